Background: an optimization exercise with open tools, aiming at small area and a short achievable clock period. Do not read the settings as production practice.
RTL that was checked went through simulation tests only; none was proved equivalent to the original.
The runs stand in the order in which they began. Some may have run side by side, so a run need not build on the results above it, and the first need not be the original design.
Not every run is shown, and edits may drop behaviour that the tests do not exercise.
For runs 2, 5 to 8, 10, 12, 13, 15 and 26, only the layout was checked, not whether the RTL still works.
Power and IR drop assume default switching activity.

## flow/design.v

```verilog
module blackBox(gL,aL,gR,gOut);
input gL,aL,gR;
output gOut;
assign gOut = gL | (aL&gR);
endmodule
module whiteBox(gL,aL,gR,aR,gOut,aOut);
input gL,aL,gR,aR;
output gOut,aOut;
assign gOut = gL | (aL&gR);
assign aOut = aL&aR;
endmodule
module DFlipFlop(data,clk,q);
input data,clk;
output reg  q;
always@ (posedge clk)
begin
	q <= data;
end
endmodule  
module DFlipFlop2(DATA,clk,OUT);
input[1:0] DATA;
input clk;
output[1:0] OUT;
reg[1:0] OUT;
always @(posedge clk)
begin
	OUT <= DATA;
end
endmodule  
module DFlipFlop2IN(data1,data2,clk,out1,out2);
input data1, data2, clk;
output reg out1, out2;
always @(posedge clk)
begin
	out1 <= data1;
	out2 <= data2;
end
endmodule  
module DFlipFlop3(DATA,clk,OUT);
input[2:0] DATA;
input clk;
output[2:0] OUT;
reg[2:0] OUT;
always @(posedge clk)
begin
	OUT <= DATA;
end
endmodule  
module DFlipFlop4(DATA,clk,OUT);
input[3:0] DATA;
input clk;
output[3:0] OUT;
reg[3:0] OUT;
always @(posedge clk)
begin
	OUT <= DATA;
end
endmodule  
module DFlipFlop4IN(DATA1,DATA2,clk,OUT);
input[1:0] DATA1;
input[1:0] DATA2;
input clk;
output[3:0] OUT;
reg[3:0] OUT;
always @(posedge clk)
begin
	OUT[3:2] <= DATA1;
	OUT[1:0] <= DATA2;
end
endmodule  
module DFlipFlop5(DATA,clk,OUT);
input[4:0] DATA;
input clk;
output[4:0] OUT;
reg[4:0] OUT;
always @(posedge clk)
begin
	OUT <= DATA;
end
endmodule  
module DFlipFlop8IN(DATA1,DATA2,clk,OUT);
input[3:0] DATA1;
input[3:0] DATA2;
input clk;
output[7:0] OUT;
reg[7:0] OUT;
always @(posedge clk)
begin
	OUT[7:4] <= DATA1;
	OUT[3:0] <= DATA2;
end
endmodule  
module DFlipFlop8(DATA,clk,OUT);
input[7:0] DATA;
input clk;
output[7:0] OUT;
reg[7:0] OUT;
always @(posedge clk)
begin
	OUT <= DATA;
end
endmodule  
module DFlipFlop12(DATA,clk,OUT);
input[11:0] DATA;
input clk;
output[11:0] OUT;
reg[11:0] OUT;
always @(posedge clk)
begin
	OUT <= DATA;
end
endmodule  
module DFlipFlop14(DATA,clk,OUT);
input[13:0] DATA;
input clk;
output[13:0] OUT;
reg[13:0] OUT;
always @(posedge clk)
begin
	OUT <= DATA;
end
endmodule  
module DFlipFlop15(DATA,clk,OUT);
input[14:0] DATA;
input clk;
output[14:0] OUT;
reg[14:0] OUT;
always @(posedge clk)
begin
	OUT <= DATA;
end
endmodule  
module DFlipFlop16(DATA,clk,OUT);
input[15:0] DATA;
input clk;
output[15:0] OUT;
reg[15:0] OUT;
always @(posedge clk)
begin
	OUT <= DATA;
end
endmodule  
module DFlipFlop16IN(DATA1,DATA2,clk,OUT);
input[7:0] DATA1;
input[7:0] DATA2;
input clk;
output[15:0] OUT;
reg[15:0] OUT;
always @(posedge clk)
begin
	OUT[15:8] <= DATA1;
	OUT[7:0] <= DATA2;
end
endmodule  
module DFlipFlop23(DATA,clk, OUT);
input [22:0] DATA;
input clk;
output[22:0] OUT;
reg[22:0] OUT;
always @(posedge clk)
begin
	OUT <= DATA;
end
endmodule  
module DFlipFlop24(DATA,clk, OUT);
input [23:0] DATA;
input clk;
output[23:0] OUT;
reg[23:0] OUT;
always @(posedge clk)
begin
	OUT <= DATA;
end
endmodule  
module DFlipFlop32IN(DATA1,DATA2,clk,OUT);
input [15:0] DATA1;
input [15:0] DATA2;
input clk;
output[31:0] OUT;
reg[31:0] OUT;
always @(posedge clk)
begin
	OUT[31:16] <= DATA1;
	OUT[15:0]  <= DATA2;
end
endmodule  
module DFlipFlop32(DATA,clk, OUT);
input [31:0] DATA;
input clk;
output[31:0] OUT;
reg[31:0] OUT;
always @(posedge clk)
begin
	OUT <= DATA;
end
endmodule  
module DFlipFlop63bit(DATA,clk,OUT);
input[62:0] DATA;
input clk;
output[62:0] OUT;
reg[62:0] OUT;
always@ (posedge clk)
begin
	OUT <= DATA;
end
endmodule  
module DFlipFlop64(DATA,clk,OUT);
input[63:0] DATA;
input clk;
output[63:0] OUT;
reg[63:0] OUT;
always@ (posedge clk)
begin
	OUT <= DATA;
end
endmodule  
module delay10_1bit_DFF(in,clk,out);
	input in,clk;
	output out;
	wire level1_FF_OUT;
	DFlipFlop DFF_layer1(in,clk,level1_FF_OUT);
	wire level2_FF_OUT;
	DFlipFlop DFF_layer2(level1_FF_OUT,clk,level2_FF_OUT);
	wire level3_FF_OUT;
	DFlipFlop DFF_layer3(level2_FF_OUT,clk,level3_FF_OUT);
	wire level4_FF_OUT;
	DFlipFlop DFF_layer4(level3_FF_OUT,clk,level4_FF_OUT);
	wire level5_FF_OUT;
	DFlipFlop DFF_layer5(level4_FF_OUT,clk,level5_FF_OUT);
	wire level6_FF_OUT;
	DFlipFlop DFF_layer6(level5_FF_OUT,clk,level6_FF_OUT);
	wire level7_FF_OUT;
	DFlipFlop DFF_layer7(level6_FF_OUT,clk,level7_FF_OUT);
	wire level8_FF_OUT;
	DFlipFlop DFF_layer8(level7_FF_OUT,clk,level8_FF_OUT);
	wire level9_FF_OUT;
	DFlipFlop DFF_layer9(level8_FF_OUT,clk,level9_FF_OUT);
	wire level10_FF_OUT;
	DFlipFlop DFF_layer10(level9_FF_OUT,clk,out);
endmodule
module MUX_2x1(A,select,out);
	input[1:0] A;
	input select;
	output out;
	assign out=A[0]&(~select)|A[1]&select;
endmodule
module MUX2x1(data0,data1,select,out);
	input data0,data1,select;
	output out;
	assign out = data0 & (~select) | data1 & select;
endmodule  
module MUX8bit_2x1(DATA0,DATA1,select,OUT);
	input[7:0] DATA0, DATA1;
	input select;
	output[7:0] OUT;
	MUX2x1 MUX0(DATA0[0],DATA1[0],select,OUT[0]);
	MUX2x1 MUX1(DATA0[1],DATA1[1],select,OUT[1]);
	MUX2x1 MUX2(DATA0[2],DATA1[2],select,OUT[2]);
	MUX2x1 MUX3(DATA0[3],DATA1[3],select,OUT[3]);
	MUX2x1 MUX4(DATA0[4],DATA1[4],select,OUT[4]);
	MUX2x1 MUX5(DATA0[5],DATA1[5],select,OUT[5]);
	MUX2x1 MUX6(DATA0[6],DATA1[6],select,OUT[6]);
	MUX2x1 MUX7(DATA0[7],DATA1[7],select,OUT[7]);
endmodule  
module MUX24bit_2x1(DATA0,DATA1,select,OUT);
	input[23:0] DATA0,DATA1;
	input select;
	output[23:0] OUT;
	MUX2x1 MUX0(DATA0[0],DATA1[0],select,OUT[0]);
	MUX2x1 MUX1(DATA0[1],DATA1[1],select,OUT[1]);
	MUX2x1 MUX2(DATA0[2],DATA1[2],select,OUT[2]);
	MUX2x1 MUX3(DATA0[3],DATA1[3],select,OUT[3]);
	MUX2x1 MUX4(DATA0[4],DATA1[4],select,OUT[4]);
	MUX2x1 MUX5(DATA0[5],DATA1[5],select,OUT[5]);
	MUX2x1 MUX6(DATA0[6],DATA1[6],select,OUT[6]);
	MUX2x1 MUX7(DATA0[7],DATA1[7],select,OUT[7]);
	MUX2x1 MUX8(DATA0[8],DATA1[8],select,OUT[8]);
	MUX2x1 MUX9(DATA0[9],DATA1[9],select,OUT[9]);
	MUX2x1 MUX10(DATA0[10],DATA1[10],select,OUT[10]);
	MUX2x1 MUX11(DATA0[11],DATA1[11],select,OUT[11]);
	MUX2x1 MUX12(DATA0[12],DATA1[12],select,OUT[12]);
	MUX2x1 MUX13(DATA0[13],DATA1[13],select,OUT[13]);
	MUX2x1 MUX14(DATA0[14],DATA1[14],select,OUT[14]);
	MUX2x1 MUX15(DATA0[15],DATA1[15],select,OUT[15]);
	MUX2x1 MUX16(DATA0[16],DATA1[16],select,OUT[16]);
	MUX2x1 MUX17(DATA0[17],DATA1[17],select,OUT[17]);
	MUX2x1 MUX18(DATA0[18],DATA1[18],select,OUT[18]);
	MUX2x1 MUX19(DATA0[19],DATA1[19],select,OUT[19]);
	MUX2x1 MUX20(DATA0[20],DATA1[20],select,OUT[20]);
	MUX2x1 MUX21(DATA0[21],DATA1[21],select,OUT[21]);
	MUX2x1 MUX22(DATA0[22],DATA1[22],select,OUT[22]);
	MUX2x1 MUX23(DATA0[23],DATA1[23],select,OUT[23]);
endmodule  
module MUX32bit_2x1(DATA0,DATA1,select,OUT);
	input[31:0] DATA0,DATA1;
	input select;
	output[31:0] OUT;
	MUX2x1 MUX0(DATA0[0],DATA1[0],select,OUT[0]);
	MUX2x1 MUX1(DATA0[1],DATA1[1],select,OUT[1]);
	MUX2x1 MUX2(DATA0[2],DATA1[2],select,OUT[2]);
	MUX2x1 MUX3(DATA0[3],DATA1[3],select,OUT[3]);
	MUX2x1 MUX4(DATA0[4],DATA1[4],select,OUT[4]);
	MUX2x1 MUX5(DATA0[5],DATA1[5],select,OUT[5]);
	MUX2x1 MUX6(DATA0[6],DATA1[6],select,OUT[6]);
	MUX2x1 MUX7(DATA0[7],DATA1[7],select,OUT[7]);
	MUX2x1 MUX8(DATA0[8],DATA1[8],select,OUT[8]);
	MUX2x1 MUX9(DATA0[9],DATA1[9],select,OUT[9]);
	MUX2x1 MUX10(DATA0[10],DATA1[10],select,OUT[10]);
	MUX2x1 MUX11(DATA0[11],DATA1[11],select,OUT[11]);
	MUX2x1 MUX12(DATA0[12],DATA1[12],select,OUT[12]);
	MUX2x1 MUX13(DATA0[13],DATA1[13],select,OUT[13]);
	MUX2x1 MUX14(DATA0[14],DATA1[14],select,OUT[14]);
	MUX2x1 MUX15(DATA0[15],DATA1[15],select,OUT[15]);
	MUX2x1 MUX16(DATA0[16],DATA1[16],select,OUT[16]);
	MUX2x1 MUX17(DATA0[17],DATA1[17],select,OUT[17]);
	MUX2x1 MUX18(DATA0[18],DATA1[18],select,OUT[18]);
	MUX2x1 MUX19(DATA0[19],DATA1[19],select,OUT[19]);
	MUX2x1 MUX20(DATA0[20],DATA1[20],select,OUT[20]);
	MUX2x1 MUX21(DATA0[21],DATA1[21],select,OUT[21]);
	MUX2x1 MUX22(DATA0[22],DATA1[22],select,OUT[22]);
	MUX2x1 MUX23(DATA0[23],DATA1[23],select,OUT[23]);
	MUX2x1 MUX24(DATA0[24],DATA1[24],select,OUT[24]);
	MUX2x1 MUX25(DATA0[25],DATA1[25],select,OUT[25]);
	MUX2x1 MUX26(DATA0[26],DATA1[26],select,OUT[26]);
	MUX2x1 MUX27(DATA0[27],DATA1[27],select,OUT[27]);
	MUX2x1 MUX28(DATA0[28],DATA1[28],select,OUT[28]);
	MUX2x1 MUX29(DATA0[29],DATA1[29],select,OUT[29]);
	MUX2x1 MUX30(DATA0[30],DATA1[30],select,OUT[30]);
	MUX2x1 MUX31(DATA0[31],DATA1[31],select,OUT[31]);
endmodule  
module MUX_24bitShifter(DATA,shift,OUT);
	input[23:0] DATA;
	input shift;
	output[23:0] OUT;
	MUX2x1 MUX0(DATA[0],DATA[1],shift,OUT[0]);
	MUX2x1 MUX1(DATA[1],DATA[2],shift,OUT[1]);
	MUX2x1 MUX2(DATA[2],DATA[3],shift,OUT[2]);
	MUX2x1 MUX3(DATA[3],DATA[4],shift,OUT[3]);
	MUX2x1 MUX4(DATA[4],DATA[5],shift,OUT[4]);
	MUX2x1 MUX5(DATA[5],DATA[6],shift,OUT[5]);
	MUX2x1 MUX6(DATA[6],DATA[7],shift,OUT[6]);
	MUX2x1 MUX7(DATA[7],DATA[8],shift,OUT[7]);
	MUX2x1 MUX8(DATA[8],DATA[9],shift,OUT[8]);
	MUX2x1 MUX9(DATA[9],DATA[10],shift,OUT[9]);
	MUX2x1 MUX10(DATA[10],DATA[11],shift,OUT[10]);
	MUX2x1 MUX11(DATA[11],DATA[12],shift,OUT[11]);
	MUX2x1 MUX12(DATA[12],DATA[13],shift,OUT[12]);
	MUX2x1 MUX13(DATA[13],DATA[14],shift,OUT[13]);
	MUX2x1 MUX14(DATA[14],DATA[15],shift,OUT[14]);
	MUX2x1 MUX15(DATA[15],DATA[16],shift,OUT[15]);
	MUX2x1 MUX16(DATA[16],DATA[17],shift,OUT[16]);
	MUX2x1 MUX17(DATA[17],DATA[18],shift,OUT[17]);
	MUX2x1 MUX18(DATA[18],DATA[19],shift,OUT[18]);
	MUX2x1 MUX19(DATA[19],DATA[20],shift,OUT[19]);
	MUX2x1 MUX20(DATA[20],DATA[21],shift,OUT[20]);
	MUX2x1 MUX21(DATA[21],DATA[22],shift,OUT[21]);
	MUX2x1 MUX22(DATA[22],DATA[23],shift,OUT[22]);
	MUX2x1 MUX23(DATA[23],0,shift,OUT[23]);
endmodule
module MUX2x1_DFF(data0,data1,select,out,clk);
	input data0,data1,select,clk;
	output out;
	wire mux_out;
	assign mux_out = data0 & (~select) | data1 & select;
	DFlipFlop DFF(mux_out,clk,out);
endmodule  
module MUX4x1(data0,data1,data2,data3,SELECT,out,clk);
	input data0,data1,data2,data3,clk;
	input[1:0] SELECT;
	output out;
	wire level1_MUX0_out,level1_MUX1_out;
	MUX2x1 level1_MUX0(data0,data1,SELECT[0],level1_MUX0_out);
	MUX2x1 level1_MUX1(data2,data3,SELECT[0],level1_MUX1_out);
	MUX2x1 level2_MUX(level1_MUX0_out,level1_MUX1_out,SELECT[1],out);
endmodule  
module MUX64bit_4x1(DATA0,DATA1,DATA2,DATA3,SELECT,OUT,clk);
	input[63:0] DATA0,DATA1,DATA2,DATA3;
	input[1:0] SELECT;
	input clk;
	output[63:0] OUT;
	MUX4x1 MUX0(DATA0[0],DATA1[0],DATA2[0],DATA3[0],SELECT,OUT[0],clk);
	MUX4x1 MUX1(DATA0[1],DATA1[1],DATA2[1],DATA3[1],SELECT,OUT[1],clk);
	MUX4x1 MUX2(DATA0[2],DATA1[2],DATA2[2],DATA3[2],SELECT,OUT[2],clk);
	MUX4x1 MUX3(DATA0[3],DATA1[3],DATA2[3],DATA3[3],SELECT,OUT[3],clk);
	MUX4x1 MUX4(DATA0[4],DATA1[4],DATA2[4],DATA3[4],SELECT,OUT[4],clk);
	MUX4x1 MUX5(DATA0[5],DATA1[5],DATA2[5],DATA3[5],SELECT,OUT[5],clk);
	MUX4x1 MUX6(DATA0[6],DATA1[6],DATA2[6],DATA3[6],SELECT,OUT[6],clk);
	MUX4x1 MUX7(DATA0[7],DATA1[7],DATA2[7],DATA3[7],SELECT,OUT[7],clk);
	MUX4x1 MUX8(DATA0[8],DATA1[8],DATA2[8],DATA3[8],SELECT,OUT[8],clk);
	MUX4x1 MUX9(DATA0[9],DATA1[9],DATA2[9],DATA3[9],SELECT,OUT[9],clk);
	MUX4x1 MUX10(DATA0[10],DATA1[10],DATA2[10],DATA3[10],SELECT,OUT[10],clk);
	MUX4x1 MUX11(DATA0[11],DATA1[11],DATA2[11],DATA3[11],SELECT,OUT[11],clk);
	MUX4x1 MUX12(DATA0[12],DATA1[12],DATA2[12],DATA3[12],SELECT,OUT[12],clk);
	MUX4x1 MUX13(DATA0[13],DATA1[13],DATA2[13],DATA3[13],SELECT,OUT[13],clk);
	MUX4x1 MUX14(DATA0[14],DATA1[14],DATA2[14],DATA3[14],SELECT,OUT[14],clk);
	MUX4x1 MUX15(DATA0[15],DATA1[15],DATA2[15],DATA3[15],SELECT,OUT[15],clk);
	MUX4x1 MUX16(DATA0[16],DATA1[16],DATA2[16],DATA3[16],SELECT,OUT[16],clk);
	MUX4x1 MUX17(DATA0[17],DATA1[17],DATA2[17],DATA3[17],SELECT,OUT[17],clk);
	MUX4x1 MUX18(DATA0[18],DATA1[18],DATA2[18],DATA3[18],SELECT,OUT[18],clk);
	MUX4x1 MUX19(DATA0[19],DATA1[19],DATA2[19],DATA3[19],SELECT,OUT[19],clk);
	MUX4x1 MUX20(DATA0[20],DATA1[20],DATA2[20],DATA3[20],SELECT,OUT[20],clk);
	MUX4x1 MUX21(DATA0[21],DATA1[21],DATA2[21],DATA3[21],SELECT,OUT[21],clk);
	MUX4x1 MUX22(DATA0[22],DATA1[22],DATA2[22],DATA3[22],SELECT,OUT[22],clk);
	MUX4x1 MUX23(DATA0[23],DATA1[23],DATA2[23],DATA3[23],SELECT,OUT[23],clk);
	MUX4x1 MUX24(DATA0[24],DATA1[24],DATA2[24],DATA3[24],SELECT,OUT[24],clk);
	MUX4x1 MUX25(DATA0[25],DATA1[25],DATA2[25],DATA3[25],SELECT,OUT[25],clk);
	MUX4x1 MUX26(DATA0[26],DATA1[26],DATA2[26],DATA3[26],SELECT,OUT[26],clk);
	MUX4x1 MUX27(DATA0[27],DATA1[27],DATA2[27],DATA3[27],SELECT,OUT[27],clk);
	MUX4x1 MUX28(DATA0[28],DATA1[28],DATA2[28],DATA3[28],SELECT,OUT[28],clk);
	MUX4x1 MUX29(DATA0[29],DATA1[29],DATA2[29],DATA3[29],SELECT,OUT[29],clk);
	MUX4x1 MUX30(DATA0[30],DATA1[30],DATA2[30],DATA3[30],SELECT,OUT[30],clk);
	MUX4x1 MUX31(DATA0[31],DATA1[31],DATA2[31],DATA3[31],SELECT,OUT[31],clk);
	MUX4x1 MUX32(DATA0[32],DATA1[32],DATA2[32],DATA3[32],SELECT,OUT[32],clk);
	MUX4x1 MUX33(DATA0[33],DATA1[33],DATA2[33],DATA3[33],SELECT,OUT[33],clk);
	MUX4x1 MUX34(DATA0[34],DATA1[34],DATA2[34],DATA3[34],SELECT,OUT[34],clk);
	MUX4x1 MUX35(DATA0[35],DATA1[35],DATA2[35],DATA3[35],SELECT,OUT[35],clk);
	MUX4x1 MUX36(DATA0[36],DATA1[36],DATA2[36],DATA3[36],SELECT,OUT[36],clk);
	MUX4x1 MUX37(DATA0[37],DATA1[37],DATA2[37],DATA3[37],SELECT,OUT[37],clk);
	MUX4x1 MUX38(DATA0[38],DATA1[38],DATA2[38],DATA3[38],SELECT,OUT[38],clk);
	MUX4x1 MUX39(DATA0[39],DATA1[39],DATA2[39],DATA3[39],SELECT,OUT[39],clk);
	MUX4x1 MUX40(DATA0[40],DATA1[40],DATA2[40],DATA3[40],SELECT,OUT[40],clk);
	MUX4x1 MUX41(DATA0[41],DATA1[41],DATA2[41],DATA3[41],SELECT,OUT[41],clk);
	MUX4x1 MUX42(DATA0[42],DATA1[42],DATA2[42],DATA3[42],SELECT,OUT[42],clk);
	MUX4x1 MUX43(DATA0[43],DATA1[43],DATA2[43],DATA3[43],SELECT,OUT[43],clk);
	MUX4x1 MUX44(DATA0[44],DATA1[44],DATA2[44],DATA3[44],SELECT,OUT[44],clk);
	MUX4x1 MUX45(DATA0[45],DATA1[45],DATA2[45],DATA3[45],SELECT,OUT[45],clk);
	MUX4x1 MUX46(DATA0[46],DATA1[46],DATA2[46],DATA3[46],SELECT,OUT[46],clk);
	MUX4x1 MUX47(DATA0[47],DATA1[47],DATA2[47],DATA3[47],SELECT,OUT[47],clk);
	MUX4x1 MUX48(DATA0[48],DATA1[48],DATA2[48],DATA3[48],SELECT,OUT[48],clk);
	MUX4x1 MUX49(DATA0[49],DATA1[49],DATA2[49],DATA3[49],SELECT,OUT[49],clk);
	MUX4x1 MUX50(DATA0[50],DATA1[50],DATA2[50],DATA3[50],SELECT,OUT[50],clk);
	MUX4x1 MUX51(DATA0[51],DATA1[51],DATA2[51],DATA3[51],SELECT,OUT[51],clk);
	MUX4x1 MUX52(DATA0[52],DATA1[52],DATA2[52],DATA3[52],SELECT,OUT[52],clk);
	MUX4x1 MUX53(DATA0[53],DATA1[53],DATA2[53],DATA3[53],SELECT,OUT[53],clk);
	MUX4x1 MUX54(DATA0[54],DATA1[54],DATA2[54],DATA3[54],SELECT,OUT[54],clk);
	MUX4x1 MUX55(DATA0[55],DATA1[55],DATA2[55],DATA3[55],SELECT,OUT[55],clk);
	MUX4x1 MUX56(DATA0[56],DATA1[56],DATA2[56],DATA3[56],SELECT,OUT[56],clk);
	MUX4x1 MUX57(DATA0[57],DATA1[57],DATA2[57],DATA3[57],SELECT,OUT[57],clk);
	MUX4x1 MUX58(DATA0[58],DATA1[58],DATA2[58],DATA3[58],SELECT,OUT[58],clk);
	MUX4x1 MUX59(DATA0[59],DATA1[59],DATA2[59],DATA3[59],SELECT,OUT[59],clk);
	MUX4x1 MUX60(DATA0[60],DATA1[60],DATA2[60],DATA3[60],SELECT,OUT[60],clk);
	MUX4x1 MUX61(DATA0[61],DATA1[61],DATA2[61],DATA3[61],SELECT,OUT[61],clk);
	MUX4x1 MUX62(DATA0[62],DATA1[62],DATA2[62],DATA3[62],SELECT,OUT[62],clk);
	MUX4x1 MUX63(DATA0[63],DATA1[63],DATA2[63],DATA3[63],SELECT,OUT[63],clk);
endmodule  
module MUX64bit_16x1(DATA0,DATA1,DATA2,DATA3,DATA4,DATA5,DATA6,DATA7,DATA8,DATA9,DATA10,DATA11,DATA12,DATA13,DATA14,DATA15,SELECT,OUT,clk);
	input[63:0] DATA0,DATA1,DATA2,DATA3,DATA4,DATA5,DATA6,DATA7,DATA8,DATA9,DATA10,DATA11,DATA12,DATA13,DATA14,DATA15;
	input[3:0] SELECT;
	input clk;
	output[63:0] OUT;
	wire[63:0] LEVEL1_MUX0_OUT,LEVEL1_MUX1_OUT,LEVEL1_MUX2_OUT,LEVEL1_MUX3_OUT;
  	MUX64bit_4x1 level1_MUX0(DATA0,DATA1,DATA2,DATA3,SELECT[1:0],LEVEL1_MUX0_OUT,clk);
	MUX64bit_4x1 level1_MUX1(DATA4,DATA5,DATA6,DATA7,SELECT[1:0],LEVEL1_MUX1_OUT,clk);
	MUX64bit_4x1 level1_MUX2(DATA8,DATA9,DATA10,DATA11,SELECT[1:0],LEVEL1_MUX2_OUT,clk);
	MUX64bit_4x1 level1_MUX3(DATA12,DATA13,DATA14,DATA15,SELECT[1:0],LEVEL1_MUX3_OUT,clk);
	wire[63:0] LEVEL1_MUX0_FFOUT,LEVEL1_MUX1_FFOUT,LEVEL1_MUX2_FFOUT,LEVEL1_MUX3_FFOUT;
	DFlipFlop64 MUX0_outFF(LEVEL1_MUX0_OUT,clk,LEVEL1_MUX0_FFOUT);
	DFlipFlop64 MUX1_outFF(LEVEL1_MUX1_OUT,clk,LEVEL1_MUX1_FFOUT);
	DFlipFlop64 MUX2_outFF(LEVEL1_MUX2_OUT,clk,LEVEL1_MUX2_FFOUT);
	DFlipFlop64 MUX3_outFF(LEVEL1_MUX3_OUT,clk,LEVEL1_MUX3_FFOUT);
	wire[1:0] LEVEL1_SELECT_FFOUT;
	DFlipFlop2 level1_SELECT_FF(SELECT[3:2],clk,LEVEL1_SELECT_FFOUT);
	MUX64bit_4x1 level2_MUX(LEVEL1_MUX0_FFOUT,LEVEL1_MUX1_FFOUT,LEVEL1_MUX2_FFOUT,LEVEL1_MUX3_FFOUT,LEVEL1_SELECT_FFOUT,OUT,clk);
endmodule  
module fullAdder(a,b,cin,sum,cout);
	input a, b, cin;
	output cout, sum;
	assign sum = a^b^cin;
	assign cout= (a&b) | (b&cin) | (cin&a);
endmodule  
module CSA63bit(A,B,C,SUM,CARRY);
	input[62:0] A,B,C;
	output[62:0] SUM,CARRY;
	assign CARRY[0]=0;
	fullAdder FA0(A[0],B[0],C[0],SUM[0],CARRY[1]);
	fullAdder FA1(A[1],B[1],C[1],SUM[1],CARRY[2]);
	fullAdder FA2(A[2],B[2],C[2],SUM[2],CARRY[3]);
	fullAdder FA3(A[3],B[3],C[3],SUM[3],CARRY[4]);
	fullAdder FA4(A[4],B[4],C[4],SUM[4],CARRY[5]);
	fullAdder FA5(A[5],B[5],C[5],SUM[5],CARRY[6]);
	fullAdder FA6(A[6],B[6],C[6],SUM[6],CARRY[7]);
	fullAdder FA7(A[7],B[7],C[7],SUM[7],CARRY[8]);
	fullAdder FA8(A[8],B[8],C[8],SUM[8],CARRY[9]);
	fullAdder FA9(A[9],B[9],C[9],SUM[9],CARRY[10]);
	fullAdder FA10(A[10],B[10],C[10],SUM[10],CARRY[11]);
	fullAdder FA11(A[11],B[11],C[11],SUM[11],CARRY[12]);
	fullAdder FA12(A[12],B[12],C[12],SUM[12],CARRY[13]);
	fullAdder FA13(A[13],B[13],C[13],SUM[13],CARRY[14]);
	fullAdder FA14(A[14],B[14],C[14],SUM[14],CARRY[15]);
	fullAdder FA15(A[15],B[15],C[15],SUM[15],CARRY[16]);
	fullAdder FA16(A[16],B[16],C[16],SUM[16],CARRY[17]);
	fullAdder FA17(A[17],B[17],C[17],SUM[17],CARRY[18]);
	fullAdder FA18(A[18],B[18],C[18],SUM[18],CARRY[19]);
	fullAdder FA19(A[19],B[19],C[19],SUM[19],CARRY[20]);
	fullAdder FA20(A[20],B[20],C[20],SUM[20],CARRY[21]);
	fullAdder FA21(A[21],B[21],C[21],SUM[21],CARRY[22]);
	fullAdder FA22(A[22],B[22],C[22],SUM[22],CARRY[23]);
	fullAdder FA23(A[23],B[23],C[23],SUM[23],CARRY[24]);
	fullAdder FA24(A[24],B[24],C[24],SUM[24],CARRY[25]);
	fullAdder FA25(A[25],B[25],C[25],SUM[25],CARRY[26]);
	fullAdder FA26(A[26],B[26],C[26],SUM[26],CARRY[27]);
	fullAdder FA27(A[27],B[27],C[27],SUM[27],CARRY[28]);
	fullAdder FA28(A[28],B[28],C[28],SUM[28],CARRY[29]);
	fullAdder FA29(A[29],B[29],C[29],SUM[29],CARRY[30]);
	fullAdder FA30(A[30],B[30],C[30],SUM[30],CARRY[31]);
	fullAdder FA31(A[31],B[31],C[31],SUM[31],CARRY[32]);
	fullAdder FA32(A[32],B[32],C[32],SUM[32],CARRY[33]);
	fullAdder FA33(A[33],B[33],C[33],SUM[33],CARRY[34]);
	fullAdder FA34(A[34],B[34],C[34],SUM[34],CARRY[35]);
	fullAdder FA35(A[35],B[35],C[35],SUM[35],CARRY[36]);
	fullAdder FA36(A[36],B[36],C[36],SUM[36],CARRY[37]);
	fullAdder FA37(A[37],B[37],C[37],SUM[37],CARRY[38]);
	fullAdder FA38(A[38],B[38],C[38],SUM[38],CARRY[39]);
	fullAdder FA39(A[39],B[39],C[39],SUM[39],CARRY[40]);
	fullAdder FA40(A[40],B[40],C[40],SUM[40],CARRY[41]);
	fullAdder FA41(A[41],B[41],C[41],SUM[41],CARRY[42]);
	fullAdder FA42(A[42],B[42],C[42],SUM[42],CARRY[43]);
	fullAdder FA43(A[43],B[43],C[43],SUM[43],CARRY[44]);
	fullAdder FA44(A[44],B[44],C[44],SUM[44],CARRY[45]);
	fullAdder FA45(A[45],B[45],C[45],SUM[45],CARRY[46]);
	fullAdder FA46(A[46],B[46],C[46],SUM[46],CARRY[47]);
	fullAdder FA47(A[47],B[47],C[47],SUM[47],CARRY[48]);
	fullAdder FA48(A[48],B[48],C[48],SUM[48],CARRY[49]);
	fullAdder FA49(A[49],B[49],C[49],SUM[49],CARRY[50]);
	fullAdder FA50(A[50],B[50],C[50],SUM[50],CARRY[51]);
	fullAdder FA51(A[51],B[51],C[51],SUM[51],CARRY[52]);
	fullAdder FA52(A[52],B[52],C[52],SUM[52],CARRY[53]);
	fullAdder FA53(A[53],B[53],C[53],SUM[53],CARRY[54]);
	fullAdder FA54(A[54],B[54],C[54],SUM[54],CARRY[55]);
	fullAdder FA55(A[55],B[55],C[55],SUM[55],CARRY[56]);
	fullAdder FA56(A[56],B[56],C[56],SUM[56],CARRY[57]);
	fullAdder FA57(A[57],B[57],C[57],SUM[57],CARRY[58]);
	fullAdder FA58(A[58],B[58],C[58],SUM[58],CARRY[59]);
	fullAdder FA59(A[59],B[59],C[59],SUM[59],CARRY[60]);
	fullAdder FA60(A[60],B[60],C[60],SUM[60],CARRY[61]);
	fullAdder FA61(A[61],B[61],C[61],SUM[61],CARRY[62]);
	wire temp;
	fullAdder FA62(A[62],B[62],C[62],SUM[62],temp);
endmodule  
module partialSum(A,b,OUT);
	input[31:0] A;
	input b;
	output[31:0] OUT;
	assign OUT[0] = A[0]&b;
	assign OUT[1] = A[1]&b;
	assign OUT[2] = A[2]&b;
	assign OUT[3] = A[3]&b;
	assign OUT[4] = A[4]&b;
	assign OUT[5] = A[5]&b;
	assign OUT[6] = A[6]&b;
	assign OUT[7] = A[7]&b;
	assign OUT[8] = A[8]&b;
	assign OUT[9] = A[9]&b;
	assign OUT[10] = A[10]&b;
	assign OUT[11] = A[11]&b;
	assign OUT[12] = A[12]&b;
	assign OUT[13] = A[13]&b;
	assign OUT[14] = A[14]&b;
	assign OUT[15] = A[15]&b;
	assign OUT[16] = A[16]&b;
	assign OUT[17] = A[17]&b;
	assign OUT[18] = A[18]&b;
	assign OUT[19] = A[19]&b;
	assign OUT[20] = A[20]&b;
	assign OUT[21] = A[21]&b;
	assign OUT[22] = A[22]&b;
	assign OUT[23] = A[23]&b;
	assign OUT[24] = A[24]&b;
	assign OUT[25] = A[25]&b;
	assign OUT[26] = A[26]&b;
	assign OUT[27] = A[27]&b;
	assign OUT[28] = A[28]&b;
	assign OUT[29] = A[29]&b;
	assign OUT[30] = A[30]&b;
	assign OUT[31] = A[31]&b;
endmodule  
module prefixAdder(X,Y,cin,cout,SUM,clk);
input[31:0] X,Y;
input cin,clk;
output[31:0] SUM;
output cout;
wire[31:0] P,G,A;
assign P = X^Y;
assign G = X&Y;
assign A = P|G;
wire[31:0] carry;
assign carry[0]=cin;
wire[14:0] level01_FFIN_gOutL1;
wire[14:0] level01_FFIN_aOutL1;
blackBox level1_01(G[0],A[0],carry[0],carry[1]);
whiteBox level1_02(G[2],A[2],G[1],A[1],level01_FFIN_gOutL1[0],level01_FFIN_aOutL1[0]);
whiteBox level1_03(G[4],A[4],G[3],A[3],level01_FFIN_gOutL1[1],level01_FFIN_aOutL1[1]);
whiteBox level1_04(G[6],A[6],G[5],A[5],level01_FFIN_gOutL1[2],level01_FFIN_aOutL1[2]);
whiteBox level1_05(G[8],A[8],G[7],A[7],level01_FFIN_gOutL1[3],level01_FFIN_aOutL1[3]);
whiteBox level1_06(G[10],A[10],G[9],A[9],level01_FFIN_gOutL1[4],level01_FFIN_aOutL1[4]);
whiteBox level1_07(G[12],A[12],G[11],A[11],level01_FFIN_gOutL1[5],level01_FFIN_aOutL1[5]);
whiteBox level1_08(G[14],A[14],G[13],A[13],level01_FFIN_gOutL1[6],level01_FFIN_aOutL1[6]);
whiteBox level1_09(G[16],A[16],G[15],A[15],level01_FFIN_gOutL1[7],level01_FFIN_aOutL1[7]);
whiteBox level1_10(G[18],A[18],G[17],A[17],level01_FFIN_gOutL1[8],level01_FFIN_aOutL1[8]);
whiteBox level1_11(G[20],A[20],G[19],A[19],level01_FFIN_gOutL1[9],level01_FFIN_aOutL1[9]);
whiteBox level1_12(G[22],A[22],G[21],A[21],level01_FFIN_gOutL1[10],level01_FFIN_aOutL1[10]);
whiteBox level1_13(G[24],A[24],G[23],A[23],level01_FFIN_gOutL1[11],level01_FFIN_aOutL1[11]);
whiteBox level1_14(G[26],A[26],G[25],A[25],level01_FFIN_gOutL1[12],level01_FFIN_aOutL1[12]);
whiteBox level1_15(G[28],A[28],G[27],A[27],level01_FFIN_gOutL1[13],level01_FFIN_aOutL1[13]);
whiteBox level1_16(G[30],A[30],G[29],A[29],level01_FFIN_gOutL1[14],level01_FFIN_aOutL1[14]);
wire[31:0] level01_PFF_OUT;
DFlipFlop32 layer01_P_FF(P,clk,level01_PFF_OUT);
wire[1:0] level_01_carryFF_OUT;
DFlipFlop2IN layer01_CARRY_FF(carry[1],carry[0],clk,level_01_carryFF_OUT[1],level_01_carryFF_OUT[0]);
wire[31:0] level01_FFOUT_G;
DFlipFlop32 layer01_G_FF(G[31:0],clk,level01_FFOUT_G);
wire[31:0] level01_FFOUT_A;
DFlipFlop32 layer01_A_FF(A[31:0],clk,level01_FFOUT_A);
wire[14:0] level01_FFOUT_gOutL1;
wire[14:0] level01_FFOUT_aOutL1;
DFlipFlop15 layer01_gOutL1_FF(level01_FFIN_gOutL1[14:0],clk,level01_FFOUT_gOutL1[14:0]);
DFlipFlop15 layer01_aOutL1_FF(level01_FFIN_aOutL1[14:0],clk,level01_FFOUT_aOutL1[14:0]);
wire[13:0] level02_FFIN_gOutL2;
wire[13:0] level02_FFIN_aOutL2;
blackBox level2_01(level01_FFOUT_G[1],level01_FFOUT_A[1],level_01_carryFF_OUT[1],carry[2]);
blackBox level2_02(level01_FFOUT_gOutL1[0],level01_FFOUT_aOutL1[0],level_01_carryFF_OUT[1],carry[3]);
whiteBox level2_03(level01_FFOUT_G[5],level01_FFOUT_A[5],level01_FFOUT_gOutL1[1],level01_FFOUT_aOutL1[1],level02_FFIN_gOutL2[0],level02_FFIN_aOutL2[0]);
whiteBox level2_04(level01_FFOUT_gOutL1[2],level01_FFOUT_aOutL1[2],level01_FFOUT_gOutL1[1],level01_FFOUT_aOutL1[1],level02_FFIN_gOutL2[1],level02_FFIN_aOutL2[1]);
whiteBox level2_05(level01_FFOUT_G[9],level01_FFOUT_A[9],level01_FFOUT_gOutL1[3],level01_FFOUT_aOutL1[3],level02_FFIN_gOutL2[2],level02_FFIN_aOutL2[2]);
whiteBox level2_06(level01_FFOUT_gOutL1[4],level01_FFOUT_aOutL1[4],level01_FFOUT_gOutL1[3],level01_FFOUT_aOutL1[3],level02_FFIN_gOutL2[3],level02_FFIN_aOutL2[3]);
whiteBox level2_07(level01_FFOUT_G[13],level01_FFOUT_A[13],level01_FFOUT_gOutL1[5],level01_FFOUT_aOutL1[5],level02_FFIN_gOutL2[4],level02_FFIN_aOutL2[4]);
whiteBox level2_08(level01_FFOUT_gOutL1[6],level01_FFOUT_aOutL1[6],level01_FFOUT_gOutL1[5],level01_FFOUT_aOutL1[5],level02_FFIN_gOutL2[5],level02_FFIN_aOutL2[5]);
whiteBox level2_09(level01_FFOUT_G[17],level01_FFOUT_A[17],level01_FFOUT_gOutL1[7],level01_FFOUT_aOutL1[7],level02_FFIN_gOutL2[6],level02_FFIN_aOutL2[6]);
whiteBox level2_10(level01_FFOUT_gOutL1[8],level01_FFOUT_aOutL1[8],level01_FFOUT_gOutL1[7],level01_FFOUT_aOutL1[7],level02_FFIN_gOutL2[7],level02_FFIN_aOutL2[7]);
whiteBox level2_11(level01_FFOUT_G[21],level01_FFOUT_A[21],level01_FFOUT_gOutL1[9],level01_FFOUT_aOutL1[9],level02_FFIN_gOutL2[8],level02_FFIN_aOutL2[8]);
whiteBox level2_12(level01_FFOUT_gOutL1[10],level01_FFOUT_aOutL1[10],level01_FFOUT_gOutL1[9],level01_FFOUT_aOutL1[9],level02_FFIN_gOutL2[9],level02_FFIN_aOutL2[9]);
whiteBox level2_13(level01_FFOUT_G[25],level01_FFOUT_A[25],level01_FFOUT_gOutL1[11],level01_FFOUT_aOutL1[11],level02_FFIN_gOutL2[10],level02_FFIN_aOutL2[10]);
whiteBox level2_14(level01_FFOUT_gOutL1[12],level01_FFOUT_aOutL1[12],level01_FFOUT_gOutL1[11],level01_FFOUT_aOutL1[11],level02_FFIN_gOutL2[11],level02_FFIN_aOutL2[11]);
whiteBox level2_15(level01_FFOUT_G[29],level01_FFOUT_A[29],level01_FFOUT_gOutL1[13],level01_FFOUT_aOutL1[13],level02_FFIN_gOutL2[12],level02_FFIN_aOutL2[12]);
whiteBox level2_16(level01_FFOUT_gOutL1[14],level01_FFOUT_aOutL1[14],level01_FFOUT_gOutL1[13],level01_FFOUT_aOutL1[13],level02_FFIN_gOutL2[13],level02_FFIN_aOutL2[13]);
wire[31:0] level02_PFF_OUT;
DFlipFlop32 layer02_P_FF(level01_PFF_OUT,clk,level02_PFF_OUT);
wire[3:0] level_02_carryFF_OUT;
DFlipFlop4IN layer02_CARRY_FF(carry[3:2],level_01_carryFF_OUT[1:0],clk,level_02_carryFF_OUT[3:0]);
wire[31:0] level02_FFOUT_G;
DFlipFlop32 layer02_G_FF(level01_FFOUT_G,clk,level02_FFOUT_G);
wire[31:0] level02_FFOUT_A;
DFlipFlop32 layer02_A_FF(level01_FFOUT_A,clk,level02_FFOUT_A);
wire[14:0] level02_FFOUT_gOutL1;
wire[14:0] level02_FFOUT_aOutL1;
DFlipFlop15 layer02_gOutL1_FF(level01_FFOUT_gOutL1[14:0],clk,level02_FFOUT_gOutL1[14:0]);
DFlipFlop15 layer02_aOutL1_FF(level01_FFOUT_aOutL1[14:0],clk,level02_FFOUT_aOutL1[14:0]);
wire[13:0] level02_FFOUT_gOutL2;
wire[13:0] level02_FFOUT_aOutL2;
DFlipFlop14 layer02_gOutL2_FF(level02_FFIN_gOutL2[13:0],clk,level02_FFOUT_gOutL2[13:0]);
DFlipFlop14 layer02_aOutL2_FF(level02_FFIN_aOutL2[13:0],clk,level02_FFOUT_aOutL2[13:0]);
wire[11:0] level03_FFIN_gOutL3;
wire[11:0] level03_FFIN_aOutL3;
blackBox level3_01(level02_FFOUT_G[3],level02_FFOUT_A[3],level_02_carryFF_OUT[3],carry[4]);
blackBox level3_02(level02_FFOUT_gOutL1[1],level02_FFOUT_aOutL1[1],level_02_carryFF_OUT[3],carry[5]);
blackBox level3_03(level02_FFOUT_gOutL2[0],level02_FFOUT_aOutL2[0],level_02_carryFF_OUT[3],carry[6]);
blackBox level3_04(level02_FFOUT_gOutL2[1],level02_FFOUT_aOutL2[1],level_02_carryFF_OUT[3],carry[7]);
whiteBox level3_05(level02_FFOUT_G[11],level02_FFOUT_A[11],level02_FFOUT_gOutL2[3],level02_FFOUT_aOutL2[3],level03_FFIN_gOutL3[0],level03_FFIN_aOutL3[0]);
whiteBox level3_06(level02_FFOUT_gOutL1[5],level02_FFOUT_aOutL1[5],level02_FFOUT_gOutL2[3],level02_FFOUT_aOutL2[3],level03_FFIN_gOutL3[1],level03_FFIN_aOutL3[1]);
whiteBox level3_07(level02_FFOUT_gOutL2[4],level02_FFOUT_aOutL2[4],level02_FFOUT_gOutL2[3],level02_FFOUT_aOutL2[3],level03_FFIN_gOutL3[2],level03_FFIN_aOutL3[2]);
whiteBox level3_08(level02_FFOUT_gOutL2[5],level02_FFOUT_aOutL2[5],level02_FFOUT_gOutL2[3],level02_FFOUT_aOutL2[3],level03_FFIN_gOutL3[3],level03_FFIN_aOutL3[3]);
whiteBox level3_09(level02_FFOUT_G[19],level02_FFOUT_A[19],level02_FFOUT_gOutL2[7],level02_FFOUT_aOutL2[7],level03_FFIN_gOutL3[4],level03_FFIN_aOutL3[4]);
whiteBox level3_10(level02_FFOUT_gOutL1[9],level02_FFOUT_aOutL1[9],level02_FFOUT_gOutL2[7],level02_FFOUT_aOutL2[7],level03_FFIN_gOutL3[5],level03_FFIN_aOutL3[5]);
whiteBox level3_11(level02_FFOUT_gOutL2[8],level02_FFOUT_aOutL2[8],level02_FFOUT_gOutL2[7],level02_FFOUT_aOutL2[7],level03_FFIN_gOutL3[6],level03_FFIN_aOutL3[6]);
whiteBox level3_12(level02_FFOUT_gOutL2[9],level02_FFOUT_aOutL2[9],level02_FFOUT_gOutL2[7],level02_FFOUT_aOutL2[7],level03_FFIN_gOutL3[7],level03_FFIN_aOutL3[7]);
whiteBox level3_13(level02_FFOUT_G[27],level02_FFOUT_A[27],level02_FFOUT_gOutL2[11],level02_FFOUT_aOutL2[11],level03_FFIN_gOutL3[8],level03_FFIN_aOutL3[8]);
whiteBox level3_14(level02_FFOUT_gOutL1[13],level02_FFOUT_aOutL1[13],level02_FFOUT_gOutL2[11],level02_FFOUT_aOutL2[11],level03_FFIN_gOutL3[9],level03_FFIN_aOutL3[9]);
whiteBox level3_15(level02_FFOUT_gOutL2[12],level02_FFOUT_aOutL2[12],level02_FFOUT_gOutL2[11],level02_FFOUT_aOutL2[11],level03_FFIN_gOutL3[10],level03_FFIN_aOutL3[10]);
whiteBox level3_16(level02_FFOUT_gOutL2[13],level02_FFOUT_aOutL2[13],level02_FFOUT_gOutL2[11],level02_FFOUT_aOutL2[11],level03_FFIN_gOutL3[11],level03_FFIN_aOutL3[11]);
wire[31:0] level03_PFF_OUT;
DFlipFlop32 layer03_P_FF(level02_PFF_OUT,clk,level03_PFF_OUT);
wire[7:0] level_03_carryFF_OUT;
DFlipFlop8IN layer03_CARRY_FF(carry[7:4],level_02_carryFF_OUT[3:0],clk,level_03_carryFF_OUT[7:0]);
wire[31:0] level03_FFOUT_G;
DFlipFlop32 layer03_G_FF(level02_FFOUT_G,clk,level03_FFOUT_G);
wire[31:0] level03_FFOUT_A;
DFlipFlop32 layer03_A_FF(level02_FFOUT_A,clk,level03_FFOUT_A);
wire[14:0] level03_FFOUT_gOutL1;
wire[14:0] level03_FFOUT_aOutL1;
DFlipFlop15 layer03_gOutL1_FF(level02_FFOUT_gOutL1[14:0],clk,level03_FFOUT_gOutL1[14:0]);
DFlipFlop15 layer03_aOutL1_FF(level02_FFOUT_aOutL1[14:0],clk,level03_FFOUT_aOutL1[14:0]);
wire[13:0] level03_FFOUT_gOutL2;
wire[13:0] level03_FFOUT_aOutL2;
DFlipFlop14 layer03_gOutL2_FF(level02_FFOUT_gOutL2[13:0],clk,level03_FFOUT_gOutL2[13:0]);
DFlipFlop14 layer03_aOutL2_FF(level02_FFOUT_aOutL2[13:0],clk,level03_FFOUT_aOutL2[13:0]);
wire[11:0] level03_FFOUT_gOutL3;
wire[11:0] level03_FFOUT_aOutL3;
DFlipFlop12 layer03_gOutL3_FF(level03_FFIN_gOutL3[11:0],clk,level03_FFOUT_gOutL3[11:0]);
DFlipFlop12 layer03_aOutL3_FF(level03_FFIN_aOutL3[11:0],clk,level03_FFOUT_aOutL3[11:0]);
wire[7:0] level04_FFIN_gOutL4;
wire[7:0] level04_FFIN_aOutL4;
blackBox level4_01(level03_FFOUT_G[7],level03_FFOUT_A[7],level_03_carryFF_OUT[7],carry[8]);
blackBox level4_02(level03_FFOUT_gOutL1[3],level03_FFOUT_aOutL1[3],level_03_carryFF_OUT[7],carry[9]);
blackBox level4_03(level03_FFOUT_gOutL2[2],level03_FFOUT_aOutL2[2],level_03_carryFF_OUT[7],carry[10]);
blackBox level4_04(level03_FFOUT_gOutL2[3],level03_FFOUT_aOutL2[3],level_03_carryFF_OUT[7],carry[11]);
blackBox level4_05(level03_FFOUT_gOutL3[0],level03_FFOUT_aOutL3[0],level_03_carryFF_OUT[7],carry[12]);
blackBox level4_06(level03_FFOUT_gOutL3[1],level03_FFOUT_aOutL3[1],level_03_carryFF_OUT[7],carry[13]);
blackBox level4_07(level03_FFOUT_gOutL3[2],level03_FFOUT_aOutL3[2],level_03_carryFF_OUT[7],carry[14]);
blackBox level4_08(level03_FFOUT_gOutL3[3],level03_FFOUT_aOutL3[3],level_03_carryFF_OUT[7],carry[15]);
whiteBox level4_09(level03_FFOUT_G[23],level03_FFOUT_A[23],level03_FFOUT_gOutL3[7],level03_FFOUT_aOutL3[7],level04_FFIN_gOutL4[0],level04_FFIN_aOutL4[0]);
whiteBox level4_10(level03_FFOUT_gOutL1[11],level03_FFOUT_aOutL1[11],level03_FFOUT_gOutL3[7],level03_FFOUT_aOutL3[7],level04_FFIN_gOutL4[1],level04_FFIN_aOutL4[1]);
whiteBox level4_11(level03_FFOUT_gOutL2[10],level03_FFOUT_aOutL2[10],level03_FFOUT_gOutL3[7],level03_FFOUT_aOutL3[7],level04_FFIN_gOutL4[2],level04_FFIN_aOutL4[2]);
whiteBox level4_12(level03_FFOUT_gOutL2[11],level03_FFOUT_aOutL2[11],level03_FFOUT_gOutL3[7],level03_FFOUT_aOutL3[7],level04_FFIN_gOutL4[3],level04_FFIN_aOutL4[3]);
whiteBox level4_13(level03_FFOUT_gOutL3[8],level03_FFOUT_aOutL3[8],level03_FFOUT_gOutL3[7],level03_FFOUT_aOutL3[7],level04_FFIN_gOutL4[4],level04_FFIN_aOutL4[4]);
whiteBox level4_14(level03_FFOUT_gOutL3[9],level03_FFOUT_aOutL3[9],level03_FFOUT_gOutL3[7],level03_FFOUT_aOutL3[7],level04_FFIN_gOutL4[5],level04_FFIN_aOutL4[5]);
whiteBox level4_15(level03_FFOUT_gOutL3[10],level03_FFOUT_aOutL3[10],level03_FFOUT_gOutL3[7],level03_FFOUT_aOutL3[7],level04_FFIN_gOutL4[6],level04_FFIN_aOutL4[6]);
whiteBox level4_16(level03_FFOUT_gOutL3[11],level03_FFOUT_aOutL3[11],level03_FFOUT_gOutL3[7],level03_FFOUT_aOutL3[7],level04_FFIN_gOutL4[7],level04_FFIN_aOutL4[7]);
wire[31:0] level04_PFF_OUT;
DFlipFlop32 layer04_P_FF(level03_PFF_OUT,clk,level04_PFF_OUT);
wire[15:0] level_04_carryFF_OUT;
DFlipFlop16IN layer04_CARRY_FF(carry[15:8],level_03_carryFF_OUT[7:0],clk,level_04_carryFF_OUT[15:0]);
wire[31:0] level04_FFOUT_G;
DFlipFlop32 layer04_G_FF(level03_FFOUT_G,clk,level04_FFOUT_G);
wire[31:0] level04_FFOUT_A;
DFlipFlop32 layer04_A_FF(level03_FFOUT_A,clk,level04_FFOUT_A);
wire[14:0] level04_FFOUT_gOutL1;
wire[14:0] level04_FFOUT_aOutL1;
DFlipFlop15 layer04_gOutL1_FF(level03_FFOUT_gOutL1[14:0],clk,level04_FFOUT_gOutL1[14:0]);
DFlipFlop15 layer04_aOutL1_FF(level03_FFOUT_aOutL1[14:0],clk,level04_FFOUT_aOutL1[14:0]);
wire[13:0] level04_FFOUT_gOutL2;
wire[13:0] level04_FFOUT_aOutL2;
DFlipFlop14 layer04_gOutL2_FF(level03_FFOUT_gOutL2[13:0],clk,level04_FFOUT_gOutL2[13:0]);
DFlipFlop14 layer04_aOutL2_FF(level03_FFOUT_aOutL2[13:0],clk,level04_FFOUT_aOutL2[13:0]);
wire[11:0] level04_FFOUT_gOutL3;
wire[11:0] level04_FFOUT_aOutL3;
DFlipFlop12 layer04_gOutL3_FF(level03_FFOUT_gOutL3[11:0],clk,level04_FFOUT_gOutL3[11:0]);
DFlipFlop12 layer04_aOutL3_FF(level03_FFOUT_aOutL3[11:0],clk,level04_FFOUT_aOutL3[11:0]);
wire[7:0] level04_FFOUT_gOutL4;
wire[7:0] level04_FFOUT_aOutL4;
DFlipFlop8 layer04_gOutL4_FF(level04_FFIN_gOutL4[7:0],clk,level04_FFOUT_gOutL4[7:0]);
DFlipFlop8 layer04_aOutL4_FF(level04_FFIN_aOutL4[7:0],clk,level04_FFOUT_aOutL4[7:0]);
blackBox level5_01(level04_FFOUT_G[15],level04_FFOUT_A[15],level_04_carryFF_OUT[15],carry[16]);
blackBox level5_02(level04_FFOUT_gOutL1[7],level04_FFOUT_aOutL1[7],level_04_carryFF_OUT[15],carry[17]);
blackBox level5_03(level04_FFOUT_gOutL2[6],level04_FFOUT_aOutL2[6],level_04_carryFF_OUT[15],carry[18]);
blackBox level5_04(level04_FFOUT_gOutL2[7],level04_FFOUT_aOutL2[7],level_04_carryFF_OUT[15],carry[19]);
blackBox level5_05(level04_FFOUT_gOutL3[4],level04_FFOUT_aOutL3[4],level_04_carryFF_OUT[15],carry[20]);
blackBox level5_06(level04_FFOUT_gOutL3[5],level04_FFOUT_aOutL3[5],level_04_carryFF_OUT[15],carry[21]);
blackBox level5_07(level04_FFOUT_gOutL3[6],level04_FFOUT_aOutL3[6],level_04_carryFF_OUT[15],carry[22]);
blackBox level5_08(level04_FFOUT_gOutL3[7],level04_FFOUT_aOutL3[7],level_04_carryFF_OUT[15],carry[23]);
blackBox level5_09(level04_FFOUT_gOutL4[0],level04_FFOUT_aOutL4[0],level_04_carryFF_OUT[15],carry[24]);
blackBox level5_10(level04_FFOUT_gOutL4[1],level04_FFOUT_aOutL4[1],level_04_carryFF_OUT[15],carry[25]);
blackBox level5_11(level04_FFOUT_gOutL4[2],level04_FFOUT_aOutL4[2],level_04_carryFF_OUT[15],carry[26]);
blackBox level5_12(level04_FFOUT_gOutL4[3],level04_FFOUT_aOutL4[3],level_04_carryFF_OUT[15],carry[27]);
blackBox level5_13(level04_FFOUT_gOutL4[4],level04_FFOUT_aOutL4[4],level_04_carryFF_OUT[15],carry[28]);
blackBox level5_14(level04_FFOUT_gOutL4[5],level04_FFOUT_aOutL4[5],level_04_carryFF_OUT[15],carry[29]);
blackBox level5_15(level04_FFOUT_gOutL4[6],level04_FFOUT_aOutL4[6],level_04_carryFF_OUT[15],carry[30]);
blackBox level5_16(level04_FFOUT_gOutL4[7],level04_FFOUT_aOutL4[7],level_04_carryFF_OUT[15],carry[31]);
wire[31:0] level_05_carry_OUT;
assign level_05_carry_OUT[31:16]= carry[31:16];
assign level_05_carry_OUT[15:0] = level_04_carryFF_OUT[15:0];
blackBox carry_out(level04_FFOUT_G[31],level04_FFOUT_A[31],carry[31],cout);
assign SUM = level04_PFF_OUT^level_05_carry_OUT;
endmodule
module prefixAdder8bit(X,Y,cin,cout,SUM,clk);
	input[7:0] X,Y;
	input cin,clk;
	output[7:0] SUM;
	output cout;
	wire[7:0] P,G,A;
	assign P = X ^ Y;
	assign G = X & Y;
	assign A = X | Y;
	wire[7:0] carry;
	assign carry[0]=cin;
	wire[2:0] level01_FFIN_gOutL1,level01_FFIN_aOutL1;
	blackBox level1_01(G[0],A[0],carry[0],carry[1]);
	whiteBox level1_02(G[2],A[2],G[1],A[1],level01_FFIN_gOutL1[0],level01_FFIN_aOutL1[0]);
	whiteBox level1_03(G[4],A[4],G[3],A[3],level01_FFIN_gOutL1[1],level01_FFIN_aOutL1[1]);
	whiteBox level1_04(G[6],A[6],G[5],A[5],level01_FFIN_gOutL1[2],level01_FFIN_aOutL1[2]);
	wire[7:0] level01_FFOUT_P, level01_FFOUT_G, level01_FFOUT_A;
	DFlipFlop8 level01_P_FF(P,clk,level01_FFOUT_P);
	DFlipFlop8 level01_G_FF(G,clk,level01_FFOUT_G);
	DFlipFlop8 level01_A_FF(A,clk,level01_FFOUT_A);
	wire[1:0] level_01_carryFF_OUT;
	DFlipFlop2IN layer01_CARRY_FF(carry[1],carry[0],clk,level_01_carryFF_OUT[1],level_01_carryFF_OUT[0]);
	wire[2:0] level01_FFOUT_gOutL1, level01_FFOUT_aOutL1;
	DFlipFlop3 layer01_gOutL1_FF(level01_FFIN_gOutL1,clk,level01_FFOUT_gOutL1);
	DFlipFlop3 layer01_aOutL1_FF(level01_FFIN_aOutL1,clk,level01_FFOUT_aOutL1);
	wire[1:0] level02_FFIN_gOutL2, level02_FFIN_aOutL2;
	blackBox level2_01(level01_FFOUT_G[1],level01_FFOUT_A[1],level_01_carryFF_OUT[1],carry[2]);
	blackBox level2_02(level01_FFOUT_gOutL1[0],level01_FFOUT_aOutL1[0],level_01_carryFF_OUT[1],carry[3]);
	whiteBox level2_03(level01_FFOUT_G[5],level01_FFOUT_A[5],level01_FFOUT_gOutL1[1],level01_FFOUT_aOutL1[1],level02_FFIN_gOutL2[0],level02_FFIN_aOutL2[0]);
	whiteBox level2_04(level01_FFOUT_gOutL1[2],level01_FFOUT_aOutL1[2],level01_FFOUT_gOutL1[1],level01_FFOUT_aOutL1[1],level02_FFIN_gOutL2[1],level02_FFIN_aOutL2[1]);
	wire[7:0] level02_FFOUT_P, level02_FFOUT_G, level02_FFOUT_A;
	DFlipFlop8 level02_P_FF(level01_FFOUT_P,clk,level02_FFOUT_P);
	DFlipFlop8 level02_G_FF(level01_FFOUT_G,clk,level02_FFOUT_G);
	DFlipFlop8 level02_A_FF(level01_FFOUT_A,clk,level02_FFOUT_A);
	wire[3:0] level_02_carryFF_OUT;
	DFlipFlop4IN layer02_CARRY_FF(carry[3:2],level_01_carryFF_OUT[1:0],clk,level_02_carryFF_OUT[3:0]);
	wire[2:0] level02_FFOUT_gOutL1, level02_FFOUT_aOutL1;
	DFlipFlop3 layer02_gOutL1_FF(level01_FFOUT_gOutL1,clk,level02_FFOUT_gOutL1);
	DFlipFlop3 layer02_aOutL1_FF(level01_FFOUT_aOutL1,clk,level02_FFOUT_aOutL1);
	wire[1:0] level02_FFOUT_gOutL2, level02_FFOUT_aOutL2;
	DFlipFlop2 layer02_gOutL2_FF(level02_FFIN_gOutL2,clk,level02_FFOUT_gOutL2);
	DFlipFlop2 layer02_aOutL2_FF(level02_FFIN_aOutL2,clk,level02_FFOUT_aOutL2);
	blackBox level3_01(level02_FFOUT_G[3],level02_FFOUT_A[3],level_02_carryFF_OUT[3],carry[4]);
	blackBox level3_02(level02_FFOUT_gOutL1[1],level02_FFOUT_aOutL1[1],level_02_carryFF_OUT[3],carry[5]);
	blackBox level3_03(level02_FFOUT_gOutL2[0],level02_FFOUT_aOutL2[0],level_02_carryFF_OUT[3],carry[6]);
	blackBox level3_04(level02_FFOUT_gOutL2[1],level02_FFOUT_aOutL2[1],level_02_carryFF_OUT[3],carry[7]);
	wire[7:0] level_03_carry_OUT;
	assign level_03_carry_OUT[7:4]=carry[7:4];
	assign level_03_carry_OUT[3:0]=level_02_carryFF_OUT;
	blackBox carry_out(level02_FFOUT_G[7],level02_FFOUT_A[7],carry[7],cout);
	assign SUM = level_03_carry_OUT ^ level02_FFOUT_P;
endmodule  
module prefixAdder64(A,B,cin,cout,SUM,clk);
	input[63:0] A,B;
	input cin,clk;
	output[63:0] SUM;
	output cout;
	wire PA32_LSB_cout;
	wire[31:0] PA32_LSB_SUM;
	prefixAdder PA32_LSB(A[31:0],B[31:0],cin,PA32_LSB_cout,PA32_LSB_SUM,clk);
	wire PA32_MSB_cout0,PA32_MSB_cout1;
	wire[31:0] PA32_MSB_SUM0;
	wire[31:0] PA32_MSB_SUM1;
	prefixAdder PA32_MSB_0(A[63:32],B[63:32],0,PA32_MSB_cout0,PA32_MSB_SUM0,clk);
	prefixAdder PA32_MSB_1(A[63:32],B[63:32],1,PA32_MSB_cout1,PA32_MSB_SUM1,clk);
	wire[31:0] LSB_SUM_OUT,MSB_SUM0_OUT,MSB_SUM1_OUT;
	DFlipFlop32 SUM_LSB_FF(PA32_LSB_SUM,clk,LSB_SUM_OUT);
	DFlipFlop32 SUM_MSB_FF0(PA32_MSB_SUM0,clk,MSB_SUM0_OUT);
	DFlipFlop32 SUM_MSB_FF1(PA32_MSB_SUM1,clk,MSB_SUM1_OUT);
	wire LSB_cout_OUT,MSB_cout0_OUT,MSB_cout1_OUT;
	DFlipFlop cout_LSB_FF(PA32_LSB_cout,clk,LSB_cout_OUT);
	DFlipFlop cout_MSB0_FF(PA32_MSB_cout0,clk,MSB_cout0_OUT);
	DFlipFlop cout_MSB1_FF(PA32_MSB_cout1,clk,MSB_cout1_OUT);
	assign SUM[31:0] = LSB_SUM_OUT;
	MUX32bit_2x1 SUM_SELECT(MSB_SUM0_OUT,MSB_SUM1_OUT,LSB_cout_OUT,SUM[63:32]);
	MUX2x1 cout_Select(MSB_cout0_OUT,MSB_cout1_OUT,LSB_cout_OUT,cout);
endmodule  
module wallaceMultiplier(A,B,OUT,clk);
	input[31:0] A,B;
	input clk;
	output[63:0] OUT;
	wire[62:0] level1_partial_sum[0:31];
	assign level1_partial_sum[0][62:32]=31'b0;
	assign level1_partial_sum[1][0]=0;
	assign level1_partial_sum[1][62:33]=30'b0;
	assign level1_partial_sum[2][1:0]=2'b0;
	assign level1_partial_sum[2][62:34]=29'b0;
	assign level1_partial_sum[3][2:0]=3'b0;
	assign level1_partial_sum[3][62:35]=28'b0;
	assign level1_partial_sum[4][3:0]=4'b0;
	assign level1_partial_sum[4][62:36]=27'b0;
	assign level1_partial_sum[5][4:0]=5'b0;
	assign level1_partial_sum[5][62:37]=26'b0;
	assign level1_partial_sum[6][5:0]=6'b0;
	assign level1_partial_sum[6][62:38]=25'b0;
	assign level1_partial_sum[7][6:0]=7'b0;
	assign level1_partial_sum[7][62:39]=24'b0;
	assign level1_partial_sum[8][7:0]=8'b0;
	assign level1_partial_sum[8][62:40]=23'b0;
	assign level1_partial_sum[9][8:0]=9'b0;
	assign level1_partial_sum[9][62:41]=22'b0;
	assign level1_partial_sum[10][9:0]=10'b0;
	assign level1_partial_sum[10][62:42]=21'b0;
	assign level1_partial_sum[11][10:0]=11'b0;
	assign level1_partial_sum[11][62:43]=20'b0;
	assign level1_partial_sum[12][11:0]=12'b0;
	assign level1_partial_sum[12][62:44]=19'b0;
	assign level1_partial_sum[13][12:0]=13'b0;
	assign level1_partial_sum[13][62:45]=18'b0;
	assign level1_partial_sum[14][13:0]=14'b0;
	assign level1_partial_sum[14][62:46]=17'b0;
	assign level1_partial_sum[15][14:0]=15'b0;
	assign level1_partial_sum[15][62:47]=16'b0;
	assign level1_partial_sum[16][15:0]=16'b0;
	assign level1_partial_sum[16][62:48]=15'b0;
	assign level1_partial_sum[17][16:0]=17'b0;
	assign level1_partial_sum[17][62:49]=14'b0;
	assign level1_partial_sum[18][17:0]=18'b0;
	assign level1_partial_sum[18][62:50]=13'b0;
	assign level1_partial_sum[19][18:0]=19'b0;
	assign level1_partial_sum[19][62:51]=12'b0;
	assign level1_partial_sum[20][19:0]=20'b0;
	assign level1_partial_sum[20][62:52]=11'b0;
	assign level1_partial_sum[21][20:0]=21'b0;
	assign level1_partial_sum[21][62:53]=10'b0;
	assign level1_partial_sum[22][21:0]=22'b0;
	assign level1_partial_sum[22][62:54]=9'b0;
	assign level1_partial_sum[23][22:0]=23'b0;
	assign level1_partial_sum[23][62:55]=8'b0;
	assign level1_partial_sum[24][23:0]=24'b0;
	assign level1_partial_sum[24][62:56]=7'b0;
	assign level1_partial_sum[25][24:0]=25'b0;
	assign level1_partial_sum[25][62:57]=6'b0;
	assign level1_partial_sum[26][25:0]=26'b0;
	assign level1_partial_sum[26][62:58]=5'b0;
	assign level1_partial_sum[27][26:0]=27'b0;
	assign level1_partial_sum[27][62:59]=4'b0;
	assign level1_partial_sum[28][27:0]=28'b0;
	assign level1_partial_sum[28][62:60]=3'b0;
	assign level1_partial_sum[29][28:0]=29'b0;
	assign level1_partial_sum[29][62:61]=2'b0;
	assign level1_partial_sum[30][29:0]=30'b0;
	assign level1_partial_sum[30][62]=1'b0;
	assign level1_partial_sum[31][30:0]=31'b0;
	partialSum level1_PS0(A,B[0],level1_partial_sum[0][31:0]);
	partialSum level1_PS1(A,B[1],level1_partial_sum[1][32:1]);
	partialSum level1_PS2(A,B[2],level1_partial_sum[2][33:2]);
	partialSum level1_PS3(A,B[3],level1_partial_sum[3][34:3]);
	partialSum level1_PS4(A,B[4],level1_partial_sum[4][35:4]);
	partialSum level1_PS5(A,B[5],level1_partial_sum[5][36:5]);
	partialSum level1_PS6(A,B[6],level1_partial_sum[6][37:6]);
	partialSum level1_PS7(A,B[7],level1_partial_sum[7][38:7]);
	partialSum level1_PS8(A,B[8],level1_partial_sum[8][39:8]);
	partialSum level1_PS9(A,B[9],level1_partial_sum[9][40:9]);
	partialSum level1_PS10(A,B[10],level1_partial_sum[10][41:10]);
	partialSum level1_PS11(A,B[11],level1_partial_sum[11][42:11]);
	partialSum level1_PS12(A,B[12],level1_partial_sum[12][43:12]);
	partialSum level1_PS13(A,B[13],level1_partial_sum[13][44:13]);
	partialSum level1_PS14(A,B[14],level1_partial_sum[14][45:14]);
	partialSum level1_PS15(A,B[15],level1_partial_sum[15][46:15]);
	partialSum level1_PS16(A,B[16],level1_partial_sum[16][47:16]);
	partialSum level1_PS17(A,B[17],level1_partial_sum[17][48:17]);
	partialSum level1_PS18(A,B[18],level1_partial_sum[18][49:18]);
	partialSum level1_PS19(A,B[19],level1_partial_sum[19][50:19]);
	partialSum level1_PS20(A,B[20],level1_partial_sum[20][51:20]);
	partialSum level1_PS21(A,B[21],level1_partial_sum[21][52:21]);
	partialSum level1_PS22(A,B[22],level1_partial_sum[22][53:22]);
	partialSum level1_PS23(A,B[23],level1_partial_sum[23][54:23]);
	partialSum level1_PS24(A,B[24],level1_partial_sum[24][55:24]);
	partialSum level1_PS25(A,B[25],level1_partial_sum[25][56:25]);
	partialSum level1_PS26(A,B[26],level1_partial_sum[26][57:26]);
	partialSum level1_PS27(A,B[27],level1_partial_sum[27][58:27]);
	partialSum level1_PS28(A,B[28],level1_partial_sum[28][59:28]);
	partialSum level1_PS29(A,B[29],level1_partial_sum[29][60:29]);
	partialSum level1_PS30(A,B[30],level1_partial_sum[30][61:30]);
	partialSum level1_PS31(A,B[31],level1_partial_sum[31][62:31]);
	wire[62:0] level1_PS_FFIN[0:21];
	CSA63bit CSA_level1_0(level1_partial_sum[0],level1_partial_sum[1],level1_partial_sum[2],level1_PS_FFIN[0],level1_PS_FFIN[1]);
	CSA63bit CSA_level1_1(level1_partial_sum[3],level1_partial_sum[4],level1_partial_sum[5],level1_PS_FFIN[2],level1_PS_FFIN[3]);
	CSA63bit CSA_level1_2(level1_partial_sum[6],level1_partial_sum[7],level1_partial_sum[8],level1_PS_FFIN[4],level1_PS_FFIN[5]);
	CSA63bit CSA_level1_3(level1_partial_sum[9],level1_partial_sum[10],level1_partial_sum[11],level1_PS_FFIN[6],level1_PS_FFIN[7]);
	CSA63bit CSA_level1_4(level1_partial_sum[12],level1_partial_sum[13],level1_partial_sum[14],level1_PS_FFIN[8],level1_PS_FFIN[9]);
	CSA63bit CSA_level1_5(level1_partial_sum[15],level1_partial_sum[16],level1_partial_sum[17],level1_PS_FFIN[10],level1_PS_FFIN[11]);
	CSA63bit CSA_level1_6(level1_partial_sum[18],level1_partial_sum[19],level1_partial_sum[20],level1_PS_FFIN[12],level1_PS_FFIN[13]);
	CSA63bit CSA_level1_7(level1_partial_sum[21],level1_partial_sum[22],level1_partial_sum[23],level1_PS_FFIN[14],level1_PS_FFIN[15]);
	CSA63bit CSA_level1_8(level1_partial_sum[24],level1_partial_sum[25],level1_partial_sum[26],level1_PS_FFIN[16],level1_PS_FFIN[17]);
	CSA63bit CSA_level1_9(level1_partial_sum[27],level1_partial_sum[28],level1_partial_sum[29],level1_PS_FFIN[18],level1_PS_FFIN[19]);
	assign level1_PS_FFIN[20] = level1_partial_sum[30];
	assign level1_PS_FFIN[21] = level1_partial_sum[31];
	wire[62:0] level1_PS_FFOUT[0:21];
	DFlipFlop63bit level1_PSFF0(level1_PS_FFIN[0],clk,level1_PS_FFOUT[0]);
	DFlipFlop63bit level1_PSFF1(level1_PS_FFIN[1],clk,level1_PS_FFOUT[1]);
	DFlipFlop63bit level1_PSFF2(level1_PS_FFIN[2],clk,level1_PS_FFOUT[2]);
	DFlipFlop63bit level1_PSFF3(level1_PS_FFIN[3],clk,level1_PS_FFOUT[3]);
	DFlipFlop63bit level1_PSFF4(level1_PS_FFIN[4],clk,level1_PS_FFOUT[4]);
	DFlipFlop63bit level1_PSFF5(level1_PS_FFIN[5],clk,level1_PS_FFOUT[5]);
	DFlipFlop63bit level1_PSFF6(level1_PS_FFIN[6],clk,level1_PS_FFOUT[6]);
	DFlipFlop63bit level1_PSFF7(level1_PS_FFIN[7],clk,level1_PS_FFOUT[7]);
	DFlipFlop63bit level1_PSFF8(level1_PS_FFIN[8],clk,level1_PS_FFOUT[8]);
	DFlipFlop63bit level1_PSFF9(level1_PS_FFIN[9],clk,level1_PS_FFOUT[9]);
	DFlipFlop63bit level1_PSFF10(level1_PS_FFIN[10],clk,level1_PS_FFOUT[10]);
	DFlipFlop63bit level1_PSFF11(level1_PS_FFIN[11],clk,level1_PS_FFOUT[11]);
	DFlipFlop63bit level1_PSFF12(level1_PS_FFIN[12],clk,level1_PS_FFOUT[12]);
	DFlipFlop63bit level1_PSFF13(level1_PS_FFIN[13],clk,level1_PS_FFOUT[13]);
	DFlipFlop63bit level1_PSFF14(level1_PS_FFIN[14],clk,level1_PS_FFOUT[14]);
	DFlipFlop63bit level1_PSFF15(level1_PS_FFIN[15],clk,level1_PS_FFOUT[15]);
	DFlipFlop63bit level1_PSFF16(level1_PS_FFIN[16],clk,level1_PS_FFOUT[16]);
	DFlipFlop63bit level1_PSFF17(level1_PS_FFIN[17],clk,level1_PS_FFOUT[17]);
	DFlipFlop63bit level1_PSFF18(level1_PS_FFIN[18],clk,level1_PS_FFOUT[18]);
	DFlipFlop63bit level1_PSFF19(level1_PS_FFIN[19],clk,level1_PS_FFOUT[19]);
	DFlipFlop63bit level1_PSFF20(level1_PS_FFIN[20],clk,level1_PS_FFOUT[20]);
	DFlipFlop63bit level1_PSFF21(level1_PS_FFIN[21],clk,level1_PS_FFOUT[21]);
	wire[62:0] level2_partial_sum[0:14];
	CSA63bit CSA_level2_0(level1_PS_FFOUT[0],level1_PS_FFOUT[1],level1_PS_FFOUT[2],level2_partial_sum[0],level2_partial_sum[1]);
	CSA63bit CSA_level2_1(level1_PS_FFOUT[3],level1_PS_FFOUT[4],level1_PS_FFOUT[5],level2_partial_sum[2],level2_partial_sum[3]);
	CSA63bit CSA_level2_2(level1_PS_FFOUT[6],level1_PS_FFOUT[7],level1_PS_FFOUT[8],level2_partial_sum[4],level2_partial_sum[5]);
	CSA63bit CSA_level2_3(level1_PS_FFOUT[9],level1_PS_FFOUT[10],level1_PS_FFOUT[11],level2_partial_sum[6],level2_partial_sum[7]);
	CSA63bit CSA_level2_4(level1_PS_FFOUT[12],level1_PS_FFOUT[13],level1_PS_FFOUT[14],level2_partial_sum[8],level2_partial_sum[9]);
	CSA63bit CSA_level2_5(level1_PS_FFOUT[15],level1_PS_FFOUT[16],level1_PS_FFOUT[17],level2_partial_sum[10],level2_partial_sum[11]);
	CSA63bit CSA_level2_6(level1_PS_FFOUT[18],level1_PS_FFOUT[19],level1_PS_FFOUT[20],level2_partial_sum[12],level2_partial_sum[13]);
	assign level2_partial_sum[14] = level1_PS_FFOUT[21];
	wire[62:0] level3_partial_sum[0:9];
	CSA63bit CSA_level3_0(level2_partial_sum[0],level2_partial_sum[1],level2_partial_sum[2],level3_partial_sum[0],level3_partial_sum[1]);
	CSA63bit CSA_level3_1(level2_partial_sum[3],level2_partial_sum[4],level2_partial_sum[5],level3_partial_sum[2],level3_partial_sum[3]);
	CSA63bit CSA_level3_2(level2_partial_sum[6],level2_partial_sum[7],level2_partial_sum[8],level3_partial_sum[4],level3_partial_sum[5]);
	CSA63bit CSA_level3_3(level2_partial_sum[9],level2_partial_sum[10],level2_partial_sum[11],level3_partial_sum[6],level3_partial_sum[7]);
	CSA63bit CSA_level3_4(level2_partial_sum[12],level2_partial_sum[13],level2_partial_sum[14],level3_partial_sum[8],level3_partial_sum[9]);
	wire[62:0] level3_PS_FFOUT[0:9];
	DFlipFlop63bit level3_PSFF0(level3_partial_sum[0],clk,level3_PS_FFOUT[0]);
	DFlipFlop63bit level3_PSFF1(level3_partial_sum[1],clk,level3_PS_FFOUT[1]);
	DFlipFlop63bit level3_PSFF2(level3_partial_sum[2],clk,level3_PS_FFOUT[2]);
	DFlipFlop63bit level3_PSFF3(level3_partial_sum[3],clk,level3_PS_FFOUT[3]);
	DFlipFlop63bit level3_PSFF4(level3_partial_sum[4],clk,level3_PS_FFOUT[4]);
	DFlipFlop63bit level3_PSFF5(level3_partial_sum[5],clk,level3_PS_FFOUT[5]);
	DFlipFlop63bit level3_PSFF6(level3_partial_sum[6],clk,level3_PS_FFOUT[6]);
	DFlipFlop63bit level3_PSFF7(level3_partial_sum[7],clk,level3_PS_FFOUT[7]);
	DFlipFlop63bit level3_PSFF8(level3_partial_sum[8],clk,level3_PS_FFOUT[8]);
	DFlipFlop63bit level3_PSFF9(level3_partial_sum[9],clk,level3_PS_FFOUT[9]);
	wire[62:0] level4_partial_sum[0:6];
	CSA63bit CSA_level4_0(level3_PS_FFOUT[0],level3_PS_FFOUT[1],level3_PS_FFOUT[2],level4_partial_sum[0],level4_partial_sum[1]);
	CSA63bit CSA_level4_1(level3_PS_FFOUT[3],level3_PS_FFOUT[4],level3_PS_FFOUT[5],level4_partial_sum[2],level4_partial_sum[3]);
	CSA63bit CSA_level4_2(level3_PS_FFOUT[6],level3_PS_FFOUT[7],level3_PS_FFOUT[8],level4_partial_sum[4],level4_partial_sum[5]);
	assign level4_partial_sum[6] = level3_PS_FFOUT[9];
	wire[62:0] level5_partial_sum[0:4];
	CSA63bit CSA_level5_0(level4_partial_sum[0],level4_partial_sum[1],level4_partial_sum[2],level5_partial_sum[0],level5_partial_sum[1]);
	CSA63bit CSA_level5_1(level4_partial_sum[3],level4_partial_sum[4],level4_partial_sum[5],level5_partial_sum[2],level5_partial_sum[3]);
	assign level5_partial_sum[4] = level4_partial_sum[6];
	wire[62:0] level5_PS_FFOUT[0:4];
	DFlipFlop63bit level5_PSFF0(level5_partial_sum[0],clk,level5_PS_FFOUT[0]);
	DFlipFlop63bit level5_PSFF1(level5_partial_sum[1],clk,level5_PS_FFOUT[1]);
	DFlipFlop63bit level5_PSFF2(level5_partial_sum[2],clk,level5_PS_FFOUT[2]);
	DFlipFlop63bit level5_PSFF3(level5_partial_sum[3],clk,level5_PS_FFOUT[3]);
	DFlipFlop63bit level5_PSFF4(level5_partial_sum[4],clk,level5_PS_FFOUT[4]);
	wire[62:0] level6_partial_sum[0:3];
	CSA63bit CSA_level6_0(level5_PS_FFOUT[0],level5_PS_FFOUT[1],level5_PS_FFOUT[2],level6_partial_sum[0],level6_partial_sum[1]);
	assign level6_partial_sum[2] = level5_PS_FFOUT[3];
	assign level6_partial_sum[3] = level5_PS_FFOUT[4];
	wire[62:0] level7_partial_sum[0:2];
	CSA63bit CSA_level7_0(level6_partial_sum[0],level6_partial_sum[1],level6_partial_sum[2],level7_partial_sum[0],level7_partial_sum[1]);
	assign level7_partial_sum[2] = level6_partial_sum[3];
	wire[62:0] level7_PS_FFOUT[0:2];
	DFlipFlop63bit level7_PSFF0(level7_partial_sum[0],clk,level7_PS_FFOUT[0]);
	DFlipFlop63bit level7_PSFF1(level7_partial_sum[1],clk,level7_PS_FFOUT[1]);
	DFlipFlop63bit level7_PSFF2(level7_partial_sum[2],clk,level7_PS_FFOUT[2]);
	wire[62:0] level8_partial_sum[0:1];
	CSA63bit CSA_level8_0(level7_PS_FFOUT[0],level7_PS_FFOUT[1],level7_PS_FFOUT[2],level8_partial_sum[0],level8_partial_sum[1]);
	wire[63:0] partial_sumA,partial_sumB;
	assign partial_sumA[62:0] = level8_partial_sum[0];
	assign partial_sumB[62:0] = level8_partial_sum[1];
	assign partial_sumA[63] = 0;
	assign partial_sumB[63] = 0;
	wire temp_cout;
	prefixAdder64 PS_finalFF(partial_sumA,partial_sumB,0,temp_cout,OUT,clk);
endmodule  
module FPM(A,B,SUM,clk);
	input[31:0] A,B;
	input clk;
	output[31:0] SUM;
	wire exponentSUM_PA_cout;
	wire[7:0] exponent_SUM_FFIN;
	prefixAdder8bit exponentSUM_PA8(A[30:23],B[30:23],0,exponentSUM_PA_cout,exponent_SUM_FFIN,clk);
	wire[7:0] exponent_SUM_FFOUT;
	DFlipFlop8 exponentSUM_FF(exponent_SUM_FFIN,clk,exponent_SUM_FFOUT);
	wire exp_normalise_cout0, exp_normalise_cout1;
	wire[7:0] exp_normalise0__FFIN, exp_normalise1__FFIN;
	prefixAdder8bit exp_normalisePA_case0(exponent_SUM_FFOUT,8'b10000001,0,exp_normalise_cout0,exp_normalise0__FFIN,clk);
	prefixAdder8bit exp_normalisePA_case1(exponent_SUM_FFOUT,8'b10000001,1,exp_normalise_cout1,exp_normalise1__FFIN,clk);
	wire[7:0] exp_normalise0__FF0OUT, exp_normalise1__FF0OUT;
	DFlipFlop8 expSUM_norm_FF0_level0(exp_normalise0__FFIN,clk,exp_normalise0__FF0OUT);
	DFlipFlop8 expSUM_norm_FF1_level0(exp_normalise1__FFIN,clk,exp_normalise1__FF0OUT);
	wire[7:0] exp_normalise0__FF1OUT, exp_normalise1__FF1OUT;
	DFlipFlop8 expSUM_norm_FF0_level1(exp_normalise0__FF0OUT,clk,exp_normalise0__FF1OUT);
	DFlipFlop8 expSUM_norm_FF1_level1(exp_normalise1__FF0OUT,clk,exp_normalise1__FF1OUT);
	wire[7:0] exp_normalise0__FF2OUT, exp_normalise1__FF2OUT;
	DFlipFlop8 expSUM_norm_FF0_level2(exp_normalise0__FF1OUT,clk,exp_normalise0__FF2OUT);
	DFlipFlop8 expSUM_norm_FF1_level2(exp_normalise1__FF1OUT,clk,exp_normalise1__FF2OUT);
	wire[7:0] exp_normalise0__FF3OUT, exp_normalise1__FF3OUT;
	DFlipFlop8 expSUM_norm_FF0_level3(exp_normalise0__FF2OUT,clk,exp_normalise0__FF3OUT);
	DFlipFlop8 expSUM_norm_FF1_level3(exp_normalise1__FF2OUT,clk,exp_normalise1__FF3OUT);
	wire[7:0] exp_normalise0__FFOUT, exp_normalise1__FFOUT;
	DFlipFlop8 expSUM_norm_FF0(exp_normalise0__FF3OUT,clk,exp_normalise0__FFOUT);
	DFlipFlop8 expSUM_norm_FF1(exp_normalise1__FF3OUT,clk,exp_normalise1__FFOUT);
	wire[31:0] mantissa_A, mantissa_B;
	assign mantissa_A[22:0] = A[22:0];
	assign mantissa_B[22:0] = B[22:0];
	assign mantissa_A[23]=1;
	assign mantissa_B[23]=1;
	assign mantissa_A[31:24] = 8'd0;
	assign mantissa_B[31:24] = 8'd0;
	wire[63:0] mantissa_product_FFIN, mantissa_product_FFOUT;
	wallaceMultiplier mantissas_WM(mantissa_A,mantissa_B,mantissa_product_FFIN,clk);
	DFlipFlop64 mantissa_product_FF(mantissa_product_FFIN,clk,mantissa_product_FFOUT);
	MUX8bit_2x1 MUX_exp_norm(exp_normalise0__FFOUT, exp_normalise1__FFOUT, mantissa_product_FFOUT[47],SUM[30:23]);
	wire[23:0] mantissa_pro_shifted;
	MUX_24bitShifter mantissa_shifter(mantissa_product_FFOUT[46:23],mantissa_product_FFOUT[47],mantissa_pro_shifted);
	assign SUM[22:0] = mantissa_pro_shifted[22:0];
	assign SUM_sign = A[31] ^ B[31];
	delay10_1bit_DFF sign_delay_FFs(SUM_sign,clk,SUM[31]);
endmodule  
```

## flow/run.sh

```bash
#!/bin/bash
# synth_recipe.tcl (not shown) runs the flow's synth.tcl, then flattens the netlist and writes it again
# the make line also repeats each setting of config.mk as NAME=value (left out here)
make -C /OpenROAD-flow-scripts/flow DESIGN_CONFIG=/design/flow/config.mk WORK_HOME=/design/flow/orfs CLKGATE_MAP_FILE= SYNTH_SCRIPT=/design/flow/synth_recipe.tcl finish
```

## flow/config.mk

```make
export PLATFORM = sky130hd
export DESIGN_NAME = FPM
export DESIGN_NICKNAME = FPM
export VERILOG_FILES = /design/flow/design.v
export SDC_FILE = /design/flow/constraint.sdc
export NUM_CORES = 4
export LEC_CHECK = 0
export CAP_MARGIN = 20
export CORE_MARGIN = 2
export CORE_UTILIZATION = 40
export SLEW_MARGIN = 20
```

## flow/constraint.sdc

```tcl
create_clock -name core_clock -period 3.0 [get_ports {clk}]
set_input_delay 0.6000 -clock core_clock [delete_from_list [all_inputs] [get_ports {clk}]]
set_output_delay 0.6000 -clock core_clock [all_outputs]
set_load 0.01 [all_outputs]
```

==> results of run 1 <==
per-layer routing:
layer,up-vias,share of wire (%),track usage (%)
met5,-,0,0
met2,406,46,23.7
li1,11600,-,-
met1,11800,46,18.9
met3,174,4.4,3.10
met4,0,3.3,5.81
layout by cell type (no fill, tap or decap), drive strengths merged:
| cell | count |
|---|---|
| a21o | 79 |
| a21oi | 17 |
| a22oi | 1 |
| a31oi | 5 |
| a32oi | 1 |
| and2 | 363 |
| and3 | 3 |
| buf | 53 |
| bufinv | 7 |
| clkbuf | 199 |
| clkdlybuf4s50 | 96 |
| clkinv | 39 |
| clkinvlp | 4 |
| dfxtp | 1376 |
| diode | 1 |
| fa | 487 |
| ha | 242 |
| inv | 837 |
| mux2 | 47 |
| nand2 | 63 |
| nor2 | 171 |
| o22a | 5 |
| xnor2 | 20 |
| xor2 | 42 |
logic make-up after synthesis:
| logic type | Yosys count |
|---|---|
| simple gates | 600 |
| buf+inv | 955 |
| compound gates | 108 |
| xor+xnor | 62 |
| mux | 47 |
| flops | 1376 |
| fa+ha+maj | 729 |
state kept, by name, indices dropped and copies added, names as in the netlist, 27 cells and up:
register and cells:
mantissas_WM.level7_PSFF0.OUT 40, mantissas_WM.level7_PSFF1.OUT 40, mantissas_WM.level5_PSFF2.OUT 32, mantissas_WM.level5_PSFF0.OUT 40
mantissas_WM.level3_PSFF2.OUT 31, mantissas_WM.level3_PSFF4.OUT 32, mantissas_WM.level3_PSFF0.OUT 28, mantissas_WM.level5_PSFF1.OUT 33
mantissas_WM.level3_PSFF3.OUT 27
how the worst max path moves through the flow:
stage,from,end,slack (ns),cells past startpoint
floorplan,B[21],mantissas_WM.level1_PSFF14.OUT[26],1.40,4
global placement,B[20],mantissas_WM.level1_PSFF12.OUT[41],0.43,4
detailed placement,B[20],mantissas_WM.level1_PSFF12.OUT[20],0.40,3
CTS,mantissa_product_FF.OUT[47],SUM[29],0.03,3
global route,mantissa_product_FF.OUT[47],SUM[2],0.01,3
finish,mantissa_product_FF.OUT[47],SUM[0],0.15,3
critical path, stage by stage, from the launching register on:
cell	delay, ns
dfxtp_2	0.32
buf_6	0.28
mux2_2	0.38
clkdlybuf4s50_1	0.48
what timing repair did:
action,CTS,global route
setup endpoints to repair,31,0
setup buffers,0,0
resized for setup,1,0
through the flow:
step,util [%],area (um2),total power [mW],hold WS [ns]
floorplan,-,49100,34.3,0.310
global placement,42.6,51900,38.7,0.310
detailed placement,42.6,51900,39.0,0.312
CTS,46.4,56500,56.4,0.308
global route,46.4,56500,59.4,0.319
finish,46.4,56500,55.2,0.314
report_power, final:
| part | switching [mW] | total, mW | internal, mW | leakage [nW] |
|---|---|---|---|---|
| sequential | 1.97 | 25.9 | 24.0 | 11.5 |
| combinational | 6.59 | 12.3 | 5.67 | 13.3 |
| clock | 7.15 | 17.0 | 9.90 | 2.22 |
| total | 15.7 | 55.2 | 39.5 | 27.0 |
final cells by class:
class	instances	area share, %
Sequential cell	1376	48.8
Multi-Input combinational cell	1546	31.5
Clock buffer	199	6.99
Inverter	843	5.60
Tap cell	1625	3.60
Timing Repair Buffer	149	2.41
Clock inverter	44	1.09
Antenna cell	1	0.00443
==> metrics.cfg, run 1 <==
[synthesis]
netlist_top_cells_area=dfxtp_1 56%, fa_1 20%, inv_1 6.3%
synth_cell_types=24
synthArstFlopShare_pct=0
synth.area.mux_share_pct=1.15
synthCells=3877
synthAdderAreaFrac_pct=26.0
synthXorXnorAreaFrac_pct=1.11
ys.warnings.count=23
synthSimpleGateAreaFrac_pct=6.45
synth_compound_area_share_pct=1.57
synthTopCellsByCount=1,376 x dfxtp_1, 824 x inv_1, 487 x fa_1
synth_top_family_by_area=adder cells
mappedNetlistArea_mm2=0.0491
synth-seq-area-share_pct=56.1
synth-edff-count=0
synth_top_area_cell=dfxtp_1
syn_area_per_cell_um2=12.7
ys_ff_latch=1376
synthFlopType=dfxtp_1
synth_top_area_share_pct=56.1
yosysMostFrequentCell=dfxtp_1

[timing]
finalCriticalPeriod_ns=2.85
rsz0062_at_grt=no
slew_headroom_pct=30.6
fin_tns_setup_ns=0
fin_crit_sh_pct=95.0
worstMarginPinSlew_ns=1.04
final-max-slew-violation-count=0
clock_skew_ns=0.0243
hold_viol=0
setup_slack_ns=0.150
setup_viol=0
fmax_mhz=351

[worst_setup_path]
critPathCaptureType=primary output
rr_endpoint=mantissas_WM.level5_PSFF0.OUT[29]
critical_path_required_ns=2.40
cp_max_fo=31
critical_path_class=reg -> out
ff2ff_path_depth=4
cp-start-kind=flip-flop
r2r_start=mantissas_WM.level3_PSFF2.OUT[29]
worst-r2r-setup-slack_ns=1.31
crit_arrival_ns=2.25

[layout]
multi_input_comb_area_mm2=0.0178
layout-drive-gt1-share_pct=7.31
nFillCells=10900
syn_to_final_growth_pct=15.0
final_net_count=4852
fin_cells=5783
register_area_mm2=0.0275

[floorplanning]
io_pins=97
die-width_um=354
rows=128
start_util_pct=40.3
coreArea_mm2=0.122
dieArea_mm2=0.126
die_h_um=354

[power_and_ir_drop]
peakVddDrop_uv=639
p_leak_nw=27.0
power_density_mw_per_mm2=978

[min_path]
holdCritPathClass=reg -> reg
hp-start=exponentSUM_PA8.level01_P_FF.OUT[7]
hold_path_depth=0
holdPathEnd=exponentSUM_PA8.level02_P_FF.OUT[7]

[placed_design]
post-place-ws_ns=0.398
gp_congestion=0.808
dp_hpwl_mm=64.6
port_buffers=96
placed_cells=5539

[global_route]
grt_max_degree=32
grt_pass1_vias=26100
grt_overflow_total=0
grt_pass1_wl_mm=141
grt_use_total_pct=14.5
antenna_found_initial=2

[route]
drt_wl_total_mm=87.9
drcViolationCount=0
viasPerCell=4.14
first_pass_iters=5
antenna_left=0
drt-initial-drc-count=991
wl_per_cell_um=15.2
vias=23900

[clock_tree]
cts_inserted_buffers=142
path_clk_slew_ns=0.06
cts_hold_buf=0
h-tree-depth=4
clk_path_buf_depth=3
clk_latency_ns=0.73
cts_sinks=1376
cts_root_buf=clkbuf_16
cts_tree=built

[outcome]
status=finished clean

[job]
maxCapViolations=0

--- run 2: outline of the changes from run 1 ---
flow/design.v: 1072 -> 1643 lines; modules unchanged: 0
  FPM: edited, 45 -> 1643 lines, not shown
  removed: blackBox, whiteBox, DFlipFlop, DFlipFlop2, DFlipFlop2IN, DFlipFlop3, DFlipFlop4, DFlipFlop4IN, DFlipFlop5, DFlipFlop8IN, DFlipFlop8, DFlipFlop12, DFlipFlop14, DFlipFlop15, DFlipFlop16, DFlipFlop16IN, DFlipFlop23, DFlipFlop24, DFlipFlop32IN, DFlipFlop32, DFlipFlop63bit, DFlipFlop64, delay10_1bit_DFF, MUX_2x1, MUX2x1, MUX8bit_2x1, MUX24bit_2x1 and 13 more
==> metrics.cfg, run 2 <==
[outcome]
status=finished clean  ; unchanged

[clock_tree]
clk_latency_ns=0.66  ; was 0.73 ns
h-tree-depth=3  ; was 4
cts_tree=built  ; unchanged
clk_path_buf_depth=3  ; unchanged
cts_hold_buf=0  ; unchanged
cts_inserted_buffers=89  ; was 142
post_cts_buffers=0  ; unchanged
cts.repair.resized=0  ; was 1
cts_sinks=860  ; was 1,376
path_clk_slew_ns=0.06  ; about the same
cts_root_buf=clkbuf_16  ; unchanged

[timing]
hold_viol=0  ; unchanged
worstMarginPinSlew_ns=0.940  ; was 1.04 ns
hold_ws_ns=0.303  ; was 0.314 ns
slew_headroom_pct=37.3  ; was 30.6%
clock_skew_ns=0.0406  ; was 0.0243 ns
fin_crit_sh_pct=86.7  ; was 95.0%
setup_viol=0  ; unchanged
fin_tns_setup_ns=0  ; unchanged
rsz0062_at_grt=no  ; unchanged
final-max-slew-violation-count=0  ; unchanged
finalCriticalPeriod_ns=2.60  ; was 2.85 ns
fmax_mhz=385  ; was 351 MHz

[floorplanning]
die-width_um=301  ; was 354 um
rows=109  ; was 128
die_h_um=301  ; was 354 um
io_pins=97  ; unchanged
coreArea_mm2=0.0880  ; was 0.122 mm2
dieArea_mm2=0.0908  ; was 0.126 mm2
start_util_pct=40.2  ; was 40.3%

[synthesis]
synth-seq-area-share_pct=48.7  ; was 56.1%
synthArstFlopShare_pct=0  ; unchanged
ys_ff_latch=860  ; was 1,376
synth-edff-count=0  ; unchanged
mappedNetlistArea_mm2=0.0354  ; was 0.0491 mm2
ys.warnings.count=1  ; was 23
synthTopCellsByCount=860 x dfxtp_1, 591 x inv_1, 492 x fa_1  ; was 1,376 x dfxtp_1, 824 x inv_1, 487 x fa_1
synth_cell_types=62  ; was 24
syn_area_per_cell_um2=12.1  ; was 12.7 um2
yosysMostFrequentCell=dfxtp_1  ; unchanged
synth_top_area_cell=dfxtp_1  ; unchanged
synthFlopType=dfxtp_1  ; unchanged
synthCells=2925  ; was 3,877
synth_top_area_share_pct=48.7  ; was 56.1%
netlist_top_cells_area=dfxtp_1 49%, fa_1 28%, inv_1 6.3%  ; was dfxtp_1 56%, fa_1 20%, inv_1 6.3%

[layout]
nFillCells=7914  ; was 10,900
fin_area_mm2=0.0413  ; was 0.0565 mm2
layout-drive-gt1-share_pct=8.86  ; was 7.31%
final_common_cell=dfxtp_1  ; unchanged
largest_reg_flops=280
largest-register=r2_m
utilization_pct=46.9  ; was 46.4%
diodes=0  ; was 1
final_net_count=3777  ; was 4,852
largestRegisters=r2_m (280), r3_m (150), r4_m (94)  ; was mantissas_WM.level5_PSFF0.OUT (40), mantissas_WM.level7_PSFF0.OUT (40), mantissas_WM.level7_PSFF1.OUT (40)
syn_to_final_growth_pct=16.7  ; was 15.0%
mostFrequentLayoutCells=857 x dfxtp_1, 591 x inv_1, 492 x fa_1  ; was 1,375 x dfxtp_1, 824 x inv_1, 487 x fa_1

[power_and_ir_drop]
power_density_mw_per_mm2=960  ; was 978 mW/mm2
p_sw_share_pct=31.0  ; was 28.4%
p_leak_nw=19.5  ; was 27.0 nW
peakVddDrop_uv=552  ; was 639 uV
p_int_mw=27.4  ; was 39.5 mW
pwr-share-comb_pct=27.9  ; was 22.2%
power_frac_seq_pct=43.3  ; was 47.0%
pwr-share-clk_pct=28.8  ; was 30.9%
p_sw_mw=12.3  ; was 15.7 mW

[worst_setup_path]
cp-start-kind=flip-flop  ; unchanged
crit_arrival_ns=3.13  ; was 2.25 ns
critical-path-max-stage-delay_ns=0.40  ; was 0.48 ns
cp_max_fo=6  ; was 31
critical_path_class=reg -> reg  ; was reg -> out
critPathCaptureType=flip-flop  ; was primary output
critical_path_required_ns=3.53  ; was 2.40 ns
crit_family=simple AND/OR/NAND/NOR gates  ; was buffers and inverters
worst-r2r-setup-slack_ns=0.40  ; was 1.31 ns
crit_buf_inv=1  ; was 2
crit_chain=ha_1, nand3_1, or3_1, nor3_1, a221oi_1, buf_4, a21oi_2, nor2_1, o31a_1, xnor2_1  ; was buf_6, mux2_2, clkdlybuf4s50_1
worst_path_max_delay_cell=or3_1  ; was clkdlybuf4s50_1

[placed_design]
place_area_mm2=0.0382  ; was 0.0519 mm2
dp_hpwl_mm=56.0  ; was 64.6 mm
port_buffers=96  ; unchanged
gp_congestion=0.859  ; was 0.808

[route]
antenna_left=0  ; unchanged
drcViolationCount=0  ; unchanged
viasPerCell=4.45  ; was 4.14
drt-initial-drc-count=1239  ; was 991
drt_wl_total_mm=80.2  ; was 87.9 mm
first_pass_iters=5  ; unchanged
vias=19400  ; was 23,900
wl_per_cell_um=18.4  ; was 15.2 um

[global_route]
grt_pass1_vias=20800  ; was 26,100
antenna_found_initial=5  ; was 2
grt_pass1_wl_mm=124  ; was 141 mm
grt_use_total_pct=18.4  ; was 14.5%
grt_max_degree=25  ; was 32
grt_overflow_total=0  ; unchanged

[job]
maxCapViolations=0  ; unchanged

[min_path]
holdCritPathClass=reg -> reg  ; unchanged

==> run 2: changes by cell type in the layout (fill, tap and decap cells not counted), sizes merged, moves of 97 or more <==
cell   previous run  this run
and2            363       237
dfxtp          1376       860
ha              242       107
inv             837       600
nand2            63       238
nor2            171        74
==> run 2: logic make-up after synthesis <==
family / count (synthesis) / share of synthesized area, %
compound gates: 114 / 2.29
xor+xnor: 36 / 0.891
fa+ha+maj: 599 / 31.6
buf+inv: 685 / 7.28
flops: 860 / 48.7
mux: 23 / 0.732
simple gates: 608 / 8.52
==> run 2: per-layer routing <==
metal	track usage, %	part of all wire (%)	vias to the layer above
li1	-	-	8921
met1	25.2	44	9620
met2	28.8	45	660
met3	3.90	7.5	165
met4	6.65	3.4	0
met5	0	0	-
==> run 2: area by class of cell <==
class / instances / area, um2 / area share (%)
sequential: 860 / 17200 / 41.7
multi-input combinational: 1380 / 15600 / 37.7
clock buffer: 120 / 2560 / 6.19
inverter: 597 / 2240 / 5.43
timing repair buffer: 185 / 1670 / 4.04
tap: 1165 / 1460 / 3.53
clock inverter: 42 / 561 / 1.36
==> run 2: worst paths after layout <==
| path | startpoint | end | cells after the start |
|---|---|---|---|
| hold reg to reg | r2_m[279] | r3_m[148] | 0 |
| setup / recovery | r5_m[33] | r6_p[18] | 10 |
| hold / removal | r2_m[279] | r3_m[148] | 0 |
| setup reg to reg | r5_m[33] | r6_p[18] | 10 |
==> run 2: metrics by stage <==
stage | setup WS (ns) | power [mW] | cells
after floorplan | 0.680 | 24.0 | 2925
after global placement | 0.167 | 28.2 | 4187
after detailed placement | 0.168 | 28.5 | 4187
after CTS | 0.417 | 40.1 | 4349
after global routing | 0.208 | 42.5 | 4349
final | 0.400 | 39.7 | 4349
==> run 2: power groups by stage <==
stage / clock (mW) / sequential (mW) / combinational (mW)
after floorplan: 0 / 17.1 / 6.92
after global placement: 0 / 17.4 / 10.9
after detailed placement: 0 / 17.5 / 11.1
after CTS: 11.7 / 17.2 / 11.2
after global routing: 12.2 / 17.6 / 12.7
final: 11.4 / 17.2 / 11.1
--- run 3: outline of the changes from run 2 ---
flow/design.v: 1643 -> 901 lines; modules unchanged: 0
  FPM: edited, 1643 -> 879 lines, not shown
  fpm_fa: new, 6 lines, not shown
  fpm_ha: new, 6 lines
  fpm_x3: new, 5 lines
  fpm_mj: new, 5 lines
==> module fpm_ha as of run 3 <==
module fpm_ha(a, b, s, co);
  input a, b;
  output s, co;
  assign s = a ^ b;
  assign co = a & b;
endmodule
==> module fpm_x3 as of run 3 <==
module fpm_x3(a, b, c, s);
  input a, b, c;
  output s;
  assign s = a ^ b ^ c;
endmodule
==> module fpm_mj as of run 3 <==
module fpm_mj(a, b, c, co);
  input a, b, c;
  output co;
  assign co = (a & b) | (a & c) | (b & c);
endmodule
--- a/flow/config.mk
+++ b/flow/config.mk
@@ -7,5 +7,8 @@
 export LEC_CHECK = 0
 export CAP_MARGIN = 20
 export CORE_MARGIN = 2
-export CORE_UTILIZATION = 40
+export CORE_UTILIZATION = 55
+export SETUP_SLACK_MARGIN = 1.2
 export SLEW_MARGIN = 20
+export SYNTH_HIERARCHICAL = 1
+export SYNTH_MINIMUM_KEEP_SIZE = 0
==> metrics.cfg, run 3 <==
[layout]
final_common_cell=dfxtp_1  ; unchanged
largest-register=r1_m  ; was r2_m
nFillCells=2895  ; was 7,914
fin_area_mm2=0.0439  ; was 0.0413 mm2
largest_reg_flops=221  ; was 280
mostFrequentLayoutCells=662 x dfxtp_1, 344 x buf_4, 202 x maj3_2  ; was 857 x dfxtp_1, 591 x inv_1, 492 x fa_1
largestRegisters=r1_m (221), r2_m (109), r3_m (83)  ; was r2_m (280), r3_m (150), r4_m (94)
fin_cells=3688  ; was 4,349
utilization_pct=81.3  ; was 46.9%
layout-drive-gt1-share_pct=48.8  ; was 8.86%
final_net_count=3154  ; was 3,777
syn_to_final_growth_pct=45.4  ; was 16.7%

[global_route]
grt_overflow_total=0  ; unchanged
grt_pass1_vias=21700  ; was 20,800
grt_max_degree=39  ; was 25
antenna_found_initial=4  ; was 5
grt_pass1_wl_mm=133  ; was 124 mm
grt_use_total_pct=31.9  ; was 18.4%

[synthesis]
yosysMostFrequentCell=dfxtp_1  ; unchanged
synth_compound_area_share_pct=8.82  ; was 2.29%
synth.area.mux_share_pct=0.961  ; was 0.732%
synth_top_area_cell=dfxtp_1  ; unchanged
synthFlopType=dfxtp_1  ; unchanged
synth_cell_types=58  ; was 62
synth_top_family_by_area=XOR/XNOR gates  ; was adder cells
netlist_top_cells_area=dfxtp_1 44%, xor3_1 16%, xnor2_1 8.3%  ; was dfxtp_1 49%, fa_1 28%, inv_1 6.3%
ys.warnings.count=7  ; was 1
synth_top_area_share_pct=44.2  ; was 48.7%
synthAdderAreaFrac_pct=15.9  ; was 31.6%
mappedNetlistArea_mm2=0.0302  ; was 0.0354 mm2
synthTopCellsByCount=666 x dfxtp_1, 287 x xnor2_1, 242 x a22oi_1  ; was 860 x dfxtp_1, 591 x inv_1, 492 x fa_1
ys_ff_latch=666  ; was 860
synthXorXnorAreaFrac_pct=24.8  ; was 0.891%
synthCells=2292  ; was 2,925
synth-edff-count=0  ; unchanged
synth-seq-area-share_pct=44.2  ; was 48.7%
synthArstFlopShare_pct=0  ; unchanged
synthSimpleGateAreaFrac_pct=3.27  ; was 8.52%
syn_area_per_cell_um2=13.2  ; was 12.1 um2

[placed_design]
dp_hpwl_mm=52.9  ; was 56.0 mm
port_buffers=96  ; unchanged
place_area_mm2=0.0354  ; was 0.0382 mm2
gp_congestion=0.825  ; was 0.859
placed_cells=3231  ; was 4,187

[timing]
final-max-slew-violation-count=0  ; unchanged
fin_crit_sh_pct=87.9  ; was 86.7%
fmax_mhz=379  ; was 385 MHz
finalCriticalPeriod_ns=2.64  ; was 2.60 ns
worstMarginPinSlew_ns=0.612  ; was 0.940 ns
rsz0062_at_grt=yes  ; was no
slew_headroom_pct=58.9  ; was 37.3%
setup_viol=0  ; unchanged
hold_viol=0  ; unchanged
clock_skew_ns=0.0205  ; was 0.0406 ns

[worst_setup_path]
critical_path_class=reg -> reg  ; unchanged
critical-path-max-stage-delay_ns=0.42  ; was 0.40 ns
cp_max_fo=5  ; was 6
cp-startpoint=r3_m[29]  ; was r5_m[33]
worst_path_max_delay_cell=a221o_2  ; was or3_1
crit_family=compound AO/OA/AOI/OAI gates  ; was simple AND/OR/NAND/NOR gates
worst-r2r-setup-slack_ns=0.36  ; was 0.40 ns
rr_endpoint=r4_p[24]  ; was r6_p[18]
r2r_start=r3_m[29]  ; was r5_m[33]
cp-start-kind=flip-flop  ; unchanged
crit_arrival_ns=3.19  ; was 3.13 ns
critical_path_required_ns=3.55  ; was 3.53 ns
crit_chain=ha_4, a21o_1, a311o_1, o31ai_4, buf_6, a31oi_4, a221o_2, a311oi_2, buf_4  ; was ha_1, nand3_1, or3_1, nor3_1, a221oi_1, buf_4, a21oi_2, nor2_1, o31a_1, xnor2_1
crit_buf_inv=2  ; was 1
path_depth=9  ; was 10
critPathCaptureType=flip-flop  ; unchanged
ff2ff_path_depth=9  ; was 10
crit_end=r4_p[24]  ; was r6_p[18]

[route]
wl_per_cell_um=25.4  ; was 18.4 um
drcViolationCount=0  ; unchanged
drt-initial-drc-count=1628  ; was 1,239
vias=21400  ; was 19,400
first_pass_iters=6  ; was 5
viasPerCell=5.81  ; was 4.45
antenna_left=0  ; unchanged
drt_wl_total_mm=93.5  ; was 80.2 mm

[power_and_ir_drop]
power_density_mw_per_mm2=984  ; was 960 mW/mm2
p_leak_nw=19.3  ; was 19.5 nW
power.total_mw=43.2  ; was 39.7 mW
peakVddDrop_uv=762  ; was 552 uV

[job]
maxCapViolations=0  ; unchanged

[floorplanning]
io_pins=97  ; unchanged
coreArea_mm2=0.0540  ; was 0.0880 mm2
die-width_um=238  ; was 301 um
rows=85  ; was 109
dieArea_mm2=0.0568  ; was 0.0908 mm2
die_h_um=238  ; was 301 um
start_util_pct=55.9  ; was 40.2%

[clock_tree]
h-tree-depth=3  ; unchanged
clk_path_buf_depth=3  ; unchanged
cts_sinks=666  ; was 860
cts_hold_buf=0  ; unchanged
cts_root_buf=clkbuf_16  ; unchanged
path_clk_slew_ns=0.07  ; was 0.06 ns
cts_inserted_buffers=69  ; was 89
cts_tree=built  ; unchanged
clk_latency_ns=0.61  ; was 0.66 ns

[min_path]
holdCritPathClass=reg -> reg  ; unchanged

[outcome]
status=finished clean  ; unchanged

## run 3: cell count changes in the layout (fill, tap and decap cells not counted), sizes merged, moves of 202 or more
| cell | before | now |
|---|---|---|
| a22oi | 2 | 242 |
| fa | 492 | 75 |
| maj3 | 0 | 202 |
| and2 | 237 | 3 |
| inv | 600 | 35 |
| buf | 89 | 581 |
| xnor2 | 21 | 287 |
| xor3 | 0 | 202 |
## run 3: power breakdown
part / leakage (nW) / internal, mW / switching [mW]
Clock: 1.18 / 5.27 / 3.64
Combinational: 12.5 / 11.4 / 8.01
Sequential: 5.62 / 13.0 / 1.89
Total: 19.3 / 29.7 / 13.5
## run 3: final cells by class
cell class / count / area (um2) / area share [%]
clock inverters: 43 / 526 / 1.20
inverters: 29 / 228 / 0.519
multi-input cells: 1484 / 19600 / 44.6
repair buffers: 679 / 7440 / 16.9
diodes: 4 / 10.0 / 0.0228
clock buffers: 84 / 1890 / 4.31
well taps: 696 / 871 / 1.98
repair inverters: 3 / 23.8 / 0.0541
flip-flops and latches: 666 / 13300 / 30.4
## run 3: worst reg2reg max path, cell delays in order, from the launching register on
cell and delay [ns]:
dfxtp_2 0.33, ha_4 0.24, a21o_1 0.24, a311o_1 0.40
o31ai_4 0.19, buf_6 0.16, a31oi_4 0.12, a221o_2 0.42
a311oi_2 0.33, buf_4 0.16
## run 3: repair_timing
item | in CTS | in global routing
endpoints found under the setup margin | 269 | 171
buffers inserted | 236 | 61
pin swaps | 266 | 220
cloned | 28 | 1
gates resized for setup | 520 | 212
hold endpoints to repair | 0 | 0
## run 3: modules after synthesis (local to each module, per instance)
module / flops+latches / cells inside / times used / cell area [um2]
FPM: 666 / 1792 / 1 / 21400
fpm_x3: 0 / 1 / 202 / 23.8
fpm_mj: 0 / 1 / 202 / 11.3
fpm_fa: 0 / 1 / 74 / 20.0
fpm_ha: 0 / 1 / 22 / 12.5
## run 3: cell families (layout without fill, tap and decap cells)
| logic type | Yosys count | in the layout |
|---|---|---|
| compound gates | 379 | 379 |
| xor+xnor | 509 | 509 |
| fa+ha+maj | 359 | 359 |
| buf+inv | 165 | 838 |
| flops | 666 | 666 |
| mux | 26 | 26 |
| other cells | 1 | 28 |
| simple gates | 187 | 187 |
## run 3: layer usage
| metal | vias to the layer above | track usage [%] | part of all wire [%] |
|---|---|---|---|
| li1 | 9418 | - | - |
| met1 | 10600 | 42.1 | 40 |
| met2 | 1113 | 49.6 | 45 |
| met3 | 307 | 8.23 | 9.8 |
| met4 | 0 | 14.4 | 5.3 |
| met5 | - | 0 | 0 |
## run 3: worst min path at each step
stage | end | start | slack [ns] | cells after the start
finish | r3_m[3] | r2_m[3] | 0.32 | 0
global route | r9_o[23] | r8_o[23] | 0.33 | 0
CTS | r9_o[2] | r8_o[2] | 0.33 | 0
detailed placement | r2_m[0] | r1_m[0] | 0.31 | 0
global placement | r6_o[13] | r5_o[13] | 0.31 | 0
floorplan | r10_o[0] | r9_o[0] | 0.31 | 0
## run 3: through the flow
stage / hold slack (ns) / TNS (ns) / setup WS, ns
floorplan: 0.310 / 0 / 0.668
global placement: 0.310 / -3.51 / -0.219
detailed placement: 0.312 / -5.76 / -0.273
CTS: 0.325 / 0 / 0.361
global route: 0.330 / 0 / 0.310
finish: 0.320 / 0 / 0.363
==> inputs of run 4 (changes only) <==
--- a/flow/config.mk
+++ b/flow/config.mk
@@ -8,7 +8,6 @@
 export CAP_MARGIN = 20
 export CORE_MARGIN = 2
 export CORE_UTILIZATION = 55
-export SETUP_SLACK_MARGIN = 1.2
 export SLEW_MARGIN = 20
 export SYNTH_HIERARCHICAL = 1
 export SYNTH_MINIMUM_KEEP_SIZE = 0
==> metrics.cfg, run 4 <==
[timing]
worstMarginPinSlew_ns=0.804  ; was 0.612 ns
setup_viol=0  ; unchanged
hold_viol=0  ; unchanged
fin_tns_setup_ns=0  ; unchanged
fmax_mhz=353  ; was 379 MHz
rsz0062_at_grt=no  ; was yes
finalCriticalPeriod_ns=2.84  ; was 2.64 ns
slew_headroom_pct=46.4  ; was 58.9%
clock_skew_ns=0.0208  ; was 0.0205 ns
setup_slack_ns=0.163  ; was 0.363 ns
final-max-slew-violation-count=0  ; unchanged
fin_crit_sh_pct=94.6  ; was 87.9%
hold_ws_ns=0.321  ; was 0.320 ns

[placed_design]
dp_hpwl_mm=50.5  ; was 52.9 mm
port_buffers=96  ; unchanged
gp_congestion=0.849  ; was 0.825
placed_cells=3183  ; was 3,231
post-place-ws_ns=-0.274  ; was -0.273 ns

[layout]
fin_cells=3307  ; was 3,688
largestRegisters=r1_m (221), r2_m (109), r3_m (83)  ; unchanged
largest-register=r1_m  ; unchanged
mostFrequentLayoutCells=666 x dfxtp_1, 287 x xnor2_1, 242 x a22oi_1  ; was 662 x dfxtp_1, 344 x buf_4, 202 x maj3_2
syn_to_final_growth_pct=19.9  ; was 45.4%
largest_reg_flops=221  ; unchanged
final_common_cell=dfxtp_1  ; unchanged
final_net_count=2781  ; was 3,154
layout-drive-gt1-share_pct=22.1  ; was 48.8%

[clock_tree]
cts_root_buf=clkbuf_16  ; unchanged
post_cts_buffers=0  ; was 236
h-tree-depth=3  ; unchanged
cts_sinks=666  ; unchanged
cts_hold_buf=0  ; unchanged
clk_path_buf_depth=3  ; unchanged
cts_inserted_buffers=70  ; was 69
clk_latency_ns=0.62  ; was 0.61 ns
path_clk_slew_ns=0.06  ; was 0.07 ns
cts_tree=built  ; unchanged

[floorplanning]
die_h_um=238  ; unchanged
dieArea_mm2=0.0568  ; unchanged
rows=85  ; unchanged
die-width_um=238  ; unchanged
coreArea_mm2=0.0540  ; unchanged
start_util_pct=55.9  ; unchanged
io_pins=97  ; unchanged

[synthesis]
synthArstFlopShare_pct=0  ; unchanged
synth-edff-count=0  ; unchanged
syn_area_per_cell_um2=13.2  ; unchanged
synth-seq-area-share_pct=44.2  ; unchanged
synthFlopType=dfxtp_1  ; unchanged
yosysMostFrequentCell=dfxtp_1  ; unchanged
synthCells=2292  ; unchanged
ys.warnings.count=7  ; unchanged
netlist_top_cells_area=dfxtp_1 44%, xor3_1 16%, xnor2_1 8.3%  ; unchanged
synth_cell_types=58  ; unchanged
synth_top_area_share_pct=44.2  ; unchanged
ys_ff_latch=666  ; unchanged
synthTopCellsByCount=666 x dfxtp_1, 287 x xnor2_1, 242 x a22oi_1  ; unchanged
synth_top_area_cell=dfxtp_1  ; unchanged
mappedNetlistArea_mm2=0.0302  ; unchanged

[worst_setup_path]
crit_arrival_ns=3.40  ; was 3.19 ns
critPathCaptureType=flip-flop  ; unchanged
critical_path_class=reg -> reg  ; unchanged
worst-r2r-setup-slack_ns=0.16  ; was 0.36 ns
rr_endpoint=r4_p[24]  ; unchanged
ff2ff_path_depth=8  ; was 9
cp-start-kind=flip-flop  ; unchanged
critical_path_required_ns=3.56  ; was 3.55 ns
r2r_start=r3_m[29]  ; unchanged
cp_max_fo=6  ; was 5

[route]
drcViolationCount=0  ; unchanged
wl_per_cell_um=21.8  ; was 25.4 um
viasPerCell=5.58  ; was 5.81
antenna_left=0  ; unchanged
first_pass_iters=5  ; was 6
drt-initial-drc-count=1300  ; was 1,628
vias=18400  ; was 21,400
wl_met2_mm=31.2  ; was 41.9 mm
topRoutingLayerUsed=met5  ; was met4
wl_met3_mm=5.62  ; was 9.19 mm
drt_wl_total_mm=72.3  ; was 93.5 mm
wl_met1_mm=33.5  ; was 37.5 mm

[global_route]
grt_pass1_wl_mm=111  ; was 133 mm
antenna_found_initial=10  ; was 4
grt_max_degree=50  ; was 39
grt_use_total_pct=25.9  ; was 31.9%
grt_overflow_total=0  ; unchanged
grt_pass1_vias=18800  ; was 21,700

[power_and_ir_drop]
power_density_mw_per_mm2=1100  ; was 984 mW/mm2
peakVddDrop_uv=675  ; was 762 uV
power_frac_seq_pct=36.9  ; was 34.5%
p_int_mw=27.7  ; was 29.7 mW
p_sw_mw=12.2  ; was 13.5 mW
pwr-share-clk_pct=22.1  ; was 20.6%
p_leak_nw=15.5  ; was 19.3 nW
p_sw_share_pct=30.6  ; was 31.3%
pwr-share-comb_pct=41.1  ; was 44.8%

[min_path]
holdPathEnd=r4_exp[2]  ; was r3_m[3]
hold_path_depth=0  ; unchanged
holdCritPathClass=reg -> reg  ; unchanged
hp-start=r3_exp[2]  ; was r2_m[3]

[outcome]
status=finished clean  ; unchanged

[job]
maxCapViolations=0  ; unchanged

[run 4: cell counts after synthesis]
No cell type changed its count.
[run 4: worst max-delay path by stage]
stage | start | to | slack [ns] | cells past startpoint
3_5_place_dp | B[17] | r1_m[129] | -0.27 | 7
4_1_cts | r3_m[9] | r4_p[24] | 0.17 | 10
2_1_floorplan | B[5] | r1_m[41] | 0.20 | 8
3_3_place_gp | B[16] | r1_m[121] | -0.26 | 7
6_report | r3_m[29] | r4_p[24] | 0.16 | 8
5_1_grt | r3_m[19] | r4_p[24] | 0.06 | 10
[run 4: logic make-up after synthesis]
logic type | count (synthesis) | share of synthesized area [%]
adder cells (fa/ha/maj) | 359 | 15.9
multiplexers | 26 | 0.961
flip-flops | 666 | 44.2
AND/OR/NAND/NOR | 187 | 3.27
other | 1 | 0.0124
AO/OA/AOI/OAI | 379 | 8.82
buffers and inverters | 165 | 2.06
XOR/XNOR | 509 | 24.8
[run 4: modules after synthesis (local to each module, per instance)]
| module | cell area (um2) | copies in the design | flops+latches |
|---|---|---|---|
| FPM | 21400 | 1 | 666 |
| fpm_fa | 20.0 | 74 | 0 |
| fpm_ha | 12.5 | 22 | 0 |
| fpm_mj | 11.3 | 202 | 0 |
| fpm_x3 | 23.8 | 202 | 0 |
[run 4: power groups by stage]
stage | logic (mW) | clock network (mW) | registers (mW)
6_report | 16.4 | 8.81 | 14.7
5_1_grt | 17.7 | 9.41 | 15.1
2_1_floorplan | 11.7 | 0 | 14.5
3_3_place_gp | 16.0 | 0 | 14.8
3_5_place_dp | 16.1 | 0 | 14.9
4_1_cts | 16.4 | 9.04 | 14.8
[run 4: cell type report]
cell class	count	area, um2
fillers	4001	17800
multi-input cells	1484	16400
flip-flops and latches	666	13300
repair buffers	308	3110
clock buffers	94	2010
well taps	696	871
clock inverters	29	397
inverters	29	109
diodes	1	2.50
[run 4: metal layers]
metal	vias to the layer above	track usage, %
li1	8606	-
met1	9068	37.3
met2	638	39.0
met3	131	5.81
met4	4	8.22
met5	-	0
[run 4: repair_timing]
item | 4_1_cts | 5_1_grt
resized for setup | 0 | 1
hold endpoints to repair | 0 | 0
setup endpoints to repair | 0 | 1
[run 4: worst max-delay path, stage by stage, from the launching register on]
cell and delay (ns):
dfxtp_1 0.30, ha_1 0.34, a21o_1 0.22, a311o_1 0.37, o31ai_4 0.40, a31oi_2 0.19, a221o_1 0.46, a311oi_1 0.34
buf_4 0.17
[run 4: metrics by stage]
stage	instance area, um2	total power, mW	utilization [%]
finish	36200	39.9	67.0
floorplan	30300	26.1	-
global route	36200	42.2	67.0
detailed placement	33800	31.0	62.5
CTS	36200	40.2	67.0
global placement	33800	30.8	62.5
## Run 5: large edit since run 4, in outline
flow/design.v: 901 -> 997 lines; modules unchanged: 2
  FPM: edited, 879 -> 985 lines, shown in part
  removed: fpm_x3, fpm_mj
==> module FPM, changes in run 5, first 29 of 1476 lines <==
@@ -15,7 +15,7 @@
   end endgenerate
   wire [24:0] pp [0:11];
   generate for (gi = 0; gi < 12; gi = gi + 1) begin : rw
-    for (gj = 0; gj < 25; gj = gj + 1) begin : col
+    for (gj = 0; gj < 25; gj = gj + 1) begin : cl
       if (gj == 24)
         assign pp[gi][gj] = two[gi] ^ neg[gi];
       else
@@ -35,836 +35,942 @@
   wire n11 = ~neg[10];
   wire n12 = ~neg[11];
   wire n13, n14;
-  fpm_x3 xn13 (neg[1], pp[0][2], pp[1][0], n13);
-  fpm_mj mn14 (neg[1], pp[0][2], pp[1][0], n14);
+  fpm_fa un13 (neg[1], pp[0][2], pp[1][0], n13, n14);
   wire n15, n16;
-  fpm_x3 xn15 (neg[2], pp[0][4], pp[1][2], n15);
-  fpm_mj mn16 (neg[2], pp[0][4], pp[1][2], n16);
+  fpm_fa un15 (neg[2], pp[0][4], pp[1][2], n15, n16);
   wire n17, n18;
-  fpm_x3 xn17 (pp[0][5], pp[1][3], pp[2][1], n17);
-  fpm_mj mn18 (pp[0][5], pp[1][3], pp[2][1], n18);
+  fpm_fa un17 (pp[0][5], pp[1][3], pp[2][1], n17, n18);
   wire n19, n20;
-  fpm_x3 xn19 (neg[3], pp[0][6], pp[1][4], n19);
-  fpm_mj mn20 (neg[3], pp[0][6], pp[1][4], n20);
+  fpm_fa un19 (neg[3], pp[0][6], pp[1][4], n19, n20);
   wire n21, n22;
--- a/flow/config.mk
+++ b/flow/config.mk
@@ -8,6 +8,7 @@
 export CAP_MARGIN = 20
 export CORE_MARGIN = 2
 export CORE_UTILIZATION = 55
+export SETUP_SLACK_MARGIN = 1.0
 export SLEW_MARGIN = 20
 export SYNTH_HIERARCHICAL = 1
 export SYNTH_MINIMUM_KEEP_SIZE = 0
==> metrics.cfg, run 5 <==
[synthesis]
synth-seq-area-share_pct=50.2  ; was 44.2%
yosysMostFrequentCell=dfxtp_1  ; unchanged
synth_top_area_share_pct=50.2  ; was 44.2%
synthFlopType=dfxtp_1  ; unchanged
ys_ff_latch=699  ; was 666
ys.warnings.count=7  ; unchanged
synthTopCellsByCount=699 x dfxtp_1, 288 x xnor2_1, 277 x fa_1  ; was 666 x dfxtp_1, 287 x xnor2_1, 242 x a22oi_1
netlist_top_cells_area=dfxtp_1 50%, fa_1 20%, xnor2_1 9.1%  ; was dfxtp_1 44%, xor3_1 16%, xnor2_1 8.3%
synth-edff-count=0  ; unchanged
synthArstFlopShare_pct=0  ; unchanged
mappedNetlistArea_mm2=0.0279  ; was 0.0302 mm2
syn_area_per_cell_um2=13.1  ; was 13.2 um2
synth_top_area_cell=dfxtp_1  ; unchanged
synthCells=2123  ; was 2,292
synth_cell_types=56  ; was 58

[power_and_ir_drop]
p_int_mw=24.5  ; was 27.7 mW
pwr-share-clk_pct=25.4  ; was 22.1%
p_sw_share_pct=31.6  ; was 30.6%
power_frac_seq_pct=42.9  ; was 36.9%
p_leak_nw=13.9  ; was 15.5 nW
pwr-share-comb_pct=31.7  ; was 41.1%
power_density_mw_per_mm2=1040  ; was 1100 mW/mm2
p_sw_mw=11.3  ; was 12.2 mW
peakVddDrop_uv=818  ; was 675 uV

[floorplanning]
die-width_um=229  ; was 238 um
rows=82  ; was 85
die_h_um=229  ; was 238 um
coreArea_mm2=0.0501  ; was 0.0540 mm2
dieArea_mm2=0.0525  ; was 0.0568 mm2
start_util_pct=55.6  ; was 55.9%
io_pins=97  ; unchanged

[layout]
largest_reg_flops=253  ; was 221
largestRegisters=r1_m (253), r2_m (115), r3_m (78)  ; was r1_m (221), r2_m (109), r3_m (83)
final_common_cell=dfxtp_1  ; unchanged
largest-register=r1_m  ; unchanged
syn_to_final_growth_pct=23.7  ; was 19.9%
layout-drive-gt1-share_pct=18.5  ; was 22.1%
diodes=0  ; was 1
mostFrequentLayoutCells=684 x dfxtp_1, 283 x xnor2_1, 275 x fa_1  ; was 666 x dfxtp_1, 287 x xnor2_1, 242 x a22oi_1
nFillCells=3617  ; was 4,001
final_net_count=2761  ; was 2,781

[worst_setup_path]
worst_path_max_delay_cell=fa_2  ; was a221o_1
cp-start-kind=flip-flop  ; unchanged
crit_chain=inv_2, ha_4, inv_2, a21oi_2, o21ba_4, nor2_4, a311oi_4, buf_6, buf_6, a211oi_4, or2_4, a21oi_4, fa_2, inv_1  ; was ha_1, a21o_1, a311o_1, o31ai_4, a31oi_2, a221o_1, a311oi_1, buf_4
crit_family=compound AO/OA/AOI/OAI gates  ; unchanged
crit_arrival_ns=3.08  ; was 3.40 ns
worst-r2r-setup-slack_ns=0.48  ; was 0.16 ns
critical_path_required_ns=3.55  ; was 3.56 ns
critPathCaptureType=flip-flop  ; unchanged
crit_buf_inv=5  ; was 1
critical_path_class=reg -> reg  ; unchanged
critical-path-max-stage-delay_ns=0.44  ; was 0.46 ns
cp_max_fo=3  ; was 6

[route]
wl_per_cell_um=22.9  ; was 21.8 um
drt_wl_total_mm=70.1  ; was 72.3 mm
first_pass_iters=6  ; was 5
antenna_left=0  ; unchanged
vias=16800  ; was 18,400
drt-initial-drc-count=1505  ; was 1,300
viasPerCell=5.51  ; was 5.58
drcViolationCount=0  ; unchanged

[timing]
rsz0062_at_grt=yes  ; was no
finalCriticalPeriod_ns=2.52  ; was 2.84 ns
final-max-slew-violation-count=0  ; unchanged
slew_headroom_pct=47.6  ; was 46.4%
hold_viol=0  ; unchanged
worstMarginPinSlew_ns=0.785  ; was 0.804 ns
fin_tns_setup_ns=0  ; unchanged
fin_crit_sh_pct=84.1  ; was 94.6%
fmax_mhz=396  ; was 353 MHz
clock_skew_ns=0.0344  ; was 0.0208 ns
setup_viol=0  ; unchanged
setup_slack_ns=0.476  ; was 0.163 ns

[min_path]
holdCritPathClass=reg -> reg  ; unchanged

[job]
maxCapViolations=0  ; unchanged

[clock_tree]
cts_sinks=699  ; was 666
cts_root_buf=clkbuf_16  ; unchanged
cts_inserted_buffers=72  ; was 70
h-tree-depth=3  ; unchanged
cts_tree=built  ; unchanged
path_clk_slew_ns=0.06  ; about the same
clk_path_buf_depth=3  ; unchanged
clk_latency_ns=0.64  ; was 0.62 ns

[global_route]
grt_pass1_vias=17700  ; was 18,800
grt_overflow_total=0  ; unchanged
antenna_found_initial=0  ; was 10
grt_pass1_wl_mm=104  ; was 111 mm
grt_max_degree=47  ; was 50
grt_use_total_pct=26.4  ; was 25.9%

[placed_design]
port_buffers=96  ; unchanged
gp_congestion=0.823  ; was 0.849
post-place-ws_ns=0.126  ; was -0.274 ns
dp_hpwl_mm=43.1  ; was 50.5 mm

[outcome]
status=finished clean  ; unchanged

## run 5: cell types whose count changed in the layout (fill, tap and decap cells not counted), sizes merged, moves of 10 or more
cell / previous run / this run
maj3: 202 / 1
inv: 31 / 79
conb: 24 / 13
dlygate4sd2: 0 / 41
clkdlybuf4s50: 95 / 37
clkbuf: 94 / 113
dlymetal6s2s: 0 / 12
buf: 213 / 145
nand2: 49 / 35
a21oi: 39 / 29
fa: 75 / 277
xor3: 202 / 0
dfxtp: 666 / 699
## run 5: cell families (layout without fill, tap and decap cells)
kind of cell               after synthesis  after routing  share of synthesized area (%)
AOI/OAI and AO/OA                      357            357                           9.22
xor gates and xnor gates               310            310                           9.75
adders and majority gates              369            369                           24.0
buffers and inverters                  213            463                           2.87
DFF                                    699            699                           50.2
muxes                                   24             24                          0.970
other                                    1             13                         0.0135
and+or+nand+nor                        150            150                           2.93
## run 5: repair_timing
| item | in CTS | in global routing |
|---|---|---|
| hold buffers | 0 | 0 |
| pin swaps | 48 | 49 |
| buffers inserted | 34 | 27 |
| cloned | 5 | 10 |
| setup endpoints to repair | 211 | 98 |
| gates resized for setup | 105 | 82 |
## run 5: area by class of cell
| cell class | instances | area [um2] | area share, % |
|---|---|---|---|
| Clock buffer | 97 | 2050 | 5.94 |
| Inverter | 79 | 390 | 1.13 |
| Timing Repair Buffer | 253 | 2930 | 8.52 |
| Multi-Input combinational cell | 1223 | 13800 | 40.1 |
| Sequential cell | 699 | 14000 | 40.7 |
| Tap cell | 672 | 841 | 2.44 |
| Clock inverter | 34 | 424 | 1.23 |
## run 5: final timing paths
| path | startpoint | endpoint | cells past startpoint |
|---|---|---|---|
| setup / recovery | r3_m[42] | r4_p[16] | 14 |
| hold / removal | r5_o[15] | r6_o[15] | 0 |
| setup reg to reg | r3_m[42] | r4_p[16] | 14 |
| hold reg to reg | r5_o[15] | r6_o[15] | 0 |
## run 5: per-layer routing
metal / share of wire [%] / routed length, um / track usage (%)
met1: 42 / 29200 / 35.4
met2: 45 / 31400 / 40.7
met3: 9.6 / 6720 / 7.15
met4: 3.9 / 2770 / 10.9
met5: 0 / 0 / 0
## run 5: metrics by stage
stage | area (um2) | util [%] | cells | hold WS (ns) | power [mW]
final | 34500 | 68.8 | 3057 | 0.319 | 35.9
after detailed placement | 30500 | 60.9 | 2850 | 0.312 | 25.9
after global routing | 34500 | 68.8 | 3057 | 0.322 | 38.4
after CTS | 33700 | 67.3 | 3020 | 0.313 | 35.6
after global placement | 30500 | 60.9 | 2850 | 0.310 | 25.5
after floorplan | 28600 | - | 2135 | 0.310 | 21.7
## run 5: modules after synthesis, one instance, submodules excluded
module	cells	flip-flops and latches	area (um2)
FPM	1825	699	22100
fpm_fa	1	0	20.0
fpm_ha	1	0	12.5
## run 5: power groups by stage
| stage | registers (mW) | logic (mW) | clock network (mW) |
|---|---|---|---|
| floorplan | 15.1 | 6.63 | 0 |
| global placement | 15.5 | 10.0 | 0 |
| detailed placement | 15.6 | 10.3 | 0 |
| global route | 15.8 | 12.9 | 9.69 |
| finish | 15.4 | 11.4 | 9.09 |
| CTS | 15.4 | 10.8 | 9.30 |
==> run 6: too many edits to list; what changed since run 5 <==
flow/design.v: 997 -> 920 lines; modules unchanged: 2
  FPM: edited, 985 -> 908 lines, shown in part
==> module FPM as of run 6, first 33 of 908 lines <==
module FPM(A, B, SUM, clk);
  input [31:0] A, B;
  input clk;
  output [31:0] SUM;
  wire       s0_sgn = A[31] ^ B[31];
  wire [7:0] s0_exp = A[30:23] + B[30:23] + 8'h81;
  wire [24:0] q = {1'b1, B[22:0], 1'b0};
  wire [11:0] one, two, neg;
  wire [24:0] m = {1'b1, A[22:0], 1'b0};   
  genvar gi, gj;
  generate for (gi = 0; gi < 12; gi = gi + 1) begin : enc
    assign one[gi] = q[2*gi+1] ^ q[2*gi];
    assign two[gi] = (q[2*gi+2] & ~q[2*gi+1] & ~q[2*gi]) | (~q[2*gi+2] & q[2*gi+1] & q[2*gi]);
    assign neg[gi] = q[2*gi+2] & ~(q[2*gi+1] & q[2*gi]);
  end endgenerate
  wire [24:0] pp [0:11];
  generate for (gi = 0; gi < 12; gi = gi + 1) begin : rw
    for (gj = 0; gj < 25; gj = gj + 1) begin : cl
      if (gj == 24)
        assign pp[gi][gj] = two[gi] ^ neg[gi];
      else
        assign pp[gi][gj] = ((one[gi] & m[gj+1]) | (two[gi] & m[gj])) ^ neg[gi];
    end
  end endgenerate
  wire n1 = ~neg[0];
  wire n2 = ~neg[1];
  wire n3 = ~neg[2];
  wire n4 = ~neg[3];
  wire n5 = ~neg[4];
  wire n6 = ~neg[5];
  wire n7 = ~neg[6];
  wire n8 = ~neg[7];
  wire n9 = ~neg[8];
--- a/flow/config.mk
+++ b/flow/config.mk
@@ -8,7 +8,7 @@
 export CAP_MARGIN = 20
 export CORE_MARGIN = 2
 export CORE_UTILIZATION = 55
-export SETUP_SLACK_MARGIN = 1.0
+export SETUP_SLACK_MARGIN = 0.6
 export SLEW_MARGIN = 20
 export SYNTH_HIERARCHICAL = 1
 export SYNTH_MINIMUM_KEEP_SIZE = 0
==> metrics.cfg, run 6 <==
[synthesis]
ys.warnings.count=7  ; unchanged
yosysMostFrequentCell=dfxtp_1  ; unchanged
synthFlopType=dfxtp_1  ; unchanged
synth_cell_types=49  ; was 56
synth_top_area_cell=dfxtp_1  ; unchanged
synth-edff-count=0  ; unchanged
synth_top_area_share_pct=45.1  ; was 50.2%
mappedNetlistArea_mm2=0.0248  ; was 0.0279 mm2
syn_area_per_cell_um2=12.8  ; was 13.1 um2
netlist_top_cells_area=dfxtp_1 45%, fa_1 23%, xnor2_1 10%  ; was dfxtp_1 50%, fa_1 20%, xnor2_1 9.1%
synth-seq-area-share_pct=45.1  ; was 50.2%
synthArstFlopShare_pct=0  ; unchanged
ys_ff_latch=559  ; was 699
synthTopCellsByCount=559 x dfxtp_1, 284 x fa_1, 282 x xnor2_1  ; was 699 x dfxtp_1, 288 x xnor2_1, 277 x fa_1
synthCells=1941  ; was 2,123

[floorplanning]
die-width_um=216  ; was 229 um
io_pins=97  ; unchanged
die_h_um=216  ; was 229 um
rows=77  ; was 82
start_util_pct=55.9  ; was 55.6%
coreArea_mm2=0.0444  ; was 0.0501 mm2
dieArea_mm2=0.0468  ; was 0.0525 mm2

[power_and_ir_drop]
pwr-share-clk_pct=23.0  ; was 25.4%
power_frac_seq_pct=40.4  ; was 42.9%
pwr-share-comb_pct=36.6  ; was 31.7%
p_sw_mw=10.1  ; was 11.3 mW
p_sw_share_pct=31.9  ; was 31.6%
p_int_mw=21.5  ; was 24.5 mW
p_leak_nw=12.8  ; was 13.9 nW
power.total_mw=31.6  ; was 35.9 mW
power_density_mw_per_mm2=990  ; was 1040 mW/mm2
peakVddDrop_uv=767  ; was 818 uV

[layout]
layout-drive-gt1-share_pct=23.4  ; was 18.5%
mostFrequentLayoutCells=559 x dfxtp_1, 259 x fa_1, 254 x xnor2_1  ; was 684 x dfxtp_1, 283 x xnor2_1, 275 x fa_1
syn_to_final_growth_pct=28.7  ; was 23.7%
final_net_count=2628  ; was 2,761
largestRegisters=r1_m (184), r2_m (81), r3_m (41)  ; was r1_m (253), r2_m (115), r3_m (78)
largest-register=r1_m  ; unchanged
largest_reg_flops=184  ; was 253
final_common_cell=dfxtp_1  ; unchanged
diodes=0  ; unchanged

[route]
wl_per_cell_um=21.8  ; was 22.9 um
drt_wl_total_mm=61.8  ; was 70.1 mm
drt-initial-drc-count=1276  ; was 1,505
vias=15700  ; was 16,800
antenna_left=0  ; unchanged
first_pass_iters=5  ; was 6
drcViolationCount=0  ; unchanged
viasPerCell=5.54  ; was 5.51

[worst_setup_path]
cp_max_fo=7  ; was 3
critical_path_required_ns=3.50  ; was 3.55 ns
crit_arrival_ns=2.91  ; was 3.08 ns
critical_path_class=in -> reg  ; was reg -> reg
ff2ff_path_depth=7  ; was 14
r2r_start=r2_m[2]  ; was r3_m[42]
worst-r2r-setup-slack_ns=0.67  ; was 0.48 ns
critPathCaptureType=flip-flop  ; unchanged
cp-start-kind=input pin  ; was flip-flop
rr_endpoint=r3_m[2]  ; was r4_p[16]

[timing]
fin_crit_sh_pct=80.4  ; was 84.1%
clock_skew_ns=0.0330  ; was 0.0344 ns
hold_ws_ns=0.318  ; was 0.319 ns
final-max-slew-violation-count=0  ; unchanged
setup_viol=0  ; unchanged
slew_headroom_pct=59.5  ; was 47.6%
hold_viol=0  ; unchanged
setup_slack_ns=0.588  ; was 0.476 ns
finalCriticalPeriod_ns=2.41  ; was 2.52 ns
rsz0062_at_grt=yes  ; unchanged
fmax_mhz=415  ; was 396 MHz
worstMarginPinSlew_ns=0.606  ; was 0.785 ns

[placed_design]
port_buffers=96  ; unchanged
gp_congestion=0.905  ; was 0.823
post-place-ws_ns=-0.286  ; was 0.126 ns
dp_hpwl_mm=42.0  ; was 43.1 mm

[clock_tree]
cts_root_buf=clkbuf_16  ; unchanged
clk_path_buf_depth=3  ; unchanged
cts_inserted_buffers=54  ; was 72
cts_hold_buf=0  ; unchanged
cts_sinks=559  ; was 699
h-tree-depth=2  ; was 3
clk_latency_ns=0.62  ; was 0.64 ns
path_clk_slew_ns=0.06  ; about the same
cts_tree=built  ; unchanged

[min_path]
holdCritPathClass=reg -> reg  ; unchanged
hold_path_depth=0  ; unchanged
hp-start=r9_o[12]  ; was r5_o[15]
holdPathEnd=r10_o[12]  ; was r6_o[15]

[global_route]
grt_pass1_wl_mm=96.1  ; was 104 mm
grt_use_total_pct=27.1  ; was 26.4%
antenna_found_initial=0  ; unchanged
grt_max_degree=46  ; was 47
grt_pass1_vias=16700  ; was 17,700
grt_overflow_total=0  ; unchanged

[job]
maxCapViolations=0  ; unchanged

[outcome]
status=finished clean  ; unchanged

-- run 6: layout make-up --
class	instances	area (um2)
fill	3042	12500
clock buffer	79	1580
clock inverter	22	404
sequential	559	11200
inverter	58	343
timing repair inverter	2	17.5
multi-input combinational	1202	13900
tap	592	741
timing repair buffer	324	3820
-- run 6: per-layer routing --
metal	GRT usage (%)	share of wire, %	vias up
met3	5.82	9.5	173
met4	11.8	3.7	0
met5	0	0	-
met1	37.2	42	7801
li1	-	-	6969
met2	41.5	45	771
-- run 6: power groups by stage --
stage / Clock, mW / Sequential [mW] / Combinational (mW)
global route: 7.73 / 13.2 / 13.3
CTS: 7.45 / 12.9 / 11.6
floorplan: 0 / 12.6 / 7.17
finish: 7.28 / 12.8 / 11.6
global placement: 0 / 12.8 / 10.9
detailed placement: 0 / 13.0 / 11.2
-- run 6: repair_timing --
action / CTS / global route
buffers inserted: 39 / 12
resized for setup: 93 / 56
endpoints found under the setup margin: 97 / 57
gates cloned: 10 / 0
pin swaps: 75 / 47
-- run 6: worst max-delay path by stage --
stage | start | endpoint | slack (ns) | cells past startpoint
2_1_floorplan | B[20] | r1_m[138] | 0.50 | 7
3_3_place_gp | B[21] | r1_m[138] | -0.26 | 9
3_5_place_dp | B[21] | r1_m[138] | -0.29 | 9
4_1_cts | B[7] | r1_m[106] | 0.59 | 9
5_1_grt | B[20] | r1_m[142] | 0.57 | 8
6_report | B[7] | r1_m[117] | 0.59 | 10
-- run 6: stage by stage --
stage	TNS (ns)	utilization (%)	instance area [um2]	instances
2_1_floorplan	0	-	26100	1953
3_3_place_gp	-9.65	64.6	28700	2676
3_5_place_dp	-11.85	64.6	28700	2676
4_1_cts	0	71.2	31600	2826
5_1_grt	0	71.9	32000	2838
6_report	0	71.9	32000	2838
-- run 6: per-module statistics from Yosys (local to each module, per instance) --
module / cell area [um2] / cells inside / flops+latches
FPM: 18900 / 1640 / 559
fpm_fa: 20.0 / 1 / 0
fpm_ha: 12.5 / 1 / 0
-- run 6: cell families (layout without fill, tap and decap cells) --
group                      count (synthesis)  after routing  synth area share (%)
AOI/OAI and AO/OA                        343            343                  9.77
xor gates and xnor gates                 306            306                  10.8
adders and majority gates                365            365                  27.0
buffers and inverters                    192            485                  3.00
DFF                                      559            559                  45.1
muxes                                     24             24                  1.09
other                                      1             13                0.0151
and+or+nand+nor                          151            151                  3.28
-- run 6: critical path: stages --
cell             delay (ns)
clkdlybuf4s15_1        0.17
buf_6                  0.13
buf_12                 0.12
ha_4                   0.34
buf_8                  0.16
a22oi_2                0.08
xnor2_1                0.14
buf_4                  0.15
fa_2                   0.60
fa_1                   0.41
==> run 7: too many edits to list; what changed since run 6 <==
flow/design.v: 920 -> 777 lines; modules unchanged: 2
  FPM: edited, 908 -> 765 lines, shown in part
==> module FPM, changes in run 7, first 15 of 974 lines <==
@@ -242,660 +242,517 @@
   fpm_fa un217 (A[21], n11, pp[11][23], n217, n218);
   wire n219, n220;
   fpm_fa un219 (1'b1, A[22], pp[11][24], n219, n220);
-  wire n221, n222;
-  fpm_fa un221 (pp[0][3], pp[1][1], n14, n221, n222);
-  wire n223, n224;
-  fpm_fa un223 (pp[2][2], pp[3][0], n18, n223, n224);
+  wire n221 = neg[0] & pp[0][0];
+  wire n222 = neg[0] | pp[0][0];
+  wire n223 = 1'b0 | (pp[0][1] & n221);
+  reg [253:0] r1_m;
+  reg        r1_sgn;
+  reg [7:0]  r1_exp;
+  always @(posedge clk) begin
--- a/flow/config.mk
+++ b/flow/config.mk
@@ -8,7 +8,7 @@
 export CAP_MARGIN = 20
 export CORE_MARGIN = 2
 export CORE_UTILIZATION = 55
-export SETUP_SLACK_MARGIN = 0.6
+export SETUP_SLACK_MARGIN = 1.0
 export SLEW_MARGIN = 20
 export SYNTH_HIERARCHICAL = 1
 export SYNTH_MINIMUM_KEEP_SIZE = 0
==> metrics.cfg, run 7 <==
[timing]
hold_viol=0  ; unchanged
fin_crit_sh_pct=67.3  ; was 80.4%
rsz0062_at_grt=no  ; was yes
clock_skew_ns=0.0262  ; was 0.0330 ns
finalCriticalPeriod_ns=2.02  ; was 2.41 ns
setup_slack_ns=0.982  ; was 0.588 ns
final-max-slew-violation-count=0  ; unchanged
worstMarginPinSlew_ns=0.525  ; was 0.606 ns
setup_viol=0  ; unchanged
fin_tns_setup_ns=0  ; unchanged
slew_headroom_pct=64.8  ; was 59.5%
fmax_mhz=496  ; was 415 MHz

[synthesis]
ys_ff_latch=710  ; was 559
synthCells=2156  ; was 1,941
netlist_top_cells_area=dfxtp_1 50%, fa_1 19%, xnor2_1 8.8%  ; was dfxtp_1 45%, fa_1 23%, xnor2_1 10%
ys.warnings.count=7  ; unchanged
synth-edff-count=0  ; unchanged
synthArstFlopShare_pct=0  ; unchanged
synth_top_area_share_pct=49.6  ; was 45.1%
synth-seq-area-share_pct=49.6  ; was 45.1%
synthFlopType=dfxtp_1  ; unchanged
mappedNetlistArea_mm2=0.0286  ; was 0.0248 mm2
synth_cell_types=47  ; was 49
synthTopCellsByCount=710 x dfxtp_1, 287 x xnor2_1, 278 x fa_1  ; was 559 x dfxtp_1, 284 x fa_1, 282 x xnor2_1
yosysMostFrequentCell=dfxtp_1  ; unchanged
synth_top_area_cell=dfxtp_1  ; unchanged
syn_area_per_cell_um2=13.3  ; was 12.8 um2

[route]
viasPerCell=5.45  ; was 5.54
drt-initial-drc-count=1396  ; was 1,276
drcViolationCount=0  ; unchanged
first_pass_iters=5  ; unchanged
drt_wl_total_mm=68.3  ; was 61.8 mm
wl_per_cell_um=22.3  ; was 21.8 um
antenna_left=0  ; unchanged
vias=16700  ; was 15,700

[worst_setup_path]
critical-path-max-stage-delay_ns=0.48  ; was 0.60 ns
rr_endpoint=r2_m[66]  ; was r3_m[2]
ff2ff_path_depth=3  ; was 7
crit_end=r1_m[132]  ; was r1_m[117]
critPathCaptureType=flip-flop  ; unchanged
critical_path_required_ns=3.47  ; was 3.50 ns
crit_arrival_ns=2.49  ; was 2.91 ns
worst-r2r-setup-slack_ns=1.04  ; was 0.67 ns
worst_path_max_delay_cell=fa_1  ; was fa_2
r2r_start=r1_m[142]  ; was r2_m[2]
cp-start-kind=input pin  ; unchanged
critical_path_class=in -> reg  ; unchanged
cp-startpoint=B[17]  ; was B[7]
crit_chain=dlygate4sd2_1, ha_4, nand2b_1, inv_4, buf_4, xnor2_1, fa_1  ; was clkdlybuf4s15_1, buf_6, buf_12, ha_4, buf_8, a22oi_2, xnor2_1, buf_4, fa_2, fa_1
cp_max_fo=11  ; was 7

[floorplanning]
rows=83  ; was 77
dieArea_mm2=0.0539  ; was 0.0468 mm2
die-width_um=232  ; was 216 um
io_pins=97  ; unchanged
start_util_pct=55.7  ; was 55.9%
die_h_um=232  ; was 216 um
coreArea_mm2=0.0514  ; was 0.0444 mm2

[clock_tree]
cts_tree=built  ; unchanged
cts_inserted_buffers=72  ; was 54
cts_sinks=710  ; was 559
clk_latency_ns=0.61  ; was 0.62 ns
h-tree-depth=3  ; was 2
clk_path_buf_depth=3  ; unchanged
cts_root_buf=clkbuf_16  ; unchanged
path_clk_slew_ns=0.06  ; about the same

[placed_design]
dp_hpwl_mm=42.9  ; was 42.0 mm
placed_cells=2897  ; was 2,676
port_buffers=96  ; unchanged
gp_congestion=0.851  ; was 0.905
post-place-ws_ns=0.146  ; was -0.286 ns

[layout]
nFillCells=3757  ; was 3,042
layout-drive-gt1-share_pct=15.6  ; was 23.4%
final_common_cell=dfxtp_1  ; unchanged
diodes=0  ; unchanged
fin_cells=3071  ; was 2,838
largest-register=r1_m  ; unchanged
final_net_count=2797  ; was 2,628
register_area_mm2=0.0142  ; was 0.0112 mm2
largest_reg_flops=253  ; was 184
largestRegisters=r1_m (253), r2_m (115), r3_m (78)  ; was r1_m (184), r2_m (81), r3_m (41)
mostFrequentLayoutCells=710 x dfxtp_1, 278 x xnor2_1, 277 x fa_1  ; was 559 x dfxtp_1, 259 x fa_1, 254 x xnor2_1
multi_input_comb_area_mm2=0.0140  ; was 0.0139 mm2
syn_to_final_growth_pct=20.7  ; was 28.7%

[global_route]
grt_max_degree=47  ; was 46
grt_use_total_pct=25.5  ; was 27.1%
grt_pass1_wl_mm=102  ; was 96.1 mm
antenna_found_initial=0  ; unchanged
grt_overflow_total=0  ; unchanged
grt_pass1_vias=17500  ; was 16,700

[power_and_ir_drop]
power_density_mw_per_mm2=998  ; was 990 mW/mm2
peakVddDrop_uv=567  ; was 767 uV
power.total_mw=34.5  ; was 31.6 mW
p_leak_nw=14.2  ; was 12.8 nW

[job]
maxCapViolations=0  ; unchanged

[min_path]
holdCritPathClass=reg -> reg  ; unchanged
hold_path_depth=0  ; unchanged

[outcome]
status=finished clean  ; unchanged

==> run 7: logic make-up after synthesis <==
family,count (synthesis),synth area share (%)
fa+ha+maj,392,24.4
simple gates,160,3.04
buf+inv,206,3.10
flops,710,49.6
mux,24,0.944
other cells,1,0.0131
compound gates,336,8.58
xor+xnor,327,10.3
==> run 7: critical path: cells and delay by family <==
family / cells / cell delay, ns
buf+inv: 3 / 0.69
fa+ha+maj: 2 / 0.65
xor+xnor: 1 / 0.35
simple gates: 1 / 0.18
==> run 7: layer usage <==
layer	wire length, um	GRT usage (%)
met5	0	0
met4	2520	10.9
met3	6370	6.93
met2	30400	39.0
met1	29100	34.2
==> run 7: worst min-delay path by stage <==
| stage | from | endpoint | slack, ns |
|---|---|---|---|
| after floorplan | r9_o[0] | r10_o[0] | 0.31 |
| after global placement | r7_o[12] | r8_o[12] | 0.31 |
| after detailed placement | r9_o[19] | r10_o[19] | 0.31 |
| after CTS | r4_exp[0] | r5_exp[0] | 0.31 |
| after global routing | r4_exp[0] | r5_exp[0] | 0.32 |
| final | r4_exp[0] | r5_exp[0] | 0.31 |
==> run 7: cell type report <==
class	count	share of cell area, %
clock buffer	97	5.90
clock inverter	28	0.985
inverter	72	1.04
multi-input combinational	1252	40.5
sequential	710	41.1
tap	680	2.46
timing repair buffer	232	7.98
==> run 7: through the flow <==
stage	utilization [%]	cell area (um2)	hold slack (ns)
6_report	67.2	34600	0.308
5_1_grt	67.2	34600	0.319
2_1_floorplan	-	29200	0.310
3_5_place_dp	60.7	31200	0.312
3_3_place_gp	60.7	31200	0.310
4_1_cts	66.4	34100	0.310
==> run 7: where the power goes <==
part	internal (mW)	leakage, nW	switching (mW)	total, mW
sequential	13.7	5.98	1.84	15.5
clock	5.31	1.16	3.64	8.94
combinational	4.89	7.02	5.11	9.99
total	23.9	14.2	10.6	34.5
==> run 7: per-module statistics from Yosys (local to each module, per instance) <==
module | cell area, um2 | cells inside | times used
fpm_fa | 20.0 | 1 | 274
FPM | 22900 | 1858 | 1
fpm_ha | 12.5 | 1 | 24
==> run 7: repair_timing <==
action                                  in CTS  in global routing
pin swaps                                   14                 28
setup buffers                               30                 10
resized for setup                           68                 46
endpoints found under the setup margin     172                107
cloned                                       2                  7
hold buffers                                 0                  0
## Run 8: large edit since run 7, in outline
flow/design.v: 777 -> 843 lines; modules unchanged: 2
  FPM: edited, 765 -> 831 lines, not shown
--- a/flow/config.mk
+++ b/flow/config.mk
@@ -8,7 +8,7 @@
 export CAP_MARGIN = 20
 export CORE_MARGIN = 2
 export CORE_UTILIZATION = 55
-export SETUP_SLACK_MARGIN = 1.0
+export SETUP_SLACK_MARGIN = 0.9
 export SLEW_MARGIN = 20
 export SYNTH_HIERARCHICAL = 1
 export SYNTH_MINIMUM_KEEP_SIZE = 0
==> metrics.cfg, run 8 <==
[layout]
multi_input_comb_area_mm2=0.0137  ; was 0.0140 mm2
final_common_cell=dfxtp_1  ; unchanged
layout-drive-gt1-share_pct=10.8  ; was 15.6%
largest_reg_flops=184  ; was 253
largestRegisters=r2_m (184), r3_m (87), r4_m (71)  ; was r1_m (253), r2_m (115), r3_m (78)
final_net_count=2659  ; was 2,797
syn_to_final_growth_pct=18.3  ; was 20.7%
register_area_mm2=0.0129  ; was 0.0142 mm2
nFillCells=3651  ; was 3,757
mostFrequentLayoutCells=634 x dfxtp_1, 317 x xnor2_1, 276 x fa_1  ; was 710 x dfxtp_1, 278 x xnor2_1, 277 x fa_1
largest-register=r2_m  ; was r1_m

[synthesis]
synth_top_area_cell=dfxtp_1  ; unchanged
synth_top_family_by_area=adder cells  ; unchanged
synth-seq-area-share_pct=47.2  ; was 49.6%
netlist_top_cells_area=dfxtp_1 47%, fa_1 21%, xnor2_1 10%  ; was dfxtp_1 50%, fa_1 19%, xnor2_1 8.8%
synthCells=2065  ; was 2,156
synthArstFlopShare_pct=0  ; unchanged
synthXorXnorAreaFrac_pct=11.2  ; was 10.3%
synthAdderAreaFrac_pct=26.8  ; was 24.4%
synth_compound_area_share_pct=8.90  ; was 8.58%
synth_cell_types=41  ; was 47
synth-edff-count=0  ; unchanged
synth.area.mux_share_pct=0.950  ; was 0.944%
synth_top_area_share_pct=47.2  ; was 49.6%
mappedNetlistArea_mm2=0.0273  ; was 0.0286 mm2
synthSimpleGateAreaFrac_pct=2.01  ; was 3.04%
syn_area_per_cell_um2=13.2  ; was 13.3 um2
yosysMostFrequentCell=dfxtp_1  ; unchanged
ys.warnings.count=7  ; unchanged
ys_ff_latch=642  ; was 710
synthFlopType=dfxtp_1  ; unchanged
synthTopCellsByCount=642 x dfxtp_1, 318 x xnor2_1, 281 x fa_1  ; was 710 x dfxtp_1, 287 x xnor2_1, 278 x fa_1

[route]
drcViolationCount=0  ; unchanged
wl_per_cell_um=21.5  ; was 22.3 um
drt-initial-drc-count=1342  ; was 1,396
drt_wl_total_mm=62.3  ; was 68.3 mm
vias=15700  ; was 16,700
antenna_left=0  ; unchanged
viasPerCell=5.43  ; was 5.45
first_pass_iters=7  ; was 5

[timing]
setup_viol=0  ; unchanged
rsz0062_at_grt=yes  ; was no
hold_ws_ns=0.321  ; was 0.308 ns
setup_slack_ns=0.922  ; was 0.982 ns
finalCriticalPeriod_ns=2.08  ; was 2.02 ns
hold_viol=0  ; unchanged
fin_crit_sh_pct=69.3  ; was 67.3%
final-max-slew-violation-count=0  ; unchanged
fmax_mhz=481  ; was 496 MHz
fin_tns_setup_ns=0  ; unchanged
clock_skew_ns=0.0131  ; was 0.0262 ns
slew_headroom_pct=38.7  ; was 64.8%
worstMarginPinSlew_ns=0.909  ; was 0.525 ns

[floorplanning]
die-width_um=227  ; was 232 um
die_h_um=227  ; was 232 um
dieArea_mm2=0.0514  ; was 0.0539 mm2
start_util_pct=55.7  ; about the same
rows=81  ; was 83
coreArea_mm2=0.0490  ; was 0.0514 mm2
io_pins=97  ; unchanged

[clock_tree]
clk_path_buf_depth=3  ; unchanged
h-tree-depth=3  ; unchanged
cts_inserted_buffers=67  ; was 72
clk_latency_ns=0.60  ; was 0.61 ns
cts_tree=built  ; unchanged
cts_sinks=642  ; was 710
cts_hold_buf=0  ; unchanged
post_cts_buffers=0  ; was 30
path_clk_slew_ns=0.06  ; about the same
cts_root_buf=clkbuf_16  ; unchanged

[worst_setup_path]
critical_path_class=reg -> reg  ; was in -> reg
cp-startpoint=r1_neg[4]  ; was B[17]
critPathCaptureType=flip-flop  ; unchanged
r2r_start=r1_neg[4]  ; was r1_m[142]
crit_arrival_ns=2.53  ; was 2.49 ns
critical_path_required_ns=3.45  ; was 3.47 ns
cp_max_fo=27  ; was 11
crit_top_cell=fa_1
critical-path-max-stage-delay_ns=0.52  ; was 0.48 ns
worst_path_max_delay_cell=fa_1  ; unchanged
cp-start-kind=flip-flop  ; was input pin
crit_chain=clkbuf_8, xor2_1, fa_1, fa_1  ; was dlygate4sd2_1, ha_4, nand2b_1, inv_4, buf_4, xnor2_1, fa_1

[outcome]
status=finished clean  ; unchanged

[power_and_ir_drop]
p_leak_nw=13.1  ; was 14.2 nW
peakVddDrop_uv=600  ; was 567 uV
p_int_mw=22.9  ; was 23.9 mW
p_sw_mw=10.3  ; was 10.6 mW
pwr-share-clk_pct=26.0  ; was 25.9%
p_sw_share_pct=31.1  ; was 30.7%
pwr-share-comb_pct=31.3  ; was 29.0%
power_frac_seq_pct=42.7  ; was 45.1%
power_density_mw_per_mm2=1030  ; was 998 mW/mm2

[global_route]
grt_use_total_pct=25.0  ; was 25.5%
antenna_found_initial=0  ; unchanged
grt_max_degree=28  ; was 47
grt_overflow_total=0  ; unchanged
grt_pass1_wl_mm=95.8  ; was 102 mm
grt_pass1_vias=17000  ; was 17,500

[min_path]
hp-start=r3_m[78]  ; was r4_exp[0]
holdCritPathClass=reg -> reg  ; unchanged

[placed_design]
post-place-ws_ns=0.394  ; was 0.146 ns
dp_hpwl_mm=39.0  ; was 42.9 mm
gp_congestion=0.819  ; was 0.851
port_buffers=96  ; unchanged

[job]
maxCapViolations=0  ; unchanged

## run 8: layout make-up
| type | instances | area share [%] |
|---|---|---|
| Sequential cell | 642 | 39.9 |
| Inverter | 69 | 0.803 |
| Clock inverter | 30 | 1.23 |
| Timing Repair Buffer | 166 | 6.71 |
| Antenna cell | 1 | 0.00776 |
| Clock buffer | 94 | 6.15 |
| Multi-Input combinational cell | 1234 | 42.6 |
| Tap cell | 664 | 2.58 |
## run 8: final timing paths
kind                                   to  slack, ns  cells past startpoint
worst max-delay path            r2_m[134]       0.92                      4
worst min-delay path             r4_m[63]       0.32                      0
worst max register to register  r2_m[134]       0.92                      4
worst min register to register   r4_m[63]       0.32                      0
## run 8: layer usage
layer | track usage, % | up-vias | routed length (um)
met5 | 0 | - | 0
met4 | 9.23 | 0 | 1450
li1 | - | 7110 | -
met2 | 39.0 | 668 | 28600
met3 | 7.66 | 105 | 5710
met1 | 32.9 | 7852 | 26500
## run 8: repair_timing
| action | in CTS | in global routing |
|---|---|---|
| gates cloned | 0 | 5 |
| resized for setup | 59 | 109 |
| setup endpoints to repair | 72 | 68 |
| pin swaps | 0 | 18 |
## run 8: per-stage QoR
stage / instance area (um2) / power, mW / util [%] / std cells
floorplan: 27300 / 20.7 / - / 2077
global placement: 29100 / 24.4 / 59.5 / 2770
detailed placement: 29100 / 24.7 / 59.5 / 2770
CTS: 31700 / 33.6 / 64.8 / 2894
global route: 32200 / 35.9 / 65.9 / 2899
finish: 32200 / 33.2 / 65.9 / 2900
## run 8: power by group through the flow
stage | combinational (mW) | clock (mW) | sequential (mW)
final | 10.4 | 8.64 | 14.2
after floorplan | 6.63 | 0 | 14.1
after CTS | 10.5 | 8.86 | 14.2
after detailed placement | 10.4 | 0 | 14.4
after global routing | 12.1 | 9.21 | 14.6
after global placement | 10.1 | 0 | 14.3
## run 8: modules after synthesis, one instance, submodules excluded
module | cells | area, um2
FPM | 1740 | 21100
fpm_fa | 1 | 20.0
fpm_ha | 1 | 12.5
## run 8: cell families after synthesis
| logic type | after synthesis |
|---|---|
| buffers and inverters | 201 |
| adders and majority gates | 415 |
| DFF | 642 |
| and+or+nand+nor | 96 |
| muxes | 23 |
| other | 1 |
| xor gates and xnor gates | 350 |
| AOI/OAI and AO/OA | 337 |
## run 8: worst max-delay path, delay by kind of cell, from the launching register on
family,cells,cell delay [ns]
flops,1,0.32
fa+ha+maj,2,1.00
buf+inv,1,0.33
xor+xnor,1,0.28
--- run 9: outline of the changes from run 8 ---
flow/design.v: 843 -> 785 lines; modules unchanged: 2
  FPM: edited, 831 -> 773 lines, shown in part
==> module FPM, changes in run 9, first 28 of 847 lines <==
@@ -256,487 +256,429 @@
   wire n223, n224;
   fpm_fa un223 (pp[2][2], pp[3][0], n18, n223, n224);
   wire n225, n226;
-  fpm_fa un225 (pp[3][1], n20, n21, n225, n226);
+  fpm_fa un225 (pp[3][3], pp[4][1], n24, n225, n226);
   wire n227, n228;
-  fpm_fa un227 (n22, n23, n25, n227, n228);
+  fpm_fa un227 (pp[5][2], pp[6][0], n34, n227, n228);
   wire n229, n230;
-  fpm_fa un229 (pp[3][3], pp[4][1], n24, n229, n230);
+  fpm_fa un229 (pp[6][1], n38, n40, n229, n230);
   wire n231, n232;
-  fpm_fa un231 (pp[5][0], n28, n29, n231, n232);
+  fpm_fa un231 (pp[6][3], pp[7][1], n46, n231, n232);
   wire n233, n234;
-  fpm_fa un233 (n30, n32, n33, n233, n234);
+  fpm_fa un233 (pp[8][0], n52, n54, n233, n234);
   wire n235, n236;
-  fpm_fa un235 (pp[5][2], pp[6][0], n34, n235, n236);
+  fpm_fa un235 (n56, n58, n60, n235, n236);
   wire n237, n238;
-  fpm_fa un237 (n36, n37, n39, n237, n238);
+  fpm_fa un237 (pp[8][2], pp[9][0], n62, n237, n238);
   wire n239, n240;
-  fpm_fa un239 (pp[6][1], n38, n40, n239, n240);
+  fpm_fa un239 (pp[9][1], n68, n70, n239, n240);
   wire n241, n242;
--- a/flow/config.mk
+++ b/flow/config.mk
@@ -8,7 +8,7 @@
 export CAP_MARGIN = 20
 export CORE_MARGIN = 2
 export CORE_UTILIZATION = 55
-export SETUP_SLACK_MARGIN = 0.9
+export SETUP_SLACK_MARGIN = 1.0
 export SLEW_MARGIN = 20
 export SYNTH_HIERARCHICAL = 1
 export SYNTH_MINIMUM_KEEP_SIZE = 0
==> metrics.cfg, run 9 <==
[outcome]
status=finished clean  ; unchanged

[timing]
fin_crit_sh_pct=66.5  ; was 69.3%
slew_headroom_pct=55.7  ; was 38.7%
rsz0062_at_grt=yes  ; unchanged
fmax_mhz=501  ; was 481 MHz
finalCriticalPeriod_ns=2.00  ; was 2.08 ns
setup_viol=0  ; unchanged
hold_viol=0  ; unchanged
worstMarginPinSlew_ns=0.664  ; was 0.909 ns
final-max-slew-violation-count=0  ; unchanged
fin_tns_setup_ns=0  ; unchanged
clock_skew_ns=0.0213  ; was 0.0131 ns

[global_route]
grt_overflow_total=0  ; unchanged
grt_pass1_wl_mm=96.3  ; was 95.8 mm
grt_use_total_pct=24.0  ; was 25.0%
antenna_found_initial=2  ; was 0
grt_pass1_vias=16800  ; was 17,000
grt_max_degree=28  ; unchanged

[layout]
largest_reg_flops=218  ; was 184
final_net_count=2684  ; was 2,659
largest-register=r2_m  ; unchanged
largestRegisters=r2_m (218), r3_m (104), r4_m (74)  ; was r2_m (184), r3_m (87), r4_m (71)
final_common_cell=dfxtp_1  ; unchanged
mostFrequentLayoutCells=671 x dfxtp_1, 319 x xnor2_1, 265 x fa_1  ; was 634 x dfxtp_1, 317 x xnor2_1, 276 x fa_1
diodes=0  ; was 1
layout-drive-gt1-share_pct=12.5  ; was 10.8%
syn_to_final_growth_pct=18.2  ; was 18.3%

[synthesis]
synth-edff-count=0  ; unchanged
synth_cell_types=40  ; was 41
synth_top_area_share_pct=49.8  ; was 47.2%
yosysMostFrequentCell=dfxtp_1  ; unchanged
synth_top_area_cell=dfxtp_1  ; unchanged
synth-seq-area-share_pct=49.8  ; was 47.2%
ys.warnings.count=7  ; unchanged
synthFlopType=dfxtp_1  ; unchanged
netlist_top_cells_area=dfxtp_1 50%, fa_1 20%, xnor2_1 10%  ; was dfxtp_1 47%, fa_1 21%, xnor2_1 10%
synthCells=2094  ; was 2,065
mappedNetlistArea_mm2=0.0280  ; was 0.0273 mm2
synthArstFlopShare_pct=0  ; unchanged
syn_area_per_cell_um2=13.4  ; was 13.2 um2
synthTopCellsByCount=696 x dfxtp_1, 319 x xnor2_1, 280 x fa_1  ; was 642 x dfxtp_1, 318 x xnor2_1, 281 x fa_1
ys_ff_latch=696  ; was 642

[clock_tree]
h-tree-depth=3  ; unchanged
clk_latency_ns=0.62  ; was 0.60 ns
cts_inserted_buffers=71  ; was 67
cts_root_buf=clkbuf_16  ; unchanged
clk_path_buf_depth=3  ; unchanged
path_clk_slew_ns=0.06  ; about the same
cts_hold_buf=0  ; unchanged
cts_tree=built  ; unchanged
cts_sinks=696  ; was 642

[worst_setup_path]
cp-start-kind=flip-flop  ; unchanged
ff2ff_path_depth=5  ; was 4
crit_end=r2_m[76]  ; was r2_m[134]
r2r_start=r1_a[10]  ; was r1_neg[4]
rr_endpoint=r2_m[76]  ; was r2_m[134]
cp-startpoint=r1_a[10]  ; was r1_neg[4]
crit_arrival_ns=2.47  ; was 2.53 ns
critPathCaptureType=flip-flop  ; unchanged
cp_max_fo=25  ; was 27
critical_path_class=reg -> reg  ; unchanged
critical_path_required_ns=3.47  ; was 3.45 ns
worst-r2r-setup-slack_ns=1.00  ; was 0.92 ns

[route]
first_pass_iters=6  ; was 7
wl_per_cell_um=21.1  ; was 21.5 um
vias=15800  ; was 15,700
viasPerCell=5.34  ; was 5.43
antenna_left=0  ; unchanged
drt-initial-drc-count=1444  ; was 1,342
drcViolationCount=0  ; unchanged
drt_wl_total_mm=62.4  ; was 62.3 mm

[power_and_ir_drop]
peakVddDrop_uv=653  ; was 600 uV
power.total_mw=34.2  ; was 33.2 mW
p_leak_nw=13.4  ; was 13.1 nW
power_density_mw_per_mm2=1030  ; about the same

[placed_design]
dp_hpwl_mm=41.8  ; was 39.0 mm
port_buffers=96  ; unchanged
gp_congestion=0.831  ; was 0.819

[min_path]
holdCritPathClass=reg -> reg  ; unchanged

[floorplanning]
die_h_um=230  ; was 227 um
dieArea_mm2=0.0527  ; was 0.0514 mm2
die-width_um=230  ; was 227 um
rows=82  ; was 81
io_pins=97  ; unchanged
coreArea_mm2=0.0502  ; was 0.0490 mm2
start_util_pct=55.8  ; was 55.7%

[job]
maxCapViolations=0  ; unchanged

-- run 9: through the flow --
stage,area [um2],util (%),hold slack [ns],cells,worst slack (ns)
6_report,33100,65.9,0.319,2959,1.00
5_1_grt,33100,65.9,0.329,2959,0.947
4_1_cts,32800,65.3,0.325,2954,0.957
3_5_place_dp,30000,59.9,0.312,2826,0.384
3_3_place_gp,30000,59.9,0.310,2826,0.396
2_1_floorplan,28100,-,0.310,2106,0.986
-- run 9: cell type report --
type / instances / area (um2)
repair buffers: 185 / 2080
multi-input cells: 1207 / 13400
flip-flops and latches: 696 / 14000
well taps: 672 / 841
inverters: 71 / 267
clock buffers: 97 / 2020
fillers: 3727 / 17100
clock inverters: 31 / 484
-- run 9: kinds of logic after synthesis --
group	after synthesis	synth area share, %
compound gates	338	8.70
xor+xnor	350	11.0
fa+ha+maj	387	24.8
buf+inv	203	2.89
flops	696	49.8
mux	23	0.925
other cells	1	0.0134
simple gates	96	1.94
-- run 9: worst min-delay path by stage --
stage	startpoint	end	slack, ns	cells after the start
CTS	r7_o[10]	r8_o[10]	0.32	0
finish	r7_o[23]	r8_o[23]	0.32	0
floorplan	r9_o[0]	r10_o[0]	0.31	0
detailed placement	r2_m[13]	r3_m[3]	0.31	0
global placement	r1_exp[3]	r2_exp[3]	0.31	0
global route	r7_o[20]	r8_o[20]	0.33	0
-- run 9: per-module statistics from Yosys (local to each module, per instance) --
module,cells,flops+latches,cell area (um2),copies in the design
FPM,1796,696,22200,1
fpm_fa,1,0,20.0,277
fpm_ha,1,0,12.5,21
-- run 9: repair_timing --
item                                    in CTS  in global routing
setup buffers                                0                  1
gates resized for setup                    111                 62
endpoints found under the setup margin     122                 38
cloned                                       0                  4
pin swaps                                    0                  4
-- run 9: critical path, cell delays in order, from the launching register on --
cell and delay, ns:
dfxtp_1 0.38, buf_12 0.22, a22oi_1 0.13, xnor2_1 0.16, fa_1 0.44, fa_1 0.49
-- run 9: report_power, final --
group | internal [mW] | switching, mW
Combinational | 4.71 | 4.90
Sequential | 13.4 | 1.91
Clock | 5.56 | 3.67
-- run 9: per-layer routing --
| metal | share of wire, % | vias to the layer above | global-route usage (%) | wire (um) |
|---|---|---|---|---|
| met3 | 8.4 | 102 | 6.85 | 5260 |
| met4 | 2.2 | 0 | 7.77 | 1400 |
| li1 | - | 7202 | - | - |
| met2 | 45 | 609 | 36.7 | 27800 |
| met1 | 45 | 7887 | 33.2 | 27900 |
| met5 | 0 | - | 0 | 0 |
==> inputs of run 10 (changes only) <==
==> flow/design.v (replaced) <==
module FPM(A, B, SUM, clk);
  input [31:0] A, B;
  input clk;
  output [31:0] SUM;
  wire       s0_sgn = A[31] ^ B[31];
  wire [7:0] s0_exp = A[30:23] + B[30:23] + 8'h81;
  wire [25:0] s0_t3 = {2'b00, 1'b1, A[22:0]} + {1'b0, 1'b1, A[22:0], 1'b0};
  wire [24:0] q = {1'b1, B[22:0], 1'b0};
  wire [7:0] s0_m1, s0_m2, s0_m3, s0_m4, s0_neg;
  genvar gi, gj;
  generate for (gi = 0; gi < 8; gi = gi + 1) begin : enc
    wire [3:0] g = q[3*gi+3:3*gi];
    assign s0_neg[gi] = g[3] & ~(g[2] & g[1] & g[0]);
    assign s0_m1[gi] = (g == 4'b0001) | (g == 4'b0010) | (g == 4'b1101) | (g == 4'b1110);
    assign s0_m2[gi] = (g == 4'b0011) | (g == 4'b0100) | (g == 4'b1011) | (g == 4'b1100);
    assign s0_m3[gi] = (g == 4'b0101) | (g == 4'b0110) | (g == 4'b1001) | (g == 4'b1010);
    assign s0_m4[gi] = (g == 4'b0111) | (g == 4'b1000);
  end endgenerate
  reg [22:0] r1_a;
  reg [25:1] r1_t3;
  reg [7:0]  r1_m1, r1_m2, r1_m3, r1_m4, r1_neg;
  reg        r1_sgn;
  reg [7:0]  r1_exp;
  always @(posedge clk) begin
    r1_a <= A[22:0]; r1_t3 <= s0_t3[25:1];
    r1_m1 <= s0_m1; r1_m2 <= s0_m2; r1_m3 <= s0_m3; r1_m4 <= s0_m4; r1_neg <= s0_neg;
    r1_sgn <= s0_sgn; r1_exp <= s0_exp;
  end
  wire [27:0] m1x = {3'b001, r1_a[22:0], 2'b00};      
  wire [25:0] m3x = {r1_t3, r1_a[0]};                   
  wire [25:0] pp [0:7];
  generate for (gi = 0; gi < 8; gi = gi + 1) begin : rw
    for (gj = 0; gj < 26; gj = gj + 1) begin : cl
      assign pp[gi][gj] = ((r1_m1[gi] & m1x[gj+2]) | (r1_m2[gi] & m1x[gj+1]) |
                           (r1_m3[gi] & m3x[gj]) | (r1_m4[gi] & m1x[gj])) ^ r1_neg[gi];
    end
  end endgenerate
  wire n1 = ~r1_neg[0];
  wire n2 = ~r1_neg[1];
  wire n3 = ~r1_neg[2];
  wire n4 = ~r1_neg[3];
  wire n5 = ~r1_neg[4];
  wire n6 = ~r1_neg[5];
  wire n7 = ~r1_neg[6];
  wire n8 = ~r1_neg[7];
  wire n9, n10;
  fpm_fa un9 (r1_neg[1], pp[0][3], pp[1][0], n9, n10);
  wire n11, n12;
  fpm_fa un11 (r1_neg[2], pp[0][6], pp[1][3], n11, n12);
  wire n13, n14;
  fpm_fa un13 (pp[0][7], pp[1][4], pp[2][1], n13, n14);
  wire n15, n16;
  fpm_fa un15 (pp[0][8], pp[1][5], pp[2][2], n15, n16);
  wire n17, n18;
  fpm_fa un17 (r1_neg[3], pp[0][9], pp[1][6], n17, n18);
  wire n19, n20;
  fpm_fa un19 (pp[0][10], pp[1][7], pp[2][4], n19, n20);
  wire n21, n22;
  fpm_fa un21 (pp[0][11], pp[1][8], pp[2][5], n21, n22);
  wire n23, n24;
  fpm_fa un23 (r1_neg[4], pp[0][12], pp[1][9], n23, n24);
  wire n25, n26;
  fpm_fa un25 (pp[2][6], pp[3][3], pp[4][0], n25, n26);
  wire n27, n28;
  fpm_fa un27 (pp[0][13], pp[1][10], pp[2][7], n27, n28);
  wire n29, n30;
  fpm_fa un29 (pp[0][14], pp[1][11], pp[2][8], n29, n30);
  wire n31, n32;
  fpm_fa un31 (r1_neg[5], pp[0][15], pp[1][12], n31, n32);
  wire n33, n34;
  fpm_fa un33 (pp[2][9], pp[3][6], pp[4][3], n33, n34);
  wire n35, n36;
  fpm_fa un35 (pp[0][16], pp[1][13], pp[2][10], n35, n36);
  wire n37, n38;
  fpm_fa un37 (pp[3][7], pp[4][4], pp[5][1], n37, n38);
  wire n39, n40;
  fpm_fa un39 (pp[0][17], pp[1][14], pp[2][11], n39, n40);
  wire n41, n42;
  fpm_fa un41 (pp[3][8], pp[4][5], pp[5][2], n41, n42);
  wire n43, n44;
  fpm_fa un43 (r1_neg[6], pp[0][18], pp[1][15], n43, n44);
  wire n45, n46;
  fpm_fa un45 (pp[2][12], pp[3][9], pp[4][6], n45, n46);
  wire n47, n48;
  fpm_fa un47 (pp[0][19], pp[1][16], pp[2][13], n47, n48);
  wire n49, n50;
  fpm_fa un49 (pp[3][10], pp[4][7], pp[5][4], n49, n50);
  wire n51, n52;
  fpm_fa un51 (pp[0][20], pp[1][17], pp[2][14], n51, n52);
  wire n53, n54;
  fpm_fa un53 (pp[3][11], pp[4][8], pp[5][5], n53, n54);
  wire n55, n56;
  fpm_fa un55 (r1_neg[7], pp[0][21], pp[1][18], n55, n56);
  wire n57, n58;
  fpm_fa un57 (pp[2][15], pp[3][12], pp[4][9], n57, n58);
  wire n59, n60;
  fpm_fa un59 (pp[5][6], pp[6][3], pp[7][0], n59, n60);
  wire n61, n62;
  fpm_fa un61 (pp[0][22], pp[1][19], pp[2][16], n61, n62);
  wire n63, n64;
  fpm_fa un63 (pp[3][13], pp[4][10], pp[5][7], n63, n64);
  wire n65, n66;
  fpm_fa un65 (pp[0][23], pp[1][20], pp[2][17], n65, n66);
  wire n67, n68;
  fpm_fa un67 (pp[3][14], pp[4][11], pp[5][8], n67, n68);
  wire n69, n70;
  fpm_fa un69 (r1_a[0], pp[0][24], pp[1][21], n69, n70);
  wire n71, n72;
  fpm_fa un71 (pp[2][18], pp[3][15], pp[4][12], n71, n72);
  wire n73, n74;
  fpm_fa un73 (pp[5][9], pp[6][6], pp[7][3], n73, n74);
  wire n75, n76;
  fpm_fa un75 (r1_a[1], pp[0][25], pp[1][22], n75, n76);
  wire n77, n78;
  fpm_fa un77 (pp[2][19], pp[3][16], pp[4][13], n77, n78);
  wire n79, n80;
  fpm_fa un79 (pp[5][10], pp[6][7], pp[7][4], n79, n80);
  wire n81, n82;
  fpm_fa un81 (r1_a[2], 1'b1, n1, n81, n82);
  wire n83, n84;
  fpm_fa un83 (pp[1][23], pp[2][20], pp[3][17], n83, n84);
  wire n85, n86;
  fpm_fa un85 (pp[4][14], pp[5][11], pp[6][8], n85, n86);
  wire n87, n88;
  fpm_fa un87 (r1_a[3], 1'b1, pp[1][24], n87, n88);
  wire n89, n90;
  fpm_fa un89 (pp[2][21], pp[3][18], pp[4][15], n89, n90);
  wire n91, n92;
  fpm_fa un91 (pp[5][12], pp[6][9], pp[7][6], n91, n92);
  wire n93, n94;
  fpm_fa un93 (r1_a[4], 1'b1, pp[1][25], n93, n94);
  wire n95, n96;
  fpm_fa un95 (pp[2][22], pp[3][19], pp[4][16], n95, n96);
  wire n97, n98;
  fpm_fa un97 (pp[5][13], pp[6][10], pp[7][7], n97, n98);
  wire n99, n100;
  fpm_fa un99 (r1_a[5], n2, pp[2][23], n99, n100);
  wire n101, n102;
  fpm_fa un101 (pp[3][20], pp[4][17], pp[5][14], n101, n102);
  wire n103, n104;
  fpm_fa un103 (r1_a[6], 1'b1, pp[2][24], n103, n104);
  wire n105, n106;
  fpm_fa un105 (pp[3][21], pp[4][18], pp[5][15], n105, n106);
  wire n107, n108;
  fpm_fa un107 (r1_a[7], 1'b1, pp[2][25], n107, n108);
  wire n109, n110;
  fpm_fa un109 (pp[3][22], pp[4][19], pp[5][16], n109, n110);
  wire n111, n112;
  fpm_fa un111 (r1_a[8], n3, pp[3][23], n111, n112);
  wire n113, n114;
  fpm_fa un113 (pp[4][20], pp[5][17], pp[6][14], n113, n114);
  wire n115, n116;
  fpm_fa un115 (r1_a[9], 1'b1, pp[3][24], n115, n116);
  wire n117, n118;
  fpm_fa un117 (pp[4][21], pp[5][18], pp[6][15], n117, n118);
  wire n119, n120;
  fpm_fa un119 (r1_a[10], 1'b1, pp[3][25], n119, n120);
  wire n121, n122;
  fpm_fa un121 (pp[4][22], pp[5][19], pp[6][16], n121, n122);
  wire n123, n124;
  fpm_fa un123 (r1_a[11], n4, pp[4][23], n123, n124);
  wire n125, n126;
  fpm_fa un125 (pp[5][20], pp[6][17], pp[7][14], n125, n126);
  wire n127, n128;
  fpm_fa un127 (r1_a[12], 1'b1, pp[4][24], n127, n128);
  wire n129, n130;
  fpm_fa un129 (pp[5][21], pp[6][18], pp[7][15], n129, n130);
  wire n131, n132;
  fpm_fa un131 (r1_a[13], 1'b1, pp[4][25], n131, n132);
  wire n133, n134;
  fpm_fa un133 (pp[5][22], pp[6][19], pp[7][16], n133, n134);
  wire n135, n136;
  fpm_fa un135 (r1_a[14], n5, pp[5][23], n135, n136);
  wire n137, n138;
  fpm_fa un137 (r1_a[15], 1'b1, pp[5][24], n137, n138);
  wire n139, n140;
  fpm_fa un139 (r1_a[16], 1'b1, pp[5][25], n139, n140);
  wire n141, n142;
  fpm_fa un141 (r1_a[17], n6, pp[6][23], n141, n142);
  wire n143, n144;
  fpm_fa un143 (r1_a[18], 1'b1, pp[6][24], n143, n144);
  wire n145, n146;
  fpm_fa un145 (r1_a[19], 1'b1, pp[6][25], n145, n146);
  wire n147, n148;
  fpm_fa un147 (r1_a[20], n7, pp[7][23], n147, n148);
  wire n149, n150;
  fpm_fa un149 (r1_a[21], 1'b1, pp[7][24], n149, n150);
  wire n151, n152;
  fpm_fa un151 (r1_a[22], 1'b1, pp[7][25], n151, n152);
  wire n153 = r1_neg[0] & pp[0][0];
  wire n154 = r1_neg[0] | pp[0][0];
  wire n155 = 1'b0 | (pp[0][1] & n153);
  reg [188:0] r2_m;
  reg        r2_sgn;
  reg [7:0]  r2_exp;
  always @(posedge clk) begin
    r2_m <= {n152, n8, 1'b1, n151, n150, n149, n148, n147, n146, n145, n144, pp[7][22], n143, n142, pp[7][21], n141, n140, pp[7][20], n139, n138, pp[7][19], pp[6][22], n137, n136, pp[7][18], pp[6][21], n135, n134, n132, pp[7][17], pp[6][20], n133, n131, n130, n128, n129, n127, n126, n124, n125, n123, n122, n120, n121, n119, n118, n116, pp[7][13], n117, n115, n114, n112, pp[7][12], n113, n111, n110, n108, pp[7][11], n109, n107, n106, n104, pp[7][10], pp[6][13], n105, n103, n102, n100, pp[7][9], pp[6][12], n101, n99, n98, n96, n94, pp[7][8], pp[6][11], n97, n95, n93, n92, n90, n88, n91, n89, n87, n86, n84, n82, n85, n83, n80, n78, n76, pp[7][5], n81, n79, n77, n75, n74, n72, n70, n73, n71, n69, n68, n66, n67, n65, n64, n62, pp[7][2], pp[6][5], n63, n61, n60, n58, n56, pp[7][1], pp[6][4], n59, n57, n55, n54, n52, n53, n51, n50, n48, pp[6][2], n49, n47, n46, n44, pp[6][1], n45, n43, n42, n40, pp[6][0], pp[5][3], n41, n39, n38, n36, n37, n35, n34, n32, n33, n31, n30, pp[5][0], n29, n28, pp[4][2], pp[3][5], n27, n26, n24, pp[4][1], pp[3][4], n25, n23, n22, n21, n20, pp[3][2], n19, n18, pp[3][1], n17, n16, pp[3][0], pp[2][3], n15, n14, n13, n12, n11, pp[2][0], pp[1][2], pp[0][5], n10, pp[1][1], pp[0][4], n9, n155, pp[0][2]};
    r2_sgn <= r1_sgn; r2_exp <= r1_exp;
  end
  wire n157, n158;
  fpm_fa un157 (r2_m[3], r2_m[4], r2_m[5], n157, n158);
  wire n159, n160;
  fpm_fa un159 (r2_m[14], r2_m[15], r2_m[16], n159, n160);
  wire n161, n162;
  fpm_fa un161 (r2_m[18], r2_m[19], r2_m[20], n161, n162);
  wire n163, n164;
  fpm_fa un163 (r2_m[21], r2_m[22], r2_m[23], n163, n164);
  wire n165, n166;
  fpm_fa un165 (r2_m[24], r2_m[25], r2_m[26], n165, n166);
  wire n167, n168;
  fpm_fa un167 (r2_m[27], r2_m[28], r2_m[29], n167, n168);
  wire n169, n170;
  fpm_fa un169 (r2_m[32], r2_m[33], r2_m[34], n169, n170);
  wire n171, n172;
  fpm_fa un171 (r2_m[36], r2_m[37], r2_m[38], n171, n172);
  wire n173, n174;
  fpm_fa un173 (r2_m[40], r2_m[41], r2_m[42], n173, n174);
  wire n175, n176;
  fpm_fa un175 (r2_m[44], r2_m[45], r2_m[46], n175, n176);
  wire n177, n178;
  fpm_fa un177 (r2_m[48], r2_m[49], r2_m[50], n177, n178);
  wire n179, n180;
  fpm_fa un179 (r2_m[51], r2_m[52], r2_m[53], n179, n180);
  wire n181, n182;
  fpm_fa un181 (r2_m[54], r2_m[55], r2_m[56], n181, n182);
  wire n183, n184;
  fpm_fa un183 (r2_m[59], r2_m[60], r2_m[61], n183, n184);
  wire n185, n186;
  fpm_fa un185 (r2_m[64], r2_m[65], r2_m[66], n185, n186);
  wire n187, n188;
  fpm_fa un187 (r2_m[69], r2_m[70], r2_m[71], n187, n188);
  wire n189, n190;
  fpm_fa un189 (r2_m[72], r2_m[73], r2_m[74], n189, n190);
  wire n191, n192;
  fpm_fa un191 (r2_m[76], r2_m[77], r2_m[78], n191, n192);
  wire n193, n194;
  fpm_fa un193 (r2_m[79], r2_m[80], r2_m[81], n193, n194);
  wire n195, n196;
  fpm_fa un195 (r2_m[82], r2_m[83], r2_m[84], n195, n196);
  wire n197, n198;
  fpm_fa un197 (r2_m[87], r2_m[88], r2_m[89], n197, n198);
  wire n199, n200;
  fpm_fa un199 (r2_m[90], r2_m[91], r2_m[92], n199, n200);
  wire n201, n202;
  fpm_fa un201 (r2_m[93], r2_m[94], r2_m[95], n201, n202);
  wire n203, n204;
  fpm_fa un203 (r2_m[96], r2_m[97], r2_m[98], n203, n204);
  wire n205, n206;
  fpm_fa un205 (r2_m[100], r2_m[101], r2_m[102], n205, n206);
  wire n207, n208;
  fpm_fa un207 (r2_m[103], r2_m[104], r2_m[105], n207, n208);
  wire n209, n210;
  fpm_fa un209 (r2_m[106], r2_m[107], r2_m[108], n209, n210);
  wire n211, n212;
  fpm_fa un211 (r2_m[109], r2_m[110], r2_m[111], n211, n212);
  wire n213, n214;
  fpm_fa un213 (r2_m[112], r2_m[113], r2_m[114], n213, n214);
  wire n215, n216;
  fpm_fa un215 (r2_m[115], r2_m[116], r2_m[117], n215, n216);
  wire n217, n218;
  fpm_fa un217 (r2_m[119], r2_m[120], r2_m[121], n217, n218);
  wire n219, n220;
  fpm_fa un219 (r2_m[122], r2_m[123], r2_m[124], n219, n220);
  wire n221, n222;
  fpm_fa un221 (r2_m[125], r2_m[126], r2_m[127], n221, n222);
  wire n223, n224;
  fpm_fa un223 (r2_m[128], r2_m[129], r2_m[130], n223, n224);
  wire n225, n226;
  fpm_fa un225 (r2_m[131], r2_m[132], r2_m[133], n225, n226);
  wire n227, n228;
  fpm_fa un227 (r2_m[136], r2_m[137], r2_m[138], n227, n228);
  wire n229, n230;
  fpm_fa un229 (r2_m[141], r2_m[142], r2_m[143], n229, n230);
  wire n231, n232;
  fpm_fa un231 (r2_m[146], r2_m[147], r2_m[148], n231, n232);
  wire n233, n234;
  fpm_fa un233 (r2_m[150], r2_m[151], r2_m[152], n233, n234);
  wire n235, n236;
  fpm_fa un235 (r2_m[154], r2_m[155], r2_m[156], n235, n236);
  wire n237, n238;
  fpm_fa un237 (r2_m[158], r2_m[159], r2_m[160], n237, n238);
  wire n239, n240;
  fpm_fa un239 (r2_m[163], r2_m[164], r2_m[165], n239, n240);
  wire n241, n242;
  fpm_fa un241 (r2_m[167], r2_m[168], r2_m[169], n241, n242);
  wire n243, n244;
  fpm_fa un243 (r2_m[171], r2_m[172], r2_m[173], n243, n244);
  wire n245, n246;
  fpm_fa un245 (r2_m[174], r2_m[175], r2_m[176], n245, n246);
  wire n247, n248;
  fpm_fa un247 (r2_m[177], r2_m[178], r2_m[179], n247, n248);
  wire n249, n250;
  fpm_fa un249 (r2_m[186], r2_m[187], r2_m[188], n249, n250);
  wire n251, n252;
  fpm_fa un251 (r2_m[6], r2_m[7], n158, n251, n252);
  wire n253, n254;
  fpm_fa un253 (r2_m[30], r2_m[31], n166, n253, n254);
  wire n255, n256;
  fpm_fa un255 (r2_m[35], n168, n169, n255, n256);
  wire n257, n258;
  fpm_fa un257 (r2_m[39], n170, n171, n257, n258);
  wire n259, n260;
  fpm_fa un259 (r2_m[43], n172, n173, n259, n260);
  wire n261, n262;
  fpm_fa un261 (r2_m[47], n174, n175, n261, n262);
  wire n263, n264;
  fpm_fa un263 (n176, n177, n179, n263, n264);
  wire n265, n266;
  fpm_fa un265 (r2_m[57], r2_m[58], n178, n265, n266);
  wire n267, n268;
  fpm_fa un267 (r2_m[62], r2_m[63], n182, n267, n268);
  wire n269, n270;
  fpm_fa un269 (r2_m[67], r2_m[68], n184, n269, n270);
  wire n271, n272;
  fpm_fa un271 (r2_m[75], n186, n187, n271, n272);
  wire n273, n274;
  fpm_fa un273 (n188, n190, n191, n273, n274);
  wire n275, n276;
  fpm_fa un275 (r2_m[85], r2_m[86], n192, n275, n276);
  wire n277, n278;
  fpm_fa un277 (n196, n197, n199, n277, n278);
  wire n279, n280;
  fpm_fa un279 (r2_m[99], n198, n200, n279, n280);
  wire n281, n282;
  fpm_fa un281 (n202, n204, n205, n281, n282);
  wire n283, n284;
  fpm_fa un283 (n206, n208, n209, n283, n284);
  wire n285, n286;
  fpm_fa un285 (r2_m[118], n210, n212, n285, n286);
  wire n287, n288;
  fpm_fa un287 (n214, n216, n217, n287, n288);
  wire n289, n290;
  fpm_fa un289 (n218, n220, n221, n289, n290);
  wire n291, n292;
  fpm_fa un291 (r2_m[134], r2_m[135], n222, n291, n292);
  wire n293, n294;
  fpm_fa un293 (r2_m[139], r2_m[140], n226, n293, n294);
  wire n295, n296;
  fpm_fa un295 (r2_m[144], r2_m[145], n228, n295, n296);
  wire n297, n298;
  fpm_fa un297 (r2_m[149], n230, n231, n297, n298);
  wire n299, n300;
  fpm_fa un299 (r2_m[153], n232, n233, n299, n300);
  wire n301, n302;
  fpm_fa un301 (r2_m[157], n234, n235, n301, n302);
  wire n303, n304;
  fpm_fa un303 (r2_m[161], r2_m[162], n236, n303, n304);
  wire n305, n306;
  fpm_fa un305 (r2_m[166], n238, n239, n305, n306);
  wire n307, n308;
  fpm_fa un307 (r2_m[170], n240, n241, n307, n308);
  wire n309, n310;
  fpm_fa un309 (r2_m[180], r2_m[181], n248, n309, n310);
  wire n311, n312;
  fpm_fa un311 (r2_m[8], r2_m[9], n252, n311, n312);
  wire n313, n314;
  fpm_fa un313 (n180, n181, n265, n313, n314);
  wire n315, n316;
  fpm_fa un315 (n183, n266, n267, n315, n316);
  wire n317, n318;
  fpm_fa un317 (n185, n268, n269, n317, n318);
  wire n319, n320;
  fpm_fa un319 (n194, n195, n275, n319, n320);
  wire n321, n322;
  fpm_fa un321 (n201, n203, n279, n321, n322);
  wire n323, n324;
  fpm_fa un323 (n213, n215, n285, n323, n324);
  wire n325, n326;
  fpm_fa un325 (n224, n225, n291, n325, n326);
  wire n327, n328;
  fpm_fa un327 (n227, n292, n293, n327, n328);
  wire n329, n330;
  fpm_fa un329 (n229, n294, n295, n329, n330);
  wire n331, n332;
  fpm_fa un331 (n237, n303, n302, n331, n332);
  wire n333, n334;
  fpm_fa un333 (n242, n243, n308, n333, n334);
  wire n335, n336;
  fpm_fa un335 (r2_m[182], r2_m[183], n310, n335, n336);
  wire n337 = r2_m[0] & r2_m[1];
  wire n338 = r2_m[0] | r2_m[1];
  wire n339 = 1'b0 | (r2_m[2] & n337);
  wire n341 = 1'b0 | (n157 & n339);
  reg [94:0] r3_m;
  reg        r3_sgn;
  reg [7:0]  r3_exp;
  always @(posedge clk) begin
    r3_m <= {n249, n336, r2_m[185], r2_m[184], n335, n309, n247, n246, n334, n245, n244, n333, n307, n306, n332, n305, n304, n331, n301, n300, n299, n298, n330, n297, n296, n329, n328, n327, n326, n325, n290, n289, n288, n223, n324, n287, n286, n219, n323, n284, n283, n282, n211, n322, n281, n280, n207, n321, n278, n320, n277, n276, n319, n274, n273, n272, n193, n318, n271, n270, n189, n317, n316, n315, n314, n313, n264, n263, n262, n261, n260, n259, n258, n257, n256, n255, n254, n253, n167, n165, n164, n163, n162, n161, n160, n159, r2_m[17], r2_m[13], r2_m[12], n312, r2_m[11], r2_m[10], n311, n341, n251};
    r3_sgn <= r2_sgn; r3_exp <= r2_exp;
  end
  wire n343, n344;
  fpm_fa un343 (r3_m[3], r3_m[4], r3_m[5], n343, n344);
  wire n345, n346;
  fpm_fa un345 (r3_m[34], r3_m[35], r3_m[36], n345, n346);
  wire n347, n348;
  fpm_fa un347 (r3_m[38], r3_m[39], r3_m[40], n347, n348);
  wire n349, n350;
  fpm_fa un349 (r3_m[43], r3_m[44], r3_m[45], n349, n350);
  wire n351, n352;
  fpm_fa un351 (r3_m[48], r3_m[49], r3_m[50], n351, n352);
  wire n353, n354;
  fpm_fa un353 (r3_m[52], r3_m[53], r3_m[54], n353, n354);
  wire n355, n356;
  fpm_fa un355 (r3_m[57], r3_m[58], r3_m[59], n355, n356);
  wire n357, n358;
  fpm_fa un357 (r3_m[61], r3_m[62], r3_m[63], n357, n358);
  wire n359, n360;
  fpm_fa un359 (r3_m[70], r3_m[71], r3_m[72], n359, n360);
  wire n361, n362;
  fpm_fa un361 (r3_m[78], r3_m[79], r3_m[80], n361, n362);
  wire n363, n364;
  fpm_fa un363 (r3_m[84], r3_m[85], r3_m[86], n363, n364);
  wire n365, n366;
  fpm_fa un365 (r3_m[91], r3_m[92], r3_m[93], n365, n366);
  wire n367, n368;
  fpm_fa un367 (r3_m[6], r3_m[7], n344, n367, n368);
  wire n369, n370;
  fpm_ha hn369 (r3_m[8], r3_m[9], n369, n370);
  wire n371, n372;
  fpm_ha hn371 (r3_m[10], r3_m[11], n371, n372);
  wire n373, n374;
  fpm_ha hn373 (r3_m[12], r3_m[13], n373, n374);
  wire n375, n376;
  fpm_ha hn375 (r3_m[14], r3_m[15], n375, n376);
  wire n377, n378;
  fpm_ha hn377 (r3_m[16], r3_m[17], n377, n378);
  wire n379, n380;
  fpm_ha hn379 (r3_m[18], r3_m[19], n379, n380);
  wire n381, n382;
  fpm_ha hn381 (r3_m[20], r3_m[21], n381, n382);
  wire n383, n384;
  fpm_ha hn383 (r3_m[22], r3_m[23], n383, n384);
  wire n385, n386;
  fpm_ha hn385 (r3_m[24], r3_m[25], n385, n386);
  wire n387, n388;
  fpm_ha hn387 (r3_m[26], r3_m[27], n387, n388);
  wire n389, n390;
  fpm_ha hn389 (r3_m[28], r3_m[29], n389, n390);
  wire n391, n392;
  fpm_ha hn391 (r3_m[30], r3_m[31], n391, n392);
  wire n393, n394;
  fpm_ha hn393 (r3_m[32], r3_m[33], n393, n394);
  wire n395, n396;
  fpm_ha hn395 (r3_m[37], n345, n395, n396);
  wire n397, n398;
  fpm_ha hn397 (n346, n347, n397, n398);
  wire n399, n400;
  fpm_fa un399 (r3_m[41], r3_m[42], n348, n399, n400);
  wire n401, n402;
  fpm_fa un401 (r3_m[46], r3_m[47], n350, n401, n402);
  wire n403, n404;
  fpm_ha hn403 (r3_m[51], n351, n403, n404);
  wire n405, n406;
  fpm_ha hn405 (n352, n353, n405, n406);
  wire n407, n408;
  fpm_fa un407 (r3_m[55], r3_m[56], n354, n407, n408);
  wire n409, n410;
  fpm_ha hn409 (r3_m[60], n355, n409, n410);
  wire n411, n412;
  fpm_ha hn411 (n356, n357, n411, n412);
  wire n413, n414;
  fpm_fa un413 (r3_m[64], r3_m[65], n358, n413, n414);
  wire n415, n416;
  fpm_ha hn415 (r3_m[66], r3_m[67], n415, n416);
  wire n417, n418;
  fpm_ha hn417 (r3_m[68], r3_m[69], n417, n418);
  wire n419, n420;
  fpm_fa un419 (r3_m[73], r3_m[74], n360, n419, n420);
  wire n421, n422;
  fpm_ha hn421 (r3_m[75], r3_m[76], n421, n422);
  wire n423, n424;
  fpm_fa un423 (r3_m[81], r3_m[82], n362, n423, n424);
  wire n425, n426;
  fpm_fa un425 (r3_m[87], r3_m[88], n364, n425, n426);
  wire n427 = r3_m[0] & r3_m[1];
  wire n428 = r3_m[0] | r3_m[1];
  wire n429 = 1'b0 | (r3_m[2] & n427);
  wire n431 = 1'b0 | (n343 & n429);
  reg [71:0] r4_m;
  reg        r4_sgn;
  reg [7:0]  r4_exp;
  always @(posedge clk) begin
    r4_m <= {n366, r3_m[94], n365, r3_m[90], n426, r3_m[89], n425, n363, n424, r3_m[83], n423, n361, n422, r3_m[77], n420, n421, n419, n359, n418, n417, n416, n414, n415, n413, n412, n411, n410, n408, n409, n407, n406, n405, n404, n402, n403, n401, n400, n349, n399, n398, n397, n396, n395, n394, n393, n392, n391, n390, n389, n388, n387, n386, n385, n384, n383, n382, n381, n380, n379, n378, n377, n376, n375, n374, n373, n372, n371, n370, n368, n369, n431, n367};
    r4_sgn <= r3_sgn; r4_exp <= r3_exp;
  end
  wire [47:0] n433 = {r4_m[70], r4_m[69], r4_m[68], r4_m[66], r4_m[65], r4_m[64], r4_m[62], r4_m[61], r4_m[60], r4_m[58], r4_m[56], r4_m[55], r4_m[53], r4_m[51], r4_m[49], r4_m[47], r4_m[45], r4_m[43], r4_m[41], r4_m[39], r4_m[37], r4_m[36], r4_m[34], r4_m[32], r4_m[30], r4_m[28], r4_m[26], r4_m[24], r4_m[22], r4_m[20], r4_m[18], r4_m[16], r4_m[14], r4_m[12], r4_m[10], r4_m[8], r4_m[6], r4_m[4], r4_m[2], r4_m[0], 1'b0, 1'b0, 1'b0, 1'b0, 1'b0, 1'b0, 1'b0, 1'b0};
  wire [47:0] n434 = {r4_m[71], 1'b0, 1'b0, r4_m[67], 1'b0, 1'b0, r4_m[63], 1'b0, 1'b0, r4_m[59], r4_m[57], 1'b0, r4_m[54], r4_m[52], r4_m[50], r4_m[48], r4_m[46], r4_m[44], r4_m[42], r4_m[40], r4_m[38], 1'b0, r4_m[35], r4_m[33], r4_m[31], r4_m[29], r4_m[27], r4_m[25], r4_m[23], r4_m[21], r4_m[19], r4_m[17], r4_m[15], r4_m[13], r4_m[11], r4_m[9], r4_m[7], r4_m[5], r4_m[3], r4_m[1], 1'b0, 1'b0, 1'b0, 1'b0, 1'b0, 1'b0, 1'b0, 1'b0};
  wire [7:0] n435 = {1'b0, n433[14:8]} + {1'b0, n434[14:8]};
  wire [8:0] n436 = {1'b0, n433[22:15]} + {1'b0, n434[22:15]};
  wire [6:0] n437 = {1'b0, n433[28:23]} + {1'b0, n434[28:23]};
  wire [6:0] n438 = {1'b0, n433[34:29]} + {1'b0, n434[34:29]};
  wire [6:0] n439 = {1'b0, n433[40:35]} + {1'b0, n434[40:35]};
  wire [7:0] n440 = {1'b0, n433[47:41]} + {1'b0, n434[47:41]};
  reg r5_lg0;
  reg r5_lg1;
  reg r5_lp1;
  reg [5:0] r5_us0;
  reg r5_ug0;
  reg r5_up0;
  reg [5:0] r5_us1;
  reg r5_ug1;
  reg r5_up1;
  reg [5:0] r5_us2;
  reg r5_ug2;
  reg r5_up2;
  reg [6:0] r5_us3;
  reg r5_ug3;
  reg r5_up3;
  reg        r5_sgn;
  reg [7:0]  r5_exp;
  always @(posedge clk) begin
    r5_lg0 <= n435[7];
    r5_lg1 <= n436[8];
    r5_lp1 <= &(n433[22:15] | n434[22:15]);
    r5_us0 <= n437[5:0];
    r5_ug0 <= n437[6];
    r5_up0 <= &(n433[28:23] | n434[28:23]);
    r5_us1 <= n438[5:0];
    r5_ug1 <= n438[6];
    r5_up1 <= &(n433[34:29] | n434[34:29]);
    r5_us2 <= n439[5:0];
    r5_ug2 <= n439[6];
    r5_up2 <= &(n433[40:35] | n434[40:35]);
    r5_us3 <= n440[6:0];
    r5_ug3 <= n440[7];
    r5_up3 <= &(n433[47:41] | n434[47:41]);
    r5_sgn <= r4_sgn; r5_exp <= r4_exp;
  end
  wire n441 = r5_lg1 | (r5_lp1 & r5_lg0);
  wire [5:0] n442;
  assign n442[0] = 1'b1;
  assign n442[1] = &r5_us0[0:0];
  assign n442[2] = &r5_us0[1:0];
  assign n442[3] = &r5_us0[2:0];
  assign n442[4] = &r5_us0[3:0];
  assign n442[5] = &r5_us0[4:0];
  wire [5:0] n443 = r5_us0 ^ ({6{n441}} & n442);
  wire n444 = r5_ug0 | (r5_up0 & n441);
  wire [5:0] n445;
  assign n445[0] = 1'b1;
  assign n445[1] = &r5_us1[0:0];
  assign n445[2] = &r5_us1[1:0];
  assign n445[3] = &r5_us1[2:0];
  assign n445[4] = &r5_us1[3:0];
  assign n445[5] = &r5_us1[4:0];
  wire [5:0] n446 = r5_us1 ^ ({6{n444}} & n445);
  wire n447 = r5_ug1 | (r5_up1 & n444);
  wire [5:0] n448;
  assign n448[0] = 1'b1;
  assign n448[1] = &r5_us2[0:0];
  assign n448[2] = &r5_us2[1:0];
  assign n448[3] = &r5_us2[2:0];
  assign n448[4] = &r5_us2[3:0];
  assign n448[5] = &r5_us2[4:0];
  wire [5:0] n449 = r5_us2 ^ ({6{n447}} & n448);
  wire n450 = r5_ug2 | (r5_up2 & n447);
  wire [6:0] n451;
  assign n451[0] = 1'b1;
  assign n451[1] = &r5_us3[0:0];
  assign n451[2] = &r5_us3[1:0];
  assign n451[3] = &r5_us3[2:0];
  assign n451[4] = &r5_us3[3:0];
  assign n451[5] = &r5_us3[4:0];
  assign n451[6] = &r5_us3[5:0];
  wire [6:0] n452 = r5_us3 ^ ({7{n450}} & n451);
  wire n453 = r5_ug3 | (r5_up3 & n450);
  wire [24:0] n454 = {n452, n449, n446, n443};
  reg [24:0] r6_p;
  reg        r6_sgn;
  reg [7:0]  r6_exp;
  always @(posedge clk) begin
    r6_p <= n454;
    r6_sgn <= r5_sgn; r6_exp <= r5_exp;
  end
  wire [31:0] n455 = {r6_sgn, r6_exp + {7'd0, r6_p[24]}, r6_p[24] ? r6_p[23:1] : r6_p[22:0]};
  reg [31:0] r7_o;
  always @(posedge clk) r7_o <= n455;
  reg [31:0] r8_o;
  always @(posedge clk) r8_o <= r7_o;
  reg [31:0] r9_o;
  always @(posedge clk) r9_o <= r8_o;
  reg [31:0] r10_o;
  always @(posedge clk) r10_o <= r9_o;
  assign SUM = r10_o;
endmodule
module fpm_fa(a, b, c, s, co);
  input a, b, c;
  output s, co;
  assign s = a ^ b ^ c;
  assign co = (a & b) | (a & c) | (b & c);
endmodule
module fpm_ha(a, b, s, co);
  input a, b;
  output s, co;
  assign s = a ^ b;
  assign co = a & b;
endmodule
==> metrics.cfg, run 10 <==
[outcome]
status=finished clean  ; unchanged

[worst_setup_path]
crit_chain=buf_8, ha_4, fa_2, a211oi_4, o21ai_2, a2111oi_4, o31ai_4, a2111o_1, o21ai_1  ; was buf_12, a22oi_1, xnor2_1, fa_1, fa_1
critical_path_required_ns=3.52  ; was 3.47 ns
ff2ff_path_depth=4  ; was 5
cp-start-kind=input pin  ; was flip-flop
critPathCaptureType=flip-flop  ; unchanged
crit_arrival_ns=2.68  ; was 2.47 ns
cp_max_fo=2  ; was 25
critical-path-max-stage-delay_ns=0.42  ; was 0.49 ns
worst_path_max_delay_cell=a2111oi_4  ; was fa_1
critical_path_class=in -> reg  ; was reg -> reg

[route]
drt-initial-drc-count=1276  ; was 1,444
wl_per_cell_um=20.4  ; was 21.1 um
drcViolationCount=0  ; unchanged
drt_wl_total_mm=62.4  ; about the same
vias=17400  ; was 15,800
viasPerCell=5.68  ; was 5.34
antenna_left=0  ; unchanged
first_pass_iters=7  ; was 6

[clock_tree]
path_clk_slew_ns=0.05  ; was 0.06 ns
cts_tree=built  ; unchanged
clk_latency_ns=0.60  ; was 0.62 ns
h-tree-depth=3  ; unchanged
cts_hold_buf=0  ; unchanged
cts_sinks=684  ; was 696
clk_path_buf_depth=3  ; unchanged
cts_root_buf=clkbuf_16  ; unchanged
cts_inserted_buffers=69  ; was 71

[power_and_ir_drop]
power_density_mw_per_mm2=979  ; was 1030 mW/mm2
p_int_mw=22.1  ; was 23.7 mW
pwr-share-comb_pct=26.7  ; was 28.1%
p_sw_share_pct=30.1  ; was 30.7%
peakVddDrop_uv=699  ; was 653 uV
p_sw_mw=9.52  ; was 10.5 mW
p_leak_nw=13.0  ; was 13.4 nW
pwr-share-clk_pct=26.4  ; was 27.0%
power_frac_seq_pct=46.9  ; was 44.9%

[timing]
worstMarginPinSlew_ns=0.746  ; was 0.664 ns
clock_skew_ns=0.0336  ; was 0.0213 ns
fin_crit_sh_pct=72.0  ; was 66.5%
setup_viol=0  ; unchanged
final-max-slew-violation-count=0  ; unchanged
rsz0062_at_grt=yes  ; unchanged
slew_headroom_pct=50.2  ; was 55.7%
hold_ws_ns=0.139  ; was 0.319 ns
fmax_mhz=463  ; was 501 MHz
hold_viol=0  ; unchanged
finalCriticalPeriod_ns=2.16  ; was 2.00 ns

[synthesis]
synth-edff-count=0  ; unchanged
syn_area_per_cell_um2=12.4  ; was 13.4 um2
synthTopCellsByCount=684 x dfxtp_1, 267 x xnor2_1, 186 x fa_1  ; was 696 x dfxtp_1, 319 x xnor2_1, 280 x fa_1
ys_ff_latch=684  ; was 696
synthFlopType=dfxtp_1  ; unchanged
netlist_top_cells_area=dfxtp_1 50%, fa_1 14%, xnor2_1 8.5%  ; was dfxtp_1 50%, fa_1 20%, xnor2_1 10%
mappedNetlistArea_mm2=0.0276  ; was 0.0280 mm2
synth_cell_types=61  ; was 40
synthCells=2222  ; was 2,094
yosysMostFrequentCell=dfxtp_1  ; unchanged
ys.warnings.count=7  ; unchanged
synth_top_area_cell=dfxtp_1  ; unchanged
synth_top_area_share_pct=49.7  ; was 49.8%
synth-seq-area-share_pct=49.7  ; was 49.8%
synthArstFlopShare_pct=0  ; unchanged

[placed_design]
placed_cells=2920  ; was 2,826
dp_hpwl_mm=43.4  ; was 41.8 mm
port_buffers=96  ; unchanged
gp_congestion=0.926  ; was 0.831

[global_route]
grt_pass1_wl_mm=98.2  ; was 96.3 mm
grt_max_degree=28  ; unchanged
antenna_found_initial=2  ; unchanged
grt_pass1_vias=17800  ; was 16,800
grt_use_total_pct=24.1  ; was 24.0%
grt_overflow_total=0  ; unchanged

[layout]
largest-register=r2_m  ; unchanged
final_net_count=2702  ; was 2,684
layout-drive-gt1-share_pct=14.3  ; was 12.5%
utilization_pct=64.8  ; was 65.9%
nFillCells=3905  ; was 3,727
final_common_cell=dfxtp_1  ; unchanged
largestRegisters=r2_m (188), r3_m (95), r4_m (72)  ; was r2_m (218), r3_m (104), r4_m (74)
mostFrequentLayoutCells=661 x dfxtp_1, 266 x xnor2_1, 182 x fa_1  ; was 671 x dfxtp_1, 319 x xnor2_1, 265 x fa_1
fin_cells=3060  ; was 2,959
largest_reg_flops=188  ; was 218
syn_to_final_growth_pct=17.1  ; was 18.2%

[min_path]
hold_path_depth=1  ; was 0
holdCritPathClass=in -> reg  ; was reg -> reg

[floorplanning]
die-width_um=228  ; was 230 um
rows=82  ; unchanged
dieArea_mm2=0.0519  ; was 0.0527 mm2
start_util_pct=55.3  ; was 55.8%
io_pins=97  ; unchanged
die_h_um=228  ; was 230 um
coreArea_mm2=0.0499  ; was 0.0502 mm2

[job]
maxCapViolations=0  ; unchanged

[run 10: changes by cell type in the layout (fill, tap and decap cells not counted), sizes merged, moves of 10 or more]
cell           before  now
a22oi             263    8
nand2              24   43
dfxtp             696  684
nor2                5   31
o21ai              18   39
buf                85  113
nand3               9   19
clkdlybuf4s50      64   41
a21oi              32   46
fa                280  186
a221oi              0  177
a22o                0  168
xnor2             319  267
[run 10: kinds of logic after synthesis]
logic type               after synthesis  synth area share [%]
AO/OA/AOI/OAI                        505                  14.8
XOR/XNOR                             289                  9.18
adder cells (fa/ha/maj)              302                  18.8
AND/OR/NAND/NOR                      171                  3.25
buffers and inverters                246                  3.35
other                                  1                0.0136
flip-flops                           684                  49.7
multiplexers                          24                 0.976
[run 10: layout make-up]
cell class                 instances  area [um2]  share of cell area (%)
inverter                          68         255                   0.790
clock inverter                    28         312                   0.964
timing repair buffer             205        1750                    5.43
tap                              672         841                    2.60
antenna                            1        2.50                 0.00775
sequential                       684       13700                    42.5
multi-input combinational       1307       13500                    41.7
clock buffer                      95        1960                    6.05
[run 10: per-stage QoR]
stage | TNS, ns | instance area, um2 | setup WS (ns) | total power [mW]
2_1_floorplan | 0 | 27800 | 0.553 | 20.1
3_3_place_gp | -0.218 | 29700 | -0.114 | 23.2
3_5_place_dp | -0.431 | 29700 | -0.186 | 23.6
4_1_cts | 0 | 32000 | 0.717 | 32.0
5_1_grt | 0 | 32300 | 0.800 | 33.9
6_report | 0 | 32300 | 0.839 | 31.6
[run 10: power by group through the flow]
stage                     sequential [mW]  combinational (mW)  clock (mW)
after floorplan                      14.4                5.69           0
after detailed placement             15.0                8.58           0
after global routing                 15.2                9.72        9.00
final                                14.8                8.45        8.34
after CTS                            14.9                8.54        8.58
after global placement               14.9                8.34           0
[run 10: final timing paths]
check / startpoint / end / slack (ns)
max: A[0] / r1_t3[23] / 0.84
min: A[0] / r1_a[0] / 0.14
max reg2reg: r1_t3[18] / r2_m[66] / 1.02
min reg2reg: r7_o[25] / r8_o[25] / 0.32
[run 10: what timing repair did]
item	CTS	global route
endpoints found under the setup margin	114	47
buffers inserted	8	8
gates resized for setup	91	67
pin swaps	18	31
[run 10: metal layers]
| metal | GRT usage, % | part of all wire (%) | vias up |
|---|---|---|---|
| met5 | 0 | 0.040 | - |
| met4 | 9.21 | 3.0 | 4 |
| met3 | 6.30 | 8.6 | 144 |
| met2 | 36.6 | 44 | 725 |
| met1 | 33.3 | 45 | 8471 |
| li1 | - | - | 8030 |
[run 10: Yosys stat by module (local to each module, per instance)]
module,cells inside,flip-flops and latches,area [um2],times used
fpm_fa,1,0,20.0,182
FPM,2018,684,23700,1
fpm_ha,1,0,12.5,22
[run 10: critical path: cells and delay by family]
family	cells	cell delay [ns]
adder cells (fa/ha/maj)	2	0.54
buffers and inverters	1	0.10
AO/OA/AOI/OAI	6	1.43
==> inputs of run 11 (changes only) <==
==> flow/design.v: back to that of run 9 <==
--- a/flow/config.mk
+++ b/flow/config.mk
@@ -8,6 +8,7 @@
 export CAP_MARGIN = 20
 export CORE_MARGIN = 2
 export CORE_UTILIZATION = 55
+export CTS_BUF_LIST = sky130_fd_sc_hd__clkbuf_4 sky130_fd_sc_hd__clkbuf_8
 export SETUP_SLACK_MARGIN = 1.0
 export SLEW_MARGIN = 20
 export SYNTH_HIERARCHICAL = 1
==> metrics.cfg, run 11 <==
[outcome]
status=finished clean  ; unchanged

[timing]
clock_skew_ns=0.0283  ; was 0.0336 ns
worstMarginPinSlew_ns=0.666  ; was 0.746 ns
setup_viol=0  ; unchanged
rsz0062_at_grt=yes  ; unchanged
finalCriticalPeriod_ns=2.01  ; was 2.16 ns
fmax_mhz=498  ; was 463 MHz
final-max-slew-violation-count=0  ; unchanged
hold_viol=0  ; unchanged
hold_ws_ns=0.321  ; was 0.139 ns
fin_tns_setup_ns=0  ; unchanged
slew_headroom_pct=55.6  ; was 50.2%
fin_crit_sh_pct=67.0  ; was 72.0%

[placed_design]
dp_hpwl_mm=41.8  ; was 43.4 mm
gp_congestion=0.831  ; was 0.926
place_area_mm2=0.0300  ; was 0.0297 mm2
port_buffers=96  ; unchanged

[global_route]
grt_overflow_total=0  ; unchanged
grt_pass1_vias=17100  ; was 17,800
grt_use_total_pct=24.0  ; was 24.1%
grt_max_degree=28  ; unchanged
antenna_found_initial=2  ; unchanged
grt_pass1_wl_mm=96.8  ; was 98.2 mm

[layout]
layout-drive-gt1-share_pct=16.2  ; was 14.3%
fin_area_mm2=0.0332  ; was 0.0323 mm2
final_net_count=2722  ; was 2,702
utilization_pct=66.1  ; was 64.8%
final_common_cell=dfxtp_1  ; unchanged
largest_reg_flops=218  ; was 188
largestRegisters=r2_m (218), r3_m (104), r4_m (74)  ; was r2_m (188), r3_m (95), r4_m (72)
mostFrequentLayoutCells=669 x dfxtp_1, 319 x xnor2_1, 259 x fa_1  ; was 661 x dfxtp_1, 266 x xnor2_1, 182 x fa_1
largest-register=r2_m  ; unchanged
syn_to_final_growth_pct=18.5  ; was 17.1%

[synthesis]
ys_ff_latch=696  ; was 684
synth_cell_types=40  ; was 61
synthCells=2094  ; was 2,222
synth-seq-area-share_pct=49.8  ; was 49.7%
ys.warnings.count=7  ; unchanged
synth_top_area_cell=dfxtp_1  ; unchanged
yosysMostFrequentCell=dfxtp_1  ; unchanged
synthTopCellsByCount=696 x dfxtp_1, 319 x xnor2_1, 280 x fa_1  ; was 684 x dfxtp_1, 267 x xnor2_1, 186 x fa_1
synthFlopType=dfxtp_1  ; unchanged
syn_area_per_cell_um2=13.4  ; was 12.4 um2
synthArstFlopShare_pct=0  ; unchanged
mappedNetlistArea_mm2=0.0280  ; was 0.0276 mm2
synth_top_area_share_pct=49.8  ; was 49.7%
netlist_top_cells_area=dfxtp_1 50%, fa_1 20%, xnor2_1 10%  ; was dfxtp_1 50%, fa_1 14%, xnor2_1 8.5%
synth-edff-count=0  ; unchanged

[floorplanning]
io_pins=97  ; unchanged
die-width_um=230  ; was 228 um
rows=82  ; unchanged
dieArea_mm2=0.0527  ; was 0.0519 mm2
die_h_um=230  ; was 228 um
start_util_pct=55.8  ; was 55.3%
coreArea_mm2=0.0502  ; was 0.0499 mm2

[route]
drcViolationCount=0  ; unchanged
wl_per_cell_um=20.6  ; was 20.4 um
drt_wl_total_mm=62.5  ; was 62.4 mm
antenna_left=0  ; unchanged
viasPerCell=5.26  ; was 5.68
vias=16000  ; was 17,400
first_pass_iters=6  ; was 7
drt-initial-drc-count=1430  ; was 1,276

[clock_tree]
clk_path_buf_depth=3  ; unchanged
path_clk_slew_ns=0.07  ; was 0.05 ns
post_cts_buffers=0  ; was 8
h-tree-depth=3  ; unchanged
cts_sinks=696  ; was 684
cts_inserted_buffers=108  ; was 69
cts_hold_buf=0  ; unchanged
cts_root_buf=clkbuf_8  ; was clkbuf_16
cts_tree=built  ; unchanged
clk_latency_ns=0.71  ; was 0.60 ns

[power_and_ir_drop]
peakVddDrop_uv=491  ; was 699 uV
power.total_mw=33.8  ; was 31.6 mW
power_density_mw_per_mm2=1020  ; was 979 mW/mm2
p_leak_nw=13.5  ; was 13.0 nW

[worst_setup_path]
crit_arrival_ns=2.57  ; was 2.68 ns
critPathCaptureType=flip-flop  ; unchanged
critical_path_required_ns=3.56  ; was 3.52 ns
rr_endpoint=r2_m[57]  ; was r2_m[66]
cp-startpoint=r1_a[2]  ; was A[0]
worst_path_max_delay_cell=dfxtp_2  ; was a2111oi_4
critical_path_class=reg -> reg  ; was in -> reg
crit_chain=buf_4, a22oi_1, xnor2_1, fa_1, fa_1  ; was buf_8, ha_4, fa_2, a211oi_4, o21ai_2, a2111oi_4, o31ai_4, a2111o_1, o21ai_1
r2r_start=r1_a[2]  ; was r1_t3[18]
crit_top_cell=fa_1
worst-r2r-setup-slack_ns=0.99  ; was 1.02 ns
critical-path-max-stage-delay_ns=0.50  ; was 0.42 ns
cp-start-kind=flip-flop  ; was input pin
ff2ff_path_depth=5  ; was 4
cp_max_fo=12  ; was 2

[min_path]
hp-start=r7_o[29]  ; was A[0]
hold_path_depth=0  ; was 1
holdCritPathClass=reg -> reg  ; was in -> reg
holdPathEnd=r8_o[29]  ; was r1_a[0]

[job]
maxCapViolations=0  ; unchanged

==> run 11: changes by cell type after synthesis, moves of 32 or more <==
cell	previous run	this run
a22oi_1	8	263
a221oi_1	177	0
a22o_1	168	0
fa_1	186	280
xnor2_1	267	319
clkbuf_1	146	95
buf_2	0	37
buf_1	32	0
==> run 11: worst max-delay path, delay by kind of cell (launching register included) <==
family	cells	cell delay (ns)
adders and majority gates	2	0.83
DFF	1	0.50
buffers and inverters	1	0.28
xor gates and xnor gates	1	0.16
AOI/OAI and AO/OA	1	0.11
==> run 11: worst max path at each step <==
stage                            to  cells past startpoint
after floorplan           r1_exp[7]                      7
after global placement    r1_exp[7]                      8
after detailed placement  r1_exp[7]                      8
after CTS                  r2_m[57]                      6
after global routing       r2_m[57]                      5
final                      r2_m[57]                      5
==> run 11: kinds of logic after synthesis <==
group | after synthesis | synth area share [%]
muxes | 23 | 0.925
and+or+nand+nor | 96 | 1.94
buffers and inverters | 203 | 2.89
adders and majority gates | 387 | 24.8
AOI/OAI and AO/OA | 338 | 8.70
other | 1 | 0.0134
DFF | 696 | 49.8
xor gates and xnor gates | 350 | 11.0
==> run 11: per-module statistics from Yosys (local to each module, per instance) <==
module | cells | flops+latches | times used | area [um2]
fpm_fa | 1 | 0 | 277 | 20.0
fpm_ha | 1 | 0 | 21 | 12.5
FPM | 1796 | 696 | 1 | 22200
==> run 11: power breakdown <==
| part | total, mW | switching (mW) | internal, mW |
|---|---|---|---|
| sequential | 15.3 | 1.91 | 13.4 |
| combinational | 9.62 | 4.89 | 4.72 |
| clock | 8.81 | 3.62 | 5.19 |
| total | 33.8 | 10.4 | 23.3 |
==> run 11: per-stage QoR <==
stage | instances | worst slack (ns)
2_1_floorplan | 2106 | 0.986
3_3_place_gp | 2826 | 0.396
3_5_place_dp | 2826 | 0.384
4_1_cts | 3028 | 0.980
5_1_grt | 3035 | 0.929
6_report | 3035 | 0.990
==> run 11: per-layer routing <==
layer / wire length, um / part of all wire (%) / vias up / global-route usage [%]
li1: - / - / 7315 / -
met3: 5480 / 8.8 / 108 / 7.22
met2: 27700 / 44 / 623 / 36.3
met4: 1410 / 2.3 / 0 / 8.20
met1: 27900 / 45 / 7912 / 33.1
met5: 0 / 0 / - / 0
==> run 11: cell type report <==
cell class	count	area (um2)
multi-input cells	1207	13400
fillers	3725	17000
inverters	71	267
clock buffers	166	2100
repair buffers	186	2120
diodes	1	2.50
well taps	672	841
flip-flops and latches	696	14000
clock inverters	36	423
==> run 11: what timing repair did <==
action,CTS,global route
gates resized for setup,104,78
setup endpoints to repair,121,39
gates cloned,0,6
pin swaps,0,1
## Run 12: large edit since run 11, in outline
flow/design.v: 785 -> 841 lines; modules unchanged: 2
  FPM: edited, 773 -> 829 lines, not shown
--- a/flow/config.mk
+++ b/flow/config.mk
@@ -8,7 +8,6 @@
 export CAP_MARGIN = 20
 export CORE_MARGIN = 2
 export CORE_UTILIZATION = 55
-export CTS_BUF_LIST = sky130_fd_sc_hd__clkbuf_4 sky130_fd_sc_hd__clkbuf_8
 export SETUP_SLACK_MARGIN = 1.0
 export SLEW_MARGIN = 20
 export SYNTH_HIERARCHICAL = 1
==> metrics.cfg, run 12 <==
[outcome]
status=finished clean  ; unchanged

[timing]
rsz0062_at_grt=yes  ; unchanged
worstMarginPinSlew_ns=0.793  ; was 0.666 ns
fin_tns_setup_ns=0  ; unchanged
finalCriticalPeriod_ns=2.02  ; was 2.01 ns
hold_ws_ns=0.241  ; was 0.321 ns
fmax_mhz=496  ; was 498 MHz
hold_viol=0  ; unchanged
setup_slack_ns=0.983  ; was 0.990 ns
final-max-slew-violation-count=0  ; unchanged
fin_crit_sh_pct=67.2  ; was 67.0%
setup_viol=0  ; unchanged
clock_skew_ns=0.0299  ; was 0.0283 ns
slew_headroom_pct=47.0  ; was 55.6%

[clock_tree]
cts_hold_buf=0  ; unchanged
clk_latency_ns=0.61  ; was 0.71 ns
clk_path_buf_depth=3  ; unchanged
cts_inserted_buffers=71  ; was 108
cts_tree=built  ; unchanged
h-tree-depth=3  ; unchanged
cts_root_buf=clkbuf_16  ; was clkbuf_8
cts_sinks=684  ; was 696
path_clk_slew_ns=0.06  ; was 0.07 ns

[route]
viasPerCell=5.72  ; was 5.26
drt-initial-drc-count=1553  ; was 1,430
wl_met1_mm=27.9  ; about the same
vias=17500  ; was 16,000
wl_met3_mm=5.89  ; was 5.48 mm
wl_met2_mm=27.8  ; was 27.7 mm
first_pass_iters=7  ; was 6
drt_wl_total_mm=63.8  ; was 62.5 mm
drcViolationCount=0  ; unchanged
antenna_left=0  ; unchanged
topRoutingLayerUsed=met5  ; was met4
wl_per_cell_um=20.8  ; was 20.6 um

[synthesis]
syn_area_per_cell_um2=12.3  ; was 13.4 um2
synth_top_area_cell=dfxtp_1  ; unchanged
synthCells=2244  ; was 2,094
yosysMostFrequentCell=dfxtp_1  ; unchanged
synth_top_area_share_pct=49.5  ; was 49.8%
synthFlopType=dfxtp_1  ; unchanged
synth_cell_types=57  ; was 40
ys.warnings.count=7  ; unchanged
synthTopCellsByCount=684 x dfxtp_1, 267 x xnor2_1, 186 x fa_1  ; was 696 x dfxtp_1, 319 x xnor2_1, 280 x fa_1
ys_ff_latch=684  ; was 696
netlist_top_cells_area=dfxtp_1 50%, fa_1 13%, xnor2_1 8.5%  ; was dfxtp_1 50%, fa_1 20%, xnor2_1 10%
synth-seq-area-share_pct=49.5  ; was 49.8%
synthArstFlopShare_pct=0  ; unchanged
mappedNetlistArea_mm2=0.0277  ; was 0.0280 mm2
synth-edff-count=0  ; unchanged

[worst_setup_path]
critical_path_class=reg -> reg  ; unchanged
crit_arrival_ns=2.48  ; was 2.57 ns
cp_max_fo=8  ; was 12
critical_path_required_ns=3.46  ; was 3.56 ns
cp-start-kind=flip-flop  ; unchanged
critical-path-max-stage-delay_ns=0.55  ; was 0.50 ns
crit_chain=a22o_1, a221oi_1, xnor2_1, fa_1  ; was buf_4, a22oi_1, xnor2_1, fa_1, fa_1
critPathCaptureType=flip-flop  ; unchanged
worst_path_max_delay_cell=fa_1  ; was dfxtp_2

[floorplanning]
coreArea_mm2=0.0499  ; was 0.0502 mm2
rows=82  ; unchanged
die-width_um=228  ; was 230 um
die_h_um=228  ; was 230 um
io_pins=97  ; unchanged
start_util_pct=55.5  ; was 55.8%
dieArea_mm2=0.0521  ; was 0.0527 mm2

[power_and_ir_drop]
pwr-share-comb_pct=25.6  ; was 28.5%
power.total_mw=32.4  ; was 33.8 mW
p_sw_mw=9.64  ; was 10.4 mW
peakVddDrop_uv=708  ; was 491 uV
p_sw_share_pct=29.7  ; was 30.9%
p_int_mw=22.8  ; was 23.3 mW
p_leak_nw=13.1  ; was 13.5 nW
pwr-share-clk_pct=28.4  ; was 26.1%
power_density_mw_per_mm2=1000  ; was 1020 mW/mm2
power_frac_seq_pct=46.0  ; was 45.4%

[layout]
largestRegisters=r2_m (188), r3_m (95), r4_m (72)  ; was r2_m (218), r3_m (104), r4_m (74)
register_area_mm2=0.0137  ; was 0.0140 mm2
multi_input_comb_area_mm2=0.0134  ; about the same
syn_to_final_growth_pct=17.2  ; was 18.5%
layout-drive-gt1-share_pct=13.7  ; was 16.2%
final_net_count=2707  ; was 2,722
nFillCells=3838  ; was 3,725
largest-register=r2_m  ; unchanged
mostFrequentLayoutCells=653 x dfxtp_1, 267 x xnor2_1, 183 x fa_1  ; was 669 x dfxtp_1, 319 x xnor2_1, 259 x fa_1
largest_reg_flops=188  ; was 218
final_common_cell=dfxtp_1  ; unchanged

[placed_design]
port_buffers=96  ; unchanged
post-place-ws_ns=0.109  ; was 0.384 ns
gp_congestion=0.892  ; was 0.831
dp_hpwl_mm=43.2  ; was 41.8 mm

[global_route]
grt_use_total_pct=24.6  ; was 24.0%
grt_overflow_total=0  ; unchanged
grt_pass1_wl_mm=100  ; was 96.8 mm
antenna_found_initial=6  ; was 2
grt_max_degree=28  ; unchanged
grt_pass1_vias=17800  ; was 17,100

[min_path]
holdCritPathClass=in -> reg  ; was reg -> reg

[job]
maxCapViolations=0  ; unchanged

run 12: cell count changes in the layout (fill, tap and decap cells not counted), sizes merged, moves of 52 or more:
| cell | delta |
|---|---|
| fa | -94 |
| a22oi | -255 |
| a221oi | +177 |
| a22o | +168 |
| xnor2 | -52 |
| clkbuf | -81 |
run 12: per-stage QoR:
stage	cell area, um2	cells	util, %
6_report	32400	3066	65.0
5_1_grt	32400	3065	65.0
4_1_cts	32200	3065	64.6
3_5_place_dp	29600	2926	59.3
3_3_place_gp	29600	2926	59.3
2_1_floorplan	27800	2259	-
run 12: per-layer routing:
metal / up-vias / GRT usage [%]
met4: 12 / 9.17
met3: 207 / 7.25
li1: 8028 / -
met2: 826 / 37.4
met1: 8451 / 33.5
met5: - / 0
run 12: critical path, delay by kind of cell, from the launching register on:
kind,cells,cell delay [ns]
AO/OA/AOI/OAI,2,0.65
adder cells (fa/ha/maj),1,0.55
flip-flops,1,0.48
XOR/XNOR,1,0.19
run 12: layout make-up:
cell class,count,area share [%]
Antenna cell,1,0.00772
Clock buffer,91,6.15
Clock inverter,35,1.61
Inverter,76,0.880
Multi-Input combinational cell,1315,41.3
Sequential cell,684,42.4
Tap cell,672,2.59
Timing Repair Buffer,192,5.10
run 12: per-module statistics from Yosys (local to each module, per instance):
module | copies in the design | flops+latches | cell area (um2) | cells inside
FPM | 1 | 684 | 23700 | 2040
fpm_fa | 182 | 0 | 20.0 | 1
fpm_ha | 22 | 0 | 12.5 | 1
run 12: power groups by stage:
stage | clock network (mW) | registers [mW] | logic (mW)
floorplan | 0 | 14.4 | 5.70
global placement | 0 | 15.0 | 8.27
detailed placement | 0 | 15.1 | 8.41
CTS | 9.44 | 14.9 | 8.38
global route | 9.85 | 15.3 | 9.56
finish | 9.20 | 14.9 | 8.28
run 12: path summary, 6_finish.rpt:
kind | start | end | slack (ns) | cells past startpoint
max | r1_t3[20] | r2_m[62] | 0.98 | 4
max reg2reg | r1_t3[20] | r2_m[62] | 0.98 | 4
min | A[0] | r1_a[0] | 0.24 | 1
min reg2reg | r1_exp[4] | r2_exp[4] | 0.32 | 0
run 12: cell families (layout without fill, tap and decap cells):
kind of cell | after synthesis | count (layout) | synth area share (%)
flops | 684 | 684 | 49.5
other cells | 1 | 17 | 0.0136
compound gates | 504 | 504 | 14.7
buf+inv | 260 | 394 | 3.57
mux | 25 | 25 | 1.01
simple gates | 177 | 177 | 3.23
fa+ha+maj | 302 | 302 | 18.7
xor+xnor | 291 | 291 | 9.22
run 12: timing repair:
item	in CTS	in global routing
setup endpoints to repair	131	43
gates resized for setup	81	46
pin swaps	11	17
setup buffers	13	0
==> inputs of run 13 (changes only) <==
==> flow/design.v (replaced) <==
module FPM(A, B, SUM, clk);
  input [31:0] A, B;
  input clk;
  output [31:0] SUM;
  wire       s0_sgn = A[31] ^ B[31];
  wire [7:0] s0_exp = A[30:23] + B[30:23] + 8'h81;
  wire [24:0] q = {1'b1, B[22:0], 1'b0};
  wire [11:0] s0_one, s0_two, s0_neg;
  genvar gi, gj;
  generate for (gi = 0; gi < 12; gi = gi + 1) begin : enc
    assign s0_one[gi] = q[2*gi+1] ^ q[2*gi];
    assign s0_two[gi] = (q[2*gi+2] & ~q[2*gi+1] & ~q[2*gi]) | (~q[2*gi+2] & q[2*gi+1] & q[2*gi]);
    assign s0_neg[gi] = q[2*gi+2] & ~(q[2*gi+1] & q[2*gi]);
  end endgenerate
  reg [22:0] r1_a;
  reg [11:0] r1_one, r1_two, r1_neg;
  reg        r1_sgn;
  reg [7:0]  r1_exp;
  always @(posedge clk) begin
    r1_a <= A[22:0]; r1_one <= s0_one; r1_two <= s0_two; r1_neg <= s0_neg;
    r1_sgn <= s0_sgn; r1_exp <= s0_exp;
  end
  wire [11:0] one = r1_one, two = r1_two, neg = r1_neg;
  wire [24:0] m = {1'b1, r1_a[22:0], 1'b0};   
  wire [24:0] pp [0:11];
  generate for (gi = 0; gi < 12; gi = gi + 1) begin : rw
    for (gj = 0; gj < 25; gj = gj + 1) begin : cl
      if (gj == 24)
        assign pp[gi][gj] = two[gi] ^ neg[gi];
      else
        assign pp[gi][gj] = ((one[gi] & m[gj+1]) | (two[gi] & m[gj])) ^ neg[gi];
    end
  end endgenerate
  wire n1 = ~neg[0];
  wire n2 = ~neg[1];
  wire n3 = ~neg[2];
  wire n4 = ~neg[3];
  wire n5 = ~neg[4];
  wire n6 = ~neg[5];
  wire n7 = ~neg[6];
  wire n8 = ~neg[7];
  wire n9 = ~neg[8];
  wire n10 = ~neg[9];
  wire n11 = ~neg[10];
  wire n12 = ~neg[11];
  wire n13 = ~neg[0];
  wire n14 = ~neg[0];
  wire n15, n16;
  fpm_fa un15 (neg[1], pp[0][2], pp[1][0], n15, n16);
  wire n17, n18;
  fpm_fa un17 (neg[2], pp[0][4], pp[1][2], n17, n18);
  wire n19, n20;
  fpm_fa un19 (pp[0][5], pp[1][3], pp[2][1], n19, n20);
  wire n21, n22;
  fpm_fa un21 (neg[3], pp[0][6], pp[1][4], n21, n22);
  wire n23, n24;
  fpm_fa un23 (pp[0][7], pp[1][5], pp[2][3], n23, n24);
  wire n25, n26;
  fpm_fa un25 (neg[4], pp[0][8], pp[1][6], n25, n26);
  wire n27, n28;
  fpm_fa un27 (pp[2][4], pp[3][2], pp[4][0], n27, n28);
  wire n29, n30;
  fpm_fa un29 (pp[0][9], pp[1][7], pp[2][5], n29, n30);
  wire n31, n32;
  fpm_fa un31 (neg[5], pp[0][10], pp[1][8], n31, n32);
  wire n33, n34;
  fpm_fa un33 (pp[2][6], pp[3][4], pp[4][2], n33, n34);
  wire n35, n36;
  fpm_fa un35 (pp[0][11], pp[1][9], pp[2][7], n35, n36);
  wire n37, n38;
  fpm_fa un37 (pp[3][5], pp[4][3], pp[5][1], n37, n38);
  wire n39, n40;
  fpm_fa un39 (neg[6], pp[0][12], pp[1][10], n39, n40);
  wire n41, n42;
  fpm_fa un41 (pp[2][8], pp[3][6], pp[4][4], n41, n42);
  wire n43, n44;
  fpm_fa un43 (pp[0][13], pp[1][11], pp[2][9], n43, n44);
  wire n45, n46;
  fpm_fa un45 (pp[3][7], pp[4][5], pp[5][3], n45, n46);
  wire n47, n48;
  fpm_fa un47 (neg[7], pp[0][14], pp[1][12], n47, n48);
  wire n49, n50;
  fpm_fa un49 (pp[2][10], pp[3][8], pp[4][6], n49, n50);
  wire n51, n52;
  fpm_fa un51 (pp[5][4], pp[6][2], pp[7][0], n51, n52);
  wire n53, n54;
  fpm_fa un53 (pp[0][15], pp[1][13], pp[2][11], n53, n54);
  wire n55, n56;
  fpm_fa un55 (pp[3][9], pp[4][7], pp[5][5], n55, n56);
  wire n57, n58;
  fpm_fa un57 (neg[8], pp[0][16], pp[1][14], n57, n58);
  wire n59, n60;
  fpm_fa un59 (pp[2][12], pp[3][10], pp[4][8], n59, n60);
  wire n61, n62;
  fpm_fa un61 (pp[5][6], pp[6][4], pp[7][2], n61, n62);
  wire n63, n64;
  fpm_fa un63 (pp[0][17], pp[1][15], pp[2][13], n63, n64);
  wire n65, n66;
  fpm_fa un65 (pp[3][11], pp[4][9], pp[5][7], n65, n66);
  wire n67, n68;
  fpm_fa un67 (pp[6][5], pp[7][3], pp[8][1], n67, n68);
  wire n69, n70;
  fpm_fa un69 (neg[9], pp[0][18], pp[1][16], n69, n70);
  wire n71, n72;
  fpm_fa un71 (pp[2][14], pp[3][12], pp[4][10], n71, n72);
  wire n73, n74;
  fpm_fa un73 (pp[5][8], pp[6][6], pp[7][4], n73, n74);
  wire n75, n76;
  fpm_fa un75 (pp[0][19], pp[1][17], pp[2][15], n75, n76);
  wire n77, n78;
  fpm_fa un77 (pp[3][13], pp[4][11], pp[5][9], n77, n78);
  wire n79, n80;
  fpm_fa un79 (pp[6][7], pp[7][5], pp[8][3], n79, n80);
  wire n81, n82;
  fpm_fa un81 (neg[10], pp[0][20], pp[1][18], n81, n82);
  wire n83, n84;
  fpm_fa un83 (pp[2][16], pp[3][14], pp[4][12], n83, n84);
  wire n85, n86;
  fpm_fa un85 (pp[5][10], pp[6][8], pp[7][6], n85, n86);
  wire n87, n88;
  fpm_fa un87 (pp[8][4], pp[9][2], pp[10][0], n87, n88);
  wire n89, n90;
  fpm_fa un89 (pp[0][21], pp[1][19], pp[2][17], n89, n90);
  wire n91, n92;
  fpm_fa un91 (pp[3][15], pp[4][13], pp[5][11], n91, n92);
  wire n93, n94;
  fpm_fa un93 (pp[6][9], pp[7][7], pp[8][5], n93, n94);
  wire n95, n96;
  fpm_fa un95 (neg[11], pp[0][22], pp[1][20], n95, n96);
  wire n97, n98;
  fpm_fa un97 (pp[2][18], pp[3][16], pp[4][14], n97, n98);
  wire n99, n100;
  fpm_fa un99 (pp[5][12], pp[6][10], pp[7][8], n99, n100);
  wire n101, n102;
  fpm_fa un101 (pp[8][6], pp[9][4], pp[10][2], n101, n102);
  wire n103, n104;
  fpm_fa un103 (pp[0][23], pp[1][21], pp[2][19], n103, n104);
  wire n105, n106;
  fpm_fa un105 (pp[3][17], pp[4][15], pp[5][13], n105, n106);
  wire n107, n108;
  fpm_fa un107 (pp[6][11], pp[7][9], pp[8][7], n107, n108);
  wire n109, n110;
  fpm_fa un109 (pp[9][5], pp[10][3], pp[11][1], n109, n110);
  wire n111, n112;
  fpm_fa un111 (r1_a[0], pp[0][24], pp[1][22], n111, n112);
  wire n113, n114;
  fpm_fa un113 (pp[2][20], pp[3][18], pp[4][16], n113, n114);
  wire n115, n116;
  fpm_fa un115 (pp[5][14], pp[6][12], pp[7][10], n115, n116);
  wire n117, n118;
  fpm_fa un117 (pp[8][8], pp[9][6], pp[10][4], n117, n118);
  wire n119, n120;
  fpm_fa un119 (r1_a[1], neg[0], pp[1][23], n119, n120);
  wire n121, n122;
  fpm_fa un121 (pp[2][21], pp[3][19], pp[4][17], n121, n122);
  wire n123, n124;
  fpm_fa un123 (pp[5][15], pp[6][13], pp[7][11], n123, n124);
  wire n125, n126;
  fpm_fa un125 (pp[8][9], pp[9][7], pp[10][5], n125, n126);
  wire n127, n128;
  fpm_fa un127 (r1_a[2], neg[0], pp[1][24], n127, n128);
  wire n129, n130;
  fpm_fa un129 (pp[2][22], pp[3][20], pp[4][18], n129, n130);
  wire n131, n132;
  fpm_fa un131 (pp[5][16], pp[6][14], pp[7][12], n131, n132);
  wire n133, n134;
  fpm_fa un133 (pp[8][10], pp[9][8], pp[10][6], n133, n134);
  wire n135, n136;
  fpm_fa un135 (r1_a[3], n2, n14, n135, n136);
  wire n137, n138;
  fpm_fa un137 (pp[2][23], pp[3][21], pp[4][19], n137, n138);
  wire n139, n140;
  fpm_fa un139 (pp[5][17], pp[6][15], pp[7][13], n139, n140);
  wire n141, n142;
  fpm_fa un141 (pp[8][11], pp[9][9], pp[10][7], n141, n142);
  wire n143, n144;
  fpm_fa un143 (r1_a[4], 1'b1, pp[2][24], n143, n144);
  wire n145, n146;
  fpm_fa un145 (pp[3][22], pp[4][20], pp[5][18], n145, n146);
  wire n147, n148;
  fpm_fa un147 (pp[6][16], pp[7][14], pp[8][12], n147, n148);
  wire n149, n150;
  fpm_fa un149 (pp[9][10], pp[10][8], pp[11][6], n149, n150);
  wire n151, n152;
  fpm_fa un151 (r1_a[5], n3, pp[3][23], n151, n152);
  wire n153, n154;
  fpm_fa un153 (pp[4][21], pp[5][19], pp[6][17], n153, n154);
  wire n155, n156;
  fpm_fa un155 (pp[7][15], pp[8][13], pp[9][11], n155, n156);
  wire n157, n158;
  fpm_fa un157 (r1_a[6], 1'b1, pp[3][24], n157, n158);
  wire n159, n160;
  fpm_fa un159 (pp[4][22], pp[5][20], pp[6][18], n159, n160);
  wire n161, n162;
  fpm_fa un161 (pp[7][16], pp[8][14], pp[9][12], n161, n162);
  wire n163, n164;
  fpm_fa un163 (r1_a[7], n4, pp[4][23], n163, n164);
  wire n165, n166;
  fpm_fa un165 (pp[5][21], pp[6][19], pp[7][17], n165, n166);
  wire n167, n168;
  fpm_fa un167 (pp[8][15], pp[9][13], pp[10][11], n167, n168);
  wire n169, n170;
  fpm_fa un169 (r1_a[8], 1'b1, pp[4][24], n169, n170);
  wire n171, n172;
  fpm_fa un171 (pp[5][22], pp[6][20], pp[7][18], n171, n172);
  wire n173, n174;
  fpm_fa un173 (pp[8][16], pp[9][14], pp[10][12], n173, n174);
  wire n175, n176;
  fpm_fa un175 (r1_a[9], n5, pp[5][23], n175, n176);
  wire n177, n178;
  fpm_fa un177 (pp[6][21], pp[7][19], pp[8][17], n177, n178);
  wire n179, n180;
  fpm_fa un179 (pp[9][15], pp[10][13], pp[11][11], n179, n180);
  wire n181, n182;
  fpm_fa un181 (r1_a[10], 1'b1, pp[5][24], n181, n182);
  wire n183, n184;
  fpm_fa un183 (pp[6][22], pp[7][20], pp[8][18], n183, n184);
  wire n185, n186;
  fpm_fa un185 (pp[9][16], pp[10][14], pp[11][12], n185, n186);
  wire n187, n188;
  fpm_fa un187 (r1_a[11], n6, pp[6][23], n187, n188);
  wire n189, n190;
  fpm_fa un189 (pp[7][21], pp[8][19], pp[9][17], n189, n190);
  wire n191, n192;
  fpm_fa un191 (r1_a[12], 1'b1, pp[6][24], n191, n192);
  wire n193, n194;
  fpm_fa un193 (pp[7][22], pp[8][20], pp[9][18], n193, n194);
  wire n195, n196;
  fpm_fa un195 (r1_a[13], n7, pp[7][23], n195, n196);
  wire n197, n198;
  fpm_fa un197 (pp[8][21], pp[9][19], pp[10][17], n197, n198);
  wire n199, n200;
  fpm_fa un199 (r1_a[14], 1'b1, pp[7][24], n199, n200);
  wire n201, n202;
  fpm_fa un201 (pp[8][22], pp[9][20], pp[10][18], n201, n202);
  wire n203, n204;
  fpm_fa un203 (r1_a[15], n8, pp[8][23], n203, n204);
  wire n205, n206;
  fpm_fa un205 (pp[9][21], pp[10][19], pp[11][17], n205, n206);
  wire n207, n208;
  fpm_fa un207 (r1_a[16], 1'b1, pp[8][24], n207, n208);
  wire n209, n210;
  fpm_fa un209 (pp[9][22], pp[10][20], pp[11][18], n209, n210);
  wire n211, n212;
  fpm_fa un211 (r1_a[17], n9, pp[9][23], n211, n212);
  wire n213, n214;
  fpm_fa un213 (r1_a[18], 1'b1, pp[9][24], n213, n214);
  wire n215, n216;
  fpm_fa un215 (r1_a[19], n10, pp[10][23], n215, n216);
  wire n217, n218;
  fpm_fa un217 (r1_a[20], 1'b1, pp[10][24], n217, n218);
  wire n219, n220;
  fpm_fa un219 (r1_a[21], n11, pp[11][23], n219, n220);
  wire n221, n222;
  fpm_fa un221 (r1_a[22], 1'b1, pp[11][24], n221, n222);
  wire n223, n224;
  fpm_fa un223 (pp[0][3], pp[1][1], n16, n223, n224);
  wire n225, n226;
  fpm_fa un225 (pp[2][2], pp[3][0], n20, n225, n226);
  wire n227, n228;
  fpm_fa un227 (pp[3][1], n22, n23, n227, n228);
  wire n229, n230;
  fpm_fa un229 (n24, n25, n27, n229, n230);
  wire n231, n232;
  fpm_fa un231 (pp[3][3], pp[4][1], n26, n231, n232);
  wire n233, n234;
  fpm_fa un233 (pp[5][0], n30, n31, n233, n234);
  wire n235, n236;
  fpm_fa un235 (n32, n34, n35, n235, n236);
  wire n237, n238;
  fpm_fa un237 (pp[5][2], pp[6][0], n36, n237, n238);
  wire n239, n240;
  fpm_fa un239 (n38, n39, n41, n239, n240);
  wire n241, n242;
  fpm_fa un241 (pp[6][1], n40, n42, n241, n242);
  wire n243, n244;
  fpm_fa un243 (n44, n46, n47, n243, n244);
  wire n245, n246;
  fpm_fa un245 (pp[6][3], pp[7][1], n48, n245, n246);
  wire n247, n248;
  fpm_fa un247 (n50, n52, n53, n247, n248);
  wire n249, n250;
  fpm_fa un249 (pp[8][0], n54, n56, n249, n250);
  wire n251, n252;
  fpm_fa un251 (n57, n59, n61, n251, n252);
  wire n253, n254;
  fpm_fa un253 (n58, n60, n62, n253, n254);
  wire n255, n256;
  fpm_fa un255 (n63, n65, n67, n255, n256);
  wire n257, n258;
  fpm_fa un257 (pp[8][2], pp[9][0], n64, n257, n258);
  wire n259, n260;
  fpm_fa un259 (n66, n68, n69, n259, n260);
  wire n261, n262;
  fpm_fa un261 (pp[9][1], n70, n72, n261, n262);
  wire n263, n264;
  fpm_fa un263 (n74, n75, n77, n263, n264);
  wire n265, n266;
  fpm_fa un265 (n76, n78, n80, n265, n266);
  wire n267, n268;
  fpm_fa un267 (n81, n83, n85, n267, n268);
  wire n269, n270;
  fpm_fa un269 (pp[9][3], pp[10][1], n82, n269, n270);
  wire n271, n272;
  fpm_fa un271 (n84, n86, n88, n271, n272);
  wire n273, n274;
  fpm_fa un273 (n89, n91, n93, n273, n274);
  wire n275, n276;
  fpm_fa un275 (pp[11][0], n90, n92, n275, n276);
  wire n277, n278;
  fpm_fa un277 (n94, n95, n97, n277, n278);
  wire n279, n280;
  fpm_ha hn279 (n99, n101, n279, n280);
  wire n281, n282;
  fpm_fa un281 (n96, n98, n100, n281, n282);
  wire n283, n284;
  fpm_fa un283 (n102, n103, n105, n283, n284);
  wire n285, n286;
  fpm_ha hn285 (n107, n109, n285, n286);
  wire n287, n288;
  fpm_fa un287 (pp[11][2], n104, n106, n287, n288);
  wire n289, n290;
  fpm_fa un289 (n108, n110, n111, n289, n290);
  wire n291, n292;
  fpm_fa un291 (n113, n115, n117, n291, n292);
  wire n293, n294;
  fpm_fa un293 (pp[11][3], n112, n114, n293, n294);
  wire n295, n296;
  fpm_fa un295 (n116, n118, n119, n295, n296);
  wire n297, n298;
  fpm_fa un297 (n121, n123, n125, n297, n298);
  wire n299, n300;
  fpm_fa un299 (pp[11][4], n120, n122, n299, n300);
  wire n301, n302;
  fpm_fa un301 (n124, n126, n127, n301, n302);
  wire n303, n304;
  fpm_fa un303 (n129, n131, n133, n303, n304);
  wire n305, n306;
  fpm_fa un305 (pp[11][5], n135, n128, n305, n306);
  wire n307, n308;
  fpm_fa un307 (n130, n132, n134, n307, n308);
  wire n309, n310;
  fpm_fa un309 (n137, n139, n141, n309, n310);
  wire n311, n312;
  fpm_fa un311 (n136, n138, n140, n311, n312);
  wire n313, n314;
  fpm_fa un313 (n142, n143, n145, n313, n314);
  wire n315, n316;
  fpm_ha hn315 (n147, n149, n315, n316);
  wire n317, n318;
  fpm_fa un317 (pp[10][9], pp[11][7], n144, n317, n318);
  wire n319, n320;
  fpm_fa un319 (n146, n148, n150, n319, n320);
  wire n321, n322;
  fpm_fa un321 (n151, n153, n155, n321, n322);
  wire n323, n324;
  fpm_fa un323 (pp[10][10], pp[11][8], n152, n323, n324);
  wire n325, n326;
  fpm_fa un325 (n154, n156, n157, n325, n326);
  wire n327, n328;
  fpm_ha hn327 (n159, n161, n327, n328);
  wire n329, n330;
  fpm_fa un329 (pp[11][9], n158, n160, n329, n330);
  wire n331, n332;
  fpm_fa un331 (n162, n163, n165, n331, n332);
  wire n333, n334;
  fpm_fa un333 (pp[11][10], n164, n166, n333, n334);
  wire n335, n336;
  fpm_fa un335 (n168, n169, n171, n335, n336);
  wire n337, n338;
  fpm_fa un337 (n170, n172, n174, n337, n338);
  wire n339, n340;
  fpm_fa un339 (n175, n177, n179, n339, n340);
  wire n341, n342;
  fpm_fa un341 (n176, n178, n180, n341, n342);
  wire n343, n344;
  fpm_fa un343 (n181, n183, n185, n343, n344);
  wire n345, n346;
  fpm_fa un345 (pp[10][15], pp[11][13], n182, n345, n346);
  wire n347, n348;
  fpm_fa un347 (n184, n186, n187, n347, n348);
  wire n349, n350;
  fpm_fa un349 (pp[10][16], pp[11][14], n188, n349, n350);
  wire n351, n352;
  fpm_fa un351 (n190, n191, n193, n351, n352);
  wire n353, n354;
  fpm_fa un353 (pp[11][15], n192, n194, n353, n354);
  wire n355, n356;
  fpm_fa un355 (pp[11][16], n196, n198, n355, n356);
  wire n357, n358;
  fpm_fa un357 (n200, n202, n203, n357, n358);
  wire n359, n360;
  fpm_fa un359 (n204, n206, n207, n359, n360);
  wire n361, n362;
  fpm_fa un361 (pp[10][21], pp[11][19], n208, n361, n362);
  wire n363, n364;
  fpm_fa un363 (pp[10][22], pp[11][20], n212, n363, n364);
  wire n365, n366;
  fpm_fa un365 (pp[11][21], n214, n215, n365, n366);
  wire n367, n368;
  fpm_fa un367 (pp[11][22], n216, n217, n367, n368);
  wire n369, n370;
  fpm_ha hn369 (n43, n45, n369, n370);
  wire n371, n372;
  fpm_ha hn371 (n49, n51, n371, n372);
  wire n373, n374;
  fpm_ha hn373 (n71, n73, n373, n374);
  wire n375, n376;
  fpm_ha hn375 (n195, n197, n375, n376);
  wire n377, n378;
  fpm_ha hn377 (n199, n201, n377, n378);
  wire n379 = neg[0] & pp[0][0];
  wire n380 = neg[0] | pp[0][0];
  wire n381 = 1'b0 | (pp[0][1] & n379);
  reg [183:0] r2_m;
  reg        r2_sgn;
  reg [7:0]  r2_exp;
  always @(posedge clk) begin
    r2_m <= {n222, neg[11], n221, n220, n368, n219, n218, n367, n366, n365, n364, n363, n362, n213, n360, n361, n211, n210, n359, n358, n209, n357, n356, n378, n205, n355, n354, n377, n376, n352, n353, n350, n375, n351, n348, n349, n346, n347, n344, n345, n342, n189, n343, n340, n341, n338, n339, n336, n337, n334, n335, n332, n333, n330, n173, n331, n326, n329, n324, n328, n167, n325, n322, n323, n320, n318, n327, n321, n314, n319, n317, n312, n316, n313, n310, n311, n308, n306, n315, n309, n304, n302, n307, n305, n300, n303, n301, n298, n296, n299, n294, n297, n295, n292, n290, n293, n288, n291, n289, n284, n287, n282, n286, n283, n278, n281, n276, n285, n280, n277, n274, n275, n272, n270, n279, n273, n268, n271, n269, n266, n267, n264, n265, n262, n87, n263, n260, n261, n258, n374, n79, n259, n256, n257, n254, n373, n255, n252, n253, n250, n251, n248, n249, n246, n247, n244, n245, n372, n55, n243, n242, n371, n370, n240, n241, n238, n369, n239, n236, n237, n235, n234, n37, n233, n232, n33, n230, n231, n29, n28, n229, n228, n227, n226, n225, n21, n19, n18, n224, n17, pp[2][0], n223, n15, n381};
    r2_sgn <= r1_sgn; r2_exp <= r1_exp;
  end
  wire n383, n384;
  fpm_fa un383 (r2_m[3], r2_m[4], r2_m[5], n383, n384);
  wire n385, n386;
  fpm_fa un385 (r2_m[14], r2_m[15], r2_m[16], n385, n386);
  wire n387, n388;
  fpm_fa un387 (r2_m[18], r2_m[19], r2_m[20], n387, n388);
  wire n389, n390;
  fpm_fa un389 (r2_m[21], r2_m[22], r2_m[23], n389, n390);
  wire n391, n392;
  fpm_fa un391 (r2_m[24], r2_m[25], r2_m[26], n391, n392);
  wire n393, n394;
  fpm_fa un393 (r2_m[27], r2_m[28], r2_m[29], n393, n394);
  wire n395, n396;
  fpm_fa un395 (r2_m[31], r2_m[32], r2_m[33], n395, n396);
  wire n397, n398;
  fpm_fa un397 (r2_m[35], r2_m[36], r2_m[37], n397, n398);
  wire n399, n400;
  fpm_fa un399 (r2_m[40], r2_m[41], r2_m[42], n399, n400);
  wire n401, n402;
  fpm_fa un401 (r2_m[44], r2_m[45], r2_m[46], n401, n402);
  wire n403, n404;
  fpm_fa un403 (r2_m[48], r2_m[49], r2_m[50], n403, n404);
  wire n405, n406;
  fpm_fa un405 (r2_m[53], r2_m[54], r2_m[55], n405, n406);
  wire n407, n408;
  fpm_fa un407 (r2_m[56], r2_m[57], r2_m[58], n407, n408);
  wire n409, n410;
  fpm_fa un409 (r2_m[59], r2_m[60], r2_m[61], n409, n410);
  wire n411, n412;
  fpm_ha hn411 (r2_m[62], r2_m[63], n411, n412);
  wire n413, n414;
  fpm_fa un413 (r2_m[64], r2_m[65], r2_m[66], n413, n414);
  wire n415, n416;
  fpm_ha hn415 (r2_m[67], r2_m[68], n415, n416);
  wire n417, n418;
  fpm_fa un417 (r2_m[69], r2_m[70], r2_m[71], n417, n418);
  wire n419, n420;
  fpm_fa un419 (r2_m[72], r2_m[73], r2_m[74], n419, n420);
  wire n421, n422;
  fpm_fa un421 (r2_m[75], r2_m[76], r2_m[77], n421, n422);
  wire n423, n424;
  fpm_fa un423 (r2_m[78], r2_m[79], r2_m[80], n423, n424);
  wire n425, n426;
  fpm_fa un425 (r2_m[81], r2_m[82], r2_m[83], n425, n426);
  wire n427, n428;
  fpm_fa un427 (r2_m[84], r2_m[85], r2_m[86], n427, n428);
  wire n429, n430;
  fpm_fa un429 (r2_m[87], r2_m[88], r2_m[89], n429, n430);
  wire n431, n432;
  fpm_fa un431 (r2_m[90], r2_m[91], r2_m[92], n431, n432);
  wire n433, n434;
  fpm_fa un433 (r2_m[93], r2_m[94], r2_m[95], n433, n434);
  wire n435, n436;
  fpm_fa un435 (r2_m[96], r2_m[97], r2_m[98], n435, n436);
  wire n437, n438;
  fpm_fa un437 (r2_m[99], r2_m[100], r2_m[101], n437, n438);
  wire n439, n440;
  fpm_fa un439 (r2_m[102], r2_m[103], r2_m[104], n439, n440);
  wire n441, n442;
  fpm_fa un441 (r2_m[105], r2_m[106], r2_m[107], n441, n442);
  wire n443, n444;
  fpm_fa un443 (r2_m[108], r2_m[109], r2_m[110], n443, n444);
  wire n445, n446;
  fpm_fa un445 (r2_m[111], r2_m[112], r2_m[113], n445, n446);
  wire n447, n448;
  fpm_fa un447 (r2_m[114], r2_m[115], r2_m[116], n447, n448);
  wire n449, n450;
  fpm_fa un449 (r2_m[117], r2_m[118], r2_m[119], n449, n450);
  wire n451, n452;
  fpm_fa un451 (r2_m[120], r2_m[121], r2_m[122], n451, n452);
  wire n453, n454;
  fpm_fa un453 (r2_m[123], r2_m[124], r2_m[125], n453, n454);
  wire n455, n456;
  fpm_fa un455 (r2_m[126], r2_m[127], r2_m[128], n455, n456);
  wire n457, n458;
  fpm_fa un457 (r2_m[129], r2_m[130], r2_m[131], n457, n458);
  wire n459, n460;
  fpm_ha hn459 (r2_m[132], r2_m[133], n459, n460);
  wire n461, n462;
  fpm_fa un461 (r2_m[134], r2_m[135], r2_m[136], n461, n462);
  wire n463, n464;
  fpm_fa un463 (r2_m[138], r2_m[139], r2_m[140], n463, n464);
  wire n465, n466;
  fpm_fa un465 (r2_m[142], r2_m[143], r2_m[144], n465, n466);
  wire n467, n468;
  fpm_fa un467 (r2_m[147], r2_m[148], r2_m[149], n467, n468);
  wire n469, n470;
  fpm_fa un469 (r2_m[151], r2_m[152], r2_m[153], n469, n470);
  wire n471, n472;
  fpm_fa un471 (r2_m[155], r2_m[156], r2_m[157], n471, n472);
  wire n473, n474;
  fpm_fa un473 (r2_m[159], r2_m[160], r2_m[161], n473, n474);
  wire n475, n476;
  fpm_fa un475 (r2_m[163], r2_m[164], r2_m[165], n475, n476);
  wire n477, n478;
  fpm_fa un477 (r2_m[166], r2_m[167], r2_m[168], n477, n478);
  wire n479, n480;
  fpm_fa un479 (r2_m[170], r2_m[171], r2_m[172], n479, n480);
  wire n481, n482;
  fpm_fa un481 (r2_m[177], r2_m[178], r2_m[179], n481, n482);
  wire n483, n484;
  fpm_fa un483 (r2_m[6], r2_m[7], n384, n483, n484);
  wire n485, n486;
  fpm_fa un485 (r2_m[30], n392, n393, n485, n486);
  wire n487, n488;
  fpm_fa un487 (r2_m[34], n394, n395, n487, n488);
  wire n489, n490;
  fpm_fa un489 (r2_m[38], r2_m[39], n396, n489, n490);
  wire n491, n492;
  fpm_fa un491 (r2_m[43], n398, n399, n491, n492);
  wire n493, n494;
  fpm_fa un493 (r2_m[47], n400, n401, n493, n494);
  wire n495, n496;
  fpm_fa un495 (r2_m[51], r2_m[52], n402, n495, n496);
  wire n497, n498;
  fpm_fa un497 (n404, n405, n407, n497, n498);
  wire n499, n500;
  fpm_fa un499 (n411, n406, n408, n499, n500);
  wire n501, n502;
  fpm_fa un501 (n412, n415, n410, n501, n502);
  wire n503, n504;
  fpm_fa un503 (n416, n414, n417, n503, n504);
  wire n505, n506;
  fpm_fa un505 (n418, n420, n421, n505, n506);
  wire n507, n508;
  fpm_fa un507 (n422, n424, n425, n507, n508);
  wire n509, n510;
  fpm_fa un509 (n426, n428, n429, n509, n510);
  wire n511, n512;
  fpm_fa un511 (n430, n432, n433, n511, n512);
  wire n513, n514;
  fpm_fa un513 (n434, n436, n437, n513, n514);
  wire n515, n516;
  fpm_fa un515 (n438, n440, n441, n515, n516);
  wire n517, n518;
  fpm_fa un517 (n442, n444, n445, n517, n518);
  wire n519, n520;
  fpm_fa un519 (n446, n448, n449, n519, n520);
  wire n521, n522;
  fpm_fa un521 (n450, n452, n453, n521, n522);
  wire n523, n524;
  fpm_fa un523 (n459, n454, n456, n523, n524);
  wire n525, n526;
  fpm_fa un525 (r2_m[137], n460, n458, n525, n526);
  wire n527, n528;
  fpm_fa un527 (r2_m[141], n462, n463, n527, n528);
  wire n529, n530;
  fpm_fa un529 (r2_m[145], r2_m[146], n464, n529, n530);
  wire n531, n532;
  fpm_fa un531 (r2_m[150], n466, n467, n531, n532);
  wire n533, n534;
  fpm_fa un533 (r2_m[154], n468, n469, n533, n534);
  wire n535, n536;
  fpm_fa un535 (r2_m[158], n470, n471, n535, n536);
  wire n537, n538;
  fpm_fa un537 (r2_m[162], n472, n473, n537, n538);
  wire n539, n540;
  fpm_fa un539 (r2_m[169], n476, n477, n539, n540);
  wire n541, n542;
  fpm_fa un541 (r2_m[173], r2_m[174], n480, n541, n542);
  wire n543, n544;
  fpm_fa un543 (r2_m[180], r2_m[181], n482, n543, n544);
  wire n545, n546;
  fpm_fa un545 (r2_m[8], r2_m[9], n484, n545, n546);
  wire n547, n548;
  fpm_ha hn547 (r2_m[10], r2_m[11], n547, n548);
  wire n549, n550;
  fpm_ha hn549 (r2_m[12], r2_m[13], n549, n550);
  wire n551, n552;
  fpm_ha hn551 (r2_m[17], n385, n551, n552);
  wire n553, n554;
  fpm_ha hn553 (n386, n387, n553, n554);
  wire n555, n556;
  fpm_ha hn555 (n388, n389, n555, n556);
  wire n557, n558;
  fpm_ha hn557 (n390, n391, n557, n558);
  wire n559, n560;
  fpm_fa un559 (n397, n489, n488, n559, n560);
  wire n561, n562;
  fpm_ha hn561 (n490, n491, n561, n562);
  wire n563, n564;
  fpm_ha hn563 (n492, n493, n563, n564);
  wire n565, n566;
  fpm_fa un565 (n403, n495, n494, n565, n566);
  wire n567, n568;
  fpm_ha hn567 (n496, n497, n567, n568);
  wire n569, n570;
  fpm_fa un569 (n409, n499, n498, n569, n570);
  wire n571, n572;
  fpm_fa un571 (n413, n500, n501, n571, n572);
  wire n573, n574;
  fpm_fa un573 (n419, n502, n503, n573, n574);
  wire n575, n576;
  fpm_fa un575 (n423, n504, n505, n575, n576);
  wire n577, n578;
  fpm_fa un577 (n427, n506, n507, n577, n578);
  wire n579, n580;
  fpm_fa un579 (n431, n508, n509, n579, n580);
  wire n581, n582;
  fpm_fa un581 (n435, n510, n511, n581, n582);
  wire n583, n584;
  fpm_fa un583 (n439, n512, n513, n583, n584);
  wire n585, n586;
  fpm_fa un585 (n443, n514, n515, n585, n586);
  wire n587, n588;
  fpm_fa un587 (n447, n516, n517, n587, n588);
  wire n589, n590;
  fpm_fa un589 (n451, n518, n519, n589, n590);
  wire n591, n592;
  fpm_fa un591 (n455, n520, n521, n591, n592);
  wire n593, n594;
  fpm_fa un593 (n457, n523, n522, n593, n594);
  wire n595, n596;
  fpm_fa un595 (n461, n524, n525, n595, n596);
  wire n597, n598;
  fpm_ha hn597 (n526, n527, n597, n598);
  wire n599, n600;
  fpm_fa un599 (n465, n529, n528, n599, n600);
  wire n601, n602;
  fpm_ha hn601 (n530, n531, n601, n602);
  wire n603, n604;
  fpm_ha hn603 (n532, n533, n603, n604);
  wire n605, n606;
  fpm_ha hn605 (n534, n535, n605, n606);
  wire n607, n608;
  fpm_ha hn607 (n536, n537, n607, n608);
  wire n609, n610;
  fpm_fa un609 (n474, n475, n538, n609, n610);
  wire n611, n612;
  fpm_fa un611 (n478, n479, n540, n611, n612);
  wire n613, n614;
  fpm_fa un613 (r2_m[175], r2_m[176], n542, n613, n614);
  wire n615, n616;
  fpm_fa un615 (r2_m[182], r2_m[183], n544, n615, n616);
  wire n617 = r2_m[0] & r2_m[1];
  wire n618 = r2_m[0] | r2_m[1];
  wire n619 = 1'b0 | (r2_m[2] & n617);
  wire n621 = 1'b0 | (n383 & n619);
  reg [79:0] r3_m;
  reg        r3_sgn;
  reg [7:0]  r3_exp;
  always @(posedge clk) begin
    r3_m <= {n615, n543, n614, n481, n613, n612, n541, n611, n610, n539, n609, n608, n607, n606, n605, n604, n603, n602, n600, n601, n599, n598, n596, n597, n595, n594, n592, n593, n591, n590, n589, n588, n587, n586, n585, n584, n583, n582, n581, n580, n579, n578, n577, n576, n575, n574, n573, n572, n571, n570, n569, n568, n566, n567, n565, n564, n563, n562, n560, n561, n559, n487, n486, n485, n558, n557, n556, n555, n554, n553, n552, n551, n550, n549, n548, n546, n547, n545, n621, n483};
    r3_sgn <= r2_sgn; r3_exp <= r2_exp;
  end
  wire [47:0] n623 = {r3_m[79], r3_m[78], r3_m[76], r3_m[75], r3_m[73], r3_m[72], r3_m[70], r3_m[68], r3_m[66], r3_m[64], r3_m[62], r3_m[60], r3_m[58], r3_m[56], r3_m[54], r3_m[52], r3_m[50], r3_m[48], r3_m[46], r3_m[44], r3_m[42], r3_m[40], r3_m[38], r3_m[36], r3_m[34], r3_m[32], r3_m[30], r3_m[28], r3_m[26], r3_m[24], r3_m[22], r3_m[20], r3_m[19], r3_m[17], r3_m[15], r3_m[13], r3_m[11], r3_m[9], r3_m[7], r3_m[5], r3_m[3], r3_m[2], r3_m[0], 1'b0, 1'b0, 1'b0, 1'b0, 1'b0};
  wire [47:0] n624 = {1'b0, 1'b0, r3_m[77], 1'b0, r3_m[74], 1'b0, r3_m[71], r3_m[69], r3_m[67], r3_m[65], r3_m[63], r3_m[61], r3_m[59], r3_m[57], r3_m[55], r3_m[53], r3_m[51], r3_m[49], r3_m[47], r3_m[45], r3_m[43], r3_m[41], r3_m[39], r3_m[37], r3_m[35], r3_m[33], r3_m[31], r3_m[29], r3_m[27], r3_m[25], r3_m[23], r3_m[21], 1'b0, r3_m[18], r3_m[16], r3_m[14], r3_m[12], r3_m[10], r3_m[8], r3_m[6], r3_m[4], 1'b0, r3_m[1], 1'b0, 1'b0, 1'b0, 1'b0, 1'b0};
  wire [2:0] n625 = {1'b0, n623[6:5]} + {1'b0, n624[6:5]};
  wire [8:0] n626 = {1'b0, n623[14:7]} + {1'b0, n624[14:7]};
  wire [8:0] n627 = {1'b0, n623[22:15]} + {1'b0, n624[22:15]};
  wire [6:0] n628 = {1'b0, n623[28:23]} + {1'b0, n624[28:23]};
  wire [6:0] n629 = {1'b0, n623[34:29]} + {1'b0, n624[34:29]};
  wire [6:0] n630 = {1'b0, n623[40:35]} + {1'b0, n624[40:35]};
  wire [7:0] n631 = {1'b0, n623[47:41]} + {1'b0, n624[47:41]};
  reg r4_lg0;
  reg r4_lg1;
  reg r4_lp1;
  reg r4_lg2;
  reg r4_lp2;
  reg [5:0] r4_us0;
  reg r4_ug0;
  reg r4_up0;
  reg [5:0] r4_us1;
  reg r4_ug1;
  reg r4_up1;
  reg [5:0] r4_us2;
  reg r4_ug2;
  reg r4_up2;
  reg [6:0] r4_us3;
  reg r4_ug3;
  reg r4_up3;
  reg        r4_sgn;
  reg [7:0]  r4_exp;
  always @(posedge clk) begin
    r4_lg0 <= n625[2];
    r4_lg1 <= n626[8];
    r4_lp1 <= &(n623[14:7] | n624[14:7]);
    r4_lg2 <= n627[8];
    r4_lp2 <= &(n623[22:15] | n624[22:15]);
    r4_us0 <= n628[5:0];
    r4_ug0 <= n628[6];
    r4_up0 <= &(n623[28:23] | n624[28:23]);
    r4_us1 <= n629[5:0];
    r4_ug1 <= n629[6];
    r4_up1 <= &(n623[34:29] | n624[34:29]);
    r4_us2 <= n630[5:0];
    r4_ug2 <= n630[6];
    r4_up2 <= &(n623[40:35] | n624[40:35]);
    r4_us3 <= n631[6:0];
    r4_ug3 <= n631[7];
    r4_up3 <= &(n623[47:41] | n624[47:41]);
    r4_sgn <= r3_sgn; r4_exp <= r3_exp;
  end
  wire n632 = r4_lg1 | (r4_lp1 & r4_lg0);
  wire n633 = r4_lg2 | (r4_lp2 & n632);
  wire [5:0] n634;
  assign n634[0] = 1'b1;
  assign n634[1] = &r4_us0[0:0];
  assign n634[2] = &r4_us0[1:0];
  assign n634[3] = &r4_us0[2:0];
  assign n634[4] = &r4_us0[3:0];
  assign n634[5] = &r4_us0[4:0];
  wire [5:0] n635 = r4_us0 ^ ({6{n633}} & n634);
  wire n636 = r4_ug0 | (r4_up0 & n633);
  wire [5:0] n637;
  assign n637[0] = 1'b1;
  assign n637[1] = &r4_us1[0:0];
  assign n637[2] = &r4_us1[1:0];
  assign n637[3] = &r4_us1[2:0];
  assign n637[4] = &r4_us1[3:0];
  assign n637[5] = &r4_us1[4:0];
  wire [5:0] n638 = r4_us1 ^ ({6{n636}} & n637);
  wire n639 = r4_ug1 | (r4_up1 & n636);
  wire [5:0] n640;
  assign n640[0] = 1'b1;
  assign n640[1] = &r4_us2[0:0];
  assign n640[2] = &r4_us2[1:0];
  assign n640[3] = &r4_us2[2:0];
  assign n640[4] = &r4_us2[3:0];
  assign n640[5] = &r4_us2[4:0];
  wire [5:0] n641 = r4_us2 ^ ({6{n639}} & n640);
  wire n642 = r4_ug2 | (r4_up2 & n639);
  wire [6:0] n643;
  assign n643[0] = 1'b1;
  assign n643[1] = &r4_us3[0:0];
  assign n643[2] = &r4_us3[1:0];
  assign n643[3] = &r4_us3[2:0];
  assign n643[4] = &r4_us3[3:0];
  assign n643[5] = &r4_us3[4:0];
  assign n643[6] = &r4_us3[5:0];
  wire [6:0] n644 = r4_us3 ^ ({7{n642}} & n643);
  wire n645 = r4_ug3 | (r4_up3 & n642);
  wire [24:0] n646 = {n644, n641, n638, n635};
  reg [24:0] r5_p;
  reg        r5_sgn;
  reg [7:0]  r5_exp;
  always @(posedge clk) begin
    r5_p <= n646;
    r5_sgn <= r4_sgn; r5_exp <= r4_exp;
  end
  wire [31:0] n647 = {r5_sgn, r5_exp + {7'd0, r5_p[24]}, r5_p[24] ? r5_p[23:1] : r5_p[22:0]};
  reg [31:0] r6_o;
  always @(posedge clk) r6_o <= n647;
  reg [31:0] r7_o;
  always @(posedge clk) r7_o <= r6_o;
  reg [31:0] r8_o;
  always @(posedge clk) r8_o <= r7_o;
  reg [31:0] r9_o;
  always @(posedge clk) r9_o <= r8_o;
  reg [31:0] r10_o;
  always @(posedge clk) r10_o <= r9_o;
  assign SUM = r10_o;
endmodule
module fpm_fa(a, b, c, s, co);
  input a, b, c;
  output s, co;
  assign s = a ^ b ^ c;
  assign co = (a & b) | (a & c) | (b & c);
endmodule
module fpm_ha(a, b, s, co);
  input a, b;
  output s, co;
  assign s = a ^ b;
  assign co = a & b;
endmodule
--- a/flow/config.mk
+++ b/flow/config.mk
@@ -8,7 +8,7 @@
 export CAP_MARGIN = 20
 export CORE_MARGIN = 2
 export CORE_UTILIZATION = 55
-export SETUP_SLACK_MARGIN = 1.0
+export SETUP_SLACK_MARGIN = 0.95
 export SLEW_MARGIN = 20
 export SYNTH_HIERARCHICAL = 1
 export SYNTH_MINIMUM_KEEP_SIZE = 0
==> metrics.cfg, run 13 <==
[outcome]
status=finished clean  ; unchanged

[min_path]
hp-start=r6_o[12]  ; was A[0]
holdCritPathClass=reg -> reg  ; was in -> reg
hold_path_depth=0  ; was 1

[worst_setup_path]
crit_chain=buf_8, a22oi_1, xnor2_1, fa_1, fa_1  ; was a22o_1, a221oi_1, xnor2_1, fa_1
cp-startpoint=r1_one[8]  ; was r1_t3[20]
critical_path_required_ns=3.52  ; was 3.46 ns
crit_family=adder cells  ; was compound AO/OA/AOI/OAI gates
crit_buf_inv=1  ; was 0
path_depth=5  ; was 4
crit_top_cell=fa_1
critPathCaptureType=flip-flop  ; unchanged
worst_path_max_delay_cell=fa_1  ; unchanged
cp_max_fo=24  ; was 8
crit_arrival_ns=2.62  ; was 2.48 ns
critical-path-max-stage-delay_ns=0.50  ; was 0.55 ns
cp-start-kind=flip-flop  ; unchanged
critical_path_class=reg -> reg  ; unchanged
ff2ff_path_depth=5  ; was 4
r2r_start=r1_one[8]  ; was r1_t3[20]

[timing]
hold_viol=0  ; unchanged
finalCriticalPeriod_ns=2.11  ; was 2.02 ns
setup_viol=0  ; unchanged
fin_crit_sh_pct=70.3  ; was 67.2%
clock_skew_ns=0.0228  ; was 0.0299 ns
slew_headroom_pct=62.4  ; was 47.0%
fin_tns_setup_ns=0  ; unchanged
fmax_mhz=474  ; was 496 MHz
rsz0062_at_grt=yes  ; unchanged
final-max-slew-violation-count=0  ; unchanged
hold_ws_ns=0.323  ; was 0.241 ns
worstMarginPinSlew_ns=0.559  ; was 0.793 ns

[route]
vias=16100  ; was 17,500
wl_per_cell_um=23.6  ; was 20.8 um
drt-initial-drc-count=1315  ; was 1,553
first_pass_iters=6  ; was 7
viasPerCell=5.71  ; was 5.72
antenna_left=0  ; unchanged
drcViolationCount=0  ; unchanged
drt_wl_total_mm=66.4  ; was 63.8 mm

[layout]
final_common_cell=dfxtp_1  ; unchanged
syn_to_final_growth_pct=22.1  ; was 17.2%
largest_reg_flops=184  ; was 188
largestRegisters=r2_m (184), r3_m (80)  ; was r2_m (188), r3_m (95), r4_m (72)
nFillCells=3430  ; was 3,838
largest-register=r2_m  ; unchanged
final_net_count=2628  ; was 2,707
mostFrequentLayoutCells=563 x dfxtp_1, 292 x xnor2_1, 254 x fa_1  ; was 653 x dfxtp_1, 267 x xnor2_1, 183 x fa_1
layout-drive-gt1-share_pct=17.2  ; was 13.7%
fin_cells=2817  ; was 3,066

[synthesis]
synth-seq-area-share_pct=45.1  ; was 49.5%
ys.warnings.count=7  ; unchanged
synthArstFlopShare_pct=0  ; unchanged
synthFlopType=dfxtp_1  ; unchanged
synth_top_area_cell=dfxtp_1  ; unchanged
ys_ff_latch=589  ; was 684
syn_area_per_cell_um2=12.8  ; was 12.3 um2
yosysMostFrequentCell=dfxtp_1  ; unchanged
netlist_top_cells_area=dfxtp_1 45%, fa_1 21%, xnor2_1 11%  ; was dfxtp_1 50%, fa_1 13%, xnor2_1 8.5%
synth-edff-count=0  ; unchanged
synthTopCellsByCount=589 x dfxtp_1, 318 x xnor2_1, 277 x fa_1  ; was 684 x dfxtp_1, 267 x xnor2_1, 186 x fa_1
synth_top_area_share_pct=45.1  ; was 49.5%
synthCells=2035  ; was 2,244
synth_cell_types=44  ; was 57
mappedNetlistArea_mm2=0.0261  ; was 0.0277 mm2

[placed_design]
placed_cells=2679  ; was 2,926
dp_hpwl_mm=37.6  ; was 43.2 mm
port_buffers=96  ; unchanged
gp_congestion=0.864  ; was 0.892

[floorplanning]
start_util_pct=55.9  ; was 55.5%
dieArea_mm2=0.0493  ; was 0.0521 mm2
rows=79  ; was 82
coreArea_mm2=0.0468  ; was 0.0499 mm2
die-width_um=222  ; was 228 um
io_pins=97  ; unchanged
die_h_um=222  ; was 228 um

[global_route]
antenna_found_initial=1  ; was 6
grt_max_degree=28  ; unchanged
grt_pass1_wl_mm=96.1  ; was 100 mm
grt_overflow_total=0  ; unchanged
grt_use_total_pct=25.6  ; was 24.6%
grt_pass1_vias=16800  ; was 17,800

[clock_tree]
cts_sinks=589  ; was 684
cts_hold_buf=0  ; unchanged
path_clk_slew_ns=0.06  ; about the same
h-tree-depth=2  ; was 3
clk_path_buf_depth=3  ; unchanged
clk_latency_ns=0.64  ; was 0.61 ns
cts_tree=built  ; unchanged
cts_root_buf=clkbuf_16  ; unchanged
cts_inserted_buffers=57  ; was 71

[job]
maxCapViolations=0  ; unchanged

[power_and_ir_drop]
power_density_mw_per_mm2=1010  ; was 1000 mW/mm2
peakVddDrop_uv=645  ; was 708 uV
power.total_mw=32.2  ; was 32.4 mW
p_leak_nw=13.0  ; was 13.1 nW

## run 13: cell count changes in the layout (fill, tap and decap cells not counted), moves of 43 or more
cell / before / now
a221oi_1: 162 / 0
buf_12: 1 / 44
buf_4: 94 / 12
fa_1: 183 / 254
a22o_1: 168 / 0
a22oi_1: 8 / 189
dfxtp_1: 653 / 563
a22oi_2: 0 / 74
## run 13: cells by family after synthesis
kind of cell | count (synthesis) | share of synthesized area [%]
adder cells (fa/ha/maj) | 400 | 27.1
other | 1 | 0.0144
multiplexers | 23 | 0.991
flip-flops | 589 | 45.1
AND/OR/NAND/NOR | 99 | 2.14
XOR/XNOR | 349 | 11.7
buffers and inverters | 231 | 3.50
AO/OA/AOI/OAI | 343 | 9.42
## run 13: what timing repair did
item | in CTS | in global routing
endpoints found under the setup margin | 130 | 64
setup buffers | 0 | 5
gates cloned | 7 | 20
gates resized for setup | 173 | 185
pin swaps | 25 | 85
## run 13: per-stage QoR
stage	utilization, %	cell area (um2)	setup WS, ns
final	68.2	31900	0.892
after global routing	68.2	31900	0.874
after CTS	65.4	30600	0.921
after detailed placement	59.6	27900	0.356
after global placement	59.6	27900	0.417
after floorplan	-	26200	0.938
## run 13: worst reg2reg max path: stages, from the launching register on
cell,delay (ns)
dfxtp_1,0.34
buf_8,0.26
a22oi_1,0.15
xnor2_1,0.29
fa_1,0.50
fa_1,0.46
## run 13: modules after synthesis (local to each module, per instance)
module  cells inside  flip-flops and latches  times used
fpm_fa             1                       0         273
fpm_ha             1                       0          26
FPM             1736                     589           1
## run 13: final timing paths
| path | slack, ns | to |
|---|---|---|
| worst max-delay path | 0.89 | r2_m[137] |
| worst min-delay path | 0.32 | r7_o[12] |
| worst max register to register | 0.89 | r2_m[137] |
| worst min register to register | 0.32 | r7_o[12] |
## run 13: layer usage
| metal | GRT usage (%) | part of all wire, % |
|---|---|---|
| met1 | 33.9 | 40 |
| met2 | 40.0 | 44 |
| met3 | 6.59 | 11 |
| met4 | 11.4 | 5.0 |
| met5 | 0 | 0 |
## run 13: final cells by class
type | instances | area, um2 | share of cell area (%)
Antenna cell | 2 | 5.00 | 0.0157
Sequential cell | 589 | 11900 | 37.2
Clock inverter | 31 | 400 | 1.26
Multi-Input combinational cell | 1224 | 14100 | 44.2
Inverter | 99 | 372 | 1.16
Clock buffer | 73 | 1600 | 5.01
Timing Repair Buffer | 192 | 2790 | 8.73
Tap cell | 607 | 759 | 2.38
## run 13: power by group
group	internal (mW)	switching, mW	total, mW
clock	4.39	3.08	7.46
combinational	5.71	6.07	11.8
sequential	11.5	1.49	13.0
==> inputs of run 14 (changes only) <==
==> flow/design.v (replaced) <==
module FPM(A, B, SUM, clk);
  input [31:0] A, B;
  input clk;
  output [31:0] SUM;
  wire       s0_sgn = A[31] ^ B[31];
  wire [7:0] s0_exp = A[30:23] + B[30:23] + 8'h81;
  wire n1 = A[1] & A[0];
  wire n2 = A[1] ^ A[0];
  wire n3 = A[2] & A[1];
  wire n4 = A[2] ^ A[1];
  wire n5 = A[3] & A[2];
  wire n6 = A[3] ^ A[2];
  wire n7 = A[4] & A[3];
  wire n8 = A[4] ^ A[3];
  wire n9 = A[5] & A[4];
  wire n10 = A[5] ^ A[4];
  wire n11 = A[6] & A[5];
  wire n12 = A[6] ^ A[5];
  wire n13 = A[7] & A[6];
  wire n14 = A[7] ^ A[6];
  wire n15 = A[8] & A[7];
  wire n16 = A[8] ^ A[7];
  wire n17 = A[9] & A[8];
  wire n18 = A[9] ^ A[8];
  wire n19 = A[10] & A[9];
  wire n20 = A[10] ^ A[9];
  wire n21 = A[11] & A[10];
  wire n22 = A[11] ^ A[10];
  wire n23 = A[12] & A[11];
  wire n24 = A[12] ^ A[11];
  wire n25 = A[13] & A[12];
  wire n26 = A[13] ^ A[12];
  wire n27 = A[14] & A[13];
  wire n28 = A[14] ^ A[13];
  wire n29 = A[15] & A[14];
  wire n30 = A[15] ^ A[14];
  wire n31 = A[16] & A[15];
  wire n32 = A[16] ^ A[15];
  wire n33 = A[17] & A[16];
  wire n34 = A[17] ^ A[16];
  wire n35 = A[18] & A[17];
  wire n36 = A[18] ^ A[17];
  wire n37 = A[19] & A[18];
  wire n38 = A[19] ^ A[18];
  wire n39 = A[20] & A[19];
  wire n40 = A[20] ^ A[19];
  wire n41 = A[21] & A[20];
  wire n42 = A[21] ^ A[20];
  wire n43 = A[22] & A[21];
  wire n44 = A[22] ^ A[21];
  wire n45 = 1'b1 & A[22];
  wire n46 = 1'b1 ^ A[22];
  wire n47 = n1 | (n2 & 1'b0);
  wire n48 = n2 & A[0];
  wire n49 = n3 | (n4 & n1);
  wire n50 = n4 & n2;
  wire n51 = n5 | (n6 & n3);
  wire n52 = n6 & n4;
  wire n53 = n7 | (n8 & n5);
  wire n54 = n8 & n6;
  wire n55 = n9 | (n10 & n7);
  wire n56 = n10 & n8;
  wire n57 = n11 | (n12 & n9);
  wire n58 = n12 & n10;
  wire n59 = n13 | (n14 & n11);
  wire n60 = n14 & n12;
  wire n61 = n15 | (n16 & n13);
  wire n62 = n16 & n14;
  wire n63 = n17 | (n18 & n15);
  wire n64 = n18 & n16;
  wire n65 = n19 | (n20 & n17);
  wire n66 = n20 & n18;
  wire n67 = n21 | (n22 & n19);
  wire n68 = n22 & n20;
  wire n69 = n23 | (n24 & n21);
  wire n70 = n24 & n22;
  wire n71 = n25 | (n26 & n23);
  wire n72 = n26 & n24;
  wire n73 = n27 | (n28 & n25);
  wire n74 = n28 & n26;
  wire n75 = n29 | (n30 & n27);
  wire n76 = n30 & n28;
  wire n77 = n31 | (n32 & n29);
  wire n78 = n32 & n30;
  wire n79 = n33 | (n34 & n31);
  wire n80 = n34 & n32;
  wire n81 = n35 | (n36 & n33);
  wire n82 = n36 & n34;
  wire n83 = n37 | (n38 & n35);
  wire n84 = n38 & n36;
  wire n85 = n39 | (n40 & n37);
  wire n86 = n40 & n38;
  wire n87 = n41 | (n42 & n39);
  wire n88 = n42 & n40;
  wire n89 = n43 | (n44 & n41);
  wire n90 = n44 & n42;
  wire n91 = n45 | (n46 & n43);
  wire n92 = n46 & n44;
  wire n93 = 1'b0 | (1'b1 & n45);
  wire n94 = 1'b1 & n46;
  wire n95 = 1'b0 | (1'b0 & 1'b0);
  wire n96 = 1'b0 & 1'b1;
  wire n97 = n49 | (n50 & 1'b0);
  wire n98 = n50 & A[0];
  wire n99 = n51 | (n52 & n47);
  wire n100 = n52 & n48;
  wire n101 = n53 | (n54 & n49);
  wire n102 = n54 & n50;
  wire n103 = n55 | (n56 & n51);
  wire n104 = n56 & n52;
  wire n105 = n57 | (n58 & n53);
  wire n106 = n58 & n54;
  wire n107 = n59 | (n60 & n55);
  wire n108 = n60 & n56;
  wire n109 = n61 | (n62 & n57);
  wire n110 = n62 & n58;
  wire n111 = n63 | (n64 & n59);
  wire n112 = n64 & n60;
  wire n113 = n65 | (n66 & n61);
  wire n114 = n66 & n62;
  wire n115 = n67 | (n68 & n63);
  wire n116 = n68 & n64;
  wire n117 = n69 | (n70 & n65);
  wire n118 = n70 & n66;
  wire n119 = n71 | (n72 & n67);
  wire n120 = n72 & n68;
  wire n121 = n73 | (n74 & n69);
  wire n122 = n74 & n70;
  wire n123 = n75 | (n76 & n71);
  wire n124 = n76 & n72;
  wire n125 = n77 | (n78 & n73);
  wire n126 = n78 & n74;
  wire n127 = n79 | (n80 & n75);
  wire n128 = n80 & n76;
  wire n129 = n81 | (n82 & n77);
  wire n130 = n82 & n78;
  wire n131 = n83 | (n84 & n79);
  wire n132 = n84 & n80;
  wire n133 = n85 | (n86 & n81);
  wire n134 = n86 & n82;
  wire n135 = n87 | (n88 & n83);
  wire n136 = n88 & n84;
  wire n137 = n89 | (n90 & n85);
  wire n138 = n90 & n86;
  wire n139 = n91 | (n92 & n87);
  wire n140 = n92 & n88;
  wire n141 = n93 | (n94 & n89);
  wire n142 = n94 & n90;
  wire n143 = n95 | (n96 & n91);
  wire n144 = n96 & n92;
  wire n145 = n101 | (n102 & 1'b0);
  wire n146 = n102 & A[0];
  wire n147 = n103 | (n104 & n47);
  wire n148 = n104 & n48;
  wire n149 = n105 | (n106 & n97);
  wire n150 = n106 & n98;
  wire n151 = n107 | (n108 & n99);
  wire n152 = n108 & n100;
  wire n153 = n109 | (n110 & n101);
  wire n154 = n110 & n102;
  wire n155 = n111 | (n112 & n103);
  wire n156 = n112 & n104;
  wire n157 = n113 | (n114 & n105);
  wire n158 = n114 & n106;
  wire n159 = n115 | (n116 & n107);
  wire n160 = n116 & n108;
  wire n161 = n117 | (n118 & n109);
  wire n162 = n118 & n110;
  wire n163 = n119 | (n120 & n111);
  wire n164 = n120 & n112;
  wire n165 = n121 | (n122 & n113);
  wire n166 = n122 & n114;
  wire n167 = n123 | (n124 & n115);
  wire n168 = n124 & n116;
  wire n169 = n125 | (n126 & n117);
  wire n170 = n126 & n118;
  wire n171 = n127 | (n128 & n119);
  wire n172 = n128 & n120;
  wire n173 = n129 | (n130 & n121);
  wire n174 = n130 & n122;
  wire n175 = n131 | (n132 & n123);
  wire n176 = n132 & n124;
  wire n177 = n133 | (n134 & n125);
  wire n178 = n134 & n126;
  wire n179 = n135 | (n136 & n127);
  wire n180 = n136 & n128;
  wire n181 = n137 | (n138 & n129);
  wire n182 = n138 & n130;
  wire n183 = n139 | (n140 & n131);
  wire n184 = n140 & n132;
  wire n185 = n141 | (n142 & n133);
  wire n186 = n142 & n134;
  wire n187 = n143 | (n144 & n135);
  wire n188 = n144 & n136;
  wire n189 = n153 | (n154 & 1'b0);
  wire n190 = n154 & A[0];
  wire n191 = n155 | (n156 & n47);
  wire n192 = n156 & n48;
  wire n193 = n157 | (n158 & n97);
  wire n194 = n158 & n98;
  wire n195 = n159 | (n160 & n99);
  wire n196 = n160 & n100;
  wire n197 = n161 | (n162 & n145);
  wire n198 = n162 & n146;
  wire n199 = n163 | (n164 & n147);
  wire n200 = n164 & n148;
  wire n201 = n165 | (n166 & n149);
  wire n202 = n166 & n150;
  wire n203 = n167 | (n168 & n151);
  wire n204 = n168 & n152;
  wire n205 = n169 | (n170 & n153);
  wire n206 = n170 & n154;
  wire n207 = n171 | (n172 & n155);
  wire n208 = n172 & n156;
  wire n209 = n173 | (n174 & n157);
  wire n210 = n174 & n158;
  wire n211 = n175 | (n176 & n159);
  wire n212 = n176 & n160;
  wire n213 = n177 | (n178 & n161);
  wire n214 = n178 & n162;
  wire n215 = n179 | (n180 & n163);
  wire n216 = n180 & n164;
  wire n217 = n181 | (n182 & n165);
  wire n218 = n182 & n166;
  wire n219 = n183 | (n184 & n167);
  wire n220 = n184 & n168;
  wire n221 = n185 | (n186 & n169);
  wire n222 = n186 & n170;
  wire n223 = n187 | (n188 & n171);
  wire n224 = n188 & n172;
  wire n225 = n205 | (n206 & 1'b0);
  wire n226 = n206 & A[0];
  wire n227 = n207 | (n208 & n47);
  wire n228 = n208 & n48;
  wire n229 = n209 | (n210 & n97);
  wire n230 = n210 & n98;
  wire n231 = n211 | (n212 & n99);
  wire n232 = n212 & n100;
  wire n233 = n213 | (n214 & n145);
  wire n234 = n214 & n146;
  wire n235 = n215 | (n216 & n147);
  wire n236 = n216 & n148;
  wire n237 = n217 | (n218 & n149);
  wire n238 = n218 & n150;
  wire n239 = n219 | (n220 & n151);
  wire n240 = n220 & n152;
  wire n241 = n221 | (n222 & n189);
  wire n242 = n222 & n190;
  wire n243 = n223 | (n224 & n191);
  wire n244 = n224 & n192;
  wire [25:0] s0_t3 = {(1'b0 ^ n241), (1'b1 ^ n239), (n46 ^ n237), (n44 ^ n235), (n42 ^ n233), (n40 ^ n231), (n38 ^ n229), (n36 ^ n227), (n34 ^ n225), (n32 ^ n203), (n30 ^ n201), (n28 ^ n199), (n26 ^ n197), (n24 ^ n195), (n22 ^ n193), (n20 ^ n191), (n18 ^ n189), (n16 ^ n151), (n14 ^ n149), (n12 ^ n147), (n10 ^ n145), (n8 ^ n99), (n6 ^ n97), (n4 ^ n47), (n2 ^ 1'b0), A[0]};
  wire [24:0] q = {1'b1, B[22:0], 1'b0};
  wire [7:0] s0_m1, s0_m2, s0_m3, s0_m4, s0_neg;
  genvar gi, gj;
  generate for (gi = 0; gi < 8; gi = gi + 1) begin : enc
    wire [3:0] g = q[3*gi+3:3*gi];
    assign s0_neg[gi] = g[3] & ~(g[2] & g[1] & g[0]);
    assign s0_m1[gi] = (g == 4'b0001) | (g == 4'b0010) | (g == 4'b1101) | (g == 4'b1110);
    assign s0_m2[gi] = (g == 4'b0011) | (g == 4'b0100) | (g == 4'b1011) | (g == 4'b1100);
    assign s0_m3[gi] = (g == 4'b0101) | (g == 4'b0110) | (g == 4'b1001) | (g == 4'b1010);
    assign s0_m4[gi] = (g == 4'b0111) | (g == 4'b1000);
  end endgenerate
  reg [22:0] r1_a;
  reg [25:1] r1_t3;
  reg [7:0]  r1_m1, r1_m2, r1_m3, r1_m4, r1_neg;
  reg        r1_sgn;
  reg [7:0]  r1_exp;
  always @(posedge clk) begin
    r1_a <= A[22:0]; r1_t3 <= s0_t3[25:1];
    r1_m1 <= s0_m1; r1_m2 <= s0_m2; r1_m3 <= s0_m3; r1_m4 <= s0_m4; r1_neg <= s0_neg;
    r1_sgn <= s0_sgn; r1_exp <= s0_exp;
  end
  wire [27:0] m1x = {3'b001, r1_a[22:0], 2'b00};      
  wire [25:0] m3x = {r1_t3, r1_a[0]};                   
  wire [25:0] pp [0:7];
  generate for (gi = 0; gi < 8; gi = gi + 1) begin : rw
    for (gj = 0; gj < 26; gj = gj + 1) begin : cl
      assign pp[gi][gj] = ((r1_m1[gi] & m1x[gj+2]) | (r1_m2[gi] & m1x[gj+1]) |
                           (r1_m3[gi] & m3x[gj]) | (r1_m4[gi] & m1x[gj])) ^ r1_neg[gi];
    end
  end endgenerate
  wire n245 = ~r1_neg[0];
  wire n246 = ~r1_neg[1];
  wire n247 = ~r1_neg[2];
  wire n248 = ~r1_neg[3];
  wire n249 = ~r1_neg[4];
  wire n250 = ~r1_neg[5];
  wire n251 = ~r1_neg[6];
  wire n252 = ~r1_neg[7];
  wire n253 = ~r1_neg[0];
  wire n254 = ~r1_neg[0];
  wire n255 = ~r1_neg[0];
  wire n256, n257;
  fpm_fa un256 (r1_neg[1], pp[0][3], pp[1][0], n256, n257);
  wire n258, n259;
  fpm_fa un258 (r1_neg[2], pp[0][6], pp[1][3], n258, n259);
  wire n260, n261;
  fpm_fa un260 (pp[0][7], pp[1][4], pp[2][1], n260, n261);
  wire n262, n263;
  fpm_fa un262 (pp[0][8], pp[1][5], pp[2][2], n262, n263);
  wire n264, n265;
  fpm_fa un264 (r1_neg[3], pp[0][9], pp[1][6], n264, n265);
  wire n266, n267;
  fpm_fa un266 (pp[0][10], pp[1][7], pp[2][4], n266, n267);
  wire n268, n269;
  fpm_fa un268 (pp[0][11], pp[1][8], pp[2][5], n268, n269);
  wire n270, n271;
  fpm_fa un270 (r1_neg[4], pp[0][12], pp[1][9], n270, n271);
  wire n272, n273;
  fpm_fa un272 (pp[2][6], pp[3][3], pp[4][0], n272, n273);
  wire n274, n275;
  fpm_fa un274 (pp[0][13], pp[1][10], pp[2][7], n274, n275);
  wire n276, n277;
  fpm_fa un276 (pp[0][14], pp[1][11], pp[2][8], n276, n277);
  wire n278, n279;
  fpm_fa un278 (r1_neg[5], pp[0][15], pp[1][12], n278, n279);
  wire n280, n281;
  fpm_fa un280 (pp[2][9], pp[3][6], pp[4][3], n280, n281);
  wire n282, n283;
  fpm_fa un282 (pp[0][16], pp[1][13], pp[2][10], n282, n283);
  wire n284, n285;
  fpm_fa un284 (pp[3][7], pp[4][4], pp[5][1], n284, n285);
  wire n286, n287;
  fpm_fa un286 (pp[0][17], pp[1][14], pp[2][11], n286, n287);
  wire n288, n289;
  fpm_fa un288 (pp[3][8], pp[4][5], pp[5][2], n288, n289);
  wire n290, n291;
  fpm_fa un290 (r1_neg[6], pp[0][18], pp[1][15], n290, n291);
  wire n292, n293;
  fpm_fa un292 (pp[2][12], pp[3][9], pp[4][6], n292, n293);
  wire n294, n295;
  fpm_fa un294 (pp[0][19], pp[1][16], pp[2][13], n294, n295);
  wire n296, n297;
  fpm_fa un296 (pp[3][10], pp[4][7], pp[5][4], n296, n297);
  wire n298, n299;
  fpm_fa un298 (pp[0][20], pp[1][17], pp[2][14], n298, n299);
  wire n300, n301;
  fpm_fa un300 (pp[3][11], pp[4][8], pp[5][5], n300, n301);
  wire n302, n303;
  fpm_fa un302 (r1_neg[7], pp[0][21], pp[1][18], n302, n303);
  wire n304, n305;
  fpm_fa un304 (pp[2][15], pp[3][12], pp[4][9], n304, n305);
  wire n306, n307;
  fpm_fa un306 (pp[5][6], pp[6][3], pp[7][0], n306, n307);
  wire n308, n309;
  fpm_fa un308 (pp[0][22], pp[1][19], pp[2][16], n308, n309);
  wire n310, n311;
  fpm_fa un310 (pp[3][13], pp[4][10], pp[5][7], n310, n311);
  wire n312, n313;
  fpm_ha hn312 (pp[6][4], pp[7][1], n312, n313);
  wire n314, n315;
  fpm_fa un314 (pp[0][23], pp[1][20], pp[2][17], n314, n315);
  wire n316, n317;
  fpm_fa un316 (pp[3][14], pp[4][11], pp[5][8], n316, n317);
  wire n318, n319;
  fpm_ha hn318 (pp[6][5], pp[7][2], n318, n319);
  wire n320, n321;
  fpm_fa un320 (r1_a[0], pp[0][24], pp[1][21], n320, n321);
  wire n322, n323;
  fpm_fa un322 (pp[2][18], pp[3][15], pp[4][12], n322, n323);
  wire n324, n325;
  fpm_fa un324 (pp[5][9], pp[6][6], pp[7][3], n324, n325);
  wire n326, n327;
  fpm_fa un326 (r1_a[1], pp[0][25], pp[1][22], n326, n327);
  wire n328, n329;
  fpm_fa un328 (pp[2][19], pp[3][16], pp[4][13], n328, n329);
  wire n330, n331;
  fpm_fa un330 (pp[5][10], pp[6][7], pp[7][4], n330, n331);
  wire n332, n333;
  fpm_fa un332 (r1_a[2], r1_neg[0], pp[1][23], n332, n333);
  wire n334, n335;
  fpm_fa un334 (pp[2][20], pp[3][17], pp[4][14], n334, n335);
  wire n336, n337;
  fpm_fa un336 (pp[5][11], pp[6][8], pp[7][5], n336, n337);
  wire n338, n339;
  fpm_fa un338 (r1_a[3], r1_neg[0], pp[1][24], n338, n339);
  wire n340, n341;
  fpm_fa un340 (pp[2][21], pp[3][18], pp[4][15], n340, n341);
  wire n342, n343;
  fpm_fa un342 (pp[5][12], pp[6][9], pp[7][6], n342, n343);
  wire n344, n345;
  fpm_fa un344 (r1_a[4], r1_neg[0], pp[1][25], n344, n345);
  wire n346, n347;
  fpm_fa un346 (pp[2][22], pp[3][19], pp[4][16], n346, n347);
  wire n348, n349;
  fpm_fa un348 (pp[5][13], pp[6][10], pp[7][7], n348, n349);
  wire n350, n351;
  fpm_fa un350 (r1_a[5], n246, n255, n350, n351);
  wire n352, n353;
  fpm_fa un352 (pp[2][23], pp[3][20], pp[4][17], n352, n353);
  wire n354, n355;
  fpm_fa un354 (pp[5][14], pp[6][11], pp[7][8], n354, n355);
  wire n356, n357;
  fpm_fa un356 (r1_a[6], 1'b1, pp[2][24], n356, n357);
  wire n358, n359;
  fpm_fa un358 (pp[3][21], pp[4][18], pp[5][15], n358, n359);
  wire n360, n361;
  fpm_ha hn360 (pp[6][12], pp[7][9], n360, n361);
  wire n362, n363;
  fpm_fa un362 (r1_a[7], 1'b1, pp[2][25], n362, n363);
  wire n364, n365;
  fpm_fa un364 (pp[3][22], pp[4][19], pp[5][16], n364, n365);
  wire n366, n367;
  fpm_ha hn366 (pp[6][13], pp[7][10], n366, n367);
  wire n368, n369;
  fpm_fa un368 (r1_a[8], n247, pp[3][23], n368, n369);
  wire n370, n371;
  fpm_fa un370 (pp[4][20], pp[5][17], pp[6][14], n370, n371);
  wire n372, n373;
  fpm_fa un372 (r1_a[9], 1'b1, pp[3][24], n372, n373);
  wire n374, n375;
  fpm_fa un374 (pp[4][21], pp[5][18], pp[6][15], n374, n375);
  wire n376, n377;
  fpm_fa un376 (r1_a[10], 1'b1, pp[3][25], n376, n377);
  wire n378, n379;
  fpm_fa un378 (pp[4][22], pp[5][19], pp[6][16], n378, n379);
  wire n380, n381;
  fpm_fa un380 (r1_a[11], n248, pp[4][23], n380, n381);
  wire n382, n383;
  fpm_fa un382 (pp[5][20], pp[6][17], pp[7][14], n382, n383);
  wire n384, n385;
  fpm_fa un384 (r1_a[12], 1'b1, pp[4][24], n384, n385);
  wire n386, n387;
  fpm_fa un386 (pp[5][21], pp[6][18], pp[7][15], n386, n387);
  wire n388, n389;
  fpm_fa un388 (r1_a[13], 1'b1, pp[4][25], n388, n389);
  wire n390, n391;
  fpm_fa un390 (pp[5][22], pp[6][19], pp[7][16], n390, n391);
  wire n392, n393;
  fpm_fa un392 (r1_a[14], n249, pp[5][23], n392, n393);
  wire n394, n395;
  fpm_fa un394 (r1_a[15], 1'b1, pp[5][24], n394, n395);
  wire n396, n397;
  fpm_fa un396 (r1_a[16], 1'b1, pp[5][25], n396, n397);
  wire n398, n399;
  fpm_fa un398 (r1_a[17], n250, pp[6][23], n398, n399);
  wire n400, n401;
  fpm_fa un400 (r1_a[18], 1'b1, pp[6][24], n400, n401);
  wire n402, n403;
  fpm_fa un402 (r1_a[19], 1'b1, pp[6][25], n402, n403);
  wire n404, n405;
  fpm_fa un404 (r1_a[20], n251, pp[7][23], n404, n405);
  wire n406, n407;
  fpm_fa un406 (r1_a[21], 1'b1, pp[7][24], n406, n407);
  wire n408, n409;
  fpm_fa un408 (r1_a[22], 1'b1, pp[7][25], n408, n409);
  wire n410, n411;
  fpm_ha hn410 (pp[3][4], pp[4][1], n410, n411);
  wire n412, n413;
  fpm_ha hn412 (pp[3][5], pp[4][2], n412, n413);
  wire n414, n415;
  fpm_ha hn414 (pp[5][3], pp[6][0], n414, n415);
  wire n416, n417;
  fpm_ha hn416 (pp[6][20], pp[7][17], n416, n417);
  wire n418, n419;
  fpm_ha hn418 (pp[6][21], pp[7][18], n418, n419);
  wire n420, n421;
  fpm_ha hn420 (pp[6][22], pp[7][19], n420, n421);
  wire n422 = r1_neg[0] & pp[0][0];
  wire n423 = r1_neg[0] | pp[0][0];
  wire n424 = 1'b0 | (pp[0][1] & n422);
  reg [186:0] r2_m;
  reg        r2_sgn;
  reg [7:0]  r2_exp;
  always @(posedge clk) begin
    r2_m <= {n409, r1_neg[7], n408, n407, n406, n405, n404, n403, n402, n401, pp[7][22], n400, n399, pp[7][21], n398, n397, n421, pp[7][20], n396, n395, n420, n419, n394, n393, n418, n417, n392, n391, n389, n416, n390, n388, n387, n385, n386, n384, n383, n381, n382, n380, n379, n377, n378, n376, n375, n373, pp[7][13], n374, n372, n371, n369, pp[7][12], n370, n368, n365, n363, n367, pp[7][11], n364, n362, n359, n357, n366, n361, n358, n356, n355, n353, n360, n351, n354, n352, n349, n347, n345, n350, n348, n346, n344, n343, n341, n339, n342, n340, n338, n337, n335, n333, n336, n334, n332, n331, n329, n327, n330, n328, n326, n325, n323, n321, n324, n322, n320, n317, n315, n319, n316, n314, n311, n309, n318, n313, n310, n308, n307, n305, n303, n312, n306, n304, n302, n301, n299, n300, n298, n297, n295, pp[6][2], n296, n294, n293, n291, n415, pp[6][1], n292, n290, n289, n287, n414, n288, n286, n285, n283, n284, n282, n281, n279, n280, n278, n277, n413, pp[5][0], n276, n275, n412, n411, n274, n273, n271, n410, n272, n270, n269, n268, n267, pp[3][2], n266, n265, pp[3][1], n264, n263, pp[3][0], pp[2][3], n262, n261, n260, n259, n258, pp[2][0], pp[1][2], pp[0][5], n257, pp[1][1], pp[0][4], n256, n424, pp[0][2]};
    r2_sgn <= r1_sgn; r2_exp <= r1_exp;
  end
  wire n426, n427;
  fpm_fa un426 (r2_m[3], r2_m[4], r2_m[5], n426, n427);
  wire n428, n429;
  fpm_fa un428 (r2_m[14], r2_m[15], r2_m[16], n428, n429);
  wire n430, n431;
  fpm_fa un430 (r2_m[18], r2_m[19], r2_m[20], n430, n431);
  wire n432, n433;
  fpm_fa un432 (r2_m[21], r2_m[22], r2_m[23], n432, n433);
  wire n434, n435;
  fpm_fa un434 (r2_m[24], r2_m[25], r2_m[26], n434, n435);
  wire n436, n437;
  fpm_fa un436 (r2_m[27], r2_m[28], r2_m[29], n436, n437);
  wire n438, n439;
  fpm_fa un438 (r2_m[31], r2_m[32], r2_m[33], n438, n439);
  wire n440, n441;
  fpm_fa un440 (r2_m[35], r2_m[36], r2_m[37], n440, n441);
  wire n442, n443;
  fpm_fa un442 (r2_m[40], r2_m[41], r2_m[42], n442, n443);
  wire n444, n445;
  fpm_fa un444 (r2_m[44], r2_m[45], r2_m[46], n444, n445);
  wire n446, n447;
  fpm_fa un446 (r2_m[48], r2_m[49], r2_m[50], n446, n447);
  wire n448, n449;
  fpm_fa un448 (r2_m[53], r2_m[54], r2_m[55], n448, n449);
  wire n450, n451;
  fpm_fa un450 (r2_m[56], r2_m[57], r2_m[58], n450, n451);
  wire n452, n453;
  fpm_fa un452 (r2_m[59], r2_m[60], r2_m[61], n452, n453);
  wire n454, n455;
  fpm_ha hn454 (r2_m[62], r2_m[63], n454, n455);
  wire n456, n457;
  fpm_fa un456 (r2_m[64], r2_m[65], r2_m[66], n456, n457);
  wire n458, n459;
  fpm_ha hn458 (r2_m[67], r2_m[68], n458, n459);
  wire n460, n461;
  fpm_fa un460 (r2_m[69], r2_m[70], r2_m[71], n460, n461);
  wire n462, n463;
  fpm_fa un462 (r2_m[72], r2_m[73], r2_m[74], n462, n463);
  wire n464, n465;
  fpm_fa un464 (r2_m[75], r2_m[76], r2_m[77], n464, n465);
  wire n466, n467;
  fpm_fa un466 (r2_m[78], r2_m[79], r2_m[80], n466, n467);
  wire n468, n469;
  fpm_fa un468 (r2_m[81], r2_m[82], r2_m[83], n468, n469);
  wire n470, n471;
  fpm_fa un470 (r2_m[84], r2_m[85], r2_m[86], n470, n471);
  wire n472, n473;
  fpm_fa un472 (r2_m[87], r2_m[88], r2_m[89], n472, n473);
  wire n474, n475;
  fpm_fa un474 (r2_m[90], r2_m[91], r2_m[92], n474, n475);
  wire n476, n477;
  fpm_fa un476 (r2_m[93], r2_m[94], r2_m[95], n476, n477);
  wire n478, n479;
  fpm_fa un478 (r2_m[96], r2_m[97], r2_m[98], n478, n479);
  wire n480, n481;
  fpm_fa un480 (r2_m[99], r2_m[100], r2_m[101], n480, n481);
  wire n482, n483;
  fpm_fa un482 (r2_m[102], r2_m[103], r2_m[104], n482, n483);
  wire n484, n485;
  fpm_fa un484 (r2_m[105], r2_m[106], r2_m[107], n484, n485);
  wire n486, n487;
  fpm_fa un486 (r2_m[108], r2_m[109], r2_m[110], n486, n487);
  wire n488, n489;
  fpm_fa un488 (r2_m[111], r2_m[112], r2_m[113], n488, n489);
  wire n490, n491;
  fpm_fa un490 (r2_m[114], r2_m[115], r2_m[116], n490, n491);
  wire n492, n493;
  fpm_fa un492 (r2_m[117], r2_m[118], r2_m[119], n492, n493);
  wire n494, n495;
  fpm_fa un494 (r2_m[120], r2_m[121], r2_m[122], n494, n495);
  wire n496, n497;
  fpm_fa un496 (r2_m[123], r2_m[124], r2_m[125], n496, n497);
  wire n498, n499;
  fpm_fa un498 (r2_m[126], r2_m[127], r2_m[128], n498, n499);
  wire n500, n501;
  fpm_fa un500 (r2_m[129], r2_m[130], r2_m[131], n500, n501);
  wire n502, n503;
  fpm_fa un502 (r2_m[132], r2_m[133], r2_m[134], n502, n503);
  wire n504, n505;
  fpm_fa un504 (r2_m[135], r2_m[136], r2_m[137], n504, n505);
  wire n506, n507;
  fpm_ha hn506 (r2_m[138], r2_m[139], n506, n507);
  wire n508, n509;
  fpm_fa un508 (r2_m[140], r2_m[141], r2_m[142], n508, n509);
  wire n510, n511;
  fpm_ha hn510 (r2_m[143], r2_m[144], n510, n511);
  wire n512, n513;
  fpm_fa un512 (r2_m[145], r2_m[146], r2_m[147], n512, n513);
  wire n514, n515;
  fpm_fa un514 (r2_m[149], r2_m[150], r2_m[151], n514, n515);
  wire n516, n517;
  fpm_fa un516 (r2_m[153], r2_m[154], r2_m[155], n516, n517);
  wire n518, n519;
  fpm_fa un518 (r2_m[157], r2_m[158], r2_m[159], n518, n519);
  wire n520, n521;
  fpm_fa un520 (r2_m[161], r2_m[162], r2_m[163], n520, n521);
  wire n522, n523;
  fpm_fa un522 (r2_m[165], r2_m[166], r2_m[167], n522, n523);
  wire n524, n525;
  fpm_fa un524 (r2_m[169], r2_m[170], r2_m[171], n524, n525);
  wire n526, n527;
  fpm_fa un526 (r2_m[173], r2_m[174], r2_m[175], n526, n527);
  wire n528, n529;
  fpm_fa un528 (r2_m[176], r2_m[177], r2_m[178], n528, n529);
  wire n530, n531;
  fpm_fa un530 (r2_m[6], r2_m[7], n427, n530, n531);
  wire n532, n533;
  fpm_fa un532 (r2_m[30], n435, n436, n532, n533);
  wire n534, n535;
  fpm_fa un534 (r2_m[34], n437, n438, n534, n535);
  wire n536, n537;
  fpm_fa un536 (r2_m[38], r2_m[39], n439, n536, n537);
  wire n538, n539;
  fpm_fa un538 (r2_m[43], n441, n442, n538, n539);
  wire n540, n541;
  fpm_fa un540 (r2_m[47], n443, n444, n540, n541);
  wire n542, n543;
  fpm_fa un542 (r2_m[51], r2_m[52], n445, n542, n543);
  wire n544, n545;
  fpm_fa un544 (n447, n448, n450, n544, n545);
  wire n546, n547;
  fpm_fa un546 (n454, n449, n451, n546, n547);
  wire n548, n549;
  fpm_fa un548 (n455, n458, n453, n548, n549);
  wire n550, n551;
  fpm_fa un550 (n459, n457, n460, n550, n551);
  wire n552, n553;
  fpm_fa un552 (n461, n463, n464, n552, n553);
  wire n554, n555;
  fpm_fa un554 (n465, n467, n468, n554, n555);
  wire n556, n557;
  fpm_fa un556 (n469, n471, n472, n556, n557);
  wire n558, n559;
  fpm_fa un558 (n473, n475, n476, n558, n559);
  wire n560, n561;
  fpm_fa un560 (n477, n479, n480, n560, n561);
  wire n562, n563;
  fpm_fa un562 (n481, n483, n484, n562, n563);
  wire n564, n565;
  fpm_fa un564 (n485, n487, n488, n564, n565);
  wire n566, n567;
  fpm_fa un566 (n489, n491, n492, n566, n567);
  wire n568, n569;
  fpm_fa un568 (n493, n495, n496, n568, n569);
  wire n570, n571;
  fpm_fa un570 (n497, n499, n500, n570, n571);
  wire n572, n573;
  fpm_fa un572 (n506, n501, n503, n572, n573);
  wire n574, n575;
  fpm_fa un574 (n507, n510, n505, n574, n575);
  wire n576, n577;
  fpm_fa un576 (r2_m[148], n511, n509, n576, n577);
  wire n578, n579;
  fpm_fa un578 (r2_m[152], n513, n514, n578, n579);
  wire n580, n581;
  fpm_fa un580 (r2_m[156], n515, n516, n580, n581);
  wire n582, n583;
  fpm_fa un582 (r2_m[160], n517, n518, n582, n583);
  wire n584, n585;
  fpm_fa un584 (r2_m[164], n519, n520, n584, n585);
  wire n586, n587;
  fpm_fa un586 (r2_m[168], n521, n522, n586, n587);
  wire n588, n589;
  fpm_fa un588 (r2_m[172], n523, n524, n588, n589);
  wire n590, n591;
  fpm_fa un590 (r2_m[179], r2_m[180], n529, n590, n591);
  wire n592, n593;
  fpm_fa un592 (r2_m[8], r2_m[9], n531, n592, n593);
  wire n594, n595;
  fpm_ha hn594 (r2_m[10], r2_m[11], n594, n595);
  wire n596, n597;
  fpm_ha hn596 (r2_m[12], r2_m[13], n596, n597);
  wire n598, n599;
  fpm_ha hn598 (r2_m[17], n428, n598, n599);
  wire n600, n601;
  fpm_ha hn600 (n429, n430, n600, n601);
  wire n602, n603;
  fpm_ha hn602 (n431, n432, n602, n603);
  wire n604, n605;
  fpm_ha hn604 (n433, n434, n604, n605);
  wire n606, n607;
  fpm_fa un606 (n440, n536, n535, n606, n607);
  wire n608, n609;
  fpm_ha hn608 (n537, n538, n608, n609);
  wire n610, n611;
  fpm_ha hn610 (n539, n540, n610, n611);
  wire n612, n613;
  fpm_fa un612 (n446, n542, n541, n612, n613);
  wire n614, n615;
  fpm_ha hn614 (n543, n544, n614, n615);
  wire n616, n617;
  fpm_fa un616 (n452, n546, n545, n616, n617);
  wire n618, n619;
  fpm_fa un618 (n456, n547, n548, n618, n619);
  wire n620, n621;
  fpm_fa un620 (n462, n549, n550, n620, n621);
  wire n622, n623;
  fpm_fa un622 (n466, n551, n552, n622, n623);
  wire n624, n625;
  fpm_fa un624 (n470, n553, n554, n624, n625);
  wire n626, n627;
  fpm_fa un626 (n474, n555, n556, n626, n627);
  wire n628, n629;
  fpm_fa un628 (n478, n557, n558, n628, n629);
  wire n630, n631;
  fpm_fa un630 (n482, n559, n560, n630, n631);
  wire n632, n633;
  fpm_fa un632 (n486, n561, n562, n632, n633);
  wire n634, n635;
  fpm_fa un634 (n490, n563, n564, n634, n635);
  wire n636, n637;
  fpm_fa un636 (n494, n565, n566, n636, n637);
  wire n638, n639;
  fpm_fa un638 (n498, n567, n568, n638, n639);
  wire n640, n641;
  fpm_fa un640 (n502, n569, n570, n640, n641);
  wire n642, n643;
  fpm_fa un642 (n504, n572, n571, n642, n643);
  wire n644, n645;
  fpm_fa un644 (n508, n573, n574, n644, n645);
  wire n646, n647;
  fpm_fa un646 (n512, n575, n576, n646, n647);
  wire n648, n649;
  fpm_ha hn648 (n577, n578, n648, n649);
  wire n650, n651;
  fpm_ha hn650 (n579, n580, n650, n651);
  wire n652, n653;
  fpm_ha hn652 (n581, n582, n652, n653);
  wire n654, n655;
  fpm_ha hn654 (n583, n584, n654, n655);
  wire n656, n657;
  fpm_ha hn656 (n585, n586, n656, n657);
  wire n658, n659;
  fpm_ha hn658 (n587, n588, n658, n659);
  wire n660, n661;
  fpm_fa un660 (n525, n526, n589, n660, n661);
  wire n662, n663;
  fpm_ha hn662 (n527, n528, n662, n663);
  wire n664, n665;
  fpm_fa un664 (r2_m[181], r2_m[182], n591, n664, n665);
  wire n666, n667;
  fpm_ha hn666 (r2_m[183], r2_m[184], n666, n667);
  wire n668, n669;
  fpm_ha hn668 (r2_m[185], r2_m[186], n668, n669);
  wire n670 = r2_m[0] & r2_m[1];
  wire n671 = r2_m[0] | r2_m[1];
  wire n672 = 1'b0 | (r2_m[2] & n670);
  wire n674 = 1'b0 | (n426 & n672);
  reg [82:0] r3_m;
  reg        r3_sgn;
  reg [7:0]  r3_exp;
  always @(posedge clk) begin
    r3_m <= {n668, n667, n665, n666, n664, n590, n663, n661, n662, n660, n659, n658, n657, n656, n655, n654, n653, n652, n651, n650, n649, n647, n648, n646, n645, n644, n643, n641, n642, n640, n639, n638, n637, n636, n635, n634, n633, n632, n631, n630, n629, n628, n627, n626, n625, n624, n623, n622, n621, n620, n619, n618, n617, n616, n615, n613, n614, n612, n611, n610, n609, n607, n608, n606, n534, n533, n532, n605, n604, n603, n602, n601, n600, n599, n598, n597, n596, n595, n593, n594, n592, n674, n530};
    r3_sgn <= r2_sgn; r3_exp <= r2_exp;
  end
  wire [47:0] n676 = {r3_m[81], r3_m[79], r3_m[78], r3_m[76], r3_m[74], r3_m[72], r3_m[70], r3_m[68], r3_m[66], r3_m[64], r3_m[62], r3_m[60], r3_m[58], r3_m[56], r3_m[54], r3_m[52], r3_m[50], r3_m[48], r3_m[46], r3_m[44], r3_m[42], r3_m[40], r3_m[38], r3_m[36], r3_m[34], r3_m[32], r3_m[30], r3_m[28], r3_m[26], r3_m[24], r3_m[22], r3_m[20], r3_m[19], r3_m[17], r3_m[15], r3_m[13], r3_m[11], r3_m[9], r3_m[7], r3_m[5], r3_m[3], r3_m[2], r3_m[0], 1'b0, 1'b0, 1'b0, 1'b0, 1'b0};
  wire [47:0] n677 = {r3_m[82], r3_m[80], 1'b0, r3_m[77], r3_m[75], r3_m[73], r3_m[71], r3_m[69], r3_m[67], r3_m[65], r3_m[63], r3_m[61], r3_m[59], r3_m[57], r3_m[55], r3_m[53], r3_m[51], r3_m[49], r3_m[47], r3_m[45], r3_m[43], r3_m[41], r3_m[39], r3_m[37], r3_m[35], r3_m[33], r3_m[31], r3_m[29], r3_m[27], r3_m[25], r3_m[23], r3_m[21], 1'b0, r3_m[18], r3_m[16], r3_m[14], r3_m[12], r3_m[10], r3_m[8], r3_m[6], r3_m[4], 1'b0, r3_m[1], 1'b0, 1'b0, 1'b0, 1'b0, 1'b0};
  wire [2:0] n678 = {1'b0, n676[6:5]} + {1'b0, n677[6:5]};
  wire [8:0] n679 = {1'b0, n676[14:7]} + {1'b0, n677[14:7]};
  wire [8:0] n680 = {1'b0, n676[22:15]} + {1'b0, n677[22:15]};
  wire [6:0] n681 = {1'b0, n676[28:23]} + {1'b0, n677[28:23]};
  wire [6:0] n682 = {1'b0, n676[34:29]} + {1'b0, n677[34:29]};
  wire [6:0] n683 = {1'b0, n676[40:35]} + {1'b0, n677[40:35]};
  wire [7:0] n684 = {1'b0, n676[47:41]} + {1'b0, n677[47:41]};
  reg r4_lg0;
  reg r4_lg1;
  reg r4_lp1;
  reg r4_lg2;
  reg r4_lp2;
  reg [5:0] r4_us0;
  reg r4_ug0;
  reg r4_up0;
  reg [5:0] r4_us1;
  reg r4_ug1;
  reg r4_up1;
  reg [5:0] r4_us2;
  reg r4_ug2;
  reg r4_up2;
  reg [6:0] r4_us3;
  reg r4_ug3;
  reg r4_up3;
  reg        r4_sgn;
  reg [7:0]  r4_exp;
  always @(posedge clk) begin
    r4_lg0 <= n678[2];
    r4_lg1 <= n679[8];
    r4_lp1 <= &(n676[14:7] | n677[14:7]);
    r4_lg2 <= n680[8];
    r4_lp2 <= &(n676[22:15] | n677[22:15]);
    r4_us0 <= n681[5:0];
    r4_ug0 <= n681[6];
    r4_up0 <= &(n676[28:23] | n677[28:23]);
    r4_us1 <= n682[5:0];
    r4_ug1 <= n682[6];
    r4_up1 <= &(n676[34:29] | n677[34:29]);
    r4_us2 <= n683[5:0];
    r4_ug2 <= n683[6];
    r4_up2 <= &(n676[40:35] | n677[40:35]);
    r4_us3 <= n684[6:0];
    r4_ug3 <= n684[7];
    r4_up3 <= &(n676[47:41] | n677[47:41]);
    r4_sgn <= r3_sgn; r4_exp <= r3_exp;
  end
  wire n685 = r4_lg1 | (r4_lp1 & r4_lg0);
  wire n686 = r4_lg2 | (r4_lp2 & n685);
  wire [5:0] n687;
  assign n687[0] = 1'b1;
  assign n687[1] = &r4_us0[0:0];
  assign n687[2] = &r4_us0[1:0];
  assign n687[3] = &r4_us0[2:0];
  assign n687[4] = &r4_us0[3:0];
  assign n687[5] = &r4_us0[4:0];
  wire [5:0] n688 = r4_us0 ^ ({6{n686}} & n687);
  wire n689 = r4_ug0 | (r4_up0 & n686);
  wire [5:0] n690;
  assign n690[0] = 1'b1;
  assign n690[1] = &r4_us1[0:0];
  assign n690[2] = &r4_us1[1:0];
  assign n690[3] = &r4_us1[2:0];
  assign n690[4] = &r4_us1[3:0];
  assign n690[5] = &r4_us1[4:0];
  wire [5:0] n691 = r4_us1 ^ ({6{n689}} & n690);
  wire n692 = r4_ug1 | (r4_up1 & n689);
  wire [5:0] n693;
  assign n693[0] = 1'b1;
  assign n693[1] = &r4_us2[0:0];
  assign n693[2] = &r4_us2[1:0];
  assign n693[3] = &r4_us2[2:0];
  assign n693[4] = &r4_us2[3:0];
  assign n693[5] = &r4_us2[4:0];
  wire [5:0] n694 = r4_us2 ^ ({6{n692}} & n693);
  wire n695 = r4_ug2 | (r4_up2 & n692);
  wire [6:0] n696;
  assign n696[0] = 1'b1;
  assign n696[1] = &r4_us3[0:0];
  assign n696[2] = &r4_us3[1:0];
  assign n696[3] = &r4_us3[2:0];
  assign n696[4] = &r4_us3[3:0];
  assign n696[5] = &r4_us3[4:0];
  assign n696[6] = &r4_us3[5:0];
  wire [6:0] n697 = r4_us3 ^ ({7{n695}} & n696);
  wire n698 = r4_ug3 | (r4_up3 & n695);
  wire [24:0] n699 = {n697, n694, n691, n688};
  reg [24:0] r5_p;
  reg        r5_sgn;
  reg [7:0]  r5_exp;
  always @(posedge clk) begin
    r5_p <= n699;
    r5_sgn <= r4_sgn; r5_exp <= r4_exp;
  end
  wire [31:0] n700 = {r5_sgn, r5_exp + {7'd0, r5_p[24]}, r5_p[24] ? r5_p[23:1] : r5_p[22:0]};
  reg [31:0] r6_o;
  always @(posedge clk) r6_o <= n700;
  reg [31:0] r7_o;
  always @(posedge clk) r7_o <= r6_o;
  reg [31:0] r8_o;
  always @(posedge clk) r8_o <= r7_o;
  reg [31:0] r9_o;
  always @(posedge clk) r9_o <= r8_o;
  reg [31:0] r10_o;
  always @(posedge clk) r10_o <= r9_o;
  assign SUM = r10_o;
endmodule
module fpm_fa(a, b, c, s, co);
  input a, b, c;
  output s, co;
  assign s = a ^ b ^ c;
  assign co = (a & b) | (a & c) | (b & c);
endmodule
module fpm_ha(a, b, s, co);
  input a, b;
  output s, co;
  assign s = a ^ b;
  assign co = a & b;
endmodule
==> metrics.cfg, run 14 <==
[clock_tree]
cts_hold_buf=0  ; unchanged
path_clk_slew_ns=0.06  ; about the same
cts_sinks=624  ; was 589
clk_latency_ns=0.63  ; was 0.64 ns
clk_path_buf_depth=3  ; unchanged
cts_inserted_buffers=60  ; was 57
cts_tree=built  ; unchanged
h-tree-depth=2  ; unchanged
cts_root_buf=clkbuf_16  ; unchanged

[worst_setup_path]
cp_max_fo=20  ; was 24
crit_arrival_ns=2.50  ; was 2.62 ns
critPathCaptureType=flip-flop  ; unchanged
ff2ff_path_depth=3  ; was 5
cp-start-kind=flip-flop  ; unchanged
worst-r2r-setup-slack_ns=0.98  ; was 0.89 ns
critical_path_required_ns=3.48  ; was 3.52 ns
critical_path_class=reg -> reg  ; unchanged

[power_and_ir_drop]
p_leak_nw=12.7  ; was 13.0 nW
power_density_mw_per_mm2=1000  ; was 1010 mW/mm2
peakVddDrop_uv=582  ; was 645 uV
power.total_mw=31.0  ; was 32.2 mW

[timing]
setup_viol=0  ; unchanged
fin_tns_setup_ns=0  ; unchanged
worstMarginPinSlew_ns=0.836  ; was 0.559 ns
setup_slack_ns=0.979  ; was 0.892 ns
rsz0062_at_grt=yes  ; unchanged
clock_skew_ns=0.0242  ; was 0.0228 ns
fin_crit_sh_pct=67.4  ; was 70.3%
hold_viol=0  ; unchanged
fmax_mhz=495  ; was 474 MHz
finalCriticalPeriod_ns=2.02  ; was 2.11 ns
final-max-slew-violation-count=0  ; unchanged
slew_headroom_pct=44.2  ; was 62.4%

[placed_design]
place_area_mm2=0.0286  ; was 0.0279 mm2
gp_congestion=0.886  ; was 0.864
port_buffers=96  ; unchanged
post-place-ws_ns=-0.155  ; was 0.356 ns
dp_hpwl_mm=42.4  ; was 37.6 mm

[global_route]
grt_overflow_total=0  ; unchanged
grt_pass1_vias=17300  ; was 16,800
grt_max_degree=29  ; was 28
antenna_found_initial=4  ; was 1
grt_use_total_pct=24.6  ; was 25.6%
grt_pass1_wl_mm=96.2  ; was 96.1 mm

[min_path]
hold_path_depth=1  ; was 0
holdCritPathClass=in -> reg  ; was reg -> reg

[floorplanning]
start_util_pct=55.8  ; was 55.9%
io_pins=97  ; unchanged
die-width_um=224  ; was 222 um
dieArea_mm2=0.0503  ; was 0.0493 mm2
rows=80  ; was 79
die_h_um=224  ; was 222 um
coreArea_mm2=0.0478  ; was 0.0468 mm2

[layout]
final_net_count=2689  ; was 2,628
layout-drive-gt1-share_pct=11.6  ; was 17.2%
largest-register=r2_m  ; unchanged
largest_reg_flops=187  ; was 184
mostFrequentLayoutCells=606 x dfxtp_1, 263 x xnor2_1, 177 x fa_1  ; was 563 x dfxtp_1, 292 x xnor2_1, 254 x fa_1
utilization_pct=64.5  ; was 68.2%
syn_to_final_growth_pct=15.6  ; was 22.1%
largestRegisters=r2_m (187), r3_m (83)  ; was r2_m (184), r3_m (80)
final_common_cell=dfxtp_1  ; unchanged
fin_area_mm2=0.0309  ; was 0.0319 mm2

[synthesis]
netlist_top_cells_area=dfxtp_1 47%, fa_1 13%, xnor2_1 8.6%  ; was dfxtp_1 45%, fa_1 21%, xnor2_1 11%
ys_ff_latch=624  ; was 589
synth_top_area_share_pct=46.8  ; was 45.1%
synth_top_area_cell=dfxtp_1  ; unchanged
synthFlopType=dfxtp_1  ; unchanged
ys.warnings.count=7  ; unchanged
yosysMostFrequentCell=dfxtp_1  ; unchanged
synth-seq-area-share_pct=46.8  ; was 45.1%
synthTopCellsByCount=624 x dfxtp_1, 263 x xnor2_1, 179 x fa_1  ; was 589 x dfxtp_1, 318 x xnor2_1, 277 x fa_1
mappedNetlistArea_mm2=0.0267  ; was 0.0261 mm2
synth_cell_types=61  ; was 44
synthCells=2220  ; was 2,035
synth-edff-count=0  ; unchanged
synthArstFlopShare_pct=0  ; unchanged
syn_area_per_cell_um2=12.0  ; was 12.8 um2

[route]
first_pass_iters=6  ; unchanged
vias=17200  ; was 16,100
drt-initial-drc-count=1559  ; was 1,315
wl_per_cell_um=20.8  ; was 23.6 um
antenna_left=0  ; unchanged
drcViolationCount=0  ; unchanged
drt_wl_total_mm=61.7  ; was 66.4 mm
viasPerCell=5.78  ; was 5.71

[outcome]
status=finished clean  ; unchanged

[job]
maxCapViolations=0  ; unchanged

==> run 14: changes by cell type in the layout (fill, tap and decap cells not counted), sizes merged, moves of 24 or more <==
cell,change
a22oi,-255
o21ai,+24
fa,-98
dfxtp,+35
nor2,+24
a221oi,+177
buf,+26
a22o,+168
xnor2,-55
==> run 14: worst paths after layout <==
check,from,endpoint
worst min-delay path,A[0],r1_a[0]
worst max-delay path,r1_m1[0],r2_m[66]
worst max register to register,r1_m1[0],r2_m[66]
worst min register to register,r9_o[28],r10_o[28]
==> run 14: power breakdown <==
part / total, mW / leakage [nW] / internal, mW / switching [mW]
Combinational: 9.61 / 6.36 / 4.77 / 4.85
Clock: 7.90 / 1.05 / 4.70 / 3.21
Sequential: 13.5 / 5.26 / 11.8 / 1.70
Total: 31.0 / 12.7 / 21.2 / 9.75
==> run 14: layout make-up <==
cell class | count | area (um2)
inverters | 108 | 405
multi-input cells | 1321 | 13400
diodes | 1 | 2.50
fillers | 3771 | 17000
well taps | 615 | 769
repair buffers | 189 | 1590
clock inverters | 33 | 440
flip-flops and latches | 624 | 12500
clock buffers | 79 | 1690
==> run 14: per-stage QoR <==
step	instances	hold WS (ns)
finish	2970	0.0951
global route	2969	0.0765
CTS	2966	0.203
detailed placement	2851	0.312
global placement	2851	0.310
floorplan	2231	0.310
==> run 14: cell families after synthesis <==
family          synth area share [%]
fa+ha+maj                       20.0
simple gates                    3.02
buf+inv                         4.06
mux                            0.970
xor+xnor                        9.41
flops                           46.8
other cells                   0.0140
compound gates                  15.7
==> run 14: modules after synthesis, one instance, submodules excluded <==
module / times used / flip-flops and latches / cells / cell area (um2)
FPM: 1 / 624 / 2015 / 22800
fpm_fa: 173 / 0 / 1 / 20.0
fpm_ha: 32 / 0 / 1 / 12.5
==> run 14: critical path, stage by stage (launching register included) <==
cell and delay (ns):
dfxtp_1 0.82, a221oi_1 0.22, xnor2_1 0.33, fa_1 0.52
==> run 14: routing by layer <==
layer  vias up  global-route usage, %  wire [um]
met2       766                   38.0      27200
met1      8307                   33.4      27300
met4         2                   9.40       1930
met5         -                      0         18
met3       167                   6.13       5340
li1       7926                      -          -
==> run 14: timing repair <==
action | CTS | global route
gates resized for setup | 75 | 39
pin swaps | 12 | 11
endpoints found under the setup margin | 67 | 61
buffers inserted | 3 | 3
==> inputs of run 15 (changes only) <==
==> flow/design.v: back to that of run 12 <==
--- a/flow/config.mk
+++ b/flow/config.mk
@@ -8,7 +8,9 @@
 export CAP_MARGIN = 20
 export CORE_MARGIN = 2
 export CORE_UTILIZATION = 55
-export SETUP_SLACK_MARGIN = 0.95
+export CTS_CLUSTER_DIAMETER = 100
+export CTS_CLUSTER_SIZE = 32
+export SETUP_SLACK_MARGIN = 1.0
 export SLEW_MARGIN = 20
 export SYNTH_HIERARCHICAL = 1
 export SYNTH_MINIMUM_KEEP_SIZE = 0
==> metrics.cfg, run 15 <==
[floorplanning]
io_pins=97  ; unchanged
coreArea_mm2=0.0499  ; was 0.0478 mm2
rows=82  ; was 80
start_util_pct=55.5  ; was 55.8%
dieArea_mm2=0.0521  ; was 0.0503 mm2
die-width_um=228  ; was 224 um
die_h_um=228  ; was 224 um

[timing]
clock_skew_ns=0.0265  ; was 0.0242 ns
fmax_mhz=494  ; was 495 MHz
fin_crit_sh_pct=67.4  ; about the same
finalCriticalPeriod_ns=2.02  ; about the same
final-max-slew-violation-count=0  ; unchanged
setup_viol=0  ; unchanged
hold_viol=0  ; unchanged
rsz0062_at_grt=yes  ; unchanged
worstMarginPinSlew_ns=0.847  ; was 0.836 ns
setup_slack_ns=0.978  ; was 0.979 ns
slew_headroom_pct=43.4  ; was 44.2%
fin_tns_setup_ns=0  ; unchanged

[placed_design]
placed_cells=2926  ; was 2,851
dp_hpwl_mm=43.2  ; was 42.4 mm
port_buffers=96  ; unchanged
post-place-ws_ns=0.109  ; was -0.155 ns
gp_congestion=0.892  ; was 0.886

[layout]
layout-drive-gt1-share_pct=10.1  ; was 11.6%
diodes=0  ; was 1
largest-register=r2_m  ; unchanged
syn_to_final_growth_pct=10.5  ; was 15.6%
final_net_count=2658  ; was 2,689
fin_cells=2968  ; was 2,970
largestRegisters=r2_m (188), r3_m (95), r4_m (72)  ; was r2_m (187), r3_m (83)
nFillCells=4005  ; was 3,771
final_common_cell=dfxtp_1  ; unchanged
largest_reg_flops=188  ; was 187
mostFrequentLayoutCells=654 x dfxtp_1, 267 x xnor2_1, 183 x fa_1  ; was 606 x dfxtp_1, 263 x xnor2_1, 177 x fa_1

[global_route]
grt_max_degree=33  ; was 29
grt_overflow_total=0  ; unchanged
grt_use_total_pct=23.7  ; was 24.6%
antenna_found_initial=5  ; was 4
grt_pass1_vias=17300  ; about the same
grt_pass1_wl_mm=97.6  ; was 96.2 mm

[worst_setup_path]
critPathCaptureType=flip-flop  ; unchanged
cp-start-kind=input pin  ; was flip-flop
worst_path_max_delay_cell=clkdlybuf4s50_1  ; was dfxtp_1
crit_arrival_ns=2.50  ; about the same
rr_endpoint=r2_m[62]  ; was r2_m[66]
critical_path_required_ns=3.47  ; was 3.48 ns
crit_buf_inv=1  ; was 0
critical-path-max-stage-delay_ns=0.54  ; was 0.82 ns
crit_family=compound AO/OA/AOI/OAI gates  ; was flip-flops
r2r_start=r1_t3[20]  ; was r1_m1[0]
crit_top_cell=a21o_1
cp-startpoint=A[13]  ; was r1_m1[0]
crit_chain=clkdlybuf4s50_1, ha_4, a21o_1, a21o_1, a21o_1, or3_1, mux2i_1, a311oi_1  ; was a221oi_1, xnor2_1, fa_1
ff2ff_path_depth=4  ; was 3
worst-r2r-setup-slack_ns=1.01  ; was 0.98 ns
cp_max_fo=5  ; was 20
critical_path_class=in -> reg  ; was reg -> reg

[clock_tree]
cts_tree=built  ; unchanged
path_clk_slew_ns=0.12  ; was 0.06 ns
cts_inserted_buffers=26  ; was 60
cts_root_buf=clkbuf_16  ; unchanged
cts_sinks=684  ; was 624
h-tree-depth=1  ; was 2
clk_path_buf_depth=3  ; unchanged
cts_hold_buf=0  ; unchanged
clk_latency_ns=0.61  ; was 0.63 ns

[job]
maxCapViolations=0  ; unchanged

[min_path]
hold_path_depth=1  ; unchanged
hp-start=A[6]  ; was A[0]
holdCritPathClass=in -> reg  ; unchanged
holdPathEnd=r1_a[6]  ; was r1_a[0]

[power_and_ir_drop]
p_sw_share_pct=31.9  ; was 31.5%
peakVddDrop_uv=563  ; was 582 uV
pwr-share-comb_pct=30.2  ; was 31.0%
pwr-share-clk_pct=15.7  ; was 25.5%
p_int_mw=18.7  ; was 21.2 mW
power_density_mw_per_mm2=899  ; was 1000 mW/mm2
power_frac_seq_pct=54.1  ; was 43.5%
p_sw_mw=8.76  ; was 9.75 mW
p_leak_nw=12.2  ; was 12.7 nW

[synthesis]
synthArstFlopShare_pct=0  ; unchanged
mappedNetlistArea_mm2=0.0277  ; was 0.0267 mm2
ys_ff_latch=684  ; was 624
synth_top_area_cell=dfxtp_1  ; unchanged
synthFlopType=dfxtp_1  ; unchanged
yosysMostFrequentCell=dfxtp_1  ; unchanged
synth_cell_types=57  ; was 61
netlist_top_cells_area=dfxtp_1 50%, fa_1 13%, xnor2_1 8.5%  ; was dfxtp_1 47%, fa_1 13%, xnor2_1 8.6%
synth_top_area_share_pct=49.5  ; was 46.8%
ys.warnings.count=7  ; unchanged
synth-edff-count=0  ; unchanged
synthTopCellsByCount=684 x dfxtp_1, 267 x xnor2_1, 186 x fa_1  ; was 624 x dfxtp_1, 263 x xnor2_1, 179 x fa_1
syn_area_per_cell_um2=12.3  ; was 12.0 um2
synth-seq-area-share_pct=49.5  ; was 46.8%
synthCells=2244  ; was 2,220

[route]
antenna_left=0  ; unchanged
drt_wl_total_mm=62.3  ; was 61.7 mm
drt-initial-drc-count=1528  ; was 1,559
wl_per_cell_um=21.0  ; was 20.8 um
vias=17100  ; was 17,200
first_pass_iters=9  ; was 6
viasPerCell=5.77  ; was 5.78
drcViolationCount=0  ; unchanged

[outcome]
status=finished clean  ; unchanged

## run 15: final cells by class
| class | count | area (um2) | area share, % |
|---|---|---|---|
| tap | 672 | 841 | 2.75 |
| sequential | 684 | 13700 | 44.9 |
| inverter | 76 | 285 | 0.933 |
| timing repair buffer | 188 | 1640 | 5.36 |
| clock inverter | 6 | 66.3 | 0.217 |
| multi-input combinational | 1315 | 13300 | 43.6 |
| clock buffer | 27 | 676 | 2.21 |
## run 15: logic make-up (layout without fill, tap and decap cells)
kind of cell | count (synthesis) | after routing | synth area share (%)
compound gates | 504 | 504 | 14.7
buf+inv | 260 | 297 | 3.57
fa+ha+maj | 302 | 302 | 18.7
mux | 25 | 25 | 1.01
flops | 684 | 684 | 49.5
simple gates | 177 | 177 | 3.23
xor+xnor | 291 | 291 | 9.22
other cells | 1 | 16 | 0.0136
## run 15: worst max path at each step
stage,end,cells past startpoint
2_1_floorplan,r1_t3[23],8
3_3_place_gp,r1_t3[23],10
3_5_place_dp,r1_t3[23],10
4_1_cts,r1_t3[20],8
5_1_grt,r1_t3[20],8
6_report,r1_t3[20],8
## run 15: Yosys stat by module (local to each module, per instance)
| module | times used | cells |
|---|---|---|
| fpm_ha | 22 | 1 |
| fpm_fa | 182 | 1 |
| FPM | 1 | 2040 |
## run 15: routing by layer
layer	part of all wire, %	global-route usage (%)	vias up
met4	3.0	7.37	8
met1	45	33.7	8336
li1	-	-	7884
met2	43	36.5	725
met3	8.6	4.90	159
met5	0.090	0	-
## run 15: worst reg2reg max path, delay by kind of cell, from the launching register on
family	cells	cell delay [ns]
xor+xnor	1	0.19
compound gates	2	0.64
fa+ha+maj	1	0.55
flops	1	0.51
## run 15: power groups by stage
stage | clock (mW) | combinational [mW] | sequential (mW)
6_report | 4.32 | 8.30 | 14.9
5_1_grt | 4.82 | 9.56 | 15.3
4_1_cts | 4.50 | 8.40 | 14.9
3_5_place_dp | 0 | 8.41 | 15.1
3_3_place_gp | 0 | 8.27 | 15.0
2_1_floorplan | 0 | 5.70 | 14.4
## run 15: stage by stage
stage          power (mW)  hold WS [ns]  area, um2  utilization, %
6_report             27.5         0.232      30600            61.3
5_1_grt              29.6         0.211      30600            61.3
4_1_cts              27.8         0.218      30400            61.0
3_5_place_dp         23.5         0.312      29600            59.3
3_3_place_gp         23.2         0.310      29600            59.3
2_1_floorplan        20.1         0.310      27800               -
## run 15: repair_timing
item,4_1_cts,5_1_grt
pin swaps,7,12
setup buffers,9,0
setup endpoints to repair,135,50
resized for setup,78,42
cloned,0,0
==> inputs of run 16 (changes only) <==
==> flow/design.v: back to that of run 14 <==
==> flow/flow/run.sh (new file) <==
#!/bin/bash
# Layout: the standard ORFS flow (standard.sh, unchanged synthesis and
# steps), except that the buffers global placement puts on the input and
# output ports are plain buffers (buf_1, resized later as timing needs)
# instead of the delay cell buffer_ports picks by default.
set -euo pipefail
cd "$(dirname "$0")/.."
export BUFFER_PORTS_ARGS="-buffer_cell sky130_fd_sc_hd__buf_1"
bash standard.sh > standard_flow.log 2>&1
==> flow/standard.sh (new file) <==
#!/bin/bash
# synth_recipe.tcl (not shown) runs the flow's synth.tcl, then flattens the netlist and writes it again
# the make line also repeats each setting of config.mk as NAME=value (left out here)
make -C /OpenROAD-flow-scripts/flow DESIGN_CONFIG=/design/flow/config.mk WORK_HOME=/design/flow/orfs CLKGATE_MAP_FILE= SYNTH_SCRIPT=/design/flow/synth_recipe.tcl "${@:-finish}"
--- a/flow/config.mk
+++ b/flow/config.mk
@@ -8,9 +8,7 @@
 export CAP_MARGIN = 20
 export CORE_MARGIN = 2
 export CORE_UTILIZATION = 55
-export CTS_CLUSTER_DIAMETER = 100
-export CTS_CLUSTER_SIZE = 32
-export SETUP_SLACK_MARGIN = 1.0
+export SETUP_SLACK_MARGIN = 0.95
 export SLEW_MARGIN = 20
 export SYNTH_HIERARCHICAL = 1
 export SYNTH_MINIMUM_KEEP_SIZE = 0
removed: flow/run.sh
==> metrics.cfg, run 16 <==
[outcome]
status=finished clean  ; unchanged

[layout]
largest_reg_flops=187  ; was 188
fin_cells=2959  ; was 2,968
largestRegisters=r2_m (187), r3_m (83)  ; was r2_m (188), r3_m (95), r4_m (72)
largest-register=r2_m  ; unchanged
syn_to_final_growth_pct=13.5  ; was 10.5%
final_net_count=2679  ; was 2,658
layout-drive-gt1-share_pct=10.8  ; was 10.1%
nFillCells=3756  ; was 4,005
mostFrequentLayoutCells=601 x dfxtp_1, 263 x xnor2_1, 177 x fa_1  ; was 654 x dfxtp_1, 267 x xnor2_1, 183 x fa_1
fin_area_mm2=0.0303  ; was 0.0306 mm2
final_common_cell=dfxtp_1  ; unchanged

[synthesis]
yosysMostFrequentCell=dfxtp_1  ; unchanged
syn_area_per_cell_um2=12.0  ; was 12.3 um2
synthArstFlopShare_pct=0  ; unchanged
synth_cell_types=61  ; was 57
netlist_top_cells_area=dfxtp_1 47%, fa_1 13%, xnor2_1 8.6%  ; was dfxtp_1 50%, fa_1 13%, xnor2_1 8.5%
mappedNetlistArea_mm2=0.0267  ; was 0.0277 mm2
synth-edff-count=0  ; unchanged
synth_top_area_cell=dfxtp_1  ; unchanged
synthFlopType=dfxtp_1  ; unchanged
ys.warnings.count=7  ; unchanged
synth_top_area_share_pct=46.8  ; was 49.5%
synthCells=2220  ; was 2,244
synthTopCellsByCount=624 x dfxtp_1, 263 x xnor2_1, 179 x fa_1  ; was 684 x dfxtp_1, 267 x xnor2_1, 186 x fa_1
ys_ff_latch=624  ; was 684
synth-seq-area-share_pct=46.8  ; was 49.5%

[power_and_ir_drop]
power.total_mw=31.2  ; was 27.5 mW
power_density_mw_per_mm2=1030  ; was 899 mW/mm2
p_leak_nw=12.4  ; was 12.2 nW
peakVddDrop_uv=658  ; was 563 uV

[clock_tree]
h-tree-depth=2  ; was 1
cts_sinks=624  ; was 684
clk_latency_ns=0.63  ; was 0.61 ns
clk_path_buf_depth=3  ; unchanged
cts_hold_buf=0  ; unchanged
cts_tree=built  ; unchanged
cts_inserted_buffers=60  ; was 26
cts_root_buf=clkbuf_16  ; unchanged
path_clk_slew_ns=0.06  ; was 0.12 ns

[placed_design]
place_area_mm2=0.0279  ; was 0.0296 mm2
gp_congestion=0.929  ; was 0.892
dp_hpwl_mm=42.4  ; was 43.2 mm
post-place-ws_ns=0.0782  ; was 0.109 ns
port_buffers=96  ; unchanged
placed_cells=2840  ; was 2,926

[route]
vias=17200  ; was 17,100
drcViolationCount=0  ; unchanged
wl_per_cell_um=20.7  ; was 21.0 um
drt-initial-drc-count=1472  ; was 1,528
antenna_left=0  ; unchanged
viasPerCell=5.81  ; was 5.77
drt_wl_total_mm=61.2  ; was 62.3 mm
first_pass_iters=6  ; was 9

[floorplanning]
coreArea_mm2=0.0478  ; was 0.0499 mm2
start_util_pct=55.8  ; was 55.5%
die_h_um=224  ; was 228 um
io_pins=97  ; unchanged
dieArea_mm2=0.0503  ; was 0.0521 mm2
die-width_um=224  ; was 228 um
rows=80  ; was 82

[global_route]
grt_pass1_vias=17600  ; was 17,300
antenna_found_initial=4  ; was 5
grt_max_degree=29  ; was 33
global_route.usage.met3_pct=6.09  ; was 4.90%
met1_usage_pct=32.4  ; was 33.7%
grt_overflow_total=0  ; unchanged
grt_use_total_pct=24.4  ; was 23.7%
top_usage_layer=met2  ; unchanged
grt_util_met2_pct=38.5  ; was 36.5%
grt_pass1_wl_mm=96.3  ; was 97.6 mm

[worst_setup_path]
r2r_start=r1_a[19]  ; was r1_t3[20]
cp-startpoint=A[1]  ; was A[13]
crit_arrival_ns=2.60  ; was 2.50 ns
critPathCaptureType=flip-flop  ; unchanged
worst-r2r-setup-slack_ns=0.98  ; was 1.01 ns
critical_path_class=in -> reg  ; unchanged
critical_path_required_ns=3.48  ; was 3.47 ns
cp-start-kind=input pin  ; unchanged
ff2ff_path_depth=5  ; was 4
cp_max_fo=4  ; was 5
crit_end=r1_t3[25]  ; was r1_t3[20]
rr_endpoint=r2_m[66]  ; was r2_m[62]

[timing]
finalCriticalPeriod_ns=2.12  ; was 2.02 ns
worstMarginPinSlew_ns=0.857  ; was 0.847 ns
fin_crit_sh_pct=70.8  ; was 67.4%
rsz0062_at_grt=yes  ; unchanged
slew_headroom_pct=42.8  ; was 43.4%
fin_tns_setup_ns=0  ; unchanged
fmax_mhz=471  ; was 494 MHz
setup_slack_ns=0.877  ; was 0.978 ns
hold_viol=0  ; unchanged
clock_skew_ns=0.0292  ; was 0.0265 ns
final-max-slew-violation-count=0  ; unchanged
setup_viol=0  ; unchanged

[job]
maxCapViolations=0  ; unchanged

[min_path]
holdCritPathClass=in -> reg  ; unchanged

-- run 16: power by group --
part	leakage [nW]	switching (mW)	internal, mW
sequential	5.26	1.75	11.8
clock	1.09	3.16	5.10
combinational	6.00	4.81	4.61
total	12.4	9.72	21.5
-- run 16: area by class of cell --
class / count / area [um2] / area share (%)
flip-flops and latches: 624 / 12500 / 41.3
repair buffers: 179 / 1020 / 3.37
diodes: 2 / 5.00 / 0.0165
clock buffers: 75 / 1640 / 5.40
well taps: 615 / 769 / 2.54
inverters: 108 / 405 / 1.34
clock inverters: 35 / 593 / 1.96
multi-input cells: 1321 / 13400 / 44.1
-- run 16: cells by family after synthesis --
group,after synthesis,share of synthesized area (%)
adder cells (fa/ha/maj),320,20.0
AO/OA/AOI/OAI,521,15.7
multiplexers,23,0.970
other,1,0.0140
flip-flops,624,46.8
buffers and inverters,286,4.06
AND/OR/NAND/NOR,158,3.02
XOR/XNOR,287,9.41
-- run 16: metal layers --
layer  up-vias  routed length [um]
met5         -                  13
met2       767               27600
met1      8352               26200
met3       172                5390
li1       7913                   -
met4         2                2030
-- run 16: worst max-delay path: stages --
cell and delay, ns:
buf_8 0.11, ha_4 0.16, inv_2 0.06, fa_2 0.24, nor2b_4 0.05, o31a_1 0.33, o2111ai_2 0.26, a21boi_2 0.13
a221oi_4 0.38, o21ba_1 0.19, o211ai_1 0.09
-- run 16: stage by stage --
stage                     util (%)  hold slack, ns
after floorplan                  -           0.310
after global placement        58.3           0.310
after detailed placement      58.3           0.312
after CTS                     63.1           0.109
after global routing          63.3          0.0808
final                         63.3           0.101
-- run 16: worst min-delay path by stage --
stage	endpoint	start	cells past startpoint
floorplan	r10_o[0]	r9_o[0]	0
global placement	r2_exp[0]	r1_exp[0]	0
detailed placement	r2_exp[2]	r1_exp[2]	0
CTS	r1_sgn	A[31]	2
global route	r1_a[0]	A[0]	1
finish	r1_a[0]	A[0]	1
-- run 16: Yosys stat by module (local to each module, per instance) --
module	copies in the design	cells
FPM	1	2015
fpm_ha	32	1
fpm_fa	173	1
-- run 16: repair_timing --
item                                    4_1_cts  5_1_grt
resized for setup                            20       24
buffers inserted                              2        5
pin swaps                                     5        9
endpoints found under the setup margin       35       32
cloned                                        0        0
==> inputs of run 17 (changes only) <==
==> flow/run.sh (new file) <==
#!/bin/bash
# synth_recipe.tcl (not shown) runs the flow's synth.tcl, then flattens the netlist and writes it again
# the make line also repeats each setting of config.mk as NAME=value (left out here)
make -C /OpenROAD-flow-scripts/flow DESIGN_CONFIG=/design/flow/config.mk WORK_HOME=/design/flow/orfs CLKGATE_MAP_FILE= SYNTH_SCRIPT=/design/flow/synth_recipe.tcl finish
--- a/flow/config.mk
+++ b/flow/config.mk
@@ -8,6 +8,8 @@
 export CAP_MARGIN = 20
 export CORE_MARGIN = 2
 export CORE_UTILIZATION = 55
+export CTS_CLUSTER_DIAMETER = 80
+export CTS_CLUSTER_SIZE = 24
 export SETUP_SLACK_MARGIN = 0.95
 export SLEW_MARGIN = 20
 export SYNTH_HIERARCHICAL = 1
removed: flow/flow/run.sh
removed: flow/standard.sh
==> metrics.cfg, run 17 <==
[global_route]
grt_max_degree=29  ; unchanged
grt_pass1_wl_mm=95.0  ; was 96.3 mm
global_route.usage.met3_pct=5.30  ; was 6.09%
grt_pass1_vias=17000  ; was 17,600
antenna_found_initial=3  ; was 4
grt_util_met2_pct=37.5  ; was 38.5%
grt_overflow_total=0  ; unchanged
met1_usage_pct=33.8  ; was 32.4%
top_usage_layer=met2  ; unchanged
grt_use_total_pct=24.3  ; was 24.4%

[power_and_ir_drop]
power_frac_seq_pct=47.8  ; was 43.3%
pwr-share-comb_pct=34.4  ; was 30.2%
peakVddDrop_uv=556  ; was 658 uV
p_int_mw=18.9  ; was 21.5 mW
power.total_mw=28.1  ; was 31.2 mW
p_sw_share_pct=32.7  ; was 31.2%
pwr-share-clk_pct=17.8  ; was 26.5%
p_leak_nw=12.3  ; was 12.4 nW
power_density_mw_per_mm2=941  ; was 1030 mW/mm2
p_sw_mw=9.21  ; was 9.72 mW

[min_path]
holdCritPathClass=in -> reg  ; unchanged

[floorplanning]
die-width_um=224  ; unchanged
io_pins=97  ; unchanged
dieArea_mm2=0.0503  ; unchanged
coreArea_mm2=0.0478  ; unchanged
start_util_pct=55.8  ; unchanged
die_h_um=224  ; unchanged
rows=80  ; unchanged

[clock_tree]
cts_root_buf=clkbuf_16  ; unchanged
clk_path_buf_depth=3  ; unchanged
clk_latency_ns=0.57  ; was 0.63 ns
cts_sinks=624  ; unchanged
h-tree-depth=2  ; unchanged
cts_inserted_buffers=34  ; was 60
cts_hold_buf=0  ; unchanged
cts_tree=built  ; unchanged
path_clk_slew_ns=0.09  ; was 0.06 ns

[synthesis]
synth_cell_types=61  ; unchanged
synthArstFlopShare_pct=0  ; unchanged
yosysMostFrequentCell=dfxtp_1  ; unchanged
synth-edff-count=0  ; unchanged
ys.warnings.count=7  ; unchanged
synthCells=2220  ; unchanged
ys_ff_latch=624  ; unchanged
synth-seq-area-share_pct=46.8  ; unchanged
mappedNetlistArea_mm2=0.0267  ; unchanged
synthFlopType=dfxtp_1  ; unchanged
synth_top_area_cell=dfxtp_1  ; unchanged
syn_area_per_cell_um2=12.0  ; unchanged
netlist_top_cells_area=dfxtp_1 47%, fa_1 13%, xnor2_1 8.6%  ; unchanged
synth_top_area_share_pct=46.8  ; unchanged
synthTopCellsByCount=624 x dfxtp_1, 263 x xnor2_1, 179 x fa_1  ; unchanged

[timing]
setup_slack_ns=0.940  ; was 0.877 ns
worstMarginPinSlew_ns=0.820  ; was 0.857 ns
slew_headroom_pct=45.3  ; was 42.8%
hold_viol=0  ; unchanged
fin_crit_sh_pct=68.7  ; was 70.8%
final-max-slew-violation-count=0  ; unchanged
fmax_mhz=485  ; was 471 MHz
clock_skew_ns=0.0295  ; was 0.0292 ns
rsz0062_at_grt=yes  ; unchanged
fin_tns_setup_ns=0  ; unchanged
setup_viol=0  ; unchanged
finalCriticalPeriod_ns=2.06  ; was 2.12 ns

[route]
viasPerCell=5.84  ; was 5.81
vias=17000  ; was 17,200
drcViolationCount=0  ; unchanged
wl_per_cell_um=21.0  ; was 20.7 um
drt-initial-drc-count=1662  ; was 1,472
drt_wl_total_mm=61.1  ; was 61.2 mm
antenna_left=0  ; unchanged
first_pass_iters=6  ; unchanged

[worst_setup_path]
critPathCaptureType=flip-flop  ; unchanged
crit_arrival_ns=2.50  ; was 2.60 ns
cp_max_fo=3  ; was 4
critical_path_class=in -> reg  ; unchanged
critical_path_required_ns=3.44  ; was 3.48 ns
cp-start-kind=input pin  ; unchanged

[placed_design]
dp_hpwl_mm=42.4  ; about the same
post-place-ws_ns=-0.155  ; was 0.0782 ns
placed_cells=2851  ; was 2,840
port_buffers=96  ; unchanged
gp_congestion=0.886  ; was 0.929

[layout]
mostFrequentLayoutCells=608 x dfxtp_1, 262 x xnor2_1, 177 x fa_1  ; was 601 x dfxtp_1, 263 x xnor2_1, 177 x fa_1
largest-register=r2_m  ; unchanged
fin_cells=2906  ; was 2,959
layout-drive-gt1-share_pct=9.69  ; was 10.8%
syn_to_final_growth_pct=12.0  ; was 13.5%
largestRegisters=r2_m (187), r3_m (83)  ; unchanged
utilization_pct=62.5  ; was 63.3%
final_common_cell=dfxtp_1  ; unchanged
largest_reg_flops=187  ; unchanged
final_net_count=2664  ; was 2,679

[outcome]
status=finished clean  ; unchanged

[job]
maxCapViolations=0  ; unchanged

[run 17: what timing repair did]
action,in CTS,in global routing
buffers inserted,4,3
gates resized for setup,63,63
pin swaps,12,18
setup endpoints to repair,51,79
[run 17: cell type report]
class,count,area (um2)
sequential,624,12500
fill,3833,17900
tap,615,769
inverter,108,405
clock inverter,9,135
multi-input combinational,1321,13500
antenna,1,2.50
clock buffer,38,917
timing repair buffer,190,1670
[run 17: worst max-delay path, cell delays in order]
cell       delay, ns
buf_8           0.08
ha_4            0.13
inv_2           0.04
fa_2            0.37
nor2b_2         0.13
o31a_1          0.25
o2111ai_2       0.17
a21boi_2        0.24
a221oi_4        0.11
nor4b_2         0.32
a211oi_2        0.07
[run 17: per-layer routing]
layer | vias to the layer above | share of wire (%)
met4 | 0 | 3.1
li1 | 7844 | -
met3 | 145 | 8.4
met2 | 749 | 44
met5 | - | 0
met1 | 8224 | 45
[run 17: logic make-up after synthesis]
group | count (synthesis) | share of synthesized area (%)
flops | 624 | 46.8
compound gates | 521 | 15.7
fa+ha+maj | 320 | 20.0
xor+xnor | 287 | 9.41
buf+inv | 286 | 4.06
simple gates | 158 | 3.02
mux | 23 | 0.970
other cells | 1 | 0.0140
[run 17: power groups by stage]
| stage | clock network, mW | logic [mW] | registers, mW |
|---|---|---|---|
| 2_1_floorplan | 0 | 6.80 | 13.0 |
| 3_3_place_gp | 0 | 9.60 | 13.6 |
| 3_5_place_dp | 0 | 9.78 | 13.7 |
| 4_1_cts | 5.19 | 9.83 | 13.5 |
| 5_1_grt | 5.48 | 11.3 | 13.8 |
| 6_report | 5.01 | 9.66 | 13.4 |
[run 17: stage by stage]
step,cell area [um2],hold slack (ns)
after global placement,28600,0.310
after global routing,29900,0.113
after floorplan,26900,0.310
after detailed placement,28600,0.312
after CTS,29800,0.148
final,29900,0.134
[run 17: per-module statistics from Yosys, one instance, submodules excluded]
module,cells,flip-flops and latches
FPM,2015,624
fpm_ha,1,0
fpm_fa,1,0
[run 17: path summary, 6_finish.rpt]
check               to  slack, ns  depth (start not counted)       from
max          r1_t3[23]       0.94                         11       A[1]
min            r1_a[0]       0.13                          1       A[0]
max reg2reg   r2_m[63]       1.00                          4  r1_t3[11]
min reg2reg    r8_o[0]       0.32                          0    r7_o[0]
==> inputs of run 18 (changes only) <==
--- a/flow/config.mk
+++ b/flow/config.mk
@@ -8,8 +8,8 @@
 export CAP_MARGIN = 20
 export CORE_MARGIN = 2
 export CORE_UTILIZATION = 55
-export CTS_CLUSTER_DIAMETER = 80
-export CTS_CLUSTER_SIZE = 24
+export CTS_CLUSTER_DIAMETER = 60
+export CTS_CLUSTER_SIZE = 32
 export SETUP_SLACK_MARGIN = 0.95
 export SLEW_MARGIN = 20
 export SYNTH_HIERARCHICAL = 1
==> metrics.cfg, run 18 <==
[route]
antenna_left=0  ; unchanged
first_pass_iters=5  ; was 6
drt_wl_total_mm=61.3  ; was 61.1 mm
drt-initial-drc-count=1511  ; was 1,662
wl_met1_mm=27.2  ; about the same
wl_met2_mm=26.9  ; was 26.8 mm
wl_met3_mm=5.21  ; was 5.15 mm
topRoutingLayerUsed=met5  ; was met4
vias=17000  ; about the same
viasPerCell=5.80  ; was 5.84
drcViolationCount=0  ; unchanged
wl_per_cell_um=20.9  ; was 21.0 um

[min_path]
hold_path_depth=1  ; unchanged
holdCritPathClass=in -> reg  ; unchanged

[layout]
mostFrequentLayoutCells=609 x dfxtp_1, 262 x xnor2_1, 177 x fa_1  ; was 608 x dfxtp_1, 262 x xnor2_1, 177 x fa_1
final_common_cell=dfxtp_1  ; unchanged
largestRegisters=r2_m (187), r3_m (83)  ; unchanged
layout-drive-gt1-share_pct=10.5  ; was 9.69%
largest_reg_flops=187  ; unchanged
final_net_count=2669  ; was 2,664
fin_cells=2932  ; was 2,906
syn_to_final_growth_pct=13.6  ; was 12.0%
largest-register=r2_m  ; unchanged

[synthesis]
mappedNetlistArea_mm2=0.0267  ; unchanged
synthFlopType=dfxtp_1  ; unchanged
synth-edff-count=0  ; unchanged
synthTopCellsByCount=624 x dfxtp_1, 263 x xnor2_1, 179 x fa_1  ; unchanged
synth_top_area_share_pct=46.8  ; unchanged
yosysMostFrequentCell=dfxtp_1  ; unchanged
syn_area_per_cell_um2=12.0  ; unchanged
netlist_top_cells_area=dfxtp_1 47%, fa_1 13%, xnor2_1 8.6%  ; unchanged
synth-seq-area-share_pct=46.8  ; unchanged
synth_cell_types=61  ; unchanged
ys.warnings.count=7  ; unchanged
synth_top_area_cell=dfxtp_1  ; unchanged
ys_ff_latch=624  ; unchanged
synthArstFlopShare_pct=0  ; unchanged
synthCells=2220  ; unchanged

[worst_setup_path]
crit_arrival_ns=2.52  ; was 2.50 ns
worst_path_max_delay_cell=dfxtp_1  ; was fa_2
crit_buf_inv=1  ; was 2
path_depth=4  ; was 11
critical-path-max-stage-delay_ns=0.88  ; was 0.37 ns
crit_chain=buf_4, a221oi_1, xnor2_1, fa_1  ; was buf_8, ha_4, inv_2, fa_2, nor2b_2, o31a_1, o2111ai_2, a21boi_2, a221oi_4, nor4b_2, a211oi_2
critical_path_class=reg -> reg  ; was in -> reg
cp_max_fo=17  ; was 3
critical_path_required_ns=3.47  ; was 3.44 ns
crit_family=flip-flops  ; was compound AO/OA/AOI/OAI gates
cp-start-kind=flip-flop  ; was input pin
critPathCaptureType=flip-flop  ; unchanged
ff2ff_path_depth=4  ; unchanged

[clock_tree]
clk_path_buf_depth=3  ; unchanged
cts_inserted_buffers=40  ; was 34
path_clk_slew_ns=0.10  ; was 0.09 ns
cts_sinks=624  ; unchanged
h-tree-depth=2  ; unchanged
cts_tree=built  ; unchanged
cts_root_buf=clkbuf_16  ; unchanged
clk_latency_ns=0.59  ; was 0.57 ns

[timing]
clock_skew_ns=0.0382  ; was 0.0295 ns
finalCriticalPeriod_ns=2.05  ; was 2.06 ns
worstMarginPinSlew_ns=0.849  ; was 0.820 ns
hold_ws_ns=0.134  ; about the same
final-max-slew-violation-count=0  ; unchanged
slew_headroom_pct=43.3  ; was 45.3%
setup_slack_ns=0.948  ; was 0.940 ns
fin_crit_sh_pct=68.4  ; was 68.7%
fin_tns_setup_ns=0  ; unchanged
setup_viol=0  ; unchanged
rsz0062_at_grt=yes  ; unchanged
hold_viol=0  ; unchanged
fmax_mhz=487  ; was 485 MHz

[floorplanning]
io_pins=97  ; unchanged
die-width_um=224  ; unchanged
rows=80  ; unchanged
coreArea_mm2=0.0478  ; unchanged
start_util_pct=55.8  ; unchanged
die_h_um=224  ; unchanged
dieArea_mm2=0.0503  ; unchanged

[placed_design]
gp_congestion=0.886  ; unchanged
port_buffers=96  ; unchanged
placed_cells=2851  ; unchanged
dp_hpwl_mm=42.4  ; unchanged
post-place-ws_ns=-0.155  ; unchanged

[global_route]
grt_overflow_total=0  ; unchanged
grt_pass1_vias=17000  ; about the same
grt_pass1_wl_mm=95.0  ; about the same
grt_max_degree=33  ; was 29
grt_use_total_pct=24.3  ; about the same
antenna_found_initial=4  ; was 3

[outcome]
status=finished clean  ; unchanged

[power_and_ir_drop]
p_leak_nw=12.4  ; was 12.3 nW
peakVddDrop_uv=520  ; was 556 uV
power_density_mw_per_mm2=970  ; was 941 mW/mm2

[job]
maxCapViolations=0  ; unchanged

==> run 18: worst register-to-register path, cell delays in order, from the launching register on <==
cell,delay [ns]
dfxtp_1,0.88
buf_4,0.27
a221oi_1,0.09
xnor2_1,0.26
fa_1,0.45
==> run 18: metal layers <==
layer  vias up  GRT usage (%)
li1       7872              -
met1      8251           33.6
met2       736           37.8
met3       148           5.43
met4         2           8.69
met5         -              0
==> run 18: power breakdown <==
part	switching (mW)	leakage [nW]	internal, mW	total (mW)
logic	4.83	6.37	4.75	9.58
clock network	3.31	0.754	3.10	6.40
registers	1.70	5.26	11.7	13.4
total	9.84	12.4	19.6	29.4
==> run 18: path summary, 6_finish.rpt <==
kind / from / endpoint / slack, ns
setup / recovery: r1_m4[6] / r2_m[175] / 0.95
setup reg to reg: r1_m4[6] / r2_m[175] / 0.95
hold / removal: A[0] / r1_a[0] / 0.13
hold reg to reg: r1_exp[1] / r2_exp[1] / 0.33
==> run 18: cell type report <==
| class | instances | area, um2 |
|---|---|---|
| antenna | 1 | 2.50 |
| tap | 615 | 769 |
| fill | 3795 | 17500 |
| clock buffer | 44 | 1080 |
| inverter | 108 | 405 |
| multi-input combinational | 1321 | 13500 |
| timing repair buffer | 189 | 1590 |
| sequential | 624 | 12500 |
| clock inverter | 30 | 510 |
==> run 18: repair_timing <==
action	4_1_cts	5_1_grt
hold buffers	0	0
hold endpoints to repair	0	0
buffers inserted	3	3
pin swaps	12	14
endpoints found under the setup margin	69	45
resized for setup	82	41
==> run 18: modules after synthesis, one instance, submodules excluded <==
module,area [um2],copies in the design,flops+latches,cells
fpm_fa,20.0,173,0,1
FPM,22800,1,624,2015
fpm_ha,12.5,32,0,1
==> run 18: per-stage QoR <==
| step | utilization (%) | total power [mW] | area (um2) |
|---|---|---|---|
| floorplan | - | 19.8 | 26900 |
| global placement | 59.8 | 23.2 | 28600 |
| detailed placement | 59.8 | 23.4 | 28600 |
| CTS | 63.3 | 29.8 | 30300 |
| global route | 63.4 | 31.8 | 30300 |
| finish | 63.4 | 29.4 | 30300 |
==> run 18: cells by family (layout without fill, tap and decap cells) <==
logic type               Yosys count  in the layout  share of synthesized area [%]
buffers and inverters            286            371                           4.06
flip-flops                       624            624                           46.8
AND/OR/NAND/NOR                  158            158                           3.02
XOR/XNOR                         287            287                           9.41
adder cells (fa/ha/maj)          320            320                           20.0
other                              1             13                         0.0140
multiplexers                      23             23                          0.970
AO/OA/AOI/OAI                    521            521                           15.7
==> inputs of run 19 (changes only) <==
--- a/flow/config.mk
+++ b/flow/config.mk
@@ -8,7 +8,7 @@
 export CAP_MARGIN = 20
 export CORE_MARGIN = 2
 export CORE_UTILIZATION = 55
-export CTS_CLUSTER_DIAMETER = 60
+export CTS_CLUSTER_DIAMETER = 100
 export CTS_CLUSTER_SIZE = 32
 export SETUP_SLACK_MARGIN = 0.95
 export SLEW_MARGIN = 20
==> metrics.cfg, run 19 <==
[outcome]
status=finished clean  ; unchanged

[clock_tree]
cts_inserted_buffers=24  ; was 40
path_clk_slew_ns=0.12  ; was 0.10 ns
cts_tree=built  ; unchanged
h-tree-depth=1  ; was 2
clk_path_buf_depth=3  ; unchanged
clk_latency_ns=0.60  ; was 0.59 ns
cts_sinks=624  ; unchanged
cts_root_buf=clkbuf_16  ; unchanged

[synthesis]
synth_top_family_by_area=adder cells  ; unchanged
netlist_top_cells_area=dfxtp_1 47%, fa_1 13%, xnor2_1 8.6%  ; unchanged
synth.area.mux_share_pct=0.970  ; unchanged
synth-seq-area-share_pct=46.8  ; unchanged
synthCells=2220  ; unchanged
synthFlopType=dfxtp_1  ; unchanged
mappedNetlistArea_mm2=0.0267  ; unchanged
ys_ff_latch=624  ; unchanged
synthArstFlopShare_pct=0  ; unchanged
synth_top_area_share_pct=46.8  ; unchanged
synth-edff-count=0  ; unchanged
syn_area_per_cell_um2=12.0  ; unchanged
synth_top_area_cell=dfxtp_1  ; unchanged
synthXorXnorAreaFrac_pct=9.41  ; unchanged
synthAdderAreaFrac_pct=20.0  ; unchanged
synth_compound_area_share_pct=15.7  ; unchanged
yosysMostFrequentCell=dfxtp_1  ; unchanged
synthSimpleGateAreaFrac_pct=3.02  ; unchanged
ys.warnings.count=7  ; unchanged
synth_cell_types=61  ; unchanged
synthTopCellsByCount=624 x dfxtp_1, 263 x xnor2_1, 179 x fa_1  ; unchanged

[route]
antenna_left=0  ; unchanged
viasPerCell=5.84  ; was 5.80
first_pass_iters=8  ; was 5
wl_per_cell_um=21.0  ; was 20.9 um
vias=16900  ; was 17,000
drcViolationCount=0  ; unchanged
drt_wl_total_mm=60.7  ; was 61.3 mm
drt-initial-drc-count=1496  ; was 1,511

[layout]
largest-register=r2_m  ; unchanged
final_common_cell=dfxtp_1  ; unchanged
final_net_count=2654  ; was 2,669
largestRegisters=r2_m (187), r3_m (83)  ; unchanged
syn_to_final_growth_pct=10.1  ; was 13.6%
nFillCells=3889  ; was 3,795
layout-drive-gt1-share_pct=8.67  ; was 10.5%
largest_reg_flops=187  ; unchanged
fin_cells=2888  ; was 2,932
fin_area_mm2=0.0294  ; was 0.0303 mm2
mostFrequentLayoutCells=605 x dfxtp_1, 263 x xnor2_1, 177 x fa_1  ; was 609 x dfxtp_1, 262 x xnor2_1, 177 x fa_1

[floorplanning]
start_util_pct=55.8  ; unchanged
dieArea_mm2=0.0503  ; unchanged
rows=80  ; unchanged
die-width_um=224  ; unchanged
coreArea_mm2=0.0478  ; unchanged
die_h_um=224  ; unchanged
io_pins=97  ; unchanged

[worst_setup_path]
critPathCaptureType=flip-flop  ; unchanged
cp-start-kind=input pin  ; was flip-flop
crit_chain=dlygate4sd2_1, ha_4, a21o_1, a31o_1, a41oi_2, a21boi_2, a221oi_4, o21ba_1, o211ai_1  ; was buf_4, a221oi_1, xnor2_1, fa_1
cp-startpoint=A[9]  ; was r1_m4[6]
cp_max_fo=5  ; was 17
r2r_start=r1_a[20]  ; was r1_m4[6]
critical_path_required_ns=3.49  ; was 3.47 ns
worst_path_max_delay_cell=a221oi_4  ; was dfxtp_1
crit_arrival_ns=2.51  ; was 2.52 ns
critical-path-max-stage-delay_ns=0.34  ; was 0.88 ns
critical_path_class=in -> reg  ; was reg -> reg

[global_route]
antenna_found_initial=2  ; was 4
grt_pass1_wl_mm=94.6  ; was 95.0 mm
grt_max_degree=33  ; unchanged
grt_pass1_vias=16900  ; was 17,000
grt_use_total_pct=24.1  ; was 24.3%
grt_overflow_total=0  ; unchanged

[power_and_ir_drop]
power_density_mw_per_mm2=918  ; was 970 mW/mm2
peakVddDrop_uv=591  ; was 520 uV
power.total_mw=27.0  ; was 29.4 mW
p_leak_nw=12.0  ; was 12.4 nW

[placed_design]
post-place-ws_ns=-0.155  ; unchanged
place_area_mm2=0.0286  ; unchanged
gp_congestion=0.886  ; unchanged
placed_cells=2851  ; unchanged
port_buffers=96  ; unchanged
dp_hpwl_mm=42.4  ; unchanged

[timing]
slew_headroom_pct=45.1  ; was 43.3%
fmax_mhz=495  ; was 487 MHz
finalCriticalPeriod_ns=2.02  ; was 2.05 ns
clock_skew_ns=0.0226  ; was 0.0382 ns
final-max-slew-violation-count=0  ; unchanged
rsz0062_at_grt=yes  ; unchanged
fin_crit_sh_pct=67.3  ; was 68.4%
hold_viol=0  ; unchanged
setup_slack_ns=0.980  ; was 0.948 ns
worstMarginPinSlew_ns=0.822  ; was 0.849 ns
setup_viol=0  ; unchanged

[min_path]
hp-start=A[0]  ; unchanged
holdCritPathClass=in -> reg  ; unchanged

[job]
maxCapViolations=0  ; unchanged

## run 19: changes by cell type in the layout (fill, tap and decap cells not counted), sizes merged
cell and delta:
clkdlybuf4s15 -2, inv -14, dlygate4sd2 +3, clkdlybuf4s50 +1, clkinvlp -2, clkinv -8, bufinv -2, clkbuf -20
## run 19: path summary, 6_finish.rpt
| check | end | slack, ns | cells after the start |
|---|---|---|---|
| max | r1_t3[25] | 0.98 | 9 |
| max reg2reg | r2_m[139] | 0.99 | 4 |
| min reg2reg | r10_o[16] | 0.33 | 0 |
| min | r1_a[0] | 0.10 | 1 |
## run 19: modules after synthesis (local to each module, per instance)
module / flops+latches / cells / area [um2]
FPM: 624 / 2015 / 22800
fpm_fa: 0 / 1 / 20.0
fpm_ha: 0 / 1 / 12.5
## run 19: layout make-up
type	count	area [um2]	area share, %
clock buffers	25	614	2.09
inverters	108	405	1.38
flip-flops and latches	624	12500	42.6
diodes	1	2.50	0.00851
repair buffers	190	1600	5.44
well taps	615	769	2.62
clock inverters	4	68.8	0.234
multi-input cells	1321	13400	45.7
## run 19: logic make-up after synthesis
logic type / Yosys count
AND/OR/NAND/NOR: 158
adder cells (fa/ha/maj): 320
multiplexers: 23
flip-flops: 624
other: 1
AO/OA/AOI/OAI: 521
buffers and inverters: 286
XOR/XNOR: 287
## run 19: metrics by stage
step / hold slack [ns] / setup TNS [ns] / util (%)
floorplan: 0.310 / 0 / -
global placement: 0.310 / -0.208 / 59.8
detailed placement: 0.312 / -0.351 / 59.8
CTS: 0.114 / 0 / 61.4
global route: 0.0701 / 0 / 61.5
finish: 0.102 / 0 / 61.5
## run 19: what timing repair did
item | in CTS | in global routing
pin swaps | 12 | 13
hold buffers | 0 | 0
endpoints found under the hold margin | 0 | 0
endpoints found under the setup margin | 76 | 36
resized for setup | 80 | 33
setup buffers | 4 | 3
## run 19: power by group
part           total [mW]  internal [mW]  switching (mW)  leakage, nW
Clock                4.00           1.53            2.47        0.334
Combinational        9.56           4.75            4.82         6.36
Sequential           13.4           11.7            1.70         5.26
Total                27.0           18.0            8.98         12.0
## run 19: routing by layer
metal | GRT usage (%) | wire (um) | up-vias
met5 | 0 | 18 | -
met4 | 8.10 | 2010 | 2
met3 | 5.43 | 5220 | 159
met2 | 37.3 | 26600 | 703
met1 | 33.5 | 26900 | 8190
li1 | - | - | 7800
## run 19: worst max-delay path, delay by kind of cell
family / cells / cell delay, ns
buf+inv: 1 / 0.30
compound gates: 7 / 1.33
fa+ha+maj: 1 / 0.28
==> inputs of run 20 (changes only) <==
--- a/flow/config.mk
+++ b/flow/config.mk
@@ -7,9 +7,10 @@
 export LEC_CHECK = 0
 export CAP_MARGIN = 20
 export CORE_MARGIN = 2
-export CORE_UTILIZATION = 55
+export CORE_UTILIZATION = 65
 export CTS_CLUSTER_DIAMETER = 100
 export CTS_CLUSTER_SIZE = 32
+export PLACE_DENSITY = 0.8
 export SETUP_SLACK_MARGIN = 0.95
 export SLEW_MARGIN = 20
 export SYNTH_HIERARCHICAL = 1
==> metrics.cfg, run 20 <==
[placed_design]
port_buffers=96  ; unchanged
post-place-ws_ns=-0.167  ; was -0.155 ns
gp_congestion=0.954  ; was 0.886
dp_hpwl_mm=41.6  ; was 42.4 mm

[route]
vias=17700  ; was 16,900
antenna_left=0  ; unchanged
drt_wl_total_mm=59.8  ; was 60.7 mm
drt-initial-drc-count=2036  ; was 1,496
viasPerCell=6.33  ; was 5.84
first_pass_iters=6  ; was 8
drcViolationCount=0  ; unchanged
wl_per_cell_um=21.4  ; was 21.0 um

[clock_tree]
cts_tree=built  ; unchanged
path_clk_slew_ns=0.11  ; was 0.12 ns
cts_hold_buf=0  ; unchanged
cts_root_buf=clkbuf_16  ; unchanged
cts_inserted_buffers=23  ; was 24
cts_sinks=624  ; unchanged
h-tree-depth=1  ; unchanged
clk_latency_ns=0.59  ; was 0.60 ns
clk_path_buf_depth=3  ; unchanged

[global_route]
grt_overflow_total=0  ; unchanged
grt_pass1_wl_mm=93.1  ; was 94.6 mm
grt_pass1_vias=17500  ; was 16,900
antenna_found_initial=3  ; was 2
grt_max_degree=33  ; unchanged
grt_use_total_pct=28.0  ; was 24.1%

[synthesis]
synth-edff-count=0  ; unchanged
synth_top_area_cell=dfxtp_1  ; unchanged
synth_top_area_share_pct=46.8  ; unchanged
syn_area_per_cell_um2=12.0  ; unchanged
synthAdderAreaFrac_pct=20.0  ; unchanged
yosysMostFrequentCell=dfxtp_1  ; unchanged
ys.warnings.count=7  ; unchanged
synthTopCellsByCount=624 x dfxtp_1, 263 x xnor2_1, 179 x fa_1  ; unchanged
synth_top_family_by_area=adder cells  ; unchanged
synthCells=2220  ; unchanged
netlist_top_cells_area=dfxtp_1 47%, fa_1 13%, xnor2_1 8.6%  ; unchanged
synth_compound_area_share_pct=15.7  ; unchanged
synthArstFlopShare_pct=0  ; unchanged
synthXorXnorAreaFrac_pct=9.41  ; unchanged
synth-seq-area-share_pct=46.8  ; unchanged
synth_cell_types=61  ; unchanged
mappedNetlistArea_mm2=0.0267  ; unchanged
synthFlopType=dfxtp_1  ; unchanged
synthSimpleGateAreaFrac_pct=3.02  ; unchanged
synth.area.mux_share_pct=0.970  ; unchanged
ys_ff_latch=624  ; unchanged

[floorplanning]
die-width_um=207  ; was 224 um
dieArea_mm2=0.0427  ; was 0.0503 mm2
io_pins=97  ; unchanged
die_h_um=207  ; was 224 um
start_util_pct=65.7  ; was 55.8%
coreArea_mm2=0.0406  ; was 0.0478 mm2
rows=74  ; was 80

[layout]
final_net_count=2647  ; was 2,654
largest-register=r2_m  ; unchanged
syn_to_final_growth_pct=9.49  ; was 10.1%
largest_reg_flops=187  ; unchanged
largestRegisters=r2_m (187), r3_m (83)  ; unchanged
final_common_cell=dfxtp_1  ; unchanged
nFillCells=2750  ; was 3,889
layout-drive-gt1-share_pct=8.84  ; was 8.67%
mostFrequentLayoutCells=596 x dfxtp_1, 263 x xnor2_1, 177 x fa_1  ; was 605 x dfxtp_1, 263 x xnor2_1, 177 x fa_1

[worst_setup_path]
cp-startpoint=A[5]  ; was A[9]
worst-r2r-setup-slack_ns=0.95  ; was 0.99 ns
ff2ff_path_depth=5  ; was 4
crit_end=r1_t3[23]  ; was r1_t3[25]
critical_path_class=in -> reg  ; unchanged
critPathCaptureType=flip-flop  ; unchanged
crit_arrival_ns=2.53  ; was 2.51 ns
cp_max_fo=4  ; was 5
rr_endpoint=r2_m[80]  ; was r2_m[139]
cp-start-kind=input pin  ; unchanged
critical_path_required_ns=3.47  ; was 3.49 ns
r2r_start=r1_a[6]  ; was r1_a[20]

[timing]
finalCriticalPeriod_ns=2.06  ; was 2.02 ns
rsz0062_at_grt=yes  ; unchanged
setup_slack_ns=0.940  ; was 0.980 ns
slew_headroom_pct=44.6  ; was 45.1%
setup_viol=0  ; unchanged
fin_tns_setup_ns=0  ; unchanged
fmax_mhz=485  ; was 495 MHz
fin_crit_sh_pct=68.7  ; was 67.3%
worstMarginPinSlew_ns=0.830  ; was 0.822 ns
clock_skew_ns=0.0250  ; was 0.0226 ns
final-max-slew-violation-count=0  ; unchanged
hold_viol=0  ; unchanged

[min_path]
holdCritPathClass=in -> reg  ; unchanged

[power_and_ir_drop]
peakVddDrop_uv=548  ; was 591 uV
power_density_mw_per_mm2=927  ; was 918 mW/mm2
p_leak_nw=11.9  ; was 12.0 nW

[job]
maxCapViolations=0  ; unchanged

[outcome]
status=finished clean  ; unchanged

==> run 20: worst min path at each step <==
stage                     depth (start not counted)  startpoint         to
final                                             1        A[0]    r1_a[0]
after CTS                                         1        A[0]    r1_a[0]
after global placement                            0    r8_o[23]   r9_o[23]
after global routing                              1        A[0]    r1_a[0]
after floorplan                                   0     r9_o[0]   r10_o[0]
after detailed placement                          0   r3_exp[6]  r4_exp[6]
==> run 20: kinds of logic (layout without fill, tap and decap cells) <==
family,Yosys count,after routing
XOR/XNOR,287,287
adder cells (fa/ha/maj),320,320
flip-flops,624,624
AO/OA/AOI/OAI,521,521
AND/OR/NAND/NOR,158,158
buffers and inverters,286,317
multiplexers,23,23
other,1,13
==> run 20: metal layers <==
| metal | track usage [%] | routed length, um | up-vias |
|---|---|---|---|
| met5 | 0 | 9 | - |
| met4 | 9.97 | 2260 | 2 |
| met3 | 7.50 | 7160 | 244 |
| met2 | 45.1 | 27300 | 1168 |
| met1 | 36.5 | 23200 | 8470 |
| li1 | - | - | 7808 |
==> run 20: timing repair <==
item | 4_1_cts | 5_1_grt
gates resized for setup | 82 | 49
endpoints found under the hold margin | 0 | 0
setup endpoints to repair | 94 | 78
pin swaps | 11 | 12
buffers inserted | 5 | 4
==> run 20: through the flow <==
stage          power [mW]  utilization, %  instances  hold slack, ns  area, um2
2_1_floorplan        19.8               -       2231           0.310      26900
3_3_place_gp         22.7            70.0       2760           0.310      28400
3_5_place_dp         23.5            70.0       2760           0.312      28400
4_1_cts              27.3            71.7       2790           0.140      29100
5_1_grt              29.2            71.9       2795           0.101      29200
6_report             27.1            71.9       2795           0.121      29200
==> run 20: Yosys stat by module, one instance, submodules excluded <==
| module | cells inside | times used |
|---|---|---|
| fpm_fa | 1 | 173 |
| fpm_ha | 1 | 32 |
| FPM | 2015 | 1 |
==> run 20: critical path, stage by stage <==
cell,delay (ns)
dlygate4sd2_1,0.29
ha_4,0.30
o21a_1,0.14
o31a_1,0.26
o2111ai_2,0.20
a21boi_2,0.26
a221oi_4,0.11
nor4b_2,0.31
a211oi_2,0.06
==> run 20: final cells by class <==
class                           instances  area, um2  share of cell area (%)
Antenna cell                            1       2.50                 0.00856
Clock buffer                           23        576                    1.97
Clock inverter                          2       25.0                  0.0856
Inverter                              108        405                    1.39
Multi-Input combinational cell       1321      13400                    46.0
Sequential cell                       624      12500                    42.8
Tap cell                              532        666                    2.28
Timing Repair Buffer                  184       1590                    5.44
==> run 20: where the power goes <==
part	total [mW]	switching (mW)	leakage (nW)	internal, mW
clock network	3.75	2.34	0.295	1.41
registers	13.5	1.77	5.26	11.7
logic	9.84	4.96	6.39	4.88
==> inputs of run 21 (changes only) <==
--- a/flow/config.mk
+++ b/flow/config.mk
@@ -7,11 +7,10 @@
 export LEC_CHECK = 0
 export CAP_MARGIN = 20
 export CORE_MARGIN = 2
-export CORE_UTILIZATION = 65
+export CORE_UTILIZATION = 55
 export CTS_CLUSTER_DIAMETER = 100
 export CTS_CLUSTER_SIZE = 32
-export PLACE_DENSITY = 0.8
-export SETUP_SLACK_MARGIN = 0.95
+export SETUP_SLACK_MARGIN = 1.0
 export SLEW_MARGIN = 20
 export SYNTH_HIERARCHICAL = 1
 export SYNTH_MINIMUM_KEEP_SIZE = 0
==> metrics.cfg, run 21 <==
[placed_design]
place_area_mm2=0.0286  ; was 0.0284 mm2
post-place-ws_ns=-0.180  ; was -0.167 ns
gp_congestion=0.893  ; was 0.954
dp_hpwl_mm=43.1  ; was 41.6 mm
port_buffers=96  ; unchanged

[floorplanning]
io_pins=97  ; unchanged
coreArea_mm2=0.0478  ; was 0.0406 mm2
die-width_um=224  ; was 207 um
die_h_um=224  ; was 207 um
start_util_pct=55.8  ; was 65.7%
dieArea_mm2=0.0503  ; was 0.0427 mm2
rows=80  ; was 74

[worst_setup_path]
r2r_start=r1_a[5]  ; was r1_a[6]
critical_path_required_ns=3.50  ; was 3.47 ns
ff2ff_path_depth=5  ; unchanged
rr_endpoint=r2_m[11]  ; was r2_m[80]
critical_path_class=in -> reg  ; unchanged
cp-start-kind=input pin  ; unchanged
cp-startpoint=A[1]  ; was A[5]
worst_path_max_delay_cell=fa_2  ; was nor4b_2
critPathCaptureType=flip-flop  ; unchanged
worst-r2r-setup-slack_ns=1.02  ; was 0.95 ns
crit_arrival_ns=2.51  ; was 2.53 ns
cp_max_fo=4  ; unchanged
crit_chain=buf_8, ha_4, inv_2, fa_2, nor2b_2, o31a_1, o2111ai_2, a21boi_2, a221oi_4, nor4b_2, a211oi_2  ; was dlygate4sd2_1, ha_4, o21a_1, o31a_1, o2111ai_2, a21boi_2, a221oi_4, nor4b_2, a211oi_2
critical-path-max-stage-delay_ns=0.36  ; was 0.31 ns

[timing]
slew_headroom_pct=49.7  ; was 44.6%
hold_ws_ns=0.109  ; was 0.121 ns
rsz0062_at_grt=yes  ; unchanged
setup_viol=0  ; unchanged
final-max-slew-violation-count=0  ; unchanged
clock_skew_ns=0.0258  ; was 0.0250 ns
finalCriticalPeriod_ns=2.00  ; was 2.06 ns
setup_slack_ns=0.995  ; was 0.940 ns
hold_viol=0  ; unchanged
worstMarginPinSlew_ns=0.754  ; was 0.830 ns
fmax_mhz=499  ; was 485 MHz
fin_crit_sh_pct=66.8  ; was 68.7%

[synthesis]
synthTopCellsByCount=624 x dfxtp_1, 263 x xnor2_1, 179 x fa_1  ; unchanged
yosysMostFrequentCell=dfxtp_1  ; unchanged
synth-seq-area-share_pct=46.8  ; unchanged
synth-edff-count=0  ; unchanged
netlist_top_cells_area=dfxtp_1 47%, fa_1 13%, xnor2_1 8.6%  ; unchanged
synth_top_area_cell=dfxtp_1  ; unchanged
syn_area_per_cell_um2=12.0  ; unchanged
synthFlopType=dfxtp_1  ; unchanged
synthCells=2220  ; unchanged
synthArstFlopShare_pct=0  ; unchanged
ys_ff_latch=624  ; unchanged
synth_top_area_share_pct=46.8  ; unchanged
synth_cell_types=61  ; unchanged
ys.warnings.count=7  ; unchanged
mappedNetlistArea_mm2=0.0267  ; unchanged

[min_path]
hold_path_depth=1  ; unchanged
hp-start=A[0]  ; unchanged
holdCritPathClass=in -> reg  ; unchanged
holdPathEnd=r1_a[0]  ; unchanged

[layout]
layout-drive-gt1-share_pct=11.1  ; was 8.84%
fin_area_mm2=0.0296  ; was 0.0292 mm2
mostFrequentLayoutCells=590 x dfxtp_1, 263 x xnor2_1, 173 x fa_1  ; was 596 x dfxtp_1, 263 x xnor2_1, 177 x fa_1
final_common_cell=dfxtp_1  ; unchanged
largest-register=r2_m  ; unchanged
utilization_pct=61.9  ; was 71.9%
largestRegisters=r2_m (187), r3_m (83)  ; unchanged
diodes=0  ; was 1
final_net_count=2658  ; was 2,647
syn_to_final_growth_pct=10.9  ; was 9.49%
largest_reg_flops=187  ; unchanged

[route]
drt-initial-drc-count=1541  ; was 2,036
drt_wl_total_mm=61.1  ; was 59.8 mm
antenna_left=0  ; unchanged
vias=17000  ; was 17,700
first_pass_iters=6  ; unchanged
viasPerCell=5.87  ; was 6.33
drcViolationCount=0  ; unchanged
wl_per_cell_um=21.1  ; was 21.4 um

[job]
maxCapViolations=0  ; unchanged

[outcome]
status=finished clean  ; unchanged

[power_and_ir_drop]
power_density_mw_per_mm2=915  ; was 927 mW/mm2
p_leak_nw=12.0  ; was 11.9 nW
peakVddDrop_uv=672  ; was 548 uV
power.total_mw=27.1  ; about the same

[clock_tree]
cts_tree=built  ; unchanged
path_clk_slew_ns=0.12  ; was 0.11 ns
cts_sinks=624  ; unchanged
clk_path_buf_depth=3  ; unchanged
h-tree-depth=1  ; unchanged
cts_inserted_buffers=24  ; was 23
cts_hold_buf=0  ; unchanged
clk_latency_ns=0.61  ; was 0.59 ns
cts_root_buf=clkbuf_16  ; unchanged

[global_route]
grt_overflow_total=0  ; unchanged
grt_pass1_wl_mm=95.8  ; was 93.1 mm
grt_use_total_pct=24.3  ; was 28.0%
grt_pass1_vias=17200  ; was 17,500
antenna_found_initial=3  ; unchanged
grt_max_degree=33  ; unchanged

[run 21: how the worst max path moves through the flow]
stage           endpoint  cells past startpoint
2_1_floorplan  r1_t3[23]                     10
3_3_place_gp   r1_t3[23]                     11
3_5_place_dp   r1_t3[23]                     11
4_1_cts        r1_exp[7]                     11
5_1_grt         r2_m[92]                      5
6_report       r1_t3[23]                     11
[run 21: cells by family after synthesis]
group	count (synthesis)	share of synthesized area [%]
compound gates	521	15.7
xor+xnor	287	9.41
fa+ha+maj	320	20.0
buf+inv	286	4.06
flops	624	46.8
mux	23	0.970
other cells	1	0.0140
simple gates	158	3.02
[run 21: power breakdown]
group | total, mW | internal [mW] | switching [mW]
combinational | 9.64 | 4.80 | 4.84
sequential | 13.5 | 11.7 | 1.76
clock | 3.96 | 1.50 | 2.45
total | 27.1 | 18.0 | 9.05
[run 21: critical path, delay by kind of cell]
kind / cells / cell delay [ns]
AO/OA/AOI/OAI: 5 / 0.85
adder cells (fa/ha/maj): 2 / 0.49
AND/OR/NAND/NOR: 2 / 0.45
buffers and inverters: 2 / 0.11
[run 21: metal layers]
metal	track usage, %	part of all wire, %	wire (um)
met5	0	0	0
met4	8.16	3.1	1900
met3	5.13	8.1	4970
met2	38.1	45	27400
met1	33.5	44	26900
[run 21: final cells by class]
cell class / count / area, um2
Clock buffer: 24 / 601
Clock inverter: 8 / 77.6
Fill cell: 3888 / 18200
Inverter: 108 / 405
Multi-Input combinational cell: 1321 / 13600
Sequential cell: 624 / 12500
Tap cell: 615 / 769
Timing Repair Buffer: 194 / 1630
[run 21: modules after synthesis (local to each module, per instance)]
| module | cells | flip-flops and latches | area (um2) |
|---|---|---|---|
| fpm_ha | 1 | 0 | 12.5 |
| fpm_fa | 1 | 0 | 20.0 |
| FPM | 2015 | 624 | 22800 |
[run 21: per-stage QoR]
stage | setup TNS (ns) | std cells
2_1_floorplan | 0 | 2231
3_3_place_gp | -0.254 | 2855
3_5_place_dp | -0.524 | 2855
4_1_cts | 0 | 2891
5_1_grt | 0 | 2894
6_report | 0 | 2894
[run 21: timing repair]
| item | in CTS | in global routing |
|---|---|---|
| setup endpoints to repair | 128 | 75 |
| resized for setup | 98 | 83 |
| pin swaps | 12 | 32 |
| buffers inserted | 4 | 3 |
==> inputs of run 22 (changes only) <==
--- a/flow/config.mk
+++ b/flow/config.mk
@@ -10,7 +10,7 @@
 export CORE_UTILIZATION = 55
 export CTS_CLUSTER_DIAMETER = 100
 export CTS_CLUSTER_SIZE = 32
-export SETUP_SLACK_MARGIN = 1.0
+export SETUP_SLACK_MARGIN = 0.85
 export SLEW_MARGIN = 20
 export SYNTH_HIERARCHICAL = 1
 export SYNTH_MINIMUM_KEEP_SIZE = 0
==> metrics.cfg, run 22 <==
[global_route]
grt_pass1_wl_mm=94.9  ; was 95.8 mm
grt_max_degree=33  ; unchanged
met1_usage_pct=34.4  ; was 33.5%
global_route.usage.met3_pct=4.68  ; was 5.13%
grt_overflow_total=0  ; unchanged
grt_use_total_pct=24.0  ; was 24.3%
antenna_found_initial=1  ; was 3
grt_util_met2_pct=36.8  ; was 38.1%
top_usage_layer=met2  ; unchanged
grt_pass1_vias=16900  ; was 17,200

[layout]
mostFrequentLayoutCells=611 x dfxtp_1, 263 x xnor2_1, 177 x fa_1  ; was 590 x dfxtp_1, 263 x xnor2_1, 173 x fa_1
layout-drive-gt1-share_pct=7.93  ; was 11.1%
final_common_cell=dfxtp_1  ; unchanged
largest_reg_flops=187  ; unchanged
utilization_pct=61.4  ; was 61.9%
diodes=0  ; unchanged
largestRegisters=r2_m (187), r3_m (83)  ; unchanged
final_net_count=2651  ; was 2,658
syn_to_final_growth_pct=10.0  ; was 10.9%
largest-register=r2_m  ; unchanged

[worst_setup_path]
crit_arrival_ns=2.64  ; was 2.51 ns
critical_path_class=reg -> reg  ; was in -> reg
critPathCaptureType=flip-flop  ; unchanged
critical_path_required_ns=3.49  ; was 3.50 ns
cp-start-kind=flip-flop  ; was input pin
cp_max_fo=20  ; was 4

[placed_design]
port_buffers=96  ; unchanged
gp_congestion=0.924  ; was 0.893
dp_hpwl_mm=42.4  ; was 43.1 mm

[synthesis]
synthCells=2220  ; unchanged
yosysMostFrequentCell=dfxtp_1  ; unchanged
synth_cell_types=61  ; unchanged
synth-edff-count=0  ; unchanged
netlist_top_cells_area=dfxtp_1 47%, fa_1 13%, xnor2_1 8.6%  ; unchanged
mappedNetlistArea_mm2=0.0267  ; unchanged
syn_area_per_cell_um2=12.0  ; unchanged
synthFlopType=dfxtp_1  ; unchanged
synthArstFlopShare_pct=0  ; unchanged
synth_top_area_cell=dfxtp_1  ; unchanged
synth_top_area_share_pct=46.8  ; unchanged
synth-seq-area-share_pct=46.8  ; unchanged
ys_ff_latch=624  ; unchanged
ys.warnings.count=7  ; unchanged
synthTopCellsByCount=624 x dfxtp_1, 263 x xnor2_1, 179 x fa_1  ; unchanged

[outcome]
status=finished clean  ; unchanged

[route]
drcViolationCount=0  ; unchanged
drt_wl_total_mm=60.4  ; was 61.1 mm
antenna_left=0  ; unchanged
wl_per_cell_um=20.9  ; was 21.1 um
viasPerCell=5.87  ; about the same
vias=16900  ; was 17,000
first_pass_iters=5  ; was 6
drt-initial-drc-count=1651  ; was 1,541

[clock_tree]
path_clk_slew_ns=0.12  ; about the same
cts_tree=built  ; unchanged
clk_path_buf_depth=3  ; unchanged
cts_root_buf=clkbuf_16  ; unchanged
h-tree-depth=1  ; unchanged
cts_sinks=624  ; unchanged
clk_latency_ns=0.61  ; about the same
cts_inserted_buffers=23  ; was 24

[timing]
clock_skew_ns=0.0228  ; was 0.0258 ns
setup_viol=0  ; unchanged
fin_crit_sh_pct=71.8  ; was 66.8%
hold_viol=0  ; unchanged
rsz0062_at_grt=no  ; was yes
worstMarginPinSlew_ns=0.952  ; was 0.754 ns
final-max-slew-violation-count=0  ; unchanged
fmax_mhz=464  ; was 499 MHz
hold_ws_ns=0.139  ; was 0.109 ns
finalCriticalPeriod_ns=2.15  ; was 2.00 ns
slew_headroom_pct=36.4  ; was 49.7%

[power_and_ir_drop]
power_density_mw_per_mm2=917  ; was 915 mW/mm2
power_frac_seq_pct=49.9  ; was 49.8%
p_leak_nw=11.9  ; was 12.0 nW
peakVddDrop_uv=551  ; was 672 uV
pwr-share-clk_pct=14.2  ; was 14.6%
p_sw_mw=8.90  ; was 9.05 mW
p_sw_share_pct=33.0  ; was 33.4%
pwr-share-comb_pct=35.8  ; was 35.6%
p_int_mw=18.1  ; was 18.0 mW

[floorplanning]
die_h_um=224  ; unchanged
rows=80  ; unchanged
die-width_um=224  ; unchanged
dieArea_mm2=0.0503  ; unchanged
io_pins=97  ; unchanged
coreArea_mm2=0.0478  ; unchanged
start_util_pct=55.8  ; unchanged

[min_path]
holdCritPathClass=in -> reg  ; unchanged

[job]
maxCapViolations=0  ; unchanged

[run 22: timing repair]
item	4_1_cts	5_1_grt
hold buffers	0	0
resized for setup	23	50
setup endpoints to repair	17	40
pin swaps	7	11
buffers inserted	4	4
[run 22: kinds of logic after synthesis]
family          synth area share, %
other cells                  0.0140
simple gates                   3.02
fa+ha+maj                      20.0
xor+xnor                       9.41
buf+inv                        4.06
compound gates                 15.7
flops                          46.8
mux                           0.970
[run 22: power groups by stage]
| stage | registers, mW | clock network (mW) | logic, mW |
|---|---|---|---|
| final | 13.5 | 3.84 | 9.66 |
| after global routing | 13.8 | 4.25 | 11.2 |
| after CTS | 13.5 | 4.00 | 9.81 |
| after detailed placement | 13.7 | 0 | 9.72 |
| after global placement | 13.6 | 0 | 9.55 |
| after floorplan | 13.0 | 0 | 6.78 |
[run 22: final timing paths]
kind	startpoint	endpoint	slack [ns]	cells after the start
setup reg to reg	r1_m1[3]	r2_m[74]	0.85	3
hold / removal	A[0]	r1_a[0]	0.14	1
setup / recovery	r1_m1[3]	r2_m[74]	0.85	3
hold reg to reg	r6_o[25]	r7_o[25]	0.33	0
[run 22: final cells by class]
class,count,area [um2]
Fill cell,3918,18500
Multi-Input combinational cell,1321,13400
Sequential cell,624,12500
Timing Repair Buffer,188,1670
Tap cell,615,769
Clock buffer,25,593
Inverter,108,405
Clock inverter,3,36.3
[run 22: through the flow]
| stage | std cells | cell area, um2 | power (mW) | setup slack, ns | setup TNS (ns) |
|---|---|---|---|---|---|
| after floorplan | 2231 | 26800 | 19.8 | 0.610 | 0 |
| after global placement | 2848 | 28500 | 23.1 | -0.114 | -0.232 |
| after detailed placement | 2848 | 28500 | 23.4 | -0.176 | -0.556 |
| after CTS | 2880 | 29200 | 27.3 | 0.810 | 0 |
| after global routing | 2884 | 29400 | 29.3 | 0.808 | 0 |
| final | 2884 | 29400 | 27.0 | 0.845 | 0 |
[run 22: modules after synthesis, one instance, submodules excluded]
module | cells inside | copies in the design
fpm_ha | 1 | 32
fpm_fa | 1 | 173
FPM | 2015 | 1
[run 22: critical path, stage by stage (launching register included)]
cell      delay, ns
dfxtp_1        0.94
a221oi_1       0.24
xnor2_1        0.38
fa_1           0.46
[run 22: per-layer routing]
| layer | up-vias | wire [um] |
|---|---|---|
| met5 | - | 13 |
| met4 | 2 | 1840 |
| met3 | 133 | 5060 |
| met2 | 737 | 26600 |
| met1 | 8242 | 26900 |
| li1 | 7806 | - |
==> inputs of run 23 (changes only) <==
==> flow/flow/run.sh (new file) <==
#!/bin/bash
# Layout: the standard ORFS flow (standard.sh, unchanged synthesis and
# steps), except that the buffers global placement puts on the input and
# output ports are plain buffers (buf_1, resized later as timing needs)
# instead of the delay cell buffer_ports picks by default.
set -euo pipefail
cd "$(dirname "$0")/.."
export BUFFER_PORTS_ARGS="-buffer_cell sky130_fd_sc_hd__buf_2"
bash standard.sh > standard_flow.log 2>&1
==> flow/standard.sh (new file) <==
#!/bin/bash
# synth_recipe.tcl (not shown) runs the flow's synth.tcl, then flattens the netlist and writes it again
# the make line also repeats each setting of config.mk as NAME=value (left out here)
make -C /OpenROAD-flow-scripts/flow DESIGN_CONFIG=/design/flow/config.mk WORK_HOME=/design/flow/orfs CLKGATE_MAP_FILE= SYNTH_SCRIPT=/design/flow/synth_recipe.tcl "${@:-finish}"
--- a/flow/config.mk
+++ b/flow/config.mk
@@ -10,7 +10,7 @@
 export CORE_UTILIZATION = 55
 export CTS_CLUSTER_DIAMETER = 100
 export CTS_CLUSTER_SIZE = 32
-export SETUP_SLACK_MARGIN = 0.85
+export SETUP_SLACK_MARGIN = 0.95
 export SLEW_MARGIN = 20
 export SYNTH_HIERARCHICAL = 1
 export SYNTH_MINIMUM_KEEP_SIZE = 0
removed: flow/run.sh
==> metrics.cfg, run 23 <==
[worst_setup_path]
worst-r2r-setup-slack_ns=0.99  ; was 0.85 ns
crit_arrival_ns=2.50  ; was 2.64 ns
ff2ff_path_depth=5  ; was 3
critical_path_class=in -> reg  ; was reg -> reg
cp_max_fo=4  ; was 20
cp-start-kind=input pin  ; was flip-flop
rr_endpoint=r2_m[122]  ; was r2_m[74]
critPathCaptureType=flip-flop  ; unchanged
r2r_start=r1_m3[3]  ; was r1_m1[3]
critical_path_required_ns=3.49  ; about the same

[min_path]
holdCritPathClass=in -> reg  ; unchanged
hold_path_depth=1  ; unchanged
hp-start=A[0]  ; unchanged
holdPathEnd=r1_a[0]  ; unchanged

[power_and_ir_drop]
pwr-share-comb_pct=35.1  ; was 35.8%
peakVddDrop_uv=503  ; was 551 uV
p_sw_mw=9.05  ; was 8.90 mW
pwr-share-clk_pct=15.1  ; was 14.2%
p_int_mw=18.0  ; was 18.1 mW
power_frac_seq_pct=49.8  ; was 49.9%
p_sw_share_pct=33.5  ; was 33.0%
p_leak_nw=11.9  ; about the same
power_density_mw_per_mm2=935  ; was 917 mW/mm2

[placed_design]
port_buffers=96  ; unchanged
gp_congestion=0.903  ; was 0.924
dp_hpwl_mm=42.8  ; was 42.4 mm

[layout]
mostFrequentLayoutCells=598 x dfxtp_1, 263 x xnor2_1, 177 x fa_1  ; was 611 x dfxtp_1, 263 x xnor2_1, 177 x fa_1
layout-drive-gt1-share_pct=12.2  ; was 7.93%
largest_reg_flops=187  ; unchanged
final_net_count=2644  ; was 2,651
largest-register=r2_m  ; unchanged
final_common_cell=dfxtp_1  ; unchanged
nFillCells=3935  ; was 3,918
largestRegisters=r2_m (187), r3_m (83)  ; unchanged
utilization_pct=60.5  ; was 61.4%
syn_to_final_growth_pct=8.38  ; was 10.0%

[timing]
slew_headroom_pct=50.4  ; was 36.4%
final-max-slew-violation-count=0  ; unchanged
fin_crit_sh_pct=67.2  ; was 71.8%
finalCriticalPeriod_ns=2.02  ; was 2.15 ns
worstMarginPinSlew_ns=0.743  ; was 0.952 ns
fmax_mhz=496  ; was 464 MHz
fin_tns_setup_ns=0  ; unchanged
rsz0062_at_grt=yes  ; was no
setup_viol=0  ; unchanged
hold_viol=0  ; unchanged
clock_skew_ns=0.0324  ; was 0.0228 ns

[synthesis]
synthArstFlopShare_pct=0  ; unchanged
yosysMostFrequentCell=dfxtp_1  ; unchanged
synth-edff-count=0  ; unchanged
synthTopCellsByCount=624 x dfxtp_1, 263 x xnor2_1, 179 x fa_1  ; unchanged
ys.warnings.count=7  ; unchanged
synthCells=2220  ; unchanged
syn_area_per_cell_um2=12.0  ; unchanged
synthFlopType=dfxtp_1  ; unchanged
synth_top_area_cell=dfxtp_1  ; unchanged
synth_top_area_share_pct=46.8  ; unchanged
mappedNetlistArea_mm2=0.0267  ; unchanged
synth-seq-area-share_pct=46.8  ; unchanged
netlist_top_cells_area=dfxtp_1 47%, fa_1 13%, xnor2_1 8.6%  ; unchanged
ys_ff_latch=624  ; unchanged
synth_cell_types=61  ; unchanged

[global_route]
grt_use_total_pct=24.0  ; about the same
grt_max_degree=33  ; unchanged
grt_pass1_vias=16800  ; was 16,900
grt_overflow_total=0  ; unchanged
grt_pass1_wl_mm=94.6  ; was 94.9 mm
antenna_found_initial=7  ; was 1

[route]
antenna_left=0  ; unchanged
wl_met2_mm=27.0  ; was 26.6 mm
drt-initial-drc-count=1541  ; was 1,651
vias=16900  ; unchanged
wl_met1_mm=27.2  ; was 26.9 mm
drcViolationCount=0  ; unchanged
wl_per_cell_um=21.1  ; was 20.9 um
wl_met3_mm=4.88  ; was 5.06 mm
viasPerCell=5.88  ; was 5.87
first_pass_iters=6  ; was 5
topRoutingLayerUsed=met5  ; unchanged
drt_wl_total_mm=60.8  ; was 60.4 mm

[clock_tree]
path_clk_slew_ns=0.12  ; about the same
cts_tree=built  ; unchanged
clk_latency_ns=0.60  ; was 0.61 ns
h-tree-depth=1  ; unchanged
cts_hold_buf=0  ; unchanged
cts_inserted_buffers=25  ; was 23
cts_sinks=624  ; unchanged
cts_root_buf=clkbuf_16  ; unchanged
clk_path_buf_depth=3  ; unchanged

[floorplanning]
coreArea_mm2=0.0478  ; unchanged
io_pins=97  ; unchanged
die_h_um=224  ; unchanged
dieArea_mm2=0.0503  ; unchanged
die-width_um=224  ; unchanged
start_util_pct=55.8  ; unchanged
rows=80  ; unchanged

[outcome]
status=finished clean  ; unchanged

[job]
maxCapViolations=0  ; unchanged

[run 23: cell counts after synthesis]
Identical to the previous run, type by type.
[run 23: worst max-delay path by stage]
| stage | start | to | slack, ns | depth (start not counted) |
|---|---|---|---|---|
| 2_1_floorplan | A[0] | r1_t3[23] | 0.61 | 10 |
| 3_3_place_gp | A[1] | r1_t3[23] | 0.25 | 11 |
| 3_5_place_dp | A[1] | r1_t3[23] | 0.16 | 11 |
| 4_1_cts | A[1] | r1_t3[23] | 0.90 | 11 |
| 5_1_grt | A[1] | r1_t3[25] | 0.91 | 11 |
| 6_report | A[1] | r1_t3[15] | 0.98 | 12 |
[run 23: worst max-delay path: stages]
cell	delay, ns
buf_8	0.08
ha_4	0.14
inv_2	0.04
fa_2	0.34
nor2b_2	0.14
o31a_1	0.25
buf_4	0.17
o21ai_2	0.09
o211a_1	0.26
o21bai_1	0.16
a21oi_1	0.10
xnor2_1	0.13
[run 23: repair_timing]
item,CTS,global route
resized for setup,12,31
hold endpoints to repair,0,0
endpoints found under the setup margin,40,51
pin swaps,2,10
gates cloned,0,0
buffers inserted,2,4
[run 23: logic make-up after synthesis]
kind of cell             count (synthesis)  share of synthesized area, %
flip-flops                             624                          46.8
AO/OA/AOI/OAI                          521                          15.7
adder cells (fa/ha/maj)                320                          20.0
XOR/XNOR                               287                          9.41
buffers and inverters                  286                          4.06
AND/OR/NAND/NOR                        158                          3.02
multiplexers                            23                         0.970
other                                    1                        0.0140
[run 23: area by class of cell]
class	instances	area, um2	share of cell area, %
flip-flops and latches	624	12500	43.3
inverters	108	405	1.40
clock buffers	26	639	2.21
multi-input cells	1321	13400	46.2
well taps	615	769	2.66
clock inverters	4	97.6	0.337
diodes	2	5.00	0.0173
repair buffers	179	1130	3.92
[run 23: routing by layer]
| layer | vias to the layer above | track usage (%) |
|---|---|---|
| li1 | 7793 | - |
| met1 | 8262 | 33.1 |
| met2 | 720 | 38.1 |
| met3 | 137 | 4.77 |
| met4 | 8 | 7.84 |
| met5 | - | 0 |
[run 23: Yosys stat by module, one instance, submodules excluded]
module	area, um2	times used	flops+latches
fpm_ha	12.5	32	0
FPM	22800	1	624
fpm_fa	20.0	173	0
[run 23: metrics by stage]
stage | cell area [um2] | std cells | setup WS (ns) | hold slack (ns) | power, mW
finish | 28900 | 2879 | 0.983 | 0.102 | 27.0
global route | 28900 | 2878 | 0.913 | 0.0899 | 29.4
CTS | 28800 | 2873 | 0.905 | 0.102 | 27.4
detailed placement | 28000 | 2841 | 0.158 | 0.312 | 23.2
global placement | 28000 | 2841 | 0.248 | 0.310 | 22.9
floorplan | 26900 | 2231 | 0.610 | 0.310 | 19.8
[run 23: power groups by stage]
stage	Sequential (mW)	Combinational, mW	Clock (mW)
finish	13.5	9.48	4.10
global route	13.8	11.0	4.52
CTS	13.5	9.66	4.24
detailed placement	13.7	9.58	0
global placement	13.6	9.30	0
floorplan	13.0	6.80	0
==> inputs of run 24 (changes only) <==
==> flow/run.sh (new file) <==
#!/bin/bash
# synth_recipe.tcl (not shown) runs the flow's synth.tcl, then flattens the netlist and writes it again
# the make line also repeats each setting of config.mk as NAME=value (left out here)
make -C /OpenROAD-flow-scripts/flow DESIGN_CONFIG=/design/flow/config.mk WORK_HOME=/design/flow/orfs CLKGATE_MAP_FILE= SYNTH_SCRIPT=/design/flow/synth_recipe.tcl finish
--- a/flow/config.mk
+++ b/flow/config.mk
@@ -5,6 +5,7 @@
 export SDC_FILE = /design/flow/constraint.sdc
 export NUM_CORES = 4
 export LEC_CHECK = 0
+export ABC_AREA = 1
 export CAP_MARGIN = 20
 export CORE_MARGIN = 2
 export CORE_UTILIZATION = 55
removed: flow/flow/run.sh
removed: flow/standard.sh
==> metrics.cfg, run 24 <==
[layout]
final_net_count=2899  ; was 2,644
syn_to_final_growth_pct=10.1  ; was 8.38%
largestRegisters=r2_m (187), r3_m (83)  ; unchanged
mostFrequentLayoutCells=613 x dfxtp_1, 246 x xor2_1, 185 x inv_1  ; was 598 x dfxtp_1, 263 x xnor2_1, 177 x fa_1
fin_area_mm2=0.0303  ; was 0.0289 mm2
largest_reg_flops=187  ; unchanged
largest-register=r2_m  ; unchanged
fin_cells=3185  ; was 2,879
layout-drive-gt1-share_pct=12.9  ; was 12.2%
final_common_cell=dfxtp_1  ; unchanged

[route]
drcViolationCount=0  ; unchanged
viasPerCell=5.89  ; was 5.88
first_pass_iters=7  ; was 6
antenna_left=0  ; unchanged
vias=18800  ; was 16,900
drt-initial-drc-count=1991  ; was 1,541
wl_per_cell_um=23.1  ; was 21.1 um
drt_wl_total_mm=73.5  ; was 60.8 mm

[worst_setup_path]
worst-r2r-setup-slack_ns=0.93  ; was 0.99 ns
ff2ff_path_depth=6  ; was 5
rr_endpoint=r2_m[156]  ; was r2_m[122]
crit_arrival_ns=2.56  ; was 2.50 ns
cp_max_fo=18  ; was 4
critical_path_required_ns=3.49  ; about the same
critPathCaptureType=flip-flop  ; unchanged
cp-start-kind=flip-flop  ; was input pin
r2r_start=r1_m1[7]  ; was r1_m3[3]
critical_path_class=reg -> reg  ; was in -> reg

[synthesis]
ys.warnings.count=7  ; unchanged
synthXorXnorAreaFrac_pct=8.60  ; was 9.41%
synthSimpleGateAreaFrac_pct=4.85  ; was 3.02%
synthAdderAreaFrac_pct=19.5  ; was 20.0%
synthFlopType=dfxtp_1  ; unchanged
synthTopCellsByCount=624 x dfxtp_1, 250 x xor2_1, 194 x inv_1  ; was 624 x dfxtp_1, 263 x xnor2_1, 179 x fa_1
synth.area.mux_share_pct=0.0410  ; was 0.970%
synth_cell_types=47  ; was 61
syn_area_per_cell_um2=11.3  ; was 12.0 um2
synthCells=2439  ; was 2,220
synthArstFlopShare_pct=0  ; unchanged
ys_ff_latch=624  ; unchanged
synth_top_family_by_area=adder cells  ; unchanged
netlist_top_cells_area=dfxtp_1 45%, fa_1 13%, xor2_1 8.0%  ; was dfxtp_1 47%, fa_1 13%, xnor2_1 8.6%
synth-edff-count=0  ; unchanged
synth_top_area_cell=dfxtp_1  ; unchanged
synth_compound_area_share_pct=14.7  ; was 15.7%
synth_top_area_share_pct=45.4  ; was 46.8%
yosysMostFrequentCell=dfxtp_1  ; unchanged
synth-seq-area-share_pct=45.4  ; was 46.8%
mappedNetlistArea_mm2=0.0275  ; was 0.0267 mm2

[global_route]
antenna_found_initial=4  ; was 7
grt_use_total_pct=28.5  ; was 24.0%
grt_overflow_total=0  ; unchanged
grt_pass1_vias=18600  ; was 16,800
global_route.usage.met3_pct=7.36  ; was 4.77%
top_usage_layer=met2  ; unchanged
met1_usage_pct=37.7  ; was 33.1%
grt_util_met2_pct=44.0  ; was 38.1%
grt_pass1_wl_mm=110  ; was 94.6 mm
grt_max_degree=47  ; was 33

[clock_tree]
cts_inserted_buffers=25  ; unchanged
clk_latency_ns=0.63  ; was 0.60 ns
cts_hold_buf=0  ; unchanged
cts_sinks=624  ; unchanged
cts_root_buf=clkbuf_16  ; unchanged
cts_tree=built  ; unchanged
path_clk_slew_ns=0.12  ; about the same
clk_path_buf_depth=3  ; unchanged
h-tree-depth=1  ; unchanged

[power_and_ir_drop]
p_int_mw=17.7  ; was 18.0 mW
p_sw_share_pct=35.4  ; was 33.5%
power_frac_seq_pct=48.7  ; was 49.8%
p_leak_nw=12.9  ; was 11.9 nW
pwr-share-comb_pct=36.0  ; was 35.1%
p_sw_mw=9.68  ; was 9.05 mW
power_density_mw_per_mm2=904  ; was 935 mW/mm2
peakVddDrop_uv=487  ; was 503 uV
pwr-share-clk_pct=15.3  ; was 15.1%
power.total_mw=27.4  ; was 27.0 mW

[placed_design]
place_area_mm2=0.0290  ; was 0.0280 mm2
port_buffers=96  ; unchanged
placed_cells=3133  ; was 2,841
dp_hpwl_mm=52.8  ; was 42.8 mm
gp_congestion=1.05  ; was 0.903

[min_path]
holdCritPathClass=in -> reg  ; unchanged
hp-start=A[2]  ; was A[0]
holdPathEnd=r1_a[2]  ; was r1_a[0]
hold_path_depth=1  ; unchanged

[floorplanning]
coreArea_mm2=0.0492  ; was 0.0478 mm2
die-width_um=228  ; was 224 um
rows=81  ; was 80
die_h_um=228  ; was 224 um
start_util_pct=55.9  ; was 55.8%
io_pins=97  ; unchanged
dieArea_mm2=0.0518  ; was 0.0503 mm2

[timing]
clock_skew_ns=0.0345  ; was 0.0324 ns
slew_headroom_pct=44.9  ; was 50.4%
setup_viol=0  ; unchanged
fmax_mhz=482  ; was 496 MHz
final-max-slew-violation-count=0  ; unchanged
hold_viol=0  ; unchanged
fin_crit_sh_pct=69.2  ; was 67.2%
worstMarginPinSlew_ns=0.826  ; was 0.743 ns
rsz0062_at_grt=no  ; was yes
fin_tns_setup_ns=0  ; unchanged
finalCriticalPeriod_ns=2.07  ; was 2.02 ns

[job]
maxCapViolations=0  ; unchanged

[outcome]
status=finished clean  ; unchanged

==> run 24: metal layers <==
layer	part of all wire [%]	up-vias
li1	-	8419
met1	42	9034
met2	43	1047
met3	9.8	253
met4	5.0	4
met5	0.087	-
==> run 24: logic make-up after synthesis <==
| kind of cell | count (synthesis) |
|---|---|
| buffers and inverters | 389 |
| muxes | 1 |
| AOI/OAI and AO/OA | 520 |
| adders and majority gates | 320 |
| and+or+nand+nor | 314 |
| other | 1 |
| xor gates and xnor gates | 270 |
| DFF | 624 |
==> run 24: power by group through the flow <==
stage | Sequential, mW | Combinational, mW | Clock (mW)
finish | 13.3 | 9.84 | 4.19
global route | 13.7 | 11.3 | 4.58
CTS | 13.3 | 9.83 | 4.31
detailed placement | 13.5 | 9.87 | 0
global placement | 13.4 | 9.66 | 0
floorplan | 12.9 | 6.62 | 0
==> run 24: layout make-up <==
cell class                      count  area (um2)
Antenna cell                        1        2.50
Clock buffer                       27         643
Clock inverter                      6         106
Fill cell                        4053       18900
Inverter                          224         931
Multi-Input combinational cell   1437       13400
Sequential cell                   624       12500
Tap cell                          664         831
Timing Repair Buffer              201        1860
Timing Repair inverter              1        5.00
==> run 24: how the worst max path moves through the flow <==
stage	end	cells after the start	from
3_3_place_gp	r1_t3[15]	12	A[0]
6_report	r2_m[156]	6	r1_m1[7]
3_5_place_dp	r1_t3[11]	11	A[0]
2_1_floorplan	r1_exp[7]	10	A[24]
5_1_grt	r2_m[79]	6	r1_m1[0]
4_1_cts	r2_m[156]	6	r1_m1[7]
==> run 24: repair_timing <==
item	CTS	global route
pin swaps	2	8
setup endpoints to repair	123	59
cloned	1	1
gates resized for setup	66	77
setup buffers	12	4
==> run 24: Yosys stat by module, one instance, submodules excluded <==
module	flops+latches	cell area, um2	copies in the design	cells
FPM	624	23600	1	2234
fpm_fa	0	20.0	173	1
fpm_ha	0	12.5	32	1
==> run 24: critical path: stages, from the launching register on <==
cell,delay [ns]
dfxtp_2,0.40
clkinvlp_4,0.10
buf_12,0.15
o22ai_1,0.08
a221oi_1,0.48
xor2_1,0.25
fa_1,0.46
==> run 24: metrics by stage <==
step                      hold WS, ns  worst slack (ns)  utilization, %
after floorplan                 0.310             0.961               -
after global placement          0.310            0.0747            58.9
after detailed placement        0.312            0.0600            58.9
after CTS                       0.323             0.954            60.9
after global routing            0.189             0.920            61.6
final                           0.198             0.925            61.6
==> inputs of run 25 (changes only) <==
==> flow/flow/run.sh (new file) <==
#!/bin/bash
# Layout: the standard ORFS flow (standard.sh, unchanged synthesis and
# steps), except that the buffers global placement puts on the input and
# output ports are plain buffers (buf_2, resized later as timing needs)
# instead of the delay cell buffer_ports picks by default.
set -euo pipefail
cd "$(dirname "$0")/.."
export BUFFER_PORTS_ARGS="-buffer_cell sky130_fd_sc_hd__buf_2"
bash standard.sh > standard_flow.log 2>&1
==> flow/standard.sh (new file) <==
#!/bin/bash
# synth_recipe.tcl (not shown) runs the flow's synth.tcl, then flattens the netlist and writes it again
# the make line also repeats each setting of config.mk as NAME=value (left out here)
make -C /OpenROAD-flow-scripts/flow DESIGN_CONFIG=/design/flow/config.mk WORK_HOME=/design/flow/orfs CLKGATE_MAP_FILE= SYNTH_SCRIPT=/design/flow/synth_recipe.tcl "${@:-finish}"
--- a/flow/config.mk
+++ b/flow/config.mk
@@ -5,7 +5,6 @@
 export SDC_FILE = /design/flow/constraint.sdc
 export NUM_CORES = 4
 export LEC_CHECK = 0
-export ABC_AREA = 1
 export CAP_MARGIN = 20
 export CORE_MARGIN = 2
 export CORE_UTILIZATION = 55
removed: flow/run.sh
==> metrics.cfg, run 25 <==
[route]
viasPerCell=5.88  ; was 5.89
first_pass_iters=6  ; was 7
drt-initial-drc-count=1541  ; was 1,991
wl_per_cell_um=21.1  ; was 23.1 um
drcViolationCount=0  ; unchanged
vias=16900  ; was 18,800
drt_wl_total_mm=60.8  ; was 73.5 mm
antenna_left=0  ; unchanged

[timing]
rsz0062_at_grt=yes  ; was no
fmax_mhz=496  ; was 482 MHz
setup_viol=0  ; unchanged
fin_crit_sh_pct=67.2  ; was 69.2%
final-max-slew-violation-count=0  ; unchanged
finalCriticalPeriod_ns=2.02  ; was 2.07 ns
hold_viol=0  ; unchanged
fin_tns_setup_ns=0  ; unchanged
worstMarginPinSlew_ns=0.743  ; was 0.826 ns
slew_headroom_pct=50.4  ; was 44.9%
clock_skew_ns=0.0324  ; was 0.0345 ns

[layout]
largest-register=r2_m  ; unchanged
final_net_count=2644  ; was 2,899
nFillCells=3935  ; was 4,053
largest_reg_flops=187  ; unchanged
multi_input_comb_area_mm2=0.0134  ; about the same
layout-drive-gt1-share_pct=12.2  ; was 12.9%
final_common_cell=dfxtp_1  ; unchanged
largestRegisters=r2_m (187), r3_m (83)  ; unchanged
syn_to_final_growth_pct=8.38  ; was 10.1%
register_area_mm2=0.0125  ; about the same
mostFrequentLayoutCells=598 x dfxtp_1, 263 x xnor2_1, 177 x fa_1  ; was 613 x dfxtp_1, 246 x xor2_1, 185 x inv_1

[synthesis]
synthFlopType=dfxtp_1  ; unchanged
synthArstFlopShare_pct=0  ; unchanged
yosysMostFrequentCell=dfxtp_1  ; unchanged
synth.area.mux_share_pct=0.970  ; was 0.0410%
synthTopCellsByCount=624 x dfxtp_1, 263 x xnor2_1, 179 x fa_1  ; was 624 x dfxtp_1, 250 x xor2_1, 194 x inv_1
synth_top_family_by_area=adder cells  ; unchanged
synthAdderAreaFrac_pct=20.0  ; was 19.5%
netlist_top_cells_area=dfxtp_1 47%, fa_1 13%, xnor2_1 8.6%  ; was dfxtp_1 45%, fa_1 13%, xor2_1 8.0%
synth_top_area_share_pct=46.8  ; was 45.4%
synthCells=2220  ; was 2,439
ys.warnings.count=7  ; unchanged
synth-edff-count=0  ; unchanged
synth_compound_area_share_pct=15.7  ; was 14.7%
synth_top_area_cell=dfxtp_1  ; unchanged
synthSimpleGateAreaFrac_pct=3.02  ; was 4.85%
synth-seq-area-share_pct=46.8  ; was 45.4%
ys_ff_latch=624  ; unchanged
syn_area_per_cell_um2=12.0  ; was 11.3 um2
synth_cell_types=61  ; was 47
synthXorXnorAreaFrac_pct=9.41  ; was 8.60%
mappedNetlistArea_mm2=0.0267  ; was 0.0275 mm2

[global_route]
grt_use_total_pct=24.0  ; was 28.5%
grt_pass1_vias=16800  ; was 18,600
grt_overflow_total=0  ; unchanged
grt_pass1_wl_mm=94.6  ; was 110 mm
top_usage_layer=met2  ; unchanged
antenna_found_initial=7  ; was 4
met1_usage_pct=33.1  ; was 37.7%
grt_util_met2_pct=38.1  ; was 44.0%
global_route.usage.met3_pct=4.77  ; was 7.36%
grt_max_degree=33  ; was 47

[clock_tree]
clk_path_buf_depth=3  ; unchanged
h-tree-depth=1  ; unchanged
path_clk_slew_ns=0.12  ; about the same
cts_inserted_buffers=25  ; unchanged
cts_sinks=624  ; unchanged
cts_tree=built  ; unchanged
cts_root_buf=clkbuf_16  ; unchanged
clk_latency_ns=0.60  ; was 0.63 ns

[worst_setup_path]
cp_max_fo=4  ; was 18
critical_path_class=in -> reg  ; was reg -> reg
worst_path_max_delay_cell=fa_2  ; was a221oi_1
critical-path-max-stage-delay_ns=0.34  ; was 0.48 ns
crit_arrival_ns=2.50  ; was 2.56 ns
crit_chain=buf_8, ha_4, inv_2, fa_2, nor2b_2, o31a_1, buf_4, o21ai_2, o211a_1, o21bai_1, a21oi_1, xnor2_1  ; was clkinvlp_4, buf_12, o22ai_1, a221oi_1, xor2_1, fa_1
critPathCaptureType=flip-flop  ; unchanged
critical_path_required_ns=3.49  ; about the same
cp-start-kind=input pin  ; was flip-flop

[power_and_ir_drop]
pwr-share-clk_pct=15.1  ; was 15.3%
power.total_mw=27.0  ; was 27.4 mW
p_leak_nw=11.9  ; was 12.9 nW
p_sw_share_pct=33.5  ; was 35.4%
pwr-share-comb_pct=35.1  ; was 36.0%
p_int_mw=18.0  ; was 17.7 mW
peakVddDrop_uv=503  ; was 487 uV
power_frac_seq_pct=49.8  ; was 48.7%
p_sw_mw=9.05  ; was 9.68 mW
power_density_mw_per_mm2=935  ; was 904 mW/mm2

[placed_design]
gp_congestion=0.903  ; was 1.05
dp_hpwl_mm=42.8  ; was 52.8 mm
port_buffers=96  ; unchanged

[job]
maxCapViolations=0  ; unchanged

[floorplanning]
dieArea_mm2=0.0503  ; was 0.0518 mm2
die-width_um=224  ; was 228 um
io_pins=97  ; unchanged
die_h_um=224  ; was 228 um
coreArea_mm2=0.0478  ; was 0.0492 mm2
rows=80  ; was 81
start_util_pct=55.8  ; was 55.9%

[min_path]
holdCritPathClass=in -> reg  ; unchanged

[outcome]
status=finished clean  ; unchanged

## run 25: changes by cell type in the layout (fill, tap and decap cells not counted), sizes merged, moves of 17 or more
| cell | delta |
|---|---|
| clkdlybuf4s50 | -60 |
| a22o | +168 |
| dlygate4sd2 | -33 |
| o22ai | -174 |
| mux2 | +22 |
| a21oi | -30 |
| a21o | +26 |
| inv | -105 |
| nand2 | -137 |
| nand3 | -17 |
| xor2 | -226 |
| xnor2 | +243 |
| nor2 | -40 |
| buf | +74 |
## run 25: routing by layer
metal	wire (um)	share of wire, %
met3	4880	8.0
met4	1720	2.8
met1	27200	45
met5	37	0.061
met2	27000	44
## run 25: area by class of cell
type	count	share of cell area [%]
Multi-Input combinational cell	1321	46.2
Sequential cell	624	43.3
Timing Repair Buffer	179	3.92
Tap cell	615	2.66
Clock buffer	26	2.21
Inverter	108	1.40
Clock inverter	4	0.337
Antenna cell	2	0.0173
## run 25: timing repair
action / CTS / global route
setup buffers: 2 / 4
hold buffers: 0 / 0
cloned: 0 / 0
resized for setup: 12 / 31
setup endpoints to repair: 40 / 51
pin swaps: 2 / 10
## run 25: critical path: cells and delay by family
kind | cells | cell delay [ns]
compound gates | 5 | 0.86
xor+xnor | 1 | 0.13
buf+inv | 3 | 0.29
simple gates | 1 | 0.14
fa+ha+maj | 2 | 0.48
## run 25: cells by family after synthesis
family	after synthesis
DFF	624
AOI/OAI and AO/OA	521
adders and majority gates	320
xor gates and xnor gates	287
buffers and inverters	286
and+or+nand+nor	158
muxes	23
other	1
## run 25: path summary, 6_finish.rpt
check | start | endpoint | slack, ns | depth (start not counted)
setup reg to reg | r1_m3[3] | r2_m[122] | 0.99 | 5
hold / removal | A[0] | r1_a[0] | 0.10 | 1
hold reg to reg | r6_o[30] | r7_o[30] | 0.33 | 0
setup / recovery | A[1] | r1_t3[15] | 0.98 | 12
## run 25: per-module statistics from Yosys (local to each module, per instance)
module,times used,cells
fpm_ha,32,1
FPM,1,2015
fpm_fa,173,1
## run 25: power by group through the flow
stage / Sequential, mW / Clock (mW) / Combinational, mW
final: 13.5 / 4.10 / 9.48
after CTS: 13.5 / 4.24 / 9.66
after global routing: 13.8 / 4.52 / 11.0
after global placement: 13.6 / 0 / 9.30
after detailed placement: 13.7 / 0 / 9.58
after floorplan: 13.0 / 0 / 6.80
## run 25: stage by stage
| step | cells | worst slack, ns | utilization [%] | instance area [um2] | hold slack [ns] |
|---|---|---|---|---|---|
| after detailed placement | 2841 | 0.158 | 58.6 | 28000 | 0.312 |
| after CTS | 2873 | 0.905 | 60.2 | 28800 | 0.102 |
| after global placement | 2841 | 0.248 | 58.6 | 28000 | 0.310 |
| final | 2879 | 0.983 | 60.5 | 28900 | 0.102 |
| after global routing | 2878 | 0.913 | 60.5 | 28900 | 0.0899 |
| after floorplan | 2231 | 0.610 | - | 26900 | 0.310 |
--- run 26: outline of the changes from run 25 ---
flow/design.v: 843 -> 891 lines; modules unchanged: 2
  FPM: edited, 831 -> 864 lines, not shown
  fpm_x3: new, 5 lines
  fpm_mj: new, 5 lines
  fpm_ao: new, 5 lines
==> module fpm_x3 as of run 26 <==
module fpm_x3(a, b, c, s);
  input a, b, c;
  output s;
  assign s = a ^ b ^ c;
endmodule
==> module fpm_mj as of run 26 <==
module fpm_mj(a, b, c, co);
  input a, b, c;
  output co;
  assign co = (a & b) | (a & c) | (b & c);
endmodule
==> module fpm_ao as of run 26 <==
module fpm_ao(g, p, c, y);
  input g, p, c;
  output y;
  assign y = g | (p & c);
endmodule
--- a/flow/config.mk
+++ b/flow/config.mk
@@ -10,7 +10,7 @@
 export CORE_UTILIZATION = 55
 export CTS_CLUSTER_DIAMETER = 100
 export CTS_CLUSTER_SIZE = 32
-export SETUP_SLACK_MARGIN = 0.95
+export SETUP_SLACK_MARGIN = 1.05
 export SLEW_MARGIN = 20
 export SYNTH_HIERARCHICAL = 1
 export SYNTH_MINIMUM_KEEP_SIZE = 0
==> metrics.cfg, run 26 <==
[timing]
final-max-slew-violation-count=0  ; unchanged
slew_headroom_pct=56.5  ; was 50.4%
rsz0062_at_grt=yes  ; unchanged
fin_crit_sh_pct=64.4  ; was 67.2%
clock_skew_ns=0.0427  ; was 0.0324 ns
worstMarginPinSlew_ns=0.652  ; was 0.743 ns
finalCriticalPeriod_ns=1.93  ; was 2.02 ns
setup_viol=0  ; unchanged
fin_tns_setup_ns=0  ; unchanged
hold_viol=0  ; unchanged
fmax_mhz=518  ; was 496 MHz

[power_and_ir_drop]
p_sw_share_pct=33.1  ; was 33.5%
pwr-share-comb_pct=40.2  ; was 35.1%
p_leak_nw=13.5  ; was 11.9 nW
p_int_mw=20.0  ; was 18.0 mW
pwr-share-clk_pct=14.0  ; was 15.1%
p_sw_mw=9.90  ; was 9.05 mW
peakVddDrop_uv=528  ; was 503 uV
power_density_mw_per_mm2=952  ; was 935 mW/mm2
power_frac_seq_pct=45.7  ; was 49.8%

[worst_setup_path]
critical_path_required_ns=3.50  ; was 3.49 ns
crit_arrival_ns=2.43  ; was 2.50 ns
cp_max_fo=24  ; was 4
cp-startpoint=r1_m4[4]  ; was A[1]
worst_path_max_delay_cell=xor3_2  ; was fa_2
cp-start-kind=flip-flop  ; was input pin
crit_chain=buf_4, a22o_1, a221oi_1, xnor2_1, xor3_2  ; was buf_8, ha_4, inv_2, fa_2, nor2b_2, o31a_1, buf_4, o21ai_2, o211a_1, o21bai_1, a21oi_1, xnor2_1
r2r_start=r1_m4[4]  ; was r1_m3[3]
critical_path_class=reg -> reg  ; was in -> reg
critPathCaptureType=flip-flop  ; unchanged
critical-path-max-stage-delay_ns=0.56  ; was 0.34 ns

[layout]
largest_reg_flops=189  ; was 187
register_area_mm2=0.0126  ; was 0.0125 mm2
multi_input_comb_area_mm2=0.0153  ; was 0.0134 mm2
final_common_cell=dfxtp_1  ; unchanged
largest-register=r2_m  ; unchanged
syn_to_final_growth_pct=9.24  ; was 8.38%
layout-drive-gt1-share_pct=23.4  ; was 12.2%
largestRegisters=r2_m (189), r3_m (82)  ; was r2_m (187), r3_m (83)
nFillCells=4251  ; was 3,935
mostFrequentLayoutCells=575 x dfxtp_1, 254 x xnor2_1, 168 x a22o_1  ; was 598 x dfxtp_1, 263 x xnor2_1, 177 x fa_1
fin_area_mm2=0.0314  ; was 0.0289 mm2
utilization_pct=60.9  ; was 60.5%
final_net_count=2681  ; was 2,644

[synthesis]
synthFlopType=dfxtp_1  ; unchanged
ys.warnings.count=7  ; unchanged
synthTopCellsByCount=625 x dfxtp_1, 257 x xnor2_1, 168 x a22o_1  ; was 624 x dfxtp_1, 263 x xnor2_1, 179 x fa_1
synth_cell_types=51  ; was 61
ys_ff_latch=625  ; was 624
mappedNetlistArea_mm2=0.0287  ; was 0.0267 mm2
synth-edff-count=0  ; unchanged
synthArstFlopShare_pct=0  ; unchanged
yosysMostFrequentCell=dfxtp_1  ; unchanged
synth_top_area_cell=dfxtp_1  ; unchanged
synth-seq-area-share_pct=43.6  ; was 46.8%
synth_top_family_by_area=compound AO/OA/AOI/OAI gates  ; was adder cells
synthXorXnorAreaFrac_pct=15.9  ; was 9.41%
syn_area_per_cell_um2=12.6  ; was 12.0 um2
synth.area.mux_share_pct=0.902  ; was 0.970%
synthCells=2285  ; was 2,220
synthSimpleGateAreaFrac_pct=2.87  ; was 3.02%
synth_top_area_share_pct=43.6  ; was 46.8%
netlist_top_cells_area=dfxtp_1 44%, xnor2_1 7.8%, xor3_1 6.9%  ; was dfxtp_1 47%, fa_1 13%, xnor2_1 8.6%
synth_compound_area_share_pct=16.6  ; was 15.7%
synthAdderAreaFrac_pct=16.0  ; was 20.0%

[clock_tree]
clk_latency_ns=0.64  ; was 0.60 ns
cts_sinks=625  ; was 624
clk_path_buf_depth=3  ; unchanged
cts_root_buf=clkbuf_16  ; unchanged
cts_inserted_buffers=25  ; unchanged
cts_tree=built  ; unchanged
path_clk_slew_ns=0.12  ; about the same
h-tree-depth=1  ; unchanged

[placed_design]
dp_hpwl_mm=48.8  ; was 42.8 mm
place_area_mm2=0.0302  ; was 0.0280 mm2
port_buffers=96  ; unchanged
gp_congestion=0.907  ; was 0.903

[global_route]
grt_pass1_vias=17700  ; was 16,800
grt_overflow_total=0  ; unchanged
grt_max_degree=33  ; unchanged
grt_pass1_wl_mm=104  ; was 94.6 mm
grt_use_total_pct=24.8  ; was 24.0%
antenna_found_initial=3  ; was 7

[min_path]
hp-start=A[0]  ; unchanged
holdCritPathClass=in -> reg  ; unchanged

[route]
antenna_left=0  ; unchanged
wl_per_cell_um=21.9  ; was 21.1 um
vias=17700  ; was 16,900
drt_wl_total_mm=67.2  ; was 60.8 mm
first_pass_iters=7  ; was 6
drt-initial-drc-count=1135  ; was 1,541
drcViolationCount=0  ; unchanged
viasPerCell=5.76  ; was 5.88

[floorplanning]
dieArea_mm2=0.0541  ; was 0.0503 mm2
io_pins=97  ; unchanged
rows=83  ; was 80
coreArea_mm2=0.0515  ; was 0.0478 mm2
start_util_pct=55.8  ; about the same
die_h_um=233  ; was 224 um
die-width_um=233  ; was 224 um

[job]
maxCapViolations=0  ; unchanged

[outcome]
status=finished clean  ; unchanged

-- run 26: changes by cell type after synthesis, sizes merged, moves of 7 or more --
cell,change
a21o,+39
a21oi,-10
and2,+15
and3,+7
buf,+102
clkbuf,-104
fa,-84
inv,-7
maj3,+83
nor2,-15
o21ai,-13
xor2,+15
xor3,+83
-- run 26: final timing paths --
check	endpoint	slack [ns]	cells past startpoint
hold / removal	r1_a[0]	0.07	1
setup / recovery	r2_m[124]	1.07	5
setup reg to reg	r2_m[124]	1.07	5
hold reg to reg	r7_o[27]	0.33	0
-- run 26: worst max-delay path: cells and delay by family (launching register included) --
kind | cells | cell delay, ns
xor+xnor | 2 | 0.79
flops | 1 | 0.32
compound gates | 2 | 0.46
buf+inv | 1 | 0.22
-- run 26: through the flow --
step	setup WS (ns)	hold WS (ns)	power, mW	instances
2_1_floorplan	0.900	0.310	22.2	2310
3_3_place_gp	0.646	0.310	25.5	3015
3_5_place_dp	0.618	0.312	25.8	3015
4_1_cts	1.00	0.0397	30.1	3049
5_1_grt	0.984	0.0400	32.1	3067
6_report	1.07	0.0702	29.9	3068
-- run 26: power groups by stage --
| stage | sequential (mW) | combinational, mW | clock, mW |
|---|---|---|---|
| finish | 13.7 | 12.0 | 4.20 |
| global placement | 13.8 | 11.7 | 0 |
| CTS | 13.7 | 12.1 | 4.35 |
| detailed placement | 13.9 | 11.9 | 0 |
| floorplan | 13.1 | 9.19 | 0 |
| global route | 14.0 | 13.5 | 4.63 |
-- run 26: area by class of cell --
type,instances,area share [%]
antenna,1,0.00797
clock buffer,25,1.99
clock inverter,9,0.359
inverter,100,1.20
multi-input combinational,1409,48.8
sequential,625,40.2
tap,680,2.71
timing repair buffer,219,4.73
-- run 26: modules after synthesis (local to each module, per instance) --
module / area [um2] / flops+latches / cells
fpm_x3: 23.8 / 0 / 1
fpm_ha: 12.5 / 0 / 1
fpm_ao: 7.51 / 0 / 1
fpm_mj: 11.3 / 0 / 1
fpm_fa: 20.0 / 0 / 1
FPM: 23200 / 625 / 1943
-- run 26: cells by family after synthesis --
| group | count (synthesis) |
|---|---|
| compound gates | 509 |
| flops | 625 |
| buf+inv | 276 |
| simple gates | 152 |
| xor+xnor | 379 |
| fa+ha+maj | 319 |
| other cells | 2 |
| mux | 23 |
-- run 26: layer usage --
layer,vias to the layer above,track usage [%],share of wire (%)
met4,0,7.05,2.9
met1,8635,35.3,46
li1,8251,-,-
met2,640,38.7,44
met3,141,4.50,7.6
met5,-,0,0
-- run 26: repair_timing --
item,in CTS,in global routing
pin swaps,8,19
buffers inserted,0,18
hold buffers,0,0
endpoints found under the setup margin,91,39
gates resized for setup,47,56
==> inputs of run 27 (changes only) <==
==> flow/design.v: back to that of run 14 <==
==> flow/flow/run.sh (replaced) <==
#!/bin/bash
# Layout: the standard ORFS flow (standard.sh, unchanged synthesis and
# steps), except that the buffers global placement puts on the input and
# output ports are plain buffers (buf_1, resized later as timing needs)
# instead of the delay cell buffer_ports picks by default.
set -euo pipefail
cd "$(dirname "$0")/.."
export BUFFER_PORTS_ARGS="-buffer_cell sky130_fd_sc_hd__buf_2"
bash standard.sh > standard_flow.log 2>&1
--- a/flow/config.mk
+++ b/flow/config.mk
@@ -8,9 +8,9 @@
 export CAP_MARGIN = 20
 export CORE_MARGIN = 2
 export CORE_UTILIZATION = 55
-export CTS_CLUSTER_DIAMETER = 100
-export CTS_CLUSTER_SIZE = 32
-export SETUP_SLACK_MARGIN = 1.05
+export CTS_CLUSTER_DIAMETER = 90
+export CTS_CLUSTER_SIZE = 28
+export SETUP_SLACK_MARGIN = 0.95
 export SLEW_MARGIN = 20
 export SYNTH_HIERARCHICAL = 1
 export SYNTH_MINIMUM_KEEP_SIZE = 0
==> metrics.cfg, run 27 <==
[route]
first_pass_iters=5  ; was 7
wl_per_cell_um=21.2  ; was 21.9 um
antenna_left=0  ; unchanged
viasPerCell=5.87  ; was 5.76
drcViolationCount=0  ; unchanged
drt_wl_total_mm=61.2  ; was 67.2 mm
vias=17000  ; was 17,700
drt-initial-drc-count=1554  ; was 1,135

[layout]
largestRegisters=r2_m (187), r3_m (83)  ; was r2_m (189), r3_m (82)
final_common_cell=dfxtp_1  ; unchanged
syn_to_final_growth_pct=9.07  ; was 9.24%
mostFrequentLayoutCells=602 x dfxtp_1, 263 x xnor2_1, 177 x fa_1  ; was 575 x dfxtp_1, 254 x xnor2_1, 168 x a22o_1
layout-drive-gt1-share_pct=12.4  ; was 23.4%
nFillCells=3920  ; was 4,251
largest-register=r2_m  ; unchanged
largest_reg_flops=187  ; was 189
final_net_count=2649  ; was 2,681

[global_route]
grt_pass1_vias=16900  ; was 17,700
grt_pass1_wl_mm=95.2  ; was 104 mm
antenna_found_initial=7  ; was 3
grt_use_total_pct=24.2  ; was 24.8%
grt_overflow_total=0  ; unchanged
grt_max_degree=29  ; was 33

[power_and_ir_drop]
power.total_mw=27.6  ; was 29.9 mW
peakVddDrop_uv=566  ; was 528 uV
p_leak_nw=12.0  ; was 13.5 nW
power_density_mw_per_mm2=947  ; was 952 mW/mm2

[clock_tree]
cts_sinks=624  ; was 625
clk_latency_ns=0.63  ; was 0.64 ns
cts_root_buf=clkbuf_16  ; unchanged
path_clk_slew_ns=0.10  ; was 0.12 ns
clk_path_buf_depth=3  ; unchanged
h-tree-depth=1  ; unchanged
cts_tree=built  ; unchanged
cts_hold_buf=0  ; unchanged
cts_inserted_buffers=30  ; was 25

[outcome]
status=finished clean  ; unchanged

[timing]
hold_viol=0  ; unchanged
slew_headroom_pct=43.2  ; was 56.5%
fin_tns_setup_ns=0  ; unchanged
hold_ws_ns=0.0772  ; was 0.0702 ns
rsz0062_at_grt=yes  ; unchanged
fin_crit_sh_pct=67.8  ; was 64.4%
finalCriticalPeriod_ns=2.03  ; was 1.93 ns
setup_viol=0  ; unchanged
clock_skew_ns=0.0295  ; was 0.0427 ns
final-max-slew-violation-count=0  ; unchanged
worstMarginPinSlew_ns=0.852  ; was 0.652 ns
fmax_mhz=491  ; was 518 MHz

[synthesis]
synthFlopType=dfxtp_1  ; unchanged
ys_ff_latch=624  ; was 625
synth-seq-area-share_pct=46.8  ; was 43.6%
synthArstFlopShare_pct=0  ; unchanged
netlist_top_cells_area=dfxtp_1 47%, fa_1 13%, xnor2_1 8.6%  ; was dfxtp_1 44%, xnor2_1 7.8%, xor3_1 6.9%
syn_area_per_cell_um2=12.0  ; was 12.6 um2
yosysMostFrequentCell=dfxtp_1  ; unchanged
synth_top_area_cell=dfxtp_1  ; unchanged
synth_cell_types=61  ; was 51
mappedNetlistArea_mm2=0.0267  ; was 0.0287 mm2
synthTopCellsByCount=624 x dfxtp_1, 263 x xnor2_1, 179 x fa_1  ; was 625 x dfxtp_1, 257 x xnor2_1, 168 x a22o_1
synth-edff-count=0  ; unchanged
ys.warnings.count=7  ; unchanged
synthCells=2220  ; was 2,285
synth_top_area_share_pct=46.8  ; was 43.6%

[worst_setup_path]
crit_arrival_ns=2.53  ; was 2.43 ns
crit_family=flip-flops  ; was XOR/XNOR gates
cp-start-kind=flip-flop  ; unchanged
cp_max_fo=8  ; was 24
crit_chain=a22o_1, a221oi_1, xnor2_1, fa_1  ; was buf_4, a22o_1, a221oi_1, xnor2_1, xor3_2
critical-path-max-stage-delay_ns=0.82  ; was 0.56 ns
worst_path_max_delay_cell=dfxtp_1  ; was xor3_2
critical_path_class=reg -> reg  ; unchanged
critical_path_required_ns=3.49  ; was 3.50 ns
critPathCaptureType=flip-flop  ; unchanged
crit_buf_inv=0  ; was 1

[floorplanning]
start_util_pct=55.8  ; about the same
coreArea_mm2=0.0478  ; was 0.0515 mm2
rows=80  ; was 83
die-width_um=224  ; was 233 um
io_pins=97  ; unchanged
die_h_um=224  ; was 233 um
dieArea_mm2=0.0503  ; was 0.0541 mm2

[min_path]
holdCritPathClass=in -> reg  ; unchanged

[placed_design]
port_buffers=96  ; unchanged
dp_hpwl_mm=42.8  ; was 48.8 mm
gp_congestion=0.903  ; was 0.907

[job]
maxCapViolations=0  ; unchanged

[run 27: cell types whose count changed after synthesis, sizes merged, moves of 6 or more]
cell,previous run,this run
and3,16,9
xor2,39,24
buf,121,19
inv,100,107
maj3,83,0
clkbuf,55,159
o21ai,31,44
a21oi,36,46
and2,24,9
xnor2,257,263
fa,95,179
nor2,19,34
a21o,67,28
xor3,83,0
[run 27: final timing paths]
path / slack [ns] / end / start / cells after the start
worst max-delay path: 0.97 / r2_m[58] / r1_t3[10] / 4
worst min-delay path: 0.08 / r1_a[0] / A[0] / 1
worst max register to register: 0.97 / r2_m[58] / r1_t3[10] / 4
worst min register to register: 0.33 / r8_o[18] / r7_o[18] / 0
[run 27: through the flow]
step / instance area (um2) / setup slack, ns / util [%] / cells
after floorplan: 26900 / 0.610 / - / 2231
after global placement: 28000 / 0.248 / 58.6 / 2841
after detailed placement: 28000 / 0.158 / 58.6 / 2841
after CTS: 29000 / 0.885 / 60.6 / 2886
after global routing: 29100 / 0.915 / 60.9 / 2891
final: 29100 / 0.965 / 60.9 / 2892
[run 27: repair_timing]
| item | 4_1_cts | 5_1_grt |
|---|---|---|
| setup buffers | 2 | 4 |
| endpoints found under the setup margin | 38 | 45 |
| resized for setup | 8 | 30 |
| pin swaps | 2 | 10 |
[run 27: logic make-up (layout without fill, tap and decap cells)]
group | Yosys count | count (layout) | synth area share [%]
AO/OA/AOI/OAI | 521 | 521 | 15.7
XOR/XNOR | 287 | 287 | 9.41
adder cells (fa/ha/maj) | 320 | 320 | 20.0
buffers and inverters | 286 | 330 | 4.06
flip-flops | 624 | 624 | 46.8
multiplexers | 23 | 23 | 0.970
other | 1 | 14 | 0.0140
AND/OR/NAND/NOR | 158 | 158 | 3.02
[run 27: metal layers]
layer / share of wire [%] / track usage, % / up-vias / routed length [um]
li1: - / - / 7815 / -
met1: 44 / 33.4 / 8242 / 27000
met2: 44 / 37.9 / 746 / 27100
met3: 8.4 / 4.99 / 160 / 5160
met4: 3.2 / 8.14 / 8 / 1940
met5: 0.075 / 0 / - / 46
[run 27: power by group]
part           internal, mW  leakage, nW  switching, mW
sequential             11.7         5.26           1.73
clock                  1.92        0.448           2.70
combinational          4.66         6.24           4.82
[run 27: modules after synthesis (local to each module, per instance)]
| module | cells | cell area, um2 | copies in the design | flops+latches |
|---|---|---|---|---|
| FPM | 2015 | 22800 | 1 | 624 |
| fpm_ha | 1 | 12.5 | 32 | 0 |
| fpm_fa | 1 | 20.0 | 173 | 0 |
[run 27: final cells by class]
| class | count | area [um2] | area share [%] |
|---|---|---|---|
| antenna | 2 | 5.00 | 0.0172 |
| clock buffer | 31 | 754 | 2.59 |
| clock inverter | 12 | 179 | 0.614 |
| inverter | 108 | 405 | 1.39 |
| multi-input combinational | 1321 | 13400 | 45.9 |
| sequential | 624 | 12500 | 43.0 |
| tap | 615 | 769 | 2.64 |
| timing repair buffer | 179 | 1130 | 3.90 |
[run 27: worst reg2reg max path, delay by kind of cell (launching register included)]
kind | cells | cell delay [ns]
xor gates and xnor gates | 1 | 0.32
adders and majority gates | 1 | 0.45
AOI/OAI and AO/OA | 2 | 0.31
DFF | 1 | 0.82
## Run 28: large edit since run 27, in outline
flow/design.v: 843 -> 1035 lines; modules unchanged: 2
  FPM: edited, 831 -> 1008 lines, not shown
  fpm_x3: new, 5 lines
  fpm_mj: new, 5 lines, not shown
  fpm_ao: new, 5 lines
==> module fpm_x3 as of run 28 <==
module fpm_x3(a, b, c, s);
  input a, b, c;
  output s;
  assign s = a ^ b ^ c;
endmodule
==> module fpm_ao as of run 28 <==
module fpm_ao(g, p, c, y);
  input g, p, c;
  output y;
  assign y = g | (p & c);
endmodule
==> flow/flow/run.sh (replaced) <==
#!/bin/bash
# Layout: the standard ORFS flow (standard.sh, unchanged synthesis and
# steps), except that the buffers global placement puts on the input and
# output ports are plain buffers (buf_2, resized later as timing needs)
# instead of the delay cell buffer_ports picks by default.
set -euo pipefail
cd "$(dirname "$0")/.."
export BUFFER_PORTS_ARGS="-buffer_cell sky130_fd_sc_hd__buf_2"
bash standard.sh > standard_flow.log 2>&1
--- a/flow/config.mk
+++ b/flow/config.mk
@@ -8,8 +8,8 @@
 export CAP_MARGIN = 20
 export CORE_MARGIN = 2
 export CORE_UTILIZATION = 55
-export CTS_CLUSTER_DIAMETER = 90
-export CTS_CLUSTER_SIZE = 28
+export CTS_CLUSTER_DIAMETER = 100
+export CTS_CLUSTER_SIZE = 32
 export SETUP_SLACK_MARGIN = 0.95
 export SLEW_MARGIN = 20
 export SYNTH_HIERARCHICAL = 1
==> metrics.cfg, run 28 <==
[clock_tree]
h-tree-depth=1  ; unchanged
path_clk_slew_ns=0.11  ; was 0.10 ns
post_cts_buffers=0  ; was 2
cts_inserted_buffers=25  ; was 30
cts_hold_buf=0  ; unchanged
clk_path_buf_depth=3  ; unchanged
cts_tree=built  ; unchanged
clk_latency_ns=0.59  ; was 0.63 ns
cts_sinks=624  ; unchanged
cts_root_buf=clkbuf_16  ; unchanged

[floorplanning]
die_h_um=222  ; was 224 um
rows=79  ; was 80
io_pins=97  ; unchanged
dieArea_mm2=0.0493  ; was 0.0503 mm2
die-width_um=222  ; was 224 um
start_util_pct=55.9  ; was 55.8%
coreArea_mm2=0.0468  ; was 0.0478 mm2

[worst_setup_path]
crit_family=compound AO/OA/AOI/OAI gates  ; was flip-flops
r2r_start=r1_m3[0]  ; was r1_t3[10]
crit_arrival_ns=2.51  ; was 2.53 ns
worst-r2r-setup-slack_ns=0.97  ; about the same
rr_endpoint=r2_m[38]  ; was r2_m[58]
critPathCaptureType=flip-flop  ; unchanged
crit_chain=buf_4, a22o_1, a221oi_1, xnor2_1, fa_1  ; was a22o_1, a221oi_1, xnor2_1, fa_1
critical-path-max-stage-delay_ns=0.47  ; was 0.82 ns
cp_max_fo=15  ; was 8
worst_path_max_delay_cell=fa_1  ; was dfxtp_1
ff2ff_path_depth=5  ; was 4
critical_path_required_ns=3.48  ; was 3.49 ns
cp-start-kind=flip-flop  ; unchanged
critical_path_class=reg -> reg  ; unchanged
crit_buf_inv=1  ; was 0

[synthesis]
synth_top_area_share_pct=47.8  ; was 46.8%
syn_area_per_cell_um2=12.3  ; was 12.0 um2
ys.warnings.count=7  ; unchanged
ys_ff_latch=624  ; unchanged
yosysMostFrequentCell=dfxtp_1  ; unchanged
synthTopCellsByCount=624 x dfxtp_1, 254 x xnor2_1, 176 x a221oi_1  ; was 624 x dfxtp_1, 263 x xnor2_1, 179 x fa_1
synth_cell_types=58  ; was 61
synth-seq-area-share_pct=47.8  ; was 46.8%
synthFlopType=dfxtp_1  ; unchanged
synth_top_area_cell=dfxtp_1  ; unchanged
netlist_top_cells_area=dfxtp_1 48%, fa_1 13%, xnor2_1 8.5%  ; was dfxtp_1 47%, fa_1 13%, xnor2_1 8.6%
synthArstFlopShare_pct=0  ; unchanged
synth-edff-count=0  ; unchanged
synthCells=2124  ; was 2,220
mappedNetlistArea_mm2=0.0261  ; was 0.0267 mm2

[layout]
layout-drive-gt1-share_pct=12.8  ; was 12.4%
largestRegisters=r2_m (187), r3_m (83)  ; unchanged
largest_reg_flops=187  ; unchanged
final_common_cell=dfxtp_1  ; unchanged
syn_to_final_growth_pct=8.36  ; was 9.07%
final_net_count=2506  ; was 2,649
mostFrequentLayoutCells=607 x dfxtp_1, 254 x xnor2_1, 173 x fa_1  ; was 602 x dfxtp_1, 263 x xnor2_1, 177 x fa_1
utilization_pct=60.6  ; was 60.9%
largest-register=r2_m  ; unchanged
nFillCells=3847  ; was 3,920
fin_area_mm2=0.0283  ; was 0.0291 mm2

[timing]
clock_skew_ns=0.0203  ; was 0.0295 ns
hold_viol=0  ; unchanged
rsz0062_at_grt=yes  ; unchanged
slew_headroom_pct=42.8  ; was 43.2%
finalCriticalPeriod_ns=2.03  ; about the same
final-max-slew-violation-count=0  ; unchanged
hold_ws_ns=0.135  ; was 0.0772 ns
fin_tns_setup_ns=0  ; unchanged
fin_crit_sh_pct=67.5  ; was 67.8%
worstMarginPinSlew_ns=0.856  ; was 0.852 ns
setup_viol=0  ; unchanged
fmax_mhz=494  ; was 491 MHz

[power_and_ir_drop]
peakVddDrop_uv=606  ; was 566 uV
p_leak_nw=11.5  ; was 12.0 nW
power.total_mw=26.9  ; was 27.6 mW
power_density_mw_per_mm2=950  ; was 947 mW/mm2

[global_route]
grt_overflow_total=0  ; unchanged
grt_use_total_pct=24.6  ; was 24.2%
antenna_found_initial=9  ; was 7
grt_pass1_vias=16800  ; was 16,900
grt_max_degree=33  ; was 29
grt_pass1_wl_mm=95.5  ; was 95.2 mm

[outcome]
status=finished clean  ; unchanged

[min_path]
hold_path_depth=1  ; unchanged
holdCritPathClass=in -> reg  ; unchanged
holdPathEnd=r1_a[5]  ; was r1_a[0]
hp-start=A[5]  ; was A[0]

[route]
drt-initial-drc-count=1332  ; was 1,554
antenna_left=0  ; unchanged
viasPerCell=5.97  ; was 5.87
wl_per_cell_um=22.0  ; was 21.2 um
vias=16500  ; was 17,000
first_pass_iters=6  ; was 5
drcViolationCount=0  ; unchanged
drt_wl_total_mm=60.7  ; was 61.2 mm

[placed_design]
gp_congestion=0.889  ; was 0.903
port_buffers=96  ; unchanged
place_area_mm2=0.0275  ; was 0.0280 mm2
dp_hpwl_mm=42.0  ; was 42.8 mm

[job]
maxCapViolations=0  ; unchanged

run 28: cell count changes after synthesis, sizes merged, moves of 9 or more:
cell / before / now
a21o: 28 / 52
a21oi: 46 / 36
and2: 9 / 22
ha: 141 / 114
inv: 107 / 27
o21ai: 44 / 34
o21bai: 12 / 1
xnor2: 263 / 254
xor2: 24 / 39
run 28: cell families after synthesis:
logic type | count (synthesis) | synth area share (%)
AOI/OAI and AO/OA | 513 | 16.0
buffers and inverters | 206 | 2.98
DFF | 624 | 47.8
other | 2 | 0.0287
and+or+nand+nor | 174 | 3.56
adders and majority gates | 289 | 18.9
muxes | 23 | 0.991
xor gates and xnor gates | 293 | 9.81
run 28: layout make-up:
| cell class | instances | area [um2] | share of cell area [%] |
|---|---|---|---|
| clock inverters | 7 | 135 | 0.477 |
| well taps | 607 | 759 | 2.68 |
| multi-input cells | 1308 | 13200 | 46.5 |
| flip-flops and latches | 624 | 12500 | 44.2 |
| clock buffers | 25 | 626 | 2.21 |
| inverters | 27 | 101 | 0.358 |
| diodes | 1 | 2.50 | 0.00883 |
| repair buffers | 166 | 1020 | 3.59 |
run 28: worst max path at each step:
stage	to	depth (start not counted)	from	slack [ns]
2_1_floorplan	r1_t3[19]	9	A[0]	0.90
3_3_place_gp	r1_t3[19]	10	A[1]	0.50
3_5_place_dp	r1_t3[19]	10	A[1]	0.49
4_1_cts	r2_m[62]	4	r1_t3[20]	0.95
5_1_grt	r2_m[38]	5	r1_m3[0]	0.93
6_report	r2_m[38]	5	r1_m3[0]	0.97
run 28: metal layers:
layer	part of all wire (%)	track usage [%]
met1	44	34.7
met2	44	37.9
met5	0.10	0
met3	9.3	5.50
met4	2.4	7.39
run 28: per-module statistics from Yosys (local to each module, per instance):
| module | times used | cells inside |
|---|---|---|
| fpm_ha | 72 | 1 |
| FPM | 1 | 1836 |
| fpm_fa | 173 | 1 |
| fpm_ao | 43 | 1 |
run 28: what timing repair did:
| action | CTS | global route |
|---|---|---|
| resized for setup | 6 | 20 |
| gates cloned | 0 | 0 |
| endpoints found under the setup margin | 28 | 45 |
| pin swaps | 0 | 2 |
| hold endpoints to repair | 0 | 0 |
run 28: worst reg2reg max path: cells and delay by family (launching register included):
| family | cells | cell delay [ns] |
|---|---|---|
| compound gates | 2 | 0.51 |
| fa+ha+maj | 1 | 0.47 |
| flops | 1 | 0.44 |
| buf+inv | 1 | 0.25 |
| xor+xnor | 1 | 0.24 |
run 28: power by group:
group / total, mW / switching (mW) / internal (mW)
sequential: 13.4 / 1.68 / 11.7
combinational: 9.31 / 4.70 / 4.61
clock: 4.20 / 2.53 / 1.67
total: 26.9 / 8.90 / 18.0
run 28: through the flow:
step / std cells / setup slack, ns
floorplan: 2138 / 0.902
global placement: 2732 / 0.495
detailed placement: 2732 / 0.493
CTS: 2764 / 0.951
global route: 2765 / 0.934
finish: 2765 / 0.974
==> inputs of run 29 (changes only) <==
--- a/flow/config.mk
+++ b/flow/config.mk
@@ -8,8 +8,8 @@
 export CAP_MARGIN = 20
 export CORE_MARGIN = 2
 export CORE_UTILIZATION = 55
-export CTS_CLUSTER_DIAMETER = 100
-export CTS_CLUSTER_SIZE = 32
+export CTS_CLUSTER_DIAMETER = 90
+export CTS_CLUSTER_SIZE = 28
 export SETUP_SLACK_MARGIN = 0.95
 export SLEW_MARGIN = 20
 export SYNTH_HIERARCHICAL = 1
==> metrics.cfg, run 29 <==
[clock_tree]
h-tree-depth=1  ; unchanged
clk_latency_ns=0.62  ; was 0.59 ns
cts_sinks=624  ; unchanged
cts_tree=built  ; unchanged
cts_root_buf=clkbuf_16  ; unchanged
path_clk_slew_ns=0.10  ; was 0.11 ns
cts_inserted_buffers=29  ; was 25
clk_path_buf_depth=3  ; unchanged
post_cts_buffers=0  ; unchanged

[timing]
hold_ws_ns=0.117  ; was 0.135 ns
setup_viol=0  ; unchanged
final-max-slew-violation-count=0  ; unchanged
finalCriticalPeriod_ns=2.02  ; was 2.03 ns
slew_headroom_pct=44.7  ; was 42.8%
fin_tns_setup_ns=0  ; unchanged
clock_skew_ns=0.0388  ; was 0.0203 ns
rsz0062_at_grt=yes  ; unchanged
worstMarginPinSlew_ns=0.828  ; was 0.856 ns
fin_crit_sh_pct=67.2  ; was 67.5%
hold_viol=0  ; unchanged
fmax_mhz=496  ; was 494 MHz

[worst_setup_path]
critical_path_required_ns=3.48  ; about the same
crit_chain=buf_4, a221oi_1, xnor2_1, fa_1  ; was buf_4, a22o_1, a221oi_1, xnor2_1, fa_1
crit_arrival_ns=2.50  ; was 2.51 ns
worst_path_max_delay_cell=dfxtp_1  ; was fa_1
crit_family=flip-flops  ; was compound AO/OA/AOI/OAI gates
critical_path_class=reg -> reg  ; unchanged
critPathCaptureType=flip-flop  ; unchanged
cp_max_fo=13  ; was 15
cp-start-kind=flip-flop  ; unchanged
critical-path-max-stage-delay_ns=0.69  ; was 0.47 ns
crit_buf_inv=1  ; unchanged

[synthesis]
synthFlopType=dfxtp_1  ; unchanged
syn_area_per_cell_um2=12.3  ; unchanged
mappedNetlistArea_mm2=0.0261  ; unchanged
yosysMostFrequentCell=dfxtp_1  ; unchanged
synth_cell_types=58  ; unchanged
ys.warnings.count=7  ; unchanged
synthCells=2124  ; unchanged
synth_top_area_share_pct=47.8  ; unchanged
synthArstFlopShare_pct=0  ; unchanged
synthTopCellsByCount=624 x dfxtp_1, 254 x xnor2_1, 176 x a221oi_1  ; unchanged
ys_ff_latch=624  ; unchanged
netlist_top_cells_area=dfxtp_1 48%, fa_1 13%, xnor2_1 8.5%  ; unchanged
synth-edff-count=0  ; unchanged
synth_top_area_cell=dfxtp_1  ; unchanged
synth-seq-area-share_pct=47.8  ; unchanged

[route]
drcViolationCount=0  ; unchanged
viasPerCell=5.95  ; was 5.97
first_pass_iters=8  ; was 6
antenna_left=0  ; unchanged
vias=16500  ; about the same
drt-initial-drc-count=1283  ; was 1,332
wl_per_cell_um=21.9  ; was 22.0 um
drt_wl_total_mm=60.8  ; was 60.7 mm

[power_and_ir_drop]
peakVddDrop_uv=586  ; was 606 uV
power_density_mw_per_mm2=955  ; was 950 mW/mm2
p_leak_nw=11.5  ; about the same

[job]
maxCapViolations=0  ; unchanged

[floorplanning]
rows=79  ; unchanged
die-width_um=222  ; unchanged
io_pins=97  ; unchanged
die_h_um=222  ; unchanged
coreArea_mm2=0.0468  ; unchanged
start_util_pct=55.9  ; unchanged
dieArea_mm2=0.0493  ; unchanged

[global_route]
grt_use_total_pct=24.7  ; was 24.6%
met1_usage_pct=34.7  ; about the same
grt_util_met2_pct=38.1  ; was 37.9%
global_route.usage.met3_pct=5.35  ; was 5.50%
grt_pass1_wl_mm=95.9  ; was 95.5 mm
grt_overflow_total=0  ; unchanged
grt_max_degree=29  ; was 33
grt_pass1_vias=16900  ; was 16,800
antenna_found_initial=8  ; was 9
top_usage_layer=met2  ; unchanged

[layout]
largest-register=r2_m  ; unchanged
largest_reg_flops=187  ; unchanged
final_net_count=2510  ; was 2,506
mostFrequentLayoutCells=604 x dfxtp_1, 254 x xnor2_1, 172 x fa_1  ; was 607 x dfxtp_1, 254 x xnor2_1, 173 x fa_1
utilization_pct=60.9  ; was 60.6%
largestRegisters=r2_m (187), r3_m (83)  ; unchanged
final_common_cell=dfxtp_1  ; unchanged
layout-drive-gt1-share_pct=13.3  ; was 12.8%
syn_to_final_growth_pct=8.82  ; was 8.36%

[placed_design]
dp_hpwl_mm=42.0  ; unchanged
gp_congestion=0.889  ; unchanged
port_buffers=96  ; unchanged

[min_path]
holdCritPathClass=in -> reg  ; unchanged

[outcome]
status=finished clean  ; unchanged

run 29: logic make-up (layout without fill, tap and decap cells):
family          after synthesis  count (layout)  share of synthesized area, %
xor+xnor                    293             293                          9.81
mux                          23              23                         0.991
fa+ha+maj                   289             289                          18.9
buf+inv                     206             234                          2.98
simple gates                174             174                          3.56
flops                       624             624                          47.8
compound gates              513             513                          16.0
other cells                   2              17                        0.0287
run 29: power by group:
group          switching [mW]  total (mW)  internal, mW  leakage [nW]
Clock                    2.61        4.44          1.83         0.410
Sequential               1.68        13.4          11.7          5.26
Combinational            4.70        9.32          4.63          5.85
run 29: final timing paths:
kind	start	to	slack [ns]	cells after the start
setup / recovery	r1_m1[2]	r2_m[46]	0.98	4
hold / removal	A[5]	r1_a[5]	0.12	1
setup reg to reg	r1_m1[2]	r2_m[46]	0.98	4
hold reg to reg	r2_exp[0]	r3_exp[0]	0.33	0
run 29: per-layer routing:
layer,vias to the layer above,part of all wire (%),routed length (um)
met4,10,3.1,1860
met5,-,0.094,57
met3,141,8.6,5210
li1,7576,-,-
met2,722,44,26600
met1,8066,44,27000
run 29: timing repair:
item,in CTS,in global routing
hold buffers,0,0
pin swaps,0,2
hold endpoints to repair,0,0
endpoints found under the setup margin,33,50
resized for setup,10,21
run 29: layout make-up:
cell class / instances / area (um2)
repair buffers: 166 / 1020
diodes: 1 / 2.50
flip-flops and latches: 624 / 12500
inverters: 27 / 101
well taps: 607 / 759
multi-input cells: 1308 / 13200
clock buffers: 31 / 733
fillers: 3826 / 18300
clock inverters: 10 / 138
run 29: Yosys stat by module (local to each module, per instance):
| module | cells inside | copies in the design | flip-flops and latches |
|---|---|---|---|
| FPM | 1836 | 1 | 624 |
| fpm_ha | 1 | 72 | 0 |
| fpm_ao | 1 | 43 | 0 |
| fpm_fa | 1 | 173 | 0 |
run 29: per-stage QoR:
| stage | total power, mW | worst slack (ns) | instance area (um2) | cells |
|---|---|---|---|---|
| final | 27.2 | 0.983 | 28500 | 2774 |
| after global routing | 29.4 | 0.937 | 28500 | 2774 |
| after CTS | 27.5 | 0.948 | 28400 | 2773 |
| after detailed placement | 23.0 | 0.493 | 27500 | 2732 |
| after global placement | 22.7 | 0.495 | 27500 | 2732 |
| after floorplan | 19.6 | 0.902 | 26400 | 2138 |
==> inputs of run 30 (changes only) <==
--- a/flow/config.mk
+++ b/flow/config.mk
@@ -8,9 +8,9 @@
 export CAP_MARGIN = 20
 export CORE_MARGIN = 2
 export CORE_UTILIZATION = 55
-export CTS_CLUSTER_DIAMETER = 90
-export CTS_CLUSTER_SIZE = 28
-export SETUP_SLACK_MARGIN = 0.95
+export CTS_CLUSTER_DIAMETER = 100
+export CTS_CLUSTER_SIZE = 32
+export SETUP_SLACK_MARGIN = 1.0
 export SLEW_MARGIN = 20
 export SYNTH_HIERARCHICAL = 1
 export SYNTH_MINIMUM_KEEP_SIZE = 0
==> metrics.cfg, run 30 <==
[synthesis]
synthTopCellsByCount=624 x dfxtp_1, 254 x xnor2_1, 176 x a221oi_1  ; unchanged
synthArstFlopShare_pct=0  ; unchanged
synth_top_area_share_pct=47.8  ; unchanged
synth-seq-area-share_pct=47.8  ; unchanged
synth_top_area_cell=dfxtp_1  ; unchanged
yosysMostFrequentCell=dfxtp_1  ; unchanged
synthFlopType=dfxtp_1  ; unchanged
ys_ff_latch=624  ; unchanged
synth-edff-count=0  ; unchanged
netlist_top_cells_area=dfxtp_1 48%, fa_1 13%, xnor2_1 8.5%  ; unchanged
ys.warnings.count=7  ; unchanged
syn_area_per_cell_um2=12.3  ; unchanged
synth_cell_types=58  ; unchanged
mappedNetlistArea_mm2=0.0261  ; unchanged
synthCells=2124  ; unchanged

[min_path]
holdCritPathClass=in -> reg  ; unchanged

[timing]
rsz0062_at_grt=yes  ; unchanged
clock_skew_ns=0.0740  ; was 0.0388 ns
fin_crit_sh_pct=66.8  ; was 67.2%
fin_tns_setup_ns=0  ; unchanged
hold_ws_ns=0.103  ; was 0.117 ns
setup_slack_ns=0.995  ; was 0.983 ns
setup_viol=0  ; unchanged
worstMarginPinSlew_ns=0.759  ; was 0.828 ns
slew_headroom_pct=49.3  ; was 44.7%
finalCriticalPeriod_ns=2.00  ; was 2.02 ns
hold_viol=0  ; unchanged
fmax_mhz=499  ; was 496 MHz
final-max-slew-violation-count=0  ; unchanged

[layout]
largestRegisters=r2_m (187), r3_m (83)  ; unchanged
final_net_count=2511  ; was 2,510
largest_reg_flops=187  ; unchanged
mostFrequentLayoutCells=599 x dfxtp_1, 254 x xnor2_1, 170 x fa_1  ; was 604 x dfxtp_1, 254 x xnor2_1, 172 x fa_1
syn_to_final_growth_pct=8.73  ; was 8.82%
final_common_cell=dfxtp_1  ; unchanged
largest-register=r2_m  ; unchanged
nFillCells=3786  ; was 3,826
utilization_pct=60.8  ; was 60.9%
layout-drive-gt1-share_pct=14.3  ; was 13.3%

[outcome]
status=finished clean  ; unchanged

[global_route]
grt_pass1_vias=16200  ; was 16,900
grt_overflow_total=0  ; unchanged
antenna_found_initial=11  ; was 8
grt_pass1_wl_mm=94.0  ; was 95.9 mm
grt_max_degree=33  ; was 29
grt_use_total_pct=24.2  ; was 24.7%

[route]
vias=16500  ; about the same
viasPerCell=5.96  ; was 5.95
drt_wl_total_mm=60.7  ; was 60.8 mm
antenna_left=0  ; unchanged
drcViolationCount=0  ; unchanged
wl_per_cell_um=21.9  ; about the same
drt-initial-drc-count=1480  ; was 1,283
first_pass_iters=6  ; was 8

[placed_design]
port_buffers=96  ; unchanged
dp_hpwl_mm=42.9  ; was 42.0 mm
post-place-ws_ns=0.464  ; was 0.493 ns
gp_congestion=0.896  ; was 0.889

[worst_setup_path]
crit_family=flip-flops  ; unchanged
critical_path_class=reg -> reg  ; unchanged
crit_buf_inv=0  ; was 1
cp-start-kind=flip-flop  ; unchanged
critical-path-max-stage-delay_ns=0.83  ; was 0.69 ns
critPathCaptureType=flip-flop  ; unchanged
cp_max_fo=15  ; was 13
worst_path_max_delay_cell=dfxtp_1  ; unchanged
critical_path_required_ns=3.47  ; was 3.48 ns
crit_arrival_ns=2.48  ; was 2.50 ns
crit_chain=a22o_1, a221oi_1, xnor2_1, fa_1  ; was buf_4, a221oi_1, xnor2_1, fa_1

[power_and_ir_drop]
power_density_mw_per_mm2=938  ; was 955 mW/mm2
p_leak_nw=11.5  ; about the same
peakVddDrop_uv=563  ; was 586 uV

[floorplanning]
die-width_um=222  ; unchanged
rows=79  ; unchanged
start_util_pct=55.9  ; unchanged
dieArea_mm2=0.0493  ; unchanged
die_h_um=222  ; unchanged
coreArea_mm2=0.0468  ; unchanged
io_pins=97  ; unchanged

[clock_tree]
cts_sinks=624  ; unchanged
clk_latency_ns=0.63  ; was 0.62 ns
h-tree-depth=1  ; unchanged
cts_tree=built  ; unchanged
cts_inserted_buffers=24  ; was 29
cts_root_buf=clkbuf_16  ; unchanged
path_clk_slew_ns=0.12  ; was 0.10 ns
clk_path_buf_depth=3  ; unchanged

[job]
maxCapViolations=0  ; unchanged

run 30: cell counts after synthesis:
No cell type changed its count.
run 30: routing by layer:
metal | share of wire [%] | up-vias | track usage (%)
li1 | - | 7579 | -
met1 | 45 | 8053 | 34.7
met2 | 43 | 722 | 37.0
met3 | 8.1 | 140 | 4.65
met4 | 3.1 | 12 | 7.61
met5 | 0.12 | - | 0
run 30: cells by family (layout without fill, tap and decap cells):
kind of cell | Yosys count | after routing | synth area share (%)
AO/OA/AOI/OAI | 513 | 513 | 16.0
buffers and inverters | 206 | 227 | 2.98
adder cells (fa/ha/maj) | 289 | 289 | 18.9
other | 2 | 20 | 0.0287
multiplexers | 23 | 23 | 0.991
AND/OR/NAND/NOR | 174 | 174 | 3.56
XOR/XNOR | 293 | 293 | 9.81
flip-flops | 624 | 624 | 47.8
run 30: final timing paths:
| check | start | to | slack (ns) | cells after the start |
|---|---|---|---|---|
| max | r1_m4[7] | r2_m[92] | 1.0 | 4 |
| min | A[14] | r1_a[14] | 0.10 | 1 |
| max reg2reg | r1_m4[7] | r2_m[92] | 1.0 | 4 |
| min reg2reg | r9_o[23] | r10_o[23] | 0.33 | 0 |
run 30: what timing repair did:
action / 4_1_cts / 5_1_grt
cloned: 0 / 0
pin swaps: 1 / 11
resized for setup: 20 / 42
buffers inserted: 0 / 0
setup endpoints to repair: 56 / 49
hold buffers: 0 / 0
run 30: final cells by class:
class                   count  area [um2]  area share, %
diodes                      4        10.0         0.0352
clock buffers              24         601           2.11
clock inverters             4        67.6          0.238
inverters                  27         101          0.356
multi-input cells        1308       13300           46.8
flip-flops and latches    624       12500           44.1
well taps                 607         759           2.67
repair buffers            172        1060           3.72
run 30: through the flow:
step / total power, mW / instances / area, um2
2_1_floorplan: 19.6 / 2138 / 26400
3_3_place_gp: 22.7 / 2738 / 27500
3_5_place_dp: 23.0 / 2738 / 27500
4_1_cts: 26.9 / 2766 / 28200
5_1_grt: 28.8 / 2766 / 28400
6_report: 26.7 / 2770 / 28400
run 30: worst reg2reg max path, delay by kind of cell, from the launching register on:
family                     cells  cell delay, ns
adders and majority gates      1            0.48
DFF                            1            0.83
AOI/OAI and AO/OA              2            0.30
xor gates and xnor gates       1            0.27
run 30: modules after synthesis, one instance, submodules excluded:
module / copies in the design / flip-flops and latches / cells
FPM: 1 / 624 / 1836
fpm_ha: 72 / 0 / 1
fpm_ao: 43 / 0 / 1
fpm_fa: 173 / 0 / 1
run 30: report_power, final:
| group | internal (mW) | switching (mW) | total (mW) | leakage (nW) |
|---|---|---|---|---|
| clock | 1.49 | 2.45 | 3.94 | 0.325 |
| combinational | 4.64 | 4.72 | 9.36 | 5.91 |
| sequential | 11.7 | 1.66 | 13.4 | 5.26 |
| total | 17.9 | 8.82 | 26.7 | 11.5 |
==> inputs of run 31 (changes only) <==
--- a/flow/config.mk
+++ b/flow/config.mk
@@ -7,10 +7,10 @@
 export LEC_CHECK = 0
 export CAP_MARGIN = 20
 export CORE_MARGIN = 2
-export CORE_UTILIZATION = 55
+export CORE_UTILIZATION = 62
 export CTS_CLUSTER_DIAMETER = 100
 export CTS_CLUSTER_SIZE = 32
-export SETUP_SLACK_MARGIN = 1.0
+export SETUP_SLACK_MARGIN = 0.95
 export SLEW_MARGIN = 20
 export SYNTH_HIERARCHICAL = 1
 export SYNTH_MINIMUM_KEEP_SIZE = 0
==> metrics.cfg, run 31 <==
[worst_setup_path]
critical-path-max-stage-delay_ns=0.56  ; was 0.83 ns
critical_path_required_ns=3.46  ; was 3.47 ns
cp-start-kind=flip-flop  ; unchanged
cp_max_fo=25  ; was 15
worst_path_max_delay_cell=fa_1  ; was dfxtp_1
crit_family=compound AO/OA/AOI/OAI gates  ; was flip-flops
crit_buf_inv=1  ; was 0
crit_arrival_ns=2.48  ; about the same
critical_path_class=reg -> reg  ; unchanged
crit_chain=buf_4, a22o_1, a221oi_1, xnor2_1, fa_1  ; was a22o_1, a221oi_1, xnor2_1, fa_1
critPathCaptureType=flip-flop  ; unchanged

[route]
viasPerCell=6.18  ; was 5.96
first_pass_iters=6  ; unchanged
wl_per_cell_um=22.2  ; was 21.9 um
drcViolationCount=0  ; unchanged
antenna_left=0  ; unchanged
vias=16700  ; was 16,500
drt-initial-drc-count=1828  ; was 1,480
drt_wl_total_mm=59.9  ; was 60.7 mm

[synthesis]
synth-edff-count=0  ; unchanged
synth_top_area_cell=dfxtp_1  ; unchanged
synthCells=2124  ; unchanged
synth-seq-area-share_pct=47.8  ; unchanged
mappedNetlistArea_mm2=0.0261  ; unchanged
ys.warnings.count=7  ; unchanged
synth_cell_types=58  ; unchanged
synthArstFlopShare_pct=0  ; unchanged
synthFlopType=dfxtp_1  ; unchanged
ys_ff_latch=624  ; unchanged
syn_area_per_cell_um2=12.3  ; unchanged
yosysMostFrequentCell=dfxtp_1  ; unchanged
synth_top_area_share_pct=47.8  ; unchanged
synthTopCellsByCount=624 x dfxtp_1, 254 x xnor2_1, 176 x a221oi_1  ; unchanged
netlist_top_cells_area=dfxtp_1 48%, fa_1 13%, xnor2_1 8.5%  ; unchanged

[clock_tree]
cts_tree=built  ; unchanged
clk_path_buf_depth=3  ; unchanged
clk_latency_ns=0.59  ; was 0.63 ns
cts_sinks=624  ; unchanged
h-tree-depth=1  ; unchanged
post_cts_buffers=0  ; unchanged
path_clk_slew_ns=0.11  ; was 0.12 ns
cts_root_buf=clkbuf_16  ; unchanged
cts_inserted_buffers=23  ; was 24

[placed_design]
port_buffers=96  ; unchanged
gp_congestion=0.954  ; was 0.896
dp_hpwl_mm=42.6  ; was 42.9 mm

[min_path]
holdCritPathClass=in -> reg  ; unchanged

[layout]
final_common_cell=dfxtp_1  ; unchanged
final_net_count=2512  ; was 2,511
syn_to_final_growth_pct=7.69  ; was 8.73%
multi_input_comb_area_mm2=0.0131  ; was 0.0133 mm2
largest-register=r2_m  ; unchanged
largestRegisters=r2_m (187), r3_m (83)  ; unchanged
nFillCells=3111  ; was 3,786
largest_reg_flops=187  ; unchanged
register_area_mm2=0.0125  ; about the same
mostFrequentLayoutCells=602 x dfxtp_1, 254 x xnor2_1, 173 x a221oi_1, 173 x fa_1, 168 x a22o_1  ; was 599 x dfxtp_1, 254 x xnor2_1, 170 x fa_1
layout-drive-gt1-share_pct=12.9  ; was 14.3%

[outcome]
status=finished clean  ; unchanged

[timing]
fmax_mhz=494  ; was 499 MHz
finalCriticalPeriod_ns=2.02  ; was 2.00 ns
worstMarginPinSlew_ns=0.773  ; was 0.759 ns
setup_viol=0  ; unchanged
fin_crit_sh_pct=67.4  ; was 66.8%
slew_headroom_pct=48.4  ; was 49.3%
fin_tns_setup_ns=0  ; unchanged
rsz0062_at_grt=yes  ; unchanged
hold_viol=0  ; unchanged
clock_skew_ns=0.0235  ; was 0.0740 ns
final-max-slew-violation-count=0  ; unchanged

[floorplanning]
die_h_um=209  ; was 222 um
dieArea_mm2=0.0438  ; was 0.0493 mm2
coreArea_mm2=0.0418  ; was 0.0468 mm2
io_pins=97  ; unchanged
die-width_um=209  ; was 222 um
start_util_pct=62.6  ; was 55.9%
rows=75  ; was 79

[global_route]
grt_max_degree=33  ; unchanged
grt_overflow_total=0  ; unchanged
grt_pass1_wl_mm=93.5  ; was 94.0 mm
grt_use_total_pct=27.3  ; was 24.2%
antenna_found_initial=17  ; was 11
grt_pass1_vias=16700  ; was 16,200

[power_and_ir_drop]
p_leak_nw=11.4  ; was 11.5 nW
power.total_mw=26.5  ; was 26.7 mW
power_density_mw_per_mm2=942  ; was 938 mW/mm2
peakVddDrop_uv=746  ; was 563 uV

[job]
maxCapViolations=0  ; unchanged

[run 31: cell counts after synthesis]
No cell type changed its count.
[run 31: path summary, 6_finish.rpt]
kind	from	to	slack, ns	cells after the start
max reg2reg	r1_a[17]	r2_m[57]	0.98	5
min	A[5]	r1_a[5]	0.14	1
max	r1_a[17]	r2_m[57]	0.98	5
min reg2reg	r7_o[23]	r8_o[23]	0.32	0
[run 31: layer usage]
metal	up-vias	GRT usage [%]	part of all wire [%]
met2	792	42.5	44
met4	18	9.41	3.5
met1	8135	37.7	43
li1	7584	-	-
met5	-	0	0.20
met3	171	6.46	9.1
[run 31: area by class of cell]
type                    instances  area share, %
diodes                          6         0.0533
clock inverters                 3          0.142
multi-input cells            1308           46.7
flip-flops and latches        624           44.5
inverters                      27          0.360
clock buffers                  23           2.04
well taps                     539           2.40
repair buffers                174           3.84
[run 31: power by group]
group          internal [mW]  total (mW)  leakage [nW]  switching (mW)
combinational           4.61        9.32          5.88            4.71
sequential              11.7        13.4          5.26            1.73
clock                   1.42        3.75         0.303            2.33
total                   17.8        26.5          11.4            8.76
[run 31: kinds of logic (layout without fill, tap and decap cells)]
| group | count (synthesis) | after routing | share of synthesized area [%] |
|---|---|---|---|
| DFF | 624 | 624 | 47.8 |
| AOI/OAI and AO/OA | 513 | 513 | 16.0 |
| xor gates and xnor gates | 293 | 293 | 9.81 |
| adders and majority gates | 289 | 289 | 18.9 |
| buffers and inverters | 206 | 227 | 2.98 |
| and+or+nand+nor | 174 | 174 | 3.56 |
| muxes | 23 | 23 | 0.991 |
| other | 2 | 22 | 0.0287 |
[run 31: metrics by stage]
step | setup slack [ns] | instance area, um2 | hold WS (ns) | instances | util (%)
6_report | 0.977 | 28200 | 0.139 | 2704 | 67.4
5_1_grt | 0.927 | 28100 | 0.125 | 2698 | 67.4
4_1_cts | 0.953 | 28100 | 0.104 | 2698 | 67.3
3_5_place_dp | 0.506 | 27500 | 0.312 | 2672 | 65.8
3_3_place_gp | 0.521 | 27500 | 0.310 | 2672 | 65.8
2_1_floorplan | 0.902 | 26400 | 0.310 | 2138 | -
[run 31: per-module statistics from Yosys (local to each module, per instance)]
module / times used / flops+latches / cells inside / area [um2]
FPM: 1 / 624 / 1836 / 21500
fpm_ao: 43 / 0 / 1 / 7.51
fpm_fa: 173 / 0 / 1 / 20.0
fpm_ha: 72 / 0 / 1 / 12.5
[run 31: what timing repair did]
| action | in CTS | in global routing |
|---|---|---|
| pin swaps | 0 | 1 |
| gates resized for setup | 9 | 19 |
| endpoints found under the setup margin | 27 | 32 |
| hold buffers | 0 | 0 |
--- run 32: outline of the changes from run 31 ---
flow/design.v: 1035 -> 1039 lines; modules unchanged: 5
  FPM: edited, 1008 -> 1012 lines, not shown
==> metrics.cfg, run 32 <==
[outcome]
status=finished clean  ; unchanged

[synthesis]
synth_compound_area_share_pct=15.8  ; was 16.0%
yosysMostFrequentCell=dfxtp_1  ; unchanged
synthTopCellsByCount=620 x dfxtp_1, 230 x xnor2_1, 174 x fa_1  ; was 624 x dfxtp_1, 254 x xnor2_1, 176 x a221oi_1
synthSimpleGateAreaFrac_pct=3.76  ; was 3.56%
synth-seq-area-share_pct=48.3  ; was 47.8%
synth_top_area_share_pct=48.3  ; was 47.8%
synthFlopType=dfxtp_1  ; unchanged
synth_cell_types=51  ; was 58
synth_top_area_cell=dfxtp_1  ; unchanged
ys.warnings.count=7  ; unchanged
synth-edff-count=0  ; unchanged
synth.area.mux_share_pct=1.01  ; was 0.991%
synthCells=2098  ; was 2,124
syn_area_per_cell_um2=12.2  ; was 12.3 um2
synthXorXnorAreaFrac_pct=9.10  ; was 9.81%
mappedNetlistArea_mm2=0.0257  ; was 0.0261 mm2
synthArstFlopShare_pct=0  ; unchanged
synth_top_family_by_area=adder cells  ; unchanged
synthAdderAreaFrac_pct=19.0  ; was 18.9%
ys_ff_latch=620  ; was 624
netlist_top_cells_area=dfxtp_1 48%, fa_1 14%, xnor2_1 7.8%  ; was dfxtp_1 48%, fa_1 13%, xnor2_1 8.5%

[global_route]
grt_pass1_wl_mm=90.7  ; was 93.5 mm
grt_max_degree=33  ; unchanged
grt_overflow_total=0  ; unchanged
grt_pass1_vias=16200  ; was 16,700
antenna_found_initial=2  ; was 17
grt_use_total_pct=26.3  ; was 27.3%

[route]
viasPerCell=6.07  ; was 6.18
drcViolationCount=0  ; unchanged
antenna_left=0  ; unchanged
wl_per_cell_um=21.5  ; was 22.2 um
vias=16200  ; was 16,700
drt_wl_total_mm=57.4  ; was 59.9 mm
drt-initial-drc-count=1604  ; was 1,828
first_pass_iters=8  ; was 6

[worst_setup_path]
r2r_start=r1_m2[1]  ; was r1_a[17]
cp-start-kind=flip-flop  ; unchanged
crit_arrival_ns=2.50  ; was 2.48 ns
crit_chain=buf_4, a221oi_1, xnor2_1, fa_1  ; was buf_4, a22o_1, a221oi_1, xnor2_1, fa_1
crit_family=flip-flops  ; was compound AO/OA/AOI/OAI gates
ff2ff_path_depth=4  ; was 5
worst_path_max_delay_cell=dfxtp_1  ; was fa_1
cp_max_fo=14  ; was 25
crit_buf_inv=1  ; unchanged
critical_path_class=reg -> reg  ; unchanged
critical_path_required_ns=3.47  ; was 3.46 ns
rr_endpoint=r2_m[46]  ; was r2_m[57]
critical-path-max-stage-delay_ns=0.71  ; was 0.56 ns
worst-r2r-setup-slack_ns=0.97  ; was 0.98 ns
critPathCaptureType=flip-flop  ; unchanged

[power_and_ir_drop]
p_int_mw=17.5  ; was 17.8 mW
p_sw_mw=8.54  ; was 8.76 mW
p_leak_nw=11.4  ; about the same
pwr-share-comb_pct=34.6  ; was 35.1%
peakVddDrop_uv=561  ; was 746 uV
power.total_mw=26.1  ; was 26.5 mW
pwr-share-clk_pct=14.5  ; was 14.1%
power_density_mw_per_mm2=941  ; was 942 mW/mm2
p_sw_share_pct=32.8  ; was 33.0%
power_frac_seq_pct=50.9  ; was 50.7%

[floorplanning]
die-width_um=208  ; was 209 um
dieArea_mm2=0.0431  ; was 0.0438 mm2
start_util_pct=62.9  ; was 62.6%
die_h_um=208  ; was 209 um
coreArea_mm2=0.0408  ; was 0.0418 mm2
rows=74  ; was 75
io_pins=97  ; unchanged

[layout]
mostFrequentLayoutCells=601 x dfxtp_1, 230 x xnor2_1, 173 x fa_1  ; was 602 x dfxtp_1, 254 x xnor2_1, 173 x a221oi_1, 173 x fa_1, 168 x a22o_1
layout-drive-gt1-share_pct=13.0  ; was 12.9%
largestRegisters=r2_m (185), r3_m (82)  ; was r2_m (187), r3_m (83)
final_net_count=2487  ; was 2,512
largest-register=r2_m  ; unchanged
syn_to_final_growth_pct=7.72  ; was 7.69%
final_common_cell=dfxtp_1  ; unchanged
largest_reg_flops=185  ; was 187

[timing]
setup_viol=0  ; unchanged
fin_crit_sh_pct=67.6  ; was 67.4%
final-max-slew-violation-count=0  ; unchanged
fmax_mhz=493  ; was 494 MHz
worstMarginPinSlew_ns=0.836  ; was 0.773 ns
hold_viol=0  ; unchanged
fin_tns_setup_ns=0  ; unchanged
clock_skew_ns=0.0143  ; was 0.0235 ns
slew_headroom_pct=44.2  ; was 48.4%
finalCriticalPeriod_ns=2.03  ; was 2.02 ns
rsz0062_at_grt=yes  ; unchanged

[clock_tree]
cts_root_buf=clkbuf_16  ; unchanged
h-tree-depth=1  ; unchanged
cts_inserted_buffers=23  ; unchanged
clk_latency_ns=0.59  ; about the same
cts_hold_buf=0  ; unchanged
cts_sinks=620  ; was 624
path_clk_slew_ns=0.12  ; was 0.11 ns
cts_tree=built  ; unchanged
post_cts_buffers=0  ; unchanged
clk_path_buf_depth=3  ; unchanged

[min_path]
holdCritPathClass=in -> reg  ; unchanged
hold_path_depth=1  ; unchanged
hp-start=A[0]  ; was A[5]
holdPathEnd=r1_a[0]  ; was r1_a[5]

[placed_design]
gp_congestion=0.917  ; was 0.954
port_buffers=96  ; unchanged
dp_hpwl_mm=40.6  ; was 42.6 mm

[job]
maxCapViolations=0  ; unchanged

-- run 32: through the flow --
| stage | hold WS, ns | cells | setup WS, ns | area [um2] | utilization, % |
|---|---|---|---|---|---|
| 6_report | 0.121 | 2671 | 0.972 | 27700 | 67.8 |
| 3_3_place_gp | 0.310 | 2643 | 0.573 | 27000 | 66.1 |
| 3_5_place_dp | 0.312 | 2643 | 0.514 | 27000 | 66.1 |
| 2_1_floorplan | 0.310 | 2111 | 0.776 | 25900 | - |
| 4_1_cts | 0.105 | 2670 | 0.972 | 27600 | 67.6 |
| 5_1_grt | 0.102 | 2670 | 0.940 | 27700 | 67.8 |
-- run 32: layout make-up --
cell class | count | area, um2
Antenna cell | 1 | 2.50
Clock inverter | 4 | 45.0
Multi-Input combinational cell | 1289 | 12800
Clock buffer | 23 | 576
Tap cell | 532 | 666
Inverter | 28 | 105
Fill cell | 3063 | 13100
Timing Repair Buffer | 174 | 1080
Sequential cell | 620 | 12400
-- run 32: Yosys stat by module (local to each module, per instance) --
module	times used	flip-flops and latches
FPM	1	620
fpm_fa	172	0
fpm_ha	70	0
fpm_ao	43	0
-- run 32: per-layer routing --
metal  global-route usage (%)  up-vias  share of wire (%)
li1                         -     7464                  -
met3                     6.23      150                9.7
met1                     38.1     7794                 44
met4                     8.10        2                3.0
met5                        0        -              0.019
met2                     39.3      793                 43
-- run 32: worst max-delay path by stage --
stage | cells after the start | endpoint | slack (ns) | start
floorplan | 7 | r1_t3[24] | 0.78 | A[17]
global placement | 8 | r1_t3[24] | 0.57 | A[17]
detailed placement | 10 | r1_t3[23] | 0.51 | A[1]
CTS | 4 | r2_m[2] | 0.97 | r1_a[0]
global route | 7 | r5_p[19] | 0.94 | r4_lp1
finish | 4 | r2_m[46] | 0.97 | r1_m2[1]
-- run 32: power by group through the flow --
stage	clock network, mW	logic, mW	registers [mW]
after CTS	3.92	9.15	13.3
final	3.78	9.02	13.3
after detailed placement	0	9.06	13.4
after floorplan	0	6.42	12.8
after global routing	4.19	10.4	13.6
after global placement	0	8.75	13.3
-- run 32: worst register-to-register path, cell delays in order (launching register included) --
cell and delay [ns]:
dfxtp_1 0.71, buf_4 0.31, a221oi_1 0.12, xnor2_1 0.28
fa_1 0.50
-- run 32: kinds of logic (layout without fill, tap and decap cells) --
family / after synthesis / in the layout
other: 2 / 16
multiplexers: 23 / 23
buffers and inverters: 202 / 229
AO/OA/AOI/OAI: 508 / 508
XOR/XNOR: 267 / 267
AND/OR/NAND/NOR: 190 / 190
adder cells (fa/ha/maj): 286 / 286
flip-flops: 620 / 620
-- run 32: what timing repair did --
item	4_1_cts	5_1_grt
endpoints found under the setup margin	37	61
pin swaps	0	1
resized for setup	10	19
==> inputs of run 33 (changes only) <==
--- a/flow/config.mk
+++ b/flow/config.mk
@@ -7,7 +7,7 @@
 export LEC_CHECK = 0
 export CAP_MARGIN = 20
 export CORE_MARGIN = 2
-export CORE_UTILIZATION = 62
+export CORE_UTILIZATION = 70
 export CTS_CLUSTER_DIAMETER = 100
 export CTS_CLUSTER_SIZE = 32
 export SETUP_SLACK_MARGIN = 0.95
==> metrics.cfg, run 33 <==
[route]
antenna_left=0  ; unchanged
drt-initial-drc-count=1821  ; was 1,604
first_pass_iters=6  ; was 8
drt_wl_total_mm=58.5  ; was 57.4 mm
wl_per_cell_um=22.5  ; was 21.5 um
viasPerCell=6.35  ; was 6.07
drcViolationCount=0  ; unchanged
vias=16500  ; was 16,200

[clock_tree]
clk_path_buf_depth=3  ; unchanged
cts_hold_buf=0  ; unchanged
cts_root_buf=clkbuf_16  ; unchanged
post_cts_buffers=0  ; unchanged
cts_tree=built  ; unchanged
path_clk_slew_ns=0.12  ; about the same
cts_inserted_buffers=23  ; unchanged
clk_latency_ns=0.60  ; was 0.59 ns
cts_sinks=620  ; unchanged
h-tree-depth=1  ; unchanged

[timing]
fin_tns_setup_ns=0  ; unchanged
slew_headroom_pct=36.1  ; was 44.2%
fmax_mhz=491  ; was 493 MHz
finalCriticalPeriod_ns=2.04  ; was 2.03 ns
worstMarginPinSlew_ns=0.957  ; was 0.836 ns
fin_crit_sh_pct=67.9  ; was 67.6%
rsz0062_at_grt=yes  ; unchanged
hold_viol=0  ; unchanged
final-max-slew-violation-count=0  ; unchanged
setup_viol=0  ; unchanged
clock_skew_ns=0.0383  ; was 0.0143 ns

[global_route]
grt_max_degree=33  ; unchanged
grt_pass1_vias=16800  ; was 16,200
grt_pass1_wl_mm=91.6  ; was 90.7 mm
grt_overflow_total=0  ; unchanged
antenna_found_initial=11  ; was 2
grt_use_total_pct=30.6  ; was 26.3%

[synthesis]
synthArstFlopShare_pct=0  ; unchanged
synth_top_area_cell=dfxtp_1  ; unchanged
synthCells=2098  ; unchanged
synthFlopType=dfxtp_1  ; unchanged
synth_top_area_share_pct=48.3  ; unchanged
synth-edff-count=0  ; unchanged
ys.warnings.count=7  ; unchanged
ys_ff_latch=620  ; unchanged
mappedNetlistArea_mm2=0.0257  ; unchanged
synthTopCellsByCount=620 x dfxtp_1, 230 x xnor2_1, 174 x fa_1  ; unchanged
yosysMostFrequentCell=dfxtp_1  ; unchanged
netlist_top_cells_area=dfxtp_1 48%, fa_1 14%, xnor2_1 7.8%  ; unchanged
synth-seq-area-share_pct=48.3  ; unchanged
syn_area_per_cell_um2=12.2  ; unchanged
synth_cell_types=51  ; unchanged

[power_and_ir_drop]
p_int_mw=17.6  ; was 17.5 mW
peakVddDrop_uv=652  ; was 561 uV
power_frac_seq_pct=50.4  ; was 50.9%
p_sw_mw=8.82  ; was 8.54 mW
p_sw_share_pct=33.3  ; was 32.8%
pwr-share-comb_pct=35.4  ; was 34.6%
power_density_mw_per_mm2=960  ; was 941 mW/mm2
p_leak_nw=11.4  ; about the same
pwr-share-clk_pct=14.2  ; was 14.5%

[floorplanning]
coreArea_mm2=0.0363  ; was 0.0408 mm2
start_util_pct=70.7  ; was 62.9%
dieArea_mm2=0.0383  ; was 0.0431 mm2
die_h_um=196  ; was 208 um
io_pins=97  ; unchanged
die-width_um=196  ; was 208 um
rows=70  ; was 74

[outcome]
status=finished clean  ; unchanged

[layout]
largestRegisters=r2_m (185), r3_m (82)  ; unchanged
mostFrequentLayoutCells=597 x dfxtp_1, 230 x xnor2_1, 172 x fa_1  ; was 601 x dfxtp_1, 230 x xnor2_1, 173 x fa_1
layout-drive-gt1-share_pct=12.9  ; was 13.0%
fin_area_mm2=0.0276  ; was 0.0277 mm2
syn_to_final_growth_pct=7.22  ; was 7.72%
largest_reg_flops=185  ; unchanged
final_net_count=2480  ; was 2,487
final_common_cell=dfxtp_1  ; unchanged
largest-register=r2_m  ; unchanged

[worst_setup_path]
rr_endpoint=r2_m[73]  ; was r2_m[46]
cp_max_fo=14  ; unchanged
critical_path_required_ns=3.43  ; was 3.47 ns
crit_arrival_ns=2.47  ; was 2.50 ns
critPathCaptureType=flip-flop  ; unchanged
crit_chain=buf_4, a221oi_1, xnor2_1, fa_1  ; unchanged
crit_buf_inv=1  ; unchanged
critical_path_class=reg -> reg  ; unchanged
cp-start-kind=flip-flop  ; unchanged
r2r_start=r1_m1[1]  ; was r1_m2[1]
worst_path_max_delay_cell=dfxtp_1  ; unchanged
crit_family=flip-flops  ; unchanged
critical-path-max-stage-delay_ns=0.64  ; was 0.71 ns
ff2ff_path_depth=4  ; unchanged
worst-r2r-setup-slack_ns=0.96  ; was 0.97 ns

[placed_design]
place_area_mm2=0.0268  ; was 0.0270 mm2
port_buffers=96  ; unchanged
dp_hpwl_mm=41.1  ; was 40.6 mm
gp_congestion=0.966  ; was 0.917

[job]
maxCapViolations=0  ; unchanged

[min_path]
hp-start=A[9]  ; was A[0]
hold_path_depth=1  ; unchanged
holdCritPathClass=in -> reg  ; unchanged
holdPathEnd=r1_a[9]  ; was r1_a[0]

## run 33: cell types whose count changed in the layout (fill, tap and decap cells not counted), sizes merged
cell,delta
inv,-1
clkinvlp,-1
buf,-7
diode,+4
## run 33: stage by stage
stage	util, %	setup WS, ns	hold WS, ns	total power, mW	instances
after CTS	75.6	0.953	0.0992	26.6	2597
after global routing	75.8	0.913	0.101	28.3	2601
after detailed placement	73.8	0.489	0.312	22.6	2572
after global placement	73.8	0.573	0.309	21.9	2572
final	75.8	0.964	0.126	26.5	2602
after floorplan	-	0.776	0.310	19.2	2111
## run 33: worst reg2reg max path: cells and delay by family, from the launching register on
kind | cells | cell delay (ns)
flip-flops | 1 | 0.64
adder cells (fa/ha/maj) | 1 | 0.53
buffers and inverters | 1 | 0.32
XOR/XNOR | 1 | 0.24
AO/OA/AOI/OAI | 1 | 0.14
## run 33: metal layers
metal	global-route usage (%)	wire length [um]
met5	0	72
met2	50.1	27000
met3	7.91	5810
met1	40.2	23800
met4	9.81	1800
## run 33: kinds of logic after synthesis
| kind of cell | share of synthesized area (%) |
|---|---|
| DFF | 48.3 |
| AOI/OAI and AO/OA | 15.8 |
| adders and majority gates | 19.0 |
| xor gates and xnor gates | 9.10 |
| buffers and inverters | 2.95 |
| and+or+nand+nor | 3.76 |
| muxes | 1.01 |
| other | 0.0292 |
## run 33: what timing repair did
item                       CTS  global route
setup endpoints to repair   36            49
pin swaps                    0             2
resized for setup           14            22
## run 33: power groups by stage
stage	Sequential, mW	Combinational [mW]	Clock (mW)
floorplan	12.8	6.42	0
finish	13.3	9.36	3.75
CTS	13.4	9.42	3.85
global route	13.6	10.6	4.11
detailed placement	13.5	9.15	0
global placement	13.3	8.58	0
## run 33: layout make-up
cell class,instances,area (um2)
clock buffers,23,576
well taps,468,586
multi-input cells,1289,12800
clock inverters,2,40.0
flip-flops and latches,620,12400
inverters,28,105
repair buffers,167,1020
diodes,5,12.5
fillers,2298,8790
## run 33: worst max path at each step
stage / slack (ns) / cells after the start / to / start
floorplan: 0.78 / 7 / r1_t3[24] / A[17]
global placement: 0.57 / 8 / r1_t3[24] / A[17]
detailed placement: 0.49 / 8 / r1_t3[24] / A[17]
CTS: 0.95 / 4 / r2_m[80] / r1_a[3]
global route: 0.91 / 5 / r2_m[97] / r1_m3[2]
finish: 0.96 / 4 / r2_m[73] / r1_m1[1]
## run 33: per-module statistics from Yosys (local to each module, per instance)
| module | cell area [um2] | flip-flops and latches | cells inside |
|---|---|---|---|
| fpm_ha | 12.5 | 0 | 1 |
| fpm_fa | 20.0 | 0 | 1 |
| fpm_ao | 7.51 | 0 | 1 |
| FPM | 21100 | 620 | 1813 |

==> re-timing with driven ports <==
How much do the figures lean on ideal ports? The routed layouts below were timed once more, with nothing changed but the port constraints.
Step 1, drivers: a clkbuf_16 drives clk and a buf_2 each remaining input, both assumed.
Step 2, shift: input delay + t, output delay - t, t = (earliest + latest rising clock arrival at the registers) / 2. This alone moves slack from input paths to output paths.
Three values: ideal, step 1, step 2; two values: the first two.
run	shift t [ns]	setup WS [ns]	hold WS [ns]	slew at the worst register clock pin (ns)	cell pins on the clock port's net
run 1	0.794	0.150 / 0.078 / 0.389	0.314 / 0.314 / 0.314	0.06 / 0.06	1
run 2	0.708	0.400 / 0.400 / 0.170	0.303 / 0.303 / 0.303	0.06 / 0.06	1
run 3	0.657	0.363 / 0.363 / 0.131	0.320 / 0.320 / 0.320	0.07 / 0.07	1
run 4	0.671	0.163 / 0.163 / -0.343	0.321 / 0.321 / 0.321	0.06 / 0.06	1
run 5	0.683	0.476 / 0.476 / 0.352	0.319 / 0.319 / 0.319	0.07 / 0.07	1
run 6	0.659	0.588 / 0.625 / -0.034	0.318 / 0.318 / 0.318	0.06 / 0.06	1
run 7	0.659	0.982 / 1.026 / 0.367	0.308 / 0.308 / 0.308	0.07 / 0.07	1
run 8	0.650	0.922 / 0.899 / 0.400	0.321 / 0.321 / 0.321	0.06 / 0.06	1
run 9	0.665	1.004 / 1.004 / 0.427	0.319 / 0.319 / 0.319	0.07 / 0.07	1
run 10	0.641	0.839 / 0.861 / 0.220	0.139 / 0.128 / 0.316	0.06 / 0.06	1
run 11	0.745	0.990 / 0.990 / 0.370	0.321 / 0.313 / 0.321	0.07 / 0.07	1
run 12	0.659	0.983 / 0.983 / 0.429	0.241 / 0.200 / 0.318	0.07 / 0.07	1
run 13	0.683	0.892 / 0.892 / 0.358	0.323 / 0.323 / 0.323	0.07 / 0.07	1
run 14	0.677	0.979 / 0.979 / 0.353	0.095 / 0.072 / 0.322	0.07 / 0.07	1
run 15	0.651	0.978 / 1.003 / 0.353	0.232 / 0.192 / 0.334	0.12 / 0.12	1
run 16	0.676	0.877 / 0.889 / 0.212	0.101 / 0.081 / 0.322	0.07 / 0.07	1
run 17	0.619	0.940 / 0.937 / 0.332	0.134 / 0.110 / 0.325	0.09 / 0.09	1
run 18	0.637	0.948 / 0.948 / 0.342	0.134 / 0.110 / 0.328	0.10 / 0.10	1
run 19	0.653	0.980 / 0.993 / 0.371	0.102 / 0.079 / 0.330	0.12 / 0.12	1
run 20	0.631	0.940 / 0.950 / 0.349	0.121 / 0.103 / 0.333	0.12 / 0.12	1
run 21	0.655	0.995 / 1.004 / 0.349	0.109 / 0.088 / 0.335	0.12 / 0.12	1
run 22	0.651	0.845 / 0.845 / 0.284	0.139 / 0.104 / 0.329	0.12 / 0.12	1
run 23	0.643	0.983 / 0.993 / 0.350	0.102 / 0.079 / 0.332	0.12 / 0.12	1
run 24	0.672	0.925 / 0.925 / 0.355	0.198 / 0.156 / 0.328	0.12 / 0.12	1
run 25	0.643	0.983 / 0.993 / 0.350	0.102 / 0.079 / 0.332	0.12 / 0.12	1
run 26	0.673	1.069 / 1.069 / 0.636	0.070 / 0.034 / 0.332	0.12 / 0.12	1
run 27	0.674	0.965 / 0.965 / 0.346	0.077 / 0.054 / 0.331	0.11 / 0.11	1
run 28	0.642	0.974 / 0.974 / 0.494	0.135 / 0.099 / 0.320	0.12 / 0.12	1
run 29	0.661	0.983 / 0.983 / 0.486	0.117 / 0.075 / 0.327	0.11 / 0.11	1
run 30	0.649	0.995 / 0.995 / 0.516	0.103 / 0.074 / 0.330	0.12 / 0.12	1
run 31	0.641	0.977 / 0.977 / 0.513	0.139 / 0.102 / 0.323	0.12 / 0.12	1
run 32	0.640	0.972 / 0.972 / 0.488	0.121 / 0.084 / 0.331	0.12 / 0.12	1
run 33	0.637	0.964 / 0.964 / 0.462	0.126 / 0.089 / 0.330	0.12 / 0.12	1
With both steps, setup timing fails in run 4 and run 6, where it was met with ideal ports. For run 16, which loses most, drivers alone change the setup slack by +0.012 ns; drivers and shift together by -0.665 ns.
